From an optimization exercise on the open Yosys and OpenROAD flow, aimed at small area and a short achievable clock period; shortcuts taken in it are not production practice. At most, simulation tests tie the RTL to the original design; equivalence was not proved. Runs are listed by start time; runs that overlapped did not see each other's results, and the first one shown may already differ from the original design. The series may have gaps, and a smaller design here may also do less where the tests do not look. The RTL of runs 4 to 12, 22, 27, 29 and 32 was laid out without a check of its function. No driver is modelled on the clock port, so clocking that relies on it looks cheaper here than on a real chip. No activity file was given, so power comes from the tool's default toggle rates.

## run.sh

```bash
#!/bin/bash
# synth_recipe.tcl (not shown) runs the flow's synth.tcl, then flattens the netlist and writes it again
# the make line also repeats each setting of config.mk as NAME=value (left out here)
make -C /OpenROAD-flow-scripts/flow DESIGN_CONFIG=/design/flow/config.mk WORK_HOME=/design/flow/orfs CLKGATE_MAP_FILE= SYNTH_SCRIPT=/design/flow/synth_recipe.tcl finish
```

## config.mk

```make
export PLATFORM = sky130hd
export DESIGN_NAME = kcpsm3
export DESIGN_NICKNAME = kcpsm3
export VERILOG_FILES = /design/flow/design.v
export SDC_FILE = /design/flow/constraint.sdc
export NUM_CORES = 4
export LEC_CHECK = 0
export CAP_MARGIN = 20
export CORE_MARGIN = 2
export CORE_UTILIZATION = 40
export SLEW_MARGIN = 20
```

## constraint.sdc

```tcl
create_clock -name core_clock -period 7.0 [get_ports {clk}]
set_input_delay 1.4000 -clock core_clock [delete_from_list [all_inputs] [get_ports {clk}]]
set_output_delay 1.4000 -clock core_clock [all_outputs]
set_load 0.01 [all_outputs]
```

## design.v

```verilog
`timescale 1 ps / 1ps
module LUT2 #(parameter [3:0] INIT = 4'h0) (input I0, input I1, output O);
  assign O = INIT[{I1, I0}];
endmodule
module LUT3 #(parameter [7:0] INIT = 8'h00) (input I0, input I1, input I2, output O);
  assign O = INIT[{I2, I1, I0}];
endmodule
module LUT4 #(parameter [15:0] INIT = 16'h0000) (input I0, input I1, input I2, input I3, output O);
  assign O = INIT[{I3, I2, I1, I0}];
endmodule
module INV (input I, output O);
  assign O = ~I;
endmodule
module MUXCY (input DI, input CI, input S, output O);
  assign O = S ? CI : DI;
endmodule
module XORCY (input LI, input CI, output O);
  assign O = LI ^ CI;
endmodule
module MUXF5 (input I0, input I1, input S, output O);
  assign O = S ? I1 : I0;
endmodule
module FD (input D, input C, output reg Q);
  always @(posedge C) Q <= D;
endmodule
module FDE (input D, input CE, input C, output reg Q);
  always @(posedge C) if (CE) Q <= D;
endmodule
module FDR (input D, input R, input C, output reg Q);
  always @(posedge C) Q <= R ? 1'b0 : D;
endmodule
module FDS (input D, input S, input C, output reg Q);
  always @(posedge C) Q <= S ? 1'b1 : D;
endmodule
module FDRE (input D, input CE, input R, input C, output reg Q);
  always @(posedge C)
    if (R) Q <= 1'b0;
    else if (CE) Q <= D;
endmodule
module FDRSE (input D, input CE, input R, input S, input C, output reg Q);
  always @(posedge C)
    if (R) Q <= 1'b0;
    else if (S) Q <= 1'b1;
    else if (CE) Q <= D;
endmodule
module RAM16X1D #(parameter [15:0] INIT = 16'h0000) (
  input D, input WE, input WCLK,
  input A0, input A1, input A2, input A3,
  input DPRA0, input DPRA1, input DPRA2, input DPRA3,
  output SPO, output DPO);
  reg mem [0:15];
  always @(posedge WCLK) if (WE) mem[{A3, A2, A1, A0}] <= D;
  assign SPO = mem[{A3, A2, A1, A0}];
  assign DPO = mem[{DPRA3, DPRA2, DPRA1, DPRA0}];
endmodule
module RAM32X1S #(parameter [31:0] INIT = 32'h00000000) (
  input D, input WE, input WCLK,
  input A0, input A1, input A2, input A3, input A4,
  output O);
  reg mem [0:31];
  always @(posedge WCLK) if (WE) mem[{A4, A3, A2, A1, A0}] <= D;
  assign O = mem[{A4, A3, A2, A1, A0}];
endmodule
module RAM64X1S #(parameter [63:0] INIT = 64'h0000000000000000) (
  input D, input WE, input WCLK,
  input A0, input A1, input A2, input A3, input A4, input A5,
  output O);
  reg mem [0:63];
  always @(posedge WCLK) if (WE) mem[{A5, A4, A3, A2, A1, A0}] <= D;
  assign O = mem[{A5, A4, A3, A2, A1, A0}];
endmodule
`timescale 1 ps / 1ps
module kcpsm3(
output  [9:0] address,
input  [17:0] instruction,
output  [7:0] port_id,
output        write_strobe,
output  [7:0] out_port,
output        read_strobe,
input   [7:0] in_port,
input	        interrupt,
output        interrupt_ack,
input	        reset,
input	        clk) ;
wire 		t_state ;
wire 		not_t_state ;
wire 		internal_reset ;
wire 		reset_delay ;
wire 		move_group ;
wire 		condition_met ;
wire 		normal_count ;
wire 		call_type ;
wire 		push_or_pop_type ;
wire 		valid_to_move ;
wire 		flag_type ;
wire 		flag_write ;
wire 		flag_enable ;
wire 		zero_flag ;
wire 		sel_shadow_zero ;
wire 		low_zero ;
wire 		high_zero ;
wire 		low_zero_carry ;
wire 		high_zero_carry ;
wire 		zero_carry ;
wire 		zero_fast_route ;
wire 		low_parity ;
wire 		high_parity ;
wire 		parity_carry ;
wire 		parity ;
wire 		carry_flag ;
wire 		sel_parity ;
wire 		sel_arith_carry ;
wire 		sel_shift_carry ;
wire 		sel_shadow_carry ;
wire 	[3:0]	sel_carry ;
wire 		carry_fast_route ;
wire 		active_interrupt ;
wire 		int_pulse ;
wire 		clean_int ;
wire 		shadow_carry ;
wire 		shadow_zero ;
wire 		int_enable ;
wire 		int_update_enable ;
wire 		int_enable_value ;
wire 		interrupt_ack_internal ;
wire 	[9:0]	pc ;
wire 	[9:0]	pc_vector ;
wire 	[8:0]	pc_vector_carry ;
wire 	[9:0]	inc_pc_vector ;
wire 	[9:0]	pc_value ;
wire 	[8:0]	pc_value_carry ;
wire 	[9:0]	inc_pc_value ;
wire 		pc_enable ;
wire 	[7:0]	sx ;
wire 	[7:0]	sy ;
wire 		register_type ;
wire 		register_write ;
wire 		register_enable ;
wire 	[7:0]	second_operand ;
wire 	[7:0]	memory_data ;
wire 	[7:0]	store_data ;
wire 		memory_type ;
wire 		memory_write ;
wire 		memory_enable ;
wire 	[9:0]	stack_pop_data ;
wire 	[9:0]	stack_ram_data ;
wire 	[4:0]	stack_address ;
wire 	[4:0]	half_stack_address ;
wire 	[3:0]	stack_address_carry ;
wire 	[4:0]	next_stack_address ;
wire 		stack_write_enable ;
wire 		not_active_interrupt ;
wire 	[7:0]	logical_result ;
wire 	[7:0]	logical_value ;
wire 		sel_logical ;
wire 	[7:0]	shift_result ;
wire 	[7:0]	shift_value ;
wire 		sel_shift ;
wire 		high_shift_in ;
wire 		low_shift_in ;
wire 		shift_in ;
wire 		shift_carry ;
wire 		shift_carry_value ;
wire 	[7:0]	arith_result ;
wire 	[7:0]	arith_value ;
wire 	[7:0]	half_arith ;
wire 	[7:0]	arith_internal_carry ;
wire 		sel_arith_carry_in ;
wire 		arith_carry_in ;
wire 		invert_arith_carry ;
wire 		arith_carry_out ;
wire 		sel_arith ;
wire 		arith_carry ;
wire 		input_fetch_type ;
wire 		sel_group ;
wire 	[7:0]	alu_group ;
wire 	[7:0]	input_group ;
wire 	[7:0]	alu_result ;
wire 		io_initial_decode ;
wire 		write_active ;
wire 		read_active ;
LUT2 	#(
.INIT	(4'h1)) 
t_state_lut(
.I0	(t_state),
.I1	(internal_reset),
.O	(not_t_state)) ;
FD 	toggle_flop (
.D	(not_t_state),
.Q	(t_state),
.C	(clk));
FDS 	reset_flop1 (
.D	(1'b0),
.Q	(reset_delay),
.S	(reset),
.C	(clk));
FDS 	reset_flop2 (
.D	(reset_delay),
.Q	(internal_reset),
.S	(reset),
.C	(clk));
FDR 	int_capture_flop (
.D	(interrupt),
.Q	(clean_int),
.R	(internal_reset),
.C	(clk));
LUT4 	#(
.INIT	(16'h0080))	
int_pulse_lut(
.I0	(t_state),
.I1	(clean_int),
.I2	(int_enable),
.I3	(active_interrupt),
.O	(int_pulse )) ;
FDR 	int_flop (
.D	(int_pulse),
.Q	(active_interrupt),
.R	(internal_reset),
.C	(clk));
FD 	ack_flop (
.D	(active_interrupt),
.Q	(interrupt_ack_internal),
.C	(clk));
assign interrupt_ack = interrupt_ack_internal ;
FDE 	shadow_carry_flop (
.D	(carry_flag),
.Q	(shadow_carry),
.CE	(active_interrupt),
.C	(clk));
FDE 	shadow_zero_flop (
.D	(zero_flag),
.Q	(shadow_zero),
.CE	(active_interrupt),
.C	(clk));
LUT4 	#(
.INIT	(16'hEAAA))	
int_update_lut(
.I0	(active_interrupt),
.I1	(instruction[15]),
 .I2	(instruction[16]),
 .I3	(instruction[17]),
 .O	(int_update_enable)) ;
LUT3 	#(
.INIT	(8'h04))		
int_value_lut (
.I0	(active_interrupt),
.I1	(instruction[0]),
.I2	(interrupt_ack_internal),
.O	(int_enable_value )) ;
FDRE 	int_enable_flop (
.D	(int_enable_value),
.Q	(int_enable),
.CE	(int_update_enable),
.R	(internal_reset),
.C	(clk));
LUT4 	#(
.INIT	(16'h7400))	
move_group_lut (
.I0	(instruction[14]),
.I1	(instruction[15]),
.I2	(instruction[16]),
.I3	(instruction[17]),
.O	(move_group)) ;
LUT4 	#(
.INIT	(16'h5A3C))	
condition_met_lut (
.I0	(carry_flag),
.I1	(zero_flag),
.I2	(instruction[10]),
.I3	(instruction[11]),
.O	(condition_met)) ;
LUT3 	#(
.INIT	(8'h2F))		
normal_count_lut (
.I0	(instruction[12]),
.I1	(condition_met),
.I2	(move_group),
.O	(normal_count )) ;
LUT4 	#(
.INIT	(16'h1000))	
call_type_lut (
.I0	(instruction[14]),
.I1	(instruction[15]),
.I2	(instruction[16]),
.I3	(instruction[17]),
.O	(call_type )) ;
LUT4 	#(
.INIT	(16'h5400))	
push_pop_lut (
.I0	(instruction[14]),
.I1	(instruction[15]),
.I2	(instruction[16]),
.I3	(instruction[17]),
.O	(push_or_pop_type)) ;
LUT2 	#(
.INIT	(4'hD))		
valid_move_lut (
.I0	(instruction[12]),
.I1	(condition_met),
.O	(valid_to_move )) ;
LUT4 	#(
.INIT	(16'h41FC))	
flag_type_lut (
.I0	(instruction[14]),
.I1	(instruction[15]),
.I2	(instruction[16]),
.I3	(instruction[17]),
.O	(flag_type )) ;
FD 	flag_write_flop (
.D	(flag_type),
.Q	(flag_write),
.C	(clk));
LUT2 	#(
.INIT	(4'h8))		
flag_enable_lut (
.I0	(t_state),
.I1	(flag_write),
.O	(flag_enable)) ;
LUT4 	#(
.INIT	(16'h0001))	
low_zero_lut (
.I0	(alu_result[0]),
.I1	(alu_result[1]),
.I2	(alu_result[2]),
.I3	(alu_result[3]),
.O	(low_zero )) ;
LUT4 	#(
.INIT	(16'h0001))	
high_zero_lut (
.I0	(alu_result[4]),
.I1	(alu_result[5]),
.I2	(alu_result[6]),
.I3	(alu_result[7]),
.O	(high_zero)) ;
MUXCY 	low_zero_muxcy (
.DI	(1'b0),
.CI	(1'b1),
.S	(low_zero),
.O	(low_zero_carry));
MUXCY 	high_zero_cymux (
.DI	(1'b0),
.CI	(low_zero_carry),
.S	(high_zero),
.O	(high_zero_carry));
LUT3 	#(
.INIT	(8'h3F))		
sel_shadow_zero_lut (
.I0	(shadow_zero),
.I1	(instruction[16]),
.I2	(instruction[17]),
.O	(sel_shadow_zero )) ;
MUXCY zero_cymux (
.DI	(shadow_zero),
.CI	(high_zero_carry),
.S	(sel_shadow_zero),
.O	(zero_carry ));
XORCY zero_xor(
.LI	(1'b0),
.CI	(zero_carry),
.O	(zero_fast_route));
FDRE zero_flag_flop (
.D	(zero_fast_route),
.Q	(zero_flag),
.CE	(flag_enable),
.R	(internal_reset),
.C	(clk));
LUT4 	#(
.INIT	(16'h6996))	
low_parity_lut (
.I0	(logical_result[0]),
.I1	(logical_result[1]),
.I2	(logical_result[2]),
.I3	(logical_result[3]),
.O	(low_parity )) ;
LUT4 	#(
.INIT	(16'h6996))	
high_parity_lut (
.I0	(logical_result[4]),
.I1	(logical_result[5]),
.I2	(logical_result[6]),
.I3	(logical_result[7]),
.O	(high_parity )) ;
MUXCY parity_muxcy (
.DI	(1'b0),
.CI	(1'b1),
.S	(low_parity),
.O	(parity_carry) );
XORCY parity_xor (
.LI	(high_parity),
.CI	(parity_carry),
.O	(parity));
LUT4 	#(
.INIT	(16'hF3FF))	
sel_parity_lut (
.I0	(parity),
.I1	(instruction[13]),
.I2	(instruction[15]),
.I3	(instruction[16]),
.O	(sel_parity )) ;
LUT3 #(
.INIT	(8'hF3))		
sel_arith_carry_lut (
.I0	(arith_carry),
.I1	(instruction[16]),
.I2	(instruction[17]),
.O	(sel_arith_carry )) ;
LUT2 	#(
.INIT	(4'hC))		
sel_shift_carry_lut (
.I0	(shift_carry),
.I1	(instruction[15]),
.O	(sel_shift_carry )) ;
LUT2 	#(
.INIT	(4'h3))		
sel_shadow_carry_lut (
.I0	(shadow_carry),
.I1	(instruction[17]),
.O	(sel_shadow_carry )) ;
MUXCY sel_shadow_muxcy (
.DI	(shadow_carry),
.CI	(1'b0),
.S	(sel_shadow_carry),
.O	(sel_carry[0]) );
MUXCY sel_shift_muxcy (
.DI	(shift_carry),
.CI	(sel_carry[0]),
.S	(sel_shift_carry),
.O	(sel_carry[1]) );
MUXCY sel_arith_muxcy (
.DI	(arith_carry),
.CI	(sel_carry[1]),
.S	(sel_arith_carry),
.O	(sel_carry[2]) );
MUXCY sel_parity_muxcy (
.DI	(parity),
.CI	(sel_carry[2]),
.S	(sel_parity),
.O	(sel_carry[3]) );
XORCY carry_xor(
.LI	(1'b0),
.CI	(sel_carry[3]),
.O	(carry_fast_route));
FDRE carry_flag_flop (
.D	(carry_fast_route),
.Q	(carry_flag),
.CE	(flag_enable),
.R	(internal_reset),
.C	(clk));
INV invert_enable( 
.I	(t_state),
.O	(pc_enable));
genvar i ;
generate
for (i = 0 ; i <= 9 ; i = i+1)
begin : pc_loop
FDRSE register_bit (
.D	(inc_pc_value[i]),
.Q	(pc[i]),
.R	(internal_reset),
.S	(active_interrupt),
.CE	(pc_enable),
.C	(clk));
LUT3 	#(
.INIT	(8'hE4))		
vector_select_mux (
.I0	(instruction[15]),
.I1	(instruction[i]),
.I2	(stack_pop_data[i]),
.O	(pc_vector[i])) ;
LUT3 	#(
.INIT	(8'hE4))		
value_select_mux(
.I0	(normal_count),
.I1	(inc_pc_vector[i]),
.I2	(pc[i]),
.O	(pc_value[i])) ;
if (i == 0) begin : pc_lsb_carry
MUXCY pc_vector_muxcy (
.DI	(1'b0),
.CI	(instruction[13]),
.S	(pc_vector[i]),
.O	(pc_vector_carry[i]));
XORCY pc_vector_xor (
.LI	(pc_vector[i]),
.CI	(instruction[13]),
.O	(inc_pc_vector[i]));
MUXCY pc_value_muxcy (
.DI	(1'b0),
.CI	(normal_count),
.S	(pc_value[i]),
.O	(pc_value_carry[i]));
XORCY pc_value_xor (
.LI	(pc_value[i]),
.CI	(normal_count),
.O	(inc_pc_value[i]));
end
if (i > 0 && i < 9) begin : pc_mid_carry
MUXCY pc_vector_muxcy (
.DI	(1'b0),
.CI	(pc_vector_carry[i-1]),
.S	(pc_vector[i]),
.O	(pc_vector_carry[i]));
XORCY pc_vector_xor (
.LI	(pc_vector[i]),
.CI	(pc_vector_carry[i-1]),
.O	(inc_pc_vector[i]));
MUXCY pc_value_muxcy (
.DI	(1'b0),
.CI	(pc_value_carry[i-1]),
.S	(pc_value[i]),
.O	(pc_value_carry[i]));
XORCY pc_value_xor (
.LI	(pc_value[i]),
.CI	(pc_value_carry[i-1]),
.O	(inc_pc_value[i]));
end
if (i == 9) begin : pc_msb_carry
XORCY pc_vector_xor (
.LI	(pc_vector[i]),
.CI	(pc_vector_carry[i-1]),
.O	(inc_pc_vector[i]));
XORCY pc_value_xor (
.LI	(pc_value[i]),
.CI	(pc_value_carry[i-1]),
.O	(inc_pc_value[i]));
end
end
endgenerate
assign address = pc ;
LUT4 	#(
.INIT	(16'h0145))	
register_type_lut (
.I0	(active_interrupt),
.I1	(instruction[15]),
.I2	(instruction[16]),
.I3	(instruction[17]),
.O	(register_type )) ;
FD register_write_flop (
.D	(register_type),
.Q	(register_write),
.C	(clk));
LUT2 	#(
.INIT	(4'h8))  	
register_enable_lut (
.I0	(t_state),
.I1	(register_write),
.O	(register_enable)) ;
generate
for (i = 0; i <= 7; i = i+1)
begin : reg_loop
RAM16X1D #(
.INIT	(16'h0000))	
reg_loop_register_bit(
.D	(alu_result[i]),
.WE	(register_enable),
.WCLK	(clk),
.A0	(instruction[8]),
.A1	(instruction[9]),
.A2	(instruction[10]),
.A3	(instruction[11]),
.DPRA0	(instruction[4]),
.DPRA1	(instruction[5]),
.DPRA2	(instruction[6]),
.DPRA3	(instruction[7]),
.SPO	(sx[i]),
.DPO	(sy[i])) ;
LUT3 	#(
.INIT	(8'hE4))		
operand_select_mux(
.I0	(instruction[12]),
.I1	(instruction[i]),
.I2	(sy[i]),
.O	(second_operand[i])) ;
end
endgenerate
assign out_port = sx;
assign port_id = second_operand;
LUT4 	#(
.INIT	(16'h0400))	
memory_type_lut (
.I0	(active_interrupt),
.I1	(instruction[15]),
.I2	(instruction[16]),
.I3	(instruction[17]),
.O	(memory_type )) ;
FD memory_write_flop (
.D	(memory_type),
.Q	(memory_write),
.C	(clk));
LUT4 	#(
.INIT	(16'h8000))	
memory_enable_lut (
.I0	(t_state),
.I1	(instruction[13]),
.I2	(instruction[14]),
.I3	(memory_write),
.O	(memory_enable )) ;
generate
for (i = 0; i <= 7; i = i + 1)
begin : store_loop
RAM64X1S #(
.INIT	(64'h0000000000000000))	
memory_bit (
.D	(sx[i]),
.WE	(memory_enable),
.WCLK	(clk),
.A0	(second_operand[0]),
.A1	(second_operand[1]),
.A2	(second_operand[2]),
.A3	(second_operand[3]),
.A4	(second_operand[4]),
.A5	(second_operand[5]),
.O	(memory_data[i])) ;
FD store_flop (
.D	(memory_data[i]),
.Q	(store_data[i]),
.C	(clk));
end
endgenerate
LUT4 	#(
.INIT	(16'hFFE2))	
sel_logical_lut (
.I0	(instruction[14]),
.I1	(instruction[15]),
.I2	(instruction[16]),
.I3	(instruction[17]),
.O	(sel_logical)) ;
generate
for (i = 0; i <= 7; i = i + 1)
begin : logical_loop
LUT4 	#(
.INIT	(16'h6E8A))	
logical_lut (
.I0	(second_operand[i]),
.I1	(sx[i]),
.I2	(instruction[13]),
.I3	(instruction[14]),
.O	(logical_value[i])) ;
FDR logical_flop (
.D	(logical_value[i]),
.Q	(logical_result[i]),
.R	(sel_logical),
.C	(clk));
end
endgenerate
INV sel_shift_inv( 		 
.I	(instruction[17]),
.O	(sel_shift));
LUT3 	#(
.INIT	(8'hE4))		
high_shift_in_lut (
.I0	(instruction[1]),
.I1	(sx[0]),
.I2	(instruction[0]),
.O	(high_shift_in )) ;
LUT3 	#(
.INIT	(8'hE4))		
low_shift_in_lut (
.I0	(instruction[1]),
.I1	(carry_flag),
.I2	(sx[7]),
.O	(low_shift_in)) ;
MUXF5 shift_in_muxf5 (
.I1	(high_shift_in),
.I0	(low_shift_in),
.S	(instruction[2]),
.O	(shift_in ));
LUT3 	#(
.INIT	(8'hE4))		
shift_carry_lut (
.I0	(instruction[3]),
.I1	(sx[7]),
.I2	(sx[0]),
.O	(shift_carry_value )) ;
FD pipeline_bit (
.D	(shift_carry_value),
.Q	(shift_carry),
.C	(clk));
generate
for (i = 0 ; i <= 7 ; i = i + 1)
begin : shift_loop
if (i == 0) begin : lsb_shift
LUT3 	#(
.INIT	(8'hE4))		
shift_mux_lut (
.I0	(instruction[3]),
.I1	(shift_in),
.I2	(sx[i+1]),
.O	(shift_value[i])) ;
end
if (i > 0 && i < 7) begin : mid_shift
LUT3 	#(
.INIT	(8'hE4))		
shift_mux_lut (
.I0	(instruction[3]),
.I1	(sx[i-1]),
.I2	(sx[i+1]),
.O	(shift_value[i])) ;
end
if (i == 7) begin : msb_shift
LUT3 	#(
.INIT	(8'hE4))		
shift_mux_lut (
.I0	(instruction[3]),
.I1	(sx[i-1]),
.I2	(shift_in),
.O	(shift_value[i]) ) ;
end
FDR shift_flop (
.D	(shift_value[i]),
.Q	(shift_result[i]),
.R	(sel_shift),
.C	(clk));
end
endgenerate
LUT3 	#(
.INIT	(8'h1F))		
sel_arith_lut (
.I0	(instruction[14]),
.I1	(instruction[15]),
.I2	(instruction[16]),
.O	(sel_arith)) ;
generate
for (i = 0 ; i <= 7 ; i = i + 1)
begin : arith_loop
if (i == 0) begin : lsb_arith
LUT3 	#(
.INIT	(8'h6C))		
arith_carry_in_lut (
.I0	(instruction[13]),
.I1	(instruction[14]),
.I2	(carry_flag),
.O	(sel_arith_carry_in )) ;
MUXCY arith_carry_in_muxcy (
.DI	(1'b0),
.CI	(1'b1),
.S	(sel_arith_carry_in),
.O	(arith_carry_in));
MUXCY arith_muxcy (
.DI	(sx[i]),
.CI	(arith_carry_in),
.S	(half_arith[i]),
.O	(arith_internal_carry[i]));
XORCY arith_xor (
.LI	(half_arith[i]),
.CI	(arith_carry_in),
.O	(arith_value[i]));
end
if (i > 0 && i < 7) begin : mid_arith
MUXCY arith_muxcy (
.DI	(sx[i]),
.CI	(arith_internal_carry[i-1]),
.S	(half_arith[i]),
.O	(arith_internal_carry[i]));
XORCY arith_xor (
.LI	(half_arith[i]),
.CI	(arith_internal_carry[i-1]),
.O	(arith_value[i]));
end
if (i == 7) begin : msb_arith
MUXCY arith_muxcy (
.DI	(sx[i]),
.CI	(arith_internal_carry[i-1]),
.S	(half_arith[i]),
.O	(arith_internal_carry[i]));
XORCY arith_xor (
.LI	(half_arith[i]),
.CI	(arith_internal_carry[i-1]),
.O	(arith_value[i]));
LUT2 	#(
.INIT	(4'h2))		
arith_carry_out_lut (
.I0	(instruction[14]),
.I1	(internal_reset),
.O	(invert_arith_carry )) ;
XORCY arith_carry_out_xor (
.LI	(invert_arith_carry),
.CI	(arith_internal_carry[i]),
.O	(arith_carry_out));
FDR arith_carry_flop (
.D	(arith_carry_out),
.Q	(arith_carry),
.R	(sel_arith),
.C	(clk));
end
LUT3 	#(
.INIT	(8'h96))		
arith_lut (
.I0	(sx[i]),
.I1	(second_operand[i]),
.I2	(instruction[14]),
.O	(half_arith[i])) ;
FDR arith_flop (
.D	(arith_value[i]),
.Q	(arith_result[i]),
.R	(sel_arith),
.C	(clk));
end
endgenerate
LUT4 	#(
.INIT	(16'h0002))	
input_fetch_type_lut (
.I0	(instruction[14]),
.I1	(instruction[15]),
.I2	(instruction[16]),
.I3	(instruction[17]),
.O	(input_fetch_type )) ;
FD sel_group_flop (
.D	(input_fetch_type),
.Q	(sel_group),
.C	(clk));
generate
for (i = 0 ; i <= 7 ; i = i + 1)
begin : alu_mux_loop
LUT3 	#(
.INIT	(8'hFE))		
or_lut (
.I0	(logical_result[i]),
.I1	(arith_result[i]),
.I2	(shift_result[i]),
.O	(alu_group[i])) ;
LUT3 	#(
.INIT	(8'hE4))		
mux_lut (
.I0	(instruction[13]),
.I1	(in_port[i]),
.I2	(store_data[i]),
.O	(input_group[i])) ;
MUXF5 	shift_in_muxf5 (
.I1	(input_group[i]),
.I0	(alu_group[i]),
.S	(sel_group),
.O	(alu_result[i]) );
end
endgenerate
LUT4 	#(
.INIT	(16'h0010))	
io_decode_lut (
.I0	(active_interrupt),
.I1	(instruction[13]),
.I2	(instruction[14]),
.I3	(instruction[16]),
.O	(io_initial_decode )) ;
LUT4 	#(
.INIT	(16'h4000))	
write_active_lut (
.I0	(t_state),
.I1	(instruction[15]),
.I2	(instruction[17]),
.I3	(io_initial_decode),
.O	(write_active )) ;
FDR write_strobe_flop (
.D	(write_active),
.Q	(write_strobe),
.R	(internal_reset),
.C	(clk));
LUT4 	#(
.INIT	(16'h0100))	
read_active_lut (
.I0	(t_state),
.I1	(instruction[15]),
.I2	(instruction[17]),
.I3	(io_initial_decode),
.O	(read_active )) ;
FDR read_strobe_flop (
.D	(read_active),
.Q	(read_strobe),
.R	(internal_reset),
.C	(clk));
INV stack_ram_inv (                
.I	(t_state),
.O	(stack_write_enable));
generate
for (i = 0 ; i <= 9 ; i = i + 1)
begin : stack_ram_loop
RAM32X1S #(
.INIT	(32'h00000000))	
stack_bit (
.D	(pc[i]),
.WE	(stack_write_enable),
.WCLK	(clk),
.A0	(stack_address[0]),
.A1	(stack_address[1]),
.A2	(stack_address[2]),
.A3	(stack_address[3]),
.A4	(stack_address[4]),
.O	(stack_ram_data[i])) ;
FD 	stack_flop (
.D	(stack_ram_data[i]),
.Q	(stack_pop_data[i]),
.C	(clk));
end
endgenerate
INV stack_count_inv(               
.I	(active_interrupt),
.O	(not_active_interrupt));
generate
for (i = 0 ; i <= 4 ; i = i + 1)
begin : stack_count_loop
FDRE stack_count_loop_register_bit (
.D	(next_stack_address[i]),
.Q	(stack_address[i]),
.R	(internal_reset),
.CE	(not_active_interrupt),
.C	(clk));
if (i == 0) begin : lsb_stack_count
LUT4 	#(
.INIT	(16'h6555))	
count_lut (
.I0	(stack_address[i]),
.I1	(t_state),
.I2	(valid_to_move),
.I3	(push_or_pop_type),
.O	(half_stack_address[i]) ) ;
MUXCY count_muxcy (
.DI	(stack_address[i]),
.CI	(1'b0),
.S	(half_stack_address[i]),
.O	(stack_address_carry[i]));
XORCY count_xor (
.LI	(half_stack_address[i]),
.CI	(1'b0),
.O	(next_stack_address[i]));
end
if (i > 0 && i < 4) begin : mid_stack_count
LUT4 	#(
.INIT	(16'hA999))	
count_lut (
.I0	(stack_address[i]),
.I1	(t_state),
.I2	(valid_to_move),
.I3	(call_type),
.O	(half_stack_address[i]) ) ;
MUXCY count_muxcy (
.DI	(stack_address[i]),
.CI	(stack_address_carry[i-1]),
.S	(half_stack_address[i]),
.O	(stack_address_carry[i]));
XORCY count_xor (
.LI	(half_stack_address[i]),
.CI	(stack_address_carry[i-1]),
.O	(next_stack_address[i]));
end
if (i == 4) begin : msb_stack_count
LUT4 	#(
.INIT	(16'hA999))	
count_lut (
.I0	(stack_address[i]),
.I1	(t_state),
.I2	(valid_to_move),
.I3	(call_type),
.O	(half_stack_address[i]) ) ;
XORCY count_xor (
.LI	(half_stack_address[i]),
.CI	(stack_address_carry[i-1]),
.O	(next_stack_address[i]));
end
end
endgenerate
endmodule
```

==> results.rst, run 1 <==
.. list-table::
   :header-rows: 1

   * - Metric
     - Value
   * - Outcome
     - timing/DRC/antenna clean
   * - Maximum number of pins on one net before global-route repair
     - 66
   * - Number of failing hold endpoints at the final stage
     - 0
   * - Later-pin clock latency in the skew report
     - 700 ps
   * - Resize count post-CTS
     - 0
   * - Net count after synthesis
     - 2691
   * - Element type at the critical path end
     - output port
   * - VDD IR-drop max
     - 0.2209 mV
   * - Setup_tns
     - 0 ps
   * - Post-synth EDFFs
     - 962
   * - Initial standard-cell utilization of the core
     - 40.23%
   * - Setup repair after global routing missed its margin
     - false
   * - FF-to-FF setup slack
     - 2630 ps
   * - Minimum hold slack
     - 413.3 ps
   * - Max-slew violations
     - 0
   * - Critical path's slowest cell
     - sky130_fd_sc_hd__clkdlybuf4s50_1
   * - Hold bufs inserted after CTS
     - 0
   * - Top_reg_cell synth
     - sky130_fd_sc_hd__edfxtp_1
   * - Cell Count Post-Placement
     - 4018
   * - Signed area change from the synthesized netlist to the final layout
     - 13.72%
   * - Final critical path time including I/O delays and setup
     - 6070 ps
   * - Number of iterations in the first detailed-routing pass
     - 6
   * - Type of the setup path with the least slack
     - input pin to output port
   * - Post-CTS repair timing setup buffer count
     - 0
   * - Global-route usage over all layers
     - 21.62%
   * - Share of the synthesized area in compound gates (AO/OA/AOI/OAI)
     - 6.995%
   * - Max-cap viol count
     - 0
   * - Final standard cell count with taps included and fillers excluded
     - 4217
   * - Number of global-route vias before repair
     - 24947
   * - Final setup violation count
     - 0
   * - Net switching power of the design
     - around 3.4 mW
   * - Switching portion of total power
     - 24.30%
   * - Combinational power share
     - 10.3%
   * - Area enclosed by the die boundary
     - 0.1100 mm²
   * - Sequence of cells on the critical path
     - clkdlybuf4s50_1 -> buf_4 -> mux4_2 -> mux2i_1 -> o21ai_0 -> clkdlybuf4s50_1
   * - Slew @ Worst Pin
     - 1216 ps
   * - Clock input transition at the sequential cells of the worst setup and hold paths
     - about 60 ps
   * - Port Buffer Count
     - 57
   * - CP Max Fanout
     - 17
   * - Wire length of the first global-routing pass
     - 175700 µm
   * - Fraction of the core area covered by cells at the end of the flow
     - a little under half
   * - Crit path launch type
     - input pin
   * - Worst Path Buf+Inv
     - 3
   * - Clock Skews
     - between 30 and 40 ps
   * - DR WL/cell
     - 28.59 µm
   * - Detailed router's first-iteration violation count
     - 3309
   * - Mean Syn Cell Area
     - 16.35 µm²
   * - Post-synthesis mux area share
     - 12.36%
   * - Area of the placeable core
     - 0.1068 mm²
   * - Peak clock frequency supported by timing
     - 164.7 MHz
   * - Clock network fraction of design power
     - 40.1%
   * - Leak pwr
     - 16.01 nW
   * - Data required time of the critical path
     - 5600 ps
   * - H-tree lvl count
     - 3
   * - Die boundary height
     - between 300 and 400 µm
   * - Hpwl dp
     - 76840 µm
   * - Inserted Clock Buffers
     - ~110
   * - Fraction of registers with async set/reset
     - 0%
   * - Drc violations
     - 0
   * - Cell seen most often among critical-path stages
     - sky130_fd_sc_hd__clkdlybuf4s50_1
   * - Period utilization
     - between 80 and 90%
   * - Final wirelength
     - 120600 µm
   * - Routability Congestion
     - 0.9349
   * - Synth Area in Adders
     - 1.020%
   * - Cell type group with the largest total delay on the critical path
     - buffers and inverters
   * - Overflow after GRT
     - 0
   * - Arr. time, crit path
     - ~4700 ps
   * - Per-cell via count in the routed design
     - between 5 and 6
   * - Clock tree buffer depth
     - 3
   * - Clock root buffer
     - sky130_fd_sc_hd__clkbuf_16
   * - Hold Crit Class
     - flip-flop to flip-flop
   * - Top-level I/O count
     - between 50 and 60
   * - Net count, final
     - 2788
   * - Number of placement rows
     - 120
   * - Cells after Synth
     - 2627
   * - Slowest stage delay, CP
     - 1040 ps
   * - Remaining number of nets flagged by the antenna check after routing
     - 0
   * - CTS tree
     - built
   * - Die Width
     - 331.7 µm
   * - Number of vias in the routed layout
     - between 20000 and 30000
   * - Simple-gate share of the synthesized area
     - 6.025%
   * - Share of total power in sequential cells
     - 49.5%
   * - Cell internal pwr
     - 10.72 mW
   * - CTS sink cnt
     - 1036
   * - Worst slew margin relative to its limit
     - between 10% and 20%
   * - Number of flip-flops and latches in the synthesized netlist
     - 1036
   * - Netlist area before placement
     - 0.04295 mm²
   * - XOR/XNOR Fraction of Synth Area
     - less than 1%
   * - Pwr/cell area
     - 289.9 mW/mm²
   * - Synth cell types
     - 87
   * - Dominant combinational cell family by area after synthesis
     - multiplexers
   * - Antenna violations before repair
     - 3
   * - Synth warn
     - 9
   * - Share of layout cells above drive strength 1
     - between 10% and 20%
   * - Post-synthesis sequential area ratio
     - between 70 and 80%
per-stage QoR:
stage	worst slack [ps]	total power, mW	area (µm²)
floorplan	1440	7.993	42950
global placement	404.8	8.573	45280
detailed placement	527.9	8.591	45300
CTS	872.5	14.22	48810
global route	779.3	14.56	48840
finish	929.7	14.16	48840
worst paths after layout:
path,from,end,cells past startpoint
worst max-delay path,instruction[4],port_id[7],6
worst min-delay path,reset_flop1.Q$_DFF_P_,reset_flop2.Q$_SDFF_PP1_,1
worst min register to register,reset_flop1.Q$_DFF_P_,reset_flop2.Q$_SDFF_PP1_,1
worst max register to register,reg_loop[0].reg_loop_register_bit.mem[11]$_DFFE_PP_,arith_loop[7].arith_flop.Q$_SDFF_PP0_,14
layer usage:
layer | track usage [%] | vias up | share of wire, %
met1 | 30.76 | 13059 | 42
met2 | 33.40 | 1313 | 46
met3 | 3.888 | 242 | 8.6
met4 | 7.831 | 0 | 3.8
li1 | - | 10677 | -
met5 | 0 | - | 0
layout make-up:
class | count | area [µm²]
Antenna cell | 1 | 2.502
Clock buffer | 143 | 2947
Clock inverter | 54 | 569.3
Fill cell | 9049 | 57910
Inverter | 30 | 122.6
Multi-Input combinational cell | 1373 | 11540
Sequential cell | 1036 | 30380
Tap cell | 1403 | 1755
Timing Repair Buffer | 177 | 1529
sequential cells by signal (all words and copies together), names as in the netlist, 5 cells and up:
register	flops
arith_loop.arith_flop.Q	8
store_loop.store_flop.Q	8
stack_count_loop.stack_count_loop_register_bit.Q	5
store_loop.memory_bit.mem	512
logical_loop.logical_flop.Q	8
stack_ram_loop.stack_flop.Q	10
reg_loop.reg_loop_register_bit.mem	128
pc_loop.register_bit.Q	10
shift_loop.shift_flop.Q	8
stack_ram_loop.stack_bit.mem	320
kinds of logic (layout without fill, tap and decap cells):
family	count (synthesis)	count (layout)
buf+inv	218	404
mux	337	337
compound gates	419	419
simple gates	563	563
flops	1036	1036
xor+xnor	19	19
other cells	0	1
fa+ha+maj	35	35
cells in the final DEF (no fill, tap or decap), types with 10 or more instances in the layout:
master                              n
sky130_fd_sc_hd__and3_1            14
sky130_fd_sc_hd__mux2_2            55
sky130_fd_sc_hd__a221oi_1          22
sky130_fd_sc_hd__clkbuf_1          26
sky130_fd_sc_hd__ha_1              35
sky130_fd_sc_hd__a21oi_1           83
sky130_fd_sc_hd__a22oi_1           58
sky130_fd_sc_hd__nor2_1           180
sky130_fd_sc_hd__a21boi_0          10
sky130_fd_sc_hd__clkinv_1          23
sky130_fd_sc_hd__nand2_1          179
sky130_fd_sc_hd__nor3_1            30
sky130_fd_sc_hd__nor4_1            11
sky130_fd_sc_hd__buf_4            115
sky130_fd_sc_hd__mux4_2           149
sky130_fd_sc_hd__clkbuf_16        110
sky130_fd_sc_hd__mux2i_1          130
sky130_fd_sc_hd__a22o_1            12
sky130_fd_sc_hd__a32oi_1           26
sky130_fd_sc_hd__a31oi_1           17
sky130_fd_sc_hd__xnor2_1           15
sky130_fd_sc_hd__nand3_1           38
sky130_fd_sc_hd__edfxtp_1         962
sky130_fd_sc_hd__o22ai_1           17
sky130_fd_sc_hd__clkinv_2          14
sky130_fd_sc_hd__o21ai_0           41
sky130_fd_sc_hd__dfxtp_1           72
sky130_fd_sc_hd__clkdlybuf4s50_1   53
sky130_fd_sc_hd__nand4_1           26
sky130_fd_sc_hd__a211oi_1          27
sky130_fd_sc_hd__and2_1            18
sky130_fd_sc_hd__inv_1             22
worst register-to-register path, delay by kind of cell, from the launching register on:
family / cells / cell delay [ps]
buffers and inverters: 1 / 240
and+or+nand+nor: 2 / 560
DFF: 1 / 380
muxes: 2 / 650
AOI/OAI and AO/OA: 8 / 1980
adders and majority gates: 1 / 440
Yosys cell counts, types with 5 or more instances:
library cell / instances / share of area, %
sky130_fd_sc_hd__a21boi_0: 10 / 0.17
sky130_fd_sc_hd__nand2b_1: 6 / 0.087
sky130_fd_sc_hd__a21oi_1: 86 / 1.0
sky130_fd_sc_hd__o31ai_1: 6 / 0.10
sky130_fd_sc_hd__nand4_1: 26 / 0.38
sky130_fd_sc_hd__nand2_1: 179 / 1.6
sky130_fd_sc_hd__o2bb2ai_1: 8 / 0.16
sky130_fd_sc_hd__a222oi_1: 6 / 0.14
sky130_fd_sc_hd__mux2i_1: 130 / 3.0
sky130_fd_sc_hd__a211o_1: 9 / 0.18
sky130_fd_sc_hd__dfxtp_1: 74 / 3.4
sky130_fd_sc_hd__a22o_1: 12 / 0.24
sky130_fd_sc_hd__a211oi_1: 27 / 0.47
sky130_fd_sc_hd__clkbuf_1: 84 / 0.73
sky130_fd_sc_hd__o21ai_0: 41 / 0.48
sky130_fd_sc_hd__nor2b_1: 8 / 0.12
sky130_fd_sc_hd__nand3_1: 38 / 0.44
sky130_fd_sc_hd__a221oi_1: 22 / 0.45
sky130_fd_sc_hd__a311oi_1: 9 / 0.18
sky130_fd_sc_hd__or3_1: 10 / 0.15
sky130_fd_sc_hd__a31oi_1: 17 / 0.25
sky130_fd_sc_hd__a32oi_1: 26 / 0.53
sky130_fd_sc_hd__nor2_1: 186 / 1.6
sky130_fd_sc_hd__inv_1: 24 / 0.21
sky130_fd_sc_hd__o22ai_1: 17 / 0.25
sky130_fd_sc_hd__nor3_1: 30 / 0.35
sky130_fd_sc_hd__edfxtp_1: 962 / 67
sky130_fd_sc_hd__buf_4: 43 / 0.75
sky130_fd_sc_hd__ha_1: 35 / 1.0
sky130_fd_sc_hd__nor4_1: 11 / 0.16
sky130_fd_sc_hd__and3_1: 14 / 0.20
sky130_fd_sc_hd__a21o_1: 5 / 0.087
sky130_fd_sc_hd__mux4_2: 149 / 7.8
sky130_fd_sc_hd__xnor2_1: 15 / 0.31
sky130_fd_sc_hd__a221o_1: 7 / 0.16
sky130_fd_sc_hd__or2_2: 5 / 0.073
sky130_fd_sc_hd__mux2_2: 55 / 1.4
sky130_fd_sc_hd__and2_1: 20 / 0.29
sky130_fd_sc_hd__buf_1: 21 / 0.18
sky130_fd_sc_hd__a2111oi_0: 8 / 0.16
sky130_fd_sc_hd__o211ai_1: 7 / 0.12
sky130_fd_sc_hd__buf_2: 33 / 0.38
sky130_fd_sc_hd__a22oi_1: 58 / 1.0
power by group through the flow:
stage / clock network (mW) / logic (mW) / registers, mW
6_report: 5.68 / 1.46 / 7.01
5_1_grt: 5.99 / 1.55 / 7.01
4_1_cts: 5.76 / 1.45 / 7.01
3_5_place_dp: 0 / 1.45 / 7.14
3_3_place_gp: 0 / 1.43 / 7.14
2_1_floorplan: 0 / 0.892 / 7.10
==> run 2, diff against run 1 <==
==> design.v (replaced) <==
`timescale 1 ps / 1ps
module kcpsm3(
  output [9:0]  address,
  input  [17:0] instruction,
  output [7:0]  port_id,
  output        write_strobe,
  output [7:0]  out_port,
  output        read_strobe,
  input  [7:0]  in_port,
  input         interrupt,
  output        interrupt_ack,
  input         reset,
  input         clk);
  wire [17:0] ins = instruction;
  wire [3:0]  top4 = ins[17:14];
  wire [2:0]  top3 = ins[17:15];
  reg reset_delay, internal_reset, t_state;
  always @(posedge clk) begin
    reset_delay    <= reset;
    internal_reset <= reset | reset_delay;
    t_state        <= ~t_state & ~internal_reset;
  end
  reg carry_flag, zero_flag;
  reg clean_int, active_interrupt, int_ack, int_enable, shadow_carry, shadow_zero;
  wire int_update = active_interrupt | (ins[17] & ins[16] & ins[15]);
  always @(posedge clk) begin
    clean_int        <= interrupt & ~internal_reset;
    active_interrupt <= ~internal_reset & t_state & clean_int & int_enable & ~active_interrupt;
    int_ack          <= active_interrupt;
    if (active_interrupt) begin
      shadow_carry <= carry_flag;
      shadow_zero  <= zero_flag;
    end
    if (internal_reset)
      int_enable <= 1'b0;
    else if (int_update)
      int_enable <= ~active_interrupt & ins[0] & ~int_ack;
  end
  assign interrupt_ack = int_ack;
  wire condition_met = ins[11] ? (ins[10] ? ~carry_flag : carry_flag)
                               : (ins[10] ? ~zero_flag  : zero_flag);
  wire move_group = (top4 == 4'b1100) | (top4 == 4'b1101) | (top4 == 4'b1110) | (top4 == 4'b1010);
  wire taken      = move_group & (~ins[12] | condition_met);
  wire call_op    = (top4 == 4'b1100);
  wire ret_op     = (top4 == 4'b1010) | (top4 == 4'b1110);
  reg  [9:0] pc;
  reg  [9:0] tos;
  wire [9:0] tos_inc = tos + 10'd1;
  wire [9:0] pc_inc  = pc + 10'd1;
  wire [9:0] vector  = ins[15] ? (ins[13] ? tos_inc : tos) : ins[9:0];
  always @(posedge clk)
    if (internal_reset)       pc <= 10'd0;
    else if (active_interrupt) pc <= 10'h3FF;
    else if (~t_state)        pc <= taken ? vector : pc_inc;
  assign address = pc;
  wire push = ~internal_reset & ~t_state & (active_interrupt | (call_op & taken));
  wire pop  = ~internal_reset & ~t_state & ~active_interrupt & ret_op & taken;
  reg  [4:0] sp;
  reg  [9:0] stack_mem [0:28];
  wire [9:0] stack_rd = (sp < 5'd29) ? stack_mem[sp] : 10'd0;
  always @(posedge clk) begin
    if (internal_reset) sp <= 5'd30;
    else if (push)      sp <= sp + 5'd1;
    else if (pop)       sp <= sp - 5'd1;
    if (push)     tos <= pc;
    else if (pop) tos <= stack_rd;
  end
  genvar g;
  generate
    for (g = 0; g < 29; g = g + 1) begin : stk
      always @(posedge clk)
        if (push && sp == ((g + 31) % 32)) stack_mem[g] <= tos;
    end
  endgenerate
  reg  [7:0] regs [0:15];
  wire [7:0] sx  = regs[ins[11:8]];
  wire [7:0] sy  = regs[ins[7:4]];
  reg  [7:0] sx_q, op2_q;
  always @(posedge clk) begin
    sx_q  <= sx;
    op2_q <= ins[12] ? sy : ins[7:0];
  end
  assign out_port = sx_q;
  assign port_id  = op2_q;
  wire [7:0] a = sx_q;
  wire [7:0] b = op2_q;
  reg [7:0] logical;
  always @(*)
    case (ins[14:13])
      2'b00: logical = b;
      2'b01: logical = a & b;
      2'b10: logical = a | b;
      default: logical = a ^ b;
    endcase
  wire       cin = ins[14] ^ (ins[13] & carry_flag);
  wire [8:0] sum = {1'b0, a} + {1'b0, b ^ {8{ins[14]}}} + {8'd0, cin};
  wire       arith_carry = sum[8] ^ ins[14];
  wire shift_in = ins[2] ? (ins[1] ? ins[0] : a[0]) : (ins[1] ? a[7] : carry_flag);
  wire [7:0] shifted = ins[3] ? {shift_in, a[7:1]} : {a[6:0], shift_in};
  wire shift_carry = ins[3] ? a[0] : a[7];
  reg  [7:0] scratch [0:63];
  wire [7:0] fetched = scratch[b[5:0]];
  wire sel_input = (top4 == 4'b0001);
  wire sel_arith = ins[16] & (ins[15] | ins[14]);
  wire [7:0] result = ins[17]   ? shifted :
                      sel_input ? (ins[13] ? fetched : in_port) :
                      sel_arith ? sum[7:0] : logical;
  wire reg_type  = (top3 == 3'b000) | (top3 == 3'b001) | (top3 == 3'b011) | (top3 == 3'b100);
  wire reg_en    = t_state & ~int_ack & reg_type;
  wire mem_en    = t_state & ~int_ack & (top3 == 3'b101) & ins[14] & ins[13];
  wire flag_type = (top4 == 4'b0010) | (top4 == 4'b0011) | (top4 == 4'b0100) | (top4 == 4'b0101) |
                   (top4 == 4'b0110) | (top4 == 4'b0111) | (top4 == 4'b1000) | (top4 == 4'b1110);
  wire flag_en   = t_state & flag_type;
  wire parity    = ^(a & b);
  wire new_carry = ins[17] ? (ins[15] ? shadow_carry : shift_carry)
                 : ins[16] ? ((~ins[15] & ~ins[14]) ? parity : arith_carry) : 1'b0;
  wire new_zero  = (ins[17] & ins[16]) ? shadow_zero : (result == 8'd0);
  always @(posedge clk) begin
    if (reg_en) regs[ins[11:8]] <= result;
    if (mem_en) scratch[b[5:0]] <= a;
    if (internal_reset) begin
      carry_flag <= 1'b0;
      zero_flag  <= 1'b0;
    end else if (flag_en) begin
      carry_flag <= new_carry;
      zero_flag  <= new_zero;
    end
  end
  wire io_decode = ~t_state & ~active_interrupt & ~ins[16] & ins[14] & ~ins[13];
  reg  ws, rs;
  always @(posedge clk) begin
    ws <= ~internal_reset & io_decode & ins[17] & ins[15];
    rs <= ~internal_reset & io_decode & ~ins[17] & ~ins[15];
  end
  assign write_strobe = ws;
  assign read_strobe  = rs;
endmodule
==> results.rst, run 2 <==
.. list-table::
   :header-rows: 1

   * - Metric
     - Value
   * - Clock root buffer
     - sky130_fd_sc_hd__clkbuf_16
   * - Wire length of the first global-routing pass
     - between 150000 and 200000 µm
   * - Period utilization
     - 68.36%
   * - Ranking of synthesized cells by area
     - sky130_fd_sc_hd__edfxtp_1 (69%), sky130_fd_sc_hd__mux4_2 (6.7%), sky130_fd_sc_hd__dfxtp_1 (2.1%)
   * - Share of total power in sequential cells
     - about half
   * - Cell type group with the largest total delay on the critical path
     - buffers and inverters
   * - CTS tree
     - built
   * - Data required time of the critical path
     - 7560 ps
   * - Worst slew margin relative to its limit
     - 22.98%
   * - Synth warn
     - 2
   * - Peak clock frequency supported by timing
     - 209.0 MHz
   * - Hold Crit Class
     - flip-flop to flip-flop
   * - Resize count post-CTS
     - 0
   * - Antenna violations before repair
     - 1
   * - Most frequently used cell type in the post-synthesis netlist
     - sky130_fd_sc_hd__edfxtp_1
   * - Outcome
     - timing/DRC/antenna clean
   * - Port Buffer Count
     - 57
   * - Clock tree buffer depth
     - 3
   * - Slew @ Worst Pin
     - 1151 ps
   * - Number of global-route vias before repair
     - 24179
   * - Netlist area before placement
     - 0.04086 mm²
   * - Element type at the critical path end
     - flip-flop
   * - Most common cell after layout, fill and taps aside
     - sky130_fd_sc_hd__edfxtp_1
   * - Die Width
     - 323.6 µm
   * - DR WL/cell
     - 29.03 µm
   * - FF-to-FF setup slack
     - between 2000 and 2500 ps
   * - Routability Congestion
     - approximately 0.90
   * - Overflow after GRT
     - 0
   * - Maximum number of pins on one net before global-route repair
     - 66
   * - Clock network fraction of design power
     - approximately 41%
   * - Setup_tns
     - 0 ps
   * - Switching portion of total power
     - a little under a quarter
   * - Post-synthesis sequential area ratio
     - 71.29%
   * - Arr. time, crit path
     - 5340 ps
   * - Final critical path time including I/O delays and setup
     - 4785 ps
   * - Cells after Synth
     - 2495
   * - Cell Count Post-Placement
     - 3856
   * - Top_reg_cell synth
     - sky130_fd_sc_hd__edfxtp_1
   * - Combinational power share
     - 8.2%
   * - Number of placement rows
     - 117
   * - Leading cell types in the layout, fill and taps excluded
     - sky130_fd_sc_hd__edfxtp_1 (942), sky130_fd_sc_hd__nor2_1 (163), sky130_fd_sc_hd__mux4_2 (121), sky130_fd_sc_hd__nand2_1 (107), sky130_fd_sc_hd__clkbuf_16 (98)
   * - CTS sink cnt
     - slightly below 1000
   * - Post-synthesis cell type with the largest combined area
     - sky130_fd_sc_hd__edfxtp_1
   * - Hold bufs inserted after CTS
     - 0
   * - Worst Path Buf+Inv
     - 2
   * - Initial standard-cell utilization of the core
     - 40.22%
   * - Final standard cell count with taps included and fillers excluded
     - 4043
   * - Area enclosed by the die boundary
     - 0.1047 mm²
   * - Crit path launch type
     - input pin
   * - Sequence of cells on the critical path
     - clkdlybuf4s50_1 -> xnor2_1 -> fa_1 -> fa_1 -> xnor2_1 -> nor2_1 -> a211oi_1 -> o31a_1 -> a31oi_1 -> buf_4 -> or4b_1 -> or4_1 -> o41ai_2
   * - Number of diodes added for antenna fixing
     - 0
   * - Setup repair after global routing missed its margin
     - false
   * - Flip-flop count of the largest register after layout
     - about 500
   * - Leak pwr
     - 14.88 nW
   * - Drc violations
     - 0
   * - Remaining number of nets flagged by the antenna check after routing
     - 0
   * - Number of failing hold endpoints at the final stage
     - 0
   * - Clock Skews
     - ~43 ps
   * - Net count after synthesis
     - 2558
   * - Share of layout cells above drive strength 1
     - 18.24%
   * - Top-level I/O count
     - 58
   * - Net switching power of the design
     - 3.089 mW
   * - Leading post-synthesis cells by instance count
     - sky130_fd_sc_hd__edfxtp_1 (942), sky130_fd_sc_hd__nor2_1 (173), sky130_fd_sc_hd__mux4_2 (121)
   * - Detailed router's first-iteration violation count
     - approximately 3300
   * - Max-slew violations
     - 0
   * - VDD IR-drop max
     - around 0.21 mV
   * - Die boundary height
     - 323.6 µm
   * - Type of the setup path with the least slack
     - input pin to flip-flop
   * - Cell internal pwr
     - 10.03 mW
   * - Final wirelength
     - 117400 µm
   * - Number of vias in the routed layout
     - ~25000
   * - Net count, final
     - 2654
   * - Post-CTS repair timing setup buffer count
     - 0
   * - Per-cell via count in the routed design
     - 6.094
   * - Area of the placeable core
     - around 0.1 mm²
   * - Number of iterations in the first detailed-routing pass
     - 6
   * - Hpwl dp
     - 74360 µm
   * - H-tree lvl count
     - 3
   * - Pwr/cell area
     - about 280 mW/mm²
   * - Clock input transition at the sequential cells of the worst setup and hold paths
     - 60 ps
   * - Fraction of registers with async set/reset
     - 0%
   * - Signed area change from the synthesized netlist to the final layout
     - 14.08%
   * - Post-placement setup slack
     - between 1500 and 2000 ps
   * - Max-cap viol count
     - 0
   * - Number of flip-flops and latches in the synthesized netlist
     - just under 1000
   * - Slowest stage delay, CP
     - 780 ps
   * - Area fraction of the dominant cell type after synthesis
     - 69.23%
   * - Mean Syn Cell Area
     - about 16 µm²
   * - Global-route usage over all layers
     - 22.17%
   * - CP Max Fanout
     - 17
   * - Synth cell types
     - 80
   * - Critical path's slowest cell
     - sky130_fd_sc_hd__clkdlybuf4s50_1
   * - Final setup violation count
     - 0
   * - Later-pin clock latency in the skew report
     - 690 ps
   * - Post-synth EDFFs
     - 942
   * - Inserted Clock Buffers
     - 98
   * - Fin worst setup slack
     - 2215 ps
-- run 2: cell types whose count changed after synthesis, sizes merged, moves of 17 or more --
cell / before / now
nand2: 179 / 108
a221oi: 23 / 75
mux4: 149 / 121
dfxtp: 74 / 42
a22o: 12 / 29
buf: 102 / 60
mux2i: 130 / 48
a22oi: 58 / 86
mux2: 58 / 85
nor3: 31 / 51
edfxtp: 962 / 942
-- run 2: routing by layer --
| layer | track usage [%] | routed length (µm) | vias up | share of wire [%] |
|---|---|---|---|---|
| met1 | 30.77 | 47480 | 12685 | 40 |
| met3 | 4.402 | 10990 | 235 | 9.4 |
| met5 | 0 | 0 | - | 0 |
| li1 | - | - | 10299 | - |
| met4 | 7.840 | 3969 | 0 | 3.4 |
| met2 | 34.92 | 54940 | 1421 | 47 |
-- run 2: path summary, 6_finish.rpt --
kind / startpoint / endpoint / cells after the start
worst min-delay path: reset_delay$_DFF_P_ / internal_reset$_DFF_P_ / 1
worst max register to register: sp[4]$_SDFFE_PP1P_ / tos[3]$_DFFE_PP_ / 9
worst max-delay path: instruction[14] / zero_flag$_SDFFE_PP0P_ / 13
worst min register to register: reset_delay$_DFF_P_ / internal_reset$_DFF_P_ / 1
-- run 2: final cells by class --
cell class / instances / area [µm²]
flip-flops and latches: 984 / 29150
repair buffers: 155 / 1299
multi-input cells: 1307 / 10930
inverters: 45 / 168.9
clock buffers: 117 / 2534
well taps: 1368 / 1712
clock inverters: 67 / 818.3
fillers: 8719 / 54980
-- run 2: per-stage QoR --
stage	cell area [µm²]	util [%]	power [mW]	hold WS (ps)
global route	46610	45.88	13.47	413.1
finish	46610	45.88	13.12	401.1
detailed placement	43200	42.52	7.794	401.8
floorplan	40860	-	7.353	392.5
global placement	43170	42.49	7.781	400.4
CTS	46550	45.82	13.16	412.7
-- run 2: kinds of logic after synthesis --
family | synth area share, %
compound gates | 8.933
xor+xnor | 0.7502
fa+ha+maj | 1.078
buf+inv | 2.165
flops | 71.29
mux | 10.22
simple gates | 5.570
-- run 2: power groups by stage --
stage / clock (mW) / combinational, mW / sequential [mW]
finish: 5.43 / 1.07 / 6.61
global route: 5.72 / 1.14 / 6.61
CTS: 5.49 / 1.05 / 6.62
detailed placement: 0 / 1.05 / 6.75
global placement: 0 / 1.03 / 6.75
floorplan: 0 / 0.621 / 6.73
==> run 3, diff against run 2 <==
--- a/config.mk
+++ b/config.mk
@@ -7,5 +7,7 @@
 export LEC_CHECK = 0
+export ABC_CLOCK_PERIOD_IN_PS = 2600
 export CAP_MARGIN = 20
 export CORE_MARGIN = 2
-export CORE_UTILIZATION = 40
+export CORE_UTILIZATION = 55
+export SETUP_SLACK_MARGIN = 4.4
 export SLEW_MARGIN = 20
==> results.rst, run 3 <==
.. list-table::
   :header-rows: 1

   * - Metric
     - Value
   * - Number of vias in the routed layout
     - about 28000
   * - Later-pin clock latency in the skew report
     - a little under 700 ps
   * - Overflow after GRT
     - 0
   * - CTS sink cnt
     - 984
   * - Netlist area before placement
     - between 0.04 and 0.05 mm²
   * - Number of flip-flops and latches in the synthesized netlist
     - between 900 and 1000
   * - Worst slew margin relative to its limit
     - 26.32%
   * - Switching portion of total power
     - 24.52%
   * - Final critical path time including I/O delays and setup
     - 3878 ps
   * - CP Max Fanout
     - 24
   * - Post-synthesis cell type with the largest combined area
     - sky130_fd_sc_hd__edfxtp_1
   * - Cells after Synth
     - 2495
   * - Share of total power in sequential cells
     - between 40 and 50%
   * - Cell internal pwr
     - roughly 10 mW
   * - Post-synth EDFFs
     - between 900 and 1000
   * - Top_reg_cell synth
     - sky130_fd_sc_hd__edfxtp_1
   * - Die Width
     - roughly 280 µm
   * - Clock root buffer
     - sky130_fd_sc_hd__clkbuf_16
   * - Area of the placeable core
     - 0.07321 mm²
   * - Worst flop-to-flop path startpoint
     - op2_q[0]$_DFF_P_
   * - DR WL/cell
     - roughly 35 µm
   * - Clock Skews
     - 26.18 ps
   * - Remaining number of nets flagged by the antenna check after routing
     - 0
   * - CTS tree
     - built
   * - Leak pwr
     - 18.47 nW
   * - Final wirelength
     - around 140000 µm
   * - Routability Congestion
     - around 0.92
   * - Element type at the critical path end
     - flip-flop
   * - Leading cell types in the layout, fill and taps excluded
     - sky130_fd_sc_hd__edfxtp_1 (942), sky130_fd_sc_hd__buf_4 (214), sky130_fd_sc_hd__mux4_2 (121), sky130_fd_sc_hd__clkbuf_16 (107), sky130_fd_sc_hd__buf_12 (103)
   * - Number of global-route vias before repair
     - about 27000
   * - Net count after synthesis
     - around 2600
   * - Most common cell after layout, fill and taps aside
     - sky130_fd_sc_hd__edfxtp_1
   * - Peak clock frequency supported by timing
     - between 200 and 300 MHz
   * - Maximum number of pins on one net before global-route repair
     - 67
   * - Reg2Reg Capture Point
     - zero_flag$_SDFFE_PP0P_
   * - FF-to-FF setup slack
     - 3120 ps
   * - Cell Count Post-Placement
     - around 3400
   * - Total design power
     - 13.87 mW
   * - Mean Syn Cell Area
     - 16.38 µm²
   * - Top-level I/O count
     - 58
   * - Drc violations
     - 0
   * - Net switching power of the design
     - 3.400 mW
   * - Data required time of the critical path
     - 7580 ps
   * - Hold depth
     - 1
   * - Period utilization
     - 55.40%
   * - Initial standard-cell utilization of the core
     - about 56%
   * - Final setup violation count
     - 0
   * - Detailed router's first-iteration violation count
     - about 4200
   * - Number of iterations in the first detailed-routing pass
     - 7
   * - Most frequently used cell type in the post-synthesis netlist
     - sky130_fd_sc_hd__edfxtp_1
   * - Worst min-delay path endpoint
     - internal_reset$_DFF_P_
   * - Crit path launch type
     - flip-flop
   * - Hold Crit Class
     - flip-flop to flip-flop
   * - Clock input transition at the sequential cells of the worst setup and hold paths
     - 60 ps
   * - Final standard cell count with taps included and fillers excluded
     - 4008
   * - Combinational power share
     - approximately an eighth
   * - Arr. time, crit path
     - around 4500 ps
   * - Setup repair after global routing missed its margin
     - true
   * - Type of the setup path with the least slack
     - flip-flop to flip-flop
   * - Number of failing hold endpoints at the final stage
     - 0
   * - Max-slew violations
     - 0
   * - Share of layout cells above drive strength 1
     - 40.43%
   * - Wire length of the first global-routing pass
     - 195300 µm
   * - Port Buffer Count
     - 57
   * - Area fraction of the dominant cell type after synthesis
     - just under 70%
   * - R2r worst-path depth
     - 11
   * - Slew @ Worst Pin
     - about 1100 ps
   * - Fraction of registers with async set/reset
     - 0%
   * - Post-synthesis sequential area ratio
     - 71.29%
   * - Area enclosed by the die boundary
     - 0.07649 mm²
   * - Pwr/cell area
     - 255.3 mW/mm²
   * - Global-route usage over all layers
     - 35.82%
   * - Net count, final
     - 3023
   * - Outcome
     - timing/DRC/antenna clean
   * - Number of filler instances in the final layout
     - 4264
   * - Number of placement rows
     - 99
   * - Worst min-delay path startpoint
     - reset_delay$_DFF_P_
   * - Die boundary height
     - roughly 280 µm
   * - Setup_tns
     - 0 ps
   * - Clock network fraction of design power
     - 40.0%
   * - Leading post-synthesis cells by instance count
     - sky130_fd_sc_hd__edfxtp_1 (942), sky130_fd_sc_hd__nor2_1 (173), sky130_fd_sc_hd__mux4_2 (121)
   * - Synth warn
     - 2
   * - Clock tree buffer depth
     - 3
   * - Ranking of synthesized cells by area
     - sky130_fd_sc_hd__edfxtp_1 (69%), sky130_fd_sc_hd__mux4_2 (6.7%), sky130_fd_sc_hd__dfxtp_1 (2.1%)
   * - Hpwl dp
     - 74360 µm
   * - Inserted Clock Buffers
     - ~100
   * - Per-cell via count in the routed design
     - around 7
   * - Flip-flop count of the largest register after layout
     - 512
   * - Signed area change from the synthesized netlist to the final layout
     - 32.92%
   * - Synth cell types
     - 80
   * - H-tree lvl count
     - 3
   * - Antenna violations before repair
     - 3
   * - VDD IR-drop max
     - 0.2428 mV
   * - Max-cap viol count
     - 0
run 3: worst max-delay path by stage:
| stage | from | end | slack [ps] | cells past startpoint |
|---|---|---|---|---|
| 4_1_cts | op2_q[0]$_DFF_P_ | zero_flag$_SDFFE_PP0P_ | 3230 | 11 |
| 3_3_place_gp | instruction[14] | zero_flag$_SDFFE_PP0P_ | 1360 | 12 |
| 6_report | op2_q[0]$_DFF_P_ | zero_flag$_SDFFE_PP0P_ | 3120 | 11 |
| 3_5_place_dp | instruction[14] | zero_flag$_SDFFE_PP0P_ | 1250 | 10 |
| 2_1_floorplan | instruction[13] | zero_flag$_SDFFE_PP0P_ | 2370 | 16 |
| 5_1_grt | op2_q[0]$_DFF_P_ | zero_flag$_SDFFE_PP0P_ | 3160 | 11 |
run 3: timing repair:
| item | in CTS | in global routing |
|---|---|---|
| setup buffers | 251 | 82 |
| gates cloned | 42 | 6 |
| pin swaps | 132 | 141 |
| hold endpoints to repair | 0 | 0 |
| setup endpoints to repair | 1139 | 980 |
| hold buffers | 0 | 0 |
| gates resized for setup | 572 | 123 |
run 3: critical path, stage by stage (launching register included):
cell and delay [ps]:
sky130_fd_sc_hd__dfxtp_4 410, sky130_fd_sc_hd__buf_12 160, sky130_fd_sc_hd__buf_16 180, sky130_fd_sc_hd__nor2b_2 190
sky130_fd_sc_hd__buf_6 130, sky130_fd_sc_hd__a221oi_2 270, sky130_fd_sc_hd__o21ai_1 100, sky130_fd_sc_hd__a222oi_1 960
sky130_fd_sc_hd__a31oi_4 210, sky130_fd_sc_hd__or4b_1 520, sky130_fd_sc_hd__or4_1 430, sky130_fd_sc_hd__o41ai_2 210
run 3: kinds of logic after synthesis:
group / Yosys count / share of synthesized area (%)
xor gates and xnor gates: 35 / 0.7502
muxes: 254 / 10.22
adders and majority gates: 34 / 1.078
DFF: 984 / 71.29
buffers and inverters: 204 / 2.165
AOI/OAI and AO/OA: 497 / 8.933
and+or+nand+nor: 487 / 5.570
run 3: metrics by stage:
step	instance area, µm²	setup slack [ps]	util, %	hold slack, ps
6_report	54310	3122	74.19	420.5
5_1_grt	54300	3164	74.18	457.6
4_1_cts	52640	3232	71.90	430.7
3_5_place_dp	43860	1252	59.92	417.4
3_3_place_gp	43850	1359	59.90	397.5
2_1_floorplan	42520	2370	-	392.5
run 3: final cells by class:
cell class	count	area (µm²)	share of cell area [%]
timing repair buffer	506	6613	12.18
tap	959	1200	2.209
inverter	45	182.7	0.3364
sequential	984	29240	53.85
multi-input combinational	1322	13630	25.10
antenna	2	5.005	0.009216
clock inverter	69	809.5	1.491
clock buffer	121	2623	4.829
run 3: power groups by stage:
stage | sequential, mW | clock [mW] | combinational [mW]
floorplan | 6.73 | 0 | 0.700
global placement | 6.75 | 0 | 1.10
detailed placement | 6.75 | 0 | 1.12
CTS | 6.57 | 5.56 | 1.60
global route | 6.56 | 5.81 | 1.80
finish | 6.57 | 5.54 | 1.75
run 3: routing by layer:
metal | wire length [µm] | global-route usage, % | vias to the layer above
met2 | 64840 | 55.80 | 1974
met5 | 13 | 0 | -
met3 | 15850 | 8.231 | 358
met1 | 53230 | 50.48 | 14377
li1 | - | - | 11141
met4 | 6106 | 11.74 | 2
==> run 4, diff against run 3 <==
--- a/design.v
+++ b/design.v
@@ -47,9 +47,8 @@
   reg  [9:0] tos;
-  wire [9:0] tos_inc = tos + 10'd1;
-  wire [9:0] pc_inc  = pc + 10'd1;
-  wire [9:0] vector  = ins[15] ? (ins[13] ? tos_inc : tos) : ins[9:0];
+  wire [9:0] pc_inc = pc + 10'd1;
+  wire [9:0] vector = ins[15] ? tos : ins[9:0];
   always @(posedge clk)
-    if (internal_reset)       pc <= 10'd0;
+    if (internal_reset)        pc <= 10'd0;
     else if (active_interrupt) pc <= 10'h3FF;
-    else if (~t_state)        pc <= taken ? vector : pc_inc;
+    else if (~t_state)         pc <= taken ? vector : pc_inc;
   assign address = pc;
@@ -59,3 +58,10 @@
   reg  [9:0] stack_mem [0:28];
-  wire [9:0] stack_rd = (sp < 5'd29) ? stack_mem[sp] : 10'd0;
+  wire [31:0] sp_sel = 32'd1 << sp;
+  reg  [9:0] stack_rd;
+  integer k;
+  always @(*) begin
+    stack_rd = 10'd0;
+    for (k = 0; k < 29; k = k + 1)
+      stack_rd = stack_rd | ({10{sp_sel[k]}} & stack_mem[k]);
+  end
   always @(posedge clk) begin
@@ -64,3 +70,3 @@
     else if (pop)       sp <= sp - 5'd1;
-    if (push)     tos <= pc;
+    if (push)     tos <= active_interrupt ? pc : pc_inc;
     else if (pop) tos <= stack_rd;
@@ -71,3 +77,3 @@
       always @(posedge clk)
-        if (push && sp == ((g + 31) % 32)) stack_mem[g] <= tos;
+        if (push && sp_sel[(g + 31) % 32]) stack_mem[g] <= tos;
     end
@@ -75,5 +81,16 @@
   reg  [7:0] regs [0:15];
-  wire [7:0] sx  = regs[ins[11:8]];
-  wire [7:0] sy  = regs[ins[7:4]];
+  wire [15:0] x_sel = 16'd1 << ins[11:8];
+  wire [15:0] y_sel = 16'd1 << ins[7:4];
+  reg  [7:0] sx, sy;
+  always @(*) begin
+    sx = 8'd0;
+    sy = 8'd0;
+    for (k = 0; k < 16; k = k + 1) begin
+      sx = sx | ({8{x_sel[k]}} & regs[k]);
+      sy = sy | ({8{y_sel[k]}} & regs[k]);
+    end
+  end
   reg  [7:0] sx_q, op2_q;
+  reg  [17:13] iq;       
+  reg  cin_q;            
   always @(posedge clk) begin
@@ -81,2 +98,4 @@
     op2_q <= ins[12] ? sy : ins[7:0];
+    iq    <= ins[17:13];
+    cin_q <= ins[14] ^ (ins[13] & carry_flag);
   end
@@ -86,5 +105,7 @@
   wire [7:0] b = op2_q;
+  wire [3:0] qtop4 = iq[17:14];
+  wire [2:0] qtop3 = iq[17:15];
   reg [7:0] logical;
   always @(*)
-    case (ins[14:13])
+    case (iq[14:13])
       2'b00: logical = b;
@@ -94,28 +115,39 @@
     endcase
-  wire       cin = ins[14] ^ (ins[13] & carry_flag);
-  wire [8:0] sum = {1'b0, a} + {1'b0, b ^ {8{ins[14]}}} + {8'd0, cin};
-  wire       arith_carry = sum[8] ^ ins[14];
-  wire shift_in = ins[2] ? (ins[1] ? ins[0] : a[0]) : (ins[1] ? a[7] : carry_flag);
-  wire [7:0] shifted = ins[3] ? {shift_in, a[7:1]} : {a[6:0], shift_in};
-  wire shift_carry = ins[3] ? a[0] : a[7];
+  wire [8:0] sum = {1'b0, a} + {1'b0, b ^ {8{iq[14]}}} + {8'd0, cin_q};
+  wire       arith_carry = sum[8] ^ iq[14];
+  wire shift_in = b[2] ? (b[1] ? b[0] : a[0]) : (b[1] ? a[7] : carry_flag);
+  wire [7:0] shifted = b[3] ? {shift_in, a[7:1]} : {a[6:0], shift_in};
+  wire shift_carry = b[3] ? a[0] : a[7];
   reg  [7:0] scratch [0:63];
-  wire [7:0] fetched = scratch[b[5:0]];
-  wire sel_input = (top4 == 4'b0001);
-  wire sel_arith = ins[16] & (ins[15] | ins[14]);
-  wire [7:0] result = ins[17]   ? shifted :
-                      sel_input ? (ins[13] ? fetched : in_port) :
+  wire [7:0] s_lo = 8'd1 << b[2:0];
+  wire [7:0] s_hi = 8'd1 << b[5:3];
+  reg  [63:0] s_sel;
+  reg  [7:0] fetched;
+  always @(*) begin
+    fetched = 8'd0;
+    for (k = 0; k < 64; k = k + 1) begin
+      s_sel[k] = s_hi[k / 8] & s_lo[k % 8];
+      fetched = fetched | ({8{s_sel[k]}} & scratch[k]);
+    end
+  end
+  wire sel_input = (qtop4 == 4'b0001);
+  wire sel_arith = iq[16] & (iq[15] | iq[14]);
+  wire [7:0] result = iq[17]    ? shifted :
+                      sel_input ? (iq[13] ? fetched : in_port) :
                       sel_arith ? sum[7:0] : logical;
-  wire reg_type  = (top3 == 3'b000) | (top3 == 3'b001) | (top3 == 3'b011) | (top3 == 3'b100);
+  wire reg_type  = (qtop3 == 3'b000) | (qtop3 == 3'b001) | (qtop3 == 3'b011) | (qtop3 == 3'b100);
   wire reg_en    = t_state & ~int_ack & reg_type;
-  wire mem_en    = t_state & ~int_ack & (top3 == 3'b101) & ins[14] & ins[13];
-  wire flag_type = (top4 == 4'b0010) | (top4 == 4'b0011) | (top4 == 4'b0100) | (top4 == 4'b0101) |
-                   (top4 == 4'b0110) | (top4 == 4'b0111) | (top4 == 4'b1000) | (top4 == 4'b1110);
+  wire mem_en    = t_state & ~int_ack & (qtop3 == 3'b101) & iq[14] & iq[13];
+  wire flag_type = (qtop4 == 4'b0010) | (qtop4 == 4'b0011) | (qtop4 == 4'b0100) | (qtop4 == 4'b0101) |
+                   (qtop4 == 4'b0110) | (qtop4 == 4'b0111) | (qtop4 == 4'b1000) | (qtop4 == 4'b1110);
   wire flag_en   = t_state & flag_type;
   wire parity    = ^(a & b);
-  wire new_carry = ins[17] ? (ins[15] ? shadow_carry : shift_carry)
-                 : ins[16] ? ((~ins[15] & ~ins[14]) ? parity : arith_carry) : 1'b0;
-  wire new_zero  = (ins[17] & ins[16]) ? shadow_zero : (result == 8'd0);
+  wire new_carry = iq[17] ? (iq[15] ? shadow_carry : shift_carry)
+                 : iq[16] ? ((~iq[15] & ~iq[14]) ? parity : arith_carry) : 1'b0;
+  wire new_zero  = (iq[17] & iq[16]) ? shadow_zero : (result == 8'd0);
   always @(posedge clk) begin
-    if (reg_en) regs[ins[11:8]] <= result;
-    if (mem_en) scratch[b[5:0]] <= a;
+    for (k = 0; k < 16; k = k + 1)
+      if (reg_en & x_sel[k]) regs[k] <= result;
+    for (k = 0; k < 64; k = k + 1)
+      if (mem_en & s_sel[k]) scratch[k] <= a;
     if (internal_reset) begin
--- a/config.mk
+++ b/config.mk
@@ -13 +13,2 @@
 export SLEW_MARGIN = 20
+export TNS_END_PERCENT = 5
==> results.rst, run 4 <==
.. list-table::
   :header-rows: 1

   * - Metric
     - Value
   * - Signed area change from the synthesized netlist to the final layout
     - 23.17%
   * - Port Buffer Count
     - 57
   * - Top-level I/O count
     - between 50 and 60
   * - Post-synthesis mux area share
     - approximately 2.5%
   * - Cell internal pwr
     - 10.25 mW
   * - Share of total power in sequential cells
     - 48.6%
   * - Overflow after GRT
     - 0
   * - Number of failing hold endpoints at the final stage
     - 0
   * - Cell type group with the largest total delay on the critical path
     - simple AND/OR/NAND/NOR gates
   * - Global-route usage over all layers
     - 42.54%
   * - Final critical path time including I/O delays and setup
     - approximately 3500 ps
   * - Max-slew violations
     - 0
   * - Area of the placeable core
     - between 0.07 and 0.08 mm²
   * - Net count after synthesis
     - 2851
   * - Post-synthesis sequential area ratio
     - 71.58%
   * - Flip-flop count of the largest register after layout
     - 512
   * - Synth warn
     - 4
   * - Synth Area in Adders
     - 0.9738%
   * - Worst slew margin relative to its limit
     - 12.90%
   * - Arr. time, crit path
     - 3960 ps
   * - Data required time of the critical path
     - 7420 ps
   * - H-tree lvl count
     - 3
   * - Max-cap viol count
     - 0
   * - Hold bufs inserted after CTS
     - 0
   * - Pwr/cell area
     - 271.0 mW/mm²
   * - Share of the synthesized area in compound gates (AO/OA/AOI/OAI)
     - 10.86%
   * - Share of layout cells above drive strength 1
     - 23.53%
   * - Outcome
     - timing/DRC/antenna clean
   * - Number of global-route vias before repair
     - 28780
   * - Netlist area before placement
     - 0.04086 mm²
   * - Worst Path Buf+Inv
     - 6
   * - Slowest stage delay, CP
     - 590 ps
   * - Area fraction of the dominant cell type after synthesis
     - between 60 and 70%
   * - Clock Skews
     - slightly above 30 ps
   * - Type of the setup path with the least slack
     - flip-flop to flip-flop
   * - Worst flop-to-flop path startpoint
     - op2_q[4]$_DFF_P_
   * - Maximum number of pins on one net before global-route repair
     - 65
   * - Initial standard-cell utilization of the core
     - 55.82%
   * - Area enclosed by the die boundary
     - 0.07649 mm²
   * - Final setup violation count
     - 0
   * - Cell depth of the worst setup path
     - 12
   * - Post-synthesis cell type with the largest combined area
     - sky130_fd_sc_hd__edfxtp_1
   * - Most frequently used cell type in the post-synthesis netlist
     - sky130_fd_sc_hd__edfxtp_1
   * - FF-to-FF setup slack
     - 3470 ps
   * - Detailed router's first-iteration violation count
     - roughly 6700
   * - Number of iterations in the first detailed-routing pass
     - 7
   * - Number of placement rows
     - 99
   * - Dominant combinational cell family by area after synthesis
     - simple AND/OR/NAND/NOR gates
   * - CTS tree
     - built
   * - Final standard cell count with taps included and fillers excluded
     - 4139
   * - Post-synth EDFFs
     - 942
   * - Simple-gate share of the synthesized area
     - a little over a tenth
   * - Clock network fraction of design power
     - 40.2%
   * - Die Width
     - around 280 µm
   * - Per-cell via count in the routed design
     - ~7.5
   * - R2r worst-path depth
     - 12
   * - VDD IR-drop max
     - 0.2489 mV
   * - Number of vias in the routed layout
     - 31154
   * - CP Max Fanout
     - 16
   * - Final wirelength
     - 166300 µm
   * - Later-pin clock latency in the skew report
     - 680 ps
   * - Clock tree buffer depth
     - 3
   * - XOR/XNOR Fraction of Synth Area
     - 0.8145%
   * - Inserted Clock Buffers
     - 101
   * - Leak pwr
     - ~17 nW
   * - Clock input transition at the sequential cells of the worst setup and hold paths
     - 60 ps
   * - Sequence of cells on the critical path
     - buf_8 -> buf_12 -> and2_4 -> buf_12 -> buf_16 -> nand3_1 -> nand4_1 -> nor4_4 -> nand4_1 -> o21ai_4 -> clkinvlp_4 -> buf_12
   * - Hpwl dp
     - 101800 µm
   * - Top_reg_cell synth
     - sky130_fd_sc_hd__edfxtp_1
   * - Capture point of the worst path
     - regs[0][5]$_DFFE_PP_
   * - Clock root buffer
     - sky130_fd_sc_hd__clkbuf_16
   * - Leading cell types in the layout, fill and taps excluded
     - sky130_fd_sc_hd__edfxtp_1 (942), sky130_fd_sc_hd__buf_4 (211), sky130_fd_sc_hd__a22oi_1 (165), sky130_fd_sc_hd__nand3_1 (159), sky130_fd_sc_hd__nor2_1 (137)
   * - Peak clock frequency supported by timing
     - 283.0 MHz
   * - Cell seen most often among critical-path stages
     - sky130_fd_sc_hd__buf_12
   * - Hold Crit Class
     - flip-flop to flip-flop
   * - Setup repair after global routing missed its margin
     - true
   * - Setup_tns
     - 0 ps
   * - Net switching power of the design
     - 3.393 mW
   * - DR WL/cell
     - 40.19 µm
   * - Fraction of registers with async set/reset
     - 0%
   * - CTS sink cnt
     - 990
   * - Period utilization
     - between 50 and 60%
   * - Element type at the critical path end
     - flip-flop
   * - Slew @ Worst Pin
     - 1296 ps
   * - Drc violations
     - 0
   * - Startpoint of the most critical setup path
     - op2_q[4]$_DFF_P_
   * - Antenna violations before repair
     - 11
   * - Critical path's slowest cell
     - sky130_fd_sc_hd__nor4_4
   * - Mean Syn Cell Area
     - around 15 µm²
   * - Routability Congestion
     - 1.051
   * - Reg2Reg Capture Point
     - regs[0][5]$_DFFE_PP_
   * - Ranking of synthesized cells by area
     - sky130_fd_sc_hd__edfxtp_1 (69%), sky130_fd_sc_hd__a22oi_1 (3.1%), sky130_fd_sc_hd__dfxtp_1 (2.4%)
   * - Synth cell types
     - 88
   * - Die boundary height
     - 276.6 µm
   * - Cell Count Post-Placement
     - 3779
   * - Switching portion of total power
     - 24.87%
   * - Combinational power share
     - 11.2%
   * - Remaining number of nets flagged by the antenna check after routing
     - 0
   * - Cells after Synth
     - 2792
   * - Most common cell after layout, fill and taps aside
     - sky130_fd_sc_hd__edfxtp_1
   * - Number of flip-flops and latches in the synthesized netlist
     - 990
   * - Leading post-synthesis cells by instance count
     - sky130_fd_sc_hd__edfxtp_1 (942), sky130_fd_sc_hd__nor2_1 (177), sky130_fd_sc_hd__a22oi_1 (171)
   * - Wire length of the first global-routing pass
     - 226900 µm
   * - Net count, final
     - 3142
   * - Crit path launch type
     - flip-flop
run 4: cell count changes after synthesis, sizes merged, moves of 14 or more:
cell / before / now
a32oi: 12 / 50
mux4: 121 / 14
a22o: 29 / 44
a2111oi: 0 / 17
a22oi: 86 / 171
nand2: 108 / 94
nor4: 7 / 36
clkbuf: 99 / 127
a221oi: 75 / 45
mux2: 85 / 19
nand4: 19 / 70
nor3: 51 / 107
nand3: 42 / 170
and3: 8 / 64
run 4: cell type report:
class                      count  area, µm²
clock buffer                 131       2741
clock inverter                60      604.3
inverter                      40      161.4
fill                        4927      22880
antenna                        9      22.52
multi-input combinational   1591      12260
sequential                   990      29300
tap                          959       1200
timing repair buffer         359       4034
run 4: what timing repair did:
| item | CTS | global route |
|---|---|---|
| pin swaps | 53 | 26 |
| resized for setup | 318 | 39 |
| buffers inserted | 99 | 32 |
| setup endpoints to repair | 1007 | 955 |
| cloned | 27 | 2 |
run 4: how the worst min path moves through the flow:
stage	from	end	slack, ps	cells after the start
floorplan	reset_delay$_DFF_P_	internal_reset$_DFF_P_	390	1
global placement	reset_delay$_DFF_P_	internal_reset$_DFF_P_	400	1
detailed placement	reset_delay$_DFF_P_	internal_reset$_DFF_P_	420	1
CTS	reset_delay$_DFF_P_	internal_reset$_DFF_P_	430	1
global route	reset_delay$_DFF_P_	internal_reset$_DFF_P_	440	1
finish	reset_delay$_DFF_P_	internal_reset$_DFF_P_	430	1
run 4: per-stage QoR:
stage	util (%)	total power, mW	hold slack [ps]	setup WS [ps]	cell area, µm²
floorplan	-	7.302	392.5	3413	41000
global placement	59.17	7.750	397.1	1744	43310
detailed placement	59.28	7.765	416.5	1848	43400
CTS	67.89	13.49	431.4	3707	49700
global route	68.72	13.87	440.7	3501	50310
finish	68.75	13.64	428.8	3466	50330
run 4: power groups by stage:
| stage | Sequential, mW | Combinational, mW | Clock [mW] |
|---|---|---|---|
| 2_1_floorplan | 6.79 | 0.512 | 0 |
| 3_3_place_gp | 6.80 | 0.953 | 0 |
| 3_5_place_dp | 6.80 | 0.964 | 0 |
| 4_1_cts | 6.62 | 1.40 | 5.47 |
| 5_1_grt | 6.62 | 1.54 | 5.71 |
| 6_report | 6.63 | 1.53 | 5.48 |
run 4: layer usage:
metal | track usage, % | share of wire, % | up-vias
met3 | 18.68 | 18 | 639
li1 | - | - | 11937
met5 | 3.940 | 0.34 | -
met2 | 59.00 | 41 | 3222
met4 | 15.06 | 5.0 | 18
met1 | 59.26 | 36 | 15338
run 4: logic make-up after synthesis:
| logic type | Yosys count |
|---|---|
| AO/OA/AOI/OAI | 588 |
| XOR/XNOR | 38 |
| adder cells (fa/ha/maj) | 30 |
| buffers and inverters | 220 |
| flip-flops | 990 |
| multiplexers | 81 |
| AND/OR/NAND/NOR | 845 |
==> run 5, diff against run 4 <==
--- a/design.v
+++ b/design.v
@@ -146,3 +146,7 @@
                  : iq[16] ? ((~iq[15] & ~iq[14]) ? parity : arith_carry) : 1'b0;
-  wire new_zero  = (iq[17] & iq[16]) ? shadow_zero : (result == 8'd0);
+  wire [7:0] bb = b ^ {8{iq[14]}};
+  wire [7:0] zero_carry = {a[6:0] | bb[6:0], cin_q};
+  wire arith_zero = &(~(a ^ bb ^ zero_carry));
+  wire new_zero  = iq[17] ? (iq[16] ? shadow_zero : (shifted == 8'd0))
+                          : (sel_arith ? arith_zero : (logical == 8'd0));
   always @(posedge clk) begin
==> results.rst, run 5 <==
.. list-table::
   :header-rows: 1

   * - Metric
     - Value
   * - Port Buffer Count
     - 57
   * - Drc violations
     - 0
   * - Post-Layout Inst Area
     - 0.04968 mm²
   * - Cells after Synth
     - approximately 2700
   * - Cell internal pwr
     - 10.23 mW
   * - Final critical path time including I/O delays and setup
     - 3347 ps
   * - Per-cell via count in the routed design
     - 7.356
   * - Sequence of cells on the critical path
     - buf_12 -> buf_4 -> nor4b_4 -> buf_8 -> and2_4 -> a32oi_4 -> nand4_1 -> nor4_4 -> a21o_4 -> o311ai_4
   * - Hold Crit Class
     - flip-flop to flip-flop
   * - Critical path's slowest cell
     - sky130_fd_sc_hd__nor4_4
   * - Area enclosed by the die boundary
     - 0.07581 mm²
   * - Worst flop-to-flop path startpoint
     - op2_q[2]$_DFF_P_
   * - Number of filler instances in the final layout
     - 4970
   * - Initial standard-cell utilization of the core
     - a little under three fifths
   * - Type of the setup path with the least slack
     - flip-flop to flip-flop
   * - VDD IR-drop max
     - 0.2383 mV
   * - Slew @ Worst Pin
     - 1190 ps
   * - Synth warn
     - 4
   * - Wire length of the first global-routing pass
     - roughly 220000 µm
   * - Signed area change from the synthesized netlist to the final layout
     - 22.70%
   * - Combinational power share
     - 10.6%
   * - Number of global-route vias before repair
     - 27769
   * - Area of the placeable core
     - about 0.073 mm²
   * - Leading post-synthesis cells by instance count
     - sky130_fd_sc_hd__edfxtp_1 (942), sky130_fd_sc_hd__a22oi_1 (215), sky130_fd_sc_hd__nor2_1 (201)
   * - Startpoint of the most critical setup path
     - op2_q[2]$_DFF_P_
   * - Arr. time, crit path
     - 3710 ps
   * - Peak clock frequency supported by timing
     - 298.8 MHz
   * - Net count, final
     - 3109
   * - Number of iterations in the first detailed-routing pass
     - 7
   * - Element type at the critical path end
     - flip-flop
   * - Clock input transition at the sequential cells of the worst setup and hold paths
     - 70 ps
   * - Global-route usage over all layers
     - about two fifths
   * - DR WL/cell
     - around 40 µm
   * - Max-cap viol count
     - 0
   * - Antenna violations before repair
     - 5
   * - Data required time of the critical path
     - 7360 ps
   * - Area fraction of the dominant cell type after synthesis
     - 69.86%
   * - Switching portion of total power
     - 24.50%
   * - Net switching power of the design
     - 3.318 mW
   * - Most frequently used cell type in the post-synthesis netlist
     - sky130_fd_sc_hd__edfxtp_1
   * - Routability Congestion
     - 1.026
   * - Mean Syn Cell Area
     - 14.79 µm²
   * - Worst slew margin relative to its limit
     - 20.23%
   * - Area after DPL
     - 0.04303 mm²
   * - Number of flip-flops and latches in the synthesized netlist
     - 990
   * - Ranking of synthesized cells by area
     - sky130_fd_sc_hd__edfxtp_1 (70%), sky130_fd_sc_hd__a22oi_1 (4.0%), sky130_fd_sc_hd__dfxtp_1 (2.4%)
   * - Setup repair after global routing missed its margin
     - true
   * - Later-pin clock latency in the skew report
     - between 600 and 700 ps
   * - Top-level I/O count
     - 58
   * - Hpwl dp
     - approximately 100000 µm
   * - Number of failing hold endpoints at the final stage
     - 0
   * - Final wirelength
     - 161200 µm
   * - Worst min-delay path startpoint
     - reset_delay$_DFF_P_
   * - Fraction of the core area covered by cells at the end of the flow
     - 68.10%
   * - Die boundary height
     - 275.3 µm
   * - Clock network fraction of design power
     - 40.4%
   * - Flip-flop count of the largest register after layout
     - 512
   * - Fraction of registers with async set/reset
     - 0%
   * - CP Max Fanout
     - 8
   * - Most common cell after layout, fill and taps aside
     - sky130_fd_sc_hd__edfxtp_1
   * - Post-synth EDFFs
     - 942
   * - Leak pwr
     - roughly 17 nW
   * - Netlist area before placement
     - around 0.040 mm²
   * - Net count after synthesis
     - roughly 2800
   * - Period utilization
     - about 48%
   * - Number of placement rows
     - 99
   * - Clock root buffer
     - sky130_fd_sc_hd__clkbuf_16
   * - Outcome
     - timing/DRC/antenna clean
   * - Share of layout cells above drive strength 1
     - 24.82%
   * - Inserted Clock Buffers
     - 100
   * - Leading cell types in the layout, fill and taps excluded
     - sky130_fd_sc_hd__edfxtp_1 (942), sky130_fd_sc_hd__buf_4 (232), sky130_fd_sc_hd__a22oi_1 (177), sky130_fd_sc_hd__nor2_1 (160), sky130_fd_sc_hd__nand2_1 (138)
   * - Pwr/cell area
     - ~270 mW/mm²
   * - CTS tree
     - built
   * - Synth cell types
     - 79
   * - Setup_tns
     - 0 ps
   * - Remaining number of nets flagged by the antenna check after routing
     - 0
   * - H-tree lvl count
     - 3
   * - Cell Count Post-Placement
     - 3740
   * - Share of total power in sequential cells
     - 49.0%
   * - Clock tree buffer depth
     - 3
   * - Area taken by flip-flops and latches
     - 0.02930 mm²
   * - Top_reg_cell synth
     - sky130_fd_sc_hd__edfxtp_1
   * - CTS sink cnt
     - a little under 1000
   * - Overflow after GRT
     - 0
   * - Final standard cell count with taps included and fillers excluded
     - 4088
   * - Number of vias in the routed layout
     - 30070
   * - Fin worst setup slack
     - 3653 ps
   * - Slowest stage delay, CP
     - between 700 and 800 ps
   * - Hold depth
     - 1
   * - R2r worst-path depth
     - 10
   * - Post-synthesis sequential area ratio
     - 72.23%
   * - Detailed router's first-iteration violation count
     - around 6100
   * - Post-synthesis cell type with the largest combined area
     - sky130_fd_sc_hd__edfxtp_1
   * - Die Width
     - 275.3 µm
   * - Clock Skews
     - 43.15 ps
   * - Crit path launch type
     - flip-flop
   * - Hold bufs inserted after CTS
     - 0
   * - Footprint of the multi-input gates
     - ~0.012 mm²
   * - Final setup violation count
     - 0
   * - Maximum number of pins on one net before global-route repair
     - 68
   * - Max-slew violations
     - 0
   * - Post-placement setup slack
     - between 1500 and 2000 ps
run 5: cell types whose count changed after synthesis, sizes merged, moves of 11 or more:
cell     delta
a2111oi    -11
nor2       +25
nand2      +48
nand3     -104
a22oi      +44
nand4      -12
clkbuf     -13
nor4       -17
a32oi      +50
nor3       -16
and3       -35
run 5: final cells by class:
class / count / area share, %
Clock inverter: 68 / 1.292
Timing Repair Buffer: 364 / 7.452
Tap cell: 959 / 2.415
Antenna cell: 2 / 0.01007
Sequential cell: 990 / 58.98
Multi-Input combinational cell: 1542 / 24.12
Clock buffer: 118 / 5.382
Inverter: 45 / 0.3526
run 5: final timing paths:
path | to | slack, ps
hold / removal | internal_reset$_DFF_P_ | 430
setup / recovery | regs[12][7]$_DFFE_PP_ | 3650
setup reg to reg | regs[12][7]$_DFFE_PP_ | 3650
hold reg to reg | internal_reset$_DFF_P_ | 430
run 5: worst max-delay path: cells and delay by family, from the launching register on:
family	cells	cell delay [ps]
AND/OR/NAND/NOR	4	1430
buffers and inverters	3	410
AO/OA/AOI/OAI	3	720
flip-flops	1	440
run 5: cells by family after synthesis:
kind of cell	Yosys count	share of synthesized area [%]
adder cells (fa/ha/maj)	37	1.199
XOR/XNOR	48	1.038
buffers and inverters	210	2.132
AO/OA/AOI/OAI	657	12.21
multiplexers	74	2.293
AND/OR/NAND/NOR	721	8.890
flip-flops	990	72.23
run 5: timing repair:
item                                     CTS  global route
setup buffers                             88            53
pin swaps                                 50            42
gates resized for setup                  255           142
endpoints found under the hold margin      0             0
gates cloned                              15             4
endpoints found under the setup margin  1046          1124
run 5: power by group through the flow:
stage	logic, mW	registers [mW]	clock network (mW)
floorplan	0.506	6.79	0
global placement	0.909	6.82	0
detailed placement	0.918	6.82	0
CTS	1.27	6.63	5.45
global route	1.45	6.63	5.69
finish	1.43	6.63	5.48
run 5: per-stage QoR:
| step | hold slack, ps | power (mW) |
|---|---|---|
| floorplan | 392.5 | 7.298 |
| global placement | 397.2 | 7.725 |
| detailed placement | 413.5 | 7.737 |
| CTS | 428.5 | 13.36 |
| global route | 443.8 | 13.77 |
| finish | 428.9 | 13.55 |
run 5: per-layer routing:
metal	track usage, %	share of wire (%)
met3	17.84	17
met1	57.62	36
met2	59.03	41
met4	16.20	5.6
met5	0	0.19
==> run 6, diff against run 5 <==
==> flow/run.sh (new file) <==
#!/bin/bash
# Own layout flow: the standard flow (standard.sh, unchanged synthesis), with the
# port buffers made of a faster buffer cell and gate sizing not limited to cells of the
# same footprint. Everything else, including the constraints, is the standard flow's.
set -euo pipefail
bash standard.sh \
  MATCH_CELL_FOOTPRINT=0 \
  "BUFFER_PORTS_ARGS=-buffer_cell sky130_fd_sc_hd__buf_4" \
  finish > standard_flow.log 2>&1
==> standard.sh (new file) <==
#!/bin/bash
# synth_recipe.tcl (not shown) runs the flow's synth.tcl, then flattens the netlist and writes it again
# the make line also repeats each setting of config.mk as NAME=value (left out here)
make -C /OpenROAD-flow-scripts/flow DESIGN_CONFIG=/design/flow/config.mk WORK_HOME=/design/flow/orfs CLKGATE_MAP_FILE= SYNTH_SCRIPT=/design/flow/synth_recipe.tcl "${@:-finish}"
removed: run.sh
==> results.rst, run 6 <==
.. list-table::
   :header-rows: 1

   * - Metric
     - Value
   * - Outcome
     - timing/DRC/antenna clean
   * - Die Width
     - 275.3 µm
   * - DR WL/cell
     - 38.43 µm
   * - Crit path launch type
     - flip-flop
   * - Post-synthesis cell type with the largest combined area
     - sky130_fd_sc_hd__edfxtp_1
   * - Flip-flop count of the largest register after layout
     - 512
   * - Netlist area before placement
     - 0.04049 mm²
   * - Maximum number of pins on one net before global-route repair
     - between 70 and 80
   * - Ranking of synthesized cells by area
     - sky130_fd_sc_hd__edfxtp_1 (70%), sky130_fd_sc_hd__a22oi_1 (4.0%), sky130_fd_sc_hd__dfxtp_1 (2.4%)
   * - Sequence of cells on the critical path
     - and2_4 -> buf_4 -> and2_2 -> a22oi_1 -> nand4_1 -> nor4_4 -> a41oi_4 -> a221o_2
   * - Port Buffer Count
     - 57
   * - Final critical path time including I/O delays and setup
     - 3506 ps
   * - Final wirelength
     - 155600 µm
   * - Share of layout cells above drive strength 1
     - 25.06%
   * - Number of failing hold endpoints at the final stage
     - 0
   * - Hold Crit Class
     - flip-flop to flip-flop
   * - Number of iterations in the first detailed-routing pass
     - 9
   * - Top_reg_cell synth
     - sky130_fd_sc_hd__edfxtp_1
   * - Data required time of the critical path
     - roughly 7400 ps
   * - Number of global-route vias before repair
     - 27440
   * - Leak pwr
     - 16.14 nW
   * - Hpwl dp
     - 97580 µm
   * - Global-route usage over all layers
     - 40.61%
   * - Net count, final
     - 3069
   * - Most common cell after layout, fill and taps aside
     - sky130_fd_sc_hd__edfxtp_1
   * - Remaining number of nets flagged by the antenna check after routing
     - 0
   * - Later-pin clock latency in the skew report
     - 680 ps
   * - VDD IR-drop max
     - between 0.2 and 0.3 mV
   * - Overflow after GRT
     - 0
   * - Worst slew margin relative to its limit
     - 16.49%
   * - Setup repair after global routing missed its margin
     - true
   * - Leading post-synthesis cells by instance count
     - sky130_fd_sc_hd__edfxtp_1 (942), sky130_fd_sc_hd__a22oi_1 (215), sky130_fd_sc_hd__nor2_1 (201)
   * - Max-slew violations
     - 0
   * - Post-synth EDFFs
     - roughly 940
   * - Clock tree buffer depth
     - 3
   * - Total design power
     - roughly 13 mW
   * - Drc violations
     - 0
   * - Clock input transition at the sequential cells of the worst setup and hold paths
     - 60 ps
   * - Synth cell types
     - 79
   * - Period utilization
     - 50.09%
   * - Number of flip-flops and latches in the synthesized netlist
     - just under 1000
   * - Detailed router's first-iteration violation count
     - 5810
   * - Area fraction of the dominant cell type after synthesis
     - 69.86%
   * - Final standard cell count with taps included and fillers excluded
     - 4049
   * - Routability Congestion
     - 1.016
   * - Arr. time, crit path
     - 3890 ps
   * - Area enclosed by the die boundary
     - roughly 0.076 mm²
   * - Max-cap viol count
     - 0
   * - Slowest stage delay, CP
     - 520 ps
   * - Slew @ Worst Pin
     - 1248 ps
   * - Die boundary height
     - 275.3 µm
   * - Top-level I/O count
     - 58
   * - Area after DPL
     - 0.04281 mm²
   * - Peak clock frequency supported by timing
     - roughly 290 MHz
   * - Leading cell types in the layout, fill and taps excluded
     - sky130_fd_sc_hd__edfxtp_1 (942), sky130_fd_sc_hd__buf_4 (261), sky130_fd_sc_hd__a22oi_1 (190), sky130_fd_sc_hd__nor2_1 (148), sky130_fd_sc_hd__nand2_1 (135)
   * - Cells after Synth
     - between 2000 and 3000
   * - Clock root buffer
     - sky130_fd_sc_hd__clkbuf_16
   * - Antenna violations before repair
     - 8
   * - Per-cell via count in the routed design
     - 7.337
   * - Post-synthesis sequential area ratio
     - 72.23%
   * - Post-Layout Inst Area
     - just under 0.05 mm²
   * - Fraction of registers with async set/reset
     - 0%
   * - Number of vias in the routed layout
     - between 20000 and 30000
   * - Final setup violation count
     - 0
   * - Signed area change from the synthesized netlist to the final layout
     - 20.45%
   * - CTS tree
     - built
   * - Pwr/cell area
     - 275.5 mW/mm²
   * - Clock Skews
     - 25.02 ps
   * - Number of placement rows
     - 99
   * - Critical path's slowest cell
     - sky130_fd_sc_hd__nor4_4
   * - Initial standard-cell utilization of the core
     - 55.50%
   * - Element type at the critical path end
     - flip-flop
   * - Most frequently used cell type in the post-synthesis netlist
     - sky130_fd_sc_hd__edfxtp_1
   * - Wire length of the first global-routing pass
     - 212100 µm
   * - Net count after synthesis
     - 2803
   * - Type of the setup path with the least slack
     - flip-flop to flip-flop
   * - Synth warn
     - 4
   * - Setup_tns
     - 0 ps
   * - Cell Count Post-Placement
     - around 3700
   * - Inserted Clock Buffers
     - 101
   * - CP Max Fanout
     - 17
   * - Mean Syn Cell Area
     - 14.79 µm²
   * - CTS sink cnt
     - 990
   * - H-tree lvl count
     - 3
   * - Area of the placeable core
     - 0.07296 mm²
[run 6: cell counts after synthesis]
No cell type changed its count.
[run 6: worst paths after layout]
path | slack [ps] | cells after the start | endpoint | start
setup / recovery | 3490 | 8 | regs[2][4]$_DFFE_PP_ | op2_q[4]$_DFF_P_
hold / removal | 420 | 1 | internal_reset$_DFF_P_ | reset_delay$_DFF_P_
setup reg to reg | 3490 | 8 | regs[2][4]$_DFFE_PP_ | op2_q[4]$_DFF_P_
hold reg to reg | 420 | 1 | internal_reset$_DFF_P_ | reset_delay$_DFF_P_
[run 6: power by group]
part | switching [mW] | internal [mW]
registers | 0.0560 | 6.58
logic | 0.842 | 0.433
clock network | 2.32 | 3.20
[run 6: timing repair]
item | CTS | global route
setup endpoints to repair | 988 | 1122
endpoints found under the hold margin | 0 | 0
gates resized for setup | 217 | 101
gates cloned | 10 | 1
pin swaps | 44 | 21
hold buffers | 0 | 0
setup buffers | 72 | 54
[run 6: kinds of logic (layout without fill, tap and decap cells)]
| group | after synthesis | in the layout | synth area share, % |
|---|---|---|---|
| adder cells (fa/ha/maj) | 37 | 37 | 1.199 |
| AO/OA/AOI/OAI | 657 | 660 | 12.21 |
| multiplexers | 74 | 74 | 2.293 |
| buffers and inverters | 210 | 551 | 2.132 |
| XOR/XNOR | 48 | 48 | 1.038 |
| other | 0 | 5 | 0 |
| flip-flops | 990 | 990 | 72.23 |
| AND/OR/NAND/NOR | 721 | 725 | 8.890 |
[run 6: cell type report]
class / instances / area [µm²]
Inverter: 45 / 171.4
Sequential cell: 990 / 29300
Clock inverter: 61 / 663.1
Fill cell: 5111 / 24190
Multi-Input combinational cell: 1544 / 11830
Clock buffer: 124 / 2708
Antenna cell: 5 / 12.51
Timing Repair Buffer: 321 / 2880
Tap cell: 959 / 1200
[run 6: per-layer routing]
layer	GRT usage, %	routed length [µm]
met1	57.15	57180
met3	16.58	25790
met4	14.77	7532
met5	1.754	310
met2	56.82	64770
[run 6: through the flow]
stage	hold WS, ps	utilization [%]	setup slack [ps]
final	420.4	66.85	3494
after CTS	424.6	65.58	3624
after floorplan	392.5	-	3158
after global routing	435.3	66.83	3580
after global placement	401.0	58.51	2173
after detailed placement	410.7	58.67	2195
[run 6: worst max-delay path, delay by kind of cell (launching register included)]
kind	cells	cell delay (ps)
AO/OA/AOI/OAI	3	1050
buffers and inverters	1	240
AND/OR/NAND/NOR	4	1520
flip-flops	1	390
==> run 7, diff against run 6 <==
--- a/design.v
+++ b/design.v
@@ -57,2 +57,4 @@
   reg  [4:0] sp;
+  wire [4:0] sp_up   = sp + 5'd1;
+  wire [4:0] sp_down = sp - 5'd1;
   reg  [9:0] stack_mem [0:28];
@@ -68,4 +70,4 @@
     if (internal_reset) sp <= 5'd30;
-    else if (push)      sp <= sp + 5'd1;
-    else if (pop)       sp <= sp - 5'd1;
+    else if (push)      sp <= sp_up;
+    else if (pop)       sp <= sp_down;
     if (push)     tos <= active_interrupt ? pc : pc_inc;
@@ -93,7 +95,22 @@
   reg  [7:0] sx_q, op2_q;
+  wire [7:0] op2 = ins[12] ? sy : ins[7:0];
+  reg  [7:0] s_lo, s_hi;   
   reg  [17:13] iq;       
   reg  cin_q;            
+  wire a_cycle = ~internal_reset & ~t_state;
+  wire store_op = (top3 == 3'b101) & ins[14] & ins[13];
+  wire reg_op   = (top3 == 3'b000) | (top3 == 3'b001) | (top3 == 3'b011) | (top3 == 3'b100);
+  wire flag_op  = (top4 == 4'b0010) | (top4 == 4'b0011) | (top4 == 4'b0100) | (top4 == 4'b0101) |
+                  (top4 == 4'b0110) | (top4 == 4'b0111) | (top4 == 4'b1000) | (top4 == 4'b1110);
+  reg  reg_en, mem_en, flag_en;
+  always @(posedge clk) begin
+    reg_en  <= a_cycle & ~active_interrupt & reg_op;
+    mem_en  <= a_cycle & ~active_interrupt & store_op;
+    flag_en <= a_cycle & flag_op;
+  end
   always @(posedge clk) begin
     sx_q  <= sx;
-    op2_q <= ins[12] ? sy : ins[7:0];
+    op2_q <= op2;
+    s_lo  <= 8'd1 << op2[2:0];
+    s_hi  <= 8'd1 << op2[5:3];
     iq    <= ins[17:13];
@@ -106,3 +123,2 @@
   wire [3:0] qtop4 = iq[17:14];
-  wire [2:0] qtop3 = iq[17:15];
   reg [7:0] logical;
@@ -121,11 +137,14 @@
   reg  [7:0] scratch [0:63];
-  wire [7:0] s_lo = 8'd1 << b[2:0];
-  wire [7:0] s_hi = 8'd1 << b[5:3];
   reg  [63:0] s_sel;
-  reg  [7:0] fetched;
+  reg  [7:0] fetched, row;
+  integer j;
   always @(*) begin
     fetched = 8'd0;
-    for (k = 0; k < 64; k = k + 1) begin
-      s_sel[k] = s_hi[k / 8] & s_lo[k % 8];
-      fetched = fetched | ({8{s_sel[k]}} & scratch[k]);
+    for (j = 0; j < 8; j = j + 1) begin
+      row = 8'd0;
+      for (k = 0; k < 8; k = k + 1) begin
+        s_sel[j * 8 + k] = s_hi[j] & s_lo[k];
+        row = row | ({8{s_lo[k]}} & scratch[j * 8 + k]);
+      end
+      fetched = fetched | ({8{s_hi[j]}} & row);
     end
@@ -137,8 +156,2 @@
                       sel_arith ? sum[7:0] : logical;
-  wire reg_type  = (qtop3 == 3'b000) | (qtop3 == 3'b001) | (qtop3 == 3'b011) | (qtop3 == 3'b100);
-  wire reg_en    = t_state & ~int_ack & reg_type;
-  wire mem_en    = t_state & ~int_ack & (qtop3 == 3'b101) & iq[14] & iq[13];
-  wire flag_type = (qtop4 == 4'b0010) | (qtop4 == 4'b0011) | (qtop4 == 4'b0100) | (qtop4 == 4'b0101) |
-                   (qtop4 == 4'b0110) | (qtop4 == 4'b0111) | (qtop4 == 4'b1000) | (qtop4 == 4'b1110);
-  wire flag_en   = t_state & flag_type;
   wire parity    = ^(a & b);
--- a/config.mk
+++ b/config.mk
@@ -11,4 +11,6 @@
 export CORE_UTILIZATION = 55
-export SETUP_SLACK_MARGIN = 4.4
+export CTS_CLUSTER_DIAMETER = 60
+export CTS_CLUSTER_SIZE = 30
+export SETUP_SLACK_MARGIN = 4.0
 export SLEW_MARGIN = 20
-export TNS_END_PERCENT = 5
+export TNS_END_PERCENT = 100
==> results.rst, run 7 <==
.. list-table::
   :header-rows: 1

   * - Metric
     - Value
   * - Flip-flop count of the largest register after layout
     - 512
   * - Pwr/cell area
     - about 270 mW/mm²
   * - Area enclosed by the die boundary
     - around 0.076 mm²
   * - Hold depth
     - 1
   * - FF-to-FF setup slack
     - 3850 ps
   * - Number of failing hold endpoints at the final stage
     - 0
   * - Maximum number of pins on one net before global-route repair
     - 72
   * - Number of placement rows
     - 99
   * - Wire length of the first global-routing pass
     - 182300 µm
   * - Post-synth EDFFs
     - around 940
   * - Mean Syn Cell Area
     - 15.34 µm²
   * - Final critical path time including I/O delays and setup
     - 3145 ps
   * - Port Buffer Count
     - 57
   * - Global-route usage over all layers
     - 33.97%
   * - Leading post-synthesis cells by instance count
     - sky130_fd_sc_hd__edfxtp_1 (942), sky130_fd_sc_hd__a22oi_1 (425), sky130_fd_sc_hd__clkbuf_1 (145)
   * - Footprint of the multi-input gates
     - 0.01062 mm²
   * - Signed area change from the synthesized netlist to the final layout
     - 15.25%
   * - Final setup violation count
     - 0
   * - Synth warn
     - 4
   * - Synth cell types
     - 75
   * - DR WL/cell
     - 34.60 µm
   * - Crit path launch type
     - flip-flop
   * - Period utilization
     - 44.93%
   * - Most frequently used cell type in the post-synthesis netlist
     - sky130_fd_sc_hd__edfxtp_1
   * - Hpwl dp
     - 75180 µm
   * - Top_reg_cell synth
     - sky130_fd_sc_hd__edfxtp_1
   * - Area fraction of the dominant cell type after synthesis
     - 69.87%
   * - Type of the setup path with the least slack
     - flip-flop to flip-flop
   * - Worst slew margin relative to its limit
     - between 10% and 20%
   * - Leading cell types in the layout, fill and taps excluded
     - sky130_fd_sc_hd__edfxtp_1 (942), sky130_fd_sc_hd__a22oi_1 (409), sky130_fd_sc_hd__buf_4 (126), sky130_fd_sc_hd__nor2_1 (95), sky130_fd_sc_hd__clkbuf_16 (90)
   * - Top-level I/O count
     - 58
   * - R2r worst-path depth
     - 8
   * - Leak pwr
     - 15.25 nW
   * - Share of layout cells above drive strength 1
     - around 18%
   * - Data required time of the critical path
     - approximately 7400 ps
   * - Max-cap viol count
     - 0
   * - Net count after synthesis
     - 2705
   * - Setup repair after global routing missed its margin
     - true
   * - Post-placement setup slack
     - 2651 ps
   * - Arr. time, crit path
     - approximately 3500 ps
   * - Remaining number of nets flagged by the antenna check after routing
     - 0
   * - Max-slew violations
     - 0
   * - Overflow after GRT
     - 0
   * - Number of iterations in the first detailed-routing pass
     - 6
   * - Worst min-delay path endpoint
     - internal_reset$_DFF_P_
   * - Per-cell via count in the routed design
     - 7.044
   * - Most common cell after layout, fill and taps aside
     - sky130_fd_sc_hd__edfxtp_1
   * - Net count, final
     - 2798
   * - Die Width
     - 275.3 µm
   * - Outcome
     - timing/DRC/antenna clean
   * - Worst flop-to-flop path startpoint
     - s_lo[1]$_SDFF_PP0_
   * - CP Max Fanout
     - 12
   * - H-tree lvl count
     - 3
   * - Slew @ Worst Pin
     - about 1300 ps
   * - Post-synthesis cell type with the largest combined area
     - sky130_fd_sc_hd__edfxtp_1
   * - Hold bufs inserted after CTS
     - 0
   * - Worst min-delay path startpoint
     - reset_delay$_DFF_P_
   * - Post-synthesis sequential area ratio
     - 73.18%
   * - Later-pin clock latency in the skew report
     - 660 ps
   * - Number of diodes added for antenna fixing
     - 0
   * - Routability Congestion
     - 0.9852
   * - Inserted Clock Buffers
     - 66
   * - Peak clock frequency supported by timing
     - 318.0 MHz
   * - Cells after Synth
     - about 2600
   * - Detailed router's first-iteration violation count
     - 3829
   * - Number of vias in the routed layout
     - 26381
   * - Area taken by flip-flops and latches
     - approximately 0.030 mm²
   * - Netlist area before placement
     - 0.04049 mm²
   * - Element type at the critical path end
     - flip-flop
   * - Reg2Reg Capture Point
     - regs[11][2]$_DFFE_PP_
   * - Fraction of registers with async set/reset
     - 0%
   * - Number of flip-flops and latches in the synthesized netlist
     - 1009
   * - Area of the placeable core
     - 0.07296 mm²
   * - Final wirelength
     - 129600 µm
   * - Clock input transition at the sequential cells of the worst setup and hold paths
     - 90 ps
   * - Clock Skews
     - 42.41 ps
   * - Clock root buffer
     - sky130_fd_sc_hd__clkbuf_16
   * - VDD IR-drop max
     - 0.2058 mV
   * - Initial standard-cell utilization of the core
     - 55.49%
   * - Number of global-route vias before repair
     - 24632
   * - CTS sink cnt
     - 1009
   * - Drc violations
     - 0
   * - Die boundary height
     - 275.3 µm
   * - Ranking of synthesized cells by area
     - sky130_fd_sc_hd__edfxtp_1 (70%), sky130_fd_sc_hd__a22oi_1 (7.9%), sky130_fd_sc_hd__dfxtp_1 (3.3%)
   * - Clock tree buffer depth
     - 3
   * - Hold Crit Class
     - flip-flop to flip-flop
   * - Number of filler instances in the final layout
     - 5255
   * - Fin worst setup slack
     - 3855 ps
   * - Antenna violations before repair
     - 1
   * - Setup_tns
     - 0 ps
   * - CTS tree
     - built
-- run 7: cell count changes in the layout (fill, tap and decap cells not counted), moves of 28 or more --
cell and delta:
sky130_fd_sc_hd__a22oi_1 +219, sky130_fd_sc_hd__nor3_1 -35, sky130_fd_sc_hd__nor2_1 -53, sky130_fd_sc_hd__nand2_1 -63, sky130_fd_sc_hd__a21oi_1 -31, sky130_fd_sc_hd__a32oi_1 -86, sky130_fd_sc_hd__nor2_2 -28, sky130_fd_sc_hd__buf_4 -135
sky130_fd_sc_hd__and3_1 +54, sky130_fd_sc_hd__a22o_1 -36
-- run 7: final cells by class --
type	count	area share (%)
multi-input combinational	1407	22.77
timing repair buffer	203	5.269
tap	959	2.572
clock inverter	52	1.671
clock buffer	70	3.709
inverter	45	0.3781
sequential	1009	63.63
-- run 7: cells by family (layout without fill, tap and decap cells) --
family	count (synthesis)	in the layout	share of synthesized area (%)
AND/OR/NAND/NOR	559	559	7.365
multiplexers	84	84	2.649
adder cells (fa/ha/maj)	37	37	1.199
AO/OA/AOI/OAI	682	684	12.48
XOR/XNOR	43	43	0.9303
flip-flops	1009	1009	73.18
buffers and inverters	225	370	2.191
-- run 7: layer usage --
metal  track usage (%)  vias to the layer above  wire length, µm
met1             48.86                    13427            50950
met4             10.20                        4             4470
met5                 0                        -              126
met3             5.907                      265            13890
li1                  -                    10866                -
met2             53.62                     1819            60130
-- run 7: how the worst max path moves through the flow --
stage / slack [ps] / from / to
after floorplan: 3670 / instruction[11] / sp[4]$_SDFFE_PP1P_
after global placement: 2630 / instruction[11] / sp[3]$_SDFFE_PP1P_
after detailed placement: 2650 / instruction[11] / stack_mem[27][5]$_DFFE_PP_
after CTS: 3850 / instruction[8] / regs[13][6]$_DFFE_PP_
after global routing: 3790 / iq[14]$_DFF_P_ / regs[11][6]$_DFFE_PP_
final: 3850 / s_lo[1]$_SDFF_PP0_ / regs[11][2]$_DFFE_PP_
-- run 7: where the power goes --
part	internal (mW)	switching [mW]
clock network	2.09	2.41
registers	6.68	0.0691
logic	0.481	0.820
total	9.25	3.30
-- run 7: per-stage QoR --
step	hold WS [ps]	util, %	instance area (µm²)	total power, mW	cells
finish	424.3	63.95	46660	12.55	3745
global route	452.8	63.95	46660	12.84	3745
CTS	432.9	63.30	46180	12.48	3727
detailed placement	411.9	57.65	42060	7.864	3528
global placement	401.7	57.64	42050	7.848	3527
floorplan	385.4	-	40760	7.445	2639
-- run 7: critical path, cell delays in order, from the launching register on --
cell and delay [ps]:
sky130_fd_sc_hd__dfxtp_4 390, sky130_fd_sc_hd__buf_12 160, sky130_fd_sc_hd__a22oi_2 170, sky130_fd_sc_hd__nand4_1 210
sky130_fd_sc_hd__a222oi_1 940, sky130_fd_sc_hd__nand3_1 320, sky130_fd_sc_hd__o221ai_2 280, sky130_fd_sc_hd__a31oi_4 200
sky130_fd_sc_hd__buf_6 200
-- run 7: timing repair --
action	CTS	global route
endpoints found under the setup margin	524	230
pin swaps	18	29
setup buffers	56	15
resized for setup	143	55
gates cloned	21	3
==> run 8, diff against run 7 <==
--- a/config.mk
+++ b/config.mk
@@ -13,4 +13,4 @@
 export CTS_CLUSTER_SIZE = 30
-export SETUP_SLACK_MARGIN = 4.0
+export SETUP_SLACK_MARGIN = 4.4
 export SLEW_MARGIN = 20
-export TNS_END_PERCENT = 100
+export TNS_END_PERCENT = 20
==> results.rst, run 8 <==
.. list-table::
   :header-rows: 1

   * - Metric
     - Value
   * - Outcome
     - timing/DRC/antenna clean
   * - Final critical path time including I/O delays and setup
     - 3126 ps
   * - Pwr/cell area
     - ~260 mW/mm²
   * - Slowest stage delay, CP
     - about 830 ps
   * - CTS tree
     - built
   * - Remaining number of nets flagged by the antenna check after routing
     - 0
   * - Final setup violation count
     - 0
   * - Drc violations
     - 0
   * - CTS sink cnt
     - about 1000
   * - DR WL/cell
     - 35.79 µm
   * - Per-cell via count in the routed design
     - 7.073
   * - Arr. time, crit path
     - around 3400 ps
   * - Crit path launch type
     - flip-flop
   * - Leading post-synthesis cells by instance count
     - sky130_fd_sc_hd__edfxtp_1 (942), sky130_fd_sc_hd__a22oi_1 (425), sky130_fd_sc_hd__clkbuf_1 (145)
   * - Switching portion of total power
     - a little over a quarter
   * - Later-pin clock latency in the skew report
     - 670 ps
   * - R2r worst-path depth
     - 8
   * - Signed area change from the synthesized netlist to the final layout
     - 15.81%
   * - CP Max Fanout
     - 18
   * - Sequence of cells on the critical path
     - buf_12 -> a22oi_2 -> nand4_1 -> a222oi_1 -> nand3_1 -> o221ai_4 -> buf_12 -> a31oi_4
   * - Number of placement rows
     - 99
   * - Cell internal pwr
     - between 8 and 9 mW
   * - Cell type group with the largest total delay on the critical path
     - compound AO/OA/AOI/OAI gates
   * - Global-route usage over all layers
     - 34.55%
   * - Type of the setup path with the least slack
     - flip-flop to flip-flop
   * - Netlist area before placement
     - 0.04049 mm²
   * - Net switching power of the design
     - 3.148 mW
   * - Number of flip-flops and latches in the synthesized netlist
     - ~1000
   * - Post-synth EDFFs
     - 942
   * - Flip-flop count of the largest register after layout
     - between 500 and 600
   * - Setup_tns
     - 0 ps
   * - Share of layout cells above drive strength 1
     - a little under a fifth
   * - Leading cell types in the layout, fill and taps excluded
     - sky130_fd_sc_hd__edfxtp_1 (942), sky130_fd_sc_hd__a22oi_1 (415), sky130_fd_sc_hd__buf_4 (159), sky130_fd_sc_hd__nor2_1 (93), sky130_fd_sc_hd__nand4_1 (83)
   * - VDD IR-drop max
     - 0.2272 mV
   * - Data required time of the critical path
     - 7310 ps
   * - Mean Syn Cell Area
     - 15.34 µm²
   * - Number of global-route vias before repair
     - 24356
   * - Die boundary height
     - about 280 µm
   * - Slew @ Worst Pin
     - 1098 ps
   * - Reg2Reg Capture Point
     - regs[2][2]$_DFFE_PP_
   * - Max-slew violations
     - 0
   * - Final standard cell count with taps included and fillers excluded
     - 3772
   * - Most frequently used cell type in the post-synthesis netlist
     - sky130_fd_sc_hd__edfxtp_1
   * - Post-placement setup slack
     - 2743 ps
   * - Worst slew margin relative to its limit
     - between 20% and 30%
   * - Element type at the critical path end
     - flip-flop
   * - Post-synthesis cell type with the largest combined area
     - sky130_fd_sc_hd__edfxtp_1
   * - Cell seen most often among critical-path stages
     - sky130_fd_sc_hd__buf_12
   * - Post-synthesis sequential area ratio
     - 73.18%
   * - Leak pwr
     - 15.35 nW
   * - Synth warn
     - 4
   * - Number of vias in the routed layout
     - 26678
   * - Initial standard-cell utilization of the core
     - between 50% and 60%
   * - Detailed router's first-iteration violation count
     - 4559
   * - Hpwl dp
     - 76500 µm
   * - Most common cell after layout, fill and taps aside
     - sky130_fd_sc_hd__edfxtp_1
   * - Clock Skews
     - between 30 and 40 ps
   * - Final wirelength
     - 135000 µm
   * - Net count, final
     - 2829
   * - Max-cap viol count
     - 0
   * - Maximum number of pins on one net before global-route repair
     - 71
   * - Combinational power share
     - 11.0%
   * - Ranking of synthesized cells by area
     - sky130_fd_sc_hd__edfxtp_1 (70%), sky130_fd_sc_hd__a22oi_1 (7.9%), sky130_fd_sc_hd__dfxtp_1 (3.3%)
   * - Worst min-delay path endpoint
     - internal_reset$_DFF_P_
   * - Hold depth
     - 1
   * - Top-level I/O count
     - 58
   * - Cells after Synth
     - between 2000 and 3000
   * - Clock root buffer
     - sky130_fd_sc_hd__clkbuf_16
   * - Number of failing hold endpoints at the final stage
     - 0
   * - Worst Path Buf+Inv
     - 2
   * - Top_reg_cell synth
     - sky130_fd_sc_hd__edfxtp_1
   * - Routability Congestion
     - roughly 0.98
   * - Setup repair after global routing missed its margin
     - true
   * - Die Width
     - between 200 and 300 µm
   * - Peak clock frequency supported by timing
     - 319.9 MHz
   * - Net count after synthesis
     - ~2700
   * - Share of total power in sequential cells
     - roughly 56%
   * - Overflow after GRT
     - 0
   * - Number of iterations in the first detailed-routing pass
     - 9
   * - Hold bufs inserted after CTS
     - 0
   * - Area enclosed by the die boundary
     - 0.07580 mm²
   * - H-tree lvl count
     - 2
   * - Period utilization
     - 44.66%
   * - Area of the placeable core
     - 0.07296 mm²
   * - Fraction of registers with async set/reset
     - 0%
   * - Critical path's slowest cell
     - sky130_fd_sc_hd__a222oi_1
   * - Clock tree buffer depth
     - 3
   * - Clock input transition at the sequential cells of the worst setup and hold paths
     - 90 ps
   * - Area fraction of the dominant cell type after synthesis
     - 69.87%
   * - Cell Count Post-Placement
     - 3518
   * - Clock network fraction of design power
     - 32.8%
   * - Worst flop-to-flop path startpoint
     - s_lo[6]$_SDFF_PN0_
   * - Antenna violations before repair
     - 1
   * - Port Buffer Count
     - 57
   * - Worst min-delay path startpoint
     - reset_delay$_DFF_P_
   * - FF-to-FF setup slack
     - 3870 ps
   * - Inserted Clock Buffers
     - 58
   * - Fin worst setup slack
     - between 3000 and 4000 ps
   * - Synth cell types
     - 75
   * - Wire length of the first global-routing pass
     - between 150000 and 200000 µm
   * - Hold Crit Class
     - flip-flop to flip-flop
run 8: cell counts after synthesis:
Identical to the previous run, type by type.
run 8: worst max path at each step:
stage | cells after the start | slack [ps] | end | startpoint
after floorplan | 10 | 3670 | sp[4]$_SDFFE_PP1P_ | instruction[11]
after global placement | 12 | 2770 | sp[3]$_SDFFE_PP1P_ | instruction[11]
after detailed placement | 7 | 2740 | stack_mem[22][2]$_DFFE_PP_ | instruction[11]
after CTS | 8 | 3990 | regs[2][2]$_DFFE_PP_ | s_lo[3]$_SDFF_PP0_
after global routing | 11 | 3890 | regs[10][6]$_DFFE_PP_ | iq[14]$_DFF_P_
final | 8 | 3870 | regs[2][2]$_DFFE_PP_ | s_lo[6]$_SDFF_PN0_
run 8: worst register-to-register path: stages, from the launching register on:
cell                       delay [ps]
sky130_fd_sc_hd__dfxtp_4          390
sky130_fd_sc_hd__buf_12           170
sky130_fd_sc_hd__a22oi_2          160
sky130_fd_sc_hd__nand4_1          230
sky130_fd_sc_hd__a222oi_1         840
sky130_fd_sc_hd__nand3_1          340
sky130_fd_sc_hd__o221ai_4         260
sky130_fd_sc_hd__buf_12           170
sky130_fd_sc_hd__a31oi_4          220
run 8: stage by stage:
stage	area [µm²]	power (mW)	utilization [%]	hold WS, ps
floorplan	40760	7.460	-	385.4
global placement	42000	7.860	57.57	402.5
detailed placement	42000	7.873	57.57	401.3
CTS	45920	11.97	62.94	431.0
global route	46880	12.37	64.26	456.8
finish	46890	12.07	64.26	428.6
run 8: final cells by class:
cell class / count / area (µm²)
clock buffers: 62 / 1488
diodes: 1 / 2.502
flip-flops and latches: 1009 / 29700
inverters: 45 / 180.2
well taps: 959 / 1200
repair buffers: 241 / 2910
multi-input cells: 1408 / 10770
fillers: 5208 / 26070
clock inverters: 47 / 626.9
run 8: logic make-up (layout without fill, tap and decap cells):
family          Yosys count  after routing  share of synthesized area (%)
flops                  1009           1009                          73.18
simple gates            559            559                          7.365
other cells               0              1                              0
compound gates          682            685                          12.48
xor+xnor                 43             43                         0.9303
buf+inv                 225            395                          2.191
mux                      84             84                          2.649
fa+ha+maj                37             37                          1.199
run 8: layer usage:
metal	routed length, µm	vias to the layer above	global-route usage (%)
met2	61500	1928	53.35
met3	15840	262	5.663
met1	52660	13547	51.09
met5	0	-	0
li1	-	10941	-
met4	4992	0	10.23
run 8: what timing repair did:
action | in CTS | in global routing
gates cloned | 14 | 11
pin swaps | 34 | 22
buffers inserted | 78 | 41
resized for setup | 142 | 85
setup endpoints to repair | 623 | 612
run 8: power groups by stage:
stage / sequential, mW / combinational, mW / clock [mW]
after detailed placement: 6.99 / 0.881 / 0
after global placement: 6.99 / 0.870 / 0
after floorplan: 6.91 / 0.552 / 0
after global routing: 6.78 / 1.38 / 4.21
after CTS: 6.78 / 1.20 / 3.99
final: 6.78 / 1.32 / 3.96
==> run 9, diff against run 8 <==
--- a/design.v
+++ b/design.v
@@ -79,3 +79,3 @@
       always @(posedge clk)
-        if (push && sp_sel[(g + 31) % 32]) stack_mem[g] <= tos;
+        if (sp_sel[(g + 31) % 32]) stack_mem[g] <= tos;
     end
@@ -98,2 +98,3 @@
   reg  [17:13] iq;       
+  reg  r_shift, r_in, r_fetch, r_arith, r_logic;   
   reg  cin_q;            
@@ -116,6 +117,18 @@
     iq    <= ins[17:13];
+    r_shift <= ins[17];
+    r_in    <= ~ins[17] & (top4[2:0] == 3'b001) & ~ins[13];
+    r_fetch <= ~ins[17] & (top4[2:0] == 3'b001) & ins[13];
+    r_arith <= ~ins[17] & ins[16] & (ins[15] | ins[14]);
+    r_logic <= ~ins[17] & ~(top4[2:0] == 3'b001) & ~(ins[16] & (ins[15] | ins[14]));
     cin_q <= ins[14] ^ (ins[13] & carry_flag);
   end
-  assign out_port = sx_q;
-  assign port_id  = op2_q;
+  wire io_op  = ~ins[16] & ins[14] & ~ins[13] & (ins[17] == ins[15]);
+  wire out_op = io_op & ins[17];
+  reg  [7:0] out_q, port_q;
+  always @(posedge clk) begin
+    out_q  <= sx  & {8{out_op}};
+    port_q <= op2 & {8{io_op}};
+  end
+  assign out_port = out_q;
+  assign port_id  = port_q;
   wire [7:0] a = sx_q;
@@ -151,7 +164,4 @@
   end
-  wire sel_input = (qtop4 == 4'b0001);
-  wire sel_arith = iq[16] & (iq[15] | iq[14]);
-  wire [7:0] result = iq[17]    ? shifted :
-                      sel_input ? (iq[13] ? fetched : in_port) :
-                      sel_arith ? sum[7:0] : logical;
+  wire [7:0] result = ({8{r_shift}} & shifted) | ({8{r_in}} & in_port) | ({8{r_fetch}} & fetched) |
+                      ({8{r_arith}} & sum[7:0]) | ({8{r_logic}} & logical);
   wire parity    = ^(a & b);
@@ -163,3 +173,3 @@
   wire new_zero  = iq[17] ? (iq[16] ? shadow_zero : (shifted == 8'd0))
-                          : (sel_arith ? arith_zero : (logical == 8'd0));
+                          : (r_arith ? arith_zero : (logical == 8'd0));
   always @(posedge clk) begin
==> results.rst, run 9 <==
.. list-table::
   :header-rows: 1

   * - Metric
     - Value
   * - Top-level I/O count
     - 58
   * - Slew @ Worst Pin
     - 1160 ps
   * - Data required time of the critical path
     - 7510 ps
   * - Element type at the critical path end
     - flip-flop
   * - Cells after Synth
     - 2700
   * - R2r worst-path depth
     - 11
   * - Setup_tns
     - 0 ps
   * - CTS sink cnt
     - 1029
   * - Flip-flop count of the largest register after layout
     - 512
   * - Routability Congestion
     - between 0.9 and 1
   * - Netlist area before placement
     - 0.04125 mm²
   * - Area enclosed by the die boundary
     - 0.07721 mm²
   * - Peak clock frequency supported by timing
     - 351.0 MHz
   * - Detailed router's first-iteration violation count
     - 3761
   * - Inserted Clock Buffers
     - between 60 and 70
   * - Max-cap viol count
     - 0
   * - Clock root buffer
     - sky130_fd_sc_hd__clkbuf_16
   * - Max-slew violations
     - 0
   * - Hold bufs inserted after CTS
     - 0
   * - Net count, final
     - around 2900
   * - Maximum number of pins on one net before global-route repair
     - 73
   * - Worst flop-to-flop path startpoint
     - iq[14]$_DFF_P_
   * - Number of filler instances in the final layout
     - 5452
   * - Post-synthesis sequential area ratio
     - 72.79%
   * - Global-route usage over all layers
     - a little under a third
   * - Share of layout cells above drive strength 1
     - approximately 18%
   * - Initial standard-cell utilization of the core
     - 55.51%
   * - Die Width
     - 277.9 µm
   * - Clock network fraction of design power
     - 34.7%
   * - Leading cell types in the layout, fill and taps excluded
     - sky130_fd_sc_hd__edfxtp_1 (942), sky130_fd_sc_hd__a22oi_1 (385), sky130_fd_sc_hd__buf_4 (143), sky130_fd_sc_hd__nand2_1 (115), sky130_fd_sc_hd__nand4_1 (96)
   * - Synth cell types
     - slightly below 90
   * - Post-synthesis cell type with the largest combined area
     - sky130_fd_sc_hd__edfxtp_1
   * - Leading post-synthesis cells by instance count
     - sky130_fd_sc_hd__edfxtp_1 (942), sky130_fd_sc_hd__a22oi_1 (400), sky130_fd_sc_hd__clkbuf_1 (116), sky130_fd_sc_hd__nand2_1 (116), sky130_fd_sc_hd__nor2_1 (114)
   * - Cell Count Post-Placement
     - between 3000 and 4000
   * - Overflow after GRT
     - 0
   * - Most common cell after layout, fill and taps aside
     - sky130_fd_sc_hd__edfxtp_1
   * - Synth warn
     - 4
   * - Pwr/cell area
     - 263.9 mW/mm²
   * - CTS tree
     - built
   * - CP Max Fanout
     - 51
   * - Remaining number of nets flagged by the antenna check after routing
     - 0
   * - Cell internal pwr
     - between 9 and 10 mW
   * - Combinational power share
     - 9.2%
   * - Clock Skews
     - 45.31 ps
   * - Worst slew margin relative to its limit
     - 22.41%
   * - Number of iterations in the first detailed-routing pass
     - 6
   * - Net count after synthesis
     - 2766
   * - Mean Syn Cell Area
     - about 15 µm²
   * - Clock input transition at the sequential cells of the worst setup and hold paths
     - 70 ps
   * - Capture point of the worst path
     - out_q[0]$_DFF_P_
   * - Leak pwr
     - 15.38 nW
   * - Clock tree buffer depth
     - 3
   * - Die boundary height
     - 277.9 µm
   * - Area of the placeable core
     - 0.07432 mm²
   * - Setup repair after global routing missed its margin
     - true
   * - FF-to-FF setup slack
     - between 4000 and 5000 ps
   * - DR WL/cell
     - 32.08 µm
   * - Period utilization
     - 40.70%
   * - Final critical path time including I/O delays and setup
     - 2849 ps
   * - Post-synth EDFFs
     - between 900 and 1000
   * - Final wirelength
     - 122100 µm
   * - Number of global-route vias before repair
     - 24740
   * - Number of vias in the routed layout
     - 26017
   * - Signed area change from the synthesized netlist to the final layout
     - 13.30%
   * - Number of failing hold endpoints at the final stage
     - 0
   * - Top_reg_cell synth
     - sky130_fd_sc_hd__edfxtp_1
   * - Type of the setup path with the least slack
     - input pin to flip-flop
   * - Number of placement rows
     - 100
   * - Hold Crit Class
     - flip-flop to flip-flop
   * - Reg2Reg Capture Point
     - regs[10][7]$_DFFE_PP_
   * - Number of flip-flops and latches in the synthesized netlist
     - 1029
   * - Fraction of registers with async set/reset
     - 0%
   * - Port Buffer Count
     - 57
   * - Crit path launch type
     - input pin
   * - Wire length of the first global-routing pass
     - ~170000 µm
   * - Switching portion of total power
     - 24.90%
   * - Arr. time, crit path
     - around 3400 ps
   * - Outcome
     - timing/DRC/antenna clean
   * - VDD IR-drop max
     - 0.2292 mV
   * - Ranking of synthesized cells by area
     - sky130_fd_sc_hd__edfxtp_1 (69%), sky130_fd_sc_hd__a22oi_1 (7.3%), sky130_fd_sc_hd__dfxtp_1 (4.2%)
   * - Later-pin clock latency in the skew report
     - approximately 640 ps
   * - Final standard cell count with taps included and fillers excluded
     - 3807
   * - Per-cell via count in the routed design
     - 6.834
   * - Startpoint of the most critical setup path
     - instruction[9]
   * - Net switching power of the design
     - 3.072 mW
   * - Drc violations
     - 0
   * - Area fraction of the dominant cell type after synthesis
     - 68.57%
   * - Antenna violations before repair
     - 1
   * - H-tree lvl count
     - 3
   * - Final setup violation count
     - 0
   * - Hpwl dp
     - roughly 70000 µm
   * - Share of total power in sequential cells
     - 56.1%
   * - Most frequently used cell type in the post-synthesis netlist
     - sky130_fd_sc_hd__edfxtp_1
## run 9: final cells by class
cell class	count	area, µm²	share of cell area [%]
Antenna cell	1	2.502	0.005354
Clock buffer	72	1748	3.740
Clock inverter	45	565.5	1.210
Inverter	56	221.5	0.4738
Multi-Input combinational cell	1439	10810	23.13
Sequential cell	1029	30110	64.42
Tap cell	969	1212	2.594
Timing Repair Buffer	196	2068	4.425
## run 9: per-layer routing
| metal | vias to the layer above | global-route usage (%) | share of wire (%) |
|---|---|---|---|
| met5 | - | 0 | 0 |
| li1 | 11060 | - | - |
| met2 | 1533 | 49.61 | 48 |
| met4 | 0 | 9.660 | 3.6 |
| met1 | 13205 | 43.25 | 39 |
| met3 | 219 | 4.877 | 9.4 |
## run 9: repair_timing
item,in CTS,in global routing
cloned,2,6
setup endpoints to repair,385,240
setup buffers,42,24
pin swaps,23,18
endpoints found under the hold margin,0,0
gates resized for setup,103,48
## run 9: how the worst min path moves through the flow
stage | depth (start not counted) | end | slack, ps | startpoint
global route | 1 | internal_reset$_DFF_P_ | 450 | reset_delay$_DFF_P_
global placement | 1 | internal_reset$_DFF_P_ | 400 | reset_delay$_DFF_P_
CTS | 1 | internal_reset$_DFF_P_ | 430 | reset_delay$_DFF_P_
finish | 1 | internal_reset$_DFF_P_ | 430 | reset_delay$_DFF_P_
floorplan | 1 | internal_reset$_DFF_P_ | 390 | reset_delay$_DFF_P_
detailed placement | 1 | internal_reset$_DFF_P_ | 420 | reset_delay$_DFF_P_
## run 9: logic make-up after synthesis
family          count (synthesis)  share of synthesized area [%]
buf+inv                       232                          2.429
flops                        1029                          72.79
mux                            86                          2.581
xor+xnor                       44                         0.9342
compound gates                674                          12.31
fa+ha+maj                      37                          1.177
simple gates                  598                          7.780
## run 9: worst max-delay path: stages
cell and delay, ps:
sky130_fd_sc_hd__buf_6 370, sky130_fd_sc_hd__inv_1 430, sky130_fd_sc_hd__a32o_1 380, sky130_fd_sc_hd__a22oi_1 170, sky130_fd_sc_hd__o211ai_1 290, sky130_fd_sc_hd__nor2b_1 240
## run 9: power by group through the flow
stage | Clock [mW] | Sequential (mW) | Combinational (mW)
global route | 4.55 | 6.92 | 1.20
floorplan | 0 | 7.03 | 0.578
detailed placement | 0 | 7.13 | 0.874
global placement | 0 | 7.12 | 0.864
finish | 4.28 | 6.92 | 1.14
CTS | 4.33 | 6.93 | 1.04
## run 9: through the flow
stage               util, %  power, mW  cell area [µm²]  setup slack (ps)  hold slack, ps
global route          62.89      12.67            46740              4161           450.7
global placement      57.72      7.984            42890              2629           402.0
finish                62.89      12.34            46740              4151           430.0
CTS                   62.15      12.29            46190              4209           433.4
floorplan                 -      7.609            41510              3741           392.5
detailed placement    57.73      8.000            42910              2639           418.5
==> run 10, diff against run 9 <==
--- a/design.v
+++ b/design.v
@@ -54,2 +54,38 @@
   assign address = pc;
+  function [4:0] lfsr_state(input integer n);
+    case (n)
+      0: lfsr_state = 5'h01;
+      1: lfsr_state = 5'h02;
+      2: lfsr_state = 5'h04;
+      3: lfsr_state = 5'h09;
+      4: lfsr_state = 5'h12;
+      5: lfsr_state = 5'h05;
+      6: lfsr_state = 5'h0b;
+      7: lfsr_state = 5'h16;
+      8: lfsr_state = 5'h0c;
+      9: lfsr_state = 5'h19;
+      10: lfsr_state = 5'h13;
+      11: lfsr_state = 5'h07;
+      12: lfsr_state = 5'h0f;
+      13: lfsr_state = 5'h1f;
+      14: lfsr_state = 5'h1e;
+      15: lfsr_state = 5'h1c;
+      16: lfsr_state = 5'h18;
+      17: lfsr_state = 5'h11;
+      18: lfsr_state = 5'h03;
+      19: lfsr_state = 5'h06;
+      20: lfsr_state = 5'h0d;
+      21: lfsr_state = 5'h1b;
+      22: lfsr_state = 5'h17;
+      23: lfsr_state = 5'h0e;
+      24: lfsr_state = 5'h1d;
+      25: lfsr_state = 5'h1a;
+      26: lfsr_state = 5'h15;
+      27: lfsr_state = 5'h0a;
+      28: lfsr_state = 5'h14;
+      29: lfsr_state = 5'h08;
+      30: lfsr_state = 5'h10;
+      default: lfsr_state = 5'h00;
+    endcase
+  endfunction
   wire push = ~internal_reset & ~t_state & (active_interrupt | (call_op & taken));
@@ -57,6 +93,5 @@
   reg  [4:0] sp;
-  wire [4:0] sp_up   = sp + 5'd1;
-  wire [4:0] sp_down = sp - 5'd1;
+  wire [4:0] sp_up   = {sp[3:0], sp[4] ^ sp[2]};
+  wire [4:0] sp_down = {sp[0] ^ sp[3], sp[4:1]};
   reg  [9:0] stack_mem [0:28];
-  wire [31:0] sp_sel = 32'd1 << sp;
   reg  [9:0] stack_rd;
@@ -66,6 +101,6 @@
     for (k = 0; k < 29; k = k + 1)
-      stack_rd = stack_rd | ({10{sp_sel[k]}} & stack_mem[k]);
-  end
-  always @(posedge clk) begin
-    if (internal_reset) sp <= 5'd30;
+      stack_rd = stack_rd | ({10{sp == lfsr_state(k + 2)}} & stack_mem[k]);
+  end
+  always @(posedge clk) begin
+    if (internal_reset) sp <= lfsr_state(0);
     else if (push)      sp <= sp_up;
@@ -79,3 +114,3 @@
       always @(posedge clk)
-        if (sp_sel[(g + 31) % 32]) stack_mem[g] <= tos;
+        if (sp == lfsr_state(g + 1)) stack_mem[g] <= tos;
     end
@@ -85,11 +120,16 @@
   wire [15:0] y_sel = 16'd1 << ins[7:4];
-  reg  [7:0] sx, sy;
+  reg  [7:0] rx, ry;
   always @(*) begin
-    sx = 8'd0;
-    sy = 8'd0;
+    rx = 8'd0;
+    ry = 8'd0;
     for (k = 0; k < 16; k = k + 1) begin
-      sx = sx | ({8{x_sel[k]}} & regs[k]);
-      sy = sy | ({8{y_sel[k]}} & regs[k]);
-    end
-  end
+      rx = rx | ({8{x_sel[k]}} & regs[k]);
+      ry = ry | ({8{y_sel[k]}} & regs[k]);
+    end
+  end
+  reg  [7:0] ld_data;
+  reg  [3:0] ld_x;
+  reg  ld_en, ld_pend;
+  wire [7:0] sx = (ld_pend & (ins[11:8] == ld_x)) ? ld_data : rx;
+  wire [7:0] sy = (ld_pend & (ins[7:4] == ld_x)) ? ld_data : ry;
   reg  [7:0] sx_q, op2_q;
@@ -98,3 +138,3 @@
   reg  [17:13] iq;       
-  reg  r_shift, r_in, r_fetch, r_arith, r_logic;   
+  reg  r_shift, r_fetch, r_arith, r_logic;   
   reg  cin_q;            
@@ -102,3 +142,4 @@
   wire store_op = (top3 == 3'b101) & ins[14] & ins[13];
-  wire reg_op   = (top3 == 3'b000) | (top3 == 3'b001) | (top3 == 3'b011) | (top3 == 3'b100);
+  wire load_op  = (top4 == 4'b0001);   
+  wire reg_op   = (top4 == 4'b0000) | (top3 == 3'b001) | (top3 == 3'b011) | (top3 == 3'b100);
   wire flag_op  = (top4 == 4'b0010) | (top4 == 4'b0011) | (top4 == 4'b0100) | (top4 == 4'b0101) |
@@ -108,2 +149,4 @@
     reg_en  <= a_cycle & ~active_interrupt & reg_op;
+    ld_en   <= a_cycle & ~active_interrupt & load_op;
+    ld_pend <= ld_en;
     mem_en  <= a_cycle & ~active_interrupt & store_op;
@@ -118,3 +161,2 @@
     r_shift <= ins[17];
-    r_in    <= ~ins[17] & (top4[2:0] == 3'b001) & ~ins[13];
     r_fetch <= ~ins[17] & (top4[2:0] == 3'b001) & ins[13];
@@ -164,4 +206,8 @@
   end
-  wire [7:0] result = ({8{r_shift}} & shifted) | ({8{r_in}} & in_port) | ({8{r_fetch}} & fetched) |
-                      ({8{r_arith}} & sum[7:0]) | ({8{r_logic}} & logical);
+  wire [7:0] result = ({8{r_shift}} & shifted) | ({8{r_arith}} & sum[7:0]) | ({8{r_logic}} & logical);
+  always @(posedge clk) begin
+    ld_data <= r_fetch ? fetched : in_port;
+    ld_x    <= ins[11:8];
+  end
+  wire [7:0] wdata = ld_pend ? ld_data : result;
   wire parity    = ^(a & b);
@@ -176,3 +222,3 @@
     for (k = 0; k < 16; k = k + 1)
-      if (reg_en & x_sel[k]) regs[k] <= result;
+      if ((reg_en & x_sel[k]) | (ld_pend & (ld_x == k))) regs[k] <= wdata;
     for (k = 0; k < 64; k = k + 1)
==> results.rst, run 10 <==
.. list-table::
   :header-rows: 1

   * - Metric
     - Value
   * - Per-cell via count in the routed design
     - 6.917
   * - Clock input transition at the sequential cells of the worst setup and hold paths
     - 90 ps
   * - Share of the synthesized area in compound gates (AO/OA/AOI/OAI)
     - 12.73%
   * - Slowest stage delay, CP
     - 400 ps
   * - Slew @ Worst Pin
     - 1122 ps
   * - Hold bufs inserted after CTS
     - 0
   * - Setup repair after global routing missed its margin
     - true
   * - Mean Syn Cell Area
     - roughly 15 µm²
   * - Flip-flop count of the largest register after layout
     - 512
   * - Initial standard-cell utilization of the core
     - approximately 55%
   * - Wire length of the first global-routing pass
     - 179800 µm
   * - Peak clock frequency supported by timing
     - 350.2 MHz
   * - Sequence of cells on the critical path
     - xnor2_4 -> fa_2 -> inv_2 -> fa_2 -> buf_4 -> buf_4 -> xnor2_1 -> o22ai_1 -> a211oi_1 -> a21oi_1 -> buf_4
   * - Area fraction of the dominant cell type after synthesis
     - 67.54%
   * - Clock root buffer
     - sky130_fd_sc_hd__clkbuf_16
   * - H-tree lvl count
     - 3
   * - Max-slew violations
     - 0
   * - Netlist area before placement
     - approximately 0.042 mm²
   * - CP Max Fanout
     - 16
   * - Fraction of registers with async set/reset
     - 0%
   * - DR WL/cell
     - 32.96 µm
   * - Post-synthesis sequential area ratio
     - 72.32%
   * - Element type at the critical path end
     - flip-flop
   * - Leading post-synthesis cells by instance count
     - sky130_fd_sc_hd__edfxtp_1 (942), sky130_fd_sc_hd__a22oi_1 (353), sky130_fd_sc_hd__clkbuf_1 (135)
   * - Worst slew margin relative to its limit
     - 25.23%
   * - Remaining number of nets flagged by the antenna check after routing
     - 0
   * - Type of the setup path with the least slack
     - flip-flop to flip-flop
   * - Number of diodes added for antenna fixing
     - 0
   * - Synth cell types
     - 75
   * - Pwr/cell area
     - about 270 mW/mm²
   * - Clock tree buffer depth
     - 3
   * - Die boundary height
     - 279.9 µm
   * - Max-cap viol count
     - 0
   * - Leak pwr
     - 16.12 nW
   * - Leading cell types in the layout, fill and taps excluded
     - sky130_fd_sc_hd__edfxtp_1 (942), sky130_fd_sc_hd__a22oi_1 (348), sky130_fd_sc_hd__buf_4 (183), sky130_fd_sc_hd__nor2_1 (91), sky130_fd_sc_hd__clkbuf_16 (91)
   * - Routability Congestion
     - 0.9770
   * - Detailed router's first-iteration violation count
     - 3690
   * - Top-level I/O count
     - 58
   * - Number of global-route vias before repair
     - 25301
   * - Most frequently used cell type in the post-synthesis netlist
     - sky130_fd_sc_hd__edfxtp_1
   * - XOR/XNOR Fraction of Synth Area
     - 1.108%
   * - Post-synthesis cell type with the largest combined area
     - sky130_fd_sc_hd__edfxtp_1
   * - Net count, final
     - 2974
   * - Clock Skews
     - 36.78 ps
   * - Later-pin clock latency in the skew report
     - 680 ps
   * - Arr. time, crit path
     - 3230 ps
   * - Post-synth EDFFs
     - approximately 940
   * - Final wirelength
     - 130200 µm
   * - Number of failing hold endpoints at the final stage
     - 0
   * - Number of placement rows
     - 101
   * - Number of filler instances in the final layout
     - 5422
   * - Synth Area in Adders
     - 1.022%
   * - Global-route usage over all layers
     - 31.84%
   * - Simple-gate share of the synthesized area
     - 7.576%
   * - Outcome
     - timing/DRC/antenna clean
   * - Period utilization
     - approximately two fifths
   * - Post-synthesis mux area share
     - 2.865%
   * - Die Width
     - 279.9 µm
   * - Signed area change from the synthesized netlist to the final layout
     - 16.13%
   * - Number of flip-flops and latches in the synthesized netlist
     - 1042
   * - Inserted Clock Buffers
     - 72
   * - Drc violations
     - 0
   * - Maximum number of pins on one net before global-route repair
     - 71
   * - Hold Crit Class
     - flip-flop to flip-flop
   * - CTS tree
     - built
   * - Area enclosed by the die boundary
     - between 0.07 and 0.08 mm²
   * - Cell seen most often among critical-path stages
     - sky130_fd_sc_hd__buf_4
   * - Data required time of the critical path
     - 7380 ps
   * - Ranking of synthesized cells by area
     - sky130_fd_sc_hd__edfxtp_1 (68%), sky130_fd_sc_hd__a22oi_1 (6.3%), sky130_fd_sc_hd__dfxtp_1 (4.8%)
   * - Number of vias in the routed layout
     - 27316
   * - Hpwl dp
     - 74880 µm
   * - Dominant combinational cell family by area after synthesis
     - compound AO/OA/AOI/OAI gates
   * - CTS sink cnt
     - 1042
   * - Net count after synthesis
     - 2833
   * - Synth warn
     - 4
   * - Final setup violation count
     - 0
   * - Port Buffer Count
     - 57
   * - Area after DPL
     - 0.04354 mm²
   * - Antenna violations before repair
     - 3
   * - Overflow after GRT
     - 0
   * - Critical path's slowest cell
     - sky130_fd_sc_hd__a211oi_1
   * - Crit path launch type
     - flip-flop
   * - Top_reg_cell synth
     - sky130_fd_sc_hd__edfxtp_1
   * - VDD IR-drop max
     - 0.2465 mV
   * - Number of iterations in the first detailed-routing pass
     - 6
   * - Post-Layout Inst Area
     - 0.04864 mm²
   * - Area of the placeable core
     - 0.07570 mm²
   * - Final critical path time including I/O delays and setup
     - ~2900 ps
   * - Setup_tns
     - 0 ps
   * - Most common cell after layout, fill and taps aside
     - sky130_fd_sc_hd__edfxtp_1
   * - Cells after Synth
     - between 2000 and 3000
   * - Share of layout cells above drive strength 1
     - 20.20%
==> run 10: cell count changes after synthesis, moves of 16 or more <==
cell / previous run / this run
sky130_fd_sc_hd__a221oi_1: 22 / 40
sky130_fd_sc_hd__buf_2: 34 / 18
sky130_fd_sc_hd__clkbuf_1: 116 / 135
sky130_fd_sc_hd__nor3_1: 26 / 54
sky130_fd_sc_hd__a21oi_1: 37 / 69
sky130_fd_sc_hd__a22oi_1: 400 / 353
sky130_fd_sc_hd__nor2b_1: 29 / 46
sky130_fd_sc_hd__o22ai_1: 4 / 30
sky130_fd_sc_hd__nand2_1: 116 / 75
sky130_fd_sc_hd__a22o_1: 24 / 46
==> run 10: routing by layer <==
metal | vias up | part of all wire [%] | track usage (%)
met5 | - | 0.0061 | 0
met2 | 1758 | 44 | 47.57
met4 | 2 | 3.7 | 9.351
li1 | 11489 | - | -
met1 | 13780 | 41 | 47.91
met3 | 287 | 11 | 5.980
==> run 10: cell type report <==
class	count	area [µm²]	share of cell area, %
Clock buffer	78	1846	3.795
Clock inverter	55	750.7	1.544
Multi-Input combinational cell	1490	11540	23.74
Sequential cell	1042	30340	62.38
Tap cell	978	1224	2.516
Timing Repair Buffer	250	2711	5.575
Inverter	56	219.0	0.4502
==> run 10: worst paths after layout <==
path | from | to | slack [ps] | depth (start not counted)
worst max-delay path | iq[14]$_DFF_P_ | regs[15][2]$_DFFE_PP_ | 4140 | 11
worst min-delay path | ld_en$_DFF_P_ | ld_pend$_DFF_P_ | 330 | 0
worst max register to register | iq[14]$_DFF_P_ | regs[15][2]$_DFFE_PP_ | 4140 | 11
worst min register to register | ld_en$_DFF_P_ | ld_pend$_DFF_P_ | 330 | 0
==> run 10: metrics by stage <==
| step | setup WS, ps | hold slack (ps) | util [%] | total power [mW] | std cells |
|---|---|---|---|---|---|
| floorplan | 3911 | 309.6 | - | 7.713 | 2771 |
| global placement | 2959 | 314.6 | 57.52 | 8.103 | 3694 |
| finish | 4144 | 333.6 | 64.25 | 12.94 | 3949 |
| global route | 4113 | 349.9 | 64.25 | 13.25 | 3949 |
| detailed placement | 2923 | 316.4 | 57.52 | 8.116 | 3694 |
| CTS | 4199 | 337.0 | 62.46 | 12.80 | 3875 |
==> run 10: cells by family after synthesis <==
family | Yosys count
muxes | 98
xor gates and xnor gates | 53
AOI/OAI and AO/OA | 712
and+or+nand+nor | 592
DFF | 1042
adders and majority gates | 33
buffers and inverters | 241
==> run 10: worst max-delay path, delay by kind of cell, from the launching register on <==
kind / cells / cell delay [ps]
DFF: 1 / 390
xor gates and xnor gates: 2 / 410
AOI/OAI and AO/OA: 3 / 650
adders and majority gates: 2 / 580
buffers and inverters: 4 / 520
==> run 10: what timing repair did <==
action                                 CTS  global route
pin swaps                               17            48
endpoints found under the hold margin    0             0
gates cloned                             5            15
gates resized for setup                115           127
buffers inserted                        43            58
setup endpoints to repair              385           298
==> run 10: power by group <==
group | total [mW] | internal [mW] | switching [mW]
Sequential | 6.99 | 6.89 | 0.0996
Combinational | 1.31 | 0.495 | 0.818
Clock | 4.64 | 2.18 | 2.45
Total | 12.9 | 9.57 | 3.37
==> run 11, diff against run 10 <==
--- a/design.v
+++ b/design.v
@@ -120,21 +120,15 @@
   wire [15:0] y_sel = 16'd1 << ins[7:4];
-  reg  [7:0] rx, ry;
+  reg  [7:0] sx, sy;
   always @(*) begin
-    rx = 8'd0;
-    ry = 8'd0;
+    sx = 8'd0;
+    sy = 8'd0;
     for (k = 0; k < 16; k = k + 1) begin
-      rx = rx | ({8{x_sel[k]}} & regs[k]);
-      ry = ry | ({8{y_sel[k]}} & regs[k]);
-    end
-  end
-  reg  [7:0] ld_data;
-  reg  [3:0] ld_x;
-  reg  ld_en, ld_pend;
-  wire [7:0] sx = (ld_pend & (ins[11:8] == ld_x)) ? ld_data : rx;
-  wire [7:0] sy = (ld_pend & (ins[7:4] == ld_x)) ? ld_data : ry;
+      sx = sx | ({8{x_sel[k]}} & regs[k]);
+      sy = sy | ({8{y_sel[k]}} & regs[k]);
+    end
+  end
   reg  [7:0] sx_q, op2_q;
   wire [7:0] op2 = ins[12] ? sy : ins[7:0];
-  reg  [7:0] s_lo, s_hi;   
   reg  [17:13] iq;       
-  reg  r_shift, r_fetch, r_arith, r_logic;   
+  reg  r_shift, r_in, r_fetch, r_arith, r_logic;   
   reg  cin_q;            
@@ -142,4 +136,3 @@
   wire store_op = (top3 == 3'b101) & ins[14] & ins[13];
-  wire load_op  = (top4 == 4'b0001);   
-  wire reg_op   = (top4 == 4'b0000) | (top3 == 3'b001) | (top3 == 3'b011) | (top3 == 3'b100);
+  wire reg_op   = (top3 == 3'b000) | (top3 == 3'b001) | (top3 == 3'b011) | (top3 == 3'b100);
   wire flag_op  = (top4 == 4'b0010) | (top4 == 4'b0011) | (top4 == 4'b0100) | (top4 == 4'b0101) |
@@ -149,4 +142,2 @@
     reg_en  <= a_cycle & ~active_interrupt & reg_op;
-    ld_en   <= a_cycle & ~active_interrupt & load_op;
-    ld_pend <= ld_en;
     mem_en  <= a_cycle & ~active_interrupt & store_op;
@@ -157,6 +148,5 @@
     op2_q <= op2;
-    s_lo  <= 8'd1 << op2[2:0];
-    s_hi  <= 8'd1 << op2[5:3];
     iq    <= ins[17:13];
     r_shift <= ins[17];
+    r_in    <= ~ins[17] & (top4[2:0] == 3'b001) & ~ins[13];
     r_fetch <= ~ins[17] & (top4[2:0] == 3'b001) & ins[13];
@@ -192,2 +182,4 @@
   reg  [7:0] scratch [0:63];
+  wire [7:0] s_lo = 8'd1 << b[2:0];
+  wire [7:0] s_hi = 8'd1 << b[5:3];
   reg  [63:0] s_sel;
@@ -206,8 +198,4 @@
   end
-  wire [7:0] result = ({8{r_shift}} & shifted) | ({8{r_arith}} & sum[7:0]) | ({8{r_logic}} & logical);
-  always @(posedge clk) begin
-    ld_data <= r_fetch ? fetched : in_port;
-    ld_x    <= ins[11:8];
-  end
-  wire [7:0] wdata = ld_pend ? ld_data : result;
+  wire [7:0] result = ({8{r_shift}} & shifted) | ({8{r_in}} & in_port) | ({8{r_fetch}} & fetched) |
+                      ({8{r_arith}} & sum[7:0]) | ({8{r_logic}} & logical);
   wire parity    = ^(a & b);
@@ -222,3 +210,3 @@
     for (k = 0; k < 16; k = k + 1)
-      if ((reg_en & x_sel[k]) | (ld_pend & (ld_x == k))) regs[k] <= wdata;
+      if (reg_en & x_sel[k]) regs[k] <= result;
     for (k = 0; k < 64; k = k + 1)
==> results.rst, run 11 <==
.. list-table::
   :header-rows: 1

   * - Metric
     - Value
   * - Outcome
     - timing/DRC/antenna clean
   * - Final setup violation count
     - 0
   * - Signed area change from the synthesized netlist to the final layout
     - 17.48%
   * - Hpwl dp
     - 75970 µm
   * - Netlist area before placement
     - 0.04198 mm²
   * - Remaining number of nets flagged by the antenna check after routing
     - 0
   * - Die Width
     - 280.3 µm
   * - Number of filler instances in the final layout
     - roughly 5300
   * - Area taken by flip-flops and latches
     - 0.02976 mm²
   * - Area fraction of the dominant cell type after synthesis
     - 67.39%
   * - Area of the placeable core
     - 0.07570 mm²
   * - Hold depth
     - 1
   * - Synth cell types
     - 80
   * - Setup_tns
     - 0 ps
   * - Antenna violations before repair
     - 3
   * - Worst slew margin relative to its limit
     - under 10%
   * - Ranking of synthesized cells by area
     - sky130_fd_sc_hd__edfxtp_1 (67%), sky130_fd_sc_hd__mux4_2 (3.9%), sky130_fd_sc_hd__dfxtp_1 (3.4%)
   * - Inserted Clock Buffers
     - 66
   * - Post-synth EDFFs
     - approximately 940
   * - R2r worst-path depth
     - 9
   * - Crit path launch type
     - flip-flop
   * - Slowest stage delay, CP
     - 440 ps
   * - Synth warn
     - 4
   * - Setup repair after global routing missed its margin
     - true
   * - Leak pwr
     - 16.19 nW
   * - Hold Crit Class
     - flip-flop to flip-flop
   * - Number of vias in the routed layout
     - 27559
   * - Number of placement rows
     - about 100
   * - Net count after synthesis
     - 2787
   * - Detailed router's first-iteration violation count
     - 4247
   * - Fraction of registers with async set/reset
     - 0%
   * - Fraction of the core area covered by cells at the end of the flow
     - 65.14%
   * - Per-cell via count in the routed design
     - 6.993
   * - Maximum number of pins on one net before global-route repair
     - 71
   * - Cells after Synth
     - 2725
   * - Flip-flop count of the largest register after layout
     - 512
   * - Port Buffer Count
     - 57
   * - Number of failing hold endpoints at the final stage
     - 0
   * - CP Max Fanout
     - 8
   * - Clock tree buffer depth
     - 3
   * - Leading post-synthesis cells by instance count
     - sky130_fd_sc_hd__edfxtp_1 (942), sky130_fd_sc_hd__nor2_1 (190), sky130_fd_sc_hd__a22oi_1 (150)
   * - Sequence of cells on the critical path
     - buf_16 -> buf_8 -> mux2_2 -> a22oi_2 -> o221ai_2 -> a211oi_4 -> o211ai_1 -> buf_4 -> a221o_2
   * - Number of flip-flops and latches in the synthesized netlist
     - between 1000 and 1500
   * - Top_reg_cell synth
     - sky130_fd_sc_hd__edfxtp_1
   * - Slew @ Worst Pin
     - about 1300 ps
   * - CTS sink cnt
     - 1013
   * - Clock Skews
     - 41.57 ps
   * - CTS tree
     - built
   * - Final wirelength
     - 135500 µm
   * - Worst min-delay path startpoint
     - reset_delay$_DFF_P_
   * - Peak clock frequency supported by timing
     - between 300 and 400 MHz
   * - Critical path's slowest cell
     - sky130_fd_sc_hd__dfxtp_4
   * - Clock input transition at the sequential cells of the worst setup and hold paths
     - 90 ps
   * - Number of diodes added for antenna fixing
     - 0
   * - Number of iterations in the first detailed-routing pass
     - 10
   * - Mean Syn Cell Area
     - 15.40 µm²
   * - Post-synthesis cell type with the largest combined area
     - sky130_fd_sc_hd__edfxtp_1
   * - Type of the setup path with the least slack
     - flip-flop to flip-flop
   * - Number of global-route vias before repair
     - 26314
   * - Die boundary height
     - approximately 280 µm
   * - Period utilization
     - between 40% and 50%
   * - Max-slew violations
     - 0
   * - Routability Congestion
     - 0.9425
   * - Net count, final
     - 2971
   * - Leading cell types in the layout, fill and taps excluded
     - sky130_fd_sc_hd__edfxtp_1 (942), sky130_fd_sc_hd__buf_4 (198), sky130_fd_sc_hd__a22oi_1 (145), sky130_fd_sc_hd__nand2_1 (120), sky130_fd_sc_hd__nor2_1 (119)
   * - Wire length of the first global-routing pass
     - approximately 190000 µm
   * - Area enclosed by the die boundary
     - 0.07855 mm²
   * - Final critical path time including I/O delays and setup
     - just over 3000 ps
   * - Worst flop-to-flop path startpoint
     - op2_q[0]$_DFF_P_
   * - Post-synthesis sequential area ratio
     - 70.78%
   * - Arr. time, crit path
     - 3470 ps
   * - Pwr/cell area
     - 257.9 mW/mm²
   * - FF-to-FF setup slack
     - ~4000 ps
   * - Worst min-delay path endpoint
     - internal_reset$_DFF_P_
   * - Top-level I/O count
     - 58
   * - Initial standard-cell utilization of the core
     - 55.45%
   * - Total design power
     - around 13 mW
   * - Drc violations
     - 0
   * - Max-cap viol count
     - 0
   * - Overflow after GRT
     - 0
   * - Clock root buffer
     - sky130_fd_sc_hd__clkbuf_16
   * - VDD IR-drop max
     - 0.3083 mV
   * - Later-pin clock latency in the skew report
     - 660 ps
   * - Share of layout cells above drive strength 1
     - 25.92%
   * - Footprint of the multi-input gates
     - 0.01259 mm²
   * - DR WL/cell
     - around 34 µm
   * - Reg2Reg Capture Point
     - regs[2][3]$_DFFE_PP_
   * - Data required time of the critical path
     - between 7000 and 8000 ps
   * - Global-route usage over all layers
     - approximately 33%
   * - Element type at the critical path end
     - flip-flop
   * - Most common cell after layout, fill and taps aside
     - sky130_fd_sc_hd__edfxtp_1
   * - Most frequently used cell type in the post-synthesis netlist
     - sky130_fd_sc_hd__edfxtp_1
   * - H-tree lvl count
     - 3
run 11: cell types whose count changed in the layout (fill, tap and decap cells not counted), moves of 15 or more:
| cell | delta |
|---|---|
| sky130_fd_sc_hd__o21ai_0 | +35 |
| sky130_fd_sc_hd__and3_1 | -61 |
| sky130_fd_sc_hd__mux4_2 | +58 |
| sky130_fd_sc_hd__nand2_1 | +50 |
| sky130_fd_sc_hd__dfxtp_1 | -19 |
| sky130_fd_sc_hd__a221oi_1 | +24 |
| sky130_fd_sc_hd__a22oi_1 | -203 |
| sky130_fd_sc_hd__nor2_2 | +41 |
| sky130_fd_sc_hd__nand4_1 | -55 |
| sky130_fd_sc_hd__buf_4 | +15 |
| sky130_fd_sc_hd__dfxtp_2 | -15 |
| sky130_fd_sc_hd__mux2_2 | +48 |
| sky130_fd_sc_hd__nor2_1 | +28 |
run 11: logic make-up after synthesis:
| group | synth area share (%) |
|---|---|
| adders and majority gates | 1.019 |
| muxes | 7.527 |
| buffers and inverters | 2.313 |
| xor gates and xnor gates | 0.8763 |
| AOI/OAI and AO/OA | 10.64 |
| DFF | 70.78 |
| and+or+nand+nor | 6.853 |
run 11: repair_timing:
action / in CTS / in global routing
hold buffers: 0 / 0
resized for setup: 228 / 152
pin swaps: 22 / 33
setup endpoints to repair: 880 / 704
cloned: 16 / 11
buffers inserted: 58 / 63
run 11: worst max-delay path: cells and delay by family, from the launching register on:
| kind | cells | cell delay, ps |
|---|---|---|
| AOI/OAI and AO/OA | 5 | 1450 |
| buffers and inverters | 3 | 560 |
| muxes | 1 | 360 |
| DFF | 1 | 440 |
run 11: per-stage QoR:
stage          hold WS (ps)  cells  worst slack [ps]  cell area [µm²]
2_1_floorplan         392.5   2725              3869            42240
3_3_place_gp          402.2   3670              2597            43660
3_5_place_dp          408.9   3670              2575            43680
4_1_cts               427.2   3866              3873            47890
5_1_grt               435.1   3941              3861            49310
6_report              422.3   3941              3923            49310
run 11: worst max path at each step:
stage	from	endpoint	slack (ps)
2_1_floorplan	instruction[11]	tos[6]$_DFFE_PP_	3870
3_3_place_gp	op2_q[1]$_DFF_P_	regs[13][7]$_DFFE_PP_	2600
3_5_place_dp	op2_q[1]$_DFF_P_	regs[15][7]$_DFFE_PP_	2580
4_1_cts	instruction[11]	tos[6]$_DFFE_PP_	3870
5_1_grt	op2_q[1]$_DFF_P_	regs[7][5]$_DFFE_PP_	3860
6_report	op2_q[0]$_DFF_P_	regs[2][3]$_DFFE_PP_	3920
run 11: power by group:
| part | switching (mW) | internal, mW | leakage, nW |
|---|---|---|---|
| logic | 0.989 | 0.599 | 5.93 |
| clock network | 2.30 | 2.07 | 1.13 |
| registers | 0.0537 | 6.71 | 9.12 |
run 11: cell type report:
cell class	count	share of cell area, %
timing repair buffer	282	6.417
multi-input combinational	1495	25.53
sequential	1013	60.35
clock inverter	52	1.312
clock buffer	70	3.466
inverter	51	0.4415
tap	978	2.481
run 11: metal layers:
| layer | GRT usage, % | vias up | wire length [µm] |
|---|---|---|---|
| met1 | 45.38 | 13940 | 50810 |
| met2 | 52.02 | 1940 | 62840 |
| met3 | 6.570 | 378 | 14670 |
| met5 | 0 | - | 0 |
| met4 | 16.22 | 0 | 7225 |
| li1 | - | 11301 | - |
==> run 12, diff against run 11 <==
--- a/design.v
+++ b/design.v
@@ -120,11 +120,16 @@
   wire [15:0] y_sel = 16'd1 << ins[7:4];
-  reg  [7:0] sx, sy;
+  reg  [7:0] rx, ry;
   always @(*) begin
-    sx = 8'd0;
-    sy = 8'd0;
+    rx = 8'd0;
+    ry = 8'd0;
     for (k = 0; k < 16; k = k + 1) begin
-      sx = sx | ({8{x_sel[k]}} & regs[k]);
-      sy = sy | ({8{y_sel[k]}} & regs[k]);
-    end
-  end
+      rx = rx | ({8{x_sel[k]}} & regs[k]);
+      ry = ry | ({8{y_sel[k]}} & regs[k]);
+    end
+  end
+  reg  [7:0] ld_data;
+  reg  [3:0] ld_x;
+  reg  ld_en, ld_pend;
+  wire [7:0] sx = (ld_pend & (ins[11:8] == ld_x)) ? ld_data : rx;
+  wire [7:0] sy = (ld_pend & (ins[7:4] == ld_x)) ? ld_data : ry;
   reg  [7:0] sx_q, op2_q;
@@ -132,3 +137,3 @@
   reg  [17:13] iq;       
-  reg  r_shift, r_in, r_fetch, r_arith, r_logic;   
+  reg  r_shift, r_fetch, r_arith, r_logic;   
   reg  cin_q;            
@@ -136,3 +141,4 @@
   wire store_op = (top3 == 3'b101) & ins[14] & ins[13];
-  wire reg_op   = (top3 == 3'b000) | (top3 == 3'b001) | (top3 == 3'b011) | (top3 == 3'b100);
+  wire load_op  = (top4 == 4'b0001);   
+  wire reg_op   = (top4 == 4'b0000) | (top3 == 3'b001) | (top3 == 3'b011) | (top3 == 3'b100);
   wire flag_op  = (top4 == 4'b0010) | (top4 == 4'b0011) | (top4 == 4'b0100) | (top4 == 4'b0101) |
@@ -142,2 +148,4 @@
     reg_en  <= a_cycle & ~active_interrupt & reg_op;
+    ld_en   <= a_cycle & ~active_interrupt & load_op;
+    ld_pend <= ld_en;
     mem_en  <= a_cycle & ~active_interrupt & store_op;
@@ -150,3 +158,2 @@
     r_shift <= ins[17];
-    r_in    <= ~ins[17] & (top4[2:0] == 3'b001) & ~ins[13];
     r_fetch <= ~ins[17] & (top4[2:0] == 3'b001) & ins[13];
@@ -198,4 +205,8 @@
   end
-  wire [7:0] result = ({8{r_shift}} & shifted) | ({8{r_in}} & in_port) | ({8{r_fetch}} & fetched) |
-                      ({8{r_arith}} & sum[7:0]) | ({8{r_logic}} & logical);
+  wire [7:0] result = ({8{r_shift}} & shifted) | ({8{r_arith}} & sum[7:0]) | ({8{r_logic}} & logical);
+  always @(posedge clk) begin
+    ld_data <= r_fetch ? fetched : in_port;
+    ld_x    <= ins[11:8];
+  end
+  wire [7:0] wdata = ld_pend ? ld_data : result;
   wire parity    = ^(a & b);
@@ -210,3 +221,3 @@
     for (k = 0; k < 16; k = k + 1)
-      if (reg_en & x_sel[k]) regs[k] <= result;
+      if ((reg_en & x_sel[k]) | (ld_pend & (ld_x == k))) regs[k] <= wdata;
     for (k = 0; k < 64; k = k + 1)
==> results.rst, run 12 <==
.. list-table::
   :header-rows: 1

   * - Metric
     - Value
   * - Minimum hold slack
     - about 340 ps
   * - CTS tree
     - built
   * - Slew @ Worst Pin
     - 1091 ps
   * - Hpwl dp
     - slightly below 80000 µm
   * - Initial standard-cell utilization of the core
     - 55.35%
   * - Share of total power in sequential cells
     - 52.3%
   * - Post-synthesis sequential area ratio
     - 70.24%
   * - CTS sink cnt
     - 1026
   * - Synth warn
     - 4
   * - Combinational power share
     - 11.7%
   * - Net switching power of the design
     - 3.443 mW
   * - Most common cell after layout, fill and taps aside
     - sky130_fd_sc_hd__edfxtp_1
   * - Antenna violations before repair
     - 4
   * - Sequence of cells on the critical path
     - buf_12 -> nor2_2 -> buf_4 -> nand2_1 -> nor2_2
   * - Top-level I/O count
     - between 50 and 60
   * - Number of iterations in the first detailed-routing pass
     - 8
   * - Number of global-route vias before repair
     - 25945
   * - Clock root buffer
     - sky130_fd_sc_hd__clkbuf_16
   * - Number of vias in the routed layout
     - approximately 28000
   * - Ranking of synthesized cells by area
     - sky130_fd_sc_hd__edfxtp_1 (66%), sky130_fd_sc_hd__dfxtp_1 (3.9%), sky130_fd_sc_hd__mux4_2 (3.5%)
   * - Critical path's slowest cell
     - sky130_fd_sc_hd__nor2_2
   * - Hold Crit Class
     - flip-flop to flip-flop
   * - Synth cell types
     - 86
   * - Flip-flop count of the largest register after layout
     - slightly above 500
   * - Port Buffer Count
     - 57
   * - Slowest stage delay, CP
     - 710 ps
   * - Cell internal pwr
     - 9.651 mW
   * - Leading cell types in the layout, fill and taps excluded
     - sky130_fd_sc_hd__edfxtp_1 (942), sky130_fd_sc_hd__buf_4 (174), sky130_fd_sc_hd__a22oi_1 (147), sky130_fd_sc_hd__nand2_1 (110), sky130_fd_sc_hd__mux2i_1 (108)
   * - Net count after synthesis
     - 2856
   * - Hold bufs inserted after CTS
     - 0
   * - Area after DPL
     - 0.04438 mm²
   * - Crit path launch type
     - flip-flop
   * - Worst slew margin relative to its limit
     - between 20 and 30%
   * - VDD IR-drop max
     - 0.2416 mV
   * - Outcome
     - timing/DRC/antenna clean
   * - Fraction of registers with async set/reset
     - 0%
   * - Type of the setup path with the least slack
     - flip-flop to flip-flop
   * - Routability Congestion
     - 0.9389
   * - Net count, final
     - 2996
   * - H-tree lvl count
     - 3
   * - Area enclosed by the die boundary
     - 0.07982 mm²
   * - Area fraction of the dominant cell type after synthesis
     - 66.30%
   * - Clock input transition at the sequential cells of the worst setup and hold paths
     - 100 ps
   * - Max-slew violations
     - 0
   * - Setup_tns
     - 0 ps
   * - Data required time of the critical path
     - 7260 ps
   * - Final critical path time including I/O delays and setup
     - a little under 3000 ps
   * - Element type at the critical path end
     - flip-flop
   * - Leading post-synthesis cells by instance count
     - sky130_fd_sc_hd__edfxtp_1 (942), sky130_fd_sc_hd__nor2_1 (177), sky130_fd_sc_hd__a22oi_1 (147)
   * - Global-route usage over all layers
     - 32.84%
   * - Number of placement rows
     - 102
   * - Period utilization
     - approximately two fifths
   * - Arr. time, crit path
     - 3190 ps
   * - Final setup violation count
     - 0
   * - Inserted Clock Buffers
     - 70
   * - Per-cell via count in the routed design
     - ~7
   * - CP Max Fanout
     - 9
   * - Post-synthesis cell type with the largest combined area
     - sky130_fd_sc_hd__edfxtp_1
   * - Number of failing hold endpoints at the final stage
     - 0
   * - Area of the placeable core
     - roughly 0.077 mm²
   * - Mean Syn Cell Area
     - 15.27 µm²
   * - Overflow after GRT
     - 0
   * - Top_reg_cell synth
     - sky130_fd_sc_hd__edfxtp_1
   * - Clock Skews
     - around 44 ps
   * - Signed area change from the synthesized netlist to the final layout
     - 17.04%
   * - Wire length of the first global-routing pass
     - 186500 µm
   * - Pwr/cell area
     - 262.2 mW/mm²
   * - Final wirelength
     - 136000 µm
   * - Remaining number of nets flagged by the antenna check after routing
     - 0
   * - Clock network fraction of design power
     - between 30% and 40%
   * - Leak pwr
     - 16.34 nW
   * - Die Width
     - 282.5 µm
   * - Cells after Synth
     - approximately 2800
   * - Share of layout cells above drive strength 1
     - 23.87%
   * - Max-cap viol count
     - 0
   * - Number of flip-flops and latches in the synthesized netlist
     - 1026
   * - Post-Layout Inst Area
     - between 0.04 and 0.05 mm²
   * - Post-synth EDFFs
     - 942
   * - Peak clock frequency supported by timing
     - 341.2 MHz
   * - Later-pin clock latency in the skew report
     - 650 ps
   * - Cell seen most often among critical-path stages
     - sky130_fd_sc_hd__nor2_2
   * - Netlist area before placement
     - 0.04267 mm²
   * - Switching portion of total power
     - 26.30%
   * - Die boundary height
     - between 200 and 300 µm
   * - Most frequently used cell type in the post-synthesis netlist
     - sky130_fd_sc_hd__edfxtp_1
   * - Maximum number of pins on one net before global-route repair
     - 71
   * - DR WL/cell
     - 33.73 µm
   * - Setup repair after global routing missed its margin
     - true
   * - Drc violations
     - 0
   * - Clock tree buffer depth
     - 3
   * - Detailed router's first-iteration violation count
     - 4212
==> run 12: critical path, delay by kind of cell (launching register included) <==
| kind | cells | cell delay (ps) |
|---|---|---|
| DFF | 1 | 430 |
| and+or+nand+nor | 3 | 1640 |
| buffers and inverters | 2 | 460 |
==> run 12: power groups by stage <==
stage | sequential (mW) | clock (mW) | combinational, mW
final | 6.85 | 4.71 | 1.53
after detailed placement | 7.00 | 0 | 1.14
after global routing | 6.85 | 4.96 | 1.59
after global placement | 7.00 | 0 | 1.13
after floorplan | 7.01 | 0 | 0.716
after CTS | 6.84 | 4.75 | 1.36
==> run 12: final cells by class <==
class	count	area [µm²]
fillers	5510	27150
repair buffers	250	2974
clock buffers	76	1848
multi-input cells	1531	12750
clock inverters	53	815.8
well taps	1040	1301
inverters	55	232.7
flip-flops and latches	1026	30020
diodes	1	2.502
==> run 12: cell families after synthesis <==
kind of cell | after synthesis | share of synthesized area (%)
buffers and inverters | 239 | 2.443
XOR/XNOR | 52 | 1.085
multiplexers | 234 | 7.598
adder cells (fa/ha/maj) | 33 | 1.003
AO/OA/AOI/OAI | 608 | 10.50
AND/OR/NAND/NOR | 602 | 7.138
flip-flops | 1026 | 70.24
==> run 12: path summary, 6_finish.rpt <==
kind	start	endpoint	slack (ps)	cells after the start
worst min-delay path	ld_en$_DFF_P_	ld_pend$_DFF_P_	340	0
worst max-delay path	op2_q[0]$_DFF_P_	scratch[32][3]$_DFFE_PP_	4070	5
worst max register to register	op2_q[0]$_DFF_P_	scratch[32][3]$_DFFE_PP_	4070	5
worst min register to register	ld_en$_DFF_P_	ld_pend$_DFF_P_	340	0
==> run 12: timing repair <==
item | in CTS | in global routing
pin swaps | 18 | 26
cloned | 14 | 16
buffers inserted | 50 | 39
setup endpoints to repair | 882 | 651
gates resized for setup | 224 | 104
hold endpoints to repair | 0 | 0
==> run 12: metrics by stage <==
| step | util [%] | std cells | power (mW) | setup slack (ps) |
|---|---|---|---|---|
| after floorplan | - | 2794 | 7.721 | 3798 |
| after global placement | 57.58 | 3783 | 8.132 | 2766 |
| after detailed placement | 57.58 | 3783 | 8.142 | 2643 |
| after CTS | 63.20 | 3976 | 12.95 | 4190 |
| after global routing | 64.78 | 4031 | 13.40 | 4158 |
| final | 64.78 | 4032 | 13.09 | 4069 |
==> run 12: metal layers <==
metal  GRT usage [%]  vias up  routed length, µm
met5               0        -                 32
met4           10.19        4               4159
met3           6.806      282              15490
met2           49.33     1803              61280
met1           48.51    14274              55040
li1                -    11485                  -
==> run 13, diff against run 12 <==
--- a/design.v
+++ b/design.v
@@ -120,20 +120,16 @@
   wire [15:0] y_sel = 16'd1 << ins[7:4];
-  reg  [7:0] rx, ry;
+  reg  [7:0] sx, sy;
   always @(*) begin
-    rx = 8'd0;
-    ry = 8'd0;
+    sx = 8'd0;
+    sy = 8'd0;
     for (k = 0; k < 16; k = k + 1) begin
-      rx = rx | ({8{x_sel[k]}} & regs[k]);
-      ry = ry | ({8{y_sel[k]}} & regs[k]);
-    end
-  end
-  reg  [7:0] ld_data;
-  reg  [3:0] ld_x;
-  reg  ld_en, ld_pend;
-  wire [7:0] sx = (ld_pend & (ins[11:8] == ld_x)) ? ld_data : rx;
-  wire [7:0] sy = (ld_pend & (ins[7:4] == ld_x)) ? ld_data : ry;
+      sx = sx | ({8{x_sel[k]}} & regs[k]);
+      sy = sy | ({8{y_sel[k]}} & regs[k]);
+    end
+  end
   reg  [7:0] sx_q, op2_q;
   wire [7:0] op2 = ins[12] ? sy : ins[7:0];
+  reg  [7:0] s_lo, s_hi;   
   reg  [17:13] iq;       
-  reg  r_shift, r_fetch, r_arith, r_logic;   
+  reg  r_shift, r_in, r_fetch, r_arith, r_logic;   
   reg  cin_q;            
@@ -141,4 +137,3 @@
   wire store_op = (top3 == 3'b101) & ins[14] & ins[13];
-  wire load_op  = (top4 == 4'b0001);   
-  wire reg_op   = (top4 == 4'b0000) | (top3 == 3'b001) | (top3 == 3'b011) | (top3 == 3'b100);
+  wire reg_op   = (top3 == 3'b000) | (top3 == 3'b001) | (top3 == 3'b011) | (top3 == 3'b100);
   wire flag_op  = (top4 == 4'b0010) | (top4 == 4'b0011) | (top4 == 4'b0100) | (top4 == 4'b0101) |
@@ -148,4 +143,2 @@
     reg_en  <= a_cycle & ~active_interrupt & reg_op;
-    ld_en   <= a_cycle & ~active_interrupt & load_op;
-    ld_pend <= ld_en;
     mem_en  <= a_cycle & ~active_interrupt & store_op;
@@ -156,4 +149,7 @@
     op2_q <= op2;
+    s_lo  <= 8'd1 << op2[2:0];
+    s_hi  <= 8'd1 << op2[5:3];
     iq    <= ins[17:13];
     r_shift <= ins[17];
+    r_in    <= ~ins[17] & (top4[2:0] == 3'b001) & ~ins[13];
     r_fetch <= ~ins[17] & (top4[2:0] == 3'b001) & ins[13];
@@ -189,4 +185,2 @@
   reg  [7:0] scratch [0:63];
-  wire [7:0] s_lo = 8'd1 << b[2:0];
-  wire [7:0] s_hi = 8'd1 << b[5:3];
   reg  [63:0] s_sel;
@@ -205,8 +199,4 @@
   end
-  wire [7:0] result = ({8{r_shift}} & shifted) | ({8{r_arith}} & sum[7:0]) | ({8{r_logic}} & logical);
-  always @(posedge clk) begin
-    ld_data <= r_fetch ? fetched : in_port;
-    ld_x    <= ins[11:8];
-  end
-  wire [7:0] wdata = ld_pend ? ld_data : result;
+  wire [7:0] result = ({8{r_shift}} & shifted) | ({8{r_in}} & in_port) | ({8{r_fetch}} & fetched) |
+                      ({8{r_arith}} & sum[7:0]) | ({8{r_logic}} & logical);
   wire parity    = ^(a & b);
@@ -221,3 +211,3 @@
     for (k = 0; k < 16; k = k + 1)
-      if ((reg_en & x_sel[k]) | (ld_pend & (ld_x == k))) regs[k] <= wdata;
+      if (reg_en & x_sel[k]) regs[k] <= result;
     for (k = 0; k < 64; k = k + 1)
==> results.rst, run 13 <==
.. list-table::
   :header-rows: 1

   * - Metric
     - Value
   * - Outcome
     - timing/DRC/antenna clean
   * - CTS tree
     - built
   * - Element type at the critical path end
     - output port
   * - Netlist area before placement
     - 0.04184 mm²
   * - Ranking of synthesized cells by area
     - sky130_fd_sc_hd__edfxtp_1 (68%), sky130_fd_sc_hd__a22oi_1 (6.1%), sky130_fd_sc_hd__dfxtp_1 (4.2%)
   * - Final setup violation count
     - 0
   * - Antenna violations before repair
     - 2
   * - Clock tree buffer depth
     - 3
   * - Post-synthesis sequential area ratio
     - just over 70%
   * - Type of the setup path with the least slack
     - flip-flop to output port
   * - Number of flip-flops and latches in the synthesized netlist
     - 1029
   * - Drc violations
     - 0
   * - Post-synthesis cell type with the largest combined area
     - sky130_fd_sc_hd__edfxtp_1
   * - Maximum number of pins on one net before global-route repair
     - 73
   * - Critical path's slowest cell
     - sky130_fd_sc_hd__dfxtp_1
   * - CTS sink cnt
     - 1029
   * - Cell internal pwr
     - 9.315 mW
   * - Area enclosed by the die boundary
     - 0.07830 mm²
   * - Worst slew margin relative to its limit
     - 23.03%
   * - Switching portion of total power
     - 25.07%
   * - Area of the placeable core
     - about 0.076 mm²
   * - Routability Congestion
     - 0.9267
   * - Share of layout cells above drive strength 1
     - around 18%
   * - Data required time of the critical path
     - ~5600 ps
   * - Final wirelength
     - 126800 µm
   * - Fraction of the core area covered by cells at the end of the flow
     - a little over three fifths
   * - Clock network fraction of design power
     - 35.4%
   * - Cell type group with the largest total delay on the critical path
     - flip-flops
   * - Combinational power share
     - between 9 and 10%
   * - Slowest stage delay, CP
     - 520 ps
   * - Clock root buffer
     - sky130_fd_sc_hd__clkbuf_16
   * - Pwr/cell area
     - roughly 260 mW/mm²
   * - Die Width
     - about 280 µm
   * - Remaining number of nets flagged by the antenna check after routing
     - 0
   * - Number of placement rows
     - 101
   * - Minimum hold slack
     - roughly 420 ps
   * - Period utilization
     - 38.98%
   * - Hold Crit Class
     - flip-flop to flip-flop
   * - Post-Layout Inst Area
     - 0.04734 mm²
   * - Number of vias in the routed layout
     - roughly 27000
   * - Most frequently used cell type in the post-synthesis netlist
     - sky130_fd_sc_hd__edfxtp_1
   * - Crit path launch type
     - flip-flop
   * - Area fraction of the dominant cell type after synthesis
     - 67.60%
   * - Number of failing hold endpoints at the final stage
     - 0
   * - Cell Count Post-Placement
     - 3709
   * - Net count after synthesis
     - 2867
   * - VDD IR-drop max
     - between 0.2 and 0.3 mV
   * - Clock Skews
     - 35.91 ps
   * - Sequence of cells on the critical path
     - buf_4
   * - Inserted Clock Buffers
     - 67
   * - Setup repair after global routing missed its margin
     - true
   * - Wire length of the first global-routing pass
     - 180100 µm
   * - Synth cell types
     - 90
   * - Area after DPL
     - 0.04351 mm²
   * - Mean Syn Cell Area
     - 14.92 µm²
   * - Slew @ Worst Pin
     - between 1000 and 1500 ps
   * - Signed area change from the synthesized netlist to the final layout
     - 13.14%
   * - Clock input transition at the sequential cells of the worst setup and hold paths
     - 80 ps
   * - Setup_tns
     - 0 ps
   * - Final critical path time including I/O delays and setup
     - 2729 ps
   * - Global-route usage over all layers
     - 31.69%
   * - DR WL/cell
     - 32.55 µm
   * - Top_reg_cell synth
     - sky130_fd_sc_hd__edfxtp_1
   * - Net switching power of the design
     - slightly above 3 mW
   * - Most common cell after layout, fill and taps aside
     - sky130_fd_sc_hd__edfxtp_1
   * - H-tree lvl count
     - 3
   * - Leak pwr
     - 15.53 nW
   * - Number of iterations in the first detailed-routing pass
     - 6
   * - Later-pin clock latency in the skew report
     - roughly 650 ps
   * - Cells after Synth
     - 2805
   * - CP Max Fanout
     - 6
   * - Detailed router's first-iteration violation count
     - 3653
   * - Peak clock frequency supported by timing
     - 366.5 MHz
   * - Post-synth EDFFs
     - around 940
   * - Overflow after GRT
     - 0
   * - Hpwl dp
     - 72890 µm
   * - Net count, final
     - 2926
   * - Hold bufs inserted after CTS
     - 0
   * - Max-slew violations
     - 0
   * - Arr. time, crit path
     - 1330 ps
   * - Number of global-route vias before repair
     - 25754
   * - Port Buffer Count
     - 57
   * - Worst Path Buf+Inv
     - 1
   * - Total design power
     - 12.43 mW
   * - Initial standard-cell utilization of the core
     - 55.37%
   * - Fin worst setup slack
     - 4271 ps
   * - Post-placement setup slack
     - between 3000 and 4000 ps
   * - Per-cell via count in the routed design
     - approximately 6.9
   * - Synth warn
     - 4
   * - Share of total power in sequential cells
     - ~56%
   * - Leading cell types in the layout, fill and taps excluded
     - sky130_fd_sc_hd__edfxtp_1 (942), sky130_fd_sc_hd__a22oi_1 (328), sky130_fd_sc_hd__and3_1 (138), sky130_fd_sc_hd__buf_4 (137), sky130_fd_sc_hd__nand4_1 (98)
   * - Max-cap viol count
     - 0
   * - Final standard cell count with taps included and fillers excluded
     - slightly below 4000
   * - Fraction of registers with async set/reset
     - 0%
   * - Flip-flop count of the largest register after layout
     - 512
   * - Top-level I/O count
     - 58
   * - Die boundary height
     - 279.8 µm
   * - Leading post-synthesis cells by instance count
     - sky130_fd_sc_hd__edfxtp_1 (942), sky130_fd_sc_hd__a22oi_1 (341), sky130_fd_sc_hd__clkbuf_1 (141)
## run 13: final cells by class
type | count | area [µm²]
fillers | 5587 | 28230
repair buffers | 187 | 2012
multi-input cells | 1524 | 11340
clock inverters | 47 | 608.1
flip-flops and latches | 1029 | 30100
inverters | 55 | 220.2
clock buffers | 75 | 1834
diodes | 1 | 2.502
well taps | 978 | 1224
## run 13: power groups by stage
stage / Combinational (mW) / Sequential [mW] / Clock [mW]
after floorplan: 0.565 / 7.03 / 0
after global placement: 0.858 / 7.09 / 0
after detailed placement: 0.872 / 7.10 / 0
after CTS: 1.04 / 6.90 / 4.45
after global routing: 1.19 / 6.90 / 4.66
final: 1.13 / 6.90 / 4.40
## run 13: cell families after synthesis
| kind of cell | share of synthesized area [%] |
|---|---|
| buffers and inverters | 2.419 |
| adders and majority gates | 1.023 |
| AOI/OAI and AO/OA | 11.35 |
| muxes | 2.799 |
| xor gates and xnor gates | 0.8582 |
| and+or+nand+nor | 9.790 |
| DFF | 71.77 |
## run 13: what timing repair did
item,4_1_cts,5_1_grt
pin swaps,17,9
buffers inserted,39,11
setup endpoints to repair,433,257
gates resized for setup,116,48
gates cloned,5,5
## run 13: layer usage
metal | up-vias | wire [µm] | share of wire [%] | global-route usage, %
li1 | 11426 | - | - | -
met5 | - | 8 | 0.0063 | 0
met1 | 13748 | 50790 | 40 | 44.77
met4 | 2 | 4381 | 3.5 | 10.52
met3 | 266 | 11250 | 8.9 | 4.462
met2 | 1542 | 60380 | 48 | 51.13
## run 13: final timing paths
kind,from,to,slack [ps],cells after the start
setup / recovery,pc[3]$_SDFFE_PP0P_,address[3],4270,1
hold / removal,reset_delay$_DFF_P_,internal_reset$_DFF_P_,420,1
setup reg to reg,sp[3]$_SDFFE_PP0P_,tos[1]$_DFFE_PP_,4320,7
hold reg to reg,reset_delay$_DFF_P_,internal_reset$_DFF_P_,420,1
==> run 14, diff against run 13 <==
--- a/config.mk
+++ b/config.mk
@@ -7,3 +7,2 @@
 export LEC_CHECK = 0
-export ABC_CLOCK_PERIOD_IN_PS = 2600
 export CAP_MARGIN = 20
@@ -11,4 +10,4 @@
 export CORE_UTILIZATION = 55
-export CTS_CLUSTER_DIAMETER = 60
-export CTS_CLUSTER_SIZE = 30
+export CTS_CLUSTER_DIAMETER = 100
+export CTS_CLUSTER_SIZE = 22
 export SETUP_SLACK_MARGIN = 4.4
==> results.rst, run 14 <==
.. list-table::
   :header-rows: 1

   * - Metric
     - Value
   * - Synth cell types
     - 90
   * - Clock network fraction of design power
     - 29.1%
   * - Detailed router's first-iteration violation count
     - 3665
   * - Overflow after GRT
     - 0
   * - Antenna violations before repair
     - 1
   * - Outcome
     - timing/DRC/antenna clean
   * - Fraction of registers with async set/reset
     - 0%
   * - Port Buffer Count
     - 57
   * - Final critical path time including I/O delays and setup
     - 2780 ps
   * - Routability Congestion
     - 0.9267
   * - Footprint of the multi-input gates
     - ~0.011 mm²
   * - Worst slew margin relative to its limit
     - 22.26%
   * - Die Width
     - about 280 µm
   * - Post-Layout Inst Area
     - 0.04631 mm²
   * - Share of layout cells above drive strength 1
     - ~16%
   * - Area of the placeable core
     - between 0.07 and 0.08 mm²
   * - Combinational power share
     - 9.7%
   * - Leak pwr
     - 15.02 nW
   * - Later-pin clock latency in the skew report
     - 660 ps
   * - Clock input transition at the sequential cells of the worst setup and hold paths
     - 90 ps
   * - Ranking of synthesized cells by area
     - sky130_fd_sc_hd__edfxtp_1 (68%), sky130_fd_sc_hd__a22oi_1 (6.1%), sky130_fd_sc_hd__dfxtp_1 (4.2%)
   * - Signed area change from the synthesized netlist to the final layout
     - 10.67%
   * - Per-cell via count in the routed design
     - slightly below 7
   * - Post-synthesis cell type with the largest combined area
     - sky130_fd_sc_hd__edfxtp_1
   * - Synth warn
     - 4
   * - Wire length of the first global-routing pass
     - 178200 µm
   * - Area fraction of the dominant cell type after synthesis
     - 67.60%
   * - Number of failing hold endpoints at the final stage
     - 0
   * - Final wirelength
     - 125400 µm
   * - Leading post-synthesis cells by instance count
     - sky130_fd_sc_hd__edfxtp_1 (942), sky130_fd_sc_hd__a22oi_1 (341), sky130_fd_sc_hd__clkbuf_1 (141)
   * - Pwr/cell area
     - ~240 mW/mm²
   * - Number of iterations in the first detailed-routing pass
     - 7
   * - Final setup violation count
     - 0
   * - Number of global-route vias before repair
     - 25502
   * - Period utilization
     - between 30 and 40%
   * - Cells after Synth
     - ~2800
   * - Slew @ Worst Pin
     - 1166 ps
   * - Share of total power in sequential cells
     - 61.2%
   * - Most frequently used cell type in the post-synthesis netlist
     - sky130_fd_sc_hd__edfxtp_1
   * - Total design power
     - 11.27 mW
   * - Crit path launch type
     - input pin
   * - Top-level I/O count
     - 58
   * - Inserted Clock Buffers
     - 52
   * - Flip-flop count of the largest register after layout
     - 512
   * - Netlist area before placement
     - approximately 0.042 mm²
   * - Peak clock frequency supported by timing
     - 359.7 MHz
   * - CTS tree
     - built
   * - Remaining number of nets flagged by the antenna check after routing
     - 0
   * - Drc violations
     - 0
   * - Die boundary height
     - between 200 and 300 µm
   * - Number of flip-flops and latches in the synthesized netlist
     - 1029
   * - Max-slew violations
     - 0
   * - Post-synth EDFFs
     - 942
   * - VDD IR-drop max
     - 0.2107 mV
   * - Max-cap viol count
     - 0
   * - Clock root buffer
     - sky130_fd_sc_hd__clkbuf_16
   * - Net count after synthesis
     - 2867
   * - Number of placement rows
     - just over 100
   * - Setup repair after global routing missed its margin
     - true
   * - Type of the setup path with the least slack
     - input pin to flip-flop
   * - Area taken by flip-flops and latches
     - 0.03011 mm²
   * - Minimum hold slack
     - 426.6 ps
   * - H-tree lvl count
     - 2
   * - Leading cell types in the layout, fill and taps excluded
     - sky130_fd_sc_hd__edfxtp_1 (942), sky130_fd_sc_hd__a22oi_1 (328), sky130_fd_sc_hd__and3_1 (138), sky130_fd_sc_hd__buf_4 (134), sky130_fd_sc_hd__nand4_1 (98)
   * - Post-synthesis sequential area ratio
     - 71.77%
   * - Hold Crit Class
     - flip-flop to flip-flop
   * - CP Max Fanout
     - 55
   * - Hpwl dp
     - 72890 µm
   * - DR WL/cell
     - between 30 and 40 µm
   * - Top_reg_cell synth
     - sky130_fd_sc_hd__edfxtp_1
   * - Clock Skews
     - 39.29 ps
   * - Element type at the critical path end
     - flip-flop
   * - Global-route usage over all layers
     - between 30 and 40%
   * - Number of diodes added for antenna fixing
     - 0
   * - CTS sink cnt
     - a little over 1000
   * - FF-to-FF setup slack
     - ~4300 ps
   * - Mean Syn Cell Area
     - 14.92 µm²
   * - Data required time of the critical path
     - 7280 ps
   * - Setup_tns
     - 0 ps
   * - Switching portion of total power
     - a little under a quarter
   * - Arr. time, crit path
     - between 3000 and 4000 ps
   * - Area after DPL
     - 0.04351 mm²
   * - Cell internal pwr
     - 8.585 mW
   * - Maximum number of pins on one net before global-route repair
     - 73
   * - Most common cell after layout, fill and taps aside
     - sky130_fd_sc_hd__edfxtp_1
   * - Net count, final
     - 2907
   * - Clock tree buffer depth
     - 3
   * - Number of vias in the routed layout
     - 26659
   * - Net switching power of the design
     - roughly 2.7 mW
   * - Area enclosed by the die boundary
     - around 0.08 mm²
   * - Number of filler instances in the final layout
     - 5679
   * - Initial standard-cell utilization of the core
     - 55.37%
==> run 14: cell count changes in the layout (fill, tap and decap cells not counted), moves of 6 or more <==
cell | before | now
sky130_fd_sc_hd__clkbuf_1 | 2 | 32
sky130_fd_sc_hd__clkbuf_16 | 81 | 57
sky130_fd_sc_hd__clkinv_8 | 13 | 1
sky130_fd_sc_hd__a2111oi_0 | 17 | 10
sky130_fd_sc_hd__inv_6 | 8 | 1
sky130_fd_sc_hd__a2111oi_1 | 5 | 11
sky130_fd_sc_hd__dfxtp_1 | 63 | 57
sky130_fd_sc_hd__dfxtp_2 | 7 | 13
==> run 14: area by class of cell <==
| cell class | instances | area share, % |
|---|---|---|
| clock buffers | 84 | 3.069 |
| clock inverters | 3 | 0.06755 |
| inverters | 55 | 0.4837 |
| multi-input cells | 1524 | 24.58 |
| flip-flops and latches | 1029 | 65.02 |
| well taps | 978 | 2.643 |
| repair buffers | 183 | 4.139 |
==> run 14: power groups by stage <==
stage,registers (mW),logic (mW),clock network [mW]
5_1_grt,6.90,1.15,3.53
3_5_place_dp,7.10,0.872,0
6_report,6.90,1.09,3.28
2_1_floorplan,7.03,0.565,0
3_3_place_gp,7.09,0.858,0
4_1_cts,6.90,1.04,3.31
==> run 14: critical path, stage by stage <==
cell                       delay, ps
sky130_fd_sc_hd__clkbuf_8        340
sky130_fd_sc_hd__nor2b_1         380
sky130_fd_sc_hd__nand2_1         230
sky130_fd_sc_hd__nor2_2          670
==> run 14: metal layers <==
layer | share of wire, % | wire length, µm | track usage (%)
met2 | 48 | 59910 | 50.58
met1 | 41 | 50950 | 44.52
met3 | 8.4 | 10590 | 4.370
met4 | 3.2 | 3973 | 9.420
met5 | 0 | 0 | 0
==> run 14: logic make-up (layout without fill, tap and decap cells) <==
logic type | after synthesis | in the layout | synth area share, %
compound gates | 637 | 638 | 11.35
xor+xnor | 41 | 41 | 0.8582
fa+ha+maj | 33 | 33 | 1.023
buf+inv | 253 | 325 | 2.419
flops | 1029 | 1029 | 71.77
mux | 93 | 93 | 2.799
simple gates | 719 | 719 | 9.790
==> run 14: worst paths after layout <==
check                                    startpoint                      to  cells after the start
worst max-delay path                instruction[10]    regs[7][1]$_DFFE_PP_                      4
worst min-delay path            reset_delay$_DFF_P_  internal_reset$_DFF_P_                      1
worst max register to register   sp[0]$_SDFFE_PP1P_        tos[3]$_DFFE_PP_                      7
worst min register to register  reset_delay$_DFF_P_  internal_reset$_DFF_P_                      1
==> run 14: what timing repair did <==
action                                  in CTS  in global routing
hold buffers                                 0                  0
buffers inserted                            38                 13
pin swaps                                   16                  9
endpoints found under the setup margin     440                247
gates cloned                                 3                  3
gates resized for setup                    129                 48
==> run 14: through the flow <==
stage | worst slack [ps] | instances | utilization [%]
detailed placement | 3149 | 3709 | 57.58
CTS | 4255 | 3837 | 60.74
global placement | 3195 | 3709 | 57.58
finish | 4220 | 3856 | 61.28
global route | 4224 | 3856 | 61.28
floorplan | 4081 | 2805 | -
==> run 15, diff against run 14 <==
==> flow/run.sh (replaced) <==
#!/bin/bash
# Own layout flow: the standard flow (standard.sh, unchanged synthesis), with the
# port buffers made of a faster buffer cell, gate sizing not limited to cells of the
# same footprint, and one more gate-sizing pass after clock tree synthesis
# (flow/post_cts.tcl). Everything else, including the constraints, is the standard flow's.
set -euo pipefail
bash standard.sh \
  MATCH_CELL_FOOTPRINT=0 \
  "BUFFER_PORTS_ARGS=-buffer_cell sky130_fd_sc_hd__buf_4" \
  "POST_CTS_TCL=$PWD/flow/post_cts.tcl" \
  finish > standard_flow.log 2>&1
==> flow/post_cts.tcl (new file) <==
# Extra setup repair after clock tree synthesis: gate sizing and pin swaps only
# (no new buffers), aiming at a tighter setup margin than the standard pass.
log_cmd estimate_parasitics -placement
log_cmd repair_timing -setup -setup_margin 4.7 -repair_tns 100 -sequence "sizeup,swap" -skip_last_gasp -verbose
log_cmd detailed_placement
check_placement -verbose
--- a/config.mk
+++ b/config.mk
@@ -7,2 +7,3 @@
 export LEC_CHECK = 0
+export ABC_CLOCK_PERIOD_IN_PS = 2600
 export CAP_MARGIN = 20
@@ -10,4 +11,4 @@
 export CORE_UTILIZATION = 55
-export CTS_CLUSTER_DIAMETER = 100
-export CTS_CLUSTER_SIZE = 22
+export CTS_CLUSTER_DIAMETER = 60
+export CTS_CLUSTER_SIZE = 30
 export SETUP_SLACK_MARGIN = 4.4
==> results.rst, run 15 <==
.. list-table::
   :header-rows: 1

   * - Metric
     - Value
   * - Overflow after GRT
     - 0
   * - Area of the placeable core
     - 0.07557 mm²
   * - Wire length of the first global-routing pass
     - between 150000 and 200000 µm
   * - Data required time of the critical path
     - 7370 ps
   * - Number of failing hold endpoints at the final stage
     - 0
   * - Hold depth
     - 1
   * - Antenna violations before repair
     - 4
   * - CTS sink cnt
     - between 1000 and 1500
   * - Leading cell types in the layout, fill and taps excluded
     - sky130_fd_sc_hd__edfxtp_1 (942), sky130_fd_sc_hd__a22oi_1 (324), sky130_fd_sc_hd__and3_1 (137), sky130_fd_sc_hd__nand4_1 (98), sky130_fd_sc_hd__nand3_1 (94)
   * - Cell type group with the largest total delay on the critical path
     - compound AO/OA/AOI/OAI gates
   * - Synth cell types
     - 90
   * - Netlist area before placement
     - ~0.042 mm²
   * - Peak clock frequency supported by timing
     - about 370 MHz
   * - Cell depth of the worst setup path
     - 9
   * - Hpwl dp
     - 72890 µm
   * - DR WL/cell
     - 32.45 µm
   * - Leak pwr
     - 15.64 nW
   * - Max-cap viol count
     - 0
   * - Top_reg_cell synth
     - sky130_fd_sc_hd__edfxtp_1
   * - Total design power
     - 12.47 mW
   * - CTS tree
     - built
   * - Mean Syn Cell Area
     - 14.92 µm²
   * - Leading post-synthesis cells by instance count
     - sky130_fd_sc_hd__edfxtp_1 (942), sky130_fd_sc_hd__a22oi_1 (341), sky130_fd_sc_hd__clkbuf_1 (141)
   * - Routability Congestion
     - about 0.93
   * - Critical path's slowest cell
     - sky130_fd_sc_hd__a222oi_1
   * - Number of iterations in the first detailed-routing pass
     - 6
   * - Number of vias in the routed layout
     - 26902
   * - Fraction of registers with async set/reset
     - 0%
   * - Maximum number of pins on one net before global-route repair
     - between 70 and 80
   * - Port Buffer Count
     - 57
   * - Net count after synthesis
     - 2867
   * - Sequence of cells on the critical path
     - xnor2_4 -> fa_2 -> inv_2 -> fa_2 -> xor2_1 -> a222oi_1 -> nand3b_1 -> buf_6 -> buf_8
   * - Final wirelength
     - 126100 µm
   * - Area fraction of the dominant cell type after synthesis
     - 67.60%
   * - Final setup violation count
     - 0
   * - Period utilization
     - 38.62%
   * - Setup repair after global routing missed its margin
     - true
   * - Pwr/cell area
     - ~260 mW/mm²
   * - Top-level I/O count
     - 58
   * - Die Width
     - roughly 280 µm
   * - Slew @ Worst Pin
     - 1150 ps
   * - Most common cell after layout, fill and taps aside
     - sky130_fd_sc_hd__edfxtp_1
   * - Setup_tns
     - 0 ps
   * - Element type at the critical path end
     - flip-flop
   * - Area enclosed by the die boundary
     - 0.07830 mm²
   * - CP Max Fanout
     - 8
   * - Number of global-route vias before repair
     - 25966
   * - VDD IR-drop max
     - 0.2597 mV
   * - Worst slew margin relative to its limit
     - a little under a quarter
   * - Number of placement rows
     - just over 100
   * - Crit path launch type
     - flip-flop
   * - Slowest stage delay, CP
     - about 610 ps
   * - Post-synth EDFFs
     - roughly 940
   * - Outcome
     - timing/DRC/antenna clean
   * - Per-cell via count in the routed design
     - 6.925
   * - Cells after Synth
     - 2805
   * - Share of layout cells above drive strength 1
     - between 20% and 30%
   * - Hold Crit Class
     - flip-flop to flip-flop
   * - Initial standard-cell utilization of the core
     - a little under three fifths
   * - Post-synthesis sequential area ratio
     - 71.77%
   * - Synth warn
     - 4
   * - Worst Path Buf+Inv
     - 3
   * - Net count, final
     - 2915
   * - Flip-flop count of the largest register after layout
     - just over 500
   * - Later-pin clock latency in the skew report
     - 650 ps
   * - Type of the setup path with the least slack
     - flip-flop to flip-flop
   * - Ranking of synthesized cells by area
     - sky130_fd_sc_hd__edfxtp_1 (68%), sky130_fd_sc_hd__a22oi_1 (6.1%), sky130_fd_sc_hd__dfxtp_1 (4.2%)
   * - Detailed router's first-iteration violation count
     - between 3000 and 4000
   * - Arr. time, crit path
     - 3080 ps
   * - Max-slew violations
     - 0
   * - R2r worst-path depth
     - 9
   * - Remaining number of nets flagged by the antenna check after routing
     - 0
   * - Most frequently used cell type in the post-synthesis netlist
     - sky130_fd_sc_hd__edfxtp_1
   * - Global-route usage over all layers
     - 31.94%
   * - Post-synthesis cell type with the largest combined area
     - sky130_fd_sc_hd__edfxtp_1
   * - Clock Skews
     - 39.35 ps
   * - Signed area change from the synthesized netlist to the final layout
     - 14.69%
   * - Drc violations
     - 0
   * - Clock input transition at the sequential cells of the worst setup and hold paths
     - approximately 80 ps
   * - Die boundary height
     - 279.8 µm
   * - Number of flip-flops and latches in the synthesized netlist
     - 1029
   * - Cell seen most often among critical-path stages
     - sky130_fd_sc_hd__fa_2
   * - Final critical path time including I/O delays and setup
     - 2703 ps
-- run 15: area by class of cell --
type	count	area, µm²
Sequential cell	1029	30160
Fill cell	5516	27580
Multi-Input combinational cell	1524	11830
Timing Repair Buffer	176	2085
Clock buffer	75	1834
Tap cell	978	1224
Clock inverter	47	608.1
Inverter	55	239.0
Antenna cell	1	2.502
-- run 15: logic make-up (layout without fill, tap and decap cells) --
family	after synthesis	count (layout)	share of synthesized area (%)
simple gates	719	719	9.790
other cells	0	1	0
mux	93	93	2.799
compound gates	637	638	11.35
flops	1029	1029	71.77
buf+inv	253	353	2.419
fa+ha+maj	33	33	1.023
xor+xnor	41	41	0.8582
-- run 15: final timing paths --
| path | start | end | slack [ps] |
|---|---|---|---|
| setup reg to reg | iq[14]$_DFF_P_ | regs[2][2]$_DFFE_PP_ | 4300 |
| setup / recovery | iq[14]$_DFF_P_ | regs[2][2]$_DFFE_PP_ | 4300 |
| hold reg to reg | reset_delay$_DFF_P_ | internal_reset$_DFF_P_ | 420 |
| hold / removal | reset_delay$_DFF_P_ | internal_reset$_DFF_P_ | 420 |
-- run 15: through the flow --
stage,util (%),instance area (µm²),hold slack (ps),setup slack [ps],cells
2_1_floorplan,-,42140,392.5,4081,2805
3_3_place_gp,57.58,43510,397.9,3195,3709
3_5_place_dp,57.58,43510,408.9,3149,3709
5_1_grt,63.50,47990,442.6,4259,3884
6_report,63.50,47990,424.1,4297,3885
-- run 15: metal layers --
layer	track usage [%]	vias up	wire length [µm]
met2	51.18	1568	59930
met3	4.487	265	11510
li1	-	11407	-
met5	0	-	23
met4	11.55	4	4627
met1	45.05	13658	49980
-- run 15: report_power, final --
group          total, mW  switching, mW  internal, mW
clock               4.41           2.30          2.11
combinational       1.15          0.734         0.414
sequential          6.91          0.105          6.80
==> run 16, diff against run 15 <==
==> flow/run.sh (replaced) <==
#!/bin/bash
# Own layout flow: the standard flow (standard.sh, unchanged synthesis), with the
# port buffers made of a faster buffer cell and gate sizing not limited to cells of the
# same footprint. Everything else, including the constraints, is the standard flow's.
set -euo pipefail
bash standard.sh \
  MATCH_CELL_FOOTPRINT=0 \
  "BUFFER_PORTS_ARGS=-buffer_cell sky130_fd_sc_hd__buf_4" \
  finish > standard_flow.log 2>&1
--- a/config.mk
+++ b/config.mk
@@ -7,8 +7,8 @@
 export LEC_CHECK = 0
-export ABC_CLOCK_PERIOD_IN_PS = 2600
 export CAP_MARGIN = 20
 export CORE_MARGIN = 2
-export CORE_UTILIZATION = 55
+export CORE_UTILIZATION = 70
 export CTS_CLUSTER_DIAMETER = 60
 export CTS_CLUSTER_SIZE = 30
+export PLACE_DENSITY = 0.8
 export SETUP_SLACK_MARGIN = 4.4
removed: flow/post_cts.tcl
==> results.rst, run 16 <==
.. list-table::
   :header-rows: 1

   * - Metric
     - Value
   * - Synth cell types
     - 90
   * - Clock tree buffer depth
     - 3
   * - Top_reg_cell synth
     - sky130_fd_sc_hd__edfxtp_1
   * - Later-pin clock latency in the skew report
     - 670 ps
   * - Max-slew violations
     - 0
   * - Period utilization
     - 40.11%
   * - Leak pwr
     - 15.18 nW
   * - Remaining number of nets flagged by the antenna check after routing
     - 0
   * - CTS sink cnt
     - 1029
   * - CTS tree
     - built
   * - Data required time of the critical path
     - approximately 7400 ps
   * - Number of flip-flops and latches in the synthesized netlist
     - 1029
   * - XOR/XNOR Fraction of Synth Area
     - 0.8582%
   * - Setup repair after global routing missed its margin
     - true
   * - Most frequently used cell type in the post-synthesis netlist
     - sky130_fd_sc_hd__edfxtp_1
   * - Setup_tns
     - 0 ps
   * - Dominant combinational cell family by area after synthesis
     - compound AO/OA/AOI/OAI gates
   * - Final critical path time including I/O delays and setup
     - 2808 ps
   * - R2r worst-path depth
     - 7
   * - Netlist area before placement
     - around 0.042 mm²
   * - Hpwl dp
     - 68910 µm
   * - Area enclosed by the die boundary
     - 0.06175 mm²
   * - Outcome
     - timing/DRC/antenna clean
   * - Critical path's slowest cell
     - sky130_fd_sc_hd__nor2_1
   * - Slowest stage delay, CP
     - 650 ps
   * - Cell seen most often among critical-path stages
     - sky130_fd_sc_hd__buf_4
   * - Post-synthesis mux area share
     - 2.799%
   * - VDD IR-drop max
     - between 0.2 and 0.3 mV
   * - Share of the synthesized area in compound gates (AO/OA/AOI/OAI)
     - between 10% and 20%
   * - Worst flop-to-flop path startpoint
     - s_lo[1]$_SDFF_PN0_
   * - Net count after synthesis
     - 2867
   * - Maximum number of pins on one net before global-route repair
     - 73
   * - Element type at the critical path end
     - flip-flop
   * - Crit path launch type
     - input pin
   * - Antenna violations before repair
     - 2
   * - Die boundary height
     - 248.5 µm
   * - Initial standard-cell utilization of the core
     - 70.90%
   * - Number of placement rows
     - 89
   * - CP Max Fanout
     - 49
   * - Startpoint of the most critical setup path
     - instruction[9]
   * - Post-placement setup slack
     - 3168 ps
   * - Max-cap viol count
     - 0
   * - Final wirelength
     - 118200 µm
   * - Leading post-synthesis cells by instance count
     - sky130_fd_sc_hd__edfxtp_1 (942), sky130_fd_sc_hd__a22oi_1 (341), sky130_fd_sc_hd__clkbuf_1 (141)
   * - Flip-flop count of the largest register after layout
     - 512
   * - Simple-gate share of the synthesized area
     - 9.790%
   * - Signed area change from the synthesized netlist to the final layout
     - 10.82%
   * - Post-synthesis sequential area ratio
     - between 70% and 80%
   * - Capture point of the worst path
     - regs[0][3]$_DFFE_PP_
   * - Global-route usage over all layers
     - 36.90%
   * - Routability Congestion
     - 0.9616
   * - Most common cell after layout, fill and taps aside
     - sky130_fd_sc_hd__edfxtp_1
   * - Detailed router's first-iteration violation count
     - 4062
   * - Mean Syn Cell Area
     - between 10 and 15 µm²
   * - Arr. time, crit path
     - 3170 ps
   * - Number of global-route vias before repair
     - 26106
   * - Number of failing hold endpoints at the final stage
     - 0
   * - Number of iterations in the first detailed-routing pass
     - 6
   * - Clock input transition at the sequential cells of the worst setup and hold paths
     - 90 ps
   * - Sequence of cells on the critical path
     - buf_4 -> or2_2 -> nor2_1 -> buf_4
   * - Clock Skews
     - roughly 46 ps
   * - Drc violations
     - 0
   * - Pwr/cell area
     - 248.2 mW/mm²
   * - H-tree lvl count
     - 2
   * - DR WL/cell
     - 32.35 µm
   * - Leading cell types in the layout, fill and taps excluded
     - sky130_fd_sc_hd__edfxtp_1 (942), sky130_fd_sc_hd__a22oi_1 (331), sky130_fd_sc_hd__and3_1 (138), sky130_fd_sc_hd__buf_4 (132), sky130_fd_sc_hd__nand4_1 (98)
   * - Reg2Reg Capture Point
     - regs[10][0]$_DFFE_PP_
   * - Area fraction of the dominant cell type after synthesis
     - 67.60%
   * - Top-level I/O count
     - 58
   * - Number of vias in the routed layout
     - between 20000 and 30000
   * - Port Buffer Count
     - 57
   * - Post-synthesis cell type with the largest combined area
     - sky130_fd_sc_hd__edfxtp_1
   * - Slew @ Worst Pin
     - 1077 ps
   * - Type of the setup path with the least slack
     - input pin to flip-flop
   * - Cells after Synth
     - 2805
   * - Synth warn
     - 4
   * - Worst slew margin relative to its limit
     - 28.18%
   * - Inserted Clock Buffers
     - 50
   * - Final setup violation count
     - 0
   * - Fraction of registers with async set/reset
     - 0%
   * - Ranking of synthesized cells by area
     - sky130_fd_sc_hd__edfxtp_1 (68%), sky130_fd_sc_hd__a22oi_1 (6.1%), sky130_fd_sc_hd__dfxtp_1 (4.2%)
   * - Synth Area in Adders
     - under 10%
   * - Clock root buffer
     - sky130_fd_sc_hd__clkbuf_16
   * - Fin worst setup slack
     - 4192 ps
   * - Peak clock frequency supported by timing
     - 356.1 MHz
   * - Die Width
     - 248.5 µm
   * - Fraction of the core area covered by cells at the end of the flow
     - 78.57%
   * - Post-synth EDFFs
     - between 900 and 1000
   * - Per-cell via count in the routed design
     - 7.529
   * - Area of the placeable core
     - 0.05902 mm²
   * - Minimum hold slack
     - 432.8 ps
   * - Hold Crit Class
     - flip-flop to flip-flop
   * - Share of layout cells above drive strength 1
     - 16.91%
   * - FF-to-FF setup slack
     - ~4300 ps
   * - Net count, final
     - approximately 2900
   * - Overflow after GRT
     - 0
   * - Wire length of the first global-routing pass
     - ~170000 µm
-- run 16: per-stage QoR --
stage | instances | cell area, µm² | power [mW]
5_1_grt | 3653 | 46370 | 11.75
4_1_cts | 3621 | 45650 | 11.41
3_5_place_dp | 3504 | 43200 | 7.943
3_3_place_gp | 3503 | 43190 | 7.911
6_report | 3655 | 46370 | 11.51
2_1_floorplan | 2805 | 42140 | 7.592
-- run 16: cell type report --
class                           count  area, µm²
Antenna cell                        2      5.005
Clock buffer                       59       1306
Clock inverter                     33      425.4
Fill cell                        3164      12650
Inverter                           55      220.2
Multi-Input combinational cell   1524      11430
Sequential cell                  1029      30100
Tap cell                          773      967.2
Timing Repair Buffer              180       1913
-- run 16: power breakdown --
group	switching [mW]	leakage [nW]	internal, mW	total (mW)
Combinational	0.695	5.14	0.380	1.08
Sequential	0.102	9.22	6.81	6.91
Clock	2.03	0.820	1.49	3.53
-- run 16: how the worst min path moves through the flow --
| stage | start | slack, ps | end | cells past startpoint |
|---|---|---|---|---|
| 3_3_place_gp | reset_delay$_DFF_P_ | 400 | internal_reset$_DFF_P_ | 1 |
| 5_1_grt | reset_delay$_DFF_P_ | 450 | internal_reset$_DFF_P_ | 1 |
| 6_report | reset_delay$_DFF_P_ | 430 | internal_reset$_DFF_P_ | 1 |
| 2_1_floorplan | reset_delay$_DFF_P_ | 390 | internal_reset$_DFF_P_ | 1 |
| 3_5_place_dp | reset_delay$_DFF_P_ | 420 | internal_reset$_DFF_P_ | 1 |
| 4_1_cts | reset_delay$_DFF_P_ | 440 | internal_reset$_DFF_P_ | 1 |
-- run 16: layer usage --
| layer | GRT usage (%) | share of wire [%] | vias to the layer above |
|---|---|---|---|
| met5 | 0 | 0.011 | - |
| met4 | 18.14 | 5.6 | 2 |
| met3 | 6.720 | 13 | 367 |
| met2 | 57.52 | 47 | 2412 |
| met1 | 51.03 | 34 | 13416 |
| li1 | - | - | 11323 |
-- run 16: cell families (layout without fill, tap and decap cells) --
logic type / Yosys count / count (layout)
compound gates: 637 / 638
xor+xnor: 41 / 41
fa+ha+maj: 33 / 33
buf+inv: 253 / 327
flops: 1029 / 1029
mux: 93 / 93
other cells: 0 / 2
simple gates: 719 / 719
-- run 16: repair_timing --
action / 4_1_cts / 5_1_grt
hold buffers: 0 / 0
buffers inserted: 23 / 22
resized for setup: 116 / 80
pin swaps: 13 / 13
endpoints found under the setup margin: 351 / 260
cloned: 2 / 7
-- run 16: worst max-delay path, delay by kind of cell --
family	cells	cell delay (ps)
simple gates	2	1120
buf+inv	2	620
==> run 17, diff against run 16 <==
--- a/config.mk
+++ b/config.mk
@@ -9,8 +9,7 @@
 export CORE_MARGIN = 2
-export CORE_UTILIZATION = 70
+export CORE_UTILIZATION = 55
 export CTS_CLUSTER_DIAMETER = 60
 export CTS_CLUSTER_SIZE = 30
-export PLACE_DENSITY = 0.8
-export SETUP_SLACK_MARGIN = 4.4
+export SETUP_SLACK_MARGIN = 4.7
 export SLEW_MARGIN = 20
-export TNS_END_PERCENT = 20
+export TNS_END_PERCENT = 30
==> results.rst, run 17 <==
.. list-table::
   :header-rows: 1

   * - Metric
     - Value
   * - Later-pin clock latency in the skew report
     - 680 ps
   * - Number of iterations in the first detailed-routing pass
     - 6
   * - Peak clock frequency supported by timing
     - 362.0 MHz
   * - Top-level I/O count
     - 58
   * - Most common cell after layout, fill and taps aside
     - sky130_fd_sc_hd__edfxtp_1
   * - Fraction of registers with async set/reset
     - 0%
   * - Mean Syn Cell Area
     - 14.92 µm²
   * - Netlist area before placement
     - 0.04184 mm²
   * - Hold depth
     - 1
   * - Final setup violation count
     - 0
   * - Number of flip-flops and latches in the synthesized netlist
     - 1029
   * - Area fraction of the dominant cell type after synthesis
     - 67.60%
   * - Clock input transition at the sequential cells of the worst setup and hold paths
     - 100 ps
   * - CP Max Fanout
     - 8
   * - Worst slew margin relative to its limit
     - 21.22%
   * - DR WL/cell
     - 33.80 µm
   * - Post-placement setup slack
     - approximately 3100 ps
   * - Number of vias in the routed layout
     - 27919
   * - Top_reg_cell synth
     - sky130_fd_sc_hd__edfxtp_1
   * - Type of the setup path with the least slack
     - flip-flop to flip-flop
   * - Sequence of cells on the critical path
     - buf_6 -> buf_12 -> xor2_4 -> inv_2 -> ha_4 -> nor2b_4 -> o31a_1 -> o211ai_1 -> xnor2_2 -> a211o_4
   * - Initial standard-cell utilization of the core
     - 55.37%
   * - Number of failing hold endpoints at the final stage
     - 0
   * - Net count after synthesis
     - 2867
   * - Leading cell types in the layout, fill and taps excluded
     - sky130_fd_sc_hd__edfxtp_1 (942), sky130_fd_sc_hd__a22oi_1 (325), sky130_fd_sc_hd__buf_4 (166), sky130_fd_sc_hd__and3_1 (138), sky130_fd_sc_hd__nand4_1 (98)
   * - Inserted Clock Buffers
     - just under 60
   * - Number of diodes added for antenna fixing
     - 0
   * - Ranking of synthesized cells by area
     - sky130_fd_sc_hd__edfxtp_1 (68%), sky130_fd_sc_hd__a22oi_1 (6.1%), sky130_fd_sc_hd__dfxtp_1 (4.2%)
   * - Routability Congestion
     - just over 0.9
   * - Period utilization
     - 39.46%
   * - Outcome
     - timing/DRC/antenna clean
   * - VDD IR-drop max
     - about 0.26 mV
   * - Per-cell via count in the routed design
     - 7.018
   * - Wire length of the first global-routing pass
     - approximately 190000 µm
   * - Detailed router's first-iteration violation count
     - 4413
   * - Area enclosed by the die boundary
     - 0.07830 mm²
   * - Slowest stage delay, CP
     - ~450 ps
   * - Drc violations
     - 0
   * - Post-synth EDFFs
     - ~940
   * - Die Width
     - ~280 µm
   * - Data required time of the critical path
     - 7380 ps
   * - Post-synthesis sequential area ratio
     - 71.77%
   * - Flip-flop count of the largest register after layout
     - around 500
   * - Leading post-synthesis cells by instance count
     - sky130_fd_sc_hd__edfxtp_1 (942), sky130_fd_sc_hd__a22oi_1 (341), sky130_fd_sc_hd__clkbuf_1 (141)
   * - Leak pwr
     - 16.23 nW
   * - Synth cell types
     - 90
   * - Number of global-route vias before repair
     - 26374
   * - Most frequently used cell type in the post-synthesis netlist
     - sky130_fd_sc_hd__edfxtp_1
   * - Slew @ Worst Pin
     - 1182 ps
   * - Net count, final
     - roughly 3000
   * - Overflow after GRT
     - 0
   * - Setup_tns
     - 0 ps
   * - Hpwl dp
     - 73600 µm
   * - CTS tree
     - built
   * - Die boundary height
     - 279.8 µm
   * - Maximum number of pins on one net before global-route repair
     - 71
   * - Remaining number of nets flagged by the antenna check after routing
     - 0
   * - Final critical path time including I/O delays and setup
     - 2762 ps
   * - Antenna violations before repair
     - 7
   * - Number of placement rows
     - 101
   * - Fin worst setup slack
     - about 4200 ps
   * - Signed area change from the synthesized netlist to the final layout
     - 17.13%
   * - Post-synthesis cell type with the largest combined area
     - sky130_fd_sc_hd__edfxtp_1
   * - Hold bufs inserted after CTS
     - 0
   * - Final wirelength
     - 134500 µm
   * - Hold Crit Class
     - flip-flop to flip-flop
   * - Clock tree buffer depth
     - 3
   * - R2r worst-path depth
     - 10
   * - Area of the placeable core
     - 0.07557 mm²
   * - Cells after Synth
     - about 2800
   * - Setup repair after global routing missed its margin
     - true
   * - Clock Skews
     - roughly 27 ps
   * - Synth warn
     - 4
   * - Pwr/cell area
     - roughly 250 mW/mm²
   * - Share of layout cells above drive strength 1
     - 23.03%
   * - Global-route usage over all layers
     - approximately 34%
   * - Element type at the critical path end
     - flip-flop
   * - CTS sink cnt
     - 1029
   * - Port Buffer Count
     - 57
   * - Critical path's slowest cell
     - sky130_fd_sc_hd__a211o_4
   * - Crit path launch type
     - flip-flop
   * - H-tree lvl count
     - 2
   * - Max-cap viol count
     - 0
   * - Clock root buffer
     - sky130_fd_sc_hd__clkbuf_16
   * - Arr. time, crit path
     - 3140 ps
   * - Max-slew violations
     - 0
-- run 17: cell counts after synthesis --
Identical to the previous run, type by type.
-- run 17: final timing paths --
check	startpoint	endpoint	slack (ps)
setup reg to reg	iq[14]$_DFF_P_	regs[6][7]$_DFFE_PP_	4240
hold / removal	reset_delay$_DFF_P_	internal_reset$_DFF_P_	440
hold reg to reg	reset_delay$_DFF_P_	internal_reset$_DFF_P_	440
setup / recovery	iq[14]$_DFF_P_	regs[6][7]$_DFFE_PP_	4240
-- run 17: final cells by class --
cell class                      count  area (µm²)
Clock buffer                       65        1551
Clock inverter                     46       594.3
Fill cell                        5345       26560
Inverter                           55       221.5
Multi-Input combinational cell   1527       12050
Sequential cell                  1029       30160
Tap cell                          978        1224
Timing Repair Buffer              278        3209
-- run 17: stage by stage --
step           std cells  hold WS (ps)  total power [mW]  instance area (µm²)  utilization, %
2_1_floorplan       2805         392.5             7.601                42230               -
5_1_grt             3978         449.7             12.58                49010           64.85
3_5_place_dp        3713         406.2             7.971                43520           57.59
4_1_cts             3951         434.0             12.19                48450           64.11
3_3_place_gp        3711         401.7             7.954                43490           57.55
6_report            3978         436.2             12.27                49010           64.85
-- run 17: kinds of logic after synthesis --
| group | after synthesis | share of synthesized area [%] |
|---|---|---|
| AOI/OAI and AO/OA | 637 | 11.35 |
| adders and majority gates | 33 | 1.023 |
| DFF | 1029 | 71.77 |
| buffers and inverters | 253 | 2.419 |
| muxes | 93 | 2.799 |
| and+or+nand+nor | 719 | 9.790 |
| xor gates and xnor gates | 41 | 0.8582 |
-- run 17: timing repair --
item,4_1_cts,5_1_grt
pin swaps,65,9
endpoints found under the setup margin,556,343
gates cloned,21,6
gates resized for setup,351,58
buffers inserted,106,20
hold endpoints to repair,0,0
-- run 17: report_power, final --
part | total, mW | switching (mW) | internal [mW] | leakage (nW)
clock network | 4.06 | 2.29 | 1.77 | 1.04
logic | 1.33 | 0.833 | 0.493 | 5.95
registers | 6.89 | 0.0855 | 6.80 | 9.23
total | 12.3 | 3.21 | 9.06 | 16.2
-- run 17: metal layers --
metal / vias up / track usage, % / part of all wire [%]
met5: - / 0 / 0.031
met4: 6 / 13.07 / 4.7
met3: 391 / 7.498 / 12
met2: 1956 / 52.44 / 46
met1: 13973 / 46.55 / 38
li1: 11593 / - / -
-- run 17: worst max-delay path: cells and delay by family, from the launching register on --
family | cells | cell delay (ps)
xor+xnor | 2 | 420
fa+ha+maj | 1 | 220
buf+inv | 3 | 310
flops | 1 | 370
compound gates | 3 | 1010
simple gates | 1 | 120
==> run 18, diff against run 17 <==
--- a/config.mk
+++ b/config.mk
@@ -12,4 +12,4 @@
 export CTS_CLUSTER_SIZE = 30
-export SETUP_SLACK_MARGIN = 4.7
+export SETUP_SLACK_MARGIN = 4.4
 export SLEW_MARGIN = 20
-export TNS_END_PERCENT = 30
+export TNS_END_PERCENT = 100
==> results.rst, run 18 <==
.. list-table::
   :header-rows: 1

   * - Metric
     - Value
   * - Post-synth EDFFs
     - around 940
   * - Leak pwr
     - 15.71 nW
   * - Top-level I/O count
     - 58
   * - CP Max Fanout
     - 8
   * - Outcome
     - timing/DRC/antenna clean
   * - Share of total power in sequential cells
     - 56.0%
   * - Type of the setup path with the least slack
     - flip-flop to flip-flop
   * - Die Width
     - between 200 and 300 µm
   * - Post-synthesis cell type with the largest combined area
     - sky130_fd_sc_hd__edfxtp_1
   * - Setup_tns
     - 0 ps
   * - Most common cell after layout, fill and taps aside
     - sky130_fd_sc_hd__edfxtp_1
   * - Number of diodes added for antenna fixing
     - 0
   * - DR WL/cell
     - around 33 µm
   * - Final wirelength
     - 127300 µm
   * - Period utilization
     - 37.92%
   * - H-tree lvl count
     - 3
   * - Worst min-delay path startpoint
     - reset_delay$_DFF_P_
   * - Slew @ Worst Pin
     - 1167 ps
   * - Wire length of the first global-routing pass
     - approximately 180000 µm
   * - Post-synthesis sequential area ratio
     - 71.77%
   * - Initial standard-cell utilization of the core
     - 55.37%
   * - Fin worst setup slack
     - around 4300 ps
   * - Clock network fraction of design power
     - 34.3%
   * - Inserted Clock Buffers
     - 66
   * - Area enclosed by the die boundary
     - 0.07830 mm²
   * - Data required time of the critical path
     - ~7400 ps
   * - Worst flop-to-flop path startpoint
     - iq[14]$_DFF_P_
   * - Number of placement rows
     - around 100
   * - Remaining number of nets flagged by the antenna check after routing
     - 0
   * - Synth warn
     - 4
   * - Number of filler instances in the final layout
     - 5548
   * - FF-to-FF setup slack
     - 4350 ps
   * - Clock root buffer
     - sky130_fd_sc_hd__clkbuf_16
   * - Combinational power share
     - 9.7%
   * - Max-slew violations
     - 0
   * - Worst slew margin relative to its limit
     - between 20% and 30%
   * - Number of vias in the routed layout
     - 26992
   * - Fraction of registers with async set/reset
     - 0%
   * - Final setup violation count
     - 0
   * - Cell Count Post-Placement
     - 3715
   * - Per-cell via count in the routed design
     - 6.898
   * - Net count, final
     - 2944
   * - Leading cell types in the layout, fill and taps excluded
     - sky130_fd_sc_hd__edfxtp_1 (942), sky130_fd_sc_hd__a22oi_1 (325), sky130_fd_sc_hd__buf_4 (154), sky130_fd_sc_hd__and3_1 (138), sky130_fd_sc_hd__nand4_1 (98)
   * - Leading post-synthesis cells by instance count
     - sky130_fd_sc_hd__edfxtp_1 (942), sky130_fd_sc_hd__a22oi_1 (341), sky130_fd_sc_hd__clkbuf_1 (141)
   * - Cell internal pwr
     - 9.151 mW
   * - Net count after synthesis
     - 2867
   * - Hold depth
     - 1
   * - Number of failing hold endpoints at the final stage
     - 0
   * - Switching portion of total power
     - 25.45%
   * - Antenna violations before repair
     - 2
   * - Ranking of synthesized cells by area
     - sky130_fd_sc_hd__edfxtp_1 (68%), sky130_fd_sc_hd__a22oi_1 (6.1%), sky130_fd_sc_hd__dfxtp_1 (4.2%)
   * - Global-route usage over all layers
     - around 32%
   * - Share of layout cells above drive strength 1
     - 20.41%
   * - Number of flip-flops and latches in the synthesized netlist
     - 1029
   * - Total design power
     - around 12 mW
   * - Hpwl dp
     - 72740 µm
   * - Crit path launch type
     - flip-flop
   * - Port Buffer Count
     - 57
   * - VDD IR-drop max
     - 0.2300 mV
   * - Hold bufs inserted after CTS
     - 0
   * - Final critical path time including I/O delays and setup
     - 2655 ps
   * - Netlist area before placement
     - 0.04184 mm²
   * - Most frequently used cell type in the post-synthesis netlist
     - sky130_fd_sc_hd__edfxtp_1
   * - CTS tree
     - built
   * - Worst min-delay path endpoint
     - internal_reset$_DFF_P_
   * - Area fraction of the dominant cell type after synthesis
     - 67.60%
   * - Overflow after GRT
     - 0
   * - Signed area change from the synthesized netlist to the final layout
     - 14.31%
   * - Number of iterations in the first detailed-routing pass
     - 7
   * - CTS sink cnt
     - 1029
   * - Top_reg_cell synth
     - sky130_fd_sc_hd__edfxtp_1
   * - Post-placement setup slack
     - 3013 ps
   * - Routability Congestion
     - 0.8919
   * - Setup repair after global routing missed its margin
     - true
   * - Clock input transition at the sequential cells of the worst setup and hold paths
     - 90 ps
   * - Flip-flop count of the largest register after layout
     - 512
   * - Reg2Reg Capture Point
     - regs[0][7]$_DFFE_PP_
   * - Element type at the critical path end
     - flip-flop
   * - Area of the placeable core
     - 0.07557 mm²
   * - R2r worst-path depth
     - 9
   * - Final standard cell count with taps included and fillers excluded
     - 3913
   * - Max-cap viol count
     - 0
   * - Later-pin clock latency in the skew report
     - ~640 ps
   * - Net switching power of the design
     - between 3 and 4 mW
   * - Mean Syn Cell Area
     - 14.92 µm²
   * - Hold Crit Class
     - flip-flop to flip-flop
   * - Die boundary height
     - between 200 and 300 µm
   * - Pwr/cell area
     - 256.7 mW/mm²
   * - Cells after Synth
     - around 2800
   * - Arr. time, crit path
     - 3010 ps
   * - Clock Skews
     - 22.21 ps
   * - Peak clock frequency supported by timing
     - 376.7 MHz
   * - Detailed router's first-iteration violation count
     - ~4000
   * - Synth cell types
     - 90
   * - Startpoint of the most critical setup path
     - iq[14]$_DFF_P_
   * - Drc violations
     - 0
   * - Maximum number of pins on one net before global-route repair
     - 73
   * - Number of global-route vias before repair
     - 25821
   * - Clock tree buffer depth
     - 3
## run 18: cell counts after synthesis
No cell type changed its count.
## run 18: area by class of cell
type                    count  area (µm²)  share of cell area [%]
repair buffers            205        2138                   4.471
well taps                 978        1224                   2.558
clock buffers              71        1680                   3.513
clock inverters            50       580.6                   1.214
flip-flops and latches   1029       30140                   63.02
inverters                  55       216.5                  0.4526
multi-input cells        1525       11850                   24.77
## run 18: worst max-delay path by stage
stage                                      end  slack, ps  depth (start not counted)
after CTS                     tos[8]$_DFFE_PP_       4320                          7
after global placement      sp[0]$_SDFFE_PP1P_       3000                          6
after detailed placement    sp[0]$_SDFFE_PP1P_       3010                          6
after floorplan               tos[0]$_DFFE_PP_       4080                          6
after global routing          tos[7]$_DFFE_PP_       4310                          6
final                     regs[0][7]$_DFFE_PP_       4350                          9
## run 18: power by group through the flow
stage               Sequential [mW]  Combinational [mW]  Clock [mW]
finish                         6.87                1.20        4.21
global route                   6.88                1.26        4.46
CTS                            6.88                1.13        4.25
detailed placement             7.10               0.878           0
global placement               7.10               0.866           0
floorplan                      7.03               0.589           0
## run 18: layer usage
metal  track usage [%]  routed length [µm]
met5                 0                   0
met4             11.01                4673
met3             5.646               12000
met2             50.87               60310
met1             45.08               50310
## run 18: repair_timing
action | in CTS | in global routing
setup buffers | 47 | 19
gates resized for setup | 169 | 60
gates cloned | 7 | 3
endpoints found under the setup margin | 398 | 144
pin swaps | 18 | 15
## run 18: per-stage QoR
stage | area, µm² | util, % | hold slack, ps
final | 47830 | 63.29 | 421.3
after global routing | 47830 | 63.29 | 473.3
after CTS | 47340 | 62.64 | 421.9
after detailed placement | 43790 | 57.94 | 399.0
after global placement | 43790 | 57.94 | 400.8
after floorplan | 42580 | - | 392.5
## run 18: kinds of logic after synthesis
logic type,after synthesis,synth area share [%]
compound gates,637,11.35
xor+xnor,41,0.8582
fa+ha+maj,33,1.023
buf+inv,253,2.419
flops,1029,71.77
mux,93,2.799
simple gates,719,9.790
## run 18: worst max-delay path, stage by stage (launching register included)
cell and delay [ps]:
sky130_fd_sc_hd__dfxtp_4 440, sky130_fd_sc_hd__buf_12 140, sky130_fd_sc_hd__xor2_4 140, sky130_fd_sc_hd__inv_2 60, sky130_fd_sc_hd__ha_4 210, sky130_fd_sc_hd__nor2b_1 140, sky130_fd_sc_hd__o31a_1 270, sky130_fd_sc_hd__o211ai_1 290
sky130_fd_sc_hd__xnor2_2 210, sky130_fd_sc_hd__a211o_4 460
==> run 19, diff against run 18 <==
--- a/config.mk
+++ b/config.mk
@@ -10,6 +10,6 @@
 export CORE_UTILIZATION = 55
-export CTS_CLUSTER_DIAMETER = 60
-export CTS_CLUSTER_SIZE = 30
+export CTS_CLUSTER_DIAMETER = 120
+export CTS_CLUSTER_SIZE = 28
 export SETUP_SLACK_MARGIN = 4.4
 export SLEW_MARGIN = 20
-export TNS_END_PERCENT = 100
+export TNS_END_PERCENT = 20
==> results.rst, run 19 <==
.. list-table::
   :header-rows: 1

   * - Metric
     - Value
   * - Port Buffer Count
     - 57
   * - Post-synthesis cell type with the largest combined area
     - sky130_fd_sc_hd__edfxtp_1
   * - Global-route usage over all layers
     - 31.28%
   * - Clock Skews
     - approximately 26 ps
   * - VDD IR-drop max
     - 0.1900 mV
   * - Worst flop-to-flop path startpoint
     - op2_q[0]$_DFF_P_
   * - Fraction of the core area covered by cells at the end of the flow
     - 60.93%
   * - Crit path launch type
     - input pin
   * - Final setup violation count
     - 0
   * - Area after DPL
     - 0.04351 mm²
   * - Leading cell types in the layout, fill and taps excluded
     - sky130_fd_sc_hd__edfxtp_1 (942), sky130_fd_sc_hd__a22oi_1 (332), sky130_fd_sc_hd__buf_4 (139), sky130_fd_sc_hd__and3_1 (138), sky130_fd_sc_hd__nand4_1 (98)
   * - Routability Congestion
     - 0.9267
   * - Area enclosed by the die boundary
     - 0.07830 mm²
   * - Number of vias in the routed layout
     - 26597
   * - Max-slew violations
     - 0
   * - Leak pwr
     - ~15 nW
   * - Antenna violations before repair
     - 1
   * - Worst min-delay path startpoint
     - reset_delay$_DFF_P_
   * - Drc violations
     - 0
   * - Synth warn
     - 4
   * - Cell Count Post-Placement
     - 3709
   * - Data required time of the critical path
     - 7260 ps
   * - Die Width
     - 279.8 µm
   * - Top-level I/O count
     - 58
   * - CP Max Fanout
     - between 50 and 60
   * - Peak clock frequency supported by timing
     - roughly 360 MHz
   * - Worst slew margin relative to its limit
     - between 20% and 30%
   * - Hold bufs inserted after CTS
     - 0
   * - Arr. time, crit path
     - 3050 ps
   * - Inserted Clock Buffers
     - 42
   * - Top_reg_cell synth
     - sky130_fd_sc_hd__edfxtp_1
   * - Netlist area before placement
     - 0.04184 mm²
   * - Most common cell after layout, fill and taps aside
     - sky130_fd_sc_hd__edfxtp_1
   * - Startpoint of the most critical setup path
     - instruction[10]
   * - Post-synth EDFFs
     - around 940
   * - Mean Syn Cell Area
     - approximately 15 µm²
   * - FF-to-FF setup slack
     - 4250 ps
   * - Wire length of the first global-routing pass
     - between 150000 and 200000 µm
   * - Net count after synthesis
     - 2867
   * - Number of placement rows
     - just over 100
   * - Clock tree buffer depth
     - 3
   * - Final standard cell count with taps included and fillers excluded
     - roughly 3800
   * - Period utilization
     - 39.89%
   * - Per-cell via count in the routed design
     - ~6.9
   * - Share of layout cells above drive strength 1
     - 15.66%
   * - Cells after Synth
     - around 2800
   * - Leading post-synthesis cells by instance count
     - sky130_fd_sc_hd__edfxtp_1 (942), sky130_fd_sc_hd__a22oi_1 (341), sky130_fd_sc_hd__clkbuf_1 (141)
   * - Hold Crit Class
     - flip-flop to flip-flop
   * - Type of the setup path with the least slack
     - input pin to flip-flop
   * - Detailed router's first-iteration violation count
     - roughly 3500
   * - Setup_tns
     - 0 ps
   * - CTS tree
     - built
   * - CTS sink cnt
     - approximately 1000
   * - Final critical path time including I/O delays and setup
     - 2792 ps
   * - Setup repair after global routing missed its margin
     - true
   * - R2r worst-path depth
     - 8
   * - Max-cap viol count
     - 0
   * - Flip-flop count of the largest register after layout
     - 512
   * - Initial standard-cell utilization of the core
     - between 50% and 60%
   * - Slew @ Worst Pin
     - about 1200 ps
   * - Ranking of synthesized cells by area
     - sky130_fd_sc_hd__edfxtp_1 (68%), sky130_fd_sc_hd__a22oi_1 (6.1%), sky130_fd_sc_hd__dfxtp_1 (4.2%)
   * - Final wirelength
     - between 100000 and 150000 µm
   * - Element type at the critical path end
     - flip-flop
   * - Area of the placeable core
     - between 0.07 and 0.08 mm²
   * - Maximum number of pins on one net before global-route repair
     - 73
   * - Number of failing hold endpoints at the final stage
     - 0
   * - Hpwl dp
     - 72890 µm
   * - Hold depth
     - 1
   * - Pwr/cell area
     - between 200 and 250 mW/mm²
   * - Number of flip-flops and latches in the synthesized netlist
     - 1029
   * - Clock input transition at the sequential cells of the worst setup and hold paths
     - 100 ps
   * - Area taken by flip-flops and latches
     - between 0.03 and 0.04 mm²
   * - Signed area change from the synthesized netlist to the final layout
     - 10.04%
   * - H-tree lvl count
     - 2
   * - Net count, final
     - 2900
   * - Outcome
     - timing/DRC/antenna clean
   * - Die boundary height
     - 279.8 µm
   * - Clock root buffer
     - sky130_fd_sc_hd__clkbuf_16
   * - Post-synthesis sequential area ratio
     - 71.77%
   * - Number of iterations in the first detailed-routing pass
     - 6
   * - Most frequently used cell type in the post-synthesis netlist
     - sky130_fd_sc_hd__edfxtp_1
   * - Remaining number of nets flagged by the antenna check after routing
     - 0
   * - DR WL/cell
     - between 30 and 40 µm
   * - Later-pin clock latency in the skew report
     - around 640 ps
   * - Post-Layout Inst Area
     - between 0.04 and 0.05 mm²
   * - Area fraction of the dominant cell type after synthesis
     - 67.60%
   * - Synth cell types
     - 90
   * - Overflow after GRT
     - 0
   * - Number of filler instances in the final layout
     - 5729
   * - Fraction of registers with async set/reset
     - 0%
   * - Footprint of the multi-input gates
     - 0.01137 mm²
   * - Number of global-route vias before repair
     - 25448
## run 19: cell counts after synthesis
No cell type changed its count.
## run 19: cell families after synthesis
group,Yosys count,share of synthesized area (%)
buf+inv,253,2.419
flops,1029,71.77
xor+xnor,41,0.8582
fa+ha+maj,33,1.023
mux,93,2.799
simple gates,719,9.790
compound gates,637,11.35
## run 19: critical path, stage by stage
cell and delay [ps]:
sky130_fd_sc_hd__clkbuf_8 340, sky130_fd_sc_hd__nor2b_1 370, sky130_fd_sc_hd__nand2_1 230, sky130_fd_sc_hd__nor2_2 670
## run 19: metal layers
layer  vias to the layer above  GRT usage, %  wire, µm  share of wire (%)
li1                      11309             -         -                  -
met2                      1441         50.69     59580                 48
met4                         0         9.831      4344                3.5
met1                     13610         44.52     50650                 41
met3                       237         3.995     10140                8.1
met5                         -             0         0                  0
## run 19: final timing paths
check,endpoint
worst max-delay path,regs[7][7]$_DFFE_PP_
worst min-delay path,internal_reset$_DFF_P_
worst max register to register,regs[15][2]$_DFFE_PP_
worst min register to register,internal_reset$_DFF_P_
## run 19: stage by stage
| stage | total power, mW | hold WS, ps | worst slack, ps |
|---|---|---|---|
| global placement | 7.952 | 397.9 | 3195 |
| finish | 10.96 | 429.6 | 4208 |
| CTS | 10.94 | 434.8 | 4244 |
| global route | 11.24 | 450.5 | 4194 |
| detailed placement | 7.972 | 408.9 | 3149 |
| floorplan | 7.592 | 392.5 | 4081 |
## run 19: what timing repair did
item / CTS / global route
gates resized for setup: 114 / 51
setup endpoints to repair: 441 / 250
buffers inserted: 40 / 12
gates cloned: 3 / 3
pin swaps: 14 / 8
## run 19: power by group
group	switching (mW)	leakage (nW)	internal [mW]
Clock	1.82	0.564	1.16
Sequential	0.100	9.22	6.81
Combinational	0.703	5.13	0.373
## run 19: cell type report
type                            count  share of cell area [%]
Clock inverter                      2                 0.03804
Tap cell                          978                   2.658
Antenna cell                        1                0.005435
Inverter                           55                  0.4864
Sequential cell                  1029                   65.39
Clock buffer                       64                   2.508
Multi-Input combinational cell   1524                   24.69
Timing Repair Buffer              186                   4.228
==> run 20, diff against run 19 <==
--- a/config.mk
+++ b/config.mk
@@ -10,4 +10,5 @@
 export CORE_UTILIZATION = 55
-export CTS_CLUSTER_DIAMETER = 120
-export CTS_CLUSTER_SIZE = 28
+export CTS_CLUSTER_DIAMETER = 60
+export CTS_CLUSTER_SIZE = 30
+export GPL_TIMING_DRIVEN = 1
 export SETUP_SLACK_MARGIN = 4.4
==> results.rst, run 20 <==
.. list-table::
   :header-rows: 1

   * - Metric
     - Value
   * - Clock root buffer
     - sky130_fd_sc_hd__clkbuf_16
   * - Netlist area before placement
     - 0.04184 mm²
   * - Drc violations
     - 0
   * - Initial standard-cell utilization of the core
     - 55.37%
   * - Share of total power in sequential cells
     - 55.5%
   * - Leak pwr
     - roughly 16 nW
   * - Number of vias in the routed layout
     - 26984
   * - Ranking of synthesized cells by area
     - sky130_fd_sc_hd__edfxtp_1 (68%), sky130_fd_sc_hd__a22oi_1 (6.1%), sky130_fd_sc_hd__dfxtp_1 (4.2%)
   * - Fraction of registers with async set/reset
     - 0%
   * - Clock tree buffer depth
     - 3
   * - Overflow after GRT
     - 0
   * - Arr. time, crit path
     - 1330 ps
   * - Number of flip-flops and latches in the synthesized netlist
     - about 1000
   * - Outcome
     - timing/DRC/antenna clean
   * - Crit path launch type
     - flip-flop
   * - Post-synthesis cell type with the largest combined area
     - sky130_fd_sc_hd__edfxtp_1
   * - Die boundary height
     - 279.8 µm
   * - Footprint of the multi-input gates
     - 0.01134 mm²
   * - Minimum hold slack
     - 423.6 ps
   * - Maximum number of pins on one net before global-route repair
     - 73
   * - CTS tree
     - built
   * - Share of layout cells above drive strength 1
     - 17.52%
   * - DR WL/cell
     - 32.55 µm
   * - Slowest stage delay, CP
     - 520 ps
   * - Port Buffer Count
     - 57
   * - Leading cell types in the layout, fill and taps excluded
     - sky130_fd_sc_hd__edfxtp_1 (942), sky130_fd_sc_hd__a22oi_1 (328), sky130_fd_sc_hd__and3_1 (138), sky130_fd_sc_hd__buf_4 (137), sky130_fd_sc_hd__nand4_1 (98)
   * - Most frequently used cell type in the post-synthesis netlist
     - sky130_fd_sc_hd__edfxtp_1
   * - Final critical path time including I/O delays and setup
     - 2729 ps
   * - Net count, final
     - 2926
   * - Area taken by flip-flops and latches
     - 0.03010 mm²
   * - Later-pin clock latency in the skew report
     - about 650 ps
   * - Mean Syn Cell Area
     - 14.92 µm²
   * - Global-route usage over all layers
     - 31.69%
   * - Critical path's slowest cell
     - sky130_fd_sc_hd__dfxtp_1
   * - Flip-flop count of the largest register after layout
     - between 500 and 600
   * - Fin worst setup slack
     - 4271 ps
   * - CP Max Fanout
     - 6
   * - Net switching power of the design
     - 3.116 mW
   * - Antenna violations before repair
     - 2
   * - Switching portion of total power
     - around a quarter
   * - Final setup violation count
     - 0
   * - Cells after Synth
     - 2805
   * - Final wirelength
     - 126800 µm
   * - Setup repair after global routing missed its margin
     - true
   * - Max-slew violations
     - 0
   * - Routability Congestion
     - 0.9267
   * - Top_reg_cell synth
     - sky130_fd_sc_hd__edfxtp_1
   * - Signed area change from the synthesized netlist to the final layout
     - 13.14%
   * - Area enclosed by the die boundary
     - between 0.07 and 0.08 mm²
   * - Number of filler instances in the final layout
     - between 5000 and 6000
   * - Net count after synthesis
     - 2867
   * - Element type at the critical path end
     - output port
   * - Area of the placeable core
     - 0.07557 mm²
   * - CTS sink cnt
     - 1029
   * - Max-cap viol count
     - 0
   * - Data required time of the critical path
     - 5600 ps
   * - Clock Skews
     - between 30 and 40 ps
   * - Sequence of cells on the critical path
     - buf_4
   * - Hold Crit Class
     - flip-flop to flip-flop
   * - Number of failing hold endpoints at the final stage
     - 0
   * - Clock input transition at the sequential cells of the worst setup and hold paths
     - 80 ps
   * - Setup_tns
     - 0 ps
   * - Post-placement setup slack
     - 3149 ps
   * - Most common cell after layout, fill and taps aside
     - sky130_fd_sc_hd__edfxtp_1
   * - Leading post-synthesis cells by instance count
     - sky130_fd_sc_hd__edfxtp_1 (942), sky130_fd_sc_hd__a22oi_1 (341), sky130_fd_sc_hd__clkbuf_1 (141)
   * - Wire length of the first global-routing pass
     - 180100 µm
   * - Cell type group with the largest total delay on the critical path
     - flip-flops
   * - Per-cell via count in the routed design
     - 6.926
   * - Top-level I/O count
     - 58
   * - Number of global-route vias before repair
     - 25754
   * - Worst Path Buf+Inv
     - 1
   * - Cell internal pwr
     - 9.315 mW
   * - Inserted Clock Buffers
     - 67
   * - Hold bufs inserted after CTS
     - 0
   * - Clock network fraction of design power
     - 35.4%
   * - Type of the setup path with the least slack
     - flip-flop to output port
   * - Slew @ Worst Pin
     - 1154 ps
   * - Pwr/cell area
     - between 200 and 300 mW/mm²
   * - Number of iterations in the first detailed-routing pass
     - 6
   * - Combinational power share
     - 9.1%
   * - Post-synthesis sequential area ratio
     - 71.77%
   * - Detailed router's first-iteration violation count
     - 3653
   * - VDD IR-drop max
     - 0.2590 mV
   * - Peak clock frequency supported by timing
     - 366.5 MHz
   * - Area fraction of the dominant cell type after synthesis
     - 67.60%
   * - Period utilization
     - 38.98%
   * - Worst slew margin relative to its limit
     - 23.03%
   * - Synth warn
     - 4
   * - Synth cell types
     - 90
   * - Hpwl dp
     - 72890 µm
   * - Remaining number of nets flagged by the antenna check after routing
     - 0
   * - Number of placement rows
     - 101
   * - Die Width
     - 279.8 µm
   * - H-tree lvl count
     - 3
   * - Post-synth EDFFs
     - between 900 and 1000
-- run 20: layout make-up --
type                       count  area share [%]
sequential                  1029           63.59
multi-input combinational   1524           23.95
timing repair buffer         187           4.250
clock buffer                  75           3.875
tap                          978           2.585
clock inverter                47           1.284
inverter                      55          0.4652
antenna                        1        0.005286
-- run 20: through the flow --
stage / instances / utilization (%) / power, mW / area, µm²
after floorplan: 2805 / - / 7.592 / 42140
after detailed placement: 3709 / 57.58 / 7.972 / 43510
after global placement: 3709 / 57.58 / 7.952 / 43510
final: 3896 / 62.64 / 12.43 / 47340
after CTS: 3875 / 62.04 / 12.40 / 46880
after global routing: 3895 / 62.64 / 12.75 / 47340
-- run 20: timing repair --
item / 4_1_cts / 5_1_grt
gates cloned: 5 / 5
setup endpoints to repair: 433 / 257
resized for setup: 116 / 48
pin swaps: 17 / 9
buffers inserted: 39 / 11
-- run 20: kinds of logic after synthesis --
group           after synthesis  synth area share, %
mux                          93                2.799
flops                      1029                71.77
xor+xnor                     41               0.8582
simple gates                719                9.790
buf+inv                     253                2.419
fa+ha+maj                    33                1.023
compound gates              637                11.35
-- run 20: per-layer routing --
| metal | wire (µm) | global-route usage [%] | share of wire (%) |
|---|---|---|---|
| met3 | 11250 | 4.462 | 8.9 |
| met4 | 4381 | 10.52 | 3.5 |
| met5 | 8 | 0 | 0.0063 |
| met1 | 50790 | 44.77 | 40 |
| met2 | 60380 | 51.13 | 48 |
-- run 20: power groups by stage --
stage | clock (mW) | sequential, mW | combinational, mW
floorplan | 0 | 7.03 | 0.565
detailed placement | 0 | 7.10 | 0.872
global route | 4.66 | 6.90 | 1.19
CTS | 4.45 | 6.90 | 1.04
global placement | 0 | 7.09 | 0.858
finish | 4.40 | 6.90 | 1.13
-- run 20: final timing paths --
check                      startpoint                     end  slack [ps]  depth (start not counted)
hold / removal    reset_delay$_DFF_P_  internal_reset$_DFF_P_         420                          1
setup reg to reg   sp[3]$_SDFFE_PP0P_        tos[1]$_DFFE_PP_        4320                          7
setup / recovery   pc[3]$_SDFFE_PP0P_              address[3]        4270                          1
hold reg to reg   reset_delay$_DFF_P_  internal_reset$_DFF_P_         420                          1
==> run 21, diff against run 20 <==
--- a/design.v
+++ b/design.v
@@ -133,2 +133,3 @@
   reg  [17:13] iq;       
+  reg  [3:0] xq;         
   reg  r_shift, r_in, r_fetch, r_arith, r_logic;   
@@ -152,2 +153,3 @@
     iq    <= ins[17:13];
+    xq    <= ins[11:8];
     r_shift <= ins[17];
@@ -211,3 +213,3 @@
     for (k = 0; k < 16; k = k + 1)
-      if (reg_en & x_sel[k]) regs[k] <= result;
+      if (reg_en & (xq == k)) regs[k] <= result;
     for (k = 0; k < 64; k = k + 1)
--- a/config.mk
+++ b/config.mk
@@ -12,5 +12,4 @@
 export CTS_CLUSTER_SIZE = 30
-export GPL_TIMING_DRIVEN = 1
 export SETUP_SLACK_MARGIN = 4.4
 export SLEW_MARGIN = 20
-export TNS_END_PERCENT = 20
+export TNS_END_PERCENT = 100
==> results.rst, run 21 <==
.. list-table::
   :header-rows: 1

   * - Metric
     - Value
   * - Outcome
     - timing/DRC/antenna clean
   * - Net count after synthesis
     - 2738
   * - Sequence of cells on the critical path
     - xnor2_4 -> fa_2 -> inv_2 -> fa_2 -> a222oi_1 -> nand3_4 -> buf_12
   * - Top_reg_cell synth
     - sky130_fd_sc_hd__edfxtp_1
   * - Die boundary height
     - 277.3 µm
   * - Slew @ Worst Pin
     - 1174 ps
   * - Type of the setup path with the least slack
     - flip-flop to flip-flop
   * - Flip-flop count of the largest register after layout
     - 512
   * - Clock Skews
     - 34.40 ps
   * - Net count, final
     - 2865
   * - Leading post-synthesis cells by instance count
     - sky130_fd_sc_hd__edfxtp_1 (942), sky130_fd_sc_hd__a22oi_1 (398), sky130_fd_sc_hd__clkbuf_1 (116)
   * - Synth warn
     - 4
   * - Clock input transition at the sequential cells of the worst setup and hold paths
     - 90 ps
   * - Number of global-route vias before repair
     - 24634
   * - Data required time of the critical path
     - 7380 ps
   * - Inserted Clock Buffers
     - 66
   * - Area enclosed by the die boundary
     - approximately 0.077 mm²
   * - Peak clock frequency supported by timing
     - 363.3 MHz
   * - Area of the placeable core
     - 0.07420 mm²
   * - Number of iterations in the first detailed-routing pass
     - 6
   * - DR WL/cell
     - between 30 and 40 µm
   * - Pwr/cell area
     - 264.7 mW/mm²
   * - H-tree lvl count
     - 3
   * - Number of failing hold endpoints at the final stage
     - 0
   * - Final critical path time including I/O delays and setup
     - 2753 ps
   * - Clock tree buffer depth
     - 3
   * - Most frequently used cell type in the post-synthesis netlist
     - sky130_fd_sc_hd__edfxtp_1
   * - Crit path launch type
     - flip-flop
   * - Signed area change from the synthesized netlist to the final layout
     - 14.97%
   * - Synth cell types
     - 85
   * - Period utilization
     - between 30% and 40%
   * - Number of diodes added for antenna fixing
     - 0
   * - Post-synthesis sequential area ratio
     - 73.32%
   * - Final wirelength
     - ~120000 µm
   * - Netlist area before placement
     - 0.04107 mm²
   * - Post-synthesis cell type with the largest combined area
     - sky130_fd_sc_hd__edfxtp_1
   * - Cells after Synth
     - between 2000 and 3000
   * - Detailed router's first-iteration violation count
     - 3641
   * - Ranking of synthesized cells by area
     - sky130_fd_sc_hd__edfxtp_1 (69%), sky130_fd_sc_hd__a22oi_1 (7.3%), sky130_fd_sc_hd__dfxtp_1 (4.4%)
   * - Mean Syn Cell Area
     - 15.35 µm²
   * - Critical path's slowest cell
     - sky130_fd_sc_hd__a222oi_1
   * - Leak pwr
     - 15.61 nW
   * - Clock root buffer
     - sky130_fd_sc_hd__clkbuf_16
   * - Highest metal layer with signal wires
     - met4
   * - Cell seen most often among critical-path stages
     - sky130_fd_sc_hd__fa_2
   * - Hold Crit Class
     - flip-flop to flip-flop
   * - Hpwl dp
     - 68370 µm
   * - Fraction of the core area covered by cells at the end of the flow
     - 63.63%
   * - Drc violations
     - 0
   * - Top-level I/O count
     - 58
   * - Metal2 WL
     - 57830 µm
   * - Share of layout cells above drive strength 1
     - between 20% and 30%
   * - Number of placement rows
     - 100
   * - CTS tree
     - built
   * - Number of vias in the routed layout
     - 25862
   * - Slowest stage delay, CP
     - 650 ps
   * - Setup repair after global routing missed its margin
     - true
   * - Most common cell after layout, fill and taps aside
     - sky130_fd_sc_hd__edfxtp_1
   * - Later-pin clock latency in the skew report
     - 650 ps
   * - Arr. time, crit path
     - 3130 ps
   * - Worst slew margin relative to its limit
     - 21.76%
   * - Die Width
     - between 200 and 300 µm
   * - Global-route usage over all layers
     - 30.65%
   * - Maximum number of pins on one net before global-route repair
     - 73
   * - Per-cell via count in the routed design
     - 6.765
   * - Remaining number of nets flagged by the antenna check after routing
     - 0
   * - VDD IR-drop max
     - approximately 0.25 mV
   * - Area fraction of the dominant cell type after synthesis
     - 68.88%
   * - Final setup violation count
     - 0
   * - CTS sink cnt
     - slightly above 1000
   * - Routability Congestion
     - 0.9078
   * - Port Buffer Count
     - 57
   * - Routed wl met3
     - 10330 µm
   * - Initial standard-cell utilization of the core
     - 55.35%
   * - CP Max Fanout
     - 8
   * - Fraction of registers with async set/reset
     - 0%
   * - Antenna violations before repair
     - 0
   * - Number of flip-flops and latches in the synthesized netlist
     - 1033
   * - Overflow after GRT
     - 0
   * - Wire length of the first global-routing pass
     - around 170000 µm
   * - Met1 layer wirelength in the final routing
     - 49110 µm
   * - Element type at the critical path end
     - flip-flop
   * - Leading cell types in the layout, fill and taps excluded
     - sky130_fd_sc_hd__edfxtp_1 (942), sky130_fd_sc_hd__a22oi_1 (378), sky130_fd_sc_hd__buf_4 (176), sky130_fd_sc_hd__nand2_1 (102), sky130_fd_sc_hd__nand4_1 (100)
   * - Max-cap viol count
     - 0
   * - Max-slew violations
     - 0
   * - Setup_tns
     - 0 ps
   * - Post-synth EDFFs
     - 942
==> run 21: changes by cell type in the layout (fill, tap and decap cells not counted), moves of 24 or more <==
| cell | change |
|---|---|
| sky130_fd_sc_hd__nand3b_1 | -24 |
| sky130_fd_sc_hd__nand3_1 | -57 |
| sky130_fd_sc_hd__a22oi_1 | +50 |
| sky130_fd_sc_hd__buf_4 | +39 |
| sky130_fd_sc_hd__nand2_1 | +31 |
| sky130_fd_sc_hd__and3_1 | -65 |
==> run 21: cell type report <==
cell class	instances	area, µm²
flip-flops and latches	1033	30230
repair buffers	228	2318
clock inverters	45	605.6
fillers	5344	26980
well taps	969	1212
multi-input cells	1421	10860
clock buffers	74	1788
inverters	53	207.7
==> run 21: worst max-delay path: cells and delay by family, from the launching register on <==
kind / cells / cell delay [ps]
XOR/XNOR: 1 / 150
adder cells (fa/ha/maj): 2 / 770
flip-flops: 1 / 400
buffers and inverters: 2 / 290
AND/OR/NAND/NOR: 1 / 240
AO/OA/AOI/OAI: 1 / 650
==> run 21: cells by family after synthesis <==
kind of cell | Yosys count | share of synthesized area [%]
mux | 85 | 2.568
fa+ha+maj | 33 | 1.042
compound gates | 666 | 12.21
flops | 1033 | 73.32
simple gates | 593 | 7.681
buf+inv | 225 | 2.306
xor+xnor | 41 | 0.8744
==> run 21: per-stage QoR <==
step / hold WS [ps] / std cells / setup slack [ps] / power [mW] / instance area [µm²]
2_1_floorplan: 373.1 / 2676 / 4025 / 7.631 / 41660
3_3_place_gp: 398.2 / 3597 / 3295 / 7.993 / 42960
3_5_place_dp: 409.8 / 3597 / 3258 / 8.012 / 42970
4_1_cts: 433.0 / 3765 / 4323 / 12.43 / 46490
5_1_grt: 439.7 / 3823 / 4219 / 12.82 / 47210
6_report: 430.7 / 3823 / 4247 / 12.50 / 47210
==> run 21: power breakdown <==
part | switching (mW) | internal, mW
logic | 0.774 | 0.437
clock network | 2.26 | 2.12
registers | 0.0809 | 6.82
total | 3.12 | 9.38
==> run 21: path summary, 6_finish.rpt <==
kind	from	cells after the start	endpoint	slack, ps
worst max-delay path	op2_q[0]$_DFF_P_	7	regs[1][1]$_DFFE_PP_	4250
worst max register to register	op2_q[0]$_DFF_P_	7	regs[1][1]$_DFFE_PP_	4250
worst min-delay path	reset_delay$_DFF_P_	1	internal_reset$_DFF_P_	430
worst min register to register	reset_delay$_DFF_P_	1	internal_reset$_DFF_P_	430
==> run 21: what timing repair did <==
action / CTS / global route
setup endpoints to repair: 348 / 161
setup buffers: 42 / 52
gates cloned: 7 / 6
gates resized for setup: 128 / 43
pin swaps: 17 / 28
hold buffers: 0 / 0
==> run 21: layer usage <==
layer / vias to the layer above / track usage [%]
met1: 13224 / 43.77
li1: 11056 / -
met2: 1376 / 48.58
met4: 0 / 11.02
met3: 206 / 4.397
met5: - / 0
==> run 22, diff against run 21 <==
--- a/design.v
+++ b/design.v
@@ -133,3 +133,2 @@
   reg  [17:13] iq;       
-  reg  [3:0] xq;         
   reg  r_shift, r_in, r_fetch, r_arith, r_logic;   
@@ -153,3 +152,2 @@
     iq    <= ins[17:13];
-    xq    <= ins[11:8];
     r_shift <= ins[17];
@@ -161,11 +159,4 @@
   end
-  wire io_op  = ~ins[16] & ins[14] & ~ins[13] & (ins[17] == ins[15]);
-  wire out_op = io_op & ins[17];
-  reg  [7:0] out_q, port_q;
-  always @(posedge clk) begin
-    out_q  <= sx  & {8{out_op}};
-    port_q <= op2 & {8{io_op}};
-  end
-  assign out_port = out_q;
-  assign port_id  = port_q;
+  assign out_port = sx_q;
+  assign port_id  = op2_q;
   wire [7:0] a = sx_q;
@@ -213,3 +204,3 @@
     for (k = 0; k < 16; k = k + 1)
-      if (reg_en & (xq == k)) regs[k] <= result;
+      if (reg_en & x_sel[k]) regs[k] <= result;
     for (k = 0; k < 64; k = k + 1)
==> results.rst, run 22 <==
.. list-table::
   :header-rows: 1

   * - Metric
     - Value
   * - H-tree lvl count
     - 3
   * - Hold bufs inserted after CTS
     - 0
   * - Area enclosed by the die boundary
     - approximately 0.077 mm²
   * - Wire length of the first global-routing pass
     - 180400 µm
   * - DR WL/cell
     - 33.73 µm
   * - Number of flip-flops and latches in the synthesized netlist
     - 1013
   * - Detailed router's first-iteration violation count
     - 3952
   * - Arr. time, crit path
     - 3300 ps
   * - Post-Layout Inst Area
     - 0.04730 mm²
   * - Antenna violations before repair
     - 2
   * - Post-synthesis sequential area ratio
     - 72.53%
   * - Area of the placeable core
     - 0.07407 mm²
   * - Leak pwr
     - 15.42 nW
   * - Max-slew violations
     - 0
   * - Crit path launch type
     - flip-flop
   * - Mean Syn Cell Area
     - 15.26 µm²
   * - Footprint of the multi-input gates
     - 0.01121 mm²
   * - Number of filler instances in the final layout
     - 5381
   * - Final critical path time including I/O delays and setup
     - 2931 ps
   * - Number of placement rows
     - 100
   * - Final setup violation count
     - 0
   * - Netlist area before placement
     - 0.04096 mm²
   * - Clock root buffer
     - sky130_fd_sc_hd__clkbuf_16
   * - Setup_tns
     - 0 ps
   * - Peak clock frequency supported by timing
     - 341.2 MHz
   * - Routability Congestion
     - 0.9190
   * - Initial standard-cell utilization of the core
     - between 50% and 60%
   * - Sequence of cells on the critical path
     - buf_4 -> buf_6 -> inv_2 -> ha_4 -> mux4_2 -> a222oi_1 -> nand3_4 -> clkbuf_16
   * - Data required time of the critical path
     - 7370 ps
   * - Maximum number of pins on one net before global-route repair
     - 73
   * - Setup repair after global routing missed its margin
     - true
   * - Later-pin clock latency in the skew report
     - between 600 and 700 ps
   * - Flip-flop count of the largest register after layout
     - roughly 510
   * - Fraction of the core area covered by cells at the end of the flow
     - 63.85%
   * - Synth warn
     - 4
   * - Critical path's slowest cell
     - sky130_fd_sc_hd__a222oi_1
   * - Post-synthesis cell type with the largest combined area
     - sky130_fd_sc_hd__edfxtp_1
   * - Die boundary height
     - roughly 280 µm
   * - Port Buffer Count
     - 57
   * - Hpwl dp
     - 70180 µm
   * - Number of global-route vias before repair
     - 24938
   * - Outcome
     - timing/DRC/antenna clean
   * - Net count, final
     - 2853
   * - Ranking of synthesized cells by area
     - sky130_fd_sc_hd__edfxtp_1 (69%), sky130_fd_sc_hd__a22oi_1 (7.4%), sky130_fd_sc_hd__dfxtp_1 (3.5%)
   * - Cells after Synth
     - 2684
   * - Synth cell types
     - 95
   * - Number of failing hold endpoints at the final stage
     - 0
   * - Overflow after GRT
     - 0
   * - Number of iterations in the first detailed-routing pass
     - 7
   * - Post-placement setup slack
     - 2866 ps
   * - Net count after synthesis
     - roughly 2700
   * - Type of the setup path with the least slack
     - flip-flop to flip-flop
   * - Top_reg_cell synth
     - sky130_fd_sc_hd__edfxtp_1
   * - Remaining number of nets flagged by the antenna check after routing
     - 0
   * - Clock tree buffer depth
     - 3
   * - Fraction of registers with async set/reset
     - 0%
   * - Max-cap viol count
     - 0
   * - Hold Crit Class
     - flip-flop to flip-flop
   * - Share of layout cells above drive strength 1
     - 20.63%
   * - Global-route usage over all layers
     - between 30 and 40%
   * - Slew @ Worst Pin
     - 1085 ps
   * - Clock input transition at the sequential cells of the worst setup and hold paths
     - 90 ps
   * - Post-synth EDFFs
     - 942
   * - Per-cell via count in the routed design
     - 6.930
   * - Element type at the critical path end
     - flip-flop
   * - VDD IR-drop max
     - 0.2415 mV
   * - Area fraction of the dominant cell type after synthesis
     - around 69%
   * - Leading cell types in the layout, fill and taps excluded
     - sky130_fd_sc_hd__edfxtp_1 (942), sky130_fd_sc_hd__a22oi_1 (385), sky130_fd_sc_hd__buf_4 (134), sky130_fd_sc_hd__nand4_1 (96), sky130_fd_sc_hd__nand2_1 (92)
   * - Signed area change from the synthesized netlist to the final layout
     - 15.48%
   * - Clock Skews
     - 37.46 ps
   * - Die Width
     - 276.9 µm
   * - Most common cell after layout, fill and taps aside
     - sky130_fd_sc_hd__edfxtp_1
   * - Area taken by flip-flops and latches
     - 0.02984 mm²
   * - CP Max Fanout
     - 8
   * - Fin worst setup slack
     - 4069 ps
   * - Inserted Clock Buffers
     - between 60 and 70
   * - Most frequently used cell type in the post-synthesis netlist
     - sky130_fd_sc_hd__edfxtp_1
   * - Period utilization
     - 41.87%
   * - CTS sink cnt
     - 1013
   * - Leading post-synthesis cells by instance count
     - sky130_fd_sc_hd__edfxtp_1 (942), sky130_fd_sc_hd__a22oi_1 (406), sky130_fd_sc_hd__clkbuf_1 (117)
   * - Drc violations
     - 0
   * - Slowest stage delay, CP
     - ~750 ps
   * - Final wirelength
     - 128600 µm
   * - Worst slew margin relative to its limit
     - 27.67%
   * - Area after DPL
     - roughly 0.043 mm²
   * - Top-level I/O count
     - 58
   * - CTS tree
     - built
   * - Pwr/cell area
     - between 200 and 300 mW/mm²
   * - Number of vias in the routed layout
     - ~26000
[run 22: cell families after synthesis]
group | Yosys count | synth area share, %
flops | 1013 | 72.53
buf+inv | 234 | 2.413
xor+xnor | 43 | 0.9378
fa+ha+maj | 33 | 1.045
mux | 93 | 2.927
compound gates | 673 | 12.30
simple gates | 595 | 7.839
[run 22: cell type report]
| class | count | area share [%] |
|---|---|---|
| Timing Repair Buffer | 216 | 5.272 |
| Tap cell | 969 | 2.563 |
| Clock inverter | 45 | 1.190 |
| Multi-Input combinational cell | 1441 | 23.71 |
| Inverter | 53 | 0.4365 |
| Sequential cell | 1013 | 63.09 |
| Clock buffer | 72 | 3.719 |
| Antenna cell | 3 | 0.01587 |
[run 22: final timing paths]
path / cells past startpoint / endpoint / slack (ps) / start
max reg2reg: 8 / regs[3][0]$_DFFE_PP_ / 4070 / op2_q[0]$_DFF_P_
min reg2reg: 1 / internal_reset$_DFF_P_ / 450 / reset_delay$_DFF_P_
min: 1 / internal_reset$_DFF_P_ / 450 / reset_delay$_DFF_P_
max: 8 / regs[3][0]$_DFFE_PP_ / 4070 / op2_q[0]$_DFF_P_
[run 22: where the power goes]
| group | switching (mW) | internal (mW) | total (mW) |
|---|---|---|---|
| combinational | 0.851 | 0.492 | 1.34 |
| sequential | 0.0907 | 6.71 | 6.80 |
| clock | 2.28 | 2.01 | 4.30 |
[run 22: repair_timing]
| item | in CTS | in global routing |
|---|---|---|
| setup buffers | 70 | 25 |
| pin swaps | 30 | 26 |
| endpoints found under the hold margin | 0 | 0 |
| cloned | 7 | 7 |
| resized for setup | 186 | 63 |
| endpoints found under the setup margin | 327 | 188 |
[run 22: through the flow]
step / std cells / hold WS, ps / total power, mW
final: 3812 / 446.8 / 12.44
after global routing: 3810 / 460.2 / 12.74
after CTS: 3777 / 453.4 / 12.35
after detailed placement: 3583 / 426.3 / 7.901
after global placement: 3583 / 402.0 / 7.886
after floorplan: 2684 / 392.5 / 7.505
[run 22: metal layers]
layer / track usage [%] / share of wire [%] / wire, µm
met1: 47.01 / 39 / 50600
met3: 5.037 / 10 / 13090
met5: 0 / 0 / 0
met2: 50.48 / 46 / 59460
met4: 12.68 / 4.2 / 5439
[run 22: worst max-delay path, delay by kind of cell (launching register included)]
kind,cells,cell delay [ps]
compound gates,1,750
flops,1,400
buf+inv,4,570
fa+ha+maj,1,180
mux,1,500
simple gates,1,270
==> run 23, diff against run 22 <==
--- a/design.v
+++ b/design.v
@@ -159,4 +159,11 @@
   end
-  assign out_port = sx_q;
-  assign port_id  = op2_q;
+  wire io_op  = ~ins[16] & ins[14] & ~ins[13] & (ins[17] == ins[15]);
+  wire out_op = io_op & ins[17];
+  reg  [7:0] out_q, port_q;
+  always @(posedge clk) begin
+    out_q  <= sx  & {8{out_op}};
+    port_q <= op2 & {8{io_op}};
+  end
+  assign out_port = out_q;
+  assign port_id  = port_q;
   wire [7:0] a = sx_q;
--- a/config.mk
+++ b/config.mk
@@ -10,5 +10,5 @@
 export CORE_UTILIZATION = 55
-export CTS_CLUSTER_DIAMETER = 60
-export CTS_CLUSTER_SIZE = 30
-export SETUP_SLACK_MARGIN = 4.4
+export CTS_CLUSTER_DIAMETER = 100
+export CTS_CLUSTER_SIZE = 22
+export SETUP_SLACK_MARGIN = 4.55
 export SLEW_MARGIN = 20
==> results.rst, run 23 <==
.. list-table::
   :header-rows: 1

   * - Metric
     - Value
   * - Top-level I/O count
     - 58
   * - CP Max Fanout
     - 16
   * - Clock root buffer
     - sky130_fd_sc_hd__clkbuf_16
   * - Clock tree buffer depth
     - 3
   * - Cell Count Post-Placement
     - 3710
   * - Most common cell after layout, fill and taps aside
     - sky130_fd_sc_hd__edfxtp_1
   * - CTS sink cnt
     - between 1000 and 1500
   * - Initial standard-cell utilization of the core
     - 55.37%
   * - H-tree lvl count
     - 2
   * - Later-pin clock latency in the skew report
     - 660 ps
   * - Pwr/cell area
     - 238.6 mW/mm²
   * - Post-placement setup slack
     - 3036 ps
   * - Post-Layout Inst Area
     - 0.04828 mm²
   * - Max-cap viol count
     - 0
   * - Clock network fraction of design power
     - 28.8%
   * - R2r worst-path depth
     - 8
   * - CTS tree
     - built
   * - Share of total power in sequential cells
     - about three fifths
   * - DR WL/cell
     - 33.26 µm
   * - Hold depth
     - 1
   * - Fraction of registers with async set/reset
     - 0%
   * - Leading cell types in the layout, fill and taps excluded
     - sky130_fd_sc_hd__edfxtp_1 (942), sky130_fd_sc_hd__a22oi_1 (326), sky130_fd_sc_hd__buf_4 (149), sky130_fd_sc_hd__and3_1 (137), sky130_fd_sc_hd__nand4_1 (98)
   * - Top_reg_cell synth
     - sky130_fd_sc_hd__edfxtp_1
   * - Wire length of the first global-routing pass
     - 184200 µm
   * - Number of placement rows
     - just over 100
   * - Area enclosed by the die boundary
     - 0.07830 mm²
   * - Met1 demand-to-capacity share in global routing
     - a little under half
   * - Net count, final
     - between 2000 and 3000
   * - Cells after Synth
     - 2805
   * - Drc violations
     - 0
   * - Slew @ Worst Pin
     - ~1200 ps
   * - Detailed router's first-iteration violation count
     - 4194
   * - Most frequently used cell type in the post-synthesis netlist
     - sky130_fd_sc_hd__edfxtp_1
   * - Crit path launch type
     - flip-flop
   * - Peak clock frequency supported by timing
     - around 370 MHz
   * - Leak pwr
     - approximately 16 nW
   * - Mean Syn Cell Area
     - ~15 µm²
   * - Element type at the critical path end
     - flip-flop
   * - Number of flip-flops and latches in the synthesized netlist
     - 1029
   * - Max-slew violations
     - 0
   * - Peak-usage layer in the global routing report
     - met2
   * - Outcome
     - timing/DRC/antenna clean
   * - Fin worst setup slack
     - 4291 ps
   * - Combinational power share
     - 11.5%
   * - Final standard cell count with taps included and fillers excluded
     - around 3900
   * - Grt met2 use
     - a little over half
   * - Synth warn
     - 4
   * - Period utilization
     - between 30% and 40%
   * - Flip-flop count of the largest register after layout
     - 512
   * - Number of vias in the routed layout
     - 27349
   * - Die Width
     - 279.8 µm
   * - Number of iterations in the first detailed-routing pass
     - 9
   * - Maximum number of pins on one net before global-route repair
     - 73
   * - Number of failing hold endpoints at the final stage
     - 0
   * - Inserted Clock Buffers
     - 52
   * - Synth cell types
     - 90
   * - Overflow after GRT
     - 0
   * - Data required time of the critical path
     - 7390 ps
   * - Total design power
     - between 10 and 15 mW
   * - Arr. time, crit path
     - a little over 3000 ps
   * - Switching portion of total power
     - ~24%
   * - Final critical path time including I/O delays and setup
     - roughly 2700 ps
   * - Number of global-route vias before repair
     - 26150
   * - Clock input transition at the sequential cells of the worst setup and hold paths
     - ~90 ps
   * - Cell internal pwr
     - ~8.7 mW
   * - Signed area change from the synthesized netlist to the final layout
     - 15.39%
   * - Post-synth EDFFs
     - 942
   * - Post-synthesis cell type with the largest combined area
     - sky130_fd_sc_hd__edfxtp_1
   * - Hpwl dp
     - about 72000 µm
   * - Netlist area before placement
     - 0.04184 mm²
   * - Routability Congestion
     - 0.8906
   * - Per-cell via count in the routed design
     - 6.945
   * - Final setup violation count
     - 0
   * - Post-synthesis sequential area ratio
     - 71.77%
   * - VDD IR-drop max
     - 0.2400 mV
   * - Setup repair after global routing missed its margin
     - true
   * - Share of layout cells above drive strength 1
     - 21.73%
   * - Net switching power of the design
     - 2.787 mW
   * - Area after DPL
     - about 0.044 mm²
   * - Ranking of synthesized cells by area
     - sky130_fd_sc_hd__edfxtp_1 (68%), sky130_fd_sc_hd__a22oi_1 (6.1%), sky130_fd_sc_hd__dfxtp_1 (4.2%)
   * - Area of the placeable core
     - 0.07557 mm²
   * - Global-route usage over all layers
     - about 33%
   * - Type of the setup path with the least slack
     - flip-flop to flip-flop
   * - Area fraction of the dominant cell type after synthesis
     - 67.60%
   * - Worst slew margin relative to its limit
     - 22.76%
   * - Final wirelength
     - between 100000 and 150000 µm
   * - Remaining number of nets flagged by the antenna check after routing
     - 0
   * - Leading post-synthesis cells by instance count
     - sky130_fd_sc_hd__edfxtp_1 (942), sky130_fd_sc_hd__a22oi_1 (341), sky130_fd_sc_hd__clkbuf_1 (141)
   * - Clock Skews
     - 37.30 ps
   * - Antenna violations before repair
     - 1
   * - Die boundary height
     - 279.8 µm
   * - Port Buffer Count
     - 57
   * - Hold bufs inserted after CTS
     - 0
   * - Setup_tns
     - 0 ps
   * - Number of filler instances in the final layout
     - between 5000 and 6000
   * - Net count after synthesis
     - 2867
   * - GRT met3 Usage
     - 4.520%
   * - Hold Crit Class
     - flip-flop to flip-flop
-- run 23: worst paths after layout --
path,startpoint,endpoint,slack [ps]
setup / recovery,op2_q[0]$_DFF_P_,regs[4][2]$_DFFE_PP_,4290
hold / removal,reset_delay$_DFF_P_,internal_reset$_DFF_P_,420
setup reg to reg,op2_q[0]$_DFF_P_,regs[4][2]$_DFFE_PP_,4290
hold reg to reg,reset_delay$_DFF_P_,internal_reset$_DFF_P_,420
-- run 23: layout make-up --
type | count | area, µm² | share of cell area, %
sequential | 1029 | 30180 | 62.50
multi-input combinational | 1526 | 12120 | 25.10
timing repair buffer | 263 | 3047 | 6.310
clock buffer | 84 | 1464 | 3.032
tap | 978 | 1224 | 2.534
inverter | 55 | 229.0 | 0.4742
clock inverter | 2 | 22.52 | 0.04665
antenna | 1 | 2.502 | 0.005183
-- run 23: cell families (layout without fill, tap and decap cells) --
kind of cell | count (synthesis) | count (layout) | synth area share (%)
muxes | 93 | 93 | 2.799
AOI/OAI and AO/OA | 637 | 640 | 11.35
other | 0 | 1 | 0
DFF | 1029 | 1029 | 71.77
xor gates and xnor gates | 41 | 41 | 0.8582
adders and majority gates | 33 | 33 | 1.023
buffers and inverters | 253 | 404 | 2.419
and+or+nand+nor | 719 | 719 | 9.790
-- run 23: critical path: stages, from the launching register on --
cell	delay (ps)
sky130_fd_sc_hd__dfxtp_4	390
sky130_fd_sc_hd__xnor2_4	180
sky130_fd_sc_hd__fa_2	240
sky130_fd_sc_hd__inv_2	40
sky130_fd_sc_hd__fa_2	390
sky130_fd_sc_hd__xor2_1	190
sky130_fd_sc_hd__a222oi_1	660
sky130_fd_sc_hd__nand3b_1	180
sky130_fd_sc_hd__buf_6	200
-- run 23: power by group through the flow --
| stage | Clock (mW) | Sequential (mW) | Combinational (mW) |
|---|---|---|---|
| 2_1_floorplan | 0 | 7.03 | 0.597 |
| 3_3_place_gp | 0 | 7.13 | 0.831 |
| 3_5_place_dp | 0 | 7.14 | 0.843 |
| 4_1_cts | 3.36 | 6.88 | 1.22 |
| 5_1_grt | 3.55 | 6.88 | 1.38 |
| 6_report | 3.32 | 6.88 | 1.32 |
-- run 23: layer usage --
layer	wire (µm)	vias up
li1	-	11520
met1	52060	13968
met2	61720	1595
met3	12200	266
met4	5019	0
met5	0	-
-- run 23: through the flow --
stage / hold slack [ps] / utilization, %
after floorplan: 392.5 / -
after global placement: 405.4 / 57.98
after detailed placement: 413.6 / 58.01
after CTS: 418.1 / 62.92
after global routing: 439.6 / 63.89
final: 416.5 / 63.89
-- run 23: repair_timing --
item / CTS / global route
endpoints found under the setup margin: 450 / 195
pin swaps: 32 / 34
endpoints found under the hold margin: 0 / 0
gates resized for setup: 262 / 78
buffers inserted: 97 / 26
gates cloned: 11 / 7
==> run 24, diff against run 23 <==
--- a/config.mk
+++ b/config.mk
@@ -12,3 +12,3 @@
 export CTS_CLUSTER_SIZE = 22
-export SETUP_SLACK_MARGIN = 4.55
+export SETUP_SLACK_MARGIN = 4.25
 export SLEW_MARGIN = 20
==> results.rst, run 24 <==
.. list-table::
   :header-rows: 1

   * - Metric
     - Value
   * - CP Max Fanout
     - 21
   * - Clock root buffer
     - sky130_fd_sc_hd__clkbuf_16
   * - Number of vias in the routed layout
     - approximately 27000
   * - Period utilization
     - about two fifths
   * - VDD IR-drop max
     - 0.2168 mV
   * - Signed area change from the synthesized netlist to the final layout
     - 10.93%
   * - Routability Congestion
     - 0.9028
   * - Per-cell via count in the routed design
     - just under 7
   * - Clock Skews
     - 21.71 ps
   * - Number of flip-flops and latches in the synthesized netlist
     - 1029
   * - Post-synthesis sequential area ratio
     - 71.77%
   * - Leak pwr
     - between 15 and 20 nW
   * - Leading cell types in the layout, fill and taps excluded
     - sky130_fd_sc_hd__edfxtp_1 (942), sky130_fd_sc_hd__a22oi_1 (331), sky130_fd_sc_hd__buf_4 (142), sky130_fd_sc_hd__and3_1 (137), sky130_fd_sc_hd__nand4_1 (98)
   * - Final critical path time including I/O delays and setup
     - 2774 ps
   * - Area taken by flip-flops and latches
     - 0.03009 mm²
   * - Crit path launch type
     - flip-flop
   * - Setup repair after global routing missed its margin
     - true
   * - R2r worst-path depth
     - 7
   * - Hold bufs inserted after CTS
     - 0
   * - Synth cell types
     - 90
   * - CTS sink cnt
     - 1029
   * - Peak clock frequency supported by timing
     - 360.5 MHz
   * - Most frequently used cell type in the post-synthesis netlist
     - sky130_fd_sc_hd__edfxtp_1
   * - Number of global-route vias before repair
     - 25293
   * - Outcome
     - timing/DRC/antenna clean
   * - Arr. time, crit path
     - 3140 ps
   * - Wire length of the first global-routing pass
     - 176800 µm
   * - Initial standard-cell utilization of the core
     - between 50% and 60%
   * - Area after DPL
     - 0.04371 mm²
   * - Net count, final
     - 2909
   * - Die boundary height
     - 279.8 µm
   * - Hold depth
     - 1
   * - Global-route usage over all layers
     - between 30% and 40%
   * - CTS tree
     - built
   * - Ranking of synthesized cells by area
     - sky130_fd_sc_hd__edfxtp_1 (68%), sky130_fd_sc_hd__a22oi_1 (6.1%), sky130_fd_sc_hd__dfxtp_1 (4.2%)
   * - Maximum number of pins on one net before global-route repair
     - 73
   * - Worst slew margin relative to its limit
     - a little over a quarter
   * - Max-cap viol count
     - 0
   * - Drc violations
     - 0
   * - Pwr/cell area
     - around 240 mW/mm²
   * - Top-level I/O count
     - 58
   * - H-tree lvl count
     - 2
   * - Synth warn
     - 4
   * - Hpwl dp
     - roughly 73000 µm
   * - Die Width
     - around 280 µm
   * - Share of layout cells above drive strength 1
     - 16.19%
   * - Area enclosed by the die boundary
     - approximately 0.078 mm²
   * - Number of placement rows
     - between 100 and 150
   * - Final setup violation count
     - 0
   * - Area of the placeable core
     - 0.07557 mm²
   * - Port Buffer Count
     - 57
   * - Setup_tns
     - 0 ps
   * - Most common cell after layout, fill and taps aside
     - sky130_fd_sc_hd__edfxtp_1
   * - Leading post-synthesis cells by instance count
     - sky130_fd_sc_hd__edfxtp_1 (942), sky130_fd_sc_hd__a22oi_1 (341), sky130_fd_sc_hd__clkbuf_1 (141)
   * - Post-synthesis cell type with the largest combined area
     - sky130_fd_sc_hd__edfxtp_1
   * - Type of the setup path with the least slack
     - flip-flop to flip-flop
   * - Flip-flop count of the largest register after layout
     - around 510
   * - Critical path's slowest cell
     - sky130_fd_sc_hd__a22oi_1
   * - Slowest stage delay, CP
     - 580 ps
   * - Netlist area before placement
     - 0.04184 mm²
   * - Final wirelength
     - 124900 µm
   * - Footprint of the multi-input gates
     - roughly 0.012 mm²
   * - Remaining number of nets flagged by the antenna check after routing
     - 0
   * - Overflow after GRT
     - 0
   * - Number of iterations in the first detailed-routing pass
     - 9
   * - Post-Layout Inst Area
     - roughly 0.046 mm²
   * - Detailed router's first-iteration violation count
     - 4074
   * - Later-pin clock latency in the skew report
     - 650 ps
   * - Area fraction of the dominant cell type after synthesis
     - 67.60%
   * - Antenna violations before repair
     - 3
   * - Mean Syn Cell Area
     - 14.92 µm²
   * - Slew @ Worst Pin
     - about 1100 ps
   * - Data required time of the critical path
     - 7370 ps
   * - Number of filler instances in the final layout
     - between 5000 and 6000
   * - Cells after Synth
     - 2805
   * - Element type at the critical path end
     - flip-flop
   * - Top_reg_cell synth
     - sky130_fd_sc_hd__edfxtp_1
   * - Clock tree buffer depth
     - 3
   * - Max-slew violations
     - 0
   * - Inserted Clock Buffers
     - 52
   * - Number of failing hold endpoints at the final stage
     - 0
   * - Net count after synthesis
     - 2867
   * - Hold Crit Class
     - flip-flop to flip-flop
   * - Clock input transition at the sequential cells of the worst setup and hold paths
     - 90 ps
   * - Sequence of cells on the critical path
     - buf_4 -> a22oi_1 -> nand4_1 -> a22oi_1 -> and4_1 -> o21ai_1 -> buf_4
   * - Post-synth EDFFs
     - 942
   * - Fraction of registers with async set/reset
     - 0%
   * - DR WL/cell
     - 32.36 µm
[run 24: cell counts after synthesis]
Identical to the previous run, type by type.
[run 24: per-stage QoR]
step                instances  hold WS (ps)  utilization, %  worst slack, ps  power [mW]
floorplan                2805         392.5               -             4094       7.606
global placement         3715         400.1           57.83             3212       7.971
detailed placement       3716         413.6           57.84             3088       7.991
CTS                      3823         428.3           60.59             4215       11.27
global route             3857         451.5           61.42             4178       11.65
finish                   3858         416.5           61.42             4226       11.35
[run 24: layout make-up]
class	count	area share, %
inverters	55	0.4663
well taps	978	2.636
repair buffers	184	4.070
diodes	1	0.005391
multi-input cells	1525	24.79
clock inverters	2	0.04852
clock buffers	84	3.154
flip-flops and latches	1029	64.83
[run 24: cell families (layout without fill, tap and decap cells)]
group | count (synthesis) | count (layout) | share of synthesized area [%]
adders and majority gates | 33 | 33 | 1.023
DFF | 1029 | 1029 | 71.77
muxes | 93 | 93 | 2.799
buffers and inverters | 253 | 325 | 2.419
other | 0 | 1 | 0
AOI/OAI and AO/OA | 637 | 639 | 11.35
xor gates and xnor gates | 41 | 41 | 0.8582
and+or+nand+nor | 719 | 719 | 9.790
[run 24: worst paths after layout]
kind | from | to | slack (ps)
max | s_lo[2]$_SDFF_PN0_ | regs[8][0]$_DFFE_PP_ | 4230
max reg2reg | s_lo[2]$_SDFF_PN0_ | regs[8][0]$_DFFE_PP_ | 4230
min reg2reg | reset_delay$_DFF_P_ | internal_reset$_DFF_P_ | 420
min | reset_delay$_DFF_P_ | internal_reset$_DFF_P_ | 420
[run 24: what timing repair did]
item,CTS,global route
endpoints found under the setup margin,247,157
pin swaps,7,8
resized for setup,101,57
gates cloned,3,9
buffers inserted,18,24
[run 24: layer usage]
layer	part of all wire [%]	GRT usage, %
met5	0	0
met4	2.7	7.939
met1	40	44.25
met3	9.0	4.937
met2	48	49.98
[run 24: critical path: cells and delay by family, from the launching register on]
kind	cells	cell delay, ps
DFF	1	520
AOI/OAI and AO/OA	3	870
buffers and inverters	2	550
and+or+nand+nor	2	530
[run 24: where the power goes]
group	switching (mW)	internal (mW)	total, mW
registers	0.0866	6.80	6.89
logic	0.739	0.410	1.15
clock network	1.86	1.44	3.31
==> run 25, diff against run 24 <==
--- a/config.mk
+++ b/config.mk
@@ -12,3 +12,3 @@
 export CTS_CLUSTER_SIZE = 22
-export SETUP_SLACK_MARGIN = 4.25
+export SETUP_SLACK_MARGIN = 4.4
 export SLEW_MARGIN = 20
==> results.rst, run 25 <==
.. list-table::
   :header-rows: 1

   * - Metric
     - Value
   * - Die boundary height
     - 279.8 µm
   * - Number of global-route vias before repair
     - 25636
   * - Fraction of the core area covered by cells at the end of the flow
     - 62.43%
   * - Final setup violation count
     - 0
   * - Leading cell types in the layout, fill and taps excluded
     - sky130_fd_sc_hd__edfxtp_1 (942), sky130_fd_sc_hd__a22oi_1 (328), sky130_fd_sc_hd__buf_4 (161), sky130_fd_sc_hd__and3_1 (138), sky130_fd_sc_hd__nand4_1 (98)
   * - Total design power
     - 11.41 mW
   * - Cell Count Post-Placement
     - 3715
   * - Initial standard-cell utilization of the core
     - 55.37%
   * - Final critical path time including I/O delays and setup
     - 2643 ps
   * - Wire length of the first global-routing pass
     - 180600 µm
   * - Net count after synthesis
     - around 2900
   * - Max-cap viol count
     - 0
   * - Clock Skews
     - about 18 ps
   * - Clock root buffer
     - sky130_fd_sc_hd__clkbuf_16
   * - CTS tree
     - built
   * - Final wirelength
     - 127200 µm
   * - Setup_tns
     - 0 ps
   * - Number of failing hold endpoints at the final stage
     - 0
   * - CP Max Fanout
     - 55
   * - VDD IR-drop max
     - between 0.2 and 0.25 mV
   * - H-tree lvl count
     - 2
   * - Most common cell after layout, fill and taps aside
     - sky130_fd_sc_hd__edfxtp_1
   * - Worst Path Buf+Inv
     - 1
   * - Post-synthesis sequential area ratio
     - 71.77%
   * - Fin worst setup slack
     - roughly 4400 ps
   * - Critical path's slowest cell
     - sky130_fd_sc_hd__nor2b_1
   * - Clock input transition at the sequential cells of the worst setup and hold paths
     - 80 ps
   * - Most frequently used cell type in the post-synthesis netlist
     - sky130_fd_sc_hd__edfxtp_1
   * - Post-Layout Inst Area
     - 0.04718 mm²
   * - Leak pwr
     - 15.40 nW
   * - Sequence of cells on the critical path
     - buf_16 -> nor2b_1 -> nand2_2 -> nor2_4
   * - Number of iterations in the first detailed-routing pass
     - 6
   * - Setup repair after global routing missed its margin
     - true
   * - Maximum number of pins on one net before global-route repair
     - 73
   * - Fraction of registers with async set/reset
     - 0%
   * - Port Buffer Count
     - between 50 and 60
   * - Top_reg_cell synth
     - sky130_fd_sc_hd__edfxtp_1
   * - Minimum hold slack
     - around 420 ps
   * - Detailed router's first-iteration violation count
     - 3921
   * - Later-pin clock latency in the skew report
     - 640 ps
   * - Synth warn
     - 4
   * - Leading post-synthesis cells by instance count
     - sky130_fd_sc_hd__edfxtp_1 (942), sky130_fd_sc_hd__a22oi_1 (341), sky130_fd_sc_hd__clkbuf_1 (141)
   * - Post-synthesis cell type with the largest combined area
     - sky130_fd_sc_hd__edfxtp_1
   * - Overflow after GRT
     - 0
   * - Drc violations
     - 0
   * - Cell type group with the largest total delay on the critical path
     - simple AND/OR/NAND/NOR gates
   * - Per-cell via count in the routed design
     - 6.944
   * - Remaining number of nets flagged by the antenna check after routing
     - 0
   * - Hold Crit Class
     - flip-flop to flip-flop
   * - Crit path launch type
     - input pin
   * - Max-slew violations
     - 0
   * - Number of vias in the routed layout
     - approximately 27000
   * - Antenna violations before repair
     - 1
   * - Signed area change from the synthesized netlist to the final layout
     - 12.76%
   * - Slew @ Worst Pin
     - 1122 ps
   * - Flip-flop count of the largest register after layout
     - around 510
   * - Peak clock frequency supported by timing
     - about 380 MHz
   * - Element type at the critical path end
     - flip-flop
   * - Period utilization
     - ~38%
   * - Area of the placeable core
     - 0.07557 mm²
   * - Number of placement rows
     - 101
   * - Routability Congestion
     - 0.8919
   * - Pwr/cell area
     - 241.8 mW/mm²
   * - Hpwl dp
     - between 70000 and 80000 µm
   * - Type of the setup path with the least slack
     - input pin to flip-flop
   * - Top-level I/O count
     - 58
   * - Data required time of the critical path
     - 7290 ps
   * - Net count, final
     - 2940
   * - Area enclosed by the die boundary
     - a little under 0.08 mm²
   * - Synth cell types
     - 90
   * - Die Width
     - approximately 280 µm
   * - Mean Syn Cell Area
     - 14.92 µm²
   * - Ranking of synthesized cells by area
     - sky130_fd_sc_hd__edfxtp_1 (68%), sky130_fd_sc_hd__a22oi_1 (6.1%), sky130_fd_sc_hd__dfxtp_1 (4.2%)
   * - Post-synth EDFFs
     - approximately 940
   * - CTS sink cnt
     - 1029
   * - Inserted Clock Buffers
     - between 50 and 60
   * - Final standard cell count with taps included and fillers excluded
     - 3889
   * - Share of layout cells above drive strength 1
     - a little under a fifth
   * - Worst slew margin relative to its limit
     - between 20% and 30%
   * - Outcome
     - timing/DRC/antenna clean
   * - Area fraction of the dominant cell type after synthesis
     - approximately 68%
   * - Netlist area before placement
     - 0.04184 mm²
   * - Global-route usage over all layers
     - about a third
   * - Slowest stage delay, CP
     - 610 ps
   * - Number of flip-flops and latches in the synthesized netlist
     - 1029
   * - Arr. time, crit path
     - approximately 2900 ps
   * - Area after DPL
     - about 0.044 mm²
   * - DR WL/cell
     - 32.71 µm
   * - Post-placement setup slack
     - 3013 ps
   * - Clock tree buffer depth
     - 3
   * - Cells after Synth
     - 2805
-- run 25: area by class of cell --
type,count,area (µm²)
flip-flops and latches,1029,30140
fillers,5587,28390
multi-input cells,1526,11870
repair buffers,214,2242
clock buffers,84,1464
well taps,978,1224
inverters,55,216.5
clock inverters,2,22.52
diodes,1,2.502
-- run 25: repair_timing --
item                       4_1_cts  5_1_grt
resized for setup              168       59
setup buffers                   50       23
gates cloned                     7        5
hold buffers                     0        0
setup endpoints to repair      382      149
pin swaps                       17       16
-- run 25: cells by family after synthesis --
logic type,Yosys count,share of synthesized area [%]
xor+xnor,41,0.8582
compound gates,637,11.35
mux,93,2.799
buf+inv,253,2.419
flops,1029,71.77
fa+ha+maj,33,1.023
simple gates,719,9.790
-- run 25: layer usage --
layer / up-vias / GRT usage, % / wire length (µm)
li1: 11394 / - / -
met1: 13804 / 45.24 / 50660
met2: 1564 / 50.09 / 59700
met3: 243 / 5.396 / 12030
met4: 0 / 11.12 / 4832
met5: - / 0 / 0
-- run 25: path summary, 6_finish.rpt --
path,startpoint,endpoint,slack (ps),cells past startpoint
setup / recovery,instruction[10],regs[6][0]$_DFFE_PP_,4360,4
hold / removal,reset_delay$_DFF_P_,internal_reset$_DFF_P_,420,1
setup reg to reg,iq[14]$_DFF_P_,regs[15][7]$_DFFE_PP_,4360,9
hold reg to reg,reset_delay$_DFF_P_,internal_reset$_DFF_P_,420,1
-- run 25: report_power, final --
group / leakage (nW) / switching, mW / total [mW] / internal, mW
Combinational: 5.45 / 0.783 / 1.21 / 0.429
Sequential: 9.23 / 0.0728 / 6.87 / 6.80
Clock: 0.712 / 1.88 / 3.32 / 1.44
-- run 25: worst register-to-register path, stage by stage (launching register included) --
cell and delay [ps]:
sky130_fd_sc_hd__dfxtp_4 400, sky130_fd_sc_hd__buf_12 160, sky130_fd_sc_hd__xor2_4 180, sky130_fd_sc_hd__inv_2 80, sky130_fd_sc_hd__ha_4 190, sky130_fd_sc_hd__nor2b_4 120, sky130_fd_sc_hd__o31a_1 270, sky130_fd_sc_hd__o211ai_1 290
sky130_fd_sc_hd__xnor2_2 220, sky130_fd_sc_hd__a211o_4 450
==> run 26, diff against run 25 <==
--- a/config.mk
+++ b/config.mk
@@ -7,3 +7,3 @@
 export LEC_CHECK = 0
-export CAP_MARGIN = 20
+export CAP_MARGIN = 5
 export CORE_MARGIN = 2
@@ -13,3 +13,3 @@
 export SETUP_SLACK_MARGIN = 4.4
-export SLEW_MARGIN = 20
+export SLEW_MARGIN = 5
 export TNS_END_PERCENT = 100
==> results.rst, run 26 <==
.. list-table::
   :header-rows: 1

   * - Metric
     - Value
   * - Number of failing hold endpoints at the final stage
     - 0
   * - CTS sink cnt
     - 1029
   * - Number of iterations in the first detailed-routing pass
     - 9
   * - Flip-flop count of the largest register after layout
     - 512
   * - Wire length of the first global-routing pass
     - about 180000 µm
   * - Arr. time, crit path
     - 2950 ps
   * - Share of layout cells above drive strength 1
     - 18.74%
   * - Net switching power of the design
     - roughly 2.7 mW
   * - Drc violations
     - 0
   * - DR WL/cell
     - 32.77 µm
   * - Ranking of synthesized cells by area
     - sky130_fd_sc_hd__edfxtp_1 (68%), sky130_fd_sc_hd__a22oi_1 (6.1%), sky130_fd_sc_hd__dfxtp_1 (4.2%)
   * - Area fraction of the dominant cell type after synthesis
     - 67.60%
   * - Detailed router's first-iteration violation count
     - just over 4000
   * - Mean Syn Cell Area
     - 14.92 µm²
   * - Area enclosed by the die boundary
     - 0.07830 mm²
   * - Port Buffer Count
     - 57
   * - Most common cell after layout, fill and taps aside
     - sky130_fd_sc_hd__edfxtp_1
   * - Top_reg_cell synth
     - sky130_fd_sc_hd__edfxtp_1
   * - Hold Crit Class
     - flip-flop to flip-flop
   * - Setup_tns
     - 0 ps
   * - Overflow after GRT
     - 0
   * - Data required time of the critical path
     - 7290 ps
   * - Later-pin clock latency in the skew report
     - 640 ps
   * - Per-cell via count in the routed design
     - 6.958
   * - H-tree lvl count
     - 2
   * - Synth cell types
     - 90
   * - Area after DPL
     - 0.04379 mm²
   * - Antenna violations before repair
     - 1
   * - Top-level I/O count
     - 58
   * - Net count, final
     - 2938
   * - Worst slew margin relative to its limit
     - roughly 20%
   * - Leak pwr
     - 15.38 nW
   * - Post-synth EDFFs
     - 942
   * - Final wirelength
     - 127400 µm
   * - Peak clock frequency supported by timing
     - 376.0 MHz
   * - Net count after synthesis
     - 2867
   * - Most frequently used cell type in the post-synthesis netlist
     - sky130_fd_sc_hd__edfxtp_1
   * - Cells after Synth
     - 2805
   * - Remaining number of nets flagged by the antenna check after routing
     - 0
   * - Clock input transition at the sequential cells of the worst setup and hold paths
     - approximately 80 ps
   * - Cell internal pwr
     - approximately 8.7 mW
   * - Inserted Clock Buffers
     - 52
   * - Element type at the critical path end
     - flip-flop
   * - Share of total power in sequential cells
     - 60.3%
   * - Clock root buffer
     - sky130_fd_sc_hd__clkbuf_16
   * - Pwr/cell area
     - 242.0 mW/mm²
   * - CP Max Fanout
     - 55
   * - Die boundary height
     - approximately 280 µm
   * - Crit path launch type
     - input pin
   * - Initial standard-cell utilization of the core
     - 55.37%
   * - Maximum number of pins on one net before global-route repair
     - 73
   * - Number of global-route vias before repair
     - 25636
   * - Clock tree buffer depth
     - 3
   * - Switching portion of total power
     - about a quarter
   * - Setup repair after global routing missed its margin
     - true
   * - Final critical path time including I/O delays and setup
     - 2660 ps
   * - Number of flip-flops and latches in the synthesized netlist
     - 1029
   * - Period utilization
     - 37.99%
   * - Fraction of registers with async set/reset
     - 0%
   * - Post-Layout Inst Area
     - 0.04715 mm²
   * - VDD IR-drop max
     - 0.2242 mV
   * - Outcome
     - timing/DRC/antenna clean
   * - Slew @ Worst Pin
     - about 1200 ps
   * - Synth warn
     - 4
   * - Post-synthesis sequential area ratio
     - a little under three quarters
   * - Combinational power share
     - 10.6%
   * - Leading cell types in the layout, fill and taps excluded
     - sky130_fd_sc_hd__edfxtp_1 (942), sky130_fd_sc_hd__a22oi_1 (328), sky130_fd_sc_hd__buf_4 (161), sky130_fd_sc_hd__and3_1 (138), sky130_fd_sc_hd__nand4_1 (98)
   * - Final setup violation count
     - 0
   * - Clock network fraction of design power
     - 29.1%
   * - Post-synthesis cell type with the largest combined area
     - sky130_fd_sc_hd__edfxtp_1
   * - Area of the placeable core
     - 0.07557 mm²
   * - Hpwl dp
     - 72740 µm
   * - Type of the setup path with the least slack
     - input pin to flip-flop
   * - Clock Skews
     - about 19 ps
   * - Global-route usage over all layers
     - 31.82%
   * - Netlist area before placement
     - 0.04184 mm²
   * - Leading post-synthesis cells by instance count
     - sky130_fd_sc_hd__edfxtp_1 (942), sky130_fd_sc_hd__a22oi_1 (341), sky130_fd_sc_hd__clkbuf_1 (141)
   * - Signed area change from the synthesized netlist to the final layout
     - 12.68%
   * - Max-slew violations
     - 0
   * - CTS tree
     - built
   * - Max-cap viol count
     - 0
   * - Number of placement rows
     - roughly 100
   * - Routability Congestion
     - 0.8919
   * - Number of vias in the routed layout
     - ~27000
   * - Number of filler instances in the final layout
     - 5594
   * - Die Width
     - 279.8 µm
-- run 26: cell counts after synthesis --
No cell type changed its count.
-- run 26: cells by family (layout without fill, tap and decap cells) --
kind of cell               count (synthesis)  after routing  synth area share [%]
xor gates and xnor gates                  41             41                0.8582
muxes                                     93             94                 2.799
other                                      0              1                     0
AOI/OAI and AO/OA                        637            639                 11.35
adders and majority gates                 33             33                 1.023
DFF                                     1029           1029                 71.77
buffers and inverters                    253            353                 2.419
and+or+nand+nor                          719            719                 9.790
-- run 26: power by group through the flow --
stage	Sequential [mW]	Combinational, mW	Clock (mW)
floorplan	7.03	0.589	0
global placement	7.10	0.866	0
detailed placement	7.10	0.878	0
CTS	6.88	1.14	3.35
global route	6.88	1.27	3.54
finish	6.88	1.21	3.32
-- run 26: worst paths after layout --
path	start	to	slack, ps	depth (start not counted)
worst max-delay path	instruction[10]	regs[6][0]$_DFFE_PP_	4340	4
worst min-delay path	reset_delay$_DFF_P_	internal_reset$_DFF_P_	420	1
worst max register to register	iq[14]$_DFF_P_	regs[0][7]$_DFFE_PP_	4360	9
worst min register to register	reset_delay$_DFF_P_	internal_reset$_DFF_P_	420	1
-- run 26: timing repair --
item,CTS,global route
buffers inserted,50,23
gates cloned,7,5
resized for setup,168,59
endpoints found under the hold margin,0,0
hold buffers,0,0
setup endpoints to repair,382,149
pin swaps,17,16
-- run 26: cell type report --
type / instances / area, µm² / area share, %
Tap cell: 978 / 1224 / 2.595
Sequential cell: 1029 / 30140 / 63.92
Multi-Input combinational cell: 1526 / 11870 / 25.18
Antenna cell: 1 / 2.502 / 0.005307
Inverter: 55 / 216.5 / 0.4591
Clock inverter: 2 / 22.52 / 0.04777
Clock buffer: 84 / 1464 / 3.105
Timing Repair Buffer: 212 / 2212 / 4.692
-- run 26: critical path, cell delays in order --
cell and delay (ps):
sky130_fd_sc_hd__buf_16 220, sky130_fd_sc_hd__nor2b_1 620, sky130_fd_sc_hd__nand2_2 280, sky130_fd_sc_hd__nor2_4 390
-- run 26: routing by layer --
| layer | global-route usage, % | up-vias | share of wire, % |
|---|---|---|---|
| li1 | - | 11387 | - |
| met1 | 45.24 | 13771 | 40 |
| met2 | 50.09 | 1621 | 47 |
| met3 | 5.396 | 265 | 9.4 |
| met4 | 11.12 | 0 | 4.0 |
| met5 | 0 | - | 0 |
-- run 26: through the flow --
step                instances  util (%)  setup WS (ps)  total power [mW]  hold WS (ps)
detailed placement       3715     57.94           3013             7.980         399.0
global route             3886     62.39           4308             11.69         470.7
CTS                      3858     61.67           4361             11.37         418.7
global placement         3715     57.94           3002             7.961         400.8
finish                   3887     62.39           4340             11.41         418.6
floorplan                2805         -           4082             7.617         392.5
==> run 27, diff against run 26 <==
--- a/design.v
+++ b/design.v
@@ -133,2 +133,3 @@
   reg  [17:13] iq;       
+  reg  [3:0] xq;         
   reg  r_shift, r_in, r_fetch, r_arith, r_logic;   
@@ -148,3 +149,3 @@
     sx_q  <= sx;
-    op2_q <= op2;
+    op2_q <= op2 ^ {8{~ins[17] & ins[16] & ins[14]}};
     s_lo  <= 8'd1 << op2[2:0];
@@ -152,2 +153,3 @@
     iq    <= ins[17:13];
+    xq    <= ins[11:8];
     r_shift <= ins[17];
@@ -179,3 +181,3 @@
     endcase
-  wire [8:0] sum = {1'b0, a} + {1'b0, b ^ {8{iq[14]}}} + {8'd0, cin_q};
+  wire [8:0] sum = {1'b0, a} + {1'b0, b} + {8'd0, cin_q};
   wire       arith_carry = sum[8] ^ iq[14];
@@ -204,3 +206,3 @@
                  : iq[16] ? ((~iq[15] & ~iq[14]) ? parity : arith_carry) : 1'b0;
-  wire [7:0] bb = b ^ {8{iq[14]}};
+  wire [7:0] bb = b;
   wire [7:0] zero_carry = {a[6:0] | bb[6:0], cin_q};
@@ -211,3 +213,3 @@
     for (k = 0; k < 16; k = k + 1)
-      if (reg_en & x_sel[k]) regs[k] <= result;
+      if (reg_en & (xq == k)) regs[k] <= result;
     for (k = 0; k < 64; k = k + 1)
--- a/config.mk
+++ b/config.mk
@@ -7,3 +7,3 @@
 export LEC_CHECK = 0
-export CAP_MARGIN = 5
+export CAP_MARGIN = 20
 export CORE_MARGIN = 2
@@ -13,3 +13,3 @@
 export SETUP_SLACK_MARGIN = 4.4
-export SLEW_MARGIN = 5
+export SLEW_MARGIN = 20
 export TNS_END_PERCENT = 100
==> results.rst, run 27 <==
.. list-table::
   :header-rows: 1

   * - Metric
     - Value
   * - Remaining number of nets flagged by the antenna check after routing
     - 0
   * - DR WL/cell
     - roughly 33 µm
   * - Antenna violations before repair
     - 5
   * - Net switching power of the design
     - 2.767 mW
   * - Initial standard-cell utilization of the core
     - 55.35%
   * - Number of vias in the routed layout
     - 26058
   * - Die Width
     - about 280 µm
   * - Cells after Synth
     - 2669
   * - Peak-usage layer in the global routing report
     - met2
   * - Post-synthesis sequential area ratio
     - 73.44%
   * - Element type at the critical path end
     - flip-flop
   * - Clock root buffer
     - sky130_fd_sc_hd__clkbuf_16
   * - Fraction of registers with async set/reset
     - 0%
   * - Area of the placeable core
     - 0.07407 mm²
   * - Wire length of the first global-routing pass
     - 178700 µm
   * - Top_reg_cell synth
     - sky130_fd_sc_hd__edfxtp_1
   * - Maximum number of pins on one net before global-route repair
     - 65
   * - Startpoint of the most critical setup path
     - instruction[10]
   * - Footprint of the multi-input gates
     - 0.01073 mm²
   * - Crit path launch type
     - input pin
   * - Die boundary height
     - 277.0 µm
   * - Netlist area before placement
     - just over 0.04 mm²
   * - Net count, final
     - 2831
   * - VDD IR-drop max
     - 0.1964 mV
   * - Number of placement rows
     - 100
   * - Synth cell types
     - 84
   * - Hold bufs inserted after CTS
     - 0
   * - Final critical path time including I/O delays and setup
     - 2714 ps
   * - Worst min-delay path startpoint
     - reset_delay$_DFF_P_
   * - Share of layout cells above drive strength 1
     - 18.51%
   * - Setup repair after global routing missed its margin
     - true
   * - Area fraction of the dominant cell type after synthesis
     - 69.00%
   * - Worst slew margin relative to its limit
     - 24.49%
   * - Clock input transition at the sequential cells of the worst setup and hold paths
     - 90 ps
   * - Max-cap viol count
     - 0
   * - Hold Crit Class
     - flip-flop to flip-flop
   * - Fin worst setup slack
     - 4286 ps
   * - H-tree lvl count
     - 2
   * - Overflow after GRT
     - 0
   * - Leak pwr
     - 15.07 nW
   * - Area taken by flip-flops and latches
     - ~0.03 mm²
   * - GRT met3 Usage
     - under 10%
   * - CTS tree
     - built
   * - CP Max Fanout
     - 37
   * - Peak clock frequency supported by timing
     - 368.5 MHz
   * - Number of failing hold endpoints at the final stage
     - 0
   * - Ranking of synthesized cells by area
     - sky130_fd_sc_hd__edfxtp_1 (69%), sky130_fd_sc_hd__a22oi_1 (7.6%), sky130_fd_sc_hd__dfxtp_1 (4.4%)
   * - CTS sink cnt
     - 1033
   * - Cell internal pwr
     - 8.696 mW
   * - FF-to-FF setup slack
     - about 4400 ps
   * - Drc violations
     - 0
   * - Per-cell via count in the routed design
     - 6.883
   * - Post-synthesis cell type with the largest combined area
     - sky130_fd_sc_hd__edfxtp_1
   * - Pwr/cell area
     - 247.7 mW/mm²
   * - Setup_tns
     - 0 ps
   * - Final wirelength
     - about 130000 µm
   * - Number of global-route vias before repair
     - about 25000
   * - Detailed router's first-iteration violation count
     - 4011
   * - Later-pin clock latency in the skew report
     - 650 ps
   * - Clock network fraction of design power
     - 28.8%
   * - Period utilization
     - around two fifths
   * - Top-level I/O count
     - 58
   * - Clock tree buffer depth
     - 3
   * - Routability Congestion
     - roughly 0.95
   * - Post-synth EDFFs
     - 942
   * - Grt met2 use
     - 51.51%
   * - Number of filler instances in the final layout
     - between 5000 and 6000
   * - Synth warn
     - 4
   * - Net count after synthesis
     - 2717
   * - Area enclosed by the die boundary
     - between 0.07 and 0.08 mm²
   * - Leading cell types in the layout, fill and taps excluded
     - sky130_fd_sc_hd__edfxtp_1 (942), sky130_fd_sc_hd__a22oi_1 (402), sky130_fd_sc_hd__buf_4 (173), sky130_fd_sc_hd__nand2_1 (100)
   * - Number of flip-flops and latches in the synthesized netlist
     - 1033
   * - Data required time of the critical path
     - 7560 ps
   * - Number of iterations in the first detailed-routing pass
     - 6
   * - Minimum hold slack
     - between 400 and 500 ps
   * - Share of total power in sequential cells
     - 60.3%
   * - Most common cell after layout, fill and taps aside
     - sky130_fd_sc_hd__edfxtp_1
   * - Port Buffer Count
     - 57
   * - Inserted Clock Buffers
     - 52
   * - Final setup violation count
     - 0
   * - Type of the setup path with the least slack
     - input pin to flip-flop
   * - Global-route usage over all layers
     - around 32%
   * - Post-placement setup slack
     - 2838 ps
   * - Worst flop-to-flop path startpoint
     - sp[2]$_SDFFE_PP0P_
   * - Hpwl dp
     - 71100 µm
   * - Max-slew violations
     - 0
   * - Leading post-synthesis cells by instance count
     - sky130_fd_sc_hd__edfxtp_1 (942), sky130_fd_sc_hd__a22oi_1 (414), sky130_fd_sc_hd__clkbuf_1 (128)
   * - Mean Syn Cell Area
     - 15.36 µm²
   * - Most frequently used cell type in the post-synthesis netlist
     - sky130_fd_sc_hd__edfxtp_1
   * - Outcome
     - timing/DRC/antenna clean
   * - Combinational power share
     - 10.9%
   * - Clock Skews
     - 20.09 ps
   * - Signed area change from the synthesized netlist to the final layout
     - 12.87%
   * - Arr. time, crit path
     - ~3300 ps
   * - Flip-flop count of the largest register after layout
     - 512
   * - Met1 demand-to-capacity share in global routing
     - a little under half
   * - Switching portion of total power
     - 24.14%
   * - Slew @ Worst Pin
     - 1133 ps
==> run 27: cell types whose count changed after synthesis, moves of 13 or more <==
cell | before | now
sky130_fd_sc_hd__buf_2 | 38 | 23
sky130_fd_sc_hd__a22oi_1 | 341 | 414
sky130_fd_sc_hd__a31oi_1 | 18 | 32
sky130_fd_sc_hd__nand3_1 | 95 | 49
sky130_fd_sc_hd__nand3b_1 | 38 | 15
sky130_fd_sc_hd__a21oi_1 | 59 | 37
sky130_fd_sc_hd__clkbuf_1 | 141 | 128
sky130_fd_sc_hd__nor2_1 | 97 | 112
sky130_fd_sc_hd__mux2_2 | 36 | 23
sky130_fd_sc_hd__a2111oi_0 | 23 | 4
sky130_fd_sc_hd__nand2_1 | 72 | 102
sky130_fd_sc_hd__ha_1 | 31 | 17
sky130_fd_sc_hd__and3_1 | 139 | 77
==> run 27: path summary, 6_finish.rpt <==
check / endpoint / cells past startpoint
min reg2reg: internal_reset$_DFF_P_ / 1
max reg2reg: tos[2]$_DFFE_PP_ / 7
min: internal_reset$_DFF_P_ / 1
max: sx_q[2]$_DFF_P_ / 7
==> run 27: what timing repair did <==
item                       CTS  global route
gates resized for setup    164            38
cloned                       6             2
buffers inserted            82            27
pin swaps                   26            20
setup endpoints to repair  247           126
==> run 27: final cells by class <==
cell class | count | area share (%)
Antenna cell | 3 | 0.01622
Clock buffer | 84 | 3.118
Clock inverter | 1 | 0.04326
Inverter | 52 | 0.4516
Multi-Input combinational cell | 1413 | 23.19
Sequential cell | 1033 | 65.35
Tap cell | 969 | 2.620
Timing Repair Buffer | 231 | 5.219
==> run 27: power groups by stage <==
stage          Sequential [mW]  Combinational, mW  Clock (mW)
2_1_floorplan             7.05              0.573           0
3_5_place_dp              7.18              0.821           0
5_1_grt                   6.92               1.30        3.54
6_report                  6.91               1.25        3.30
3_3_place_gp              7.17              0.815           0
4_1_cts                   6.91               1.18        3.32
==> run 27: logic make-up after synthesis <==
| family | count (synthesis) | share of synthesized area [%] |
|---|---|---|
| flip-flops | 1033 | 73.44 |
| AO/OA/AOI/OAI | 677 | 12.33 |
| AND/OR/NAND/NOR | 588 | 7.621 |
| buffers and inverters | 226 | 2.313 |
| multiplexers | 85 | 2.756 |
| XOR/XNOR | 41 | 0.9217 |
| adder cells (fa/ha/maj) | 19 | 0.6165 |
==> run 27: worst max-delay path, cell delays in order <==
cell	delay [ps]
sky130_fd_sc_hd__buf_12	150
sky130_fd_sc_hd__nor2_1	690
sky130_fd_sc_hd__and3_1	260
sky130_fd_sc_hd__a31oi_1	40
sky130_fd_sc_hd__or2_2	280
sky130_fd_sc_hd__and4b_1	230
sky130_fd_sc_hd__nand2_1	170
==> run 27: through the flow <==
step	instances	total power [mW]	util, %	cell area, µm²
detailed placement	3580	8.003	57.67	42710
CTS	3753	11.41	61.86	45820
floorplan	2669	7.623	-	41400
global route	3785	11.76	62.47	46270
global placement	3579	7.989	57.63	42690
finish	3786	11.46	62.47	46270
==> run 27: metal layers <==
| metal | share of wire (%) | wire, µm | vias up |
|---|---|---|---|
| met5 | 0 | 0 | - |
| met4 | 4.0 | 5056 | 0 |
| met3 | 8.5 | 10690 | 254 |
| met2 | 48 | 59920 | 1431 |
| met1 | 40 | 50370 | 13377 |
| li1 | - | - | 10996 |
==> run 28, diff against run 27 <==
--- a/design.v
+++ b/design.v
@@ -149,3 +149,3 @@
     sx_q  <= sx;
-    op2_q <= op2 ^ {8{~ins[17] & ins[16] & ins[14]}};
+    op2_q <= op2;
     s_lo  <= 8'd1 << op2[2:0];
@@ -181,3 +181,3 @@
     endcase
-  wire [8:0] sum = {1'b0, a} + {1'b0, b} + {8'd0, cin_q};
+  wire [8:0] sum = {1'b0, a} + {1'b0, b ^ {8{iq[14]}}} + {8'd0, cin_q};
   wire       arith_carry = sum[8] ^ iq[14];
@@ -206,3 +206,3 @@
                  : iq[16] ? ((~iq[15] & ~iq[14]) ? parity : arith_carry) : 1'b0;
-  wire [7:0] bb = b;
+  wire [7:0] bb = b ^ {8{iq[14]}};
   wire [7:0] zero_carry = {a[6:0] | bb[6:0], cin_q};
==> results.rst, run 28 <==
.. list-table::
   :header-rows: 1

   * - Metric
     - Value
   * - Critical path's slowest cell
     - sky130_fd_sc_hd__a222oi_1
   * - Net switching power of the design
     - 2.751 mW
   * - Inserted Clock Buffers
     - 53
   * - Hold bufs inserted after CTS
     - 0
   * - Later-pin clock latency in the skew report
     - 650 ps
   * - Wire length of the first global-routing pass
     - around 170000 µm
   * - Share of layout cells above drive strength 1
     - 18.69%
   * - Port Buffer Count
     - 57
   * - Per-cell via count in the routed design
     - 6.754
   * - Cells after Synth
     - about 2700
   * - CTS tree
     - built
   * - Setup_tns
     - 0 ps
   * - Post-synthesis mux area share
     - 2.568%
   * - Area of the placeable core
     - 0.07420 mm²
   * - Net count after synthesis
     - 2738
   * - Detailed router's first-iteration violation count
     - 3648
   * - Max-cap viol count
     - 0
   * - Share of total power in sequential cells
     - roughly 60%
   * - Post-synth EDFFs
     - 942
   * - Footprint of the multi-input gates
     - 0.01081 mm²
   * - Combinational power share
     - between 10% and 20%
   * - Pwr/cell area
     - ~250 mW/mm²
   * - VDD IR-drop max
     - 0.2023 mV
   * - Die Width
     - 277.3 µm
   * - Net count, final
     - 2854
   * - Mean Syn Cell Area
     - 15.35 µm²
   * - Arr. time, crit path
     - slightly above 3000 ps
   * - Signed area change from the synthesized netlist to the final layout
     - 12.95%
   * - Post-synthesis cell type with the largest combined area
     - sky130_fd_sc_hd__edfxtp_1
   * - Post-synthesis sequential area ratio
     - 73.32%
   * - Total design power
     - 11.49 mW
   * - Worst slew margin relative to its limit
     - about a fifth
   * - Clock input transition at the sequential cells of the worst setup and hold paths
     - 90 ps
   * - Final setup violation count
     - 0
   * - Cell depth of the worst setup path
     - 7
   * - Clock tree buffer depth
     - 3
   * - Area taken by flip-flops and latches
     - 0.03023 mm²
   * - Most frequently used cell type in the post-synthesis netlist
     - sky130_fd_sc_hd__edfxtp_1
   * - Drc violations
     - 0
   * - Remaining number of nets flagged by the antenna check after routing
     - 0
   * - Cell Count Post-Placement
     - around 3600
   * - Metal2 WL
     - 57290 µm
   * - Hpwl dp
     - 68370 µm
   * - Element type at the critical path end
     - flip-flop
   * - Routed wl met3
     - 9874 µm
   * - Top-level I/O count
     - 58
   * - Maximum number of pins on one net before global-route repair
     - 73
   * - Number of vias in the routed layout
     - approximately 26000
   * - Period utilization
     - between 30% and 40%
   * - Crit path launch type
     - flip-flop
   * - Fraction of the core area covered by cells at the end of the flow
     - 62.52%
   * - Final critical path time including I/O delays and setup
     - 2699 ps
   * - Number of placement rows
     - 100
   * - CP Max Fanout
     - 8
   * - Number of filler instances in the final layout
     - 5419
   * - Leading post-synthesis cells by instance count
     - sky130_fd_sc_hd__edfxtp_1 (942), sky130_fd_sc_hd__a22oi_1 (398), sky130_fd_sc_hd__clkbuf_1 (116)
   * - Netlist area before placement
     - 0.04107 mm²
   * - Flip-flop count of the largest register after layout
     - 512
   * - Data required time of the critical path
     - 7410 ps
   * - R2r worst-path depth
     - 7
   * - Worst Path Buf+Inv
     - 2
   * - Number of iterations in the first detailed-routing pass
     - 6
   * - XOR/XNOR Fraction of Synth Area
     - less than 1%
   * - Worst flop-to-flop path startpoint
     - op2_q[0]$_DFF_P_
   * - Setup repair after global routing missed its margin
     - true
   * - Clock Skews
     - around 24 ps
   * - Synth Area in Adders
     - 1.042%
   * - Final standard cell count with taps included and fillers excluded
     - 3806
   * - Most common cell after layout, fill and taps aside
     - sky130_fd_sc_hd__edfxtp_1
   * - CTS sink cnt
     - 1033
   * - Hold depth
     - 1
   * - Switching portion of total power
     - around a quarter
   * - Max-slew violations
     - 0
   * - Number of failing hold endpoints at the final stage
     - 0
   * - Type of the setup path with the least slack
     - flip-flop to flip-flop
   * - Cell seen most often among critical-path stages
     - sky130_fd_sc_hd__fa_2
   * - Startpoint of the most critical setup path
     - op2_q[0]$_DFF_P_
   * - H-tree lvl count
     - 2
   * - Clock root buffer
     - sky130_fd_sc_hd__clkbuf_16
   * - Leak pwr
     - 15.24 nW
   * - DR WL/cell
     - 31.64 µm
   * - Simple-gate share of the synthesized area
     - 7.681%
   * - Number of global-route vias before repair
     - 24217
   * - Area fraction of the dominant cell type after synthesis
     - 68.88%
   * - Global-route usage over all layers
     - approximately 30%
   * - Hold Crit Class
     - flip-flop to flip-flop
   * - Worst min-delay path startpoint
     - reset_delay$_DFF_P_
   * - Routability Congestion
     - 0.9078
   * - Cell type group with the largest total delay on the critical path
     - adder cells
   * - Sequence of cells on the critical path
     - xnor2_4 -> fa_2 -> inv_2 -> fa_2 -> a222oi_1 -> nand3_4 -> clkbuf_16
   * - Clock network fraction of design power
     - 29.4%
   * - Leading cell types in the layout, fill and taps excluded
     - sky130_fd_sc_hd__edfxtp_1 (942), sky130_fd_sc_hd__a22oi_1 (380), sky130_fd_sc_hd__buf_4 (168), sky130_fd_sc_hd__nand2_1 (103), sky130_fd_sc_hd__nand4_1 (100)
   * - Initial standard-cell utilization of the core
     - 55.35%
   * - Highest metal layer with signal wires
     - met4
   * - Overflow after GRT
     - 0
   * - Die boundary height
     - 277.3 µm
   * - Slew @ Worst Pin
     - roughly 1200 ps
   * - Ranking of synthesized cells by area
     - sky130_fd_sc_hd__edfxtp_1 (69%), sky130_fd_sc_hd__a22oi_1 (7.3%), sky130_fd_sc_hd__dfxtp_1 (4.4%)
   * - Outcome
     - timing/DRC/antenna clean
   * - Antenna violations before repair
     - 0
   * - Share of the synthesized area in compound gates (AO/OA/AOI/OAI)
     - 12.21%
   * - Minimum hold slack
     - 426.8 ps
   * - Cell internal pwr
     - between 8 and 9 mW
   * - Number of flip-flops and latches in the synthesized netlist
     - slightly above 1000
   * - Peak clock frequency supported by timing
     - 370.5 MHz
   * - Dominant combinational cell family by area after synthesis
     - compound AO/OA/AOI/OAI gates
   * - Met1 layer wirelength in the final routing
     - between 40000 and 50000 µm
   * - Slowest stage delay, CP
     - roughly 620 ps
   * - Area enclosed by the die boundary
     - 0.07687 mm²
   * - Final wirelength
     - 120400 µm
   * - Synth warn
     - 4
   * - Top_reg_cell synth
     - sky130_fd_sc_hd__edfxtp_1
   * - Synth cell types
     - 85
   * - Fraction of registers with async set/reset
     - 0%
==> run 28: cell count changes after synthesis, moves of 9 or more <==
cell / previous run / this run
sky130_fd_sc_hd__xor2_1: 14 / 23
sky130_fd_sc_hd__a22o_1: 17 / 26
sky130_fd_sc_hd__clkbuf_1: 128 / 116
sky130_fd_sc_hd__a221oi_1: 18 / 34
sky130_fd_sc_hd__nor2b_1: 25 / 35
sky130_fd_sc_hd__a22oi_1: 414 / 398
sky130_fd_sc_hd__ha_1: 17 / 31
sky130_fd_sc_hd__a31oi_1: 32 / 19
sky130_fd_sc_hd__mux2_2: 23 / 33
sky130_fd_sc_hd__buf_2: 23 / 36
==> run 28: repair_timing <==
item                                    CTS  global route
gates resized for setup                 133            49
endpoints found under the setup margin  372           177
cloned                                    5             7
pin swaps                                17            25
buffers inserted                         49            48
==> run 28: cell families (layout without fill, tap and decap cells) <==
group,after synthesis,after routing
compound gates,666,666
buf+inv,225,383
flops,1033,1033
xor+xnor,41,41
other cells,0,1
simple gates,593,595
fa+ha+maj,33,33
mux,85,85
==> run 28: final timing paths <==
check,slack (ps),to
setup / recovery,4300,regs[4][1]$_DFFE_PP_
hold / removal,430,internal_reset$_DFF_P_
setup reg to reg,4300,regs[4][1]$_DFFE_PP_
hold reg to reg,430,internal_reset$_DFF_P_
==> run 28: area by class of cell <==
cell class,count,area share [%]
tap,969,2.614
inverter,53,0.4397
multi-input combinational,1420,23.30
clock inverter,3,0.09171
timing repair buffer,231,5.112
sequential,1033,65.18
clock buffer,96,3.253
antenna,1,0.005395
==> run 28: per-stage QoR <==
stage          setup WS, ps  instance area [µm²]
6_report               4301                46380
5_1_grt                4240                46380
4_1_cts                4337                45630
3_5_place_dp           3258                42970
3_3_place_gp           3295                42960
2_1_floorplan          4025                41660
==> run 28: worst reg2reg max path, delay by kind of cell, from the launching register on <==
kind,cells,cell delay (ps)
fa+ha+maj,2,770
compound gates,1,620
flops,1,390
buf+inv,2,300
simple gates,1,230
xor+xnor,1,150
==> run 28: power by group through the flow <==
stage | sequential (mW) | combinational, mW | clock [mW]
after floorplan | 7.05 | 0.582 | 0
after global placement | 7.11 | 0.879 | 0
after detailed placement | 7.12 | 0.892 | 0
after CTS | 6.91 | 1.08 | 3.42
after global routing | 6.90 | 1.27 | 3.62
final | 6.90 | 1.21 | 3.38
==> run 28: routing by layer <==
metal  GRT usage, %  up-vias
li1               -    10990
met1          43.61    13159
met2          48.27     1358
met3          3.765      198
met4          10.03        0
met5              0        -
==> run 29, diff against run 28 <==
--- a/design.v
+++ b/design.v
@@ -149,3 +149,3 @@
     sx_q  <= sx;
-    op2_q <= op2;
+    op2_q <= op2 ^ {8{~ins[17] & ins[16] & ins[14]}};
     s_lo  <= 8'd1 << op2[2:0];
@@ -181,3 +181,3 @@
     endcase
-  wire [8:0] sum = {1'b0, a} + {1'b0, b ^ {8{iq[14]}}} + {8'd0, cin_q};
+  wire [8:0] sum = {1'b0, a} + {1'b0, b} + {8'd0, cin_q};
   wire       arith_carry = sum[8] ^ iq[14];
@@ -206,3 +206,3 @@
                  : iq[16] ? ((~iq[15] & ~iq[14]) ? parity : arith_carry) : 1'b0;
-  wire [7:0] bb = b ^ {8{iq[14]}};
+  wire [7:0] bb = b;
   wire [7:0] zero_carry = {a[6:0] | bb[6:0], cin_q};
--- a/config.mk
+++ b/config.mk
@@ -7,3 +7,3 @@
 export LEC_CHECK = 0
-export CAP_MARGIN = 20
+export CAP_MARGIN = 5
 export CORE_MARGIN = 2
@@ -13,3 +13,3 @@
 export SETUP_SLACK_MARGIN = 4.4
-export SLEW_MARGIN = 20
+export SLEW_MARGIN = 5
 export TNS_END_PERCENT = 100
==> results.rst, run 29 <==
.. list-table::
   :header-rows: 1

   * - Metric
     - Value
   * - Outcome
     - timing/DRC/antenna clean
   * - Netlist area before placement
     - 0.04100 mm²
   * - Flip-flop count of the largest register after layout
     - 512
   * - Most frequently used cell type in the post-synthesis netlist
     - sky130_fd_sc_hd__edfxtp_1
   * - Cells after Synth
     - 2669
   * - Number of global-route vias before repair
     - ~25000
   * - Leak pwr
     - 15.13 nW
   * - Die Width
     - ~280 µm
   * - Slew @ Worst Pin
     - between 1000 and 1500 ps
   * - Period utilization
     - 37.72%
   * - Hold Crit Class
     - flip-flop to flip-flop
   * - Number of vias in the routed layout
     - 26089
   * - CTS sink cnt
     - approximately 1000
   * - Leading post-synthesis cells by instance count
     - sky130_fd_sc_hd__edfxtp_1 (942), sky130_fd_sc_hd__a22oi_1 (414), sky130_fd_sc_hd__clkbuf_1 (128)
   * - Setup_tns
     - 0 ps
   * - Signed area change from the synthesized netlist to the final layout
     - 13.37%
   * - Worst slew margin relative to its limit
     - approximately 10%
   * - Max-slew violations
     - 0
   * - Clock tree buffer depth
     - 3
   * - Fin worst setup slack
     - 4360 ps
   * - CP Max Fanout
     - 27
   * - Post-synthesis cell type with the largest combined area
     - sky130_fd_sc_hd__edfxtp_1
   * - Final setup violation count
     - 0
   * - Per-cell via count in the routed design
     - 6.885
   * - Max-cap viol count
     - 0
   * - Switching portion of total power
     - between 20% and 30%
   * - Number of placement rows
     - 100
   * - Cell internal pwr
     - 8.704 mW
   * - Type of the setup path with the least slack
     - input pin to flip-flop
   * - Number of filler instances in the final layout
     - roughly 5500
   * - Hpwl dp
     - 71070 µm
   * - Share of layout cells above drive strength 1
     - between 10% and 20%
   * - Number of flip-flops and latches in the synthesized netlist
     - 1033
   * - Arr. time, crit path
     - 3210 ps
   * - Area fraction of the dominant cell type after synthesis
     - 69.00%
   * - Leading cell types in the layout, fill and taps excluded
     - sky130_fd_sc_hd__edfxtp_1 (942), sky130_fd_sc_hd__a22oi_1 (401), sky130_fd_sc_hd__buf_4 (170), sky130_fd_sc_hd__nand2_1 (99), sky130_fd_sc_hd__nor2_1 (93)
   * - Element type at the critical path end
     - flip-flop
   * - Number of failing hold endpoints at the final stage
     - 0
   * - Wire length of the first global-routing pass
     - 178200 µm
   * - Net switching power of the design
     - 2.762 mW
   * - Data required time of the critical path
     - 7570 ps
   * - Combinational power share
     - about 11%
   * - Post-synth EDFFs
     - 942
   * - Ranking of synthesized cells by area
     - sky130_fd_sc_hd__edfxtp_1 (69%), sky130_fd_sc_hd__a22oi_1 (7.6%), sky130_fd_sc_hd__dfxtp_1 (4.4%)
   * - Net count, final
     - between 2000 and 3000
   * - Net count after synthesis
     - 2717
   * - VDD IR-drop max
     - 0.1954 mV
   * - Crit path launch type
     - input pin
   * - Synth warn
     - 4
   * - Later-pin clock latency in the skew report
     - 650 ps
   * - Total design power
     - 11.47 mW
   * - Detailed router's first-iteration violation count
     - between 3000 and 4000
   * - Die boundary height
     - around 280 µm
   * - Post-placement setup slack
     - 2852 ps
   * - DR WL/cell
     - 33.45 µm
   * - Peak clock frequency supported by timing
     - 378.7 MHz
   * - Area enclosed by the die boundary
     - 0.07674 mm²
   * - Clock input transition at the sequential cells of the worst setup and hold paths
     - 90 ps
   * - Top_reg_cell synth
     - sky130_fd_sc_hd__edfxtp_1
   * - Antenna violations before repair
     - 3
   * - Inserted Clock Buffers
     - 52
   * - Remaining number of nets flagged by the antenna check after routing
     - 0
   * - Clock root buffer
     - sky130_fd_sc_hd__clkbuf_16
   * - Routability Congestion
     - 0.9456
   * - Mean Syn Cell Area
     - roughly 15 µm²
   * - Post-synthesis sequential area ratio
     - 73.44%
   * - Pwr/cell area
     - 246.7 mW/mm²
   * - Top-level I/O count
     - 58
   * - Initial standard-cell utilization of the core
     - 55.35%
   * - Global-route usage over all layers
     - approximately a third
   * - Hold bufs inserted after CTS
     - 0
   * - Setup repair after global routing missed its margin
     - true
   * - Most common cell after layout, fill and taps aside
     - sky130_fd_sc_hd__edfxtp_1
   * - H-tree lvl count
     - 2
   * - Number of iterations in the first detailed-routing pass
     - 6
   * - CTS tree
     - built
   * - Final wirelength
     - 126700 µm
   * - Port Buffer Count
     - 57
   * - Synth cell types
     - 84
   * - Clock Skews
     - approximately 18 ps
   * - Share of total power in sequential cells
     - 60.3%
   * - Final critical path time including I/O delays and setup
     - 2640 ps
   * - Fraction of registers with async set/reset
     - 0%
   * - Overflow after GRT
     - 0
   * - Maximum number of pins on one net before global-route repair
     - 65
   * - Clock network fraction of design power
     - 28.6%
   * - Drc violations
     - 0
   * - Area of the placeable core
     - 0.07407 mm²
==> run 29: changes by cell type in the layout (fill, tap and decap cells not counted), sizes merged, moves of 8 or more <==
cell	change
xor2	-9
o21ai	+9
a31oi	+12
nand4	-8
mux2	-10
xnor2	+9
nor3	+9
clkbuf	-12
a22o	-9
a21oi	-8
a22oi	+15
a221oi	-16
nor2b	-10
ha	-14
==> run 29: layer usage <==
metal | GRT usage [%] | vias to the layer above | part of all wire, %
met1 | 45.18 | 13357 | 40
met3 | 4.615 | 243 | 8.6
li1 | - | 11026 | -
met4 | 12.63 | 0 | 4.2
met2 | 50.91 | 1463 | 48
met5 | 0 | - | 0
==> run 29: cell type report <==
class / count / area [µm²] / area share (%)
antenna: 3 / 7.507 / 0.01615
tap: 969 / 1212 / 2.609
timing repair buffer: 234 / 2549 / 5.484
sequential: 1033 / 30230 / 65.05
multi-input combinational: 1414 / 10800 / 23.24
clock inverter: 1 / 20.02 / 0.04307
clock buffer: 83 / 1439 / 3.096
inverter: 52 / 215.2 / 0.4630
==> run 29: what timing repair did <==
| action | CTS | global route |
|---|---|---|
| gates resized for setup | 162 | 61 |
| buffers inserted | 67 | 43 |
| gates cloned | 6 | 7 |
| pin swaps | 19 | 25 |
| setup endpoints to repair | 245 | 170 |
==> run 29: final timing paths <==
| path | start | end | slack, ps | cells past startpoint |
|---|---|---|---|---|
| max reg2reg | s_lo[7]$_SDFF_PN0_ | regs[4][7]$_DFFE_PP_ | 4380 | 7 |
| min | reset_delay$_DFF_P_ | internal_reset$_DFF_P_ | 430 | 1 |
| max | instruction[7] | s_hi[2]$_SDFF_PP0_ | 4360 | 9 |
| min reg2reg | reset_delay$_DFF_P_ | internal_reset$_DFF_P_ | 430 | 1 |
==> run 29: stage by stage <==
stage	hold WS, ps	utilization [%]	std cells	instance area, µm²
floorplan	380.7	-	2669	41400
global placement	402.5	57.63	3579	42690
detailed placement	403.3	57.64	3579	42690
CTS	434.7	61.60	3736	45630
global route	448.8	62.74	3788	46470
finish	430.3	62.74	3789	46480
==> run 29: cells by family after synthesis <==
kind of cell / after synthesis / share of synthesized area [%]
AOI/OAI and AO/OA: 677 / 12.33
xor gates and xnor gates: 41 / 0.9217
adders and majority gates: 19 / 0.6165
buffers and inverters: 226 / 2.313
DFF: 1033 / 73.44
muxes: 85 / 2.756
and+or+nand+nor: 588 / 7.621
==> run 29: critical path: stages <==
cell and delay, ps:
sky130_fd_sc_hd__buf_16 190, sky130_fd_sc_hd__clkinvlp_4 190, sky130_fd_sc_hd__buf_4 210, sky130_fd_sc_hd__o41ai_2 400, sky130_fd_sc_hd__a311oi_4 90, sky130_fd_sc_hd__o2111ai_4 190, sky130_fd_sc_hd__o21ai_4 170, sky130_fd_sc_hd__buf_4 170
sky130_fd_sc_hd__nor3b_1 160
==> run 29: power by group through the flow <==
stage | clock (mW) | combinational, mW | sequential (mW)
finish | 3.28 | 1.27 | 6.92
floorplan | 0 | 0.573 | 7.05
global placement | 0 | 0.815 | 7.17
detailed placement | 0 | 0.822 | 7.18
CTS | 3.32 | 1.14 | 6.93
global route | 3.55 | 1.32 | 6.92
==> run 30, diff against run 29 <==
--- a/design.v
+++ b/design.v
@@ -149,3 +149,3 @@
     sx_q  <= sx;
-    op2_q <= op2 ^ {8{~ins[17] & ins[16] & ins[14]}};
+    op2_q <= op2;
     s_lo  <= 8'd1 << op2[2:0];
@@ -181,3 +181,3 @@
     endcase
-  wire [8:0] sum = {1'b0, a} + {1'b0, b} + {8'd0, cin_q};
+  wire [8:0] sum = {1'b0, a} + {1'b0, b ^ {8{iq[14]}}} + {8'd0, cin_q};
   wire       arith_carry = sum[8] ^ iq[14];
@@ -206,3 +206,3 @@
                  : iq[16] ? ((~iq[15] & ~iq[14]) ? parity : arith_carry) : 1'b0;
-  wire [7:0] bb = b;
+  wire [7:0] bb = b ^ {8{iq[14]}};
   wire [7:0] zero_carry = {a[6:0] | bb[6:0], cin_q};
--- a/config.mk
+++ b/config.mk
@@ -7,9 +7,10 @@
 export LEC_CHECK = 0
-export CAP_MARGIN = 5
+export CAP_MARGIN = 20
 export CORE_MARGIN = 2
 export CORE_UTILIZATION = 55
+export CTS_BUF_LIST = sky130_fd_sc_hd__clkbuf_8
 export CTS_CLUSTER_DIAMETER = 100
-export CTS_CLUSTER_SIZE = 22
+export CTS_CLUSTER_SIZE = 14
 export SETUP_SLACK_MARGIN = 4.4
-export SLEW_MARGIN = 5
+export SLEW_MARGIN = 20
 export TNS_END_PERCENT = 100
==> results.rst, run 30 <==
.. list-table::
   :header-rows: 1

   * - Metric
     - Value
   * - Outcome
     - timing/DRC/antenna clean
   * - Share of layout cells above drive strength 1
     - 19.65%
   * - Post-synthesis sequential area ratio
     - around 73%
   * - Most frequently used cell type in the post-synthesis netlist
     - sky130_fd_sc_hd__edfxtp_1
   * - FF-to-FF setup slack
     - 4310 ps
   * - CTS sink cnt
     - about 1000
   * - Type of the setup path with the least slack
     - flip-flop to flip-flop
   * - Net count after synthesis
     - 2738
   * - Remaining number of nets flagged by the antenna check after routing
     - 0
   * - Critical path's slowest cell
     - sky130_fd_sc_hd__mux4_2
   * - Port Buffer Count
     - 57
   * - Number of iterations in the first detailed-routing pass
     - 6
   * - Leading post-synthesis cells by instance count
     - sky130_fd_sc_hd__edfxtp_1 (942), sky130_fd_sc_hd__a22oi_1 (398), sky130_fd_sc_hd__clkbuf_1 (116)
   * - Max-cap viol count
     - 0
   * - Peak clock frequency supported by timing
     - roughly 370 MHz
   * - Cell type group with the largest total delay on the critical path
     - compound AO/OA/AOI/OAI gates
   * - Period utilization
     - 38.50%
   * - Cell Count Post-Placement
     - around 3600
   * - Global-route usage over all layers
     - between 30% and 40%
   * - Element type at the critical path end
     - flip-flop
   * - Overflow after GRT
     - 0
   * - CTS tree
     - built
   * - Number of failing hold endpoints at the final stage
     - 0
   * - VDD IR-drop max
     - around 0.18 mV
   * - Antenna violations before repair
     - 1
   * - Hpwl dp
     - 68370 µm
   * - Inserted Clock Buffers
     - 84
   * - Top-level I/O count
     - 58
   * - Initial standard-cell utilization of the core
     - a little under three fifths
   * - Ranking of synthesized cells by area
     - sky130_fd_sc_hd__edfxtp_1 (69%), sky130_fd_sc_hd__a22oi_1 (7.3%), sky130_fd_sc_hd__dfxtp_1 (4.4%)
   * - Setup_tns
     - 0 ps
   * - DR WL/cell
     - 31.80 µm
   * - Die Width
     - 277.3 µm
   * - Post-synthesis cell type with the largest combined area
     - sky130_fd_sc_hd__edfxtp_1
   * - Final wirelength
     - 121800 µm
   * - Leading cell types in the layout, fill and taps excluded
     - sky130_fd_sc_hd__edfxtp_1 (942), sky130_fd_sc_hd__a22oi_1 (379), sky130_fd_sc_hd__buf_4 (147), sky130_fd_sc_hd__nand2_1 (102), sky130_fd_sc_hd__nand4_1 (100)
   * - Number of flip-flops and latches in the synthesized netlist
     - 1033
   * - Clock tree buffer depth
     - 3
   * - Minimum hold slack
     - about 430 ps
   * - Die boundary height
     - between 200 and 300 µm
   * - Worst slew margin relative to its limit
     - 20.82%
   * - Pwr/cell area
     - ~240 mW/mm²
   * - Later-pin clock latency in the skew report
     - 730 ps
   * - Detailed router's first-iteration violation count
     - 3525
   * - Post-synth EDFFs
     - 942
   * - Area of the placeable core
     - 0.07420 mm²
   * - Net count, final
     - 2880
   * - Wire length of the first global-routing pass
     - ~170000 µm
   * - Signed area change from the synthesized netlist to the final layout
     - 12.62%
   * - Cells after Synth
     - 2676
   * - Most common cell after layout, fill and taps aside
     - sky130_fd_sc_hd__edfxtp_1
   * - Synth cell types
     - between 80 and 90
   * - Routability Congestion
     - 0.9078
   * - Per-cell via count in the routed design
     - 6.779
   * - Number of filler instances in the final layout
     - 5461
   * - Max-slew violations
     - 0
   * - Clock root buffer
     - sky130_fd_sc_hd__clkbuf_8
   * - Worst Path Buf+Inv
     - 3
   * - Slowest stage delay, CP
     - 490 ps
   * - Clock input transition at the sequential cells of the worst setup and hold paths
     - roughly 100 ps
   * - CP Max Fanout
     - 17
   * - Number of vias in the routed layout
     - 25969
   * - Post-Layout Inst Area
     - about 0.046 mm²
   * - Hold Crit Class
     - flip-flop to flip-flop
   * - Number of placement rows
     - 100
   * - Netlist area before placement
     - 0.04107 mm²
   * - Setup repair after global routing missed its margin
     - true
   * - Synth warn
     - 4
   * - Top_reg_cell synth
     - sky130_fd_sc_hd__edfxtp_1
   * - Mean Syn Cell Area
     - between 15 and 20 µm²
   * - Final standard cell count with taps included and fillers excluded
     - 3831
   * - Final critical path time including I/O delays and setup
     - 2695 ps
   * - Maximum number of pins on one net before global-route repair
     - 73
   * - Area after DPL
     - 0.04297 mm²
   * - Flip-flop count of the largest register after layout
     - just over 500
   * - Crit path launch type
     - flip-flop
   * - Drc violations
     - 0
   * - Area enclosed by the die boundary
     - 0.07687 mm²
   * - Leak pwr
     - between 15 and 20 nW
   * - Number of global-route vias before repair
     - ~25000
   * - H-tree lvl count
     - 3
   * - Area fraction of the dominant cell type after synthesis
     - 68.88%
   * - Data required time of the critical path
     - 7450 ps
   * - Slew @ Worst Pin
     - around 1200 ps
   * - Sequence of cells on the critical path
     - buf_12 -> inv_1 -> ha_1 -> mux4_2 -> a222oi_1 -> o211ai_1 -> buf_6
   * - Final setup violation count
     - 0
   * - Fraction of registers with async set/reset
     - 0%
   * - Arr. time, crit path
     - 3150 ps
   * - Clock Skews
     - 43.67 ps
==> run 30: worst paths after layout <==
kind / from / end / cells after the start
worst max-delay path: sx_q[6]$_DFF_P_ / regs[5][6]$_DFFE_PP_ / 7
worst min-delay path: reset_delay$_DFF_P_ / internal_reset$_DFF_P_ / 1
worst max register to register: sx_q[6]$_DFF_P_ / regs[5][6]$_DFFE_PP_ / 7
worst min register to register: reset_delay$_DFF_P_ / internal_reset$_DFF_P_ / 1
==> run 30: where the power goes <==
group	internal (mW)	total [mW]	switching (mW)
sequential	6.82	6.90	0.0759
combinational	0.428	1.20	0.774
clock	1.12	3.05	1.93
total	8.37	11.2	2.78
==> run 30: timing repair <==
action	in CTS	in global routing
hold buffers	0	0
setup endpoints to repair	362	155
gates resized for setup	161	37
pin swaps	14	24
setup buffers	43	49
gates cloned	6	5
==> run 30: area by class of cell <==
| class | instances | area, µm² | share of cell area [%] |
|---|---|---|---|
| Sequential cell | 1033 | 30250 | 65.40 |
| Multi-Input combinational cell | 1420 | 10810 | 23.38 |
| Antenna cell | 2 | 5.005 | 0.01082 |
| Inverter | 53 | 207.7 | 0.4491 |
| Timing Repair Buffer | 226 | 2400 | 5.189 |
| Tap cell | 969 | 1212 | 2.622 |
| Clock buffer | 84 | 1156 | 2.500 |
| Clock inverter | 44 | 206.4 | 0.4464 |
==> run 30: worst register-to-register path: stages, from the launching register on <==
cell and delay, ps:
sky130_fd_sc_hd__dfxtp_4 460, sky130_fd_sc_hd__buf_12 200, sky130_fd_sc_hd__inv_1 150, sky130_fd_sc_hd__ha_1 310, sky130_fd_sc_hd__mux4_2 490, sky130_fd_sc_hd__a222oi_1 420
sky130_fd_sc_hd__o211ai_1 200, sky130_fd_sc_hd__buf_6 200
==> run 30: metal layers <==
layer	global-route usage, %	up-vias	part of all wire [%]
met5	0	-	0
met2	48.65	1343	47
li1	-	11015	-
met4	11.71	0	4.1
met3	4.447	244	8.1
met1	43.62	13367	41
==> run 30: stage by stage <==
step	total power [mW]	setup WS [ps]	utilization [%]
after global routing	11.46	4224	62.33
after detailed placement	8.012	3258	57.91
after CTS	11.11	4330	61.37
after global placement	7.993	3295	57.90
final	11.15	4305	62.33
after floorplan	7.631	4025	-
==> run 30: cell families (layout without fill, tap and decap cells) <==
family / Yosys count / after routing / synth area share [%]
compound gates: 666 / 666 / 12.21
xor+xnor: 41 / 41 / 0.8744
fa+ha+maj: 33 / 33 / 1.042
buf+inv: 225 / 407 / 2.306
flops: 1033 / 1033 / 73.32
mux: 85 / 85 / 2.568
other cells: 0 / 2 / 0
simple gates: 593 / 595 / 7.681
==> run 31, diff against run 30 <==
--- a/config.mk
+++ b/config.mk
@@ -10,5 +10,5 @@
 export CORE_UTILIZATION = 55
-export CTS_BUF_LIST = sky130_fd_sc_hd__clkbuf_8
+export CTS_BUF_LIST = sky130_fd_sc_hd__clkbuf_8 sky130_fd_sc_hd__clkbuf_16
 export CTS_CLUSTER_DIAMETER = 100
-export CTS_CLUSTER_SIZE = 14
+export CTS_CLUSTER_SIZE = 22
 export SETUP_SLACK_MARGIN = 4.4
==> results.rst, run 31 <==
.. list-table::
   :header-rows: 1

   * - Metric
     - Value
   * - Clock input transition at the sequential cells of the worst setup and hold paths
     - 90 ps
   * - Synth cell types
     - 85
   * - Total design power
     - between 10 and 15 mW
   * - VDD IR-drop max
     - between 0.2 and 0.25 mV
   * - Wire length of the first global-routing pass
     - 169500 µm
   * - R2r worst-path depth
     - 7
   * - Max-slew violations
     - 0
   * - Drc violations
     - 0
   * - Crit path launch type
     - flip-flop
   * - Number of placement rows
     - 100
   * - Element type at the critical path end
     - flip-flop
   * - Period utilization
     - 38.55%
   * - Synth warn
     - 4
   * - Area of the placeable core
     - 0.07420 mm²
   * - Antenna violations before repair
     - 0
   * - Leak pwr
     - about 15 nW
   * - Top_reg_cell synth
     - sky130_fd_sc_hd__edfxtp_1
   * - Inserted Clock Buffers
     - 53
   * - Number of flip-flops and latches in the synthesized netlist
     - between 1000 and 1500
   * - Port Buffer Count
     - 57
   * - Outcome
     - timing/DRC/antenna clean
   * - Leading cell types in the layout, fill and taps excluded
     - sky130_fd_sc_hd__edfxtp_1 (942), sky130_fd_sc_hd__a22oi_1 (380), sky130_fd_sc_hd__buf_4 (168), sky130_fd_sc_hd__nand2_1 (103), sky130_fd_sc_hd__nand4_1 (100)
   * - Setup_tns
     - 0 ps
   * - Remaining number of nets flagged by the antenna check after routing
     - 0
   * - Number of vias in the routed layout
     - 25829
   * - Data required time of the critical path
     - ~7400 ps
   * - Number of global-route vias before repair
     - 24212
   * - Final setup violation count
     - 0
   * - Global-route usage over all layers
     - 30.23%
   * - Routability Congestion
     - 0.9078
   * - Mean Syn Cell Area
     - between 15 and 20 µm²
   * - Leading post-synthesis cells by instance count
     - sky130_fd_sc_hd__edfxtp_1 (942), sky130_fd_sc_hd__a22oi_1 (398), sky130_fd_sc_hd__clkbuf_1 (116)
   * - Combinational power share
     - 10.5%
   * - Area fraction of the dominant cell type after synthesis
     - 68.88%
   * - Initial standard-cell utilization of the core
     - 55.35%
   * - Fraction of registers with async set/reset
     - 0%
   * - H-tree lvl count
     - 2
   * - Die boundary height
     - 277.3 µm
   * - Clock tree buffer depth
     - 3
   * - Worst slew margin relative to its limit
     - 23.58%
   * - Later-pin clock latency in the skew report
     - 660 ps
   * - Cell internal pwr
     - a little under 9 mW
   * - Clock root buffer
     - sky130_fd_sc_hd__clkbuf_16
   * - Final critical path time including I/O delays and setup
     - 2698 ps
   * - Startpoint of the most critical setup path
     - op2_q[0]$_DFF_P_
   * - Ranking of synthesized cells by area
     - sky130_fd_sc_hd__edfxtp_1 (69%), sky130_fd_sc_hd__a22oi_1 (7.3%), sky130_fd_sc_hd__dfxtp_1 (4.4%)
   * - Hpwl dp
     - 68370 µm
   * - Number of iterations in the first detailed-routing pass
     - 6
   * - Number of failing hold endpoints at the final stage
     - 0
   * - Share of total power in sequential cells
     - 60.3%
   * - CP Max Fanout
     - 8
   * - Final standard cell count with taps included and fillers excluded
     - between 3000 and 4000
   * - Minimum hold slack
     - between 400 and 500 ps
   * - Post-synth EDFFs
     - 942
   * - Signed area change from the synthesized netlist to the final layout
     - 12.95%
   * - Top-level I/O count
     - 58
   * - Setup repair after global routing missed its margin
     - true
   * - Post-synthesis cell type with the largest combined area
     - sky130_fd_sc_hd__edfxtp_1
   * - Die Width
     - 277.3 µm
   * - CTS sink cnt
     - around 1000
   * - Share of layout cells above drive strength 1
     - 18.69%
   * - Most frequently used cell type in the post-synthesis netlist
     - sky130_fd_sc_hd__edfxtp_1
   * - Final wirelength
     - 120600 µm
   * - Capture point of the worst path
     - regs[4][1]$_DFFE_PP_
   * - DR WL/cell
     - roughly 32 µm
   * - Cells after Synth
     - 2676
   * - Worst flop-to-flop path startpoint
     - op2_q[0]$_DFF_P_
   * - Net count, final
     - 2854
   * - Detailed router's first-iteration violation count
     - 3578
   * - Peak clock frequency supported by timing
     - 370.6 MHz
   * - Maximum number of pins on one net before global-route repair
     - 73
   * - Max-cap viol count
     - 0
   * - FF-to-FF setup slack
     - 4300 ps
   * - Area enclosed by the die boundary
     - 0.07687 mm²
   * - Switching portion of total power
     - 24.16%
   * - Cell Count Post-Placement
     - 3597
   * - Most common cell after layout, fill and taps aside
     - sky130_fd_sc_hd__edfxtp_1
   * - Netlist area before placement
     - around 0.041 mm²
   * - CTS tree
     - built
   * - Flip-flop count of the largest register after layout
     - 512
   * - Worst min-delay path startpoint
     - reset_delay$_DFF_P_
   * - Per-cell via count in the routed design
     - 6.788
   * - Clock network fraction of design power
     - between 20 and 30%
   * - Slew @ Worst Pin
     - 1146 ps
   * - Arr. time, crit path
     - 3110 ps
   * - Net switching power of the design
     - ~2.8 mW
   * - Reg2Reg Capture Point
     - regs[4][1]$_DFFE_PP_
   * - Post-synthesis sequential area ratio
     - 73.32%
   * - Clock Skews
     - between 20 and 25 ps
   * - Overflow after GRT
     - 0
   * - Hold Crit Class
     - flip-flop to flip-flop
   * - Pwr/cell area
     - around 250 mW/mm²
   * - Type of the setup path with the least slack
     - flip-flop to flip-flop
   * - Net count after synthesis
     - approximately 2700
   * - Number of diodes added for antenna fixing
     - 0
## run 31: changes by cell type in the layout (fill, tap and decap cells not counted), moves of 5 or more
cell	delta
sky130_fd_sc_hd__buf_6	-18
sky130_fd_sc_hd__buf_4	+21
sky130_fd_sc_hd__dfxtp_1	+6
sky130_fd_sc_hd__inv_1	+5
sky130_fd_sc_hd__clkbuf_16	+54
sky130_fd_sc_hd__clkbuf_8	-85
## run 31: worst min path at each step
stage	to	slack (ps)	depth (start not counted)
floorplan	int_ack$_DFF_P_	370	0
global placement	internal_reset$_DFF_P_	400	1
detailed placement	internal_reset$_DFF_P_	410	1
CTS	internal_reset$_DFF_P_	430	1
global route	internal_reset$_DFF_P_	440	1
finish	internal_reset$_DFF_P_	430	1
## run 31: repair_timing
action	in CTS	in global routing
endpoints found under the setup margin	372	177
gates resized for setup	133	49
buffers inserted	49	48
cloned	5	7
hold buffers	0	0
endpoints found under the hold margin	0	0
pin swaps	17	25
## run 31: cell type report
cell class	instances	area (µm²)
clock buffers	54	1351
flip-flops and latches	1033	30230
inverters	53	203.9
well taps	969	1212
clock inverters	45	200.2
fillers	5419	27810
repair buffers	231	2371
multi-input cells	1420	10810
## run 31: stage by stage
| step | utilization, % | setup slack [ps] | area, µm² |
|---|---|---|---|
| floorplan | - | 4025 | 41660 |
| global placement | 57.90 | 3295 | 42960 |
| detailed placement | 57.91 | 3258 | 42970 |
| CTS | 61.50 | 4338 | 45630 |
| global route | 62.51 | 4240 | 46380 |
| finish | 62.51 | 4302 | 46380 |
## run 31: cells by family (layout without fill, tap and decap cells)
logic type,after synthesis,after routing,synth area share (%)
compound gates,666,666,12.21
xor+xnor,41,41,0.8744
mux,85,85,2.568
buf+inv,225,383,2.306
fa+ha+maj,33,33,1.042
simple gates,593,595,7.681
flops,1033,1033,73.32
## run 31: layer usage
| metal | routed length (µm) | GRT usage, % | up-vias |
|---|---|---|---|
| li1 | - | - | 10989 |
| met1 | 49340 | 43.59 | 13286 |
| met2 | 57390 | 48.27 | 1362 |
| met3 | 9774 | 3.765 | 192 |
| met4 | 4080 | 10.03 | 0 |
| met5 | 0 | 0 | - |
## run 31: power groups by stage
stage	clock network [mW]	registers [mW]	logic, mW
6_report	3.33	6.90	1.21
3_3_place_gp	0	7.11	0.879
5_1_grt	3.57	6.90	1.27
4_1_cts	3.37	6.91	1.08
3_5_place_dp	0	7.12	0.892
2_1_floorplan	0	7.05	0.582
## run 31: critical path: stages, from the launching register on
cell and delay (ps):
sky130_fd_sc_hd__dfxtp_4 390, sky130_fd_sc_hd__xnor2_4 150, sky130_fd_sc_hd__fa_2 350, sky130_fd_sc_hd__inv_2 70
sky130_fd_sc_hd__fa_2 420, sky130_fd_sc_hd__a222oi_1 610, sky130_fd_sc_hd__nand3_4 240, sky130_fd_sc_hd__clkbuf_16 220
==> run 32, diff against run 31 <==
--- a/design.v
+++ b/design.v
@@ -131,6 +131,6 @@
   wire [7:0] op2 = ins[12] ? sy : ins[7:0];
-  reg  [7:0] s_lo, s_hi;   
+  reg  [7:0] s_lo, s_hr, s_hw;
   reg  [17:13] iq;       
   reg  [3:0] xq;         
-  reg  r_shift, r_in, r_fetch, r_arith, r_logic;   
+  reg  r_shift, r_in, r_arith, r_logic;   
   reg  cin_q;            
@@ -141,6 +141,5 @@
                   (top4 == 4'b0110) | (top4 == 4'b0111) | (top4 == 4'b1000) | (top4 == 4'b1110);
-  reg  reg_en, mem_en, flag_en;
+  reg  reg_en, flag_en;
   always @(posedge clk) begin
     reg_en  <= a_cycle & ~active_interrupt & reg_op;
-    mem_en  <= a_cycle & ~active_interrupt & store_op;
     flag_en <= a_cycle & flag_op;
@@ -151,3 +150,4 @@
     s_lo  <= 8'd1 << op2[2:0];
-    s_hi  <= 8'd1 << op2[5:3];
+    s_hr  <= (8'd1 << op2[5:3]) & {8{(top4 == 4'b0001) & ins[13]}};
+    s_hw  <= (8'd1 << op2[5:3]) & {8{a_cycle & ~active_interrupt & store_op}};
     iq    <= ins[17:13];
@@ -156,3 +156,2 @@
     r_in    <= ~ins[17] & (top4[2:0] == 3'b001) & ~ins[13];
-    r_fetch <= ~ins[17] & (top4[2:0] == 3'b001) & ins[13];
     r_arith <= ~ins[17] & ins[16] & (ins[15] | ins[14]);
@@ -195,9 +194,9 @@
       for (k = 0; k < 8; k = k + 1) begin
-        s_sel[j * 8 + k] = s_hi[j] & s_lo[k];
+        s_sel[j * 8 + k] = s_hw[j] & s_lo[k];
         row = row | ({8{s_lo[k]}} & scratch[j * 8 + k]);
       end
-      fetched = fetched | ({8{s_hi[j]}} & row);
-    end
-  end
-  wire [7:0] result = ({8{r_shift}} & shifted) | ({8{r_in}} & in_port) | ({8{r_fetch}} & fetched) |
+      fetched = fetched | ({8{s_hr[j]}} & row);
+    end
+  end
+  wire [7:0] result = ({8{r_shift}} & shifted) | ({8{r_in}} & in_port) | fetched |
                       ({8{r_arith}} & sum[7:0]) | ({8{r_logic}} & logical);
@@ -215,3 +214,3 @@
     for (k = 0; k < 64; k = k + 1)
-      if (mem_en & s_sel[k]) scratch[k] <= a;
+      if (s_sel[k]) scratch[k] <= a;
     if (internal_reset) begin
--- a/config.mk
+++ b/config.mk
@@ -10,3 +10,2 @@
 export CORE_UTILIZATION = 55
-export CTS_BUF_LIST = sky130_fd_sc_hd__clkbuf_8 sky130_fd_sc_hd__clkbuf_16
 export CTS_CLUSTER_DIAMETER = 100
==> results.rst, run 32 <==
.. list-table::
   :header-rows: 1

   * - Metric
     - Value
   * - Outcome
     - timing/DRC/antenna clean
   * - Worst slew margin relative to its limit
     - approximately a quarter
   * - GRT met3 Usage
     - 5.354%
   * - Detailed router's first-iteration violation count
     - ~4400
   * - Inserted Clock Buffers
     - 53
   * - Initial standard-cell utilization of the core
     - 55.27%
   * - Number of flip-flops and latches in the synthesized netlist
     - 1039
   * - H-tree lvl count
     - 2
   * - Fraction of registers with async set/reset
     - 0%
   * - DR WL/cell
     - roughly 34 µm
   * - Data required time of the critical path
     - about 7400 ps
   * - Minimum hold slack
     - 430.9 ps
   * - Slowest stage delay, CP
     - 450 ps
   * - Net switching power of the design
     - between 2 and 3 mW
   * - Post-synth EDFFs
     - around 940
   * - Cell type group with the largest total delay on the critical path
     - compound AO/OA/AOI/OAI gates
   * - Number of vias in the routed layout
     - 27120
   * - Net count after synthesis
     - 2807
   * - Clock Skews
     - between 40 and 50 ps
   * - Pwr/cell area
     - 245.3 mW/mm²
   * - Cell internal pwr
     - 8.819 mW
   * - Slew @ Worst Pin
     - 1131 ps
   * - Top-level I/O count
     - 58
   * - Clock root buffer
     - sky130_fd_sc_hd__clkbuf_16
   * - Setup repair after global routing missed its margin
     - true
   * - Hold Crit Class
     - flip-flop to flip-flop
   * - Most frequently used cell type in the post-synthesis netlist
     - sky130_fd_sc_hd__edfxtp_1
   * - Overflow after GRT
     - 0
   * - Share of total power in sequential cells
     - approximately three fifths
   * - Hold depth
     - 1
   * - Synth warn
     - 4
   * - Max-slew violations
     - 0
   * - Worst min-delay path endpoint
     - internal_reset$_DFF_P_
   * - Final critical path time including I/O delays and setup
     - 2900 ps
   * - Antenna violations before repair
     - 2
   * - Clock input transition at the sequential cells of the worst setup and hold paths
     - around 90 ps
   * - Die Width
     - 279.6 µm
   * - Arr. time, crit path
     - approximately 3300 ps
   * - Flip-flop count of the largest register after layout
     - 512
   * - Post-placement setup slack
     - 3162 ps
   * - Remaining number of nets flagged by the antenna check after routing
     - 0
   * - R2r worst-path depth
     - 10
   * - Element type at the critical path end
     - flip-flop
   * - Leak pwr
     - 15.31 nW
   * - Maximum number of pins on one net before global-route repair
     - ~70
   * - Worst flop-to-flop path startpoint
     - iq[14]$_DFF_P_
   * - Combinational power share
     - 11.4%
   * - Drc violations
     - 0
   * - Area of the placeable core
     - 0.07557 mm²
   * - Sequence of cells on the critical path
     - buf_12 -> xor2_4 -> inv_2 -> ha_4 -> nor2b_1 -> o211ai_1 -> a21boi_2 -> o41ai_4 -> xnor2_4 -> a211o_4
   * - Hold bufs inserted after CTS
     - 0
   * - Top_reg_cell synth
     - sky130_fd_sc_hd__edfxtp_1
   * - Switching portion of total power
     - 24.39%
   * - Number of failing hold endpoints at the final stage
     - 0
   * - Number of global-route vias before repair
     - 25642
   * - FF-to-FF setup slack
     - a little over 4000 ps
   * - Worst Path Buf+Inv
     - 2
   * - Port Buffer Count
     - 57
   * - Final wirelength
     - 133900 µm
   * - Hpwl dp
     - between 70000 and 80000 µm
   * - Routability Congestion
     - 0.9675
   * - Clock tree buffer depth
     - 3
   * - Leading post-synthesis cells by instance count
     - sky130_fd_sc_hd__edfxtp_1 (942), sky130_fd_sc_hd__a22oi_1 (351), sky130_fd_sc_hd__nor2_1 (124)
   * - Peak clock frequency supported by timing
     - 344.8 MHz
   * - Later-pin clock latency in the skew report
     - 670 ps
   * - Cells after Synth
     - 2745
   * - Max-cap viol count
     - 0
   * - Number of filler instances in the final layout
     - about 5600
   * - Synth cell types
     - 100
   * - Critical path's slowest cell
     - sky130_fd_sc_hd__a211o_4
   * - Reg2Reg Capture Point
     - regs[3][7]$_DFFE_PP_
   * - Per-cell via count in the routed design
     - 6.957
   * - Post-synthesis sequential area ratio
     - 72.37%
   * - Number of placement rows
     - ~100
   * - Number of iterations in the first detailed-routing pass
     - 6
   * - Type of the setup path with the least slack
     - flip-flop to flip-flop
   * - Ranking of synthesized cells by area
     - sky130_fd_sc_hd__edfxtp_1 (68%), sky130_fd_sc_hd__a22oi_1 (6.3%), sky130_fd_sc_hd__dfxtp_1 (4.6%)
   * - Most common cell after layout, fill and taps aside
     - sky130_fd_sc_hd__edfxtp_1
   * - CTS sink cnt
     - 1039
   * - Peak-usage layer in the global routing report
     - met2
   * - Worst min-delay path startpoint
     - reset_delay$_DFF_P_
   * - Final setup violation count
     - 0
   * - Area fraction of the dominant cell type after synthesis
     - around two thirds
   * - Fin worst setup slack
     - 4100 ps
   * - Crit path launch type
     - flip-flop
   * - Clock network fraction of design power
     - approximately 30%
   * - Wire length of the first global-routing pass
     - 184300 µm
   * - Net count, final
     - 2937
   * - Netlist area before placement
     - 0.04177 mm²
   * - Setup_tns
     - 0 ps
   * - Met1 demand-to-capacity share in global routing
     - between 40% and 50%
   * - Mean Syn Cell Area
     - 15.22 µm²
   * - Share of layout cells above drive strength 1
     - around a fifth
   * - Area enclosed by the die boundary
     - 0.07816 mm²
   * - CP Max Fanout
     - 8
   * - Global-route usage over all layers
     - around a third
   * - VDD IR-drop max
     - roughly 0.24 mV
   * - Signed area change from the synthesized netlist to the final layout
     - 13.83%
   * - Period utilization
     - 41.43%
   * - Post-synthesis cell type with the largest combined area
     - sky130_fd_sc_hd__edfxtp_1
   * - CTS tree
     - built
   * - Leading cell types in the layout, fill and taps excluded
     - sky130_fd_sc_hd__edfxtp_1 (942), sky130_fd_sc_hd__a22oi_1 (343), sky130_fd_sc_hd__buf_4 (165), sky130_fd_sc_hd__nor2_1 (96), sky130_fd_sc_hd__nand4_1 (96)
   * - Grt met2 use
     - 52.31%
   * - Die boundary height
     - between 200 and 300 µm
[run 32: per-layer routing]
layer	part of all wire [%]	routed length [µm]
met1	39	52460
met2	47	62710
met3	9.9	13240
met4	4.1	5520
met5	0.0075	10
[run 32: worst register-to-register path: stages, from the launching register on]
cell and delay, ps:
sky130_fd_sc_hd__dfxtp_4 370, sky130_fd_sc_hd__buf_12 130, sky130_fd_sc_hd__xor2_4 210, sky130_fd_sc_hd__inv_2 70
sky130_fd_sc_hd__ha_4 210, sky130_fd_sc_hd__nor2b_1 140, sky130_fd_sc_hd__o211ai_1 240, sky130_fd_sc_hd__a21boi_2 140
sky130_fd_sc_hd__o41ai_4 430, sky130_fd_sc_hd__xnor2_4 190, sky130_fd_sc_hd__a211o_4 450
[run 32: cell type report]
type	instances	area, µm²	share of cell area [%]
clock inverter	2	32.53	0.06842
multi-input combinational	1479	11390	23.95
sequential	1039	30350	63.83
antenna	1	2.502	0.005263
timing repair buffer	246	2813	5.916
clock buffer	97	1513	3.182
inverter	56	224.0	0.4711
tap	978	1224	2.574
[run 32: cells by family after synthesis]
family | synth area share [%]
compound gates | 12.59
simple gates | 8.082
xor+xnor | 0.8597
mux | 2.735
buf+inv | 2.337
flops | 72.37
fa+ha+maj | 1.025
[run 32: power groups by stage]
stage / combinational [mW] / clock [mW] / sequential [mW]
5_1_grt: 1.38 / 3.64 / 6.93
4_1_cts: 1.14 / 3.44 / 6.93
6_report: 1.32 / 3.41 / 6.93
2_1_floorplan: 0.572 / 0 / 7.08
3_3_place_gp: 0.838 / 0 / 7.17
3_5_place_dp: 0.850 / 0 / 7.18
[run 32: how the worst max path moves through the flow]
stage / startpoint / endpoint / depth (start not counted)
4_1_cts: iq[14]$_DFF_P_ / regs[3][7]$_DFFE_PP_ / 9
3_3_place_gp: instruction[4] / s_hr[5]$_DFF_P_ / 8
6_report: iq[14]$_DFF_P_ / regs[3][7]$_DFFE_PP_ / 10
3_5_place_dp: instruction[4] / s_hr[5]$_DFF_P_ / 8
5_1_grt: iq[14]$_DFF_P_ / regs[3][7]$_DFFE_PP_ / 10
2_1_floorplan: instruction[4] / s_hw[4]$_DFF_P_ / 8
[run 32: stage by stage]
step           util (%)  power (mW)  cells  instance area, µm²
2_1_floorplan         -       7.651   2745               42180
5_1_grt           62.91       11.95   3897               47540
3_3_place_gp      57.52       8.007   3674               43470
6_report          62.91       11.66   3898               47540
3_5_place_dp      57.55       8.027   3675               43490
4_1_cts           61.44       11.51   3842               46430
[run 32: what timing repair did]
action,in CTS,in global routing
setup buffers,63,42
cloned,5,10
setup endpoints to repair,276,134
pin swaps,22,19
resized for setup,146,102
==> run 33, diff against run 32 <==
--- a/design.v
+++ b/design.v
@@ -131,6 +131,6 @@
   wire [7:0] op2 = ins[12] ? sy : ins[7:0];
-  reg  [7:0] s_lo, s_hr, s_hw;
+  reg  [7:0] s_lo, s_hi;   
   reg  [17:13] iq;       
   reg  [3:0] xq;         
-  reg  r_shift, r_in, r_arith, r_logic;   
+  reg  r_shift, r_in, r_fetch, r_arith, r_logic;   
   reg  cin_q;            
@@ -141,5 +141,6 @@
                   (top4 == 4'b0110) | (top4 == 4'b0111) | (top4 == 4'b1000) | (top4 == 4'b1110);
-  reg  reg_en, flag_en;
+  reg  reg_en, mem_en, flag_en;
   always @(posedge clk) begin
     reg_en  <= a_cycle & ~active_interrupt & reg_op;
+    mem_en  <= a_cycle & ~active_interrupt & store_op;
     flag_en <= a_cycle & flag_op;
@@ -150,4 +151,3 @@
     s_lo  <= 8'd1 << op2[2:0];
-    s_hr  <= (8'd1 << op2[5:3]) & {8{(top4 == 4'b0001) & ins[13]}};
-    s_hw  <= (8'd1 << op2[5:3]) & {8{a_cycle & ~active_interrupt & store_op}};
+    s_hi  <= 8'd1 << op2[5:3];
     iq    <= ins[17:13];
@@ -156,2 +156,3 @@
     r_in    <= ~ins[17] & (top4[2:0] == 3'b001) & ~ins[13];
+    r_fetch <= ~ins[17] & (top4[2:0] == 3'b001) & ins[13];
     r_arith <= ~ins[17] & ins[16] & (ins[15] | ins[14]);
@@ -194,9 +195,9 @@
       for (k = 0; k < 8; k = k + 1) begin
-        s_sel[j * 8 + k] = s_hw[j] & s_lo[k];
+        s_sel[j * 8 + k] = s_hi[j] & s_lo[k];
         row = row | ({8{s_lo[k]}} & scratch[j * 8 + k]);
       end
-      fetched = fetched | ({8{s_hr[j]}} & row);
-    end
-  end
-  wire [7:0] result = ({8{r_shift}} & shifted) | ({8{r_in}} & in_port) | fetched |
+      fetched = fetched | ({8{s_hi[j]}} & row);
+    end
+  end
+  wire [7:0] result = ({8{r_shift}} & shifted) | ({8{r_in}} & in_port) | ({8{r_fetch}} & fetched) |
                       ({8{r_arith}} & sum[7:0]) | ({8{r_logic}} & logical);
@@ -214,3 +215,3 @@
     for (k = 0; k < 64; k = k + 1)
-      if (s_sel[k]) scratch[k] <= a;
+      if (mem_en & s_sel[k]) scratch[k] <= a;
     if (internal_reset) begin
--- a/config.mk
+++ b/config.mk
@@ -9,3 +9,3 @@
 export CORE_MARGIN = 2
-export CORE_UTILIZATION = 55
+export CORE_UTILIZATION = 48
 export CTS_CLUSTER_DIAMETER = 100
==> results.rst, run 33 <==
.. list-table::
   :header-rows: 1

   * - Metric
     - Value
   * - Outcome
     - timing/DRC/antenna clean
   * - Wire length of the first global-routing pass
     - 170000 µm
   * - Overflow after GRT
     - 0
   * - Setup repair after global routing missed its margin
     - true
   * - Number of filler instances in the final layout
     - 6793
   * - Number of global-route vias before repair
     - approximately 24000
   * - Worst slew margin relative to its limit
     - 23.24%
   * - Number of iterations in the first detailed-routing pass
     - 6
   * - Hold bufs inserted after CTS
     - 0
   * - Clock input transition at the sequential cells of the worst setup and hold paths
     - 90 ps
   * - Data required time of the critical path
     - 7410 ps
   * - Most frequently used cell type in the post-synthesis netlist
     - sky130_fd_sc_hd__edfxtp_1
   * - Area fraction of the dominant cell type after synthesis
     - slightly below 70%
   * - Hold Crit Class
     - flip-flop to flip-flop
   * - Clock tree buffer depth
     - 3
   * - Post-synthesis cell type with the largest combined area
     - sky130_fd_sc_hd__edfxtp_1
   * - Clock root buffer
     - sky130_fd_sc_hd__clkbuf_16
   * - Final wirelength
     - 118600 µm
   * - Number of diodes added for antenna fixing
     - 0
   * - Max-slew violations
     - 0
   * - R2r worst-path depth
     - 10
   * - Drc violations
     - 0
   * - Ranking of synthesized cells by area
     - sky130_fd_sc_hd__edfxtp_1 (69%), sky130_fd_sc_hd__a22oi_1 (7.3%), sky130_fd_sc_hd__dfxtp_1 (4.4%)
   * - Flip-flop count of the largest register after layout
     - 512
   * - Final setup violation count
     - 0
   * - Fraction of registers with async set/reset
     - 0%
   * - Final critical path time including I/O delays and setup
     - 2689 ps
   * - Max-cap viol count
     - 0
   * - Area of the placeable core
     - 0.08501 mm²
   * - Leading post-synthesis cells by instance count
     - sky130_fd_sc_hd__edfxtp_1 (942), sky130_fd_sc_hd__a22oi_1 (398), sky130_fd_sc_hd__clkbuf_1 (116)
   * - Share of layout cells above drive strength 1
     - 17.37%
   * - CP Max Fanout
     - 21
   * - Per-cell via count in the routed design
     - around 6.5
   * - Port Buffer Count
     - 57
   * - Leak pwr
     - 15.06 nW
   * - Global-route usage over all layers
     - approximately a quarter
   * - Fraction of the core area covered by cells at the end of the flow
     - 54.42%
   * - DR WL/cell
     - 30.04 µm
   * - Die Width
     - 296.5 µm
   * - Net count, final
     - ~2800
   * - Net count after synthesis
     - about 2700
   * - VDD IR-drop max
     - 0.2361 mV
   * - Netlist area before placement
     - 0.04107 mm²
   * - Synth cell types
     - 85
   * - Crit path launch type
     - flip-flop
   * - Peak clock frequency supported by timing
     - 371.9 MHz
   * - Maximum number of pins on one net before global-route repair
     - 73
   * - Hpwl dp
     - 67700 µm
   * - CTS tree
     - built
   * - CTS sink cnt
     - 1033
   * - Routability Congestion
     - around 0.90
   * - Antenna violations before repair
     - 1
   * - Number of flip-flops and latches in the synthesized netlist
     - 1033
   * - Clock Skews
     - between 20 and 30 ps
   * - Post-synth EDFFs
     - 942
   * - Most common cell after layout, fill and taps aside
     - sky130_fd_sc_hd__edfxtp_1
   * - Leading cell types in the layout, fill and taps excluded
     - sky130_fd_sc_hd__edfxtp_1 (942), sky130_fd_sc_hd__a22oi_1 (383), sky130_fd_sc_hd__buf_4 (155), sky130_fd_sc_hd__nand2_1 (103), sky130_fd_sc_hd__nand4_1 (100)
   * - Top-level I/O count
     - 58
   * - Area enclosed by the die boundary
     - 0.08791 mm²
   * - Cells after Synth
     - 2676
   * - Slew @ Worst Pin
     - 1147 ps
   * - Period utilization
     - 38.41%
   * - Detailed router's first-iteration violation count
     - between 3000 and 4000
   * - Inserted Clock Buffers
     - 52
   * - Initial standard-cell utilization of the core
     - 48.31%
   * - Hold depth
     - 1
   * - Remaining number of nets flagged by the antenna check after routing
     - 0
   * - Number of vias in the routed layout
     - 25547
   * - H-tree lvl count
     - 2
   * - Signed area change from the synthesized netlist to the final layout
     - 12.65%
   * - Mean Syn Cell Area
     - 15.35 µm²
   * - Element type at the critical path end
     - flip-flop
   * - Number of placement rows
     - 107
   * - Number of failing hold endpoints at the final stage
     - 0
   * - Arr. time, crit path
     - a little over 3000 ps
   * - Post-synthesis sequential area ratio
     - around 73%
   * - Setup_tns
     - 0 ps
   * - Top_reg_cell synth
     - sky130_fd_sc_hd__edfxtp_1
   * - Later-pin clock latency in the skew report
     - 650 ps
   * - Pwr/cell area
     - roughly 250 mW/mm²
   * - Synth warn
     - 4
   * - Type of the setup path with the least slack
     - flip-flop to flip-flop
   * - Die boundary height
     - approximately 300 µm
run 33: final timing paths:
check                                         start                endpoint  slack [ps]
worst max register to register   s_lo[0]$_SDFF_PN0_    regs[1][5]$_DFFE_PP_        4310
worst min-delay path            reset_delay$_DFF_P_  internal_reset$_DFF_P_         420
worst min register to register  reset_delay$_DFF_P_  internal_reset$_DFF_P_         420
worst max-delay path             s_lo[0]$_SDFF_PN0_    regs[1][5]$_DFFE_PP_        4310
run 33: cell type report:
class	count	area (µm²)	area share, %
Tap cell	1144	1431	3.094
Sequential cell	1033	30230	65.35
Multi-Input combinational cell	1420	10770	23.29
Inverter	53	207.7	0.4490
Timing Repair Buffer	209	2125	4.592
Clock buffer	86	1450	3.135
Clock inverter	3	43.79	0.09466
run 33: stage by stage:
stage / hold WS [ps] / instances / cell area [µm²] / worst slack [ps] / power (mW)
after floorplan: 373.1 / 2676 / 41660 / 4025 / 7.631
after global placement: 399.8 / 3767 / 43160 / 3211 / 7.979
after detailed placement: 403.1 / 3767 / 43160 / 3254 / 7.997
after CTS: 422.8 / 3911 / 45750 / 4364 / 11.34
after global routing: 451.4 / 3948 / 46260 / 4257 / 11.68
final: 419.9 / 3948 / 46260 / 4311 / 11.36
run 33: timing repair:
action	in CTS	in global routing
hold endpoints to repair	0	0
pin swaps	8	17
setup endpoints to repair	371	165
buffers inserted	49	34
cloned	6	3
resized for setup	125	36
run 33: worst max-delay path, cell delays in order, from the launching register on:
cell and delay, ps:
sky130_fd_sc_hd__dfxtp_4 460, sky130_fd_sc_hd__buf_4 270, sky130_fd_sc_hd__a22oi_1 200, sky130_fd_sc_hd__nand4_1 230
sky130_fd_sc_hd__a22oi_2 350, sky130_fd_sc_hd__nand4_1 210, sky130_fd_sc_hd__nand2_1 140, sky130_fd_sc_hd__o211ai_1 100
sky130_fd_sc_hd__buf_4 180, sky130_fd_sc_hd__buf_4 130, sky130_fd_sc_hd__buf_6 130
run 33: logic make-up after synthesis:
| family | count (synthesis) | synth area share (%) |
|---|---|---|
| DFF | 1033 | 73.32 |
| AOI/OAI and AO/OA | 666 | 12.21 |
| and+or+nand+nor | 593 | 7.681 |
| buffers and inverters | 225 | 2.306 |
| muxes | 85 | 2.568 |
| xor gates and xnor gates | 41 | 0.8744 |
| adders and majority gates | 33 | 1.042 |
run 33: metal layers:
layer  routed length [µm]  track usage, %
met3                 9123           3.392
met2                56350           42.71
met4                 3693           7.255
met1                49410           38.27
met5                   17               0
run 33: report_power, final:
group	switching, mW	leakage, nW	total [mW]	internal [mW]
clock	1.89	0.717	3.32	1.43
sequential	0.0990	9.29	6.92	6.82
combinational	0.714	5.05	1.12	0.409
==> run 34, diff against run 33 <==
--- a/config.mk
+++ b/config.mk
@@ -9,3 +9,3 @@
 export CORE_MARGIN = 2
-export CORE_UTILIZATION = 48
+export CORE_UTILIZATION = 62
 export CTS_CLUSTER_DIAMETER = 100
==> results.rst, run 34 <==
.. list-table::
   :header-rows: 1

   * - Metric
     - Value
   * - Outcome
     - timing/DRC/antenna clean
   * - Post-synth EDFFs
     - 942
   * - Element type at the critical path end
     - flip-flop
   * - Max-cap viol count
     - 0
   * - Clock tree buffer depth
     - 3
   * - Area enclosed by the die boundary
     - 0.06831 mm²
   * - Most frequently used cell type in the post-synthesis netlist
     - sky130_fd_sc_hd__edfxtp_1
   * - Die Width
     - 261.4 µm
   * - CP Max Fanout
     - 8
   * - Final wirelength
     - between 100000 and 150000 µm
   * - Per-cell via count in the routed design
     - 7.057
   * - Signed area change from the synthesized netlist to the final layout
     - 13.20%
   * - Switching portion of total power
     - 23.83%
   * - Number of failing hold endpoints at the final stage
     - 0
   * - Type of the setup path with the least slack
     - flip-flop to flip-flop
   * - Clock network fraction of design power
     - between 20% and 30%
   * - Peak clock frequency supported by timing
     - 365.7 MHz
   * - Clock Skews
     - 32.12 ps
   * - Remaining number of nets flagged by the antenna check after routing
     - 0
   * - Clock root buffer
     - sky130_fd_sc_hd__clkbuf_16
   * - Leading post-synthesis cells by instance count
     - sky130_fd_sc_hd__edfxtp_1 (942), sky130_fd_sc_hd__a22oi_1 (398), sky130_fd_sc_hd__clkbuf_1 (116)
   * - Mean Syn Cell Area
     - 15.35 µm²
   * - Antenna violations before repair
     - 4
   * - Number of flip-flops and latches in the synthesized netlist
     - about 1000
   * - Net count after synthesis
     - 2738
   * - Later-pin clock latency in the skew report
     - ~670 ps
   * - Setup repair after global routing missed its margin
     - true
   * - Share of layout cells above drive strength 1
     - a little under a fifth
   * - Number of vias in the routed layout
     - between 20000 and 30000
   * - Initial standard-cell utilization of the core
     - a little over three fifths
   * - Cells after Synth
     - 2676
   * - Synth cell types
     - 85
   * - Maximum number of pins on one net before global-route repair
     - 73
   * - Period utilization
     - 39.06%
   * - Top_reg_cell synth
     - sky130_fd_sc_hd__edfxtp_1
   * - Hpwl dp
     - 65990 µm
   * - Inserted Clock Buffers
     - 52
   * - VDD IR-drop max
     - 0.2820 mV
   * - Arr. time, crit path
     - 3120 ps
   * - Max-slew violations
     - 0
   * - Share of total power in sequential cells
     - 60.3%
   * - Synth warn
     - 4
   * - CTS sink cnt
     - a little over 1000
   * - Drc violations
     - 0
   * - Routability Congestion
     - 0.9730
   * - Post-synthesis cell type with the largest combined area
     - sky130_fd_sc_hd__edfxtp_1
   * - Top-level I/O count
     - 58
   * - Number of global-route vias before repair
     - 24382
   * - Wire length of the first global-routing pass
     - about 160000 µm
   * - Crit path launch type
     - flip-flop
   * - Data required time of the critical path
     - between 7000 and 8000 ps
   * - Final critical path time including I/O delays and setup
     - 2734 ps
   * - FF-to-FF setup slack
     - between 4000 and 5000 ps
   * - Most common cell after layout, fill and taps aside
     - sky130_fd_sc_hd__edfxtp_1
   * - Minimum hold slack
     - 420.3 ps
   * - Overflow after GRT
     - 0
   * - Clock input transition at the sequential cells of the worst setup and hold paths
     - 90 ps
   * - Post-synthesis sequential area ratio
     - 73.32%
   * - Pwr/cell area
     - 246.7 mW/mm²
   * - Area of the placeable core
     - 0.06563 mm²
   * - Number of filler instances in the final layout
     - 4300
   * - H-tree lvl count
     - 2
   * - Number of placement rows
     - between 90 and 100
   * - Hold Crit Class
     - flip-flop to flip-flop
   * - Detailed router's first-iteration violation count
     - 4265
   * - Combinational power share
     - 10.7%
   * - Final setup violation count
     - 0
   * - Area fraction of the dominant cell type after synthesis
     - 68.88%
   * - Global-route usage over all layers
     - between 30% and 40%
   * - Net switching power of the design
     - around 2.7 mW
   * - Leading cell types in the layout, fill and taps excluded
     - sky130_fd_sc_hd__edfxtp_1 (942), sky130_fd_sc_hd__a22oi_1 (370), sky130_fd_sc_hd__buf_4 (145), sky130_fd_sc_hd__nand2_1 (101), sky130_fd_sc_hd__nand4_1 (100)
   * - Setup_tns
     - 0 ps
   * - Netlist area before placement
     - 0.04107 mm²
   * - Cell internal pwr
     - 8.735 mW
   * - Flip-flop count of the largest register after layout
     - between 500 and 600
   * - Number of iterations in the first detailed-routing pass
     - 6
   * - Leak pwr
     - 15.29 nW
   * - CTS tree
     - built
   * - Slew @ Worst Pin
     - 1130 ps
   * - Port Buffer Count
     - between 50 and 60
   * - Die boundary height
     - ~260 µm
   * - DR WL/cell
     - 32.28 µm
   * - Ranking of synthesized cells by area
     - sky130_fd_sc_hd__edfxtp_1 (69%), sky130_fd_sc_hd__a22oi_1 (7.3%), sky130_fd_sc_hd__dfxtp_1 (4.4%)
   * - Worst slew margin relative to its limit
     - about a quarter
   * - Fraction of registers with async set/reset
     - 0%
   * - Net count, final
     - 2846
   * - Hold bufs inserted after CTS
     - 0
## run 34: cell counts after synthesis
Identical to the previous run, type by type.
## run 34: final cells by class
cell class | instances | area [µm²] | share of cell area [%]
Timing Repair Buffer | 225 | 2587 | 5.566
Multi-Input combinational cell | 1419 | 10840 | 23.33
Tap cell | 864 | 1081 | 2.326
Clock inverter | 4 | 65.06 | 0.1400
Inverter | 53 | 203.9 | 0.4387
Sequential cell | 1033 | 30240 | 65.05
Clock buffer | 94 | 1459 | 3.138
Antenna cell | 2 | 5.005 | 0.01077
## run 34: cell families (layout without fill, tap and decap cells)
logic type / after synthesis / count (layout) / share of synthesized area, %
adder cells (fa/ha/maj): 33 / 33 / 1.042
AND/OR/NAND/NOR: 593 / 594 / 7.681
buffers and inverters: 225 / 376 / 2.306
multiplexers: 85 / 85 / 2.568
flip-flops: 1033 / 1033 / 73.32
other: 0 / 2 / 0
AO/OA/AOI/OAI: 666 / 666 / 12.21
XOR/XNOR: 41 / 41 / 0.8744
## run 34: final timing paths
check	start	endpoint	cells past startpoint
max	s_lo[2]$_SDFF_PN0_	regs[13][7]$_DFFE_PP_	11
min	reset_delay$_DFF_P_	internal_reset$_DFF_P_	1
max reg2reg	s_lo[2]$_SDFF_PN0_	regs[13][7]$_DFFE_PP_	11
min reg2reg	reset_delay$_DFF_P_	internal_reset$_DFF_P_	1
## run 34: layer usage
metal	GRT usage [%]	up-vias	routed length, µm
met5	0	-	0
met4	11.70	0	4912
met3	5.091	253	12650
met2	52.82	1713	56230
met1	47.85	13114	45430
li1	-	10990	-
## run 34: power by group through the flow
stage | Clock [mW] | Sequential (mW) | Combinational [mW]
CTS | 3.34 | 6.91 | 1.08
finish | 3.33 | 6.91 | 1.23
global route | 3.54 | 6.91 | 1.29
global placement | 0 | 7.11 | 0.845
detailed placement | 0 | 7.12 | 0.866
floorplan | 0 | 7.05 | 0.582
## run 34: worst max-delay path: stages, from the launching register on
cell and delay (ps):
sky130_fd_sc_hd__dfxtp_4 370, sky130_fd_sc_hd__buf_12 160, sky130_fd_sc_hd__buf_8 160, sky130_fd_sc_hd__buf_4 150
sky130_fd_sc_hd__a22oi_1 170, sky130_fd_sc_hd__nand4_1 130, sky130_fd_sc_hd__a22oi_1 380, sky130_fd_sc_hd__nand4_1 270
sky130_fd_sc_hd__nand2_1 200, sky130_fd_sc_hd__o211ai_1 110, sky130_fd_sc_hd__buf_4 190, sky130_fd_sc_hd__buf_2 180
## run 34: through the flow
stage	util, %	instances	power, mW	worst slack [ps]	area [µm²]
5_1_grt	70.83	3693	11.74	4270	46480
3_3_place_gp	65.15	3488	7.956	3310	42760
4_1_cts	69.40	3641	11.33	4393	45540
3_5_place_dp	65.22	3490	7.983	3290	42800
2_1_floorplan	-	2676	7.631	4025	41660
6_report	70.83	3694	11.47	4266	46480
## run 34: what timing repair did
action                     CTS  global route
pin swaps                   19            29
setup endpoints to repair  262           164
cloned                       9            15
resized for setup          148            69
hold endpoints to repair     0             0
buffers inserted            44            36

==> what the ideal ports hide <==
The results above use ideal ports. As a check the final layouts listed here were re-extracted and re-timed, cells and wires unchanged.
Step 1 assumes that a clkbuf_16 drives the clock port and a buf_2 every other input.
Step 2 adds t to the input delays and takes it off the output delays; t is the mean of the earliest and latest rising clock arrival at the registers after step 1. Input paths then give back, and output paths get back, about the clock's delay inside the block.
a / b / c = ideal ports / drivers / drivers and shift; a / b = the first two.
run	t (ns)	setup WS [ns]	worst setup path after step 2	latest minus earliest clock arrival (ns)	worst slew at a driven data input, ns
run 1	0.752	0.930 / 0.904 / 0.474	input to register	0.035 / 0.035	0.04
run 2	0.736	2.215 / 2.253 / 1.518	input to register	0.048 / 0.047	0.04
run 3	0.742	3.122 / 3.122 / 2.402	input to register	0.031 / 0.031	0.16
run 4	0.736	3.466 / 3.466 / 2.933	input to register	0.030 / 0.031	0.05
run 5	0.737	3.653 / 3.653 / 2.973	input to register	0.043 / 0.044	0.06
run 6	0.730	3.494 / 3.494 / 2.891	input to register	0.027 / 0.027	0.05
run 7	0.706	3.855 / 3.855 / 3.167	input to register	0.058 / 0.058	0.22
run 8	0.718	3.874 / 3.860 / 3.143	input to register	0.037 / 0.037	0.26
run 9	0.679	4.151 / 4.118 / 3.439	input to register	0.048 / 0.048	0.24
run 10	0.725	4.144 / 4.051 / 3.326	input to register	0.044 / 0.044	0.32
run 11	0.709	3.923 / 3.923 / 3.264	input to register	0.043 / 0.042	0.27
run 12	0.697	4.069 / 4.069 / 3.404	input to register	0.049 / 0.048	0.25
run 13	0.702	4.271 / 4.199 / 3.511	input to register	0.045 / 0.044	0.20
run 14	0.712	4.220 / 4.202 / 3.542	input to register	0.039 / 0.039	0.20
run 15	0.701	4.297 / 4.277 / 3.577	input to register	0.049 / 0.049	0.20
run 16	0.712	4.192 / 4.228 / 3.516	input to register	0.049 / 0.049	0.22
run 17	0.733	4.238 / 4.238 / 3.635	input to register	0.032 / 0.032	0.25
run 18	0.703	4.345 / 4.306 / 3.603	input to register	0.024 / 0.024	0.20
run 19	0.695	4.208 / 4.193 / 3.498	input to register	0.029 / 0.029	0.20
run 20	0.702	4.271 / 4.199 / 3.511	input to register	0.045 / 0.044	0.20
run 21	0.695	4.247 / 4.247 / 3.663	input to register	0.040 / 0.039	0.18
run 22	0.694	4.069 / 4.069 / 3.602	input to register	0.050 / 0.050	0.25
run 23	0.701	4.291 / 4.291 / 3.675	input to register	0.042 / 0.042	0.25
run 24	0.709	4.226 / 4.216 / 3.579	input to register	0.026 / 0.026	0.08
run 25	0.708	4.357 / 4.341 / 3.632	input to register	0.024 / 0.023	0.19
run 26	0.708	4.340 / 4.323 / 3.615	input to register	0.026 / 0.027	0.19
run 27	0.706	4.286 / 4.204 / 3.498	input to register	0.021 / 0.021	0.22
run 28	0.708	4.301 / 4.301 / 3.655	input to register	0.026 / 0.026	0.19
run 29	0.706	4.360 / 4.209 / 3.503	input to register	0.020 / 0.021	0.26
run 30	0.768	4.305 / 4.305 / 3.659	input to register	0.046 / 0.045	0.19
run 31	0.711	4.302 / 4.302 / 3.657	input to register	0.024 / 0.024	0.19
run 32	0.716	4.100 / 4.100 / 3.601	input to register	0.049 / 0.050	0.22
run 33	0.708	4.311 / 4.311 / 3.651	input to register	0.038 / 0.039	0.20
run 34	0.717	4.266 / 4.262 / 3.545	input to register	0.037 / 0.038	0.20
After both steps setup and hold are still met in every run listed. The setup slack of run 29, which loses most, moves by -0.151 ns with the drivers and by -0.857 ns with both steps.
